Source: an optimization exercise on an open RTL-to-GDS flow (aim: small area, a short achievable clock period and few clock cycles). Production flows keep margins and buffers that such runs may drop. RTL that was checked went through simulation tests only; none was proved equivalent to the original. Order is by start time. A run may have started before the one above it ended, and the first run may already hold edits. The series may have gaps, and a smaller design here may also do less where the tests do not look. Function not checked in runs 2 to 7, 15, 22 to 25 and 31: the RTL went through the layout flow alone. No activity file was given, so power comes from the tool's default toggle rates.

### flow/config.mk
export PLATFORM = sky130hd
export DESIGN_NAME = aoc_solver_top
export DESIGN_NICKNAME = aoc_solver_top
export VERILOG_FILES = /design/flow/design.v
export SDC_FILE = /design/flow/constraint.sdc
export NUM_CORES = 4
export LEC_CHECK = 0
export CAP_MARGIN = 20
export CORE_MARGIN = 2
export CORE_UTILIZATION = 40
export SLEW_MARGIN = 20
### flow/constraint.sdc
create_clock -name core_clock -period 5.0 [get_ports {clock}]
set_input_delay 1.0000 -clock core_clock [delete_from_list [all_inputs] [get_ports {clock}]]
set_output_delay 1.0000 -clock core_clock [all_outputs]
set_load 0.01 [all_outputs]
### flow/design.v
module aoc_solver_top #(
    parameter WIDTH    = 32,
    parameter HEIGHT   = 32,
    parameter LOG_SIZE = 10
) (
    input         clear,
    input         clock,
    input  [31:0] reg_wdata,
    input         reg_write_strobe,
    input  [3:0]  reg_addr,
    output [31:0] reg_rdata
);
    localparam LATENCY = WIDTH + 5;
    localparam CELLS   = WIDTH * HEIGHT;
    localparam [2:0] S_START    = 3'd0;
    localparam [2:0] S_LOAD     = 3'd1;
    localparam [2:0] S_PROCESS  = 3'd2;
    localparam [2:0] S_CHECK    = 3'd3;
    localparam [2:0] S_FINISHED = 3'd4;
    reg  [LOG_SIZE-1:0] ram_write_addr;
    wire ram_write_en = reg_write_strobe & (reg_addr == 4'd3);
    wire start        = reg_write_strobe & (reg_addr == 4'd0) & reg_wdata[0];
    always @(posedge clock)
        if (clear)
            ram_write_addr <= {LOG_SIZE{1'b0}};
        else if (reg_write_strobe & (reg_addr == 4'd2))
            ram_write_addr <= reg_wdata[LOG_SIZE-1:0];
    reg [2:0]          state;
    reg [LOG_SIZE-1:0] x_count, y_count, read_addr;
    reg [15:0]         total_removed;
    reg                has_changed;
    wire in_load      = (state == S_LOAD);
    wire in_process   = (state == S_PROCESS);
    wire enable_shift = in_load | in_process;
    reg mem [0:(1<<LOG_SIZE)-1];
    reg rd_q0, rd_q1, rd_q2;
    always @(posedge clock)
        if (clear) begin
            rd_q0 <= 1'b0;
            rd_q1 <= 1'b0;
            rd_q2 <= 1'b0;
        end else begin
            rd_q0 <= mem[read_addr];
            rd_q1 <= rd_q0;
            rd_q2 <= rd_q1;
        end
    wire row0 = rd_q2;
    reg [WIDTH-1:0] line1, line2;
    wire row1 = line1[WIDTH-1];
    wire row2 = line2[WIDTH-1];
    reg r0c1, r0c2, r1c1, r1c2, r2c1, r2c2;
    always @(posedge clock)
        if (clear) begin
            line1 <= {WIDTH{1'b0}};
            line2 <= {WIDTH{1'b0}};
            {r0c1, r0c2, r1c1, r1c2, r2c1, r2c2} <= 6'd0;
        end else if (enable_shift) begin
            line1 <= {line1[WIDTH-2:0], row0};
            line2 <= {line2[WIDTH-2:0], row1};
            r0c1 <= row0; r0c2 <= r0c1;
            r1c1 <= row1; r1c2 <= r1c1;
            r2c1 <= row2; r2c2 <= r2c1;
        end
    reg [LOG_SIZE-1:0] cur_x_pipe [0:LATENCY-2];
    reg [LOG_SIZE-1:0] cur_y_pipe [0:LATENCY-2];
    reg [LOG_SIZE-1:0] waddr_pipe [0:LATENCY-1];
    integer i;
    always @(posedge clock)
        if (clear) begin
            for (i = 0; i < LATENCY - 1; i = i + 1) begin
                cur_x_pipe[i] <= {LOG_SIZE{1'b0}};
                cur_y_pipe[i] <= {LOG_SIZE{1'b0}};
            end
            for (i = 0; i < LATENCY; i = i + 1)
                waddr_pipe[i] <= {LOG_SIZE{1'b0}};
        end else begin
            cur_x_pipe[0] <= x_count;
            cur_y_pipe[0] <= y_count;
            for (i = 1; i < LATENCY - 1; i = i + 1) begin
                cur_x_pipe[i] <= cur_x_pipe[i-1];
                cur_y_pipe[i] <= cur_y_pipe[i-1];
            end
            waddr_pipe[0] <= read_addr;
            for (i = 1; i < LATENCY; i = i + 1)
                waddr_pipe[i] <= waddr_pipe[i-1];
        end
    wire [LOG_SIZE-1:0] cur_x      = cur_x_pipe[LATENCY-2];
    wire [LOG_SIZE-1:0] cur_y      = cur_y_pipe[LATENCY-2];
    wire [LOG_SIZE-1:0] write_addr = waddr_pipe[LATENCY-1];
    wire is_left   = (cur_x == 0);
    wire is_right  = (cur_x == WIDTH - 1);
    wire is_top    = (cur_y == 0);
    wire is_bottom = (cur_y == HEIGHT - 1);
    wire n_ul = r2c2 & ~(is_top | is_left);
    wire n_u  = r2c1 & ~is_top;
    wire n_ur = row2 & ~(is_top | is_right);
    wire n_l  = r1c2 & ~is_left;
    wire n_r  = row1 & ~is_right;
    wire n_dl = r0c2 & ~(is_bottom | is_left);
    wire n_d  = r0c1 & ~is_bottom;
    wire n_dr = row0 & ~(is_bottom | is_right);
    wire [3:0] count_now = n_ul + n_u + n_ur + n_l + n_r + n_dl + n_d + n_dr;
    reg [3:0] neighbours_count;
    reg       center_delayed;
    always @(posedge clock)
        if (clear) begin
            neighbours_count <= 4'd0;
            center_delayed   <= 1'b0;
        end else if (enable_shift) begin
            neighbours_count <= count_now;
            center_delayed   <= r1c1;
        end
    wire remove    = in_process & center_delayed & (neighbours_count < 4'd4);
    wire advancing = in_load | (in_process & (read_addr < CELLS));
    wire                mem_we    = ram_write_en | remove;
    wire [LOG_SIZE-1:0] mem_waddr = remove ? write_addr : ram_write_addr;
    wire                mem_wdata = remove ? 1'b0 : reg_wdata[0];
    always @(posedge clock)
        if (mem_we)
            mem[mem_waddr] <= mem_wdata;
    always @(posedge clock)
        if (clear) begin
            state         <= S_START;
            x_count       <= {LOG_SIZE{1'b0}};
            y_count       <= {LOG_SIZE{1'b0}};
            read_addr     <= {LOG_SIZE{1'b0}};
            total_removed <= 16'd0;
            has_changed   <= 1'b0;
        end else begin
            if (advancing) begin
                read_addr <= read_addr + 1'b1;
                if (x_count == WIDTH - 1) begin
                    x_count <= {LOG_SIZE{1'b0}};
                    y_count <= y_count + 1'b1;
                end else
                    x_count <= x_count + 1'b1;
            end
            case (state)
                S_START:
                    if (start) begin
                        total_removed <= 16'd0;
                        read_addr     <= {LOG_SIZE{1'b0}};
                        x_count       <= {LOG_SIZE{1'b0}};
                        y_count       <= {LOG_SIZE{1'b0}};
                        has_changed   <= 1'b0;
                        state         <= S_LOAD;
                    end
                S_LOAD:
                    if (read_addr == LATENCY - 1)
                        state <= S_PROCESS;
                S_PROCESS: begin
                    if (remove) begin
                        has_changed   <= 1'b1;
                        total_removed <= total_removed + 16'd1;
                    end
                    if (write_addr == CELLS - 1)
                        state <= S_CHECK;
                end
                S_CHECK:
                    if (has_changed) begin
                        has_changed <= 1'b0;
                        read_addr   <= {LOG_SIZE{1'b0}};
                        x_count     <= {LOG_SIZE{1'b0}};
                        y_count     <= {LOG_SIZE{1'b0}};
                        state       <= S_LOAD;
                    end else
                        state <= S_FINISHED;
                default: ;
            endcase
        end
    wire done = (state == S_FINISHED);
    assign reg_rdata = (reg_addr == 4'd1) ? {total_removed, 15'd0, done} : 32'd0;
endmodule
### flow/run.sh
#!/bin/bash
# synth_recipe.tcl (not shown) runs the flow's synth.tcl, then flattens the netlist and writes it again
# the make line also repeats each setting of config.mk as NAME=value (left out here)
make -C /OpenROAD-flow-scripts/flow DESIGN_CONFIG=/design/flow/config.mk WORK_HOME=/design/flow/orfs CLKGATE_MAP_FILE= SYNTH_SCRIPT=/design/flow/synth_recipe.tcl finish
==> results of run 1 <==
[sequential cells by signal, indices dropped and copies added, names as in the netlist, 2 cells and up]
name              flops
mem                1024
waddr_pipe          370
cur_x_pipe          360
cur_y_pipe          360
line1                32
line2                32
total_removed        16
ram_write_addr       10
read_addr            10
x_count              10
y_count              10
state                 3
neighbours_count      2
[where the power goes]
| group | internal, mW | switching [mW] | total [mW] | leakage, nW |
|---|---|---|---|---|
| Clock | 9.41 | 6.97 | 16.4 | 3.64 |
| Sequential | 19.2 | 0.0288 | 19.2 | 19.0 |
| Combinational | 0.465 | 0.714 | 1.18 | 7.07 |
| Total | 29.1 | 7.71 | 36.8 | 29.7 |
[cells by family (layout without fill, tap and decap cells)]
family	after synthesis	after routing	synth area share
other	1	16	0.0000471
xor gates and xnor gates	41	41	0.00451
and+or+nand+nor	2661	2661	0.165
buffers and inverters	491	618	0.0304
muxes	389	389	0.0795
DFF	2245	2245	0.693
adders and majority gates	10	10	0.00185
AOI/OAI and AO/OA	308	308	0.0263
[placed cells by master (no fill, tap or decap), types with 40 or more instances in the layout]
cell type and n:
a21oi_1 110, buf_4 132, clkbuf_1 43, clkbuf_16 222, clkbuf_8 45, dfxtp_1 1215, edfxtp_1 1024, mux2i_1 170
mux4_2 186, nand2_1 259, nand3_1 43, nor2_1 1115, nor2b_1 1089, nor3_1 40, o221ai_1 47
[worst max-delay path, delay by kind of cell]
kind | cells | cell delay (ps)
buffers and inverters | 2 | 1000
AND/OR/NAND/NOR | 2 | 1140
[final cells by class]
class,count,area share
Inverter,16,0.000679
Sequential cell,2245,0.612
Clock buffer,313,0.0704
Antenna cell,1,0.0000277
Multi-Input combinational cell,3424,0.246
Tap cell,2640,0.0366
Clock inverter,84,0.0117
Timing Repair Buffer,205,0.0235
[layer usage]
layer	routed length, µm	GRT usage	share of wire	up-vias
met2	77400	0.260	0.46	1411
li1	-	-	-	20700
met3	12900	0.0310	0.077	283
met1	72000	0.221	0.43	22200
met4	4430	0.0497	0.027	2
met5	13	0	0.000078	-
[worst paths after layout]
check	endpoint	slack [ps]
worst min register to register	cur_y_pipe[23][7]	410
worst max-delay path	reg_rdata[0]	850
worst min-delay path	cur_y_pipe[23][7]	410
worst max register to register	neighbours_count[2]	1140
[through the flow]
stage / cells / cell area, µm² / TNS [ps] / hold WS [ps] / util
4_1_cts: 8926 / 90200 / 0 / 413 / 0.457
3_5_place_dp: 8529 / 82800 / 0 / 420 / 0.419
2_1_floorplan: 6160 / 79700 / -836780 / 414 / -
6_report: 8928 / 90300 / 0 / 414 / 0.457
5_1_grt: 8927 / 90300 / 0 / 427 / 0.457
3_3_place_gp: 8529 / 82800 / 0 / 415 / 0.419
==> summary.txt, run 1 <==
Cell type with the highest occurrence count on the critical path = clkdlybuf4s50_1
Post-CTS Hold Fix Bufs = 0
Maximum buffer depth of the clock tree = 3
Initial antenna violation count = 5
Reg-to-Reg Start = cur_y_pipe[35][7]
Crit. End Element = output pin
Clock tree from TritonCTS = yes
CTS root buffer = clkbuf_16
Via count of the first global-routing pass = 42.0k
Worst stage delay on the critical path = 860 ps
Worst Skew = 51.1 ps
Static leakage = 29.7 nW
Cell row count = 163
Vias post-DR = 44.6k
Fill cell instance count of the final layout = 17.6k
Proportion of register bits with asynchronous set or reset after synthesis = 0
Start point of the critical path = reg_addr[1]
Number of vias per cell after detailed routing = 5.00
Worst setup path class = in2out
Result of the run = no timing/DRC/antenna violations
Nets = 6153
Layout cells sized above 1 = 0.121
Hold Path Origin = cur_y_pipe[22][7]
Global-route wire length before repair = 252000 µm
Max-cap viol count = 0
Chain of cells forming the critical path = clkdlybuf4s50_1 -> nor4b_2 -> and3_1 -> clkdlybuf4s50_1
Register cell area after layout = 55200 µm²
Type of origin of the critical path = input port
Library cell with the highest instance count after synthesis = dfxtp_1
Final clock period utilization by the worst path = 0.830
Number of DRC markers in iteration 0 = 4343
GRT Resource Usage Total = 0.162
Area fraction of the dominant cell type after synthesis = 0.386
Largest net degree at the start of global routing = 172
Crit path max fanout = 17
Total overflow reported by the global router = 0
Overall power = 36.8 mW
WL per Instance = 18.7 µm
Half-perimeter wire length of the detailed placement result = 92400 µm
Type of the most critical hold path = reg2reg
TritonCTS Sinks = 2245
Total standard cell area after synthesis = 79700 µm²
Count of unique library cells instantiated by Yosys = 71
Sequential element share of the synthesized area = 0.693
Post-place setup slack = 834 ps
Flip-flop and latch count after synthesis = 2245
Worst-skew pair later-pin latency = 860 ps
Die width = 450 µm
Number of setup buffers added after CTS = 0
Final Routed Wirelength = 167000 µm
Full die area = 203000 µm²
First-pass detailed-route iteration total = 5
Number of top-level pins = 71
Yosys warning count = 4
Worst IR drop on VDD = 0.378 mV
Syn-to-layout area delta = 13.3%
Initial core utilization = 0.403
Dominant register cell in the synthesized netlist = dfxtp_1
Core ar. = 198000 µm²
Count of flip-flops with a built-in enable after synthesis = 1024
Reg2reg path depth = 16
Maximum operating frequency = 0.241 GHz
Number of standard cells after synthesis = 6146
Critical Path AT = 3150 ps
Worst-Margin Slew = 1150 ps
Multi-input gate area = 22200 µm²
Main area contributors after synthesis = edfxtp_1, dfxtp_1, nor2b_1
Clock-pin slew reported for the worst setup and hold paths after clock tree synthesis = 60 ps
Cell type of the slowest stage on the worst timing path = nor4b_2
H-tree Lvls = 4
Smallest setup slack after layout = 850 ps
Average size of a mapped cell = 13.0 µm²
Inserted Clock Buffers = 212
Req. time, crit path = 4000 ps
Remaining antenna violation count after routing = 0
Commonest cells in the synthesized netlist = dfxtp_1, nor2_1, nor2b_1, edfxtp_1, clkbuf_1
RePlAce Congestion = 0.817
Biggest area consumer among synthesized cells = edfxtp_1
Post_cts resized = 0
Count of buffers inserted at the top-level ports = 33
Ratio of total power to cell area = 407 nW/µm²
Tightest slew margin relative to the limit = 0.230
Hold depth = 1
Number of failing hold endpoints at the final stage = 0
Number of setup violations in the final report = 0
Minimum clock period = 4150 ps
Final-report max-slew violation count = 0
Unrepaired setup endpoints after global routing = no
Post-route DRC violation count = 0
Die height = 450 µm
Testbench counts, summed over its fixed seeds: cycles 1,697,650.
==> inputs of run 2 (changes only) <==
==> flow/design.v (replaced) <==
module aoc_solver_top (
    input         clear,
    input         clock,
    input  [31:0] reg_wdata,
    input         reg_write_strobe,
    input  [3:0]  reg_addr,
    output [31:0] reg_rdata
);
    reg       in_aw, in_dw, in_start;
    reg [9:0] in_a;
    always @(posedge clock) begin
        in_aw    <= ~clear & reg_write_strobe & (reg_addr == 4'd2);
        in_dw    <= ~clear & reg_write_strobe & (reg_addr == 4'd3);
        in_start <= ~clear & reg_write_strobe & (reg_addr == 4'd0) & reg_wdata[0];
        in_a     <= reg_wdata[9:0];
    end
    reg [4:0] off, ax, pr;
    reg       a_up, a_dn, b_up, b_dn;
    always @(posedge clock)
        if (clear) begin
            off  <= 5'd0;
            ax   <= 5'd0;
            pr   <= 5'd1;
            a_up <= 1'b1;
            a_dn <= 1'b0;
            b_up <= 1'b1;
            b_dn <= 1'b1;
        end else begin
            off  <= off + 5'd1;
            a_up <= off != 5'd30;
            a_dn <= off != 5'd31;
            b_up <= off != 5'd14;
            b_dn <= off != 5'd15;
            if (in_aw) begin
                ax <= in_a[4:0];
                pr <= in_a[9:5] + off + 5'd2;
            end else
                pr <= pr + 5'd1;
        end
    reg  [1023:0] ring;     
    wire [31:0]   outA, outB, rmA, rmB;
    wire          en;
    aoc_row_proc pa (.en(en),
        .up(ring[32*30 +: 32] & {32{a_up}}), .mid(ring[32*31 +: 32]),
        .dn(ring[0 +: 32] & {32{a_dn}}), .out(outA), .rm(rmA));
    aoc_row_proc pb (.en(en),
        .up(ring[32*14 +: 32] & {32{b_up}}), .mid(ring[32*15 +: 32]),
        .dn(ring[32*16 +: 32] & {32{b_dn}}), .out(outB), .rm(rmB));
    reg       pend_v, pend_d;
    reg [4:0] pend_x;
    reg [3:0] pend_p;
    always @(posedge clock) begin
        pend_v <= ~clear & in_dw & pr[0];
        pend_d <= in_a[0];
        pend_x <= ax;
        pend_p <= pr[4:1] + 4'd1;
    end
    wire        now_v   = in_dw & ~pr[0];
    wire        wr_v    = now_v | pend_v;
    wire        wr_d    = now_v ? in_a[0] : pend_d;
    wire [4:0]  wr_x    = now_v ? ax : pend_x;
    wire [3:0]  wr_p    = now_v ? pr[4:1] : pend_p;
    wire [31:0] col_sel = 32'd1 << wr_x;
    genvar p;
    generate
        for (p = 0; p < 32; p = p + 1) begin : g_row
            wire [31:0] prev;
            if (p == 0)       assign prev = outA;
            else if (p == 16) assign prev = outB;
            else              assign prev = ring[32*(p-1) +: 32];
            if (p % 2 == 0) begin : g_wr
                wire        rsel = wr_v & (wr_p == p / 2);
                wire [31:0] wsel = col_sel & {32{rsel}};
                always @(posedge clock)
                    ring[32*p +: 32] <= (prev & ~wsel) | ({32{wr_d}} & wsel);
            end else begin : g_nowr
                always @(posedge clock)
                    ring[32*p +: 32] <= prev;
            end
        end
    endgenerate
    wire [63:0] cin = {ring[32*31 +: 32], ring[32*15 +: 32]};
    reg  [3:0]  part [0:7];
    reg         v1, rq1;
    integer i;
    always @(posedge clock) begin
        for (i = 0; i < 8; i = i + 1)
            part[i] <= ((cin[8*i] + cin[8*i+1]) + (cin[8*i+2] + cin[8*i+3]))
                     + ((cin[8*i+4] + cin[8*i+5]) + (cin[8*i+6] + cin[8*i+7]));
        rq1 <= |{rmA, rmB};
    end
    reg [6:0] psum;
    reg       v2, rq2;
    always @(posedge clock)
        psum <= ((part[0] + part[1]) + (part[2] + part[3]))
              + ((part[4] + part[5]) + (part[6] + part[7]));
    reg        solving, done, blk0, bq;
    reg [3:0]  bc;
    reg [10:0] b0, removed;    
    wire       bq_now = (bc == 4'd0) ? rq2 : (bq | rq2);
    assign en = solving;
    always @(posedge clock)
        if (clear) begin
            v1      <= 1'b0;
            v2      <= 1'b0;
            rq2     <= 1'b0;
            solving <= 1'b0;
            done    <= 1'b0;
            blk0    <= 1'b1;
            bq      <= 1'b0;
            bc      <= 4'd0;
            b0      <= 11'd0;
            removed <= 11'd0;
        end else begin
            v1  <= en & ~done;
            v2  <= v1 & ~done;
            rq2 <= rq1;
            if (in_start & ~done)
                solving <= 1'b1;
            if (v2 & ~done) begin
                bc <= bc + 4'd1;
                bq <= bq_now;
                if (blk0)
                    b0 <= b0 + psum;
                else
                    removed <= ((bc == 4'd0) ? b0 : removed) - psum;
                if (bc == 4'd15) begin
                    blk0 <= 1'b0;
                    if (~bq_now) begin
                        solving <= 1'b0;
                        done    <= 1'b1;
                    end
                end
            end
        end
    assign reg_rdata = (reg_addr == 4'd1) ? {5'd0, removed, 15'd0, done} : 32'd0;
endmodule
module aoc_row_proc (
    input         en,
    input  [31:0] up,
    input  [31:0] mid,
    input  [31:0] dn,
    output [31:0] out,
    output [31:0] rm
);
    wire [33:0] u  = {1'b0, up, 1'b0};
    wire [33:0] m  = {1'b0, mid, 1'b0};
    wire [33:0] d  = {1'b0, dn, 1'b0};
    wire [33:0] cs = u ^ m ^ d;
    wire [33:0] cc = (u & m) | (u & d) | (m & d);
    genvar x;
    generate
        for (x = 0; x < 32; x = x + 1) begin : g_col
            wire c0 = cc[x], c1 = cc[x+1], c2 = cc[x+2];
            wire s0 = cs[x], s1 = cs[x+1], s2 = cs[x+2];
            wire ge5 = (((c0 & c1) | (c0 & c2) | (c1 & c2)) & (s0 | s1 | s2 | (c0 & c1 & c2)))
                     | ((c0 | c1 | c2) & s0 & s1 & s2);
            assign rm[x] = en & mid[x] & ~ge5;
        end
    endgenerate
    assign out = mid & ~rm;
endmodule
--- a/flow/config.mk
+++ b/flow/config.mk
@@ -5,7 +5,9 @@
 export SDC_FILE = /design/flow/constraint.sdc
 export NUM_CORES = 4
 export LEC_CHECK = 0
+export ABC_CLOCK_PERIOD_IN_PS = 2700
 export CAP_MARGIN = 20
 export CORE_MARGIN = 2
 export CORE_UTILIZATION = 40
+export SETUP_SLACK_MARGIN = 2.3
 export SLEW_MARGIN = 20
==> run 2 against run 1 <==
Still clean on timing, DRC and antenna. Via count decreased by 34%. Sequential power down 52%. Synthesized area fell by 49%. Wire length down 36%. Clock skew shrank 17 ps. Final cell count decreased by 39%. Power shrank 51%. Hold slack got worse by 110 ps. Clock power fell by 49%. Count of clock-buffer cells in the layout down 160. Sequential share of layout area fell by 13 points.
==> summary.txt, run 2 <==
Flip-flop and latch count after synthesis = 1140
WL per Instance = 19.4 µm
Static leakage = 17.6 nW
Library cell with the highest instance count after synthesis = dfxtp_1
Clock tree from TritonCTS = yes
Commonest non-fill, non-tap cell in the layout = dfxtp_1
Post-CTS Hold Fix Bufs = 0
Core ar. = 100000 µm²
Worst-Margin Slew = 1180 ps
Sequential element share of the synthesized area = 0.563
Share of total power in sequential cells = 0.512
Worst stage delay on the critical path = 550 ps
Switching pwr = 3.74 mW
Commonest cells in the synthesized netlist = dfxtp_1, a21oi_1, a31oi_1, nand2_1, clkbuf_1
Net switching share of the total power = 0.209
Die width = 322 µm
Max-cap viol count = 0
Initial core utilization = 0.404
Number of DRC markers in iteration 0 = 2527
Dominant register cell in the synthesized netlist = dfxtp_1
Inserted Clock Buffers = 108
Req. time, crit path = 5580 ps
Biggest register = ring
Vias post-DR = 29.3k
Worst Skew = 33.9 ps
Nets = 4244
Buffers plus inverters on the worst setup path = 6
CTS root buffer = clkbuf_16
Fill cell instance count of the final layout = 9106
Syn-to-layout area delta = 17.3%
Crit. End Element = flop
Largest net degree at the start of global routing = 131
Number of setup violations in the final report = 0
Chain of cells forming the critical path = inv_2 -> fa_1 -> inv_2 -> fa_1 -> fa_1 -> inv_1 -> fa_1 -> inv_2 -> ha_4 -> inv_2 -> fa_2 -> buf_4 -> xnor2_1
Power share of the clock group = 0.472
Result of the run = no timing/DRC/antenna violations
Area fraction of the dominant cell type after synthesis = 0.563
TritonCTS Sinks = 1140
Multi-input gate area = 16300 µm²
Post-route DRC violation count = 0
Average size of a mapped cell = 10.0 µm²
Number of failing hold endpoints at the final stage = 0
Number of vias per cell after detailed routing = 5.36
Number of top-level pins = 71
Cell row count = 116
Half-perimeter wire length of the detailed placement result = 63500 µm
Post-place setup slack = 1080 ps
Maximum buffer depth of the clock tree = 3
Total overflow reported by the global router = 0
Type of the most critical hold path = reg2reg
Crit-path leading delay family = adder cells
Layout cells sized above 1 = 0.153
Worst IR drop on VDD = 0.307 mV
GRT Resource Usage Total = 0.199
Minimum clock period = 3370 ps
Biggest regs = ring (1024), part (32)
Cell type of the slowest stage on the worst timing path = fa_1
Count of unique library cells instantiated by Yosys = 78
RePlAce Congestion = 0.908
Clock-pin slew reported for the worst setup and hold paths after clock tree synthesis = 60 ps
Total standard cell area after synthesis = 40500 µm²
Register cell area after layout = 22900 µm²
Smallest setup slack after layout = 1630 ps
Main area contributors after synthesis = dfxtp_1, a31oi_1, a21oi_1
Count of buffers inserted at the top-level ports = 28
Initial antenna violation count = 4
Highest-count cells in the layout ignoring fill and taps = dfxtp_1, a21oi_1, a31oi_1
Biggest area consumer among synthesized cells = dfxtp_1
Final-report max-slew violation count = 0
Via count of the first global-routing pass = 27.4k
Full die area = 104000 µm²
Count of flip-flops with a built-in enable after synthesis = 0
First-pass detailed-route iteration total = 5
Critical Path AT = 3950 ps
Max reg flops = 1024
Remaining antenna violation count after routing = 0
Yosys warning count = 2
Logic pwr share = 0.016
Final Routed Wirelength = 106000 µm
Type of origin of the critical path = flop
Worst-skew pair later-pin latency = 700 ps
Unrepaired setup endpoints after global routing = yes
Internal power of the cells = 14.1 mW
Sum Neg Setup Slack = 0 ps
Maximum operating frequency = 0.296 GHz
Die height = 322 µm
Worst setup path class = reg2reg
H-tree Lvls = 3
Final clock period utilization by the worst path = 0.675
Global-route wire length before repair = 162000 µm
Crit path max fanout = 2
Ratio of total power to cell area = 375 nW/µm²
Tightest slew margin relative to the limit = 0.208
Proportion of register bits with asynchronous set or reset after synthesis = 0
Number of standard cells after synthesis = 4036
-- run 2: cell types whose count changed after synthesis, sizes merged, moves of 191 or more --
cell	previous run	this run
nor2	1116	121
a21oi	110	558
nor2b	1091	22
a31oi	8	464
mux4	191	0
edfxtp	1024	0
-- run 2: power groups by stage --
stage	logic (mW)	clock network (mW)	registers, mW
final	0.282	8.42	9.13
after global routing	0.308	8.93	9.13
after CTS	0.266	8.58	9.13
after detailed placement	0.235	0	9.34
after global placement	0.233	0	9.34
after floorplan	0.174	0	9.32
-- run 2: worst paths after layout --
path              startpoint         to  slack, ps  cells past startpoint
setup / recovery  part[0][2]    psum[4]       1630                     13
hold / removal     ring[134]  ring[166]        310                      0
setup reg to reg  part[0][2]    psum[4]       1630                     13
hold reg to reg    ring[134]  ring[166]        310                      0
-- run 2: final cells by class --
cell class,count,share of cell area
Clock buffer,153,0.0670
Inverter,193,0.0152
Clock inverter,43,0.0109
Multi-Input combinational cell,2369,0.344
Sequential cell,1140,0.481
Tap cell,1357,0.0357
Antenna cell,1,0.0000526
Timing Repair Buffer,211,0.0459
-- run 2: cell families (layout without fill, tap and decap cells) --
logic type | Yosys count | count (layout) | share of synthesized area
other | 1 | 21 | 0.0000925
DFF | 1140 | 1140 | 0.563
AOI/OAI and AO/OA | 1269 | 1269 | 0.183
buffers and inverters | 553 | 600 | 0.0575
adders and majority gates | 211 | 211 | 0.0861
and+or+nand+nor | 787 | 794 | 0.0916
muxes | 44 | 44 | 0.0115
xor gates and xnor gates | 31 | 31 | 0.00670
-- run 2: routing by layer --
metal | track usage | vias up | routed length (µm)
li1 | - | 14100 | -
met1 | 0.276 | 14200 | 48800
met2 | 0.315 | 829 | 48200
met3 | 0.0328 | 173 | 5950
met4 | 0.0677 | 2 | 3040
met5 | 0 | - | 9
-- run 2: timing repair --
| action | in CTS | in global routing |
|---|---|---|
| pin swaps | 52 | 52 |
| endpoints found under the setup margin | 542 | 223 |
| setup buffers | 53 | 45 |
| resized for setup | 232 | 98 |
| cloned | 6 | 4 |
-- run 2: through the flow --
stage	cell area (µm²)	cells	hold slack [ps]	total power [mW]	utilization
5_1_grt	47500	5466	306	18.4	0.474
3_5_place_dp	42000	5162	312	9.57	0.418
2_1_floorplan	40800	4055	310	9.50	-
3_3_place_gp	41900	5161	310	9.57	0.418
6_report	47500	5467	305	17.8	0.474
4_1_cts	46800	5417	305	18.0	0.466
==> inputs of run 3 (changes only) <==
--- a/flow/config.mk
+++ b/flow/config.mk
@@ -5,9 +5,8 @@
 export SDC_FILE = /design/flow/constraint.sdc
 export NUM_CORES = 4
 export LEC_CHECK = 0
-export ABC_CLOCK_PERIOD_IN_PS = 2700
 export CAP_MARGIN = 20
 export CORE_MARGIN = 2
 export CORE_UTILIZATION = 40
-export SETUP_SLACK_MARGIN = 2.3
+export SETUP_SLACK_MARGIN = 1.8
 export SLEW_MARGIN = 20
==> run 3 against run 2 <==
Cell area is 2.9% lower. Register-to-register slack worse by 40 ps. Die area did not move. Wire length shrank 7.3%. Setup slack got worse by 35 ps. Count of clock-buffer cells in the layout is 4 lower. Maximum frequency fell by 1.0%. Final cell count is 1.5% lower. Hold slack worse by 23 ps. Still clean on timing, DRC and antenna.
==> summary.txt, run 3 <==
Result of the run = no timing/DRC/antenna violations
Clock tree from TritonCTS = yes
Register cell area after layout = 22800 µm²
Worst stage delay on the critical path = 610 ps
Post-placement cell area = 41900 µm²
Half-perimeter wire length of the detailed placement result = 63500 µm
Via count of the first global-routing pass = 26.9k
Biggest regs = ring (1024), part (32)
Final Routed Wirelength = 98200 µm
Cell row count = 116
Number of cells in the design after placement = 5162
Biggest register = ring
Multi-input gate area = 15800 µm²
Inserted Clock Buffers = 110
Crit-path leading delay family = simple AND/OR/NAND/NOR gates
Finished Layout Cells = 5386
Worst setup path class = reg2reg
Main area contributors after synthesis = dfxtp_1, a31oi_1, a21oi_1
Crit path max fanout = 17
Multiplexer share of the synthesized area = 0.0115
Synth Area in Compound Gates = 0.183
Proportion of register bits with asynchronous set or reset after synthesis = 0
Initial core utilization = 0.404
Critical Path AT = 3980 ps
Layout cells sized above 1 = 0.104
RePlAce Congestion = 0.903
Number of vias per cell after detailed routing = 5.30
Tightest slew margin relative to the limit = 0.315
Unrepaired setup endpoints after global routing = yes
Yosys warning count = 2
Library cell with the highest instance count after synthesis = dfxtp_1
Max-cap viol count = 0
First-pass detailed-route iteration total = 5
Highest-count cells in the layout ignoring fill and taps = dfxtp_1, a21oi_1, a31oi_1
Worst-skew pair later-pin latency = 700 ps
Count of unique library cells instantiated by Yosys = 78
Area fraction of the dominant cell type after synthesis = 0.563
Number of top-level pins = 71
Largest net degree at the start of global routing = 116
Total overflow reported by the global router = 0
Number of setup violations in the final report = 0
Nets = 4156
TritonCTS Sinks = 1140
Sequential element share of the synthesized area = 0.563
Average size of a mapped cell = 10.0 µm²
Worst Skew = 52.8 ps
Count of flip-flops with a built-in enable after synthesis = 0
Cell type with the highest occurrence count on the critical path = nand4_1
Full die area = 104000 µm²
Maximum operating frequency = 0.293 GHz
Final-report max-slew violation count = 0
Post-synthesis simple-gate area fraction = 0.0916
Req. time, crit path = 5570 ps
Cell type of the slowest stage on the worst timing path = fa_1
Remaining antenna violation count after routing = 0
Die width = 322 µm
Final clock period utilization by the worst path = 0.682
Minimum clock period = 3410 ps
Sum Neg Setup Slack = 0 ps
Main combinational cell family by area after synthesis = compound AO/OA/AOI/OAI gates
Syn-to-layout area delta = 13.9%
Buffers plus inverters on the worst setup path = 1
Core ar. = 100000 µm²
Chain of cells forming the critical path = buf_4 -> nand2_1 -> fa_1 -> or2_2 -> o311a_1 -> o31a_1 -> o21ai_0 -> nand4_1 -> nor4_1 -> nand4_1
Finished Cell Area = 46200 µm²
Count of buffers inserted at the top-level ports = 28
H-tree Lvls = 3
Clock-pin slew reported for the worst setup and hold paths after clock tree synthesis = 70 ps
Dominant register cell in the synthesized netlist = dfxtp_1
GRT Resource Usage Total = 0.187
Worst IR drop on VDD = 0.323 mV
Fill cell instance count of the final layout = 9332
Worst-Margin Slew = 1020 ps
Commonest non-fill, non-tap cell in the layout = dfxtp_1
Synthesized-area fraction occupied by adder cells = 0.0861
Global-route wire length before repair = 154000 µm
Ratio of total power to cell area = 395 nW/µm²
Biggest area consumer among synthesized cells = dfxtp_1
Crit. End Element = flop
Total standard cell area after synthesis = 40500 µm²
Number of DRC markers in iteration 0 = 2290
Type of the most critical hold path = reg2reg
Xor-xnor portion of the synthesized cell area = 0.00670
WL per Instance = 18.2 µm
Post-route DRC violation count = 0
Maximum buffer depth of the clock tree = 3
CTS root buffer = clkbuf_16
Flip-flop and latch count after synthesis = 1140
Type of origin of the critical path = flop
Commonest cells in the synthesized netlist = dfxtp_1, a21oi_1, a31oi_1, nand2_1, clkbuf_1
Initial antenna violation count = 1
Number of failing hold endpoints at the final stage = 0
Vias post-DR = 28.5k
Number of standard cells after synthesis = 4036
Max reg flops = 1024
Die height = 322 µm
Static leakage = 17.2 nW
## run 3: cell counts after synthesis
No cell type changed its count.
## run 3: layout make-up
type	count	area share
Antenna cell	2	0.000108
Clock buffer	149	0.0682
Clock inverter	55	0.0177
Inverter	193	0.0157
Multi-Input combinational cell	2363	0.343
Sequential cell	1140	0.495
Tap cell	1357	0.0368
Timing Repair Buffer	127	0.0242
## run 3: what timing repair did
| item | CTS | global route |
|---|---|---|
| gates cloned | 2 | 0 |
| hold buffers | 0 | 0 |
| buffers inserted | 10 | 5 |
| pin swaps | 22 | 10 |
| setup endpoints to repair | 59 | 106 |
| gates resized for setup | 70 | 37 |
## run 3: logic make-up (layout without fill, tap and decap cells)
family,Yosys count,after routing
AO/OA/AOI/OAI,1269,1269
XOR/XNOR,31,31
adder cells (fa/ha/maj),211,211
buffers and inverters,553,524
flip-flops,1140,1140
multiplexers,44,44
other,1,22
AND/OR/NAND/NOR,787,788
## run 3: path summary, 6_finish.rpt
kind / start / end / slack, ps / cells after the start
max: a_dn / rq1 / 1590 / 10
min: ring[733] / ring[765] / 280 / 0
max reg2reg: a_dn / rq1 / 1590 / 10
min reg2reg: ring[733] / ring[765] / 280 / 0
## run 3: through the flow
| step | hold WS, ps | power [mW] | util | setup WS [ps] |
|---|---|---|---|---|
| 3_3_place_gp | 310 | 9.57 | 0.418 | 1250 |
| 4_1_cts | 288 | 18.4 | 0.459 | 1550 |
| 3_5_place_dp | 312 | 9.57 | 0.418 | 1180 |
| 2_1_floorplan | 310 | 9.50 | - | 1730 |
| 5_1_grt | 293 | 18.9 | 0.460 | 1480 |
| 6_report | 283 | 18.3 | 0.460 | 1590 |
## run 3: report_power, final
part	switching [mW]	internal (mW)
combinational	0.165	0.0730
clock	3.60	5.28
sequential	0.0337	9.11
## run 3: per-layer routing
layer	wire, µm	track usage
met1	46800	0.262
met2	44600	0.298
met3	4080	0.0249
met4	2760	0.0628
met5	0	0
==> inputs of run 4 (changes only) <==
--- a/flow/design.v
+++ b/flow/design.v
@@ -80,60 +80,70 @@
         end
     endgenerate
     wire [63:0] cin = {ring[32*31 +: 32], ring[32*15 +: 32]};
+    wire [63:0] rmv = {rmA, rmB};
     reg  [3:0]  part [0:7];
-    reg         v1, rq1;
+    reg  [3:0]  ro;
     integer i;
     always @(posedge clock) begin
         for (i = 0; i < 8; i = i + 1)
             part[i] <= ((cin[8*i] + cin[8*i+1]) + (cin[8*i+2] + cin[8*i+3]))
                      + ((cin[8*i+4] + cin[8*i+5]) + (cin[8*i+6] + cin[8*i+7]));
-        rq1 <= |{rmA, rmB};
+        for (i = 0; i < 4; i = i + 1)
+            ro[i] <= |rmv[16*i +: 16];
     end
+    reg [5:0] q0, q1;
     reg [6:0] psum;
-    reg       v2, rq2;
-    always @(posedge clock)
-        psum <= ((part[0] + part[1]) + (part[2] + part[3]))
-              + ((part[4] + part[5]) + (part[6] + part[7]));
-    reg        solving, done, blk0, bq;
+    reg       rq2, rq3;
+    always @(posedge clock) begin
+        q0   <= (part[0] + part[1]) + (part[2] + part[3]);
+        q1   <= (part[4] + part[5]) + (part[6] + part[7]);
+        psum <= q0 + q1;
+        rq2  <= |ro;
+        rq3  <= rq2;
+    end
+    reg        solving, fin, done, blk0, cp, bq;
+    reg [2:0]  vs;            
     reg [3:0]  bc;
-    reg [10:0] b0, removed;    
-    wire       bq_now = (bc == 4'd0) ? rq2 : (bq | rq2);
+    reg [10:0] bs, b0;
+    wire       go     = vs[2] & ~fin;
+    wire       bq_now = (bc == 4'd0) ? rq3 : (bq | rq3);
     assign en = solving;
     always @(posedge clock)
         if (clear) begin
-            v1      <= 1'b0;
-            v2      <= 1'b0;
-            rq2     <= 1'b0;
             solving <= 1'b0;
+            fin     <= 1'b0;
             done    <= 1'b0;
             blk0    <= 1'b1;
+            cp      <= 1'b0;
             bq      <= 1'b0;
+            vs      <= 3'd0;
             bc      <= 4'd0;
+            bs      <= 11'd0;
             b0      <= 11'd0;
-            removed <= 11'd0;
         end else begin
-            v1  <= en & ~done;
-            v2  <= v1 & ~done;
-            rq2 <= rq1;
-            if (in_start & ~done)
+            vs <= {vs[1:0], solving & ~fin};
+            if (in_start & ~solving & ~fin & ~done)
                 solving <= 1'b1;
-            if (v2 & ~done) begin
+            cp <= go & blk0 & (bc == 4'd15);
+            if (go) begin
                 bc <= bc + 4'd1;
                 bq <= bq_now;
-                if (blk0)
-                    b0 <= b0 + psum;
-                else
-                    removed <= ((bc == 4'd0) ? b0 : removed) - psum;
+                bs <= ((bc == 4'd0) ? 11'd0 : bs) + psum;
                 if (bc == 4'd15) begin
                     blk0 <= 1'b0;
                     if (~bq_now) begin
                         solving <= 1'b0;
-                        done    <= 1'b1;
+                        fin     <= 1'b1;
                     end
                 end
             end
+            if (fin & ~done) begin
+                done <= 1'b1;
+                b0   <= cp ? 11'd0 : (b0 - bs);
+            end else if (cp)
+                b0 <= bs;
         end
-    assign reg_rdata = (reg_addr == 4'd1) ? {5'd0, removed, 15'd0, done} : 32'd0;
+    assign reg_rdata = (reg_addr == 4'd1) ? {5'd0, b0, 15'd0, done} : 32'd0;
 endmodule
 module aoc_row_proc (
     input         en,
--- a/flow/config.mk
+++ b/flow/config.mk
@@ -5,8 +5,9 @@
 export SDC_FILE = /design/flow/constraint.sdc
 export NUM_CORES = 4
 export LEC_CHECK = 0
+export ABC_CLOCK_PERIOD_IN_PS = 2500
 export CAP_MARGIN = 20
 export CORE_MARGIN = 2
 export CORE_UTILIZATION = 40
-export SETUP_SLACK_MARGIN = 1.8
+export SETUP_SLACK_MARGIN = 2.5
 export SLEW_MARGIN = 20
==> run 4 against run 3 <==
Critical path type is now in2out. Global-route usage up 2.2 points. Sequential share of layout area is 3.5 points lower. Synthesized cell count rose by 1.4%. First-iteration DRC count grew 21%.
==> summary.txt, run 4 <==
Clock-pin slew reported for the worst setup and hold paths after clock tree synthesis = 60 ps
Number of standard cells after synthesis = 4094
Syn-to-layout area delta = 21.1%
Biggest regs = ring (1024), part (32)
Worst IR drop on VDD = 0.272 mV
Max-cap viol count = 0
Commonest non-fill, non-tap cell in the layout = dfxtp_1
Logic pwr share = 0.026
Cell row count = 118
Cell type with the highest occurrence count on the critical path = buf_6
Final clock period utilization by the worst path = 0.584
Minimum clock period = 2920 ps
Library cell with the highest instance count after synthesis = dfxtp_1
GRT Resource Usage Total = 0.209
Worst-skew pair later-pin latency = 700 ps
Total standard cell area after synthesis = 41800 µm²
Chain of cells forming the critical path = buf_8 -> nor2_4 -> nand2_4 -> nor2_4 -> buf_6 -> buf_6 -> buf_6 -> and2_4 -> buf_6
Worst Skew = 28.7 ps
Hold depth = 0
Global-route wire length before repair = 174000 µm
Initial core utilization = 0.403
Worst setup path class = in2out
TritonCTS Sinks = 1159
Crit-path leading delay family = buffers and inverters
Crit path max fanout = 4
Sequential element share of the synthesized area = 0.556
Switching pwr = 4.01 mW
Number of setup violations in the final report = 0
Worst stage delay on the critical path = 130 ps
Worst-Margin Slew = 1140 ps
Number of top-level pins = 71
Area fraction of the dominant cell type after synthesis = 0.556
Count of flip-flops with a built-in enable after synthesis = 0
Reg2reg path depth = 9
CTS root buffer = clkbuf_16
Average size of a mapped cell = 10.2 µm²
Req. time, crit path = 4000 ps
Final Routed Wirelength = 117000 µm
Critical Path AT = 1920 ps
Yosys warning count = 2
RePlAce Congestion = 0.898
Number of vias per cell after detailed routing = 5.50
Crit. End Element = output pin
Setup slack of the worst register-to-register path = 2130 ps
Count of unique library cells instantiated by Yosys = 82
Number of DRC markers in iteration 0 = 2765
Largest net degree at the start of global routing = 84
End point of the worst hold path = ring[701]
Nets = 4387
Type of origin of the critical path = input port
Half-perimeter wire length of the detailed placement result = 69000 µm
Layout cells sized above 1 = 0.199
Type of the most critical hold path = reg2reg
Flip-flop and latch count after synthesis = 1159
H-tree Lvls = 3
Commonest cells in the synthesized netlist = dfxtp_1, a21oi_1, a31oi_1, nand2_1, clkbuf_1
Share of total power in sequential cells = 0.497
Sum Neg Setup Slack = 0 ps
Biggest register = ring
Highest-count cells in the layout ignoring fill and taps = dfxtp_1, a21oi_1, a31oi_1
Buffers plus inverters on the worst setup path = 5
Unrepaired setup endpoints after global routing = yes
Remaining antenna violation count after routing = 0
Proportion of register bits with asynchronous set or reset after synthesis = 0
Fill cell instance count of the final layout = 9223
Final-report max-slew violation count = 0
Maximum operating frequency = 0.342 GHz
Dominant register cell in the synthesized netlist = dfxtp_1
Internal power of the cells = 14.7 mW
Power share of the clock group = 0.477
WL per Instance = 20.8 µm
Die width = 327 µm
Die height = 327 µm
Static leakage = 19.0 nW
Inserted Clock Buffers = 114
Number of failing hold endpoints at the final stage = 0
Post-route DRC violation count = 0
Result of the run = no timing/DRC/antenna violations
Total overflow reported by the global router = 0
Ratio of total power to cell area = 371 nW/µm²
First-pass detailed-route iteration total = 6
Maximum buffer depth of the clock tree = 3
Overall power = 18.7 mW
Biggest area consumer among synthesized cells = dfxtp_1
Hold Path Origin = ring[669]
Net switching share of the total power = 0.214
Tightest slew margin relative to the limit = 0.238
Clock tree from TritonCTS = yes
Full die area = 107000 µm²
Max reg flops = 1024
Initial antenna violation count = 5
Core ar. = 103000 µm²
Main area contributors after synthesis = dfxtp_1, a21oi_1, a31oi_1
Reg-to-Reg Start = ring[497]
Cell type of the slowest stage on the worst timing path = and2_4
Vias post-DR = 31.0k
Terminus of the critical flop-to-flop path = part[2][1]
Via count of the first global-routing pass = 28.8k
Count of buffers inserted at the top-level ports = 28
run 4: changes by cell type in the layout (fill, tap and decap cells not counted), sizes merged, moves of 28 or more:
| cell | previous run | this run |
|---|---|---|
| a21oi | 558 | 503 |
| a31oi | 464 | 384 |
| buf | 105 | 283 |
| nand2 | 335 | 271 |
| nand3 | 87 | 36 |
| nor3 | 62 | 34 |
| o21ai | 100 | 161 |
| o31ai | 4 | 96 |
run 4: timing repair:
action / 4_1_cts / 5_1_grt
buffers inserted: 111 / 75
gates resized for setup: 308 / 217
hold buffers: 0 / 0
cloned: 15 / 3
pin swaps: 85 / 128
endpoints found under the setup margin: 555 / 332
run 4: logic make-up after synthesis:
| kind of cell | count (synthesis) | synth area share |
|---|---|---|
| AO/OA/AOI/OAI | 1402 | 0.208 |
| XOR/XNOR | 40 | 0.00839 |
| adder cells (fa/ha/maj) | 200 | 0.0801 |
| buffers and inverters | 561 | 0.0577 |
| flip-flops | 1159 | 0.556 |
| multiplexers | 45 | 0.0114 |
| other | 1 | 0.0000898 |
| AND/OR/NAND/NOR | 686 | 0.0788 |
run 4: layer usage:
metal	routed length (µm)	vias up	track usage
li1	-	14600	-
met1	53000	15200	0.292
met2	52500	994	0.325
met3	8430	193	0.0416
met4	3130	0	0.0665
met5	0	-	0
run 4: layout make-up:
cell class,instances,area [µm²],area share
flip-flops and latches,1159,23300,0.460
multi-input cells,2401,17700,0.350
clock buffers,155,3220,0.0637
repair buffers,307,3220,0.0636
well taps,1380,1730,0.0342
clock inverters,55,736,0.0146
inverters,177,667,0.0132
diodes,3,7.51,0.000148
run 4: how the worst max path moves through the flow:
stage                               end         from  slack (ps)  cells past startpoint
after floorplan              part[0][2]    ring[480]        2300                      9
after global placement    reg_rdata[24]  reg_addr[3]        1390                      7
after detailed placement  reg_rdata[24]  reg_addr[3]        1360                      7
after CTS                 reg_rdata[26]  reg_addr[2]        2080                      9
after global routing      reg_rdata[26]  reg_addr[3]        2030                      9
final                     reg_rdata[26]  reg_addr[3]        2080                      9
run 4: power by group through the flow:
stage               sequential, mW  combinational, mW  clock, mW
CTS                           9.31              0.458       9.06
floorplan                     9.50              0.280          0
finish                        9.31              0.497       8.94
global placement              9.52              0.380          0
detailed placement            9.52              0.390          0
global route                  9.31              0.537       9.46
run 4: stage by stage:
step           utilization  setup slack (ps)  hold slack (ps)  instances  area (µm²)
2_1_floorplan            -              2300              310       4113       41900
3_3_place_gp         0.416              1390              310       5219       43000
3_5_place_dp         0.416              1360              312       5220       43000
4_1_cts              0.474              2080              318       5556       49100
5_1_grt              0.488              2030              325       5634       50500
6_report             0.488              2080              320       5637       50600
==> inputs of run 5 (changes only) <==
--- a/flow/config.mk
+++ b/flow/config.mk
@@ -5,9 +5,9 @@
 export SDC_FILE = /design/flow/constraint.sdc
 export NUM_CORES = 4
 export LEC_CHECK = 0
-export ABC_CLOCK_PERIOD_IN_PS = 2500
+export ABC_AREA = 1
 export CAP_MARGIN = 20
 export CORE_MARGIN = 2
 export CORE_UTILIZATION = 40
-export SETUP_SLACK_MARGIN = 2.5
+export SETUP_SLACK_MARGIN = 2.2
 export SLEW_MARGIN = 20
==> run 5 against run 4 <==
Final cell count is 18% higher. Wire length decreased by 0.22%. Power shrank 0.27%. Largest power group unchanged. Highest routed layer unchanged. Critical path type is now reg2reg. Global-route usage grew 0.067 points. Die area up 3.2%.
==> summary.txt, run 5 <==
Sum Neg Setup Slack = 0 ps
Total overflow reported by the global router = 0
Post-route DRC violation count = 0
First-pass detailed-route iteration total = 5
Overall power = 18.7 mW
Commonest non-fill, non-tap cell in the layout = nand2_1
Tightest slew margin relative to the limit = 0.246
Biggest regs = ring (1024), part (32)
Nets = 5371
CTS root buffer = clkbuf_16
GRT Resource Usage Total = 0.210
Fill cell instance count of the final layout = 10.3k
Largest net degree at the start of global routing = 93
Crit. End Element = flop
H-tree Lvls = 3
Via count of the first global-routing pass = 31.5k
Post-CTS Hold Fix Bufs = 0
Count of unique library cells instantiated by Yosys = 36
Ratio of total power to cell area = 382 nW/µm²
Max reg flops = 1024
Inserted Clock Buffers = 113
Max-cap viol count = 0
Net switching share of the total power = 0.220
Number of DRC markers in iteration 0 = 2578
Main area contributors after synthesis = dfxtp_1, nand2_1, nand3_1
Layout cells sized above 1 = 0.0850
Sequential element share of the synthesized area = 0.538
Full die area = 110000 µm²
Crit path max fanout = 2
Core ar. = 107000 µm²
Number of setup violations in the final report = 0
Final-report max-slew violation count = 0
Total standard cell area after synthesis = 43100 µm²
Post-layout util = 0.457
Area fraction of the dominant cell type after synthesis = 0.538
Number of standard cells after synthesis = 5164
Worst setup path class = reg2reg
Worst Skew = 22.9 ps
Global-route wire length before repair = 184000 µm
Number of failing hold endpoints at the final stage = 0
Final clock period utilization by the worst path = 0.566
Syn-to-layout area delta = 13.6%
Power share of the clock group = 0.471
Clock-pin slew reported for the worst setup and hold paths after clock tree synthesis = 60 ps
Worst-skew pair later-pin latency = 700 ps
RePlAce Congestion = 0.860
Type of origin of the critical path = flop
Die height = 332 µm
Number of vias per cell after detailed routing = 4.94
Dominant register cell in the synthesized netlist = dfxtp_1
Half-perimeter wire length of the detailed placement result = 76100 µm
WL per Instance = 17.6 µm
Result of the run = no timing/DRC/antenna violations
TritonCTS Sinks = 1159
Commonest cells in the synthesized netlist = nand2_1, dfxtp_1, nand3_1, o21ai_0, inv_1
Yosys warning count = 2
Critical Path AT = 3430 ps
Vias post-DR = 32.8k
Internal power of the cells = 14.6 mW
Share of total power in sequential cells = 0.498
Average size of a mapped cell = 8.35 µm²
Type of the most critical hold path = reg2reg
Logic pwr share = 0.031
Minimum clock period = 2830 ps
Unrepaired setup endpoints after global routing = yes
Remaining antenna violation count after routing = 0
Highest-count cells in the layout ignoring fill and taps = nand2_1, dfxtp_1, nand3_1
Flip-flop and latch count after synthesis = 1159
Cell row count = 120
Library cell with the highest instance count after synthesis = nand2_1
Clock tree from TritonCTS = yes
Initial antenna violation count = 5
Final Routed Wirelength = 117000 µm
Worst-Margin Slew = 1130 ps
Biggest register = ring
Switching pwr = 4.11 mW
Proportion of register bits with asynchronous set or reset after synthesis = 0
Initial core utilization = 0.403
Count of buffers inserted at the top-level ports = 28
Count of flip-flops with a built-in enable after synthesis = 0
Req. time, crit path = 5600 ps
Die width = 332 µm
Maximum buffer depth of the clock tree = 3
Biggest area consumer among synthesized cells = dfxtp_1
Worst IR drop on VDD = 0.294 mV
Maximum operating frequency = 0.353 GHz
Number of top-level pins = 71
Static leakage = 22.3 nW
[run 5: what timing repair did]
item	in CTS	in global routing
gates resized for setup	140	53
endpoints found under the setup margin	346	481
gates cloned	6	0
setup buffers	24	7
pin swaps	32	17
[run 5: final timing paths]
| path | start | to | slack [ps] | cells past startpoint |
|---|---|---|---|---|
| setup reg to reg | ring[1016] | part[7][1] | 2170 | 9 |
| hold / removal | ring[200] | ring[232] | 310 | 0 |
| hold reg to reg | ring[200] | ring[232] | 310 | 0 |
| setup / recovery | ring[1016] | part[7][1] | 2170 | 9 |
[run 5: cells by family after synthesis]
group                    share of synthesized area
adder cells (fa/ha/maj)                     0.0747
other                                    0.0000870
flip-flops                                   0.538
AO/OA/AOI/OAI                               0.0700
buffers and inverters                       0.0678
XOR/XNOR                                   0.00548
AND/OR/NAND/NOR                              0.244
[run 5: power by group through the flow]
stage | sequential [mW] | combinational, mW | clock (mW)
after detailed placement | 9.53 | 0.536 | 0
after global routing | 9.31 | 0.640 | 9.33
after CTS | 9.32 | 0.561 | 8.96
after global placement | 9.53 | 0.529 | 0
after floorplan | 9.51 | 0.365 | 0
final | 9.32 | 0.573 | 8.81
[run 5: through the flow]
step / hold WS, ps / setup slack [ps] / instance area (µm²) / cells
CTS: 311 / 2030 / 48800 / 6632
finish: 312 / 2170 / 49000 / 6641
global route: 316 / 2080 / 49000 / 6639
floorplan: 310 / 2280 / 43200 / 5183
detailed placement: 312 / 1170 / 44500 / 6395
global placement: 309 / 1190 / 44500 / 6395
[run 5: layout make-up]
cell class	count	area, µm²	share of cell area
inverters	397	1520	0.0311
well taps	1403	1760	0.0358
diodes	2	5.00	0.000102
clock buffers	160	3270	0.0667
repair inverters	3	20.0	0.000409
clock inverters	47	606	0.0124
repair buffers	133	1160	0.0238
multi-input cells	3337	17400	0.355
flip-flops and latches	1159	23200	0.475
[run 5: critical path, stage by stage, from the launching register on]
cell	delay, ps
dfxtp_4	360
fa_1	540
inv_1	50
fa_1	490
fa_1	410
inv_1	80
ha_2	180
inv_2	40
fa_2	540
inv_1	30
[run 5: layer usage]
| metal | vias up | global-route usage | wire length [µm] |
|---|---|---|---|
| met5 | - | 0 | 0 |
| li1 | 16400 | - | - |
| met4 | 0 | 0.0647 | 3080 |
| met1 | 15400 | 0.291 | 54900 |
| met3 | 192 | 0.0309 | 6280 |
| met2 | 861 | 0.337 | 52600 |
==> inputs of run 6 (changes only) <==
--- a/flow/config.mk
+++ b/flow/config.mk
@@ -9,5 +9,6 @@
 export CAP_MARGIN = 20
 export CORE_MARGIN = 2
 export CORE_UTILIZATION = 40
+export CTS_BUF_LIST = sky130_fd_sc_hd__clkbuf_4 sky130_fd_sc_hd__clkbuf_8
 export SETUP_SLACK_MARGIN = 2.2
 export SLEW_MARGIN = 20
==> run 6 against run 5 <==
Die area did not move. Flip-flop and latch count unchanged. Largest cell class unchanged. Critical path depth fell by 2.
==> summary.txt, run 6 <==
Initial antenna violation count = 7
WL per Instance = 17.4 µm
Post-place setup slack = 1170 ps
Die height = 332 µm
Result of the run = no timing/DRC/antenna violations
Layout cells sized above 1 = 0.112
Final Routed Wirelength = 118000 µm
Commonest non-fill, non-tap cell in the layout = nand2_1
TritonCTS Sinks = 1159
Biggest register = ring
Worst-Margin Slew = 1150 ps
Sequential element share of the synthesized area = 0.538
Critical Path AT = 1790 ps
Post-CTS Hold Fix Bufs = 0
Smallest setup slack after layout = 2210 ps
Vias post-DR = 33.5k
Reg2reg path depth = 9
Library cell with the highest instance count after synthesis = nand2_1
Crit path max fanout = 5
Area fraction of the dominant cell type after synthesis = 0.538
Flip-flop and latch count after synthesis = 1159
Worst IR drop on VDD = 0.247 mV
Post-route DRC violation count = 0
Remaining antenna violation count after routing = 0
Worst Skew = 58.6 ps
Number of DRC markers in iteration 0 = 2853
Number of top-level pins = 71
Maximum operating frequency = 0.358 GHz
Reg-to-Reg Start = ring[499]
Number of standard cells after synthesis = 5164
Total standard cell area after synthesis = 43100 µm²
Max reg flops = 1024
Average size of a mapped cell = 8.35 µm²
Clock-pin slew reported for the worst setup and hold paths after clock tree synthesis = 60 ps
Main area contributors after synthesis = dfxtp_1, nand2_1, nand3_1
Hold Path Origin = ring[277]
Static leakage = 22.7 nW
Terminus of the critical flop-to-flop path = part[2][1]
Inserted Clock Buffers = 184
First-pass detailed-route iteration total = 6
Largest net degree at the start of global routing = 93
Biggest regs = ring (1024), part (32)
Full die area = 110000 µm²
Total overflow reported by the global router = 0
Die width = 332 µm
Type of origin of the critical path = input port
Ratio of total power to cell area = 382 nW/µm²
End point of the worst hold path = ring[309]
Count of flip-flops with a built-in enable after synthesis = 0
Half-perimeter wire length of the detailed placement result = 76100 µm
Final-report max-slew violation count = 0
Hold depth = 0
Req. time, crit path = 4000 ps
CTS root buffer = clkbuf_8
Type of the most critical hold path = reg2reg
Maximum buffer depth of the clock tree = 3
Highest-count cells in the layout ignoring fill and taps = nand2_1, dfxtp_1, nand3_1
Global-route wire length before repair = 185000 µm
Proportion of register bits with asynchronous set or reset after synthesis = 0
Minimum clock period = 2790 ps
H-tree Lvls = 4
Unrepaired setup endpoints after global routing = yes
Tightest slew margin relative to the limit = 0.232
Biggest area consumer among synthesized cells = dfxtp_1
Worst setup path class = in2out
Count of unique library cells instantiated by Yosys = 36
Cell row count = 120
Number of setup violations in the final report = 0
Number of vias per cell after detailed routing = 4.94
Setup slack of the worst register-to-register path = 2220 ps
Commonest cells in the synthesized netlist = nand2_1, dfxtp_1, nand3_1, o21ai_0, inv_1
Dominant register cell in the synthesized netlist = dfxtp_1
Max-cap viol count = 0
Initial core utilization = 0.403
Worst-skew pair later-pin latency = 880 ps
Core ar. = 107000 µm²
Syn-to-layout area delta = 14.6%
Nets = 5453
Yosys warning count = 2
Number of failing hold endpoints at the final stage = 0
RePlAce Congestion = 0.860
Sum Neg Setup Slack = 0 ps
Clock tree from TritonCTS = yes
Crit. End Element = output pin
Fill cell instance count of the final layout = 10.3k
Final clock period utilization by the worst path = 0.558
GRT Resource Usage Total = 0.213
Count of buffers inserted at the top-level ports = 28
Via count of the first global-routing pass = 32.3k
run 6: changes by cell type in the layout (fill, tap and decap cells not counted), sizes merged:
cell           before  now
diode               2    4
bufinv             11   12
clkinv             19   20
clkbuf            162  283
inv               397  399
clkinvlp           20   14
buf               118  131
clkdlybuf4s15       1    0
run 6: area by class of cell:
| cell class | count | area [µm²] | area share |
|---|---|---|---|
| timing repair buffer | 144 | 1240 | 0.0252 |
| timing repair inverter | 3 | 20.0 | 0.000405 |
| antenna | 4 | 10.0 | 0.000203 |
| clock buffer | 282 | 3560 | 0.0721 |
| sequential | 1159 | 23200 | 0.471 |
| multi-input combinational | 3337 | 17400 | 0.353 |
| clock inverter | 45 | 626 | 0.0127 |
| tap | 1403 | 1760 | 0.0355 |
| inverter | 397 | 1520 | 0.0308 |
run 6: how the worst max path moves through the flow:
stage / start / depth (start not counted) / to
5_1_grt: reg_addr[3] / 7 / reg_rdata[16]
6_report: reg_addr[3] / 7 / reg_rdata[16]
3_3_place_gp: reg_addr[3] / 5 / reg_rdata[20]
2_1_floorplan: ring[1000] / 8 / part[5][2]
4_1_cts: pr[0] / 9 / ring[530]
3_5_place_dp: reg_addr[3] / 5 / reg_rdata[26]
run 6: cell families after synthesis:
group | synth area share
DFF | 0.538
buffers and inverters | 0.0678
adders and majority gates | 0.0747
other | 0.0000870
xor gates and xnor gates | 0.00548
and+or+nand+nor | 0.244
AOI/OAI and AO/OA | 0.0700
run 6: worst max-delay path, stage by stage:
cell,delay (ps)
buf_6,90
nor2_4,110
buf_6,110
nand3_4,100
buf_4,160
nor2_1,80
buf_2,130
run 6: metrics by stage:
step                instances  area, µm²  hold slack (ps)   util  power, mW
floorplan                5183      43200              310      -       9.87
global placement         6395      44500              309  0.415       10.1
detailed placement       6395      44500              312  0.415       10.1
CTS                      6755      49100              293  0.459       19.1
global route             6772      49400              310  0.461       19.5
finish                   6774      49400              306  0.461       18.9
run 6: layer usage:
layer / part of all wire / wire [µm] / GRT usage / vias to the layer above
met5: 0 / 0 / 0 / -
met4: 0.027 / 3170 / 0.0715 / 0
met3: 0.057 / 6710 / 0.0372 / 212
met2: 0.45 / 53500 / 0.340 / 947
met1: 0.46 / 54700 / 0.291 / 15700
li1: - / - / - / 16600
run 6: repair_timing:
item | 4_1_cts | 5_1_grt
gates cloned | 6 | 0
resized for setup | 139 | 67
pin swaps | 36 | 24
setup buffers | 27 | 15
setup endpoints to repair | 338 | 466
run 6: power breakdown:
| part | switching [mW] | internal, mW | leakage [nW] | total (mW) |
|---|---|---|---|---|
| Sequential | 0.0368 | 9.28 | 9.39 | 9.32 |
| Clock | 3.80 | 5.19 | 2.21 | 8.99 |
| Combinational | 0.393 | 0.187 | 11.1 | 0.580 |
==> inputs of run 7 (changes only) <==
--- a/flow/config.mk
+++ b/flow/config.mk
@@ -9,6 +9,7 @@
 export CAP_MARGIN = 20
 export CORE_MARGIN = 2
 export CORE_UTILIZATION = 40
-export CTS_BUF_LIST = sky130_fd_sc_hd__clkbuf_4 sky130_fd_sc_hd__clkbuf_8
+export CTS_BUF_LIST = sky130_fd_sc_hd__clkbuf_8
+export CTS_CLUSTER_SIZE = 30
 export SETUP_SLACK_MARGIN = 2.2
 export SLEW_MARGIN = 20
==> run 7 against run 6 <==
Still clean. Final cell count is essentially flat. Critical endpoint is now ring[578]. Setup slack lost 21 ps. Die area is the same. Combinational power shrank 0.7%. Synthesized cell count is the same. Clock power shrank 4.2%.
==> summary.txt, run 7 <==
Internal power of the cells = 14.3 mW
Half-perimeter wire length of the detailed placement result = 76100 µm
Count of flip-flops with a built-in enable after synthesis = 0
Nets = 5449
Die height = 332 µm
Post-placement cell area = 44500 µm²
Crit path max fanout = 26
Number of DRC markers in iteration 0 = 2769
Initial core utilization = 0.403
Final clock period utilization by the worst path = 0.562
Share of total power in sequential cells = 0.504
Commonest cells in the synthesized netlist = nand2_1, dfxtp_1, nand3_1, o21ai_0, inv_1
Crit. End Element = flop
Largest net degree at the start of global routing = 93
Maximum operating frequency = 0.356 GHz
Flip-flop and latch count after synthesis = 1159
Post-layout util = 0.459
First-pass detailed-route iteration total = 6
Switching pwr = 4.23 mW
Worst-skew pair later-pin latency = 880 ps
Highest-count cells in the layout ignoring fill and taps = nand2_1, dfxtp_1, nand3_1
Number of failing hold endpoints at the final stage = 0
Hold Path Origin = ring[403]
Net switching share of the total power = 0.229
Vias post-DR = 33.5k
Count of buffers inserted at the top-level ports = 28
Xor-xnor portion of the synthesized cell area = 0.00548
Post-route DRC violation count = 0
Initial antenna violation count = 6
Count of unique library cells instantiated by Yosys = 36
Multiplexer share of the synthesized area = 0
Dominant register cell in the synthesized netlist = dfxtp_1
Number of vias per cell after detailed routing = 4.95
Worst IR drop on VDD = 0.247 mV
Proportion of register bits with asynchronous set or reset after synthesis = 0
End point of the worst hold path = ring[435]
Logic pwr share = 0.031
Req. time, crit path = 5680 ps
Biggest register = ring
Type of the most critical hold path = reg2reg
Power share of the clock group = 0.465
Synth Area in Compound Gates = 0.0700
RePlAce Congestion = 0.860
Sequential element share of the synthesized area = 0.538
Tightest slew margin relative to the limit = 0.238
H-tree Lvls = 4
Result of the run = no timing/DRC/antenna violations
Hold depth = 0
Remaining antenna violation count after routing = 0
Number of setup violations in the final report = 0
Area fraction of the dominant cell type after synthesis = 0.538
Terminus of the critical flop-to-flop path = ring[578]
Unrepaired setup endpoints after global routing = yes
Number of standard cells after synthesis = 5164
Worst Skew = 62.1 ps
Average size of a mapped cell = 8.35 µm²
Final Routed Wirelength = 118000 µm
Cell row count = 120
CTS root buffer = clkbuf_8
Layout cells sized above 1 = 0.102
Post-synthesis simple-gate area fraction = 0.244
TritonCTS Sinks = 1159
Worst setup path class = reg2reg
Worst-Margin Slew = 1140 ps
Synthesized-area fraction occupied by adder cells = 0.0747
Sum Neg Setup Slack = 0 ps
Reg-to-Reg Start = pr[0]
Commonest non-fill, non-tap cell in the layout = nand2_1
Yosys warning count = 2
Library cell with the highest instance count after synthesis = nand2_1
Finished Cell Area = 49200 µm²
Full die area = 110000 µm²
Total standard cell area after synthesis = 43100 µm²
Critical Path AT = 3500 ps
Static leakage = 22.7 nW
Inserted Clock Buffers = 184
Setup slack of the worst register-to-register path = 2190 ps
Maximum buffer depth of the clock tree = 3
Type of origin of the critical path = flop
Final-report max-slew violation count = 0
Reg2reg path depth = 8
Via count of the first global-routing pass = 32.2k
Die width = 332 µm
GRT Resource Usage Total = 0.212
Global-route wire length before repair = 185000 µm
Clock tree from TritonCTS = yes
WL per Instance = 17.4 µm
Max reg flops = 1024
Total overflow reported by the global router = 0
Main area contributors after synthesis = dfxtp_1, nand2_1, nand3_1
Minimum clock period = 2810 ps
Max-cap viol count = 0
Start point of the critical path = pr[0]
Biggest area consumer among synthesized cells = dfxtp_1
Core ar. = 107000 µm²
Number of top-level pins = 71
Biggest regs = ring (1024), part (32)
Syn-to-layout area delta = 14.0%
Main combinational cell family by area after synthesis = simple AND/OR/NAND/NOR gates
Clock-pin slew reported for the worst setup and hold paths after clock tree synthesis = 60 ps
Ratio of total power to cell area = 376 nW/µm²
## run 7: layout make-up
class | count | area (µm²)
sequential | 1159 | 23200
multi-input combinational | 3337 | 17400
fill | 10300 | 57900
tap | 1403 | 1760
antenna | 4 | 10.0
timing repair buffer | 141 | 1220
clock buffer | 231 | 3180
clock inverter | 96 | 817
timing repair inverter | 2 | 12.5
inverter | 397 | 1520
## run 7: per-layer routing
layer  vias up  GRT usage  part of all wire
li1      16600          -                 -
met1     15700      0.291              0.47
met2       972      0.336              0.45
met3       209     0.0365             0.055
met4         0     0.0744             0.028
met5         -          0                 0
## run 7: worst max path at each step
stage,depth (start not counted),end
finish,8,ring[578]
global placement,5,reg_rdata[20]
detailed placement,5,reg_rdata[26]
floorplan,8,part[5][2]
CTS,4,reg_rdata[26]
global route,9,ring[594]
## run 7: power groups by stage
stage          sequential (mW)  combinational, mW  clock, mW
2_1_floorplan             9.51              0.365          0
3_3_place_gp              9.53              0.529          0
3_5_place_dp              9.53              0.536          0
4_1_cts                   9.32              0.562       8.79
5_1_grt                   9.32              0.642       9.20
6_report                  9.32              0.576       8.61
## run 7: cells by family after synthesis
kind of cell / after synthesis
xor gates and xnor gates: 27
adders and majority gates: 188
DFF: 1159
buffers and inverters: 690
other: 1
AOI/OAI and AO/OA: 588
and+or+nand+nor: 2511
## run 7: through the flow
stage | setup WS (ps) | power, mW | hold WS [ps] | std cells
3_5_place_dp | 1170 | 10.1 | 312 | 6395
5_1_grt | 2010 | 19.2 | 309 | 6768
3_3_place_gp | 1190 | 10.1 | 309 | 6395
4_1_cts | 2120 | 18.7 | 294 | 6751
2_1_floorplan | 2280 | 9.87 | 310 | 5183
6_report | 2190 | 18.5 | 308 | 6770
## run 7: worst max-delay path, stage by stage (launching register included)
cell and delay (ps):
dfxtp_1 360, inv_2 120, nand2_4 160, nand2_1 100, nand2_1 80, inv_2 550, nand2_1 670, o21ai_0 350
nand2_1 210
## run 7: what timing repair did
item / CTS / global route
buffers inserted: 24 / 15
resized for setup: 136 / 61
endpoints found under the hold margin: 0 / 0
endpoints found under the setup margin: 339 / 431
hold buffers: 0 / 0
cloned: 5 / 0
pin swaps: 36 / 23
==> inputs of run 8 (changes only) <==
--- a/flow/design.v
+++ b/flow/design.v
@@ -79,34 +79,34 @@
             end
         end
     endgenerate
-    wire [63:0] cin = {ring[32*31 +: 32], ring[32*15 +: 32]};
+    wire [63:0] cin = {ring[32*30 +: 32], ring[32*14 +: 32]};
     wire [63:0] rmv = {rmA, rmB};
-    reg  [3:0]  part [0:7];
+    reg  [2:0]  part [0:8];
+    reg         part9;
     reg  [3:0]  ro;
     integer i;
     always @(posedge clock) begin
-        for (i = 0; i < 8; i = i + 1)
-            part[i] <= ((cin[8*i] + cin[8*i+1]) + (cin[8*i+2] + cin[8*i+3]))
-                     + ((cin[8*i+4] + cin[8*i+5]) + (cin[8*i+6] + cin[8*i+7]));
+        for (i = 0; i < 9; i = i + 1)
+            part[i] <= pop7(cin[7*i +: 7]);
+        part9 <= cin[63];
         for (i = 0; i < 4; i = i + 1)
             ro[i] <= |rmv[16*i +: 16];
     end
     reg [5:0] q0, q1;
     reg [6:0] psum;
-    reg       rq2, rq3;
+    reg       rq2;
     always @(posedge clock) begin
-        q0   <= (part[0] + part[1]) + (part[2] + part[3]);
-        q1   <= (part[4] + part[5]) + (part[6] + part[7]);
+        q0   <= ((part[0] + part[1]) + (part[2] + part[3])) + part[4];
+        q1   <= ((part[5] + part[6]) + (part[7] + part[8])) + part9;
         psum <= q0 + q1;
         rq2  <= |ro;
-        rq3  <= rq2;
     end
     reg        solving, fin, done, blk0, cp, bq;
-    reg [2:0]  vs;            
+    reg [1:0]  vs;            
     reg [3:0]  bc;
     reg [10:0] bs, b0;
-    wire       go     = vs[2] & ~fin;
-    wire       bq_now = (bc == 4'd0) ? rq3 : (bq | rq3);
+    wire       go     = vs[1] & ~fin;
+    wire       bq_now = (bc == 4'd0) ? rq2 : (bq | rq2);
     assign en = solving;
     always @(posedge clock)
         if (clear) begin
@@ -116,12 +116,12 @@
             blk0    <= 1'b1;
             cp      <= 1'b0;
             bq      <= 1'b0;
-            vs      <= 3'd0;
+            vs      <= 2'd0;
             bc      <= 4'd0;
             bs      <= 11'd0;
             b0      <= 11'd0;
         end else begin
-            vs <= {vs[1:0], solving & ~fin};
+            vs <= {vs[0], solving & ~fin};
             if (in_start & ~solving & ~fin & ~done)
                 solving <= 1'b1;
             cp <= go & blk0 & (bc == 4'd15);
@@ -143,6 +143,15 @@
             end else if (cp)
                 b0 <= bs;
         end
+    function [2:0] pop7(input [6:0] b);
+        reg c1, s1, c2, s2, c3, s3;
+        begin
+            {c1, s1} = b[0] + b[1] + b[2];
+            {c2, s2} = b[3] + b[4] + b[5];
+            {c3, s3} = s1 + s2 + b[6];
+            pop7 = {2'b00, s3} + ({1'b0, c1} + c2 + c3) * 2;
+        end
+    endfunction
     assign reg_rdata = (reg_addr == 4'd1) ? {5'd0, b0, 15'd0, done} : 32'd0;
 endmodule
 module aoc_row_proc (
--- a/flow/config.mk
+++ b/flow/config.mk
@@ -9,7 +9,5 @@
 export CAP_MARGIN = 20
 export CORE_MARGIN = 2
 export CORE_UTILIZATION = 40
-export CTS_BUF_LIST = sky130_fd_sc_hd__clkbuf_8
-export CTS_CLUSTER_SIZE = 30
 export SETUP_SLACK_MARGIN = 2.2
 export SLEW_MARGIN = 20
==> run 8 against run 7 <==
Cell area grew 0.12%. Setup slack got worse by 60 ps. Still clean on timing, DRC and antenna. Clock power decreased by 2%. Clock skew fell by 25 ps. Hold slack better by 7.1 ps. Critical path type unchanged. Non-clock buffer count increased by 16.
==> summary.txt, run 8 <==
Static leakage = 22.5 nW
Reg2reg path depth = 9
Post-placement cell area = 44600 µm²
Hold depth = 0
Cell row count = 120
Highest-count cells in the layout ignoring fill and taps = nand2_1, dfxtp_1, nand3_1
Unrepaired setup endpoints after global routing = yes
Die width = 332 µm
Post-route DRC violation count = 0
Sum Neg Setup Slack = 0 ps
Cell type with the highest occurrence count on the critical path = inv_2
Number of DRC markers in iteration 0 = 2536
Cell type of the slowest stage on the worst timing path = nor2_2
Type of origin of the critical path = flop
Finished Cell Area = 49200 µm²
First-pass detailed-route iteration total = 6
Post-CTS Hold Fix Bufs = 0
Logic pwr share = 0.036
Proportion of register bits with asynchronous set or reset after synthesis = 0
Biggest regs = ring (1024), part (27)
Yosys warning count = 2
Reg-to-Reg Start = pr[0]
Commonest non-fill, non-tap cell in the layout = nand2_1
Max-cap viol count = 0
Final clock period utilization by the worst path = 0.574
Worst setup path class = reg2reg
Met1 GRT Util = 0.277
Average size of a mapped cell = 8.14 µm²
Switching pwr = 4.12 mW
RePlAce Congestion = 0.928
Start point of the critical path = pr[0]
Buffers plus inverters on the worst setup path = 3
CTS root buffer = clkbuf_16
Main area contributors after synthesis = dfxtp_1, nand2_1, nand3_1
Most congested layer reported by global routing = met2
Clock tree from TritonCTS = yes
Critical Path AT = 3510 ps
Net switching share of the total power = 0.223
Syn-to-layout area delta = 14.1%
Remaining antenna violation count after routing = 0
Nets = 5509
Power share of the clock group = 0.460
Vias post-DR = 33.5k
Number of standard cells after synthesis = 5299
Full die area = 110000 µm²
Crit. End Element = flop
Area fraction of the dominant cell type after synthesis = 0.534
Count of unique library cells instantiated by Yosys = 40
Dominant register cell in the synthesized netlist = dfxtp_1
Tightest slew margin relative to the limit = 0.321
Ant diodes = 0
Final Routed Wirelength = 118000 µm
Count of buffers inserted at the top-level ports = 28
Type of the most critical hold path = reg2reg
Number of cells on the critical path = 9
TritonCTS Sinks = 1151
Chain of cells forming the critical path = inv_2 -> nand2_4 -> inv_2 -> nor2_1 -> inv_1 -> nand3_2 -> nor2_2 -> nand3_1 -> nand2_1
Minimum clock period = 2870 ps
Worst stage delay on the critical path = 950 ps
Ratio of total power to cell area = 374 nW/µm²
Largest net degree at the start of global routing = 120
Clock-pin slew reported for the worst setup and hold paths after clock tree synthesis = 60 ps
Req. time, crit path = 5640 ps
Hold Path Origin = ring[399]
Number of failing hold endpoints at the final stage = 0
Layout cells sized above 1 = 0.0860
Met3 Use GR = 0.0336
Sequential element share of the synthesized area = 0.534
Count of flip-flops with a built-in enable after synthesis = 0
Core ar. = 107000 µm²
Total standard cell area after synthesis = 43100 µm²
Commonest cells in the synthesized netlist = nand2_1, dfxtp_1, nand3_1, inv_1, nor2_1
Share of total power in sequential cells = 0.504
Half-perimeter wire length of the detailed placement result = 73900 µm
Crit-path leading delay family = simple AND/OR/NAND/NOR gates
Worst IR drop on VDD = 0.281 mV
Global-route wire length before repair = 180000 µm
Inserted Clock Buffers = 111
Max reg flops = 1024
Number of vias per cell after detailed routing = 4.92
Initial antenna violation count = 1
Final-report max-slew violation count = 0
Biggest register = ring
Die height = 332 µm
H-tree Lvls = 3
Initial core utilization = 0.403
Flip-flop and latch count after synthesis = 1151
Internal power of the cells = 14.3 mW
Maximum operating frequency = 0.348 GHz
GRT Resource Usage Total = 0.207
Worst-Margin Slew = 1020 ps
Number of setup violations in the final report = 0
Result of the run = no timing/DRC/antenna violations
Worst Skew = 37.3 ps
Number of top-level pins = 71
Biggest area consumer among synthesized cells = dfxtp_1
Library cell with the highest instance count after synthesis = nand2_1
WL per Instance = 17.4 µm
GR met2 Demand/Resource = 0.326
Worst-skew pair later-pin latency = 700 ps
Maximum buffer depth of the clock tree = 3
Via count of the first global-routing pass = 31.7k
Total overflow reported by the global router = 0
Crit path max fanout = 27
-- run 8: cell types whose count changed after synthesis, moves of 12 or more --
cell      change
inv_1        +37
clkbuf_1     -12
nand2_1     +276
nor2_1       -20
buf_2        +47
inv_2        +22
nor2_2       +12
o21ai_1      +42
buf_4        -38
a21oi_1      +12
o21ai_0     -215
ha_1         -26
-- run 8: per-layer routing --
metal  wire (µm)  share of wire
met1       53000           0.45
met2       52900           0.45
met3        6880          0.058
met4        5230          0.044
met5           0              0
-- run 8: cell type report --
type | instances | area (µm²)
clock inverter | 44 | 473
multi-input combinational | 3428 | 17500
fill | 10200 | 57800
clock buffer | 159 | 3250
inverter | 456 | 1730
timing repair buffer | 157 | 1480
tap | 1403 | 1760
sequential | 1151 | 23100
-- run 8: repair_timing --
item	CTS	global route
cloned	7	6
buffers inserted	39	25
endpoints found under the setup margin	330	225
resized for setup	78	59
pin swaps	23	22
-- run 8: worst paths after layout --
path | to | slack (ps)
max | ring[540] | 2130
min | ring[431] | 320
max reg2reg | ring[540] | 2130
min reg2reg | ring[431] | 320
-- run 8: logic make-up (layout without fill, tap and decap cells) --
group | Yosys count | in the layout | share of synthesized area
and+or+nand+nor | 2772 | 2785 | 0.268
DFF | 1151 | 1151 | 0.534
buffers and inverters | 752 | 816 | 0.0720
AOI/OAI and AO/OA | 438 | 438 | 0.0533
adders and majority gates | 165 | 165 | 0.0686
xor gates and xnor gates | 20 | 20 | 0.00406
other | 1 | 20 | 0.0000870
-- run 8: power by group through the flow --
stage / clock network (mW) / registers, mW / logic [mW]
after floorplan: 0 / 9.48 / 0.461
after global placement: 0 / 9.49 / 0.607
after detailed placement: 0 / 9.49 / 0.615
after CTS: 8.61 / 9.29 / 0.631
after global routing: 8.99 / 9.29 / 0.754
final: 8.48 / 9.29 / 0.671
-- run 8: through the flow --
| step | setup slack, ps | cells | total power [mW] | hold WS, ps | util |
|---|---|---|---|---|---|
| floorplan | 2290 | 5318 | 9.94 | 310 | - |
| global placement | 1340 | 6517 | 10.1 | 310 | 0.416 |
| detailed placement | 1310 | 6517 | 10.1 | 312 | 0.416 |
| CTS | 1890 | 6766 | 18.5 | 318 | 0.455 |
| global route | 2010 | 6798 | 19.0 | 323 | 0.460 |
| finish | 2130 | 6798 | 18.4 | 315 | 0.460 |
Testbench counts for the RTL of run 8, summed over its fixed seeds: cycles 148,160.
==> inputs of run 9 (changes only) <==
--- a/flow/config.mk
+++ b/flow/config.mk
@@ -9,5 +9,7 @@
 export CAP_MARGIN = 20
 export CORE_MARGIN = 2
 export CORE_UTILIZATION = 40
+export CTS_CLUSTER_DIAMETER = 100
+export CTS_CLUSTER_SIZE = 30
 export SETUP_SLACK_MARGIN = 2.2
 export SLEW_MARGIN = 20
==> run 9 against run 8 <==
Synthesized area unchanged. Combinational power decreased by 1%. Setup slack improved by 80 ps. Count of clock-buffer cells in the layout decreased by 110. Wire length decreased by 2.0%. Final cell count decreased by 2.1%. Hold slack got worse by 19 ps. Highest routed layer unchanged.
==> summary.txt, run 9 <==
Result of the run = no timing/DRC/antenna violations
Number of setup violations in the final report = 0
Number of top-level pins = 71
Crit path max fanout = 2
Terminus of the critical flop-to-flop path = q0[3]
Unrepaired setup endpoints after global routing = yes
Total overflow reported by the global router = 0
Via count of the first global-routing pass = 30.7k
TritonCTS Sinks = 1151
Commonest cells in the synthesized netlist = nand2_1, dfxtp_1, nand3_1, inv_1, nor2_1
Layout cells sized above 1 = 0.0648
Initial antenna violation count = 1
Finished Cell Area = 46900 µm²
Nets = 5442
Yosys warning count = 2
WL per Instance = 17.4 µm
Worst setup path class = reg2reg
Setup slack of the worst register-to-register path = 2210 ps
Cell row count = 120
Met3 Use GR = 0.0236
Static leakage = 21.3 nW
Number of failing hold endpoints at the final stage = 0
Dominant register cell in the synthesized netlist = dfxtp_1
Maximum operating frequency = 0.358 GHz
Ratio of total power to cell area = 314 nW/µm²
Type of the most critical hold path = reg2reg
Crit. End Element = flop
Proportion of register bits with asynchronous set or reset after synthesis = 0
Type of origin of the critical path = flop
Post-placement cell area = 44600 µm²
Highest-count cells in the layout ignoring fill and taps = nand2_1, dfxtp_1, nand3_1
Post-layout util = 0.438
Reg2reg path depth = 8
Minimum clock period = 2790 ps
Max reg flops = 1024
Final-report max-slew violation count = 0
Biggest area consumer among synthesized cells = dfxtp_1
RePlAce Congestion = 0.928
Vias post-DR = 32.9k
Max-cap viol count = 0
Final Routed Wirelength = 116000 µm
Die height = 332 µm
Clock-pin slew reported for the worst setup and hold paths after clock tree synthesis = 110 ps
Worst IR drop on VDD = 0.308 mV
Worst Skew = 28.4 ps
Remaining antenna violation count after routing = 0
Fill cell instance count of the final layout = 10.5k
Reg-to-Reg Start = part[2][1]
Average size of a mapped cell = 8.14 µm²
Sequential element share of the synthesized area = 0.534
Commonest non-fill, non-tap cell in the layout = nand2_1
GRT Resource Usage Total = 0.202
Inserted Clock Buffers = 47
Count of buffers inserted at the top-level ports = 28
Largest net degree at the start of global routing = 120
Worst-skew pair later-pin latency = 680 ps
Most congested layer reported by global routing = met2
Total standard cell area after synthesis = 43100 µm²
Hold depth = 0
Tightest slew margin relative to the limit = 0.372
Critical Path AT = 3350 ps
Syn-to-layout area delta = 8.86%
Overall power = 14.7 mW
Biggest regs = ring (1024), part (27)
Number of vias per cell after detailed routing = 4.94
Biggest register = ring
Final clock period utilization by the worst path = 0.559
Start point of the critical path = part[2][1]
Post-CTS Hold Fix Bufs = 0
Number of DRC markers in iteration 0 = 2706
Met1 GRT Util = 0.279
GR met2 Demand/Resource = 0.325
Die width = 332 µm
Flip-flop and latch count after synthesis = 1151
Hold Path Origin = ring[711]
Area fraction of the dominant cell type after synthesis = 0.534
Sum Neg Setup Slack = 0 ps
Library cell with the highest instance count after synthesis = nand2_1
Count of flip-flops with a built-in enable after synthesis = 0
CTS root buffer = clkbuf_16
Count of unique library cells instantiated by Yosys = 40
Half-perimeter wire length of the detailed placement result = 73900 µm
Core ar. = 107000 µm²
First-pass detailed-route iteration total = 6
Post-route DRC violation count = 0
Full die area = 110000 µm²
Clock tree from TritonCTS = yes
Req. time, crit path = 5560 ps
Global-route wire length before repair = 176000 µm
Main area contributors after synthesis = dfxtp_1, nand2_1, nand3_1
Number of standard cells after synthesis = 5299
H-tree Lvls = 2
Initial core utilization = 0.403
End point of the worst hold path = ring[743]
Worst-Margin Slew = 941 ps
Maximum buffer depth of the clock tree = 3
## run 9: cell counts after synthesis
No cell type changed its count.
## run 9: how the worst max path moves through the flow
| stage | depth (start not counted) | endpoint |
|---|---|---|
| 2_1_floorplan | 8 | q0[3] |
| 3_3_place_gp | 5 | reg_rdata[26] |
| 3_5_place_dp | 5 | reg_rdata[19] |
| 4_1_cts | 11 | ring[900] |
| 5_1_grt | 11 | q0[4] |
| 6_report | 8 | q0[3] |
## run 9: worst max-delay path, stage by stage, from the launching register on
cell and delay [ps]:
dfxtp_2 340, inv_2 30, fa_2 620, fa_1 420, inv_1 80, fa_1 420
ha_2 220, fa_2 360, xor2_1 170
## run 9: cells by family after synthesis
group,Yosys count,synth area share
adders and majority gates,165,0.0686
other,1,0.0000870
DFF,1151,0.534
and+or+nand+nor,2772,0.268
buffers and inverters,752,0.0720
AOI/OAI and AO/OA,438,0.0533
xor gates and xnor gates,20,0.00406
## run 9: where the power goes
part           internal, mW  total [mW]  leakage [nW]  switching [mW]
Sequential             9.24        9.28          9.35          0.0415
Combinational         0.224       0.662          11.3           0.438
Clock                  1.86        4.78         0.675            2.92
## run 9: area by class of cell
class	instances	area (µm²)	share of cell area
Sequential cell	1151	23100	0.491
Multi-Input combinational cell	3428	17500	0.373
Tap cell	1403	1760	0.0374
Inverter	456	1730	0.0369
Timing Repair Buffer	154	1510	0.0321
Clock buffer	49	1200	0.0257
Clock inverter	12	184	0.00392
Antenna cell	1	2.50	0.0000533
## run 9: what timing repair did
action	CTS	global route
endpoints found under the hold margin	0	0
pin swaps	23	16
gates resized for setup	79	71
gates cloned	7	6
setup buffers	39	22
endpoints found under the setup margin	353	251
## run 9: per-stage QoR
stage,hold slack [ps],cells,setup slack (ps)
3_3_place_gp,310,6517,1340
4_1_cts,299,6624,1890
2_1_floorplan,310,5318,2290
3_5_place_dp,312,6517,1310
6_report,296,6654,2210
5_1_grt,296,6653,2130
## run 9: routing by layer
metal  vias up  wire (µm)
li1      16400          -
met1     15500      53200
met2       797      52000
met3       178       5930
met4         0       4660
met5         -          0
==> inputs of run 10 (changes only) <==
--- a/flow/config.mk
+++ b/flow/config.mk
@@ -9,7 +9,7 @@
 export CAP_MARGIN = 20
 export CORE_MARGIN = 2
 export CORE_UTILIZATION = 40
-export CTS_CLUSTER_DIAMETER = 100
-export CTS_CLUSTER_SIZE = 30
+export CTS_CLUSTER_DIAMETER = 80
+export CTS_CLUSTER_SIZE = 24
 export SETUP_SLACK_MARGIN = 2.2
 export SLEW_MARGIN = 20
==> run 10 against run 9 <==
Flip-flop and latch count stayed put. Final cell count is 0.20% higher. Hold slack better by 20 ps. Non-clock buffer count is 1 higher. Combinational power hardly changed. Critical path type unchanged. Setup slack worse by 2.4 ps. Core utilization is 0.18 points higher. Largest power group unchanged. Via count is 0.17% higher. Global-route usage is 0.057 points lower. First-iteration DRC count is 4.8% lower.
==> summary.txt, run 10 <==
Result of the run = no timing/DRC/antenna violations
Final-report max-slew violation count = 0
Nets = 5452
Count of flip-flops with a built-in enable after synthesis = 0
Area fraction of the dominant cell type after synthesis = 0.534
Full die area = 110000 µm²
Req. time, crit path = 5550 ps
Sum Neg Setup Slack = 0 ps
Crit path max fanout = 2
Chain of cells forming the critical path = inv_2 -> fa_2 -> fa_1 -> inv_2 -> fa_1 -> ha_2 -> fa_2 -> xor2_1
Post-place setup slack = 1310 ps
Clock-pin slew reported for the worst setup and hold paths after clock tree synthesis = 100 ps
Biggest area consumer among synthesized cells = dfxtp_1
Main area contributors after synthesis = dfxtp_1, nand2_1, nand3_1
Number of standard cells after synthesis = 5299
Worst Skew = 42.2 ps
Buffers plus inverters on the worst setup path = 2
Final Routed Wirelength = 115000 µm
Worst-skew pair later-pin latency = 690 ps
Crit-path leading delay family = adder cells
Smallest setup slack after layout = 2200 ps
WL per Instance = 17.3 µm
Cell type of the slowest stage on the worst timing path = fa_1
Vias post-DR = 33.0k
Yosys warning count = 2
Largest net degree at the start of global routing = 120
Biggest register = ring
Proportion of register bits with asynchronous set or reset after synthesis = 0
H-tree Lvls = 2
TritonCTS Sinks = 1151
GRT Resource Usage Total = 0.201
Logic pwr share = 0.044
Number of cells in the design after placement = 6517
Unrepaired setup endpoints after global routing = yes
Number of failing hold endpoints at the final stage = 0
Final clock period utilization by the worst path = 0.559
Minimum clock period = 2800 ps
Maximum operating frequency = 0.358 GHz
Flip-flop and latch count after synthesis = 1151
Ratio of total power to cell area = 320 nW/µm²
Via count of the first global-routing pass = 30.9k
Syn-to-layout area delta = 9.31%
Overall power = 15.1 mW
Library cell with the highest instance count after synthesis = nand2_1
Inserted Clock Buffers = 56
Type of the most critical hold path = reg2reg
Number of top-level pins = 71
Total standard cell area after synthesis = 43100 µm²
Clock tree from TritonCTS = yes
Biggest regs = ring (1024), part (27)
Share of total power in sequential cells = 0.614
Count of unique library cells instantiated by Yosys = 40
Core ar. = 107000 µm²
Remaining antenna violation count after routing = 0
Commonest non-fill, non-tap cell in the layout = nand2_1
First-pass detailed-route iteration total = 7
Net switching share of the total power = 0.226
Max reg flops = 1024
Die width = 332 µm
Initial core utilization = 0.403
Cell row count = 120
Power share of the clock group = 0.342
Crit. End Element = flop
Worst stage delay on the critical path = 570 ps
Worst-Margin Slew = 976 ps
Critical Path AT = 3350 ps
Switching pwr = 3.41 mW
Commonest cells in the synthesized netlist = nand2_1, dfxtp_1, nand3_1, inv_1, nor2_1
Type of origin of the critical path = flop
Global-route wire length before repair = 177000 µm
Number of DRC markers in iteration 0 = 2577
Number of vias per cell after detailed routing = 4.94
Dominant register cell in the synthesized netlist = dfxtp_1
Tightest slew margin relative to the limit = 0.348
Count of buffers inserted at the top-level ports = 28
Sequential element share of the synthesized area = 0.534
Half-perimeter wire length of the detailed placement result = 73900 µm
Total overflow reported by the global router = 0
RePlAce Congestion = 0.928
Internal power of the cells = 11.7 mW
Finished Layout Cells = 6667
Max-cap viol count = 0
Post-layout util = 0.440
Post-route DRC violation count = 0
Average size of a mapped cell = 8.14 µm²
Worst setup path class = reg2reg
Die height = 332 µm
Layout cells sized above 1 = 0.0656
Static leakage = 21.5 nW
Maximum buffer depth of the clock tree = 3
Highest-count cells in the layout ignoring fill and taps = nand2_1, dfxtp_1, nand3_1
Initial antenna violation count = 0
CTS root buffer = clkbuf_16
Worst IR drop on VDD = 0.267 mV
Number of setup violations in the final report = 0
run 10: changes by cell type in the layout (fill, tap and decap cells not counted), moves of 2 or more:
cell / delta
clkbuf_16: +9
inv_6: +4
clkinv_8: -2
dfxtp_2: -2
clkbuf_8: +3
buf_2: +2
nor2_1: +6
clkinv_2: +2
inv_8: -2
nor2_4: -5
run 10: worst paths after layout:
kind | from | to | slack (ps) | depth (start not counted)
worst min register to register | ring[851] | ring[883] | 320 | 0
worst min-delay path | ring[851] | ring[883] | 320 | 0
worst max register to register | part[0][1] | q0[3] | 2200 | 8
worst max-delay path | part[0][1] | q0[3] | 2200 | 8
run 10: worst register-to-register path: cells and delay by family, from the launching register on:
family	cells	cell delay [ps]
buffers and inverters	2	90
DFF	1	340
xor gates and xnor gates	1	150
adders and majority gates	5	2110
run 10: timing repair:
action,CTS,global route
pin swaps,29,20
endpoints found under the setup margin,358,265
endpoints found under the hold margin,0,0
gates resized for setup,78,56
setup buffers,40,22
cloned,7,6
hold buffers,0,0
run 10: layout make-up:
class / instances / area (µm²)
antenna: 1 / 2.50
clock buffer: 60 / 1470
clock inverter: 13 / 155
fill: 10500 / 59900
inverter: 456 / 1730
multi-input combinational: 3428 / 17400
sequential: 1151 / 23100
tap: 1403 / 1760
timing repair buffer: 155 / 1520
run 10: layer usage:
layer / vias up / track usage / routed length (µm)
li1: 16400 / - / -
met1: 15600 / 0.278 / 53200
met2: 766 / 0.327 / 52100
met3: 188 / 0.0203 / 5480
met4: 0 / 0.0742 / 4670
met5: - / 0 / 0
run 10: cell families (layout without fill, tap and decap cells):
| family | count (synthesis) | after routing | synth area share |
|---|---|---|---|
| compound gates | 438 | 438 | 0.0533 |
| xor+xnor | 20 | 20 | 0.00406 |
| fa+ha+maj | 165 | 165 | 0.0686 |
| buf+inv | 752 | 684 | 0.0720 |
| flops | 1151 | 1151 | 0.534 |
| other cells | 1 | 21 | 0.0000870 |
| simple gates | 2772 | 2785 | 0.268 |
run 10: power groups by stage:
stage	clock network [mW]	logic, mW	registers [mW]
2_1_floorplan	0	0.461	9.48
4_1_cts	5.28	0.632	9.28
3_3_place_gp	0	0.607	9.49
3_5_place_dp	0	0.615	9.49
6_report	5.16	0.660	9.28
5_1_grt	5.60	0.746	9.29
run 10: per-stage QoR:
stage	hold slack, ps	area [µm²]
finish	316	47100
global route	315	47100
CTS	311	46700
detailed placement	312	44600
global placement	310	44600
floorplan	310	43200
==> inputs of run 11 (changes only) <==
==> flow/config.mk (replaced) <==
export PLATFORM = sky130hd
export DESIGN_NAME = aoc_solver_top
export DESIGN_NICKNAME = aoc_solver_top
export VERILOG_FILES = /design/flow/design.v
export SDC_FILE = /design/flow/constraint.sdc
export NUM_CORES = 4
export LEC_CHECK = 0
export CAP_MARGIN = 20
export CORE_MARGIN = 2
export CORE_UTILIZATION = 40
export CTS_CLUSTER_DIAMETER = 100
export CTS_CLUSTER_SIZE = 30
export SETUP_SLACK_MARGIN = 2.2
export SLEW_MARGIN = 20
==> run 11 against run 10 <==
Clock skew grew 5.4 ps. Sequential share of layout area grew 2.1 points. Die area shrank 5.2%. Critical path depth grew 2. Register-to-register slack lost 400 ps. Setup slack lost 400 ps. Highest routed layer unchanged.
==> summary.txt, run 11 <==
Tightest slew margin relative to the limit = 0.254
Via count of the first global-routing pass = 26.4k
Half-perimeter wire length of the detailed placement result = 62300 µm
Chain of cells forming the critical path = buf_6 -> nand2_1 -> fa_2 -> buf_2 -> a311o_1 -> o2111ai_2 -> a21oi_4 -> or4_1 -> or4b_4 -> or3_1
Total overflow reported by the global router = 0
Setup slack of the worst register-to-register path = 1810 ps
Number of failing hold endpoints at the final stage = 0
Number of standard cells after synthesis = 4060
Post-CTS Hold Fix Bufs = 0
Ratio of total power to cell area = 318 nW/µm²
Worst stage delay on the critical path = 510 ps
Number of DRC markers in iteration 0 = 2890
Switching pwr = 3.19 mW
RePlAce Congestion = 0.840
Die width = 324 µm
Worst-Margin Slew = 1120 ps
Count of buffers inserted at the top-level ports = 28
Final-report max-slew violation count = 0
Clock-pin slew reported for the worst setup and hold paths after clock tree synthesis = 110 ps
Max reg flops = 1024
Dominant register cell in the synthesized netlist = dfxtp_1
Count of flip-flops with a built-in enable after synthesis = 0
Critical Path AT = 3740 ps
Number of top-level pins = 71
Req. time, crit path = 5550 ps
Logic pwr share = 0.033
Syn-to-layout area delta = 10.6%
Sequential element share of the synthesized area = 0.564
Post-place setup slack = 1140 ps
Full die area = 105000 µm²
Reg2reg path depth = 10
Layout cells sized above 1 = 0.113
H-tree Lvls = 2
Result of the run = no timing/DRC/antenna violations
Commonest cells in the synthesized netlist = dfxtp_1, a21oi_1, a31oi_1, nand2_1, clkbuf_1
Main area contributors after synthesis = dfxtp_1, a21oi_1, fa_1
Yosys warning count = 2
Flip-flop and latch count after synthesis = 1151
Crit path max fanout = 6
GRT Resource Usage Total = 0.191
Initial core utilization = 0.402
Internal power of the cells = 11.2 mW
Buffers plus inverters on the worst setup path = 2
Biggest area consumer among synthesized cells = dfxtp_1
Die height = 324 µm
Worst Skew = 47.6 ps
Biggest regs = ring (1024), part (27)
WL per Instance = 19.2 µm
Share of total power in sequential cells = 0.645
Core ar. = 102000 µm²
Largest net degree at the start of global routing = 150
Cell type of the slowest stage on the worst timing path = or4b_4
CTS root buffer = clkbuf_16
Remaining antenna violation count after routing = 0
Reg-to-Reg Start = b_dn
Area fraction of the dominant cell type after synthesis = 0.564
Clock tree from TritonCTS = yes
Nets = 4153
Total standard cell area after synthesis = 40900 µm²
Highest-count cells in the layout ignoring fill and taps = dfxtp_1, a21oi_1, a31oi_1
First-pass detailed-route iteration total = 6
Power share of the clock group = 0.322
Type of origin of the critical path = flop
Static leakage = 16.5 nW
Biggest register = ring
Worst setup path class = reg2reg
Post-route DRC violation count = 0
Smallest setup slack after layout = 1810 ps
Maximum operating frequency = 0.313 GHz
Sum Neg Setup Slack = 0 ps
Type of the most critical hold path = reg2reg
Crit-path leading delay family = simple AND/OR/NAND/NOR gates
Critical Path Sink = ro[0]
Net switching share of the total power = 0.222
Crit. End Element = flop
Average size of a mapped cell = 10.1 µm²
Initial antenna violation count = 1
TritonCTS Sinks = 1151
Start point of the critical path = b_dn
Number of vias per cell after detailed routing = 5.43
Unrepaired setup endpoints after global routing = yes
Count of unique library cells instantiated by Yosys = 79
Final Routed Wirelength = 102000 µm
Library cell with the highest instance count after synthesis = dfxtp_1
Cell row count = 117
Final clock period utilization by the worst path = 0.638
Worst-skew pair later-pin latency = 670 ps
Minimum clock period = 3190 ps
Number of cells on the critical path = 10
Commonest non-fill, non-tap cell in the layout = dfxtp_1
Maximum buffer depth of the clock tree = 3
Global-route wire length before repair = 157000 µm
Vias post-DR = 28.9k
Terminus of the critical flop-to-flop path = ro[0]
Proportion of register bits with asynchronous set or reset after synthesis = 0
Number of setup violations in the final report = 0
Max-cap viol count = 0
Worst IR drop on VDD = 0.214 mV
Inserted Clock Buffers = 46
## run 11: cell families (layout without fill, tap and decap cells)
| family | count (synthesis) | count (layout) | share of synthesized area |
|---|---|---|---|
| AO/OA/AOI/OAI | 1386 | 1386 | 0.209 |
| flip-flops | 1151 | 1151 | 0.564 |
| AND/OR/NAND/NOR | 687 | 690 | 0.0785 |
| buffers and inverters | 593 | 471 | 0.0584 |
| adder cells (fa/ha/maj) | 178 | 178 | 0.0756 |
| multiplexers | 34 | 34 | 0.00839 |
| XOR/XNOR | 30 | 30 | 0.00643 |
| other | 1 | 21 | 0.0000918 |
## run 11: routing by layer
layer | wire length (µm) | track usage
met1 | 48400 | 0.275
met2 | 46100 | 0.303
met3 | 5090 | 0.0235
met4 | 2780 | 0.0530
met5 | 0 | 0
## run 11: final cells by class
class,instances,area [µm²]
clock inverters,8,120
repair buffers,202,1960
multi-input cells,2338,16300
clock buffers,51,1210
well taps,1368,1710
flip-flops and latches,1151,23100
inverters,210,788
diodes,1,2.50
fillers,9625,56400
## run 11: power by group through the flow
| stage | Clock [mW] | Combinational (mW) | Sequential [mW] |
|---|---|---|---|
| after CTS | 4.76 | 0.465 | 9.27 |
| after global placement | 0 | 0.429 | 9.48 |
| final | 4.62 | 0.473 | 9.27 |
| after floorplan | 0 | 0.317 | 9.45 |
| after detailed placement | 0 | 0.435 | 9.48 |
| after global routing | 5.07 | 0.527 | 9.28 |
## run 11: worst min path at each step
| stage | startpoint | to | slack, ps | cells past startpoint |
|---|---|---|---|---|
| floorplan | ring[68] | ring[100] | 310 | 0 |
| global placement | ring[322] | ring[354] | 310 | 0 |
| detailed placement | ring[718] | ring[750] | 310 | 0 |
| CTS | ring[275] | ring[307] | 310 | 0 |
| global route | ring[275] | ring[307] | 320 | 0 |
| finish | ring[770] | ring[802] | 310 | 0 |
## run 11: metrics by stage
step | utilization | total power [mW] | instances | area [µm²] | hold WS, ps
global placement | 0.416 | 9.91 | 5174 | 42300 | 310
detailed placement | 0.416 | 9.91 | 5174 | 42300 | 312
global route | 0.445 | 14.9 | 5328 | 45200 | 320
CTS | 0.441 | 14.5 | 5312 | 44800 | 314
finish | 0.445 | 14.4 | 5329 | 45200 | 313
floorplan | - | 9.77 | 4079 | 41000 | 310
## run 11: timing repair
action / in CTS / in global routing
resized for setup: 203 / 75
setup endpoints to repair: 531 / 156
pin swaps: 58 / 28
buffers inserted: 74 / 14
gates cloned: 5 / 2
==> inputs of run 12 (changes only) <==
--- a/flow/config.mk
+++ b/flow/config.mk
@@ -5,9 +5,10 @@
 export SDC_FILE = /design/flow/constraint.sdc
 export NUM_CORES = 4
 export LEC_CHECK = 0
+export ABC_AREA = 1
 export CAP_MARGIN = 20
 export CORE_MARGIN = 2
-export CORE_UTILIZATION = 40
+export CORE_UTILIZATION = 60
 export CTS_CLUSTER_DIAMETER = 100
 export CTS_CLUSTER_SIZE = 30
 export SETUP_SLACK_MARGIN = 2.2
==> run 12 against run 11 <==
Still clean. Hold slack improved by 12 ps. First-iteration DRC count up 16%. Critical endpoint is now q0[3]. Core utilization increased by 21 points. Synthesized area increased by 5.5%. Largest cell class unchanged. Register-to-register slack gained 270 ps.
==> summary.txt, run 12 <==
Biggest regs = ring (1024), part (27)
Biggest area consumer among synthesized cells = dfxtp_1
Biggest register = ring
Cell row count = 98
Final clock period utilization by the worst path = 0.585
Result of the run = no timing/DRC/antenna violations
Remaining antenna violation count after routing = 0
Hold depth = 0
Ratio of total power to cell area = 311 nW/µm²
Max reg flops = 1024
RePlAce Congestion = 0.905
Buffers plus inverters on the worst setup path = 2
Global-route wire length before repair = 172000 µm
Type of the most critical hold path = reg2reg
Overall power = 14.5 mW
Initial antenna violation count = 1
Flip-flop and latch count after synthesis = 1151
Number of vias per cell after detailed routing = 5.40
Logic pwr share = 0.046
Layout cells sized above 1 = 0.0701
Worst IR drop on VDD = 0.365 mV
Switching pwr = 3.32 mW
Sum Neg Setup Slack = 0 ps
Max-cap viol count = 0
Commonest non-fill, non-tap cell in the layout = nand2_1
Tightest slew margin relative to the limit = 0.291
Syn-to-layout area delta = 8.50%
Worst-Margin Slew = 1060 ps
Number of standard cells after synthesis = 5299
Core ar. = 71400 µm²
Initial core utilization = 0.604
Ant diodes = 0
Full die area = 74000 µm²
Req. time, crit path = 5540 ps
Via count of the first global-routing pass = 30.1k
Count of unique library cells instantiated by Yosys = 40
Die height = 272 µm
Number of cells on the critical path = 8
Crit. End Element = flop
Crit path max fanout = 2
GRT Resource Usage Total = 0.298
Number of top-level pins = 71
Number of setup violations in the final report = 0
Worst stage delay on the critical path = 590 ps
Largest net degree at the start of global routing = 130
Proportion of register bits with asynchronous set or reset after synthesis = 0
Chain of cells forming the critical path = inv_2 -> fa_1 -> fa_1 -> inv_2 -> fa_1 -> ha_2 -> fa_2 -> xor2_1
Cell type with the highest occurrence count on the critical path = fa_1
Total standard cell area after synthesis = 43100 µm²
Final-report max-slew violation count = 0
Dominant register cell in the synthesized netlist = dfxtp_1
Maximum buffer depth of the clock tree = 3
Commonest cells in the synthesized netlist = nand2_1, dfxtp_1, nand3_1, inv_1, nor2_1
Number of failing hold endpoints at the final stage = 0
Library cell with the highest instance count after synthesis = nand2_1
Crit-path leading delay family = adder cells
Maximum operating frequency = 0.342 GHz
Share of total power in sequential cells = 0.638
Clock tree from TritonCTS = yes
Die width = 272 µm
TritonCTS Sinks = 1151
Count of flip-flops with a built-in enable after synthesis = 0
Highest-count cells in the layout ignoring fill and taps = nand2_1, dfxtp_1, nand3_1
Clock-pin slew reported for the worst setup and hold paths after clock tree synthesis = 120 ps
Minimum clock period = 2920 ps
Worst setup path class = reg2reg
Half-perimeter wire length of the detailed placement result = 71800 µm
H-tree Lvls = 2
Sequential element share of the synthesized area = 0.534
Type of origin of the critical path = flop
Static leakage = 21.5 nW
Vias post-DR = 33.6k
Net switching share of the total power = 0.228
Multi-input gate area = 17600 µm²
Average size of a mapped cell = 8.14 µm²
Fill cell instance count of the final layout = 6094
Area fraction of the dominant cell type after synthesis = 0.534
Worst-skew pair later-pin latency = 650 ps
Power share of the clock group = 0.315
Internal power of the cells = 11.2 mW
Critical Path AT = 3460 ps
Number of DRC markers in iteration 0 = 3358
Post-route DRC violation count = 0
Final Routed Wirelength = 116000 µm
WL per Instance = 18.7 µm
Cell type of the slowest stage on the worst timing path = fa_1
Register cell area after layout = 23100 µm²
Worst Skew = 25.5 ps
Count of buffers inserted at the top-level ports = 28
Reg2reg path depth = 8
Yosys warning count = 2
Nets = 5470
Post-CTS Hold Fix Bufs = 0
Total overflow reported by the global router = 0
Main area contributors after synthesis = dfxtp_1, nand2_1, nand3_1
CTS root buffer = clkbuf_16
Inserted Clock Buffers = 46
Unrepaired setup endpoints after global routing = yes
First-pass detailed-route iteration total = 7
==> run 12: final timing paths <==
kind               from        end  slack, ps
max          part[1][1]      q0[3]       2080
min           ring[645]  ring[677]        330
max reg2reg  part[1][1]      q0[3]       2080
min reg2reg   ring[645]  ring[677]        330
==> run 12: power groups by stage <==
stage               clock network, mW  logic (mW)  registers, mW
detailed placement                  0       0.616           9.50
floorplan                           0       0.461           9.48
global placement                    0       0.604           9.50
finish                           4.59       0.676           9.29
global route                     4.98       0.750           9.30
CTS                              4.67       0.636           9.29
==> run 12: layer usage <==
| layer | wire (µm) | vias up | track usage |
|---|---|---|---|
| met5 | 0 | - | 0 |
| met1 | 52200 | 15900 | 0.428 |
| met4 | 3850 | 0 | 0.101 |
| li1 | - | 16500 | - |
| met3 | 8420 | 192 | 0.0381 |
| met2 | 52000 | 1083 | 0.467 |
==> run 12: what timing repair did <==
action / 4_1_cts / 5_1_grt
setup endpoints to repair: 359 / 464
pin swaps: 30 / 41
gates resized for setup: 84 / 77
gates cloned: 6 / 13
buffers inserted: 33 / 54
==> run 12: layout make-up <==
cell class / instances / share of cell area
flip-flops and latches: 1151 / 0.493
multi-input cells: 3434 / 0.376
repair buffers: 177 / 0.0405
inverters: 456 / 0.0372
well taps: 950 / 0.0254
clock buffers: 47 / 0.0251
clock inverters: 10 / 0.00262
==> run 12: through the flow <==
step / instance area [µm²] / cells / hold WS [ps] / setup WS [ps] / util
floorplan: 43200 / 5318 / 310 / 2290 / -
detailed placement: 44000 / 6059 / 312 / 1300 / 0.616
global placement: 43900 / 6057 / 310 / 1350 / 0.616
CTS: 45700 / 6155 / 331 / 1940 / 0.641
global route: 46800 / 6225 / 331 / 2010 / 0.656
finish: 46800 / 6225 / 325 / 2080 / 0.656
==> run 12: logic make-up (layout without fill, tap and decap cells) <==
kind of cell,after synthesis,count (layout),share of synthesized area
fa+ha+maj,165,165,0.0686
xor+xnor,20,20,0.00406
flops,1151,1151,0.534
buf+inv,752,690,0.0720
other cells,1,20,0.0000870
compound gates,438,438,0.0533
simple gates,2772,2791,0.268
==> run 12: worst register-to-register path: stages (launching register included) <==
cell     delay [ps]
dfxtp_2         340
inv_2            30
fa_1            520
fa_1            590
inv_2            60
fa_1            490
ha_2            230
fa_2            410
xor2_1          160
==> inputs of run 13 (changes only) <==
--- a/flow/design.v
+++ b/flow/design.v
@@ -46,21 +46,15 @@
     aoc_row_proc pb (.en(en),
         .up(ring[32*14 +: 32] & {32{b_up}}), .mid(ring[32*15 +: 32]),
         .dn(ring[32*16 +: 32] & {32{b_dn}}), .out(outB), .rm(rmB));
-    reg       pend_v, pend_d;
-    reg [4:0] pend_x;
-    reg [3:0] pend_p;
+    reg         pend_v, pend_d;
     always @(posedge clock) begin
         pend_v <= ~clear & in_dw & pr[0];
         pend_d <= in_a[0];
-        pend_x <= ax;
-        pend_p <= pr[4:1] + 4'd1;
     end
-    wire        now_v   = in_dw & ~pr[0];
-    wire        wr_v    = now_v | pend_v;
-    wire        wr_d    = now_v ? in_a[0] : pend_d;
-    wire [4:0]  wr_x    = now_v ? ax : pend_x;
-    wire [3:0]  wr_p    = now_v ? pr[4:1] : pend_p;
-    wire [31:0] col_sel = 32'd1 << wr_x;
+    wire        wr_v    = (in_dw | pend_v) & ~pr[0];
+    wire        wr_d    = in_dw ? in_a[0] : pend_d;
+    wire [3:0]  wr_p    = pr[4:1];
+    wire [31:0] col_sel = 32'd1 << ax;
     genvar p;
     generate
         for (p = 0; p < 32; p = p + 1) begin : g_row
--- a/flow/config.mk
+++ b/flow/config.mk
@@ -8,8 +8,8 @@
 export ABC_AREA = 1
 export CAP_MARGIN = 20
 export CORE_MARGIN = 2
-export CORE_UTILIZATION = 60
-export CTS_CLUSTER_DIAMETER = 100
-export CTS_CLUSTER_SIZE = 30
-export SETUP_SLACK_MARGIN = 2.2
+export CORE_UTILIZATION = 40
+export CTS_CLUSTER_DIAMETER = 80
+export CTS_CLUSTER_SIZE = 24
+export SETUP_SLACK_MARGIN = 2.4
 export SLEW_MARGIN = 20
==> run 13 against run 12 <==
Die area grew 39%. Highest routed layer unchanged. Combinational power shrank 65%. Synthesized cell count shrank 17%. Global-route usage shrank 12 points. Critical path type is now in2out. Still clean.
==> summary.txt, run 13 <==
Result of the run = no timing/DRC/antenna violations
Crit path max fanout = 3
Initial antenna violation count = 1
Main area contributors after synthesis = dfxtp_1, a31oi_1, nand2_1
Worst setup path class = in2out
Hold depth = 0
Max-cap viol count = 0
Die height = 321 µm
Via count of the first global-routing pass = 26.7k
Terminus of the critical flop-to-flop path = q0[3]
Largest net degree at the start of global routing = 127
Worst-Margin Slew = 1020 ps
Tightest slew margin relative to the limit = 0.322
Reg2reg path depth = 8
Remaining antenna violation count after routing = 0
Unrepaired setup endpoints after global routing = yes
Total overflow reported by the global router = 0
GRT Resource Usage Total = 0.180
Crit. End Element = output pin
Worst-skew pair later-pin latency = 660 ps
Critical Path AT = 1840 ps
Number of vias per cell after detailed routing = 5.14
Area fraction of the dominant cell type after synthesis = 0.568
Max reg flops = 1024
CTS root buffer = clkbuf_16
Highest-count cells in the layout ignoring fill and taps = dfxtp_1, nand2_1, a21oi_1
Post-CTS Hold Fix Bufs = 0
Number of setup violations in the final report = 0
Type of the most critical hold path = reg2reg
Register cell area after layout = 22900 µm²
Clock-pin slew reported for the worst setup and hold paths after clock tree synthesis = 90 ps
Global-route wire length before repair = 149000 µm
Dominant register cell in the synthesized netlist = dfxtp_1
Cell type with the highest occurrence count on the critical path = buf_6
Number of standard cells after synthesis = 4391
Number of DRC markers in iteration 0 = 2360
Proportion of register bits with asynchronous set or reset after synthesis = 0
Number of top-level pins = 71
Buffers plus inverters on the worst setup path = 4
Initial core utilization = 0.403
Commonest cells in the synthesized netlist = dfxtp_1, nand2_1, a21oi_1, inv_1, a31oi_1
Reg-to-Reg Start = part[0][1]
Commonest non-fill, non-tap cell in the layout = dfxtp_1
Crit-path leading delay family = buffers and inverters
Library cell with the highest instance count after synthesis = dfxtp_1
Fill cell instance count of the final layout = 9677
Maximum buffer depth of the clock tree = 3
Chain of cells forming the critical path = buf_6 -> nor2_4 -> nand3_4 -> buf_6 -> buf_4 -> nor2_2 -> buf_2
Ratio of total power to cell area = 329 nW/µm²
Sum Neg Setup Slack = 0 ps
Clock tree from TritonCTS = yes
Setup slack of the worst register-to-register path = 2260 ps
Biggest register = ring
Multi-input gate area = 14800 µm²
Syn-to-layout area delta = 8.04%
Req. time, crit path = 4000 ps
Count of buffers inserted at the top-level ports = 28
Hold slack = 320 ps
Hold Path Origin = ring[329]
Sequential element share of the synthesized area = 0.568
Core ar. = 99900 µm²
Worst Skew = 28.9 ps
Average size of a mapped cell = 9.16 µm²
Flip-flop and latch count after synthesis = 1142
Total standard cell area after synthesis = 40200 µm²
Vias post-DR = 28.8k
Maximum operating frequency = 0.352 GHz
Full die area = 103000 µm²
Static leakage = 17.6 nW
RePlAce Congestion = 0.884
Worst stage delay on the critical path = 190 ps
WL per Instance = 16.9 µm
Inserted Clock Buffers = 56
Biggest area consumer among synthesized cells = dfxtp_1
Die width = 321 µm
Half-perimeter wire length of the detailed placement result = 58600 µm
Nets = 4493
Count of flip-flops with a built-in enable after synthesis = 0
H-tree Lvls = 2
Final Routed Wirelength = 94700 µm
Cell type of the slowest stage on the worst timing path = nor2_4
Final-report max-slew violation count = 0
Post-route DRC violation count = 0
End point of the worst hold path = ring[361]
Layout cells sized above 1 = 0.0637
Biggest regs = ring (1024), part (27)
Yosys warning count = 2
Type of origin of the critical path = input port
TritonCTS Sinks = 1142
Number of failing hold endpoints at the final stage = 0
Minimum clock period = 2840 ps
Count of unique library cells instantiated by Yosys = 38
Final clock period utilization by the worst path = 0.568
Worst IR drop on VDD = 0.239 mV
Cell row count = 116
First-pass detailed-route iteration total = 6
==> run 13: cell types whose count changed after synthesis, sizes merged, moves of 13 or more <==
cell    before  now
a31oi       14  416
o21ai      288  207
nand2     1743  690
inv        456  426
o21bai      19    1
nor2       274  214
buf        162  149
a21oi      107  501
nand3      682  224
==> run 13: repair_timing <==
item,CTS,global route
endpoints found under the setup margin,195,281
pin swaps,11,7
buffers inserted,19,9
gates resized for setup,98,27
cloned,3,0
==> run 13: cell families after synthesis <==
group,Yosys count,synth area share
AO/OA/AOI/OAI,1135,0.155
XOR/XNOR,17,0.00370
adder cells (fa/ha/maj),164,0.0732
buffers and inverters,720,0.0735
flip-flops,1142,0.568
other,1,0.0000932
AND/OR/NAND/NOR,1212,0.127
==> run 13: layer usage <==
layer / vias up / routed length, µm / GRT usage
li1: 14300 / - / -
met1: 13600 / 46200 / 0.261
met2: 692 / 41300 / 0.283
met3: 138 / 4630 / 0.0213
met4: 0 / 2470 / 0.0489
met5: - / 0 / 0
==> run 13: per-stage QoR <==
step                      setup slack [ps]  instance area (µm²)  total power [mW]  std cells   util
final                                 2160                43500              14.3       5600  0.435
after global routing                  2130                43500              14.8       5599  0.435
after CTS                             2160                43300              14.4       5590  0.433
after detailed placement              1110                41500              9.55       5499  0.416
after global placement                1110                41500              9.55       5499  0.416
after floorplan                       2390                40300              9.49       4410      -
==> run 13: layout make-up <==
cell class	count	area share
well taps	1298	0.0374
multi-input cells	2551	0.341
clock inverters	11	0.00276
diodes	1	0.0000576
clock buffers	58	0.0329
inverters	426	0.0371
flip-flops and latches	1142	0.526
repair buffers	113	0.0230
==> run 13: worst max-delay path by stage <==
stage / startpoint / end / slack, ps / depth (start not counted)
final: reg_addr[3] / reg_rdata[18] / 2160 / 7
after global routing: reg_addr[3] / reg_rdata[18] / 2130 / 7
after CTS: reg_addr[2] / reg_rdata[18] / 2160 / 7
after detailed placement: reg_addr[3] / reg_rdata[26] / 1110 / 5
after global placement: reg_addr[3] / reg_rdata[0] / 1110 / 5
after floorplan: part[2][1] / q0[3] / 2390 / 8
==> run 13: power by group <==
group	total (mW)	leakage, nW	switching (mW)	internal (mW)
Sequential	9.12	9.21	0.0192	9.10
Clock	4.94	0.759	2.85	2.09
Combinational	0.235	7.62	0.174	0.0609
Total	14.3	17.6	3.05	11.3
Testbench counts for the RTL of run 13, summed over its fixed seeds: cycles 148,160.
==> inputs of run 14 (changes only) <==
--- a/flow/config.mk
+++ b/flow/config.mk
@@ -11,5 +11,5 @@
 export CORE_UTILIZATION = 40
 export CTS_CLUSTER_DIAMETER = 80
 export CTS_CLUSTER_SIZE = 24
-export SETUP_SLACK_MARGIN = 2.4
+export SETUP_SLACK_MARGIN = 2.2
 export SLEW_MARGIN = 20
==> run 14 against run 13 <==
Cell area is 0.64% lower. Still clean on timing, DRC and antenna. Synthesized cell count stayed put. Register-to-register slack worse by 40 ps. Largest power group unchanged. Die area stayed put. Sequential share of layout area is 0.35 points higher. Highest routed layer unchanged. Via count is 0.37% lower. Final cell count is 0.43% lower. Critical path type is now reg2reg.
==> summary.txt, run 14 <==
Layout cells sized above 1 = 0.0547
Hold depth = 0
Average size of a mapped cell = 9.16 µm²
Proportion of register bits with asynchronous set or reset after synthesis = 0
Commonest cells in the synthesized netlist = dfxtp_1, nand2_1, a21oi_1, inv_1, a31oi_1
Number of standard cells after synthesis = 4391
Half-perimeter wire length of the detailed placement result = 59500 µm
Biggest regs = ring (1024), part (27)
Library cell with the highest instance count after synthesis = dfxtp_1
Cell row count = 116
Unrepaired setup endpoints after global routing = yes
Remaining antenna violation count after routing = 0
Vias post-DR = 28.7k
Count of flip-flops with a built-in enable after synthesis = 0
Result of the run = no timing/DRC/antenna violations
Clock-pin slew reported for the worst setup and hold paths after clock tree synthesis = 100 ps
Number of failing hold endpoints at the final stage = 0
Final clock period utilization by the worst path = 0.555
Final-report max-slew violation count = 0
Full die area = 103000 µm²
Crit. End Element = flop
Count of buffers inserted at the top-level ports = 28
Total standard cell area after synthesis = 40200 µm²
Static leakage = 17.5 nW
GRT Resource Usage Total = 0.180
Area fraction of the dominant cell type after synthesis = 0.568
Finished Cell Area = 43200 µm²
Post-CTS Hold Fix Bufs = 0
Max-cap viol count = 0
Clock tree from TritonCTS = yes
Yosys warning count = 2
Worst IR drop on VDD = 0.393 mV
Max reg flops = 1024
Core ar. = 99900 µm²
Inserted Clock Buffers = 56
WL per Instance = 16.9 µm
Post-place setup slack = 1260 ps
Via count of the first global-routing pass = 26.7k
Initial antenna violation count = 0
Largest net degree at the start of global routing = 149
Nets = 4471
Maximum buffer depth of the clock tree = 3
Worst-skew pair later-pin latency = 670 ps
Flip-flop and latch count after synthesis = 1142
Critical Path AT = 3330 ps
Maximum operating frequency = 0.360 GHz
Minimum clock period = 2780 ps
Number of vias per cell after detailed routing = 5.15
Ratio of total power to cell area = 330 nW/µm²
First-pass detailed-route iteration total = 8
Post-route DRC violation count = 0
Worst setup path class = reg2reg
Biggest register = ring
Main area contributors after synthesis = dfxtp_1, a31oi_1, nand2_1
Worst-Margin Slew = 1060 ps
Post-layout util = 0.433
Commonest non-fill, non-tap cell in the layout = dfxtp_1
Req. time, crit path = 5560 ps
Type of origin of the critical path = flop
Initial core utilization = 0.403
Biggest area consumer among synthesized cells = dfxtp_1
Final Routed Wirelength = 94100 µm
CTS root buffer = clkbuf_16
Die width = 321 µm
Syn-to-layout area delta = 7.35%
Sequential element share of the synthesized area = 0.568
Worst Skew = 28.6 ps
Fill cell instance count of the final layout = 9716
RePlAce Congestion = 0.892
H-tree Lvls = 2
TritonCTS Sinks = 1142
Highest-count cells in the layout ignoring fill and taps = dfxtp_1, nand2_1, a21oi_1
Total overflow reported by the global router = 0
Type of the most critical hold path = reg2reg
Die height = 321 µm
Global-route wire length before repair = 149000 µm
Number of setup violations in the final report = 0
Tightest slew margin relative to the limit = 0.293
Number of DRC markers in iteration 0 = 2335
Sum Neg Setup Slack = 0 ps
Smallest setup slack after layout = 2220 ps
Dominant register cell in the synthesized netlist = dfxtp_1
Multi-input gate area = 14700 µm²
Register cell area after layout = 22900 µm²
Count of unique library cells instantiated by Yosys = 38
Crit path max fanout = 2
Reg2reg path depth = 8
Number of top-level pins = 71
Post-placement cell area = 41500 µm²
==> run 14: cell counts after synthesis <==
No cell type changed its count.
==> run 14: metrics by stage <==
stage | hold WS [ps] | power (mW) | instances
2_1_floorplan | 310 | 9.49 | 4410
3_3_place_gp | 310 | 9.55 | 5498
3_5_place_dp | 312 | 9.55 | 5498
4_1_cts | 309 | 14.4 | 5572
5_1_grt | 322 | 14.8 | 5575
6_report | 317 | 14.3 | 5576
==> run 14: cell families after synthesis <==
group                      synth area share
other                             0.0000932
AOI/OAI and AO/OA                     0.155
and+or+nand+nor                       0.127
xor gates and xnor gates            0.00370
DFF                                   0.568
adders and majority gates            0.0732
buffers and inverters                0.0735
==> run 14: metal layers <==
metal  up-vias  GRT usage  routed length (µm)
li1      14300          -                   -
met1     13600      0.260               46200
met2       694      0.283               40900
met3       129     0.0202                4500
met4         0     0.0504                2420
met5         -          0                   0
==> run 14: where the power goes <==
part / switching, mW / internal, mW / leakage [nW] / total (mW)
logic: 0.169 / 0.0578 / 7.51 / 0.227
clock network: 2.87 / 2.05 / 0.750 / 4.92
registers: 0.0214 / 9.10 / 9.21 / 9.12
==> run 14: timing repair <==
item / CTS / global route
endpoints found under the setup margin: 138 / 135
pin swaps: 16 / 6
cloned: 1 / 1
buffers inserted: 6 / 1
resized for setup: 79 / 21
==> run 14: critical path: stages, from the launching register on <==
cell and delay, ps:
dfxtp_4 390, inv_2 40, fa_1 560, fa_1 450, fa_1 510, inv_2 50
ha_4 160, fa_2 350, xor2_1 160
==> run 14: worst paths after layout <==
path	endpoint	start	slack (ps)
setup / recovery	q0[3]	part[1][1]	2220
hold / removal	ring[298]	ring[266]	320
setup reg to reg	q0[3]	part[1][1]	2220
hold reg to reg	ring[298]	ring[266]	320
==> run 14: layout make-up <==
type / count / area share
multi-input combinational: 2550 / 0.341
inverter: 426 / 0.0373
sequential: 1142 / 0.530
clock buffer: 56 / 0.0324
timing repair buffer: 92 / 0.0186
tap: 1298 / 0.0376
clock inverter: 11 / 0.00301
antenna: 1 / 0.0000579
==> inputs of run 15 (changes only) <==
--- a/flow/design.v
+++ b/flow/design.v
@@ -161,13 +161,19 @@
     wire [33:0] d  = {1'b0, dn, 1'b0};
     wire [33:0] cs = u ^ m ^ d;
     wire [33:0] cc = (u & m) | (u & d) | (m & d);
+    wire [32:0] cca = cc[32:0] & cc[33:1];
+    wire [32:0] cco = cc[32:0] | cc[33:1];
+    wire [32:0] csa = cs[32:0] & cs[33:1];
+    wire [32:0] cso = cs[32:0] | cs[33:1];
     genvar x;
     generate
         for (x = 0; x < 32; x = x + 1) begin : g_col
-            wire c0 = cc[x], c1 = cc[x+1], c2 = cc[x+2];
-            wire s0 = cs[x], s1 = cs[x+1], s2 = cs[x+2];
-            wire ge5 = (((c0 & c1) | (c0 & c2) | (c1 & c2)) & (s0 | s1 | s2 | (c0 & c1 & c2)))
-                     | ((c0 | c1 | c2) & s0 & s1 & s2);
+            wire c_maj = cca[x] | cca[x+1] | (cc[x] & cc[x+2]);
+            wire c_all = cca[x] & cca[x+1];
+            wire c_any = cco[x] | cco[x+1];
+            wire s_all = csa[x] & csa[x+1];
+            wire s_any = cso[x] | cso[x+1];
+            wire ge5   = (c_maj & s_any) | c_all | (c_any & s_all);
             assign rm[x] = en & mid[x] & ~ge5;
         end
     endgenerate
==> run 15 against run 14 <==
Still clean on timing, DRC and antenna. Sequential share of layout area decreased by 0.088 points. Sequential power hardly changed. First-iteration DRC count down 14%. Wire length shrank 2.7%. Maximum frequency is 3.1% lower. Via count is 1.7% lower. Power is 0.19% higher. Count of clock-buffer cells in the layout increased by 1. Hold slack got worse by 4.2 ps. Non-clock buffer count grew 9. Die area grew 0.17%. Cell area rose by 0.13%.
==> summary.txt, run 15 <==
Ratio of total power to cell area = 331 nW/µm²
Total overflow reported by the global router = 0
Overall power = 14.3 mW
Unrepaired setup endpoints after global routing = yes
Worst-skew pair later-pin latency = 670 ps
Initial antenna violation count = 1
Cell type with the highest occurrence count on the critical path = inv_2
Cell row count = 116
Biggest register = ring
Remaining antenna violation count after routing = 0
Crit-path leading delay family = adder cells
Worst setup path class = reg2reg
Worst-Margin Slew = 1060 ps
WL per Instance = 16.5 µm
Highest-count cells in the layout ignoring fill and taps = dfxtp_1, nand2_1, a21oi_1
H-tree Lvls = 2
Area fraction of the dominant cell type after synthesis = 0.567
Initial core utilization = 0.403
First-pass detailed-route iteration total = 6
Proportion of register bits with asynchronous set or reset after synthesis = 0
Main area contributors after synthesis = dfxtp_1, a31oi_1, a21oi_1
Syn-to-layout area delta = 7.30%
Post-CTS Hold Fix Bufs = 0
Number of standard cells after synthesis = 4368
Crit path max fanout = 2
Type of the most critical hold path = reg2reg
Terminus of the critical flop-to-flop path = q0[2]
Final Routed Wirelength = 91600 µm
Max reg flops = 1024
Average size of a mapped cell = 9.23 µm²
Cell type of the slowest stage on the worst timing path = fa_1
Half-perimeter wire length of the detailed placement result = 58700 µm
Hold depth = 0
Critical Path AT = 3420 ps
Clock tree from TritonCTS = yes
Maximum buffer depth of the clock tree = 3
Worst IR drop on VDD = 0.271 mV
Req. time, crit path = 5550 ps
Sequential element share of the synthesized area = 0.567
Via count of the first global-routing pass = 26.5k
Count of buffers inserted at the top-level ports = 28
Commonest cells in the synthesized netlist = dfxtp_1, nand2_1, a21oi_1, a31oi_1, inv_1
Number of vias per cell after detailed routing = 5.08
Hold Path Origin = ring[385]
End point of the worst hold path = ring[417]
Reg-to-Reg Start = part[0][1]
Buffers plus inverters on the worst setup path = 4
GRT Resource Usage Total = 0.174
Count of unique library cells instantiated by Yosys = 39
Number of top-level pins = 71
Die width = 321 µm
Sum Neg Setup Slack = 0 ps
Count of flip-flops with a built-in enable after synthesis = 0
Static leakage = 17.9 nW
Max-cap viol count = 0
Crit. End Element = flop
Ant diodes = 0
Number of setup violations in the final report = 0
Clock-pin slew reported for the worst setup and hold paths after clock tree synthesis = 100 ps
Setup slack of the worst register-to-register path = 2140 ps
Chain of cells forming the critical path = inv_2 -> fa_2 -> fa_1 -> inv_2 -> fa_1 -> ha_2 -> inv_2 -> fa_2 -> inv_1
Library cell with the highest instance count after synthesis = dfxtp_1
Nets = 4450
Yosys warning count = 2
Reg2reg path depth = 9
Worst stage delay on the critical path = 540 ps
Full die area = 103000 µm²
Final-report max-slew violation count = 0
Maximum operating frequency = 0.349 GHz
Total standard cell area after synthesis = 40300 µm²
Die height = 321 µm
CTS root buffer = clkbuf_16
Tightest slew margin relative to the limit = 0.293
Worst Skew = 26.7 ps
Dominant register cell in the synthesized netlist = dfxtp_1
Final clock period utilization by the worst path = 0.573
Commonest non-fill, non-tap cell in the layout = dfxtp_1
Inserted Clock Buffers = 55
Layout cells sized above 1 = 0.0567
Vias post-DR = 28.2k
Result of the run = no timing/DRC/antenna violations
Biggest area consumer among synthesized cells = dfxtp_1
Largest net degree at the start of global routing = 143
Minimum clock period = 2860 ps
Flip-flop and latch count after synthesis = 1142
Global-route wire length before repair = 145000 µm
TritonCTS Sinks = 1142
Number of failing hold endpoints at the final stage = 0
Core ar. = 100000 µm²
Number of DRC markers in iteration 0 = 2017
Post-route DRC violation count = 0
RePlAce Congestion = 0.903
Biggest regs = ring (1024), part (27)
Type of origin of the critical path = flop
[run 15: per-stage QoR]
stage                      util  setup slack, ps  cell area (µm²)  cells  hold slack [ps]
final                     0.432             2140            43200   5552              313
after global routing      0.432             2030            43200   5552              310
after CTS                 0.432             2110            43200   5549              313
after detailed placement  0.415             1110            41500   5477              312
after global placement    0.415             1150            41500   5476              310
after floorplan               -             2310            40400   4387              310
[run 15: worst max path at each step]
| stage | start | endpoint | slack (ps) | cells past startpoint |
|---|---|---|---|---|
| after global placement | reg_addr[3] | reg_rdata[19] | 1150 | 5 |
| after floorplan | part[0][1] | q0[3] | 2310 | 9 |
| final | part[0][1] | q0[2] | 2140 | 9 |
| after global routing | part[1][2] | q0[4] | 2030 | 11 |
| after detailed placement | reg_addr[3] | reg_rdata[26] | 1110 | 5 |
| after CTS | ax[4] | ring[528] | 2110 | 6 |
[run 15: final cells by class]
type | instances | area [µm²]
Clock inverter | 7 | 121
Multi-Input combinational cell | 2518 | 14700
Timing Repair Buffer | 101 | 886
Sequential cell | 1142 | 22900
Tap cell | 1298 | 1620
Fill cell | 9648 | 56800
Clock buffer | 57 | 1430
Inverter | 429 | 1620
[run 15: routing by layer]
| layer | global-route usage | part of all wire |
|---|---|---|
| met4 | 0.0525 | 0.027 |
| met2 | 0.279 | 0.44 |
| met5 | 0 | 0 |
| met3 | 0.0193 | 0.039 |
| met1 | 0.246 | 0.49 |
[run 15: cell families after synthesis]
family / synth area share
AOI/OAI and AO/OA: 0.160
xor gates and xnor gates: 0.00348
adders and majority gates: 0.0731
buffers and inverters: 0.0745
DFF: 0.567
other: 0.0000930
and+or+nand+nor: 0.122
[run 15: power by group]
| group | leakage [nW] | internal [mW] | switching (mW) | total (mW) |
|---|---|---|---|---|
| clock | 0.759 | 2.12 | 2.83 | 4.95 |
| sequential | 9.20 | 9.10 | 0.0218 | 9.12 |
| combinational | 7.90 | 0.0555 | 0.165 | 0.220 |
| total | 17.9 | 11.3 | 3.02 | 14.3 |
[run 15: repair_timing]
action	4_1_cts	5_1_grt
setup endpoints to repair	34	67
cloned	1	1
pin swaps	11	9
buffers inserted	7	0
resized for setup	87	10
==> inputs of run 16 (changes only) <==
--- a/flow/design.v
+++ b/flow/design.v
@@ -161,19 +161,13 @@
     wire [33:0] d  = {1'b0, dn, 1'b0};
     wire [33:0] cs = u ^ m ^ d;
     wire [33:0] cc = (u & m) | (u & d) | (m & d);
-    wire [32:0] cca = cc[32:0] & cc[33:1];
-    wire [32:0] cco = cc[32:0] | cc[33:1];
-    wire [32:0] csa = cs[32:0] & cs[33:1];
-    wire [32:0] cso = cs[32:0] | cs[33:1];
     genvar x;
     generate
         for (x = 0; x < 32; x = x + 1) begin : g_col
-            wire c_maj = cca[x] | cca[x+1] | (cc[x] & cc[x+2]);
-            wire c_all = cca[x] & cca[x+1];
-            wire c_any = cco[x] | cco[x+1];
-            wire s_all = csa[x] & csa[x+1];
-            wire s_any = cso[x] | cso[x+1];
-            wire ge5   = (c_maj & s_any) | c_all | (c_any & s_all);
+            wire c0 = cc[x], c1 = cc[x+1], c2 = cc[x+2];
+            wire s0 = cs[x], s1 = cs[x+1], s2 = cs[x+2];
+            wire ge5 = (((c0 & c1) | (c0 & c2) | (c1 & c2)) & (s0 | s1 | s2 | (c0 & c1 & c2)))
+                     | ((c0 | c1 | c2) & s0 & s1 & s2);
             assign rm[x] = en & mid[x] & ~ge5;
         end
     endgenerate
--- a/flow/config.mk
+++ b/flow/config.mk
@@ -6,10 +6,10 @@
 export NUM_CORES = 4
 export LEC_CHECK = 0
 export ABC_AREA = 1
-export CAP_MARGIN = 20
+export CAP_MARGIN = 5
 export CORE_MARGIN = 2
 export CORE_UTILIZATION = 40
 export CTS_CLUSTER_DIAMETER = 80
 export CTS_CLUSTER_SIZE = 24
 export SETUP_SLACK_MARGIN = 2.2
-export SLEW_MARGIN = 20
+export SLEW_MARGIN = 5
==> run 16 against run 15 <==
Sequential share of layout area rose by 0.080 points. Highest routed layer unchanged. Still clean. Maximum frequency up 4.0%. Flip-flop and latch count unchanged. Wire length rose by 1.9%. Synthesized cell count grew 0.53%. Combinational power increased by 2%. Global-route usage rose by 0.50 points. Final cell count rose by 0.45%.
==> summary.txt, run 16 <==
Inserted Clock Buffers = 56
Commonest non-fill, non-tap cell in the layout = dfxtp_1
Die height = 321 µm
Half-perimeter wire length of the detailed placement result = 59500 µm
Crit path max fanout = 2
Via count of the first global-routing pass = 26.5k
Ant diodes = 0
Maximum operating frequency = 0.363 GHz
Number of vias per cell after detailed routing = 5.15
Worst-Margin Slew = 1170 ps
Max reg flops = 1024
Post-CTS Hold Fix Bufs = 0
Final clock period utilization by the worst path = 0.551
Highest-count cells in the layout ignoring fill and taps = dfxtp_1, nand2_1, a21oi_1
Fill cell instance count of the final layout = 9651
Vias post-DR = 28.7k
Count of unique library cells instantiated by Yosys = 38
Critical Path AT = 3320 ps
CTS root buffer = clkbuf_16
First-pass detailed-route iteration total = 5
Initial antenna violation count = 0
Commonest cells in the synthesized netlist = dfxtp_1, nand2_1, a21oi_1, inv_1, a31oi_1
Proportion of register bits with asynchronous set or reset after synthesis = 0
Result of the run = no timing/DRC/antenna violations
Syn-to-layout area delta = 7.35%
Die width = 321 µm
Worst Skew = 23.2 ps
Number of failing hold endpoints at the final stage = 0
Type of origin of the critical path = flop
Chain of cells forming the critical path = inv_2 -> fa_1 -> fa_1 -> fa_1 -> inv_2 -> ha_4 -> fa_2 -> xor2_1
Number of DRC markers in iteration 0 = 2348
WL per Instance = 16.7 µm
Cell type of the slowest stage on the worst timing path = fa_1
Buffers plus inverters on the worst setup path = 2
H-tree Lvls = 2
RePlAce Congestion = 0.892
Biggest regs = ring (1024), part (27)
Cell row count = 116
Number of setup violations in the final report = 0
Dominant register cell in the synthesized netlist = dfxtp_1
Global-route wire length before repair = 148000 µm
Core ar. = 99900 µm²
Sequential element share of the synthesized area = 0.568
Number of standard cells after synthesis = 4391
Max-cap viol count = 0
Total overflow reported by the global router = 0
GRT Resource Usage Total = 0.179
Flip-flop and latch count after synthesis = 1142
Worst stage delay on the critical path = 530 ps
Crit. End Element = flop
Worst-skew pair later-pin latency = 660 ps
Biggest area consumer among synthesized cells = dfxtp_1
Type of the most critical hold path = reg2reg
Number of top-level pins = 71
Nets = 4472
Post-route DRC violation count = 0
Full die area = 103000 µm²
Tightest slew margin relative to the limit = 0.217
Cell type with the highest occurrence count on the critical path = fa_1
Clock-pin slew reported for the worst setup and hold paths after clock tree synthesis = 90 ps
TritonCTS Sinks = 1142
Static leakage = 17.5 nW
Main area contributors after synthesis = dfxtp_1, a31oi_1, nand2_1
Maximum buffer depth of the clock tree = 3
Req. time, crit path = 5570 ps
Biggest register = ring
Count of buffers inserted at the top-level ports = 28
Area fraction of the dominant cell type after synthesis = 0.568
Largest net degree at the start of global routing = 149
Final Routed Wirelength = 93300 µm
Layout cells sized above 1 = 0.0549
Library cell with the highest instance count after synthesis = dfxtp_1
Average size of a mapped cell = 9.16 µm²
Total standard cell area after synthesis = 40200 µm²
Worst IR drop on VDD = 0.265 mV
Crit-path leading delay family = adder cells
Clock tree from TritonCTS = yes
Final-report max-slew violation count = 0
Minimum clock period = 2750 ps
Overall power = 14.3 mW
Sum Neg Setup Slack = 0 ps
Initial core utilization = 0.403
Unrepaired setup endpoints after global routing = yes
Remaining antenna violation count after routing = 0
Ratio of total power to cell area = 332 nW/µm²
Count of flip-flops with a built-in enable after synthesis = 0
Yosys warning count = 2
Worst setup path class = reg2reg
[run 16: cell types whose count changed in the layout (fill, tap and decap cells not counted), moves of 6 or more]
cell     previous run  this run
nor2_2             29        22
nor2_1            204       169
a21oi_1           545       501
nor2_4             17        23
nand4_1             6        12
o21ai_1            24        30
a31oi_1           450       416
o21ai_0           104       177
nor3_1             13        49
o22ai_1            20         1
nand2_1           642       686
[run 16: power by group]
part	switching (mW)	internal, mW	total [mW]
registers	0.0215	9.10	9.12
logic	0.165	0.0585	0.224
clock network	2.86	2.14	5.00
[run 16: cell type report]
cell class / instances / area [µm²] / area share
Clock buffer: 57 / 1430 / 0.0330
Clock inverter: 11 / 139 / 0.00322
Inverter: 426 / 1610 / 0.0373
Multi-Input combinational cell: 2549 / 14700 / 0.341
Sequential cell: 1142 / 22900 / 0.530
Tap cell: 1298 / 1620 / 0.0376
Timing Repair Buffer: 94 / 796 / 0.0184
[run 16: logic make-up after synthesis]
kind of cell / count (synthesis) / share of synthesized area
AO/OA/AOI/OAI: 1135 / 0.155
XOR/XNOR: 17 / 0.00370
adder cells (fa/ha/maj): 164 / 0.0732
buffers and inverters: 720 / 0.0735
flip-flops: 1142 / 0.568
other: 1 / 0.0000932
AND/OR/NAND/NOR: 1212 / 0.127
[run 16: worst paths after layout]
path / slack (ps) / startpoint / cells after the start / to
min: 310 / ring[266] / 0 / ring[298]
max reg2reg: 2250 / part[1][1] / 8 / q0[3]
max: 2250 / part[1][1] / 8 / q0[3]
min reg2reg: 310 / ring[266] / 0 / ring[298]
[run 16: routing by layer]
layer	up-vias	global-route usage	wire (µm)
met3	138	0.0217	4090
met1	13700	0.259	46000
met5	-	0	0
met2	639	0.278	40500
li1	14300	-	-
met4	0	0.0549	2790
[run 16: through the flow]
stage / cells / utilization / hold slack (ps) / setup slack, ps / instance area (µm²)
after floorplan: 4410 / - / 310 / 2270 / 40300
after global placement: 5498 / 0.415 / 310 / 1300 / 41500
after detailed placement: 5498 / 0.415 / 312 / 1240 / 41500
after CTS: 5576 / 0.432 / 317 / 2200 / 43200
after global routing: 5577 / 0.433 / 325 / 2050 / 43200
final: 5577 / 0.433 / 314 / 2250 / 43200
[run 16: repair_timing]
item	CTS	global route
gates resized for setup	78	19
endpoints found under the hold margin	0	0
setup buffers	9	1
pin swaps	18	10
gates cloned	1	0
setup endpoints to repair	153	115
Testbench counts for the RTL of run 16, summed over its fixed seeds: cycles 148,160.
==> inputs of run 17 (changes only) <==
==> flow/flow/run.sh (new file) <==
#!/bin/bash
# The standard layout, with the port buffers made of sky130_fd_sc_hd__buf_4
# instead of the buffer cell buffer_ports picks by itself (a slow
# clkdlybuf4s50_1 here, which sizing then keeps within its footprint).
set -euo pipefail
bash standard.sh 'BUFFER_PORTS_ARGS=-buffer_cell sky130_fd_sc_hd__buf_4' finish > standard_make.log 2>&1
==> flow/standard.sh (new file) <==
#!/bin/bash
# synth_recipe.tcl (not shown) runs the flow's synth.tcl, then flattens the netlist and writes it again
# the make line also repeats each setting of config.mk as NAME=value (left out here)
make -C /OpenROAD-flow-scripts/flow DESIGN_CONFIG=/design/flow/config.mk WORK_HOME=/design/flow/orfs CLKGATE_MAP_FILE= SYNTH_SCRIPT=/design/flow/synth_recipe.tcl "${@:-finish}"
--- a/flow/config.mk
+++ b/flow/config.mk
@@ -6,10 +6,10 @@
 export NUM_CORES = 4
 export LEC_CHECK = 0
 export ABC_AREA = 1
-export CAP_MARGIN = 5
+export CAP_MARGIN = 20
 export CORE_MARGIN = 2
 export CORE_UTILIZATION = 40
 export CTS_CLUSTER_DIAMETER = 80
 export CTS_CLUSTER_SIZE = 24
 export SETUP_SLACK_MARGIN = 2.2
-export SLEW_MARGIN = 5
+export SLEW_MARGIN = 20
removed: flow/run.sh
==> run 17 against run 16 <==
Critical path depth fell by 3. Cell area barely moved. Register-to-register slack barely moved. Die area did not move. Clock skew rose by 11 ps. Sequential share of layout area barely moved. Setup slack improved by 1.5 ps. Wire length fell by 0.55%. Largest power group unchanged. Highest routed layer unchanged.
==> summary.txt, run 17 <==
Result of the run = no timing/DRC/antenna violations
Average size of a mapped cell = 9.16 µm²
H-tree Lvls = 2
Final-report max-slew violation count = 0
Static leakage = 17.5 nW
Clock tree from TritonCTS = yes
Worst Skew = 34.6 ps
Remaining antenna violation count after routing = 0
Post-place setup slack = 1650 ps
Main area contributors after synthesis = dfxtp_1, a31oi_1, nand2_1
Largest net degree at the start of global routing = 144
Count of flip-flops with a built-in enable after synthesis = 0
Highest-count cells in the layout ignoring fill and taps = dfxtp_1, nand2_1, a21oi_1
Tightest slew margin relative to the limit = 0.227
Worst-Margin Slew = 1160 ps
TritonCTS Sinks = 1142
Area fraction of the dominant cell type after synthesis = 0.568
Type of origin of the critical path = input port
Worst stage delay on the critical path = 190 ps
Worst IR drop on VDD = 0.293 mV
Die height = 321 µm
Max-cap viol count = 0
Fill cell instance count of the final layout = 9730
Proportion of register bits with asynchronous set or reset after synthesis = 0
Number of standard cells after synthesis = 4391
Post-CTS Hold Fix Bufs = 0
Die width = 321 µm
Ant diodes = 0
Inserted Clock Buffers = 56
Half-perimeter wire length of the detailed placement result = 59300 µm
Maximum buffer depth of the clock tree = 3
Vias post-DR = 28.5k
Count of buffers inserted at the top-level ports = 28
Cell type of the slowest stage on the worst timing path = nand3_2
Commonest non-fill, non-tap cell in the layout = dfxtp_1
Core ar. = 99900 µm²
Syn-to-layout area delta = 7.40%
Smallest setup slack after layout = 2250 ps
Cell type with the highest occurrence count on the critical path = buf_4
Minimum clock period = 2750 ps
Worst-skew pair later-pin latency = 670 ps
Critical Path AT = 1750 ps
Max reg flops = 1024
Overall power = 14.3 mW
Biggest register = ring
Commonest cells in the synthesized netlist = dfxtp_1, nand2_1, a21oi_1, inv_1, a31oi_1
Initial core utilization = 0.403
Unrepaired setup endpoints after global routing = yes
Nets = 4476
Via count of the first global-routing pass = 26.6k
Hold slack = 312 ps
Number of failing hold endpoints at the final stage = 0
Initial antenna violation count = 1
RePlAce Congestion = 0.858
Ratio of total power to cell area = 331 nW/µm²
Maximum operating frequency = 0.363 GHz
Post-placement cell area = 41500 µm²
Worst setup path class = in2out
Final clock period utilization by the worst path = 0.550
Full die area = 103000 µm²
GRT Resource Usage Total = 0.179
Clock-pin slew reported for the worst setup and hold paths after clock tree synthesis = 100 ps
Cell row count = 116
Total standard cell area after synthesis = 40200 µm²
Flip-flop and latch count after synthesis = 1142
Number of setup violations in the final report = 0
Biggest regs = ring (1024), part (27)
Biggest area consumer among synthesized cells = dfxtp_1
Number of vias per cell after detailed routing = 5.10
Global-route wire length before repair = 149000 µm
First-pass detailed-route iteration total = 5
Req. time, crit path = 4000 ps
Sequential element share of the synthesized area = 0.568
Count of unique library cells instantiated by Yosys = 38
Crit path max fanout = 6
Yosys warning count = 2
Total overflow reported by the global router = 0
Library cell with the highest instance count after synthesis = dfxtp_1
Final Routed Wirelength = 92800 µm
Sum Neg Setup Slack = 0 ps
Layout cells sized above 1 = 0.0574
Type of the most critical hold path = reg2reg
WL per Instance = 16.6 µm
Chain of cells forming the critical path = buf_4 -> nor2_4 -> nand3_2 -> nor2_1 -> buf_4
Number of DRC markers in iteration 0 = 2055
CTS root buffer = clkbuf_16
Crit. End Element = output pin
Post-route DRC violation count = 0
Number of top-level pins = 71
Dominant register cell in the synthesized netlist = dfxtp_1
Finished Cell Area = 43200 µm²
[run 17: cell counts after synthesis]
Identical to the previous run, type by type.
[run 17: final cells by class]
class | count | area [µm²] | area share
Clock buffer | 60 | 1450 | 0.0335
Tap cell | 1298 | 1620 | 0.0376
Clock inverter | 10 | 114 | 0.00263
Sequential cell | 1142 | 22900 | 0.529
Timing Repair Buffer | 98 | 826 | 0.0191
Inverter | 426 | 1610 | 0.0373
Multi-Input combinational cell | 2549 | 14700 | 0.340
[run 17: report_power, final]
| part | switching [mW] | total (mW) | internal, mW |
|---|---|---|---|
| Sequential | 0.0218 | 9.12 | 9.10 |
| Clock | 2.87 | 4.98 | 2.11 |
| Combinational | 0.164 | 0.216 | 0.0520 |
| Total | 3.06 | 14.3 | 11.3 |
[run 17: worst paths after layout]
path | startpoint | end | slack (ps) | depth (start not counted)
max reg2reg | part[1][1] | q0[3] | 2250 | 8
min | ring[913] | ring[945] | 310 | 0
max | reg_addr[3] | reg_rdata[0] | 2250 | 5
min reg2reg | ring[913] | ring[945] | 310 | 0
[run 17: critical path: cells and delay by family]
kind	cells	cell delay [ps]
buffers and inverters	2	250
AND/OR/NAND/NOR	3	510
[run 17: logic make-up after synthesis]
logic type / synth area share
AO/OA/AOI/OAI: 0.155
XOR/XNOR: 0.00370
adder cells (fa/ha/maj): 0.0732
buffers and inverters: 0.0735
flip-flops: 0.568
other: 0.0000932
AND/OR/NAND/NOR: 0.127
[run 17: metrics by stage]
step,instances,utilization
CTS,5579,0.432
global route,5583,0.433
global placement,5503,0.415
finish,5583,0.433
detailed placement,5505,0.415
floorplan,4410,-
[run 17: per-layer routing]
layer / up-vias / share of wire / GRT usage
li1: 14300 / - / -
met1: 13500 / 0.50 / 0.263
met2: 576 / 0.44 / 0.280
met3: 113 / 0.042 / 0.0203
met4: 0 / 0.025 / 0.0480
met5: - / 0 / 0
[run 17: timing repair]
action | in CTS | in global routing
pin swaps | 0 | 7
gates cloned | 0 | 1
gates resized for setup | 19 | 12
buffers inserted | 4 | 3
endpoints found under the setup margin | 171 | 58
==> inputs of run 18 (changes only) <==
==> flow/run.sh (new file) <==
#!/bin/bash
# synth_recipe.tcl (not shown) runs the flow's synth.tcl, then flattens the netlist and writes it again
# the make line also repeats each setting of config.mk as NAME=value (left out here)
make -C /OpenROAD-flow-scripts/flow DESIGN_CONFIG=/design/flow/config.mk WORK_HOME=/design/flow/orfs CLKGATE_MAP_FILE= SYNTH_SCRIPT=/design/flow/synth_recipe.tcl finish
--- a/flow/config.mk
+++ b/flow/config.mk
@@ -11,5 +11,7 @@
 export CORE_UTILIZATION = 40
 export CTS_CLUSTER_DIAMETER = 80
 export CTS_CLUSTER_SIZE = 24
+export GPL_ROUTABILITY_DRIVEN = 0
+export GPL_TIMING_DRIVEN = 0
 export SETUP_SLACK_MARGIN = 2.2
 export SLEW_MARGIN = 20
removed: flow/flow/run.sh
removed: flow/standard.sh
==> run 18 against run 17 <==
Core utilization rose by 0.71 points. Hold slack gained 14 ps. Power increased by 1.3%. Largest cell class unchanged. Critical path depth increased by 3. Flip-flop and latch count unchanged.
==> summary.txt, run 18 <==
Max reg flops = 1024
Worst Skew = 31.9 ps
Minimum clock period = 2880 ps
Sum Neg Setup Slack = 0 ps
Core ar. = 99900 µm²
Flip-flop and latch count after synthesis = 1142
Post-route DRC violation count = 0
WL per Instance = 20.0 µm
Cell row count = 116
Worst setup path class = reg2reg
Critical Path AT = 3440 ps
Post-layout util = 0.440
Unrepaired setup endpoints after global routing = yes
Static leakage = 18.1 nW
Half-perimeter wire length of the detailed placement result = 90500 µm
Buffers plus inverters on the worst setup path = 2
Type of origin of the critical path = flop
Clock-pin slew reported for the worst setup and hold paths after clock tree synthesis = 100 ps
Initial antenna violation count = 7
Cell type of the slowest stage on the worst timing path = fa_2
Biggest area consumer among synthesized cells = dfxtp_1
Post-placement cell area = 42200 µm²
Dominant register cell in the synthesized netlist = dfxtp_1
Setup slack of the worst register-to-register path = 2120 ps
Final-report max-slew violation count = 0
Largest net degree at the start of global routing = 25
Library cell with the highest instance count after synthesis = dfxtp_1
Total standard cell area after synthesis = 40200 µm²
Yosys warning count = 2
Total overflow reported by the global router = 0
Type of the most critical hold path = reg2reg
Worst-Margin Slew = 1250 ps
Finished Layout Cells = 5817
Worst IR drop on VDD = 0.295 mV
Area fraction of the dominant cell type after synthesis = 0.568
CTS root buffer = clkbuf_16
Full die area = 103000 µm²
Final clock period utilization by the worst path = 0.576
Post-place setup slack = 1270 ps
Crit-path leading delay family = adder cells
Proportion of register bits with asynchronous set or reset after synthesis = 0
GRT Resource Usage Total = 0.221
Clock tree from TritonCTS = yes
Biggest regs = ring (1024), part (27)
Worst stage delay on the critical path = 690 ps
Syn-to-layout area delta = 9.17%
Tightest slew margin relative to the limit = 0.164
Smallest setup slack after layout = 2120 ps
Vias post-DR = 30.4k
Commonest cells in the synthesized netlist = dfxtp_1, nand2_1, a21oi_1, inv_1, a31oi_1
Number of cells in the design after placement = 5736
Finished Cell Area = 43900 µm²
Initial core utilization = 0.403
Post-CTS Hold Fix Bufs = 0
Commonest non-fill, non-tap cell in the layout = dfxtp_1
Number of failing hold endpoints at the final stage = 0
Crit path max fanout = 2
H-tree Lvls = 2
Number of setup violations in the final report = 0
Highest-count cells in the layout ignoring fill and taps = dfxtp_1, nand2_1, a21oi_1
Biggest register = ring
Maximum buffer depth of the clock tree = 3
Average size of a mapped cell = 9.16 µm²
Global-route wire length before repair = 173000 µm
Overall power = 14.5 mW
Die height = 321 µm
Count of flip-flops with a built-in enable after synthesis = 0
Remaining antenna violation count after routing = 0
Worst-skew pair later-pin latency = 680 ps
Number of vias per cell after detailed routing = 5.23
Chain of cells forming the critical path = inv_2 -> fa_2 -> fa_1 -> fa_1 -> inv_1 -> ha_2 -> fa_2 -> xor2_1
Number of DRC markers in iteration 0 = 3005
Req. time, crit path = 5560 ps
Maximum operating frequency = 0.347 GHz
Count of buffers inserted at the top-level ports = 28
Inserted Clock Buffers = 56
Sequential element share of the synthesized area = 0.568
Via count of the first global-routing pass = 28.5k
First-pass detailed-route iteration total = 9
TritonCTS Sinks = 1142
Count of unique library cells instantiated by Yosys = 38
Result of the run = no timing/DRC/antenna violations
Final Routed Wirelength = 116000 µm
Nets = 4703
Fill cell instance count of the final layout = 9688
Hold slack = 326 ps
Number of top-level pins = 71
Layout cells sized above 1 = 0.0663
Crit. End Element = flop
Number of standard cells after synthesis = 4391
Ratio of total power to cell area = 330 nW/µm²
Die width = 321 µm
Max-cap viol count = 0
Main area contributors after synthesis = dfxtp_1, a31oi_1, nand2_1
[run 18: cell counts after synthesis]
No cell type changed its count.
[run 18: cell families after synthesis]
group,count (synthesis),share of synthesized area
AND/OR/NAND/NOR,1212,0.127
flip-flops,1142,0.568
AO/OA/AOI/OAI,1135,0.155
buffers and inverters,720,0.0735
adder cells (fa/ha/maj),164,0.0732
XOR/XNOR,17,0.00370
other,1,0.0000932
[run 18: final timing paths]
kind                            startpoint   endpoint  depth (start not counted)
worst max-delay path            part[1][1]      q0[3]                          8
worst min-delay path             ring[650]  ring[682]                          0
worst max register to register  part[1][1]      q0[3]                          8
worst min register to register   ring[650]  ring[682]                          0
[run 18: layout make-up]
class                           count  area (µm²)  share of cell area
Antenna cell                        6        15.0            0.000342
Sequential cell                  1142       22900               0.521
Timing Repair Buffer               32         259             0.00590
Clock inverter                     12         188             0.00427
Clock buffer                       59        1440              0.0329
Buffer                            294        1390              0.0317
Inverter                          426        1600              0.0364
Tap cell                         1298        1620              0.0370
Multi-Input combinational cell   2548       14500               0.331
[run 18: what timing repair did]
item,CTS,global route
gates resized for setup,89,18
endpoints found under the hold margin,0,0
cloned,1,0
buffers inserted,2,1
pin swaps,6,0
endpoints found under the setup margin,30,17
[run 18: layer usage]
metal,share of wire,wire [µm],track usage,vias to the layer above
met2,0.44,51500,0.353,1054
li1,-,-,-,14700
met4,0.039,4500,0.0795,4
met5,0.00021,24,0,-
met1,0.44,51500,0.300,14500
met3,0.074,8610,0.0377,185
[run 18: where the power goes]
part | total [mW] | internal (mW) | switching [mW]
clock network | 5.10 | 2.17 | 2.94
registers | 9.12 | 9.10 | 0.0168
logic | 0.278 | 0.0730 | 0.205
total | 14.5 | 11.3 | 3.16
==> inputs of run 19 (changes only) <==
--- a/flow/config.mk
+++ b/flow/config.mk
@@ -8,10 +8,9 @@
 export ABC_AREA = 1
 export CAP_MARGIN = 20
 export CORE_MARGIN = 2
-export CORE_UTILIZATION = 40
+export CORE_UTILIZATION = 50
 export CTS_CLUSTER_DIAMETER = 80
 export CTS_CLUSTER_SIZE = 24
-export GPL_ROUTABILITY_DRIVEN = 0
-export GPL_TIMING_DRIVEN = 0
+export PLACE_DENSITY = 0.65
 export SETUP_SLACK_MARGIN = 2.2
 export SLEW_MARGIN = 20
==> run 19 against run 18 <==
Largest cell class unchanged. Critical endpoint is now q0[4]. Critical path depth is 3 higher. Still clean. Sequential power about the same. Wire length fell by 23%. Synthesized area stayed put. Register-to-register slack improved by 20 ps. Hold slack worse by 14 ps.
==> summary.txt, run 19 <==
Syn-to-layout area delta = 6.95%
Clock tree from TritonCTS = yes
Via count of the first global-routing pass = 26.7k
Crit path max fanout = 2
Remaining antenna violation count after routing = 0
Finished Cell Area = 43000 µm²
Proportion of register bits with asynchronous set or reset after synthesis = 0
First-pass detailed-route iteration total = 6
Commonest non-fill, non-tap cell in the layout = dfxtp_1
Met2 Routed Length = 40200 µm
End point of the worst hold path = ring[628]
Post-placement cell area = 41200 µm²
Ant diodes = 0
Vias post-DR = 28.6k
Fill cell instance count of the final layout = 7256
Worst-skew pair later-pin latency = 650 ps
TritonCTS Sinks = 1142
Highest-count cells in the layout ignoring fill and taps = dfxtp_1, nand2_1, a21oi_1
Max reg flops = 1024
Number of setup violations in the final report = 0
Minimum clock period = 2860 ps
Nets = 4473
Post-CTS Hold Fix Bufs = 0
Reg-to-Reg Start = part[0][2]
Type of the most critical hold path = reg2reg
CTS root buffer = clkbuf_16
Unrepaired setup endpoints after global routing = yes
Hold Path Origin = ring[596]
Result of the run = no timing/DRC/antenna violations
Total standard cell area after synthesis = 40200 µm²
Number of top-level pins = 71
Maximum operating frequency = 0.350 GHz
Worst-Margin Slew = 1100 ps
Die height = 288 µm
Sum Neg Setup Slack = 0 ps
Setup slack of the worst register-to-register path = 2140 ps
Hold depth = 0
Number of vias per cell after detailed routing = 5.36
Layout cells sized above 1 = 0.0565
Reg2reg path depth = 11
Uppermost layer routed = met4
H-tree Lvls = 2
RePlAce Congestion = 0.927
Hold slack = 312 ps
Die width = 288 µm
Register cell area after layout = 22900 µm²
Final clock period utilization by the worst path = 0.571
WL per Instance = 16.8 µm
Count of flip-flops with a built-in enable after synthesis = 0
Maximum buffer depth of the clock tree = 3
Average size of a mapped cell = 9.16 µm²
Biggest area consumer among synthesized cells = dfxtp_1
Worst Skew = 21.8 ps
Initial antenna violation count = 2
Req. time, crit path = 5530 ps
Max-cap viol count = 0
Count of buffers inserted at the top-level ports = 28
Sequential element share of the synthesized area = 0.568
Biggest regs = ring (1024), part (27)
Count of unique library cells instantiated by Yosys = 38
Critical Path AT = 3390 ps
Terminus of the critical flop-to-flop path = q0[4]
Tightest slew margin relative to the limit = 0.266
Library cell with the highest instance count after synthesis = dfxtp_1
GRT Resource Usage Total = 0.216
Area fraction of the dominant cell type after synthesis = 0.568
Final-report max-slew violation count = 0
Flip-flop and latch count after synthesis = 1142
Type of origin of the critical path = flop
Largest net degree at the start of global routing = 128
Number of DRC markers in iteration 0 = 2199
Half-perimeter wire length of the detailed placement result = 57700 µm
Global-route wire length before repair = 144000 µm
Number of failing hold endpoints at the final stage = 0
Yosys warning count = 2
Biggest register = ring
Multi-input gate area = 14700 µm²
Clock-pin slew reported for the worst setup and hold paths after clock tree synthesis = 90 ps
Main area contributors after synthesis = dfxtp_1, a31oi_1, nand2_1
Worst setup path class = reg2reg
Number of standard cells after synthesis = 4391
Cell row count = 104
Commonest cells in the synthesized netlist = dfxtp_1, nand2_1, a21oi_1, inv_1, a31oi_1
Ratio of total power to cell area = 333 nW/µm²
Dominant register cell in the synthesized netlist = dfxtp_1
Met3 wire length = 4170 µm
Worst IR drop on VDD = 0.265 mV
Crit. End Element = flop
Core ar. = 80200 µm²
Total overflow reported by the global router = 0
Static leakage = 17.5 nW
Total routed wire length on the met1 layer = 43000 µm
Inserted Clock Buffers = 56
Full die area = 82800 µm²
Final Routed Wirelength = 89600 µm
Initial core utilization = 0.502
Post-route DRC violation count = 0
## run 19: worst max-delay path, cell delays in order (launching register included)
cell	delay (ps)
dfxtp_1	330
inv_2	40
fa_2	640
inv_2	50
fa_1	480
inv_1	50
fa_1	510
inv_2	50
ha_1	260
nand3_1	90
nand3_1	100
xor2_1	150
## run 19: area by class of cell
type | count | area share
Sequential cell | 1142 | 0.532
Clock inverter | 10 | 0.00326
Timing Repair Buffer | 95 | 0.0205
Clock buffer | 59 | 0.0338
Inverter | 426 | 0.0375
Multi-Input combinational cell | 2549 | 0.342
Tap cell | 1060 | 0.0308
## run 19: worst max-delay path by stage
stage / from / endpoint
2_1_floorplan: part[0][1] / q0[3]
3_3_place_gp: reg_addr[3] / reg_rdata[19]
3_5_place_dp: reg_addr[3] / reg_rdata[24]
4_1_cts: part[2][1] / q0[3]
5_1_grt: part[0][1] / q0[3]
6_report: part[0][2] / q0[4]
## run 19: kinds of logic (layout without fill, tap and decap cells)
kind of cell               Yosys count  in the layout  share of synthesized area
and+or+nand+nor                   1212           1213                      0.127
DFF                               1142           1142                      0.568
AOI/OAI and AO/OA                 1135           1135                      0.155
buffers and inverters              720            590                     0.0735
adders and majority gates          164            164                     0.0732
xor gates and xnor gates            17             17                    0.00370
other                                1             20                  0.0000932
## run 19: report_power, final
part | internal, mW | switching (mW)
logic | 0.0586 | 0.166
clock network | 2.16 | 2.82
registers | 9.10 | 0.0198
total | 11.3 | 3.01
## run 19: stage by stage
step	std cells	total power [mW]	setup WS, ps	utilization
after floorplan	4410	9.49	2270	-
after global placement	5255	9.55	1230	0.513
after detailed placement	5258	9.55	1220	0.514
after CTS	5338	14.5	2160	0.535
after global routing	5341	14.8	2070	0.537
final	5341	14.3	2140	0.537
## run 19: timing repair
action | CTS | global route
resized for setup | 96 | 22
endpoints found under the setup margin | 176 | 90
pin swaps | 12 | 9
cloned | 1 | 0
buffers inserted | 10 | 0
endpoints found under the hold margin | 0 | 0
## run 19: layer usage
| layer | GRT usage | vias up |
|---|---|---|
| met5 | 0 | - |
| met2 | 0.344 | 642 |
| met1 | 0.313 | 13600 |
| li1 | - | 14300 |
| met3 | 0.0216 | 129 |
| met4 | 0.0588 | 0 |
==> inputs of run 20 (changes only) <==
--- a/flow/design.v
+++ b/flow/design.v
@@ -39,11 +39,11 @@
         end
     reg  [1023:0] ring;     
     wire [31:0]   outA, outB, rmA, rmB;
-    wire          en;
+    wire          en, enB;
     aoc_row_proc pa (.en(en),
         .up(ring[32*30 +: 32] & {32{a_up}}), .mid(ring[32*31 +: 32]),
         .dn(ring[0 +: 32] & {32{a_dn}}), .out(outA), .rm(rmA));
-    aoc_row_proc pb (.en(en),
+    aoc_row_proc pb (.en(enB),
         .up(ring[32*14 +: 32] & {32{b_up}}), .mid(ring[32*15 +: 32]),
         .dn(ring[32*16 +: 32] & {32{b_dn}}), .out(outB), .rm(rmB));
     reg         pend_v, pend_d;
@@ -73,35 +73,29 @@
             end
         end
     endgenerate
-    wire [63:0] cin = {ring[32*30 +: 32], ring[32*14 +: 32]};
+    wire [31:0] cin = ring[32*30 +: 32];
     wire [63:0] rmv = {rmA, rmB};
-    reg  [2:0]  part [0:8];
-    reg         part9;
+    reg  [2:0]  part [0:4];
     reg  [3:0]  ro;
     integer i;
     always @(posedge clock) begin
-        for (i = 0; i < 9; i = i + 1)
+        for (i = 0; i < 4; i = i + 1)
             part[i] <= pop7(cin[7*i +: 7]);
-        part9 <= cin[63];
+        part[4] <= pop7({3'b000, cin[31:28]});
         for (i = 0; i < 4; i = i + 1)
             ro[i] <= |rmv[16*i +: 16];
     end
-    reg [5:0] q0, q1;
-    reg [6:0] psum;
-    reg       rq2;
-    always @(posedge clock) begin
-        q0   <= ((part[0] + part[1]) + (part[2] + part[3])) + part[4];
-        q1   <= ((part[5] + part[6]) + (part[7] + part[8])) + part9;
-        psum <= q0 + q1;
-        rq2  <= |ro;
-    end
-    reg        solving, fin, done, blk0, cp, bq;
-    reg [1:0]  vs;            
-    reg [3:0]  bc;
+    reg [5:0] psum;
+    always @(posedge clock)
+        psum <= ((part[0] + part[1]) + (part[2] + part[3])) + part[4];
+    reg        solving, fin, done, blk0, cp, bq, vs;
+    reg [4:0]  bc;
     reg [10:0] bs, b0;
-    wire       go     = vs[1] & ~fin;
-    wire       bq_now = (bc == 4'd0) ? rq2 : (bq | rq2);
-    assign en = solving;
+    wire       go     = vs & ~fin;
+    wire       rq     = |ro;
+    wire       bq_now = (bc == 5'd0) ? rq : (bq | rq);
+    assign en  = solving;
+    assign enB = solving & ~(blk0 & (bc < 5'd15));
     always @(posedge clock)
         if (clear) begin
             solving <= 1'b0;
@@ -110,20 +104,20 @@
             blk0    <= 1'b1;
             cp      <= 1'b0;
             bq      <= 1'b0;
-            vs      <= 2'd0;
-            bc      <= 4'd0;
+            vs      <= 1'b0;
+            bc      <= 5'd0;
             bs      <= 11'd0;
             b0      <= 11'd0;
         end else begin
-            vs <= {vs[0], solving & ~fin};
+            vs <= solving & ~fin;
             if (in_start & ~solving & ~fin & ~done)
                 solving <= 1'b1;
-            cp <= go & blk0 & (bc == 4'd15);
+            cp <= go & blk0 & (bc == 5'd31);
             if (go) begin
-                bc <= bc + 4'd1;
+                bc <= bc + 5'd1;
                 bq <= bq_now;
-                bs <= ((bc == 4'd0) ? 11'd0 : bs) + psum;
-                if (bc == 4'd15) begin
+                bs <= ((bc == 5'd0) ? 11'd0 : bs) + psum;
+                if (bc == 5'd31) begin
                     blk0 <= 1'b0;
                     if (~bq_now) begin
                         solving <= 1'b0;
--- a/flow/config.mk
+++ b/flow/config.mk
@@ -8,9 +8,8 @@
 export ABC_AREA = 1
 export CAP_MARGIN = 20
 export CORE_MARGIN = 2
-export CORE_UTILIZATION = 50
+export CORE_UTILIZATION = 40
 export CTS_CLUSTER_DIAMETER = 80
 export CTS_CLUSTER_SIZE = 24
-export PLACE_DENSITY = 0.65
-export SETUP_SLACK_MARGIN = 2.2
+export SETUP_SLACK_MARGIN = 2.3
 export SLEW_MARGIN = 20
==> run 20 against run 19 <==
Flip-flop and latch count is 25 lower. Hold slack gained 9.9 ps. Sequential share of layout area is 0.26 points lower. Highest routed layer unchanged. Still clean on timing, DRC and antenna. Power is 0.17% lower. Cell area down 1.7%. Count of clock-buffer cells in the layout is 2 lower. Non-clock buffer count rose by 5.
==> summary.txt, run 20 <==
Maximum operating frequency = 0.355 GHz
Half-perimeter wire length of the detailed placement result = 57100 µm
Net switching share of the total power = 0.220
Terminus of the critical flop-to-flop path = ring[643]
Crit. End Element = output pin
Finished Cell Area = 42300 µm²
Crit-path leading delay family = buffers and inverters
Inserted Clock Buffers = 56
CTS root buffer = clkbuf_16
Worst-Margin Slew = 1310 ps
H-tree Lvls = 2
Crit path max fanout = 6
Worst-skew pair later-pin latency = 660 ps
Cell type of the slowest stage on the worst timing path = nor2_4
Syn-to-layout area delta = 7.39%
Tightest slew margin relative to the limit = 0.123
Die width = 318 µm
Commonest cells in the synthesized netlist = dfxtp_1, nand2_1, a21oi_1, a31oi_1, inv_1
Highest-count cells in the layout ignoring fill and taps = dfxtp_1, nand2_1, a21oi_1
Start point of the critical path = reg_addr[3]
Count of flip-flops with a built-in enable after synthesis = 0
Flip-flop and latch count after synthesis = 1117
Dominant register cell in the synthesized netlist = dfxtp_1
Total overflow reported by the global router = 0
Clock tree from TritonCTS = yes
Type of origin of the critical path = input port
Number of failing hold endpoints at the final stage = 0
TritonCTS Sinks = 1117
Proportion of register bits with asynchronous set or reset after synthesis = 0
Final Routed Wirelength = 93000 µm
Number of DRC markers in iteration 0 = 2223
Internal power of the cells = 11.2 mW
WL per Instance = 17.0 µm
Unrepaired setup endpoints after global routing = yes
Max reg flops = 1024
Library cell with the highest instance count after synthesis = dfxtp_1
Number of cells in the design after placement = 5389
Result of the run = no timing/DRC/antenna violations
Nets = 4351
Biggest regs = ring (1024), part (15)
Setup slack of the worst register-to-register path = 2330 ps
Layout cells sized above 1 = 0.0651
Reg-to-Reg Start = pr[2]
Commonest non-fill, non-tap cell in the layout = dfxtp_1
Minimum clock period = 2820 ps
Cell type with the highest occurrence count on the critical path = buf_6
Number of standard cells after synthesis = 4303
Register cell area after layout = 22400 µm²
Multi-input gate area = 14500 µm²
Ant diodes = 0
Die height = 318 µm
Remaining antenna violation count after routing = 0
Core ar. = 98000 µm²
Number of top-level pins = 71
Critical Path Sink = reg_rdata[24]
Biggest register = ring
RePlAce Congestion = 0.866
Fill cell instance count of the final layout = 9545
Switching pwr = 3.15 mW
Number of cells on the critical path = 7
GRT Resource Usage Total = 0.176
Chain of cells forming the critical path = buf_6 -> nor2_4 -> buf_6 -> buf_12 -> nand3_4 -> nor2_2 -> buf_2
Sequential element share of the synthesized area = 0.568
Full die area = 101000 µm²
Largest net degree at the start of global routing = 116
Maximum buffer depth of the clock tree = 3
Via count of the first global-routing pass = 25.9k
Max-cap viol count = 0
Number of vias per cell after detailed routing = 5.15
Average size of a mapped cell = 9.16 µm²
Worst stage delay on the critical path = 140 ps
Post-route DRC violation count = 0
Count of unique library cells instantiated by Yosys = 43
Type of the most critical hold path = reg2reg
Clock-pin slew reported for the worst setup and hold paths after clock tree synthesis = 90 ps
Req. time, crit path = 4000 ps
Main area contributors after synthesis = dfxtp_1, a31oi_1, a21oi_1
First-pass detailed-route iteration total = 5
Cell row count = 115
Post-CTS Hold Fix Bufs = 0
Finished Layout Cells = 5483
Worst Skew = 34.7 ps
Final clock period utilization by the worst path = 0.564
Total standard cell area after synthesis = 39400 µm²
Area fraction of the dominant cell type after synthesis = 0.568
Count of buffers inserted at the top-level ports = 28
Buffers plus inverters on the worst setup path = 4
Hold depth = 0
Global-route wire length before repair = 144000 µm
Static leakage = 17.6 nW
Power share of the clock group = 0.346
Vias post-DR = 28.2k
Logic pwr share = 0.029
Initial core utilization = 0.402
Biggest area consumer among synthesized cells = dfxtp_1
Share of total power in sequential cells = 0.625
Final-report max-slew violation count = 0
Number of setup violations in the final report = 0
Post-placement cell area = 40300 µm²
Yosys warning count = 2
Initial antenna violation count = 0
Sum Neg Setup Slack = 0 ps
Reg2reg path depth = 5
Critical Path AT = 1820 ps
Ratio of total power to cell area = 338 nW/µm²
Worst setup path class = in2out
Overall power = 14.3 mW
Worst IR drop on VDD = 0.251 mV
Hold Path Origin = ring[913]
[run 20: changes by cell type in the layout (fill, tap and decap cells not counted), moves of 18 or more]
cell	change
a21oi_1	+18
inv_1	-79
nor2_1	+67
dfxtp_1	-27
o21ai_0	-64
nand3_1	-18
a31oi_1	+35
fa_1	-25
[run 20: stage by stage]
stage	utilization	setup WS, ps	hold WS [ps]
floorplan	-	2360	310
global route	0.432	2110	324
detailed placement	0.412	1070	312
finish	0.432	2180	322
global placement	0.412	1120	310
CTS	0.429	2190	326
[run 20: repair_timing]
action	4_1_cts	5_1_grt
pin swaps	11	20
resized for setup	95	41
setup endpoints to repair	51	102
setup buffers	7	9
gates cloned	1	3
[run 20: area by class of cell]
cell class	count	share of cell area
clock buffer	57	0.0332
inverter	352	0.0321
timing repair buffer	100	0.0214
multi-input combinational	2554	0.342
clock inverter	16	0.00435
sequential	1117	0.529
tap	1287	0.0381
[run 20: power by group through the flow]
stage / clock network (mW) / logic (mW) / registers, mW
detailed placement: 0 / 0.387 / 9.16
CTS: 5.10 / 0.401 / 8.95
global placement: 0 / 0.382 / 9.16
finish: 4.95 / 0.414 / 8.95
global route: 5.41 / 0.461 / 8.95
floorplan: 0 / 0.303 / 9.14
[run 20: worst min-delay path by stage]
stage	end	slack, ps
final	ring[945]	320
after global routing	ring[162]	320
after CTS	ring[169]	330
after detailed placement	ring[630]	310
after global placement	ring[819]	310
after floorplan	ring[100]	310
[run 20: logic make-up after synthesis]
family	count (synthesis)	share of synthesized area
compound gates	1139	0.161
xor+xnor	11	0.00245
fa+ha+maj	131	0.0591
buf+inv	655	0.0739
flops	1117	0.568
mux	1	0.000254
other cells	1	0.0000952
simple gates	1248	0.136
[run 20: routing by layer]
| metal | GRT usage | wire length (µm) | up-vias |
|---|---|---|---|
| met1 | 0.251 | 45300 | 13400 |
| met4 | 0.0489 | 2420 | 0 |
| met5 | 0 | 0 | - |
| li1 | - | - | 14100 |
| met3 | 0.0221 | 4270 | 111 |
| met2 | 0.279 | 41100 | 615 |
[run 20: worst register-to-register path, stage by stage (launching register included)]
cell,delay (ps)
dfxtp_1,490
inv_2,70
or2_1,620
nor2_8,1000
a21oi_1,220
a31oi_1,180
Testbench counts for the RTL of run 20, summed over its fixed seeds: cycles 150,336.
==> inputs of run 21 (changes only) <==
--- a/flow/config.mk
+++ b/flow/config.mk
@@ -11,5 +11,5 @@
 export CORE_UTILIZATION = 40
 export CTS_CLUSTER_DIAMETER = 80
 export CTS_CLUSTER_SIZE = 24
-export SETUP_SLACK_MARGIN = 2.3
+export SETUP_SLACK_MARGIN = 2.2
 export SLEW_MARGIN = 20
==> run 21 against run 20 <==
Count of clock-buffer cells in the layout stayed put. First-iteration DRC count is 5.2% lower. Critical path depth stayed put. Wire length is 2.5% lower. Sequential power hardly changed. Final cell count is 0.22% lower. Clock power hardly changed. Cell area is 0.37% lower. Flip-flop and latch count stayed put. Synthesized area stayed put.
==> summary.txt, run 21 <==
Hold slack = 321 ps
Type of origin of the critical path = input port
Post-place setup slack = 1070 ps
Ant diodes = 0
Result of the run = no timing/DRC/antenna violations
Crit. End Element = output pin
Nets = 4339
Flip-flop and latch count after synthesis = 1117
Count of unique library cells instantiated by Yosys = 43
Ratio of total power to cell area = 339 nW/µm²
Highest-count cells in the layout ignoring fill and taps = dfxtp_1, nand2_1, a21oi_1
Via count of the first global-routing pass = 26.0k
GRT Resource Usage Total = 0.176
H-tree Lvls = 2
Sequential element share of the synthesized area = 0.568
Yosys warning count = 2
Worst-skew pair later-pin latency = 660 ps
Biggest register = ring
Unrepaired setup endpoints after global routing = yes
Final Routed Wirelength = 90700 µm
Initial core utilization = 0.402
Total overflow reported by the global router = 0
Sum Neg Setup Slack = 0 ps
Worst IR drop on VDD = 0.250 mV
Setup slack of the worst register-to-register path = 2280 ps
Die height = 318 µm
Count of buffers inserted at the top-level ports = 28
Biggest area consumer among synthesized cells = dfxtp_1
Area fraction of the dominant cell type after synthesis = 0.568
Worst setup path class = in2out
Full die area = 101000 µm²
Number of DRC markers in iteration 0 = 2107
Post-placement cell area = 40300 µm²
Worst-Margin Slew = 1090 ps
Total standard cell area after synthesis = 39400 µm²
Type of the most critical hold path = reg2reg
Smallest setup slack after layout = 2180 ps
Vias post-DR = 28.1k
WL per Instance = 16.6 µm
Layout cells sized above 1 = 0.0600
Minimum clock period = 2820 ps
Commonest non-fill, non-tap cell in the layout = dfxtp_1
Tightest slew margin relative to the limit = 0.275
Final-report max-slew violation count = 0
Main area contributors after synthesis = dfxtp_1, a31oi_1, a21oi_1
Biggest regs = ring (1024), part (15)
Number of setup violations in the final report = 0
Number of standard cells after synthesis = 4303
Post-CTS Hold Fix Bufs = 0
Global-route wire length before repair = 144000 µm
Maximum buffer depth of the clock tree = 3
Syn-to-layout area delta = 6.99%
Proportion of register bits with asynchronous set or reset after synthesis = 0
Clock tree from TritonCTS = yes
Number of failing hold endpoints at the final stage = 0
Inserted Clock Buffers = 56
Final clock period utilization by the worst path = 0.563
Initial antenna violation count = 0
Core ar. = 98000 µm²
Die width = 318 µm
Finished Layout Cells = 5471
Library cell with the highest instance count after synthesis = dfxtp_1
Max-cap viol count = 0
RePlAce Congestion = 0.866
Count of flip-flops with a built-in enable after synthesis = 0
Number of top-level pins = 71
TritonCTS Sinks = 1117
Largest net degree at the start of global routing = 116
Static leakage = 17.5 nW
Clock-pin slew reported for the worst setup and hold paths after clock tree synthesis = 90 ps
Finished Cell Area = 42200 µm²
Max reg flops = 1024
Remaining antenna violation count after routing = 0
Req. time, crit path = 4000 ps
Number of vias per cell after detailed routing = 5.13
Maximum operating frequency = 0.355 GHz
Critical Path AT = 1820 ps
Dominant register cell in the synthesized netlist = dfxtp_1
Commonest cells in the synthesized netlist = dfxtp_1, nand2_1, a21oi_1, a31oi_1, inv_1
Average size of a mapped cell = 9.16 µm²
First-pass detailed-route iteration total = 5
Post-route DRC violation count = 0
Cell row count = 115
CTS root buffer = clkbuf_16
Worst Skew = 33.5 ps
Crit path max fanout = 6
Number of cells in the design after placement = 5389
Half-perimeter wire length of the detailed placement result = 57100 µm
run 21: layer usage:
metal / GRT usage / vias up / share of wire
met1: 0.250 / 13300 / 0.49
li1: - / 14100 / -
met3: 0.0221 / 106 / 0.044
met2: 0.280 / 584 / 0.44
met4: 0.0489 / 0 / 0.025
met5: 0 / - / 0
run 21: area by class of cell:
class | instances | area [µm²]
fill | 9557 | 55800
sequential | 1117 | 22400
multi-input combinational | 2551 | 14400
tap | 1287 | 1610
clock buffer | 57 | 1410
inverter | 352 | 1340
timing repair buffer | 91 | 835
clock inverter | 16 | 184
run 21: through the flow:
stage	power, mW	utilization
floorplan	9.45	-
detailed placement	9.54	0.412
global placement	9.54	0.412
global route	14.8	0.430
finish	14.3	0.430
CTS	14.4	0.429
run 21: where the power goes:
group	total, mW	internal, mW	switching (mW)
Sequential	8.95	8.92	0.0273
Clock	4.94	2.12	2.82
Combinational	0.401	0.121	0.280
run 21: repair_timing:
action | CTS | global route
resized for setup | 85 | 29
endpoints found under the setup margin | 15 | 63
pin swaps | 8 | 8
setup buffers | 7 | 0
cloned | 1 | 0
endpoints found under the hold margin | 0 | 0
run 21: kinds of logic (layout without fill, tap and decap cells):
family / after synthesis / in the layout / synth area share
compound gates: 1139 / 1139 / 0.161
xor+xnor: 11 / 11 / 0.00245
fa+ha+maj: 131 / 131 / 0.0591
buf+inv: 655 / 516 / 0.0739
flops: 1117 / 1117 / 0.568
mux: 1 / 1 / 0.000254
other cells: 1 / 20 / 0.0000952
simple gates: 1248 / 1249 / 0.136
run 21: worst max-delay path, cell delays in order:
cell     delay (ps)
buf_6           100
nor2_4          140
buf_6           130
buf_12          100
nand3_4         110
nor2_2          100
buf_2           130
run 21: path summary, 6_finish.rpt:
path | start | endpoint | depth (start not counted)
hold reg to reg | ring[913] | ring[945] | 0
hold / removal | ring[913] | ring[945] | 0
setup reg to reg | in_a[0] | ring[463] | 5
setup / recovery | reg_addr[3] | reg_rdata[24] | 7
==> inputs of run 22 (changes only) <==
--- a/flow/design.v
+++ b/flow/design.v
@@ -6,14 +6,10 @@
     input  [3:0]  reg_addr,
     output [31:0] reg_rdata
 );
-    reg       in_aw, in_dw, in_start;
-    reg [9:0] in_a;
-    always @(posedge clock) begin
-        in_aw    <= ~clear & reg_write_strobe & (reg_addr == 4'd2);
-        in_dw    <= ~clear & reg_write_strobe & (reg_addr == 4'd3);
-        in_start <= ~clear & reg_write_strobe & (reg_addr == 4'd0) & reg_wdata[0];
-        in_a     <= reg_wdata[9:0];
-    end
+    wire in_aw    = ~clear & reg_write_strobe & (reg_addr == 4'd2);
+    wire in_dw    = ~clear & reg_write_strobe & (reg_addr == 4'd3);
+    wire in_start = ~clear & reg_write_strobe & (reg_addr == 4'd0) & reg_wdata[0];
+    wire [9:0] in_a = reg_wdata[9:0];
     reg [4:0] off, ax, pr;
     reg       a_up, a_dn, b_up, b_dn;
     always @(posedge clock)
@@ -39,11 +35,11 @@
         end
     reg  [1023:0] ring;     
     wire [31:0]   outA, outB, rmA, rmB;
-    wire          en, enB;
+    wire          en;
     aoc_row_proc pa (.en(en),
         .up(ring[32*30 +: 32] & {32{a_up}}), .mid(ring[32*31 +: 32]),
         .dn(ring[0 +: 32] & {32{a_dn}}), .out(outA), .rm(rmA));
-    aoc_row_proc pb (.en(enB),
+    aoc_row_proc pb (.en(en),
         .up(ring[32*14 +: 32] & {32{b_up}}), .mid(ring[32*15 +: 32]),
         .dn(ring[32*16 +: 32] & {32{b_dn}}), .out(outB), .rm(rmB));
     reg         pend_v, pend_d;
@@ -73,29 +69,35 @@
             end
         end
     endgenerate
-    wire [31:0] cin = ring[32*30 +: 32];
+    wire [63:0] cin = {ring[32*30 +: 32], ring[32*14 +: 32]};
     wire [63:0] rmv = {rmA, rmB};
-    reg  [2:0]  part [0:4];
+    reg  [2:0]  part [0:8];
+    reg         part9;
     reg  [3:0]  ro;
     integer i;
     always @(posedge clock) begin
-        for (i = 0; i < 4; i = i + 1)
+        for (i = 0; i < 9; i = i + 1)
             part[i] <= pop7(cin[7*i +: 7]);
-        part[4] <= pop7({3'b000, cin[31:28]});
+        part9 <= cin[63];
         for (i = 0; i < 4; i = i + 1)
             ro[i] <= |rmv[16*i +: 16];
     end
-    reg [5:0] psum;
-    always @(posedge clock)
-        psum <= ((part[0] + part[1]) + (part[2] + part[3])) + part[4];
-    reg        solving, fin, done, blk0, cp, bq, vs;
-    reg [4:0]  bc;
+    reg [5:0] q0, q1;
+    reg [6:0] psum;
+    reg       rq2;
+    always @(posedge clock) begin
+        q0   <= ((part[0] + part[1]) + (part[2] + part[3])) + part[4];
+        q1   <= ((part[5] + part[6]) + (part[7] + part[8])) + part9;
+        psum <= q0 + q1;
+        rq2  <= |ro;
+    end
+    reg        solving, fin, done, blk0, cp, bq;
+    reg [1:0]  vs;            
+    reg [3:0]  bc;
     reg [10:0] bs, b0;
-    wire       go     = vs & ~fin;
-    wire       rq     = |ro;
-    wire       bq_now = (bc == 5'd0) ? rq : (bq | rq);
-    assign en  = solving;
-    assign enB = solving & ~(blk0 & (bc < 5'd15));
+    wire       go     = vs[1] & ~fin;
+    wire       bq_now = (bc == 4'd0) ? rq2 : (bq | rq2);
+    assign en = solving;
     always @(posedge clock)
         if (clear) begin
             solving <= 1'b0;
@@ -104,20 +106,20 @@
             blk0    <= 1'b1;
             cp      <= 1'b0;
             bq      <= 1'b0;
-            vs      <= 1'b0;
-            bc      <= 5'd0;
+            vs      <= 2'd0;
+            bc      <= 4'd0;
             bs      <= 11'd0;
             b0      <= 11'd0;
         end else begin
-            vs <= solving & ~fin;
+            vs <= {vs[0], solving & ~fin};
             if (in_start & ~solving & ~fin & ~done)
                 solving <= 1'b1;
-            cp <= go & blk0 & (bc == 5'd31);
+            cp <= go & blk0 & (bc == 4'd15);
             if (go) begin
-                bc <= bc + 5'd1;
+                bc <= bc + 4'd1;
                 bq <= bq_now;
-                bs <= ((bc == 5'd0) ? 11'd0 : bs) + psum;
-                if (bc == 5'd31) begin
+                bs <= ((bc == 4'd0) ? 11'd0 : bs) + psum;
+                if (bc == 4'd15) begin
                     blk0 <= 1'b0;
                     if (~bq_now) begin
                         solving <= 1'b0;
==> run 22 against run 21 <==
Maximum frequency grew 0.75%. Synthesized cell count rose by 14%. Core utilization rose by 0.58 points. Clock skew is 2.5 ps higher.
==> summary.txt, run 22 <==
Number of top-level pins = 71
Final clock period utilization by the worst path = 0.559
Met1 GRT Util = 0.315
GRT Resource Usage Total = 0.219
Number of setup violations in the final report = 0
Library cell with the highest instance count after synthesis = dfxtp_1
Die height = 329 µm
Half-perimeter wire length of the detailed placement result = 75600 µm
Max reg flops = 1024
Via count of the first global-routing pass = 31.2k
Xor-xnor portion of the synthesized cell area = 0.00353
Number of failing hold endpoints at the final stage = 0
Setup slack of the worst register-to-register path = 2210 ps
TritonCTS Sinks = 1129
Unrepaired setup endpoints after global routing = yes
Maximum operating frequency = 0.358 GHz
Post-synthesis simple-gate area fraction = 0.225
GR met2 Demand/Resource = 0.343
Reg-to-Reg Start = part[1][1]
Count of flip-flops with a built-in enable after synthesis = 0
Result of the run = no timing/DRC/antenna violations
Cell row count = 119
Main combinational cell family by area after synthesis = simple AND/OR/NAND/NOR gates
Crit path max fanout = 2
Crit. End Element = flop
Terminus of the critical flop-to-flop path = q0[3]
Fill cell instance count of the final layout = 10.3k
Chain of cells forming the critical path = inv_2 -> fa_1 -> fa_1 -> fa_1 -> inv_2 -> ha_4 -> fa_2 -> xor2_1
Flip-flop and latch count after synthesis = 1129
Number of standard cells after synthesis = 4926
Final Routed Wirelength = 121000 µm
Cell type of the slowest stage on the worst timing path = fa_1
Die width = 329 µm
Ant diodes = 0
Average size of a mapped cell = 8.56 µm²
Worst setup path class = reg2reg
Type of origin of the critical path = flop
Synthesized-area fraction occupied by adder cells = 0.0699
Clock-pin slew reported for the worst setup and hold paths after clock tree synthesis = 100 ps
Static leakage = 20.1 nW
Count of buffers inserted at the top-level ports = 28
Req. time, crit path = 5550 ps
Post-CTS Hold Fix Bufs = 0
CTS root buffer = clkbuf_16
Ratio of total power to cell area = 319 nW/µm²
Critical Path AT = 3340 ps
Crit-path leading delay family = adder cells
Met3 Use GR = 0.0285
Nets = 5018
Reg2reg path depth = 8
Highest-count cells in the layout ignoring fill and taps = dfxtp_1, nand2_1, o21ai_0
Sequential element share of the synthesized area = 0.536
Most congested layer reported by global routing = met2
Buffers plus inverters on the worst setup path = 2
Overall power = 14.6 mW
H-tree Lvls = 2
Core ar. = 105000 µm²
Final-report max-slew violation count = 0
First-pass detailed-route iteration total = 6
Biggest area consumer among synthesized cells = dfxtp_1
End point of the worst hold path = ring[187]
Full die area = 108000 µm²
Main area contributors after synthesis = dfxtp_1, nand2_1, o21ai_0
Cell type with the highest occurrence count on the critical path = fa_1
Hold Path Origin = ring[155]
Layout cells sized above 1 = 0.0621
Worst Skew = 36.0 ps
Vias post-DR = 33.0k
Yosys warning count = 2
Biggest register = ring
WL per Instance = 19.4 µm
Inserted Clock Buffers = 55
Tightest slew margin relative to the limit = 0.373
RePlAce Congestion = 0.888
Type of the most critical hold path = reg2reg
Worst-skew pair later-pin latency = 670 ps
Initial antenna violation count = 3
Proportion of register bits with asynchronous set or reset after synthesis = 0
Sum Neg Setup Slack = 0 ps
Post-route DRC violation count = 0
Maximum buffer depth of the clock tree = 3
Hold depth = 0
Worst stage delay on the critical path = 580 ps
Dominant register cell in the synthesized netlist = dfxtp_1
Number of DRC markers in iteration 0 = 3045
Multiplexer share of the synthesized area = 0
Syn-to-layout area delta = 8.58%
Clock tree from TritonCTS = yes
Initial core utilization = 0.402
Worst-Margin Slew = 941 ps
Multi-input gate area = 16800 µm²
Total standard cell area after synthesis = 42100 µm²
Global-route wire length before repair = 186000 µm
Max-cap viol count = 0
Number of vias per cell after detailed routing = 5.30
Biggest regs = ring (1024), part (27)
Minimum clock period = 2790 ps
Worst IR drop on VDD = 0.322 mV
Largest net degree at the start of global routing = 99
Area fraction of the dominant cell type after synthesis = 0.536
Commonest cells in the synthesized netlist = dfxtp_1, nand2_1, o21ai_0, inv_1, nand4_1
Commonest non-fill, non-tap cell in the layout = dfxtp_1
Synth Area in Compound Gates = 0.0884
Hold slack = 309 ps
Total overflow reported by the global router = 0
Register cell area after layout = 22600 µm²
Remaining antenna violation count after routing = 0
Count of unique library cells instantiated by Yosys = 43
## run 22: what timing repair did
item,in CTS,in global routing
setup endpoints to repair,531,433
resized for setup,130,66
cloned,3,3
setup buffers,8,5
pin swaps,4,12
hold endpoints to repair,0,0
## run 22: cells by family (layout without fill, tap and decap cells)
family	Yosys count	count (layout)
compound gates	733	733
xor+xnor	17	17
fa+ha+maj	164	164
buf+inv	773	656
flops	1129	1129
other cells	1	20
simple gates	2109	2109
## run 22: cell type report
class,instances,share of cell area
clock inverter,10,0.00227
multi-input combinational,3043,0.367
inverter,452,0.0373
timing repair buffer,134,0.0293
sequential,1129,0.494
clock buffer,60,0.0316
tap,1391,0.0380
## run 22: metal layers
metal  vias up  wire (µm)
met1     16000      57100
li1      15800          -
met3       152       6940
met4         0       3360
met2       951      53400
met5         -          0
## run 22: worst max-delay path by stage
stage          startpoint   endpoint  slack (ps)  cells past startpoint
3_3_place_gp        clear  ring[799]         840                     10
5_1_grt        part[1][1]      q0[5]        2150                      9
2_1_floorplan  part[0][1]      q0[3]        2270                      8
4_1_cts             clear  ring[335]        2120                     11
3_5_place_dp        clear  ring[335]         760                     10
6_report       part[1][1]      q0[3]        2210                      8
## run 22: metrics by stage
stage / std cells / setup WS, ps / util / instance area [µm²]
3_3_place_gp: 6130 / 838 / 0.415 / 43600
2_1_floorplan: 4945 / 2270 / - / 42200
3_5_place_dp: 6130 / 759 / 0.415 / 43600
5_1_grt: 6219 / 2150 / 0.436 / 45800
6_report: 6219 / 2210 / 0.436 / 45800
4_1_cts: 6211 / 2120 / 0.433 / 45400
## run 22: power breakdown
group	total, mW	leakage (nW)	switching (mW)	internal [mW]
logic	0.503	10.1	0.355	0.148
clock network	4.98	0.766	2.88	2.10
registers	9.10	9.19	0.0399	9.06
total	14.6	20.1	3.28	11.3
==> inputs of run 23 (changes only) <==
--- a/flow/design.v
+++ b/flow/design.v
@@ -6,10 +6,14 @@
     input  [3:0]  reg_addr,
     output [31:0] reg_rdata
 );
-    wire in_aw    = ~clear & reg_write_strobe & (reg_addr == 4'd2);
-    wire in_dw    = ~clear & reg_write_strobe & (reg_addr == 4'd3);
-    wire in_start = ~clear & reg_write_strobe & (reg_addr == 4'd0) & reg_wdata[0];
-    wire [9:0] in_a = reg_wdata[9:0];
+    reg       in_aw, in_dw, in_start;
+    reg [9:0] in_a;
+    always @(posedge clock) begin
+        in_aw    <= ~clear & reg_write_strobe & (reg_addr == 4'd2);
+        in_dw    <= ~clear & reg_write_strobe & (reg_addr == 4'd3);
+        in_start <= ~clear & reg_write_strobe & (reg_addr == 4'd0) & reg_wdata[0];
+        in_a     <= reg_wdata[9:0];
+    end
     reg [4:0] off, ax, pr;
     reg       a_up, a_dn, b_up, b_dn;
     always @(posedge clock)
@@ -82,13 +86,14 @@
         for (i = 0; i < 4; i = i + 1)
             ro[i] <= |rmv[16*i +: 16];
     end
-    reg [5:0] q0, q1;
+    reg [4:0] q0, q1, q2;
     reg [6:0] psum;
     reg       rq2;
     always @(posedge clock) begin
-        q0   <= ((part[0] + part[1]) + (part[2] + part[3])) + part[4];
-        q1   <= ((part[5] + part[6]) + (part[7] + part[8])) + part9;
-        psum <= q0 + q1;
+        q0   <= (part[0] + part[1]) + part[2];
+        q1   <= (part[3] + part[4]) + part[5];
+        q2   <= (part[6] + part[7]) + (part[8] + part9);
+        psum <= (q0 + q1) + q2;
         rq2  <= |ro;
     end
     reg        solving, fin, done, blk0, cp, bq;
==> flow/flow/run.sh (new file) <==
#!/bin/bash
# The standard layout with two changes, both to the design's combinational
# logic in front of the ports, none to its registers:
#  - reg_rdata: flow/rdata_patch.py replaces the shared reg_addr decode that
#    synthesis puts in front of the status bits by a 2-gate cone per bit
#    (see the script);
#  - the port buffers are sky130_fd_sc_hd__buf_4, not the slow
#    clkdlybuf4s50_1 that buffer_ports picks by itself.
# Each step's output goes to a log file of its own in this folder.
set -euo pipefail
bash standard.sh synth > standard_synth.log 2>&1
python3 flow/rdata_patch.py orfs/results/sky130hd/aoc_solver_top/base/1_2_yosys.v > rdata_patch.log 2>&1
bash standard.sh 'BUFFER_PORTS_ARGS=-buffer_cell sky130_fd_sc_hd__buf_4' finish > standard_finish.log 2>&1
==> flow/flow/rdata_patch.py (new file) <==
#!/usr/bin/env python3
"""Rewrites the logic in front of reg_rdata in a Yosys netlist of aoc_solver_top.

Every reg_rdata bit that holds state is (reg_addr == 1) & state_bit. Synthesis shares one
decode of reg_addr among them, three gates deep behind the port. This puts a 2-gate cone
in front of each such bit instead:
  n   = nand2(reg_addr[0], state_bit)
  out = nor4(reg_addr[3], reg_addr[2], reg_addr[1], n)
and drops the gates left driving nothing. The registers are not touched.
usage: rdata_patch.py NETLIST  (rewritten in place)
"""
import re, sys

path = sys.argv[1]
text = open(path).read()
STATE = {0: 'done'}
STATE.update({16 + i: '\\b0[%d]' % i for i in range(11)})
OUTPINS = {'X', 'Y', 'Q', 'Q_N', 'SUM', 'COUT', 'HI', 'LO'}

head_end = text.index('  sky130_fd_sc_hd__')
head, body = text[:head_end], text[head_end:]
tail_start = body.rindex('endmodule')
body, tail = body[:tail_start], body[tail_start:]
inst_re = re.compile(r'  (sky130_fd_sc_hd__\w+) (\\?\S+)\s+\((.*?)\n  \);\n', re.S)
insts = []
pos = 0
for m in inst_re.finditer(body):
    assert body[pos:m.start()].strip() == '', body[pos:m.start()][:200]
    pins = [(p, n.strip()) for p, n in re.findall(r'\.(\w+)\(([^()]*)\)', m.group(3))]
    insts.append([m.group(1), m.group(2), pins])
    pos = m.end()
rest = body[pos:]
assert rest.strip().startswith('assign') or rest.strip() == '' or True

def esc(n):
    return n + ' ' if n.startswith('\\') else n

def outs(i):
    return [n for p, n in i[2] if p in OUTPINS]

drivers = {}
for i in insts:
    for n in outs(i):
        drivers[n] = i
# the state nets must be flip-flop outputs
for bit, net in STATE.items():
    d = drivers.get(net)
    if d is None or 'df' not in d[0]:
        print('state net %r not a flip-flop output; netlist left as is' % net)
        sys.exit(0)
removed = set()
for bit in STATE:
    d = drivers.get('reg_rdata[%d]' % bit)
    if d is None:
        print('reg_rdata[%d] has no driver; netlist left as is' % bit)
        sys.exit(0)
    removed.add(id(d))
# drop gates that drive nothing (not flip-flops)
ports = set(re.findall(r'(?:output|input)\s+(?:\[\d+:\d+\]\s+)?(\w+)', head))
changed = True
while changed:
    changed = False
    used = set()
    for i in insts:
        if id(i) in removed:
            continue
        for p, n in i[2]:
            if p not in OUTPINS:
                used.add(n)
    used |= set(re.findall(r'assign\s+\S+\s*=\s*(\\?\S+?)\s*;', rest))
    for i in insts:
        if id(i) in removed or 'df' in i[0]:
            continue
        o = outs(i)
        if o and all((n not in used) and not n.startswith('reg_rdata') for n in o):
            removed.add(id(i))
            changed = True
kept = [i for i in insts if id(i) not in removed]
new = []
wires = []
for bit, net in sorted(STATE.items()):
    w = 'rdpatch_n%d' % bit
    wires.append('  wire %s;\n' % w)
    new.append('  sky130_fd_sc_hd__nand2_1 rdpatch_nand%d (\n    .A(reg_addr[0]),\n    .B(%s),\n    .Y(%s)\n  );\n' % (bit, esc(net), w))
    new.append('  sky130_fd_sc_hd__nor4_1 rdpatch_nor%d (\n    .A(reg_addr[3]),\n    .B(reg_addr[2]),\n    .C(reg_addr[1]),\n    .D(%s),\n    .Y(reg_rdata[%d])\n  );\n' % (bit, w, bit))
def fmt(i):
    return '  %s %s (\n%s\n  );\n' % (i[0], esc(i[1]), ',\n'.join('    .%s(%s)' % (p, esc(n)) for p, n in i[2]))
out = head + ''.join(wires) + ''.join(fmt(i) for i in kept) + ''.join(new) + rest + tail
open(path, 'w').write(out)
print('removed %d cells, added %d' % (len(insts) - len(kept), len(new)))
==> flow/standard.sh (new file) <==
#!/bin/bash
# synth_recipe.tcl (not shown) runs the flow's synth.tcl, then flattens the netlist and writes it again
# the make line also repeats each setting of config.mk as NAME=value (left out here)
make -C /OpenROAD-flow-scripts/flow DESIGN_CONFIG=/design/flow/config.mk WORK_HOME=/design/flow/orfs CLKGATE_MAP_FILE= SYNTH_SCRIPT=/design/flow/synth_recipe.tcl "${@:-finish}"
--- a/flow/config.mk
+++ b/flow/config.mk
@@ -11,5 +11,5 @@
 export CORE_UTILIZATION = 40
 export CTS_CLUSTER_DIAMETER = 80
 export CTS_CLUSTER_SIZE = 24
-export SETUP_SLACK_MARGIN = 2.2
+export SETUP_SLACK_MARGIN = 2.5
 export SLEW_MARGIN = 20
removed: flow/run.sh
==> run 23 against run 22 <==
Die area down 5.0%. Flip-flop and latch count up 17. Clock skew down 4.2 ps. Global-route usage down 3.1 points. Clock power down 2%. Critical path type is now in2out. Final cell count down 12%. First-iteration DRC count down 17%. Count of clock-buffer cells in the layout down 3. Power down 1.8%. Critical endpoint is now reg_rdata[22]. Core utilization up 0.22 points.
==> summary.txt, run 23 <==
Final clock period utilization by the worst path = 0.543
Static leakage = 17.5 nW
Library cell with the highest instance count after synthesis = dfxtp_1
Multi-input gate area = 14900 µm²
Register cell area after layout = 23000 µm²
Chain of cells forming the critical path = buf_12 -> buf_4 -> nand2_1 -> nor4_1 -> buf_4
Syn-to-layout area delta = 9.15%
Worst setup path class = in2out
Max reg flops = 1024
Critical Path AT = 1710 ps
Crit-path leading delay family = buffers and inverters
Crit. End Element = output pin
Die width = 320 µm
Ant diodes = 0
Tightest slew margin relative to the limit = 0.295
Ratio of total power to cell area = 328 nW/µm²
GRT Resource Usage Total = 0.188
First-pass detailed-route iteration total = 6
Cell row count = 116
Worst-skew pair later-pin latency = 670 ps
Layout cells sized above 1 = 0.0720
TritonCTS Sinks = 1146
Vias post-DR = 29.1k
Commonest non-fill, non-tap cell in the layout = dfxtp_1
Type of the most critical hold path = reg2reg
Count of flip-flops with a built-in enable after synthesis = 0
Number of setup violations in the final report = 0
Initial core utilization = 0.401
Count of buffers inserted at the top-level ports = 28
RePlAce Congestion = 0.894
Worst-Margin Slew = 1060 ps
Fill cell instance count of the final layout = 9531
Initial antenna violation count = 0
Sum Neg Setup Slack = 0 ps
Half-perimeter wire length of the detailed placement result = 59900 µm
Max-cap viol count = 0
Core ar. = 99700 µm²
Post-place setup slack = 1860 ps
Highest-count cells in the layout ignoring fill and taps = dfxtp_1, a21oi_1, nand2_1
Inserted Clock Buffers = 55
Maximum operating frequency = 0.368 GHz
Nets = 4391
Number of vias per cell after detailed routing = 5.29
Die height = 320 µm
Clock tree from TritonCTS = yes
Yosys warning count = 2
Req. time, crit path = 4000 ps
Global-route wire length before repair = 153000 µm
H-tree Lvls = 2
Biggest area consumer among synthesized cells = dfxtp_1
Commonest cells in the synthesized netlist = dfxtp_1, a21oi_1, nand2_1, a31oi_1, inv_1
Worst IR drop on VDD = 0.247 mV
Count of unique library cells instantiated by Yosys = 38
Unrepaired setup endpoints after global routing = yes
Full die area = 103000 µm²
CTS root buffer = clkbuf_16
Biggest register = ring
Number of DRC markers in iteration 0 = 2534
Number of standard cells after synthesis = 4275
Remaining antenna violation count after routing = 0
Number of failing hold endpoints at the final stage = 0
Main area contributors after synthesis = dfxtp_1, a31oi_1, a21oi_1
Clock-pin slew reported for the worst setup and hold paths after clock tree synthesis = 90 ps
Worst stage delay on the critical path = 270 ps
Sequential element share of the synthesized area = 0.574
Result of the run = no timing/DRC/antenna violations
Hold slack = 323 ps
Average size of a mapped cell = 9.36 µm²
Dominant register cell in the synthesized netlist = dfxtp_1
Maximum buffer depth of the clock tree = 3
Total standard cell area after synthesis = 40000 µm²
Biggest regs = ring (1024), part (27)
Buffers plus inverters on the worst setup path = 3
WL per Instance = 18.4 µm
Crit path max fanout = 6
Smallest setup slack after layout = 2290 ps
Total overflow reported by the global router = 0
Type of origin of the critical path = input port
Via count of the first global-routing pass = 26.6k
Flip-flop and latch count after synthesis = 1146
Number of top-level pins = 71
Largest net degree at the start of global routing = 138
Area fraction of the dominant cell type after synthesis = 0.574
Cell type of the slowest stage on the worst timing path = nor4_1
Cell type with the highest occurrence count on the critical path = buf_4
Minimum clock period = 2710 ps
Post-route DRC violation count = 0
Final-report max-slew violation count = 0
Worst Skew = 31.8 ps
Final Routed Wirelength = 101000 µm
Proportion of register bits with asynchronous set or reset after synthesis = 0
## run 23: cell count changes after synthesis, sizes merged, moves of 13 or more
cell and change:
nand3 -59, a31oi +457, nand4 -399, a21oi +444
o21ai -441, o211ai +13, dfxtp +17, nor2 -75
buf -32, inv -56, nand2 -540
## run 23: metal layers
| metal | global-route usage | routed length, µm |
|---|---|---|
| met3 | 0.0191 | 4600 |
| met1 | 0.277 | 49500 |
| met2 | 0.294 | 44300 |
| met4 | 0.0477 | 2500 |
| met5 | 0 | 0 |
## run 23: layout make-up
class / instances / area share
Timing Repair Buffer: 125 / 0.0286
Clock buffer: 57 / 0.0322
Sequential cell: 1146 / 0.526
Clock inverter: 8 / 0.00218
Timing Repair inverter: 2 / 0.000344
Tap cell: 1298 / 0.0372
Inverter: 385 / 0.0336
Multi-Input combinational cell: 2474 / 0.340
## run 23: repair_timing
| action | in CTS | in global routing |
|---|---|---|
| cloned | 7 | 8 |
| endpoints found under the setup margin | 281 | 185 |
| hold endpoints to repair | 0 | 0 |
| setup buffers | 12 | 24 |
| hold buffers | 0 | 0 |
| resized for setup | 65 | 31 |
| pin swaps | 14 | 11 |
## run 23: logic make-up (layout without fill, tap and decap cells)
family          after synthesis  in the layout  synth area share
compound gates             1212           1212             0.168
flops                      1146           1146             0.574
simple gates               1039           1060             0.110
buf+inv                     695            577            0.0699
fa+ha+maj                   163            163            0.0737
xor+xnor                     19             19           0.00416
other cells                   1             20         0.0000938
## run 23: report_power, final
part	leakage, nW	switching (mW)	internal (mW)
clock network	0.732	2.85	2.03
registers	9.25	0.0194	9.14
logic	7.48	0.208	0.0762
total	17.5	3.08	11.2
## run 23: final timing paths
path / slack, ps / start / endpoint / cells after the start
min: 320 / ring[654] / ring[686] / 0
max: 2290 / reg_addr[0] / reg_rdata[22] / 5
max reg2reg: 2580 / in_dw / ring[971] / 7
min reg2reg: 320 / ring[654] / ring[686] / 0
## run 23: through the flow
stage / utilization / cells / total power [mW] / cell area (µm²)
final: 0.438 / 5495 / 14.3 / 43700
after global placement: 0.414 / 5378 / 9.60 / 41200
after floorplan: - / 4294 / 9.53 / 40100
after global routing: 0.438 / 5495 / 14.8 / 43700
after detailed placement: 0.414 / 5378 / 9.61 / 41200
after CTS: 0.433 / 5462 / 14.4 / 43200
==> inputs of run 24 (changes only) <==
==> flow/run.sh (new file) <==
#!/bin/bash
# synth_recipe.tcl (not shown) runs the flow's synth.tcl, then flattens the netlist and writes it again
# the make line also repeats each setting of config.mk as NAME=value (left out here)
make -C /OpenROAD-flow-scripts/flow DESIGN_CONFIG=/design/flow/config.mk WORK_HOME=/design/flow/orfs CLKGATE_MAP_FILE= SYNTH_SCRIPT=/design/flow/synth_recipe.tcl finish
--- a/flow/config.mk
+++ b/flow/config.mk
@@ -11,5 +11,5 @@
 export CORE_UTILIZATION = 40
 export CTS_CLUSTER_DIAMETER = 80
 export CTS_CLUSTER_SIZE = 24
-export SETUP_SLACK_MARGIN = 2.5
+export SETUP_SLACK_MARGIN = 2.2
 export SLEW_MARGIN = 20
removed: flow/flow/run.sh
removed: flow/flow/rdata_patch.py
removed: flow/standard.sh
==> run 24 against run 23 <==
Still clean. Wire length down 7.6%. Via count decreased by 2.1%. Synthesized cell count unchanged. Cell area down 1.1%. Synthesized area hardly changed. Final cell count down 0.53%. Setup slack got worse by 46 ps. Non-clock buffer count decreased by 21. Clock skew hardly changed. Register-to-register slack got worse by 300 ps. Clock power up 5.5%. Count of clock-buffer cells in the layout up 7. Critical path type unchanged. Highest routed layer unchanged.
==> summary.txt, run 24 <==
Commonest non-fill, non-tap cell in the layout = dfxtp_1
Proportion of register bits with asynchronous set or reset after synthesis = 0
Worst setup path class = in2out
Unrepaired setup endpoints after global routing = yes
Final clock period utilization by the worst path = 0.552
Overall power = 14.5 mW
Die width = 320 µm
Dominant register cell in the synthesized netlist = dfxtp_1
Nets = 4361
Max-cap viol count = 0
Count of buffers inserted at the top-level ports = 28
Remaining antenna violation count after routing = 0
Max reg flops = 1024
Total overflow reported by the global router = 0
Clock tree from TritonCTS = yes
Main area contributors after synthesis = dfxtp_1, a31oi_1, a21oi_1
RePlAce Congestion = 0.913
Crit. End Element = output pin
Average size of a mapped cell = 9.36 µm²
Ratio of total power to cell area = 337 nW/µm²
Flip-flop and latch count after synthesis = 1146
Commonest cells in the synthesized netlist = dfxtp_1, a21oi_1, nand2_1, a31oi_1, inv_1
Logic pwr share = 0.016
Post-layout util = 0.438
Tightest slew margin relative to the limit = 0.241
Library cell with the highest instance count after synthesis = dfxtp_1
Net switching share of the total power = 0.214
GRT Resource Usage Total = 0.178
Yosys warning count = 2
Static leakage = 17.3 nW
Type of origin of the critical path = input port
Biggest register = ring
Multi-input gate area = 14500 µm²
Internal power of the cells = 11.4 mW
Sequential element share of the synthesized area = 0.574
Number of failing hold endpoints at the final stage = 0
Half-perimeter wire length of the detailed placement result = 59300 µm
Vias post-DR = 28.5k
WL per Instance = 17.1 µm
Area fraction of the dominant cell type after synthesis = 0.574
Worst Skew = 31.6 ps
Die height = 320 µm
CTS root buffer = clkbuf_16
Post-CTS Hold Fix Bufs = 0
Critical Path AT = 1760 ps
Worst-Margin Slew = 1140 ps
Final Routed Wirelength = 93300 µm
Hold slack = 312 ps
Count of unique library cells instantiated by Yosys = 38
Number of DRC markers in iteration 0 = 2330
Switching pwr = 3.12 mW
Global-route wire length before repair = 148000 µm
Share of total power in sequential cells = 0.629
Maximum buffer depth of the clock tree = 3
Minimum clock period = 2760 ps
Cell row count = 115
Sum Neg Setup Slack = 0 ps
First-pass detailed-route iteration total = 7
Type of the most critical hold path = reg2reg
Largest net degree at the start of global routing = 141
Number of standard cells after synthesis = 4275
Fill cell instance count of the final layout = 9507
Result of the run = no timing/DRC/antenna violations
Biggest regs = ring (1024), part (27)
Register cell area after layout = 23000 µm²
Number of setup violations in the final report = 0
Via count of the first global-routing pass = 26.5k
Initial core utilization = 0.405
Req. time, crit path = 4000 ps
Maximum operating frequency = 0.362 GHz
Clock-pin slew reported for the worst setup and hold paths after clock tree synthesis = 90 ps
Crit path max fanout = 3
Number of vias per cell after detailed routing = 5.21
Highest-count cells in the layout ignoring fill and taps = dfxtp_1, a21oi_1, nand2_1
Worst IR drop on VDD = 0.287 mV
Post-route DRC violation count = 0
Total standard cell area after synthesis = 40000 µm²
Initial antenna violation count = 1
Count of flip-flops with a built-in enable after synthesis = 0
Power share of the clock group = 0.354
Number of top-level pins = 71
Syn-to-layout area delta = 8.04%
Final-report max-slew violation count = 0
Worst-skew pair later-pin latency = 670 ps
Biggest area consumer among synthesized cells = dfxtp_1
H-tree Lvls = 2
Layout cells sized above 1 = 0.0582
Full die area = 103000 µm²
Inserted Clock Buffers = 57
Core ar. = 98700 µm²
TritonCTS Sinks = 1146
-- run 24: cell count changes in the layout (fill, tap and decap cells not counted), moves of 8 or more --
cell	before	now
dfxtp_1	1134	1142
nand2_4	8	0
inv_1	378	389
nor4_4	10	0
buf_2	0	11
buf_4	102	64
clkdlybuf4s50_1	0	12
-- run 24: logic make-up after synthesis --
logic type / share of synthesized area
other: 0.0000938
adder cells (fa/ha/maj): 0.0737
buffers and inverters: 0.0699
flip-flops: 0.574
AO/OA/AOI/OAI: 0.168
AND/OR/NAND/NOR: 0.110
XOR/XNOR: 0.00416
-- run 24: power groups by stage --
stage,combinational (mW),sequential [mW],clock [mW]
3_3_place_gp,0.227,9.37,0
2_1_floorplan,0.171,9.36,0
5_1_grt,0.267,9.16,5.64
3_5_place_dp,0.229,9.37,0
4_1_cts,0.237,9.16,5.30
6_report,0.240,9.16,5.15
-- run 24: critical path, cell delays in order --
cell and delay (ps):
buf_6 90, nor2_4 180, nand3_4 130, buf_6 160
nor2_2 60, buf_2 130
-- run 24: metal layers --
metal  global-route usage  vias to the layer above  share of wire
met5                    0                        -              0
met4               0.0483                        0          0.024
met3               0.0225                      142          0.055
met2                0.278                      696           0.44
met1                0.260                    13500           0.48
li1                     -                    14100              -
-- run 24: per-stage QoR --
stage               setup slack, ps  area (µm²)  instances
floorplan                      2360       40100       4294
global placement               1180       41300       5372
detailed placement             1120       41300       5372
CTS                            2190       43100       5457
global route                   2100       43200       5464
finish                         2240       43200       5466
-- run 24: what timing repair did --
item,CTS,global route
buffers inserted,8,3
resized for setup,80,16
cloned,1,1
endpoints found under the setup margin,32,41
pin swaps,4,5
-- run 24: worst paths after layout --
kind	slack (ps)	start	end	depth (start not counted)
min	310	ring[196]	ring[228]	0
min reg2reg	310	ring[196]	ring[228]	0
max reg2reg	2280	in_dw	ring[204]	7
max	2240	reg_addr[3]	reg_rdata[23]	6
-- run 24: layout make-up --
cell class | instances | share of cell area
well taps | 1287 | 0.0373
repair buffers | 104 | 0.0216
multi-input cells | 2455 | 0.336
inverters | 395 | 0.0346
diodes | 3 | 0.000174
clock buffers | 64 | 0.0358
flip-flops and latches | 1146 | 0.531
clock inverters | 12 | 0.00307
==> inputs of run 25 (changes only) <==
==> flow/flow/run.sh (new file) <==
#!/bin/bash
# The standard layout with two changes, both to the design's combinational
# logic in front of the ports, none to its registers:
#  - reg_rdata: flow/rdata_patch.py replaces the shared reg_addr decode that
#    synthesis puts in front of the status bits by a 2-gate cone per bit
#    (see the script);
#  - the port buffers are sky130_fd_sc_hd__buf_4, not the slow
#    clkdlybuf4s50_1 that buffer_ports picks by itself.
# Each step's output goes to a log file of its own in this folder.
set -euo pipefail
bash standard.sh synth > standard_synth.log 2>&1
python3 flow/rdata_patch.py orfs/results/sky130hd/aoc_solver_top/base/1_2_yosys.v > rdata_patch.log 2>&1
bash standard.sh 'BUFFER_PORTS_ARGS=-buffer_cell sky130_fd_sc_hd__buf_4' finish > standard_finish.log 2>&1
==> flow/flow/rdata_patch.py (new file) <==
#!/usr/bin/env python3
"""Rewrites the logic in front of reg_rdata in a Yosys netlist of aoc_solver_top.

Every reg_rdata bit that holds state is (reg_addr == 1) & state_bit. Synthesis shares one
decode of reg_addr among them, three gates deep behind the port. This puts a 2-gate cone
in front of each such bit instead:
  n   = nand2(reg_addr[0], state_bit)
  out = nor4(reg_addr[3], reg_addr[2], reg_addr[1], n)   (a nor4_2: the port buffer after it
  is the only load, and a nor4_1 drives it with a slow edge)
and drops the gates left driving nothing. The registers are not touched.
usage: rdata_patch.py NETLIST  (rewritten in place)
"""
import re, sys

path = sys.argv[1]
text = open(path).read()
STATE = {0: 'done'}
STATE.update({16 + i: '\\b0[%d]' % i for i in range(11)})
OUTPINS = {'X', 'Y', 'Q', 'Q_N', 'SUM', 'COUT', 'HI', 'LO'}

head_end = text.index('  sky130_fd_sc_hd__')
head, body = text[:head_end], text[head_end:]
tail_start = body.rindex('endmodule')
body, tail = body[:tail_start], body[tail_start:]
inst_re = re.compile(r'  (sky130_fd_sc_hd__\w+) (\\?\S+)\s+\((.*?)\n  \);\n', re.S)
insts = []
pos = 0
for m in inst_re.finditer(body):
    assert body[pos:m.start()].strip() == '', body[pos:m.start()][:200]
    pins = [(p, n.strip()) for p, n in re.findall(r'\.(\w+)\(([^()]*)\)', m.group(3))]
    insts.append([m.group(1), m.group(2), pins])
    pos = m.end()
rest = body[pos:]
assert rest.strip().startswith('assign') or rest.strip() == '' or True

def esc(n):
    return n + ' ' if n.startswith('\\') else n

def outs(i):
    return [n for p, n in i[2] if p in OUTPINS]

drivers = {}
for i in insts:
    for n in outs(i):
        drivers[n] = i
# the state nets must be flip-flop outputs
for bit, net in STATE.items():
    d = drivers.get(net)
    if d is None or 'df' not in d[0]:
        print('state net %r not a flip-flop output; netlist left as is' % net)
        sys.exit(0)
removed = set()
for bit in STATE:
    d = drivers.get('reg_rdata[%d]' % bit)
    if d is None:
        print('reg_rdata[%d] has no driver; netlist left as is' % bit)
        sys.exit(0)
    removed.add(id(d))
# drop gates that drive nothing (not flip-flops)
ports = set(re.findall(r'(?:output|input)\s+(?:\[\d+:\d+\]\s+)?(\w+)', head))
changed = True
while changed:
    changed = False
    used = set()
    for i in insts:
        if id(i) in removed:
            continue
        for p, n in i[2]:
            if p not in OUTPINS:
                used.add(n)
    used |= set(re.findall(r'assign\s+\S+\s*=\s*(\\?\S+?)\s*;', rest))
    for i in insts:
        if id(i) in removed or 'df' in i[0]:
            continue
        o = outs(i)
        if o and all((n not in used) and not n.startswith('reg_rdata') for n in o):
            removed.add(id(i))
            changed = True
kept = [i for i in insts if id(i) not in removed]
new = []
wires = []
for bit, net in sorted(STATE.items()):
    w = 'rdpatch_n%d' % bit
    wires.append('  wire %s;\n' % w)
    new.append('  sky130_fd_sc_hd__nand2_1 rdpatch_nand%d (\n    .A(reg_addr[0]),\n    .B(%s),\n    .Y(%s)\n  );\n' % (bit, esc(net), w))
    new.append('  sky130_fd_sc_hd__nor4_2 rdpatch_nor%d (\n    .A(reg_addr[3]),\n    .B(reg_addr[2]),\n    .C(reg_addr[1]),\n    .D(%s),\n    .Y(reg_rdata[%d])\n  );\n' % (bit, w, bit))
def fmt(i):
    return '  %s %s (\n%s\n  );\n' % (i[0], esc(i[1]), ',\n'.join('    .%s(%s)' % (p, esc(n)) for p, n in i[2]))
out = head + ''.join(wires) + ''.join(fmt(i) for i in kept) + ''.join(new) + rest + tail
open(path, 'w').write(out)
print('removed %d cells, added %d' % (len(insts) - len(kept), len(new)))
==> flow/standard.sh (new file) <==
#!/bin/bash
# synth_recipe.tcl (not shown) runs the flow's synth.tcl, then flattens the netlist and writes it again
# the make line also repeats each setting of config.mk as NAME=value (left out here)
make -C /OpenROAD-flow-scripts/flow DESIGN_CONFIG=/design/flow/config.mk WORK_HOME=/design/flow/orfs CLKGATE_MAP_FILE= SYNTH_SCRIPT=/design/flow/synth_recipe.tcl "${@:-finish}"
--- a/flow/config.mk
+++ b/flow/config.mk
@@ -11,5 +11,5 @@
 export CORE_UTILIZATION = 40
 export CTS_CLUSTER_DIAMETER = 80
 export CTS_CLUSTER_SIZE = 24
-export SETUP_SLACK_MARGIN = 2.2
+export SETUP_SLACK_MARGIN = 2.5
 export SLEW_MARGIN = 20
removed: flow/run.sh
==> run 25 against run 24 <==
Still clean on timing, DRC and antenna. Global-route usage up 0.49 points. Critical path type is now reg2reg. Cell area rose by 0.95%. Hold slack better by 10 ps. Sequential share of layout area down 0.47 points. Synthesized area up 0.26%.
==> summary.txt, run 25 <==
GRT Resource Usage Total = 0.183
Number of top-level pins = 71
Cell row count = 116
Die width = 321 µm
Max-cap viol count = 0
Largest net degree at the start of global routing = 139
Library cell with the highest instance count after synthesis = dfxtp_1
Logic pwr share = 0.019
Number of standard cells after synthesis = 4275
Biggest regs = ring (1024), part (27)
Area fraction of the dominant cell type after synthesis = 0.574
Core ar. = 99700 µm²
Global-route wire length before repair = 152000 µm
Hold slack = 322 ps
Worst-Margin Slew = 1070 ps
Ant diodes = 0
Type of the most critical hold path = reg2reg
Yosys warning count = 2
Internal power of the cells = 11.4 mW
Clock-pin slew reported for the worst setup and hold paths after clock tree synthesis = 110 ps
Reg-to-Reg Start = pr[2]
Chain of cells forming the critical path = inv_2 -> or2_1 -> nor2_4 -> buf_4 -> a21oi_1 -> a31oi_1
Result of the run = no timing/DRC/antenna violations
Layout cells sized above 1 = 0.0681
Share of total power in sequential cells = 0.634
Inserted Clock Buffers = 55
Req. time, crit path = 5590 ps
Type of origin of the critical path = flop
Syn-to-layout area delta = 8.78%
Vias post-DR = 28.8k
Crit-path leading delay family = simple AND/OR/NAND/NOR gates
Nets = 4378
Full die area = 103000 µm²
Crit path max fanout = 35
Worst stage delay on the critical path = 770 ps
Count of flip-flops with a built-in enable after synthesis = 0
Count of buffers inserted at the top-level ports = 28
Dominant register cell in the synthesized netlist = dfxtp_1
H-tree Lvls = 2
Tightest slew margin relative to the limit = 0.287
Crit. End Element = flop
Proportion of register bits with asynchronous set or reset after synthesis = 0
Sequential element share of the synthesized area = 0.574
Die height = 321 µm
Number of vias per cell after detailed routing = 5.25
Max reg flops = 1024
Final Routed Wirelength = 97200 µm
Main area contributors after synthesis = dfxtp_1, a31oi_1, a21oi_1
Maximum operating frequency = 0.376 GHz
Clock tree from TritonCTS = yes
Post-CTS Hold Fix Bufs = 0
Hold Path Origin = ring[735]
Reg2reg path depth = 6
Yosys stat chip area = 40000 µm²
Ratio of total power to cell area = 331 nW/µm²
Worst setup path class = reg2reg
Hold depth = 0
Cell type of the slowest stage on the worst timing path = nor2_4
Average size of a mapped cell = 9.38 µm²
Total overflow reported by the global router = 0
Maximum buffer depth of the clock tree = 3
Final-report max-slew violation count = 0
Net switching share of the total power = 0.213
Critical Path AT = 3250 ps
Commonest cells in the synthesized netlist = dfxtp_1, a21oi_1, nand2_1, a31oi_1, inv_1
RePlAce Congestion = 0.886
Biggest area consumer among synthesized cells = dfxtp_1
Count of unique library cells instantiated by Yosys = 38
Terminus of the critical flop-to-flop path = ring[395]
CTS root buffer = clkbuf_16
Via count of the first global-routing pass = 27.0k
Static leakage = 17.4 nW
Remaining antenna violation count after routing = 0
Switching pwr = 3.08 mW
Flip-flop and latch count after synthesis = 1146
Unrepaired setup endpoints after global routing = yes
Worst-skew pair later-pin latency = 680 ps
Worst IR drop on VDD = 0.265 mV
Number of setup violations in the final report = 0
Worst Skew = 33.7 ps
Number of DRC markers in iteration 0 = 2378
Initial core utilization = 0.402
First-pass detailed-route iteration total = 6
Power share of the clock group = 0.347
Biggest register = ring
Initial antenna violation count = 2
Post-route DRC violation count = 0
Number of failing hold endpoints at the final stage = 0
Minimum clock period = 2660 ps
Total standard cell area after synthesis = 40100 µm²
Setup slack of the worst register-to-register path = 2340 ps
Highest-count cells in the layout ignoring fill and taps = dfxtp_1, a21oi_1, nand2_1
Commonest non-fill, non-tap cell in the layout = dfxtp_1
End point of the worst hold path = ring[767]
TritonCTS Sinks = 1146
Buffers plus inverters on the worst setup path = 2
WL per Instance = 17.7 µm
Final clock period utilization by the worst path = 0.532
Sum Neg Setup Slack = 0 ps
Half-perimeter wire length of the detailed placement result = 61700 µm
==> run 25: cell counts after synthesis <==
Identical to the previous run, type by type.
==> run 25: cell type report <==
class,count,area [µm²]
clock buffers,58,1410
fillers,9613,56100
repair inverters,2,15.0
well taps,1298,1620
inverters,385,1460
multi-input cells,2465,14800
flip-flops and latches,1146,23000
repair buffers,121,1230
clock inverters,9,145
==> run 25: kinds of logic (layout without fill, tap and decap cells) <==
logic type,after synthesis,count (layout),synth area share
AOI/OAI and AO/OA,1212,1212,0.168
xor gates and xnor gates,19,19,0.00416
adders and majority gates,163,163,0.0737
buffers and inverters,695,575,0.0699
DFF,1146,1146,0.574
other,1,20,0.0000938
and+or+nand+nor,1039,1051,0.110
==> run 25: worst max path at each step <==
stage              endpoint   startpoint  depth (start not counted)
3_3_place_gp          ro[2]         a_up                         11
2_1_floorplan  reg_rdata[0]  reg_addr[3]                          1
4_1_cts           ring[908]        pr[2]                          6
3_5_place_dp          ro[2]         a_up                         11
6_report          ring[395]        pr[2]                          6
5_1_grt           ring[845]        in_dw                          7
==> run 25: routing by layer <==
layer	GRT usage	vias to the layer above	wire length [µm]
met5	0	-	0
met4	0.0444	0	2010
met3	0.0188	113	4780
met2	0.287	650	42500
met1	0.270	13800	48000
li1	-	14200	-
==> run 25: repair_timing <==
action	4_1_cts	5_1_grt
pin swaps	9	5
gates resized for setup	43	30
cloned	1	6
endpoints found under the hold margin	0	0
setup buffers	4	19
setup endpoints to repair	226	202
==> run 25: metrics by stage <==
| stage | cell area, µm² | power [mW] | std cells | util | worst slack, ps |
|---|---|---|---|---|---|
| 3_5_place_dp | 41400 | 9.61 | 5384 | 0.415 | 1910 |
| 4_1_cts | 43100 | 14.6 | 5456 | 0.433 | 2310 |
| 5_1_grt | 43600 | 14.9 | 5484 | 0.437 | 2160 |
| 2_1_floorplan | 40200 | 9.53 | 4294 | - | 2650 |
| 6_report | 43600 | 14.4 | 5484 | 0.437 | 2340 |
| 3_3_place_gp | 41400 | 9.61 | 5384 | 0.415 | 1930 |
==> run 25: power groups by stage <==
stage               registers, mW  logic, mW  clock network, mW
floorplan                    9.36      0.170                  0
global placement             9.37      0.239                  0
detailed placement           9.37      0.241                  0
CTS                          9.16      0.256               5.15
global route                 9.16      0.301               5.45
finish                       9.16      0.274               5.00
==> inputs of run 26 (changes only) <==
--- a/flow/design.v
+++ b/flow/design.v
@@ -51,10 +51,14 @@
         pend_v <= ~clear & in_dw & pr[0];
         pend_d <= in_a[0];
     end
-    wire        wr_v    = (in_dw | pend_v) & ~pr[0];
     wire        wr_d    = in_dw ? in_a[0] : pend_d;
-    wire [3:0]  wr_p    = pr[4:1];
     wire [31:0] col_sel = 32'd1 << ax;
+    wire        dw_next = ~clear & reg_write_strobe & (reg_addr == 4'd3);
+    wire        pv_next = ~clear & in_dw & pr[0];
+    wire [4:0]  pr_next = clear ? 5'd1 : in_aw ? (in_a[9:5] + off + 5'd2) : (pr + 5'd1);
+    reg  [15:0] rs;
+    always @(posedge clock)
+        rs <= ((dw_next | pv_next) & ~pr_next[0]) ? (16'd1 << pr_next[4:1]) : 16'd0;
     genvar p;
     generate
         for (p = 0; p < 32; p = p + 1) begin : g_row
@@ -63,7 +67,7 @@
             else if (p == 16) assign prev = outB;
             else              assign prev = ring[32*(p-1) +: 32];
             if (p % 2 == 0) begin : g_wr
-                wire        rsel = wr_v & (wr_p == p / 2);
+                wire        rsel = rs[p / 2];
                 wire [31:0] wsel = col_sel & {32{rsel}};
                 always @(posedge clock)
                     ring[32*p +: 32] <= (prev & ~wsel) | ({32{wr_d}} & wsel);
==> flow/run.sh (new file) <==
#!/bin/bash
# synth_recipe.tcl (not shown) runs the flow's synth.tcl, then flattens the netlist and writes it again
# the make line also repeats each setting of config.mk as NAME=value (left out here)
make -C /OpenROAD-flow-scripts/flow DESIGN_CONFIG=/design/flow/config.mk WORK_HOME=/design/flow/orfs CLKGATE_MAP_FILE= SYNTH_SCRIPT=/design/flow/synth_recipe.tcl finish
--- a/flow/config.mk
+++ b/flow/config.mk
@@ -11,5 +11,5 @@
 export CORE_UTILIZATION = 40
 export CTS_CLUSTER_DIAMETER = 80
 export CTS_CLUSTER_SIZE = 24
-export SETUP_SLACK_MARGIN = 2.5
+export SETUP_SLACK_MARGIN = 2.2
 export SLEW_MARGIN = 20
removed: flow/flow/run.sh
removed: flow/flow/rdata_patch.py
removed: flow/standard.sh
==> run 26 against run 25 <==
Wire length fell by 2.5%. Clock skew rose by 8.4 ps. Maximum frequency fell by 6.3%. Die area rose by 1.4%. Largest power group unchanged. Sequential power rose by 1%. Largest cell class unchanged. Still clean on timing, DRC and antenna. Global-route usage fell by 0.25 points.
==> summary.txt, run 26 <==
Worst setup path class = in2out
Post-place setup slack = 1210 ps
Yosys warning count = 2
Result of the run = no timing/DRC/antenna violations
Cell row count = 116
Biggest register = ring
Multiplexer share of the synthesized area = 0.000277
Post-route DRC violation count = 0
Post-CTS Hold Fix Bufs = 0
TritonCTS Sinks = 1161
RePlAce Congestion = 0.898
Vias post-DR = 29.0k
Crit. End Element = output pin
Commonest non-fill, non-tap cell in the layout = dfxtp_1
Finished Cell Area = 43800 µm²
Chain of cells forming the critical path = buf_6 -> nor2_4 -> buf_12 -> nand3_4 -> buf_6 -> nor2_4 -> buf_6
Half-perimeter wire length of the detailed placement result = 61600 µm
Total overflow reported by the global router = 0
Ratio of total power to cell area = 335 nW/µm²
Final-report max-slew violation count = 0
Area fraction of the dominant cell type after synthesis = 0.571
Number of DRC markers in iteration 0 = 2363
Static leakage = 17.6 nW
Main combinational cell family by area after synthesis = compound AO/OA/AOI/OAI gates
Full die area = 104000 µm²
WL per Instance = 16.5 µm
Nets = 4588
Minimum clock period = 2840 ps
Synth Area in Compound Gates = 0.144
Core ar. = 100000 µm²
Req. time, crit path = 4000 ps
Overall power = 14.7 mW
Worst IR drop on VDD = 0.290 mV
Number of failing hold endpoints at the final stage = 0
Synthesized-area fraction occupied by adder cells = 0.0725
Syn-to-layout area delta = 7.59%
Clock tree from TritonCTS = yes
Commonest cells in the synthesized netlist = dfxtp_1, nand2_1, inv_1, a21oi_1, o21ai_0
Via count of the first global-routing pass = 26.5k
Sequential element share of the synthesized area = 0.571
Maximum operating frequency = 0.353 GHz
Smallest setup slack after layout = 2160 ps
GRT Resource Usage Total = 0.181
Cell type of the slowest stage on the worst timing path = nor2_4
Maximum buffer depth of the clock tree = 3
Final Routed Wirelength = 94800 µm
Type of the most critical hold path = reg2reg
Dominant register cell in the synthesized netlist = dfxtp_1
Hold slack = 306 ps
Number of setup violations in the final report = 0
Initial core utilization = 0.405
Post-placement cell area = 42100 µm²
Count of flip-flops with a built-in enable after synthesis = 0
Average size of a mapped cell = 9.06 µm²
Post-synthesis simple-gate area fraction = 0.139
Die height = 323 µm
Remaining antenna violation count after routing = 0
Number of vias per cell after detailed routing = 5.03
Proportion of register bits with asynchronous set or reset after synthesis = 0
Number of top-level pins = 71
Number of standard cells after synthesis = 4489
Sum Neg Setup Slack = 0 ps
Layout cells sized above 1 = 0.0471
Highest-count cells in the layout ignoring fill and taps = dfxtp_1, nand2_1, inv_1
Cell type with the highest occurrence count on the critical path = buf_6
Unrepaired setup endpoints after global routing = yes
Worst-skew pair later-pin latency = 670 ps
Max-cap viol count = 0
Critical Path AT = 1840 ps
Total standard cell area after synthesis = 40700 µm²
Type of origin of the critical path = input port
Main area contributors after synthesis = dfxtp_1, nand2_1, fa_1
Flip-flop and latch count after synthesis = 1161
Clock-pin slew reported for the worst setup and hold paths after clock tree synthesis = 90 ps
Crit path max fanout = 4
Inserted Clock Buffers = 57
Global-route wire length before repair = 149000 µm
Count of unique library cells instantiated by Yosys = 38
Die width = 323 µm
CTS root buffer = clkbuf_16
Biggest area consumer among synthesized cells = dfxtp_1
Tightest slew margin relative to the limit = 0.271
Largest net degree at the start of global routing = 139
Worst Skew = 42.1 ps
Library cell with the highest instance count after synthesis = dfxtp_1
First-pass detailed-route iteration total = 6
Initial antenna violation count = 2
Biggest regs = ring (1024), part (27), rs (16)
Xor-xnor portion of the synthesized cell area = 0.00323
Worst-Margin Slew = 1090 ps
Worst stage delay on the critical path = 170 ps
Count of buffers inserted at the top-level ports = 28
Max reg flops = 1024
H-tree Lvls = 2
Final clock period utilization by the worst path = 0.567
==> run 26: cell types whose count changed in the layout (fill, tap and decap cells not counted), sizes merged, moves of 13 or more <==
cell | before | now
a21oi | 537 | 374
o211ai | 15 | 2
a31oi | 461 | 283
inv | 386 | 438
o31ai | 0 | 56
nor2 | 209 | 238
nand4 | 25 | 12
o21ai | 180 | 337
dfxtp | 1146 | 1161
buf | 117 | 74
nand2 | 541 | 854
==> run 26: routing by layer <==
metal  wire (µm)  GRT usage  up-vias  part of all wire
met1       46100      0.260    13700              0.49
met2       41400      0.281      629              0.44
li1            -          -    14500                 -
met3        4680     0.0227      125             0.049
met5           0          0        -                 0
met4        2690     0.0566        0             0.028
==> run 26: stage by stage <==
| stage | instances | util |
|---|---|---|
| CTS | 5753 | 0.436 |
| finish | 5754 | 0.436 |
| global route | 5753 | 0.436 |
| global placement | 5679 | 0.419 |
| detailed placement | 5679 | 0.419 |
| floorplan | 4508 | - |
==> run 26: path summary, 6_finish.rpt <==
check / from / to / slack (ps) / depth (start not counted)
hold / removal: ring[659] / ring[691] / 310 / 0
setup / recovery: reg_addr[3] / reg_rdata[23] / 2160 / 7
hold reg to reg: ring[659] / ring[691] / 310 / 0
setup reg to reg: ax[4] / ring[967] / 2380 / 3
==> run 26: kinds of logic (layout without fill, tap and decap cells) <==
| family | count (synthesis) | in the layout |
|---|---|---|
| compound gates | 1064 | 1064 |
| flops | 1161 | 1161 |
| other cells | 1 | 21 |
| mux | 1 | 1 |
| fa+ha+maj | 163 | 163 |
| buf+inv | 704 | 591 |
| xor+xnor | 15 | 15 |
| simple gates | 1380 | 1381 |
==> run 26: critical path, delay by kind of cell <==
kind	cells	cell delay, ps
buffers and inverters	4	480
AND/OR/NAND/NOR	3	350
==> run 26: area by class of cell <==
class	instances	area [µm²]
Multi-Input combinational cell	2644	14800
Antenna cell	1	2.50
Sequential cell	1161	23300
Inverter	435	1640
Clock inverter	10	170
Clock buffer	59	1480
Timing Repair Buffer	87	727
Fill cell	9769	56700
Tap cell	1357	1700
==> run 26: where the power goes <==
part / switching (mW) / internal (mW)
clock network: 2.89 / 2.25
registers: 0.0226 / 9.26
logic: 0.177 / 0.0718
==> run 26: repair_timing <==
item | CTS | global route
pin swaps | 5 | 1
gates resized for setup | 74 | 14
buffers inserted | 4 | 0
endpoints found under the setup margin | 32 | 13
gates cloned | 1 | 0
Testbench counts for the RTL of run 26, summed over its fixed seeds: cycles 148,160.
==> inputs of run 27 (changes only) <==
==> flow/flow/run.sh (new file) <==
#!/bin/bash
# The standard layout with two changes, both to the design's combinational
# logic in front of the ports, none to its registers:
#  - reg_rdata: flow/rdata_patch.py replaces the shared reg_addr decode that
#    synthesis puts in front of the status bits by a 2-gate cone per bit
#    (see the script);
#  - the port buffers are sky130_fd_sc_hd__buf_4, not the slow
#    clkdlybuf4s50_1 that buffer_ports picks by itself.
# Each step's output goes to a log file of its own in this folder.
set -euo pipefail
bash standard.sh synth > standard_synth.log 2>&1
python3 flow/rdata_patch.py orfs/results/sky130hd/aoc_solver_top/base/1_2_yosys.v > rdata_patch.log 2>&1
bash standard.sh 'BUFFER_PORTS_ARGS=-buffer_cell sky130_fd_sc_hd__buf_4' finish > standard_finish.log 2>&1
==> flow/flow/rdata_patch.py: back to that of run 25 <==
==> flow/standard.sh (new file) <==
#!/bin/bash
# synth_recipe.tcl (not shown) runs the flow's synth.tcl, then flattens the netlist and writes it again
# the make line also repeats each setting of config.mk as NAME=value (left out here)
make -C /OpenROAD-flow-scripts/flow DESIGN_CONFIG=/design/flow/config.mk WORK_HOME=/design/flow/orfs CLKGATE_MAP_FILE= SYNTH_SCRIPT=/design/flow/synth_recipe.tcl "${@:-finish}"
--- a/flow/config.mk
+++ b/flow/config.mk
@@ -11,5 +11,5 @@
 export CORE_UTILIZATION = 40
 export CTS_CLUSTER_DIAMETER = 80
 export CTS_CLUSTER_SIZE = 24
-export SETUP_SLACK_MARGIN = 2.2
+export SETUP_SLACK_MARGIN = 2.5
 export SLEW_MARGIN = 20
removed: flow/run.sh
==> run 27 against run 26 <==
Hold slack better by 3.0 ps. Die area up 0.25%. Synthesized cell count unchanged. Clock power about the same. Count of clock-buffer cells in the layout up 4. Final cell count up 0.35%. Largest power group unchanged. Register-to-register slack better by 210 ps. Flip-flop and latch count unchanged. Via count down 0.37%. Synthesized area up 0.26%. Setup slack better by 230 ps. First-iteration DRC count up 6.8%.
==> summary.txt, run 27 <==
Flip-flop and latch count after synthesis = 1161
Count of buffers inserted at the top-level ports = 28
Terminus of the critical flop-to-flop path = ring[136]
Ratio of total power to cell area = 333 nW/µm²
Post-placement cell area = 42100 µm²
Crit-path leading delay family = buffers and inverters
Number of failing hold endpoints at the final stage = 0
Global-route wire length before repair = 150000 µm
TritonCTS Sinks = 1161
Commonest cells in the synthesized netlist = dfxtp_1, nand2_1, inv_1, a21oi_1, o21ai_0
Yosys stat chip area = 40700 µm²
Chain of cells forming the critical path = buf_12 -> buf_6 -> nand2_1 -> nor4_2 -> buf_4
Static leakage = 17.7 nW
Initial antenna violation count = 2
Unrepaired setup endpoints after global routing = yes
WL per Instance = 16.9 µm
Number of standard cells after synthesis = 4489
Max reg flops = 1024
Biggest area consumer among synthesized cells = dfxtp_1
Hold depth = 0
Number of DRC markers in iteration 0 = 2523
Die width = 323 µm
Full die area = 105000 µm²
Maximum buffer depth of the clock tree = 3
H-tree Lvls = 2
Cell row count = 117
Die height = 323 µm
Vias post-DR = 28.9k
Post-route DRC violation count = 0
Worst stage delay on the critical path = 170 ps
Biggest regs = ring (1024), part (27), rs (16)
Type of origin of the critical path = input port
Sequential element share of the synthesized area = 0.571
CTS root buffer = clkbuf_16
Proportion of register bits with asynchronous set or reset after synthesis = 0
Sum Neg Setup Slack = 0 ps
Main area contributors after synthesis = dfxtp_1, nand2_1, fa_1
RePlAce Congestion = 0.877
Cell type of the slowest stage on the worst timing path = nor4_2
Half-perimeter wire length of the detailed placement result = 60900 µm
Worst setup path class = in2out
Average size of a mapped cell = 9.09 µm²
Minimum clock period = 2600 ps
Inserted Clock Buffers = 57
Area fraction of the dominant cell type after synthesis = 0.571
Req. time, crit path = 4000 ps
Biggest register = ring
Worst IR drop on VDD = 0.278 mV
Layout cells sized above 1 = 0.0565
Remaining antenna violation count after routing = 0
Initial core utilization = 0.402
Total standard cell area after synthesis = 40800 µm²
Buffers plus inverters on the worst setup path = 3
Post-layout util = 0.435
Hold Path Origin = ring[338]
Number of setup violations in the final report = 0
Nets = 4592
Count of flip-flops with a built-in enable after synthesis = 0
Post-place setup slack = 1850 ps
Reg2reg path depth = 4
Worst-skew pair later-pin latency = 660 ps
Yosys warning count = 2
Type of the most critical hold path = reg2reg
Clock-pin slew reported for the worst setup and hold paths after clock tree synthesis = 90 ps
GRT Resource Usage Total = 0.184
Tightest slew margin relative to the limit = 0.345
Core ar. = 101000 µm²
Smallest setup slack after layout = 2400 ps
Reg-to-Reg Start = in_dw
First-pass detailed-route iteration total = 6
Worst-Margin Slew = 983 ps
Max-cap viol count = 0
Setup slack of the worst register-to-register path = 2590 ps
Final-report max-slew violation count = 0
Finished Cell Area = 44100 µm²
Crit path max fanout = 6
Count of unique library cells instantiated by Yosys = 38
Result of the run = no timing/DRC/antenna violations
Maximum operating frequency = 0.384 GHz
Dominant register cell in the synthesized netlist = dfxtp_1
Largest net degree at the start of global routing = 123
Total overflow reported by the global router = 0
Highest-count cells in the layout ignoring fill and taps = dfxtp_1, nand2_1, inv_1
Worst Skew = 34.0 ps
Final clock period utilization by the worst path = 0.521
Clock tree from TritonCTS = yes
Crit. End Element = output pin
Library cell with the highest instance count after synthesis = dfxtp_1
Number of top-level pins = 71
Syn-to-layout area delta = 8.11%
Number of vias per cell after detailed routing = 5.00
Critical Path AT = 1600 ps
Via count of the first global-routing pass = 26.3k
Fill cell instance count of the final layout = 9783
End point of the worst hold path = ring[370]
Commonest non-fill, non-tap cell in the layout = dfxtp_1
Final Routed Wirelength = 97800 µm
run 27: cell counts after synthesis:
No cell type changed its count.
run 27: final cells by class:
type                    instances  area (µm²)  area share
flip-flops and latches       1161       23300       0.528
multi-input cells            2654       15000       0.340
well taps                    1368        1710      0.0388
inverters                     425        1600      0.0363
clock buffers                  63        1490      0.0338
repair buffers                 91         873      0.0198
clock inverters                11         140     0.00318
diodes                          1        2.50   0.0000568
run 27: kinds of logic after synthesis:
logic type                 after synthesis  synth area share
other                                    1         0.0000922
buffers and inverters                  704            0.0702
muxes                                    1          0.000277
AOI/OAI and AO/OA                     1064             0.144
and+or+nand+nor                       1380             0.139
adders and majority gates              163            0.0725
DFF                                   1161             0.571
xor gates and xnor gates                15           0.00323
run 27: worst max-delay path by stage:
stage,from,end,slack [ps],depth (start not counted)
after floorplan,reg_addr[3],reg_rdata[0],2650,1
after global placement,b_dn,ro[1],1860,11
after detailed placement,b_up,ro[0],1850,11
after CTS,reg_addr[0],reg_rdata[22],2430,5
after global routing,reg_addr[0],reg_rdata[17],2350,5
final,reg_addr[0],reg_rdata[17],2400,5
run 27: report_power, final:
part	total [mW]	internal, mW	switching (mW)
logic	0.269	0.0784	0.191
registers	9.28	9.26	0.0198
clock network	5.12	2.21	2.91
total	14.7	11.5	3.12
run 27: per-layer routing:
| layer | global-route usage | up-vias | routed length [µm] |
|---|---|---|---|
| met5 | 0 | - | 0 |
| met4 | 0.0518 | 0 | 2630 |
| met2 | 0.287 | 642 | 42400 |
| met3 | 0.0245 | 137 | 5140 |
| li1 | - | 14500 | - |
| met1 | 0.265 | 13600 | 47600 |
run 27: what timing repair did:
item,CTS,global route
resized for setup,35,19
cloned,0,1
setup endpoints to repair,155,65
hold buffers,0,0
setup buffers,6,9
pin swaps,3,3
run 27: through the flow:
stage | std cells | total power [mW] | hold WS, ps
final | 5774 | 14.7 | 309
after global routing | 5773 | 15.2 | 317
after CTS | 5763 | 14.8 | 308
after detailed placement | 5683 | 9.74 | 312
after global placement | 5683 | 9.74 | 309
after floorplan | 4508 | 9.67 | 310
==> inputs of run 28 (changes only) <==
--- a/flow/design.v
+++ b/flow/design.v
@@ -81,14 +81,14 @@
     wire [63:0] rmv = {rmA, rmB};
     reg  [2:0]  part [0:8];
     reg         part9;
-    reg  [3:0]  ro;
+    reg  [7:0]  ro;
     integer i;
     always @(posedge clock) begin
         for (i = 0; i < 9; i = i + 1)
             part[i] <= pop7(cin[7*i +: 7]);
         part9 <= cin[63];
-        for (i = 0; i < 4; i = i + 1)
-            ro[i] <= |rmv[16*i +: 16];
+        for (i = 0; i < 8; i = i + 1)
+            ro[i] <= |rmv[8*i +: 8];
     end
     reg [4:0] q0, q1, q2;
     reg [6:0] psum;
--- a/flow/flow/rdata_patch.py
+++ b/flow/flow/rdata_patch.py
@@ -4,9 +4,8 @@
 Every reg_rdata bit that holds state is (reg_addr == 1) & state_bit. Synthesis shares one
 decode of reg_addr among them, three gates deep behind the port. This puts a 2-gate cone
 in front of each such bit instead:
-  n   = nand2(reg_addr[0], state_bit)
-  out = nor4(reg_addr[3], reg_addr[2], reg_addr[1], n)   (a nor4_2: the port buffer after it
-  is the only load, and a nor4_1 drives it with a slow edge)
+  z   = nor3(reg_addr[3], reg_addr[2], reg_addr[1])
+  out = and3(z, reg_addr[0], state_bit)
 and drops the gates left driving nothing. The registers are not touched.
 usage: rdata_patch.py NETLIST  (rewritten in place)
 """
@@ -82,8 +81,8 @@
 for bit, net in sorted(STATE.items()):
     w = 'rdpatch_n%d' % bit
     wires.append('  wire %s;\n' % w)
-    new.append('  sky130_fd_sc_hd__nand2_1 rdpatch_nand%d (\n    .A(reg_addr[0]),\n    .B(%s),\n    .Y(%s)\n  );\n' % (bit, esc(net), w))
-    new.append('  sky130_fd_sc_hd__nor4_2 rdpatch_nor%d (\n    .A(reg_addr[3]),\n    .B(reg_addr[2]),\n    .C(reg_addr[1]),\n    .D(%s),\n    .Y(reg_rdata[%d])\n  );\n' % (bit, w, bit))
+    new.append('  sky130_fd_sc_hd__nor3_1 rdpatch_nor%d (\n    .A(reg_addr[3]),\n    .B(reg_addr[2]),\n    .C(reg_addr[1]),\n    .Y(%s)\n  );\n' % (bit, w))
+    new.append('  sky130_fd_sc_hd__and3_1 rdpatch_and%d (\n    .A(%s),\n    .B(reg_addr[0]),\n    .C(%s),\n    .X(reg_rdata[%d])\n  );\n' % (bit, w, esc(net), bit))
 def fmt(i):
     return '  %s %s (\n%s\n  );\n' % (i[0], esc(i[1]), ',\n'.join('    .%s(%s)' % (p, esc(n)) for p, n in i[2]))
 out = head + ''.join(wires) + ''.join(fmt(i) for i in kept) + ''.join(new) + rest + tail
--- a/flow/config.mk
+++ b/flow/config.mk
@@ -11,5 +11,5 @@
 export CORE_UTILIZATION = 40
 export CTS_CLUSTER_DIAMETER = 80
 export CTS_CLUSTER_SIZE = 24
-export SETUP_SLACK_MARGIN = 2.5
+export SETUP_SLACK_MARGIN = 2.55
 export SLEW_MARGIN = 20
==> run 28 against run 27 <==
Still clean. Clock skew decreased by 7.2 ps. Setup slack lost 4.4 ps. Die area decreased by 1.2%. Sequential power about the same. Synthesized cell count down 3.9%. Via count fell by 1.4%. Critical path depth is 1 lower. First-iteration DRC count down 14%. Clock power up 2%. Power rose by 0.62%. Final cell count is 4.1% lower. Maximum frequency down 0.17%. Critical endpoint is now reg_rdata[24]. Largest power group unchanged.
==> summary.txt, run 28 <==
Reg2reg path depth = 10
Hold slack = 326 ps
Yosys stat chip area = 40300 µm²
Unrepaired setup endpoints after global routing = yes
Yosys warning count = 2
Critical Path AT = 1610 ps
Biggest register = ring
Minimum clock period = 2610 ps
Via count of the first global-routing pass = 26.5k
Count of flip-flops with a built-in enable after synthesis = 0
Vias post-DR = 28.5k
Smallest setup slack after layout = 2390 ps
Total overflow reported by the global router = 0
Result of the run = no timing/DRC/antenna violations
Half-perimeter wire length of the detailed placement result = 63600 µm
Largest net degree at the start of global routing = 115
Number of top-level pins = 71
Clock-pin slew reported for the worst setup and hold paths after clock tree synthesis = 90 ps
Post-route DRC violation count = 0
Maximum buffer depth of the clock tree = 3
Req. time, crit path = 4000 ps
Initial core utilization = 0.403
Worst Skew = 26.8 ps
Main area contributors after synthesis = dfxtp_1, nand2_1, fa_1
Dominant register cell in the synthesized netlist = dfxtp_1
GRT Resource Usage Total = 0.187
Tightest slew margin relative to the limit = 0.360
Area fraction of the dominant cell type after synthesis = 0.579
Switching pwr = 3.10 mW
Number of DRC markers in iteration 0 = 2173
Final clock period utilization by the worst path = 0.522
Post-CTS Hold Fix Bufs = 0
Logic pwr share = 0.015
Layout cells sized above 1 = 0.0632
Number of standard cells after synthesis = 4313
Type of the most critical hold path = reg2reg
Number of failing hold endpoints at the final stage = 0
Worst-skew pair later-pin latency = 660 ps
Count of unique library cells instantiated by Yosys = 37
Nets = 4428
Core ar. = 100000 µm²
Global-route wire length before repair = 152000 µm
Hold depth = 0
Share of total power in sequential cells = 0.630
Sum Neg Setup Slack = 0 ps
Maximum operating frequency = 0.383 GHz
Max reg flops = 1024
Library cell with the highest instance count after synthesis = dfxtp_1
Proportion of register bits with asynchronous set or reset after synthesis = 0
Number of setup violations in the final report = 0
Die height = 321 µm
H-tree Lvls = 2
First-pass detailed-route iteration total = 6
Ratio of total power to cell area = 338 nW/µm²
Remaining antenna violation count after routing = 0
Worst setup path class = in2out
Average size of a mapped cell = 9.35 µm²
TritonCTS Sinks = 1165
WL per Instance = 17.6 µm
Static leakage = 16.9 nW
Sequential element share of the synthesized area = 0.579
Worst-Margin Slew = 959 ps
Die width = 321 µm
Full die area = 103000 µm²
Syn-to-layout area delta = 8.46%
Crit. End Element = output pin
Net switching share of the total power = 0.210
Highest-count cells in the layout ignoring fill and taps = dfxtp_1, nand2_1, inv_1
Final-report max-slew violation count = 0
Clock tree from TritonCTS = yes
Total standard cell area after synthesis = 40300 µm²
Worst IR drop on VDD = 0.240 mV
Initial antenna violation count = 5
Inserted Clock Buffers = 57
Count of buffers inserted at the top-level ports = 28
Flip-flop and latch count after synthesis = 1165
Type of origin of the critical path = input port
Internal power of the cells = 11.7 mW
Crit path max fanout = 7
RePlAce Congestion = 0.919
Cell row count = 116
Commonest cells in the synthesized netlist = dfxtp_1, nand2_1, inv_1, a21oi_1, o21ai_0
Power share of the clock group = 0.355
Final Routed Wirelength = 97800 µm
Commonest non-fill, non-tap cell in the layout = dfxtp_1
Biggest regs = ring (1024), part (27), rs (16)
CTS root buffer = clkbuf_16
Biggest area consumer among synthesized cells = dfxtp_1
Max-cap viol count = 0
Post-place setup slack = 2110 ps
Number of vias per cell after detailed routing = 5.14
## run 28: cell types whose count changed in the layout (fill, tap and decap cells not counted), moves of 8 or more
cell | before | now
a21oi_1 | 374 | 366
and3_1 | 1 | 9
buf_4 | 73 | 83
inv_1 | 421 | 371
nand2_1 | 860 | 714
nand3_1 | 204 | 157
nand4_1 | 12 | 54
nor2_1 | 198 | 150
nor3_1 | 47 | 55
nor3_2 | 3 | 12
nor4_2 | 9 | 0
o211ai_1 | 2 | 22
o21ai_0 | 329 | 339
o21ai_1 | 8 | 41
## run 28: metrics by stage
stage                     instances  total power, mW  utilization  instance area [µm²]
after global placement         5450             9.72        0.416                41600
after floorplan                4332             9.66            -                40400
after global routing           5539             15.3        0.437                43700
after CTS                      5526             14.9        0.434                43400
final                          5540             14.8        0.437                43700
after detailed placement       5451             9.72        0.416                41600
## run 28: what timing repair did
action / CTS / global route
resized for setup: 31 / 42
pin swaps: 6 / 11
cloned: 0 / 3
setup buffers: 1 / 10
hold endpoints to repair: 0 / 0
endpoints found under the setup margin: 99 / 82
## run 28: cell families (layout without fill, tap and decap cells)
kind of cell	after synthesis	count (layout)	synth area share
other cells	1	21	0.0000931
flops	1165	1165	0.579
simple gates	1204	1215	0.126
buf+inv	655	553	0.0662
fa+ha+maj	163	163	0.0732
xor+xnor	13	13	0.00283
compound gates	1111	1111	0.152
mux	1	1	0.000342
## run 28: path summary, 6_finish.rpt
| path | slack [ps] | from | to |
|---|---|---|---|
| worst max-delay path | 2390 | reg_addr[3] | reg_rdata[24] |
| worst min-delay path | 330 | ring[74] | ring[106] |
| worst max register to register | 2690 | a_dn | ro[5] |
| worst min register to register | 330 | ring[74] | ring[106] |
## run 28: metal layers
layer	vias to the layer above	routed length, µm	global-route usage	share of wire
met2	735	43300	0.297	0.44
met1	13400	46400	0.265	0.47
met5	-	13	0	0.00013
met3	142	5250	0.0246	0.054
met4	2	2810	0.0548	0.029
li1	14200	-	-	-
## run 28: area by class of cell
class                           count  area, µm²
Fill cell                        9479      56300
Sequential cell                  1165      23300
Multi-Input combinational cell   2523      14700
Tap cell                         1298       1620
Clock buffer                       61       1490
Inverter                          377       1420
Timing Repair Buffer              102        976
Clock inverter                     13        183
Antenna cell                        1       2.50
## run 28: worst max-delay path: stages
cell and delay [ps]:
buf_16 130, nor3_4 180, and3_4 210, buf_6 100
## run 28: power groups by stage
stage | Combinational (mW) | Clock [mW] | Sequential, mW
2_1_floorplan | 0.147 | 0 | 9.51
3_3_place_gp | 0.200 | 0 | 9.52
3_5_place_dp | 0.202 | 0 | 9.52
4_1_cts | 0.209 | 5.37 | 9.30
5_1_grt | 0.248 | 5.71 | 9.30
6_report | 0.227 | 5.24 | 9.30
Testbench counts for the RTL of run 28, summed over its fixed seeds: cycles 148,160.
==> inputs of run 29 (changes only) <==
--- a/flow/config.mk
+++ b/flow/config.mk
@@ -11,5 +11,5 @@
 export CORE_UTILIZATION = 40
 export CTS_CLUSTER_DIAMETER = 80
 export CTS_CLUSTER_SIZE = 24
-export SETUP_SLACK_MARGIN = 2.55
+export SETUP_SLACK_MARGIN = 2.45
 export SLEW_MARGIN = 20
==> run 29 against run 28 <==
Still clean. Die area stayed put. Maximum frequency grew 0.33%. Clock skew grew 3.0 ps. Sequential power barely moved. Power hardly changed. Hold slack worse by 1.9 ps. Cell area decreased by 0.31%. Critical path type unchanged. Critical endpoint unchanged. Largest cell class unchanged.
==> summary.txt, run 29 <==
Number of top-level pins = 71
Full die area = 103000 µm²
Worst-skew pair later-pin latency = 660 ps
Commonest non-fill, non-tap cell in the layout = dfxtp_1
Total routed wire length on the met1 layer = 46600 µm
Worst Skew = 29.8 ps
Vias post-DR = 28.5k
Commonest cells in the synthesized netlist = dfxtp_1, nand2_1, inv_1, a21oi_1, o21ai_0
Final-report max-slew violation count = 0
Max reg flops = 1024
Crit path max fanout = 7
Remaining antenna violation count after routing = 0
Number of failing hold endpoints at the final stage = 0
Core ar. = 100000 µm²
Number of DRC markers in iteration 0 = 2227
Max-cap viol count = 0
Number of standard cells after synthesis = 4313
Dominant register cell in the synthesized netlist = dfxtp_1
Main area contributors after synthesis = dfxtp_1, nand2_1, fa_1
Area fraction of the dominant cell type after synthesis = 0.579
Number of setup violations in the final report = 0
Tightest slew margin relative to the limit = 0.353
Critical Path AT = 1600 ps
Crit-path leading delay family = simple AND/OR/NAND/NOR gates
Clock tree from TritonCTS = yes
Post-layout util = 0.436
Worst IR drop on VDD = 0.240 mV
Met2 Routed Length = 43200 µm
Inserted Clock Buffers = 57
Crit. End Element = output pin
Global-route wire length before repair = 152000 µm
Result of the run = no timing/DRC/antenna violations
Minimum clock period = 2600 ps
Count of buffers inserted at the top-level ports = 28
Unrepaired setup endpoints after global routing = yes
Reg2reg path depth = 5
Post-place setup slack = 2110 ps
Largest net degree at the start of global routing = 115
Smallest setup slack after layout = 2400 ps
Sequential element share of the synthesized area = 0.579
CTS root buffer = clkbuf_16
Type of origin of the critical path = input port
Final clock period utilization by the worst path = 0.520
Via count of the first global-routing pass = 26.5k
Maximum buffer depth of the clock tree = 3
First-pass detailed-route iteration total = 5
Total overflow reported by the global router = 0
WL per Instance = 17.6 µm
Buffers plus inverters on the worst setup path = 2
Type of the most critical hold path = reg2reg
Ratio of total power to cell area = 338 nW/µm²
GRT Resource Usage Total = 0.187
Yosys stat chip area = 40300 µm²
Syn-to-layout area delta = 8.12%
Initial antenna violation count = 5
Count of unique library cells instantiated by Yosys = 37
Library cell with the highest instance count after synthesis = dfxtp_1
Biggest regs = ring (1024), part (27), rs (16)
Die height = 321 µm
RePlAce Congestion = 0.919
Maximum operating frequency = 0.385 GHz
Number of cells on the critical path = 4
Proportion of register bits with asynchronous set or reset after synthesis = 0
Nets = 4421
Total standard cell area after synthesis = 40300 µm²
Flip-flop and latch count after synthesis = 1165
Half-perimeter wire length of the detailed placement result = 63600 µm
Worst setup path class = in2out
Chain of cells forming the critical path = buf_16 -> nor3_2 -> and3_1 -> buf_4
Initial core utilization = 0.403
Die width = 321 µm
Met3 wire length = 4970 µm
Yosys warning count = 2
Static leakage = 16.8 nW
Cell row count = 116
Uppermost layer routed = met5
TritonCTS Sinks = 1165
H-tree Lvls = 2
Highest-count cells in the layout ignoring fill and taps = dfxtp_1, nand2_1, inv_1
Sum Neg Setup Slack = 0 ps
Clock-pin slew reported for the worst setup and hold paths after clock tree synthesis = 90 ps
Req. time, crit path = 4000 ps
Biggest area consumer among synthesized cells = dfxtp_1
Cell type of the slowest stage on the worst timing path = and3_1
Final Routed Wirelength = 97300 µm
Average size of a mapped cell = 9.35 µm²
Layout cells sized above 1 = 0.0593
Worst stage delay on the critical path = 190 ps
Hold depth = 0
Number of vias per cell after detailed routing = 5.15
Worst-Margin Slew = 971 ps
Count of flip-flops with a built-in enable after synthesis = 0
Biggest register = ring
Post-route DRC violation count = 0
[run 29: cell counts after synthesis]
Identical to the previous run, type by type.
[run 29: timing repair]
item	in CTS	in global routing
hold buffers	0	0
gates cloned	0	2
gates resized for setup	26	30
setup endpoints to repair	74	46
setup buffers	1	4
pin swaps	6	8
[run 29: logic make-up after synthesis]
family          after synthesis  synth area share
simple gates               1204             0.126
flops                      1165             0.579
compound gates             1111             0.152
buf+inv                     655            0.0662
fa+ha+maj                   163            0.0732
xor+xnor                     13           0.00283
other cells                   1         0.0000931
mux                           1          0.000342
[run 29: final timing paths]
| kind | from | end | slack [ps] |
|---|---|---|---|
| min reg2reg | ring[74] | ring[106] | 320 |
| min | ring[74] | ring[106] | 320 |
| max | reg_addr[3] | reg_rdata[24] | 2400 |
| max reg2reg | ax[2] | ring[967] | 2570 |
[run 29: through the flow]
| stage | hold WS (ps) | cells | total power [mW] | cell area, µm² |
|---|---|---|---|---|
| after floorplan | 310 | 4332 | 9.66 | 40400 |
| after global placement | 309 | 5450 | 9.72 | 41600 |
| after detailed placement | 312 | 5451 | 9.72 | 41600 |
| after CTS | 328 | 5526 | 14.9 | 43400 |
| after global routing | 331 | 5532 | 15.3 | 43600 |
| final | 325 | 5533 | 14.7 | 43600 |
[run 29: final cells by class]
| class | count | area [µm²] |
|---|---|---|
| Clock inverter | 13 | 183 |
| Fill cell | 9494 | 56400 |
| Inverter | 377 | 1420 |
| Antenna cell | 1 | 2.50 |
| Tap cell | 1298 | 1620 |
| Clock buffer | 61 | 1490 |
| Timing Repair Buffer | 95 | 886 |
| Sequential cell | 1165 | 23300 |
| Multi-Input combinational cell | 2523 | 14600 |
[run 29: per-layer routing]
layer / global-route usage / vias to the layer above
li1: - / 14100
met2: 0.298 / 700
met5: 0 / -
met1: 0.265 / 13500
met4: 0.0548 / 2
met3: 0.0246 / 135
[run 29: where the power goes]
part / internal [mW] / total [mW] / switching, mW
Clock: 2.32 / 5.23 / 2.91
Sequential: 9.28 / 9.30 / 0.0133
Combinational: 0.0584 / 0.220 / 0.162
[run 29: worst register-to-register path, delay by kind of cell (launching register included)]
kind,cells,cell delay [ps]
AOI/OAI and AO/OA,1,690
and+or+nand+nor,3,640
DFF,1,570
buffers and inverters,1,330
==> inputs of run 30 (changes only) <==
--- a/flow/design.v
+++ b/flow/design.v
@@ -39,11 +39,11 @@
         end
     reg  [1023:0] ring;     
     wire [31:0]   outA, outB, rmA, rmB;
-    wire          en;
+    wire          en, enB;
     aoc_row_proc pa (.en(en),
         .up(ring[32*30 +: 32] & {32{a_up}}), .mid(ring[32*31 +: 32]),
         .dn(ring[0 +: 32] & {32{a_dn}}), .out(outA), .rm(rmA));
-    aoc_row_proc pb (.en(en),
+    aoc_row_proc pb (.en(enB),
         .up(ring[32*14 +: 32] & {32{b_up}}), .mid(ring[32*15 +: 32]),
         .dn(ring[32*16 +: 32] & {32{b_dn}}), .out(outB), .rm(rmB));
     reg         pend_v, pend_d;
@@ -77,36 +77,35 @@
             end
         end
     endgenerate
-    wire [63:0] cin = {ring[32*30 +: 32], ring[32*14 +: 32]};
+    wire [31:0] cin = ring[32*30 +: 32];
     wire [63:0] rmv = {rmA, rmB};
-    reg  [2:0]  part [0:8];
-    reg         part9;
+    reg  [2:0]  part [0:4];
     reg  [7:0]  ro;
     integer i;
     always @(posedge clock) begin
-        for (i = 0; i < 9; i = i + 1)
+        for (i = 0; i < 4; i = i + 1)
             part[i] <= pop7(cin[7*i +: 7]);
-        part9 <= cin[63];
+        part[4] <= pop7({3'b000, cin[31:28]});
         for (i = 0; i < 8; i = i + 1)
             ro[i] <= |rmv[8*i +: 8];
     end
-    reg [4:0] q0, q1, q2;
-    reg [6:0] psum;
+    reg [4:0] q0, q1;
+    reg [5:0] psum;
     reg       rq2;
     always @(posedge clock) begin
         q0   <= (part[0] + part[1]) + part[2];
-        q1   <= (part[3] + part[4]) + part[5];
-        q2   <= (part[6] + part[7]) + (part[8] + part9);
-        psum <= (q0 + q1) + q2;
+        q1   <= part[3] + part[4];
+        psum <= q0 + q1;
         rq2  <= |ro;
     end
     reg        solving, fin, done, blk0, cp, bq;
     reg [1:0]  vs;            
-    reg [3:0]  bc;
+    reg [4:0]  bc;
     reg [10:0] bs, b0;
     wire       go     = vs[1] & ~fin;
-    wire       bq_now = (bc == 4'd0) ? rq2 : (bq | rq2);
-    assign en = solving;
+    wire       bq_now = (bc == 5'd0) ? rq2 : (bq | rq2);
+    assign en  = solving;
+    assign enB = solving & ~(blk0 & (bc < 5'd14));
     always @(posedge clock)
         if (clear) begin
             solving <= 1'b0;
@@ -116,19 +115,19 @@
             cp      <= 1'b0;
             bq      <= 1'b0;
             vs      <= 2'd0;
-            bc      <= 4'd0;
+            bc      <= 5'd0;
             bs      <= 11'd0;
             b0      <= 11'd0;
         end else begin
             vs <= {vs[0], solving & ~fin};
             if (in_start & ~solving & ~fin & ~done)
                 solving <= 1'b1;
-            cp <= go & blk0 & (bc == 4'd15);
+            cp <= go & blk0 & (bc == 5'd31);
             if (go) begin
-                bc <= bc + 4'd1;
+                bc <= bc + 5'd1;
                 bq <= bq_now;
-                bs <= ((bc == 4'd0) ? 11'd0 : bs) + psum;
-                if (bc == 4'd15) begin
+                bs <= ((bc == 5'd0) ? 11'd0 : bs) + psum;
+                if (bc == 5'd31) begin
                     blk0 <= 1'b0;
                     if (~bq_now) begin
                         solving <= 1'b0;
==> run 30 against run 29 <==
Critical path type unchanged. Largest cell class unchanged. Synthesized area shrank 2.4%. Register-to-register slack lost 70 ps. Highest routed layer is now met4. Still clean on timing, DRC and antenna. Core utilization shrank 0.26 points. First-iteration DRC count is essentially flat.
==> summary.txt, run 30 <==
CTS root buffer = clkbuf_16
Multiplexer share of the synthesized area = 0
Synthesized-area fraction occupied by adder cells = 0.0592
WL per Instance = 16.6 µm
Post-CTS Hold Fix Bufs = 0
Cell row count = 115
Number of standard cells after synthesis = 4283
Fill cell instance count of the final layout = 9548
Syn-to-layout area delta = 7.92%
Biggest regs = ring (1024), rs (16), part (15)
Post-route DRC violation count = 0
Worst setup path class = in2out
Minimum clock period = 2600 ps
Vias post-DR = 27.9k
Total overflow reported by the global router = 0
Req. time, crit path = 4000 ps
Remaining antenna violation count after routing = 0
GRT Resource Usage Total = 0.176
Number of setup violations in the final report = 0
Number of cells in the design after placement = 5389
Ant diodes = 0
Worst IR drop on VDD = 0.314 mV
Die width = 318 µm
Clock tree from TritonCTS = yes
Number of vias per cell after detailed routing = 5.09
Overall power = 14.5 mW
Yosys stat chip area = 39300 µm²
Highest-count cells in the layout ignoring fill and taps = dfxtp_1, nand2_1, a21oi_1
Chain of cells forming the critical path = buf_16 -> nor3_2 -> and3_1 -> buf_4
Cell type of the slowest stage on the worst timing path = and3_1
Die height = 318 µm
Smallest setup slack after layout = 2400 ps
H-tree Lvls = 2
Unrepaired setup endpoints after global routing = yes
Count of buffers inserted at the top-level ports = 28
Number of failing hold endpoints at the final stage = 0
Post-layout util = 0.433
Hold slack = 319 ps
Commonest non-fill, non-tap cell in the layout = dfxtp_1
Count of unique library cells instantiated by Yosys = 35
Max reg flops = 1024
Finished Cell Area = 42400 µm²
Largest net degree at the start of global routing = 149
Biggest area consumer among synthesized cells = dfxtp_1
Crit. End Element = output pin
Xor-xnor portion of the synthesized cell area = 0.00223
Yosys warning count = 2
Ratio of total power to cell area = 341 nW/µm²
Crit path max fanout = 7
Inserted Clock Buffers = 56
Post-placement cell area = 40300 µm²
Initial core utilization = 0.401
Final Routed Wirelength = 91000 µm
Post-synthesis simple-gate area fraction = 0.142
Post-place setup slack = 2130 ps
Area fraction of the dominant cell type after synthesis = 0.584
Via count of the first global-routing pass = 26.4k
Initial antenna violation count = 0
Maximum operating frequency = 0.385 GHz
Multi-input gate area = 14200 µm²
Type of the most critical hold path = reg2reg
Worst stage delay on the critical path = 180 ps
Number of top-level pins = 71
Main combinational cell family by area after synthesis = compound AO/OA/AOI/OAI gates
Static leakage = 16.2 nW
Flip-flop and latch count after synthesis = 1147
Count of flip-flops with a built-in enable after synthesis = 0
Final clock period utilization by the worst path = 0.520
Worst Skew = 30.3 ps
Synth Area in Compound Gates = 0.147
Core ar. = 98000 µm²
Critical Path AT = 1600 ps
Number of DRC markers in iteration 0 = 2225
Nets = 4348
Type of origin of the critical path = input port
Library cell with the highest instance count after synthesis = dfxtp_1
Result of the run = no timing/DRC/antenna violations
Tightest slew margin relative to the limit = 0.258
Max-cap viol count = 0
Full die area = 101000 µm²
Finished Layout Cells = 5476
Final-report max-slew violation count = 0
Proportion of register bits with asynchronous set or reset after synthesis = 0
Sequential element share of the synthesized area = 0.584
Layout cells sized above 1 = 0.0640
Clock-pin slew reported for the worst setup and hold paths after clock tree synthesis = 90 ps
Dominant register cell in the synthesized netlist = dfxtp_1
First-pass detailed-route iteration total = 7
Main area contributors after synthesis = dfxtp_1, nand2_1, a21oi_1
Maximum buffer depth of the clock tree = 3
Sum Neg Setup Slack = 0 ps
Global-route wire length before repair = 144000 µm
Biggest register = ring
Half-perimeter wire length of the detailed placement result = 57000 µm
Total standard cell area after synthesis = 39300 µm²
Average size of a mapped cell = 9.18 µm²
Register cell area after layout = 23000 µm²
Worst-skew pair later-pin latency = 670 ps
RePlAce Congestion = 0.839
Commonest cells in the synthesized netlist = dfxtp_1, nand2_1, a21oi_1, inv_1, a31oi_1
Worst-Margin Slew = 1110 ps
TritonCTS Sinks = 1147
-- run 30: cell types whose count changed after synthesis, sizes merged, moves of 15 or more --
cell	previous run	this run
nand2	715	817
inv	385	322
o31ai	56	0
fa	121	90
a21oi	366	391
buf	114	139
clkbuf	154	136
dfxtp	1165	1147
nand4	54	39
nor2	190	205
-- run 30: layout make-up --
class,count,area share
multi-input cells,2569,0.334
well taps,1287,0.0379
flip-flops and latches,1147,0.542
repair buffers,91,0.0208
clock buffers,61,0.0345
inverters,312,0.0279
clock inverters,9,0.00318
-- run 30: what timing repair did --
action | CTS | global route
gates resized for setup | 38 | 37
setup endpoints to repair | 57 | 104
endpoints found under the hold margin | 0 | 0
cloned | 0 | 2
pin swaps | 6 | 12
setup buffers | 5 | 10
-- run 30: worst paths after layout --
kind	startpoint	endpoint	slack, ps	depth (start not counted)
worst max-delay path	reg_addr[3]	reg_rdata[18]	2400	4
worst min-delay path	ring[276]	ring[308]	320	0
worst max register to register	ax[4]	ring[926]	2500	6
worst min register to register	ring[276]	ring[308]	320	0
-- run 30: logic make-up after synthesis --
logic type | after synthesis
simple gates | 1326
flops | 1147
xor+xnor | 10
other cells | 1
buf+inv | 597
fa+ha+maj | 132
compound gates | 1070
-- run 30: metal layers --
metal,wire length (µm),GRT usage
met4,1800,0.0416
met3,3240,0.0204
met2,40700,0.287
met1,45300,0.250
met5,0,0
-- run 30: worst max-delay path: cells and delay by family --
kind          cells  cell delay, ps
simple gates      2             330
buf+inv           2             260
-- run 30: where the power goes --
group	internal, mW	leakage [nW]	total, mW	switching (mW)
Sequential	9.14	9.25	9.15	0.0135
Clock	2.17	0.778	5.08	2.91
Combinational	0.0576	6.21	0.224	0.166
Total	11.4	16.2	14.5	3.09
Testbench counts for the RTL of run 30, summed over its fixed seeds: cycles 150,400.
==> inputs of run 31 (changes only) <==
--- a/flow/design.v
+++ b/flow/design.v
@@ -98,12 +98,11 @@
         psum <= q0 + q1;
         rq2  <= |ro;
     end
-    reg        solving, fin, done, blk0, cp, bq;
+    reg        solving, fin, done, blk0;
     reg [1:0]  vs;            
-    reg [4:0]  bc;
+    reg [4:0]  bc, qc;
     reg [10:0] bs, b0;
-    wire       go     = vs[1] & ~fin;
-    wire       bq_now = (bc == 5'd0) ? rq2 : (bq | rq2);
+    wire       go = vs[1] & ~fin;
     assign en  = solving;
     assign enB = solving & ~(blk0 & (bc < 5'd14));
     always @(posedge clock)
@@ -112,24 +111,29 @@
             fin     <= 1'b0;
             done    <= 1'b0;
             blk0    <= 1'b1;
-            cp      <= 1'b0;
-            bq      <= 1'b0;
             vs      <= 2'd0;
             bc      <= 5'd0;
+            qc      <= 5'd0;
             bs      <= 11'd0;
             b0      <= 11'd0;
         end else begin
             vs <= {vs[0], solving & ~fin};
             if (in_start & ~solving & ~fin & ~done)
                 solving <= 1'b1;
-            cp <= go & blk0 & (bc == 5'd31);
             if (go) begin
-                bc <= bc + 5'd1;
-                bq <= bq_now;
-                bs <= ((bc == 5'd0) ? 11'd0 : bs) + psum;
-                if (bc == 5'd31) begin
-                    blk0 <= 1'b0;
-                    if (~bq_now) begin
+                if (blk0) begin
+                    bc <= bc + 5'd1;
+                    b0 <= b0 + psum;
+                    if (bc == 5'd31)
+                        blk0 <= 1'b0;
+                end
+                if (rq2) begin
+                    qc <= 5'd0;
+                    bs <= 11'd0;
+                end else begin
+                    qc <= qc + 5'd1;
+                    bs <= bs + psum;
+                    if (qc == 5'd31) begin
                         solving <= 1'b0;
                         fin     <= 1'b1;
                     end
@@ -137,9 +141,8 @@
             end
             if (fin & ~done) begin
                 done <= 1'b1;
-                b0   <= cp ? 11'd0 : (b0 - bs);
-            end else if (cp)
-                b0 <= bs;
+                b0   <= b0 - bs;
+            end
         end
     function [2:0] pop7(input [6:0] b);
         reg c1, s1, c2, s2, c3, s3;
==> run 31 against run 30 <==
Critical endpoint is now reg_rdata[22]. Register-to-register slack improved by 80 ps. Still clean. Clock power fell by 3%. Wire length fell by 4.1%. Non-clock buffer count rose by 2. Synthesized area rose by 0.44%. Flip-flop and latch count rose by 3. Cell area rose by 0.47%.
==> summary.txt, run 31 <==
Result of the run = no timing/DRC/antenna violations
Type of the most critical hold path = reg2reg
Maximum buffer depth of the clock tree = 3
Inserted Clock Buffers = 55
Global-route wire length before repair = 141000 µm
Number of setup violations in the final report = 0
Post-CTS Hold Fix Bufs = 0
Number of failing hold endpoints at the final stage = 0
First-pass detailed-route iteration total = 5
RePlAce Congestion = 0.852
Clock-pin slew reported for the worst setup and hold paths after clock tree synthesis = 90 ps
Half-perimeter wire length of the detailed placement result = 56200 µm
Max reg flops = 1024
H-tree Lvls = 2
Post-layout util = 0.435
CTS root buffer = clkbuf_16
Worst Skew = 29.3 ps
Average size of a mapped cell = 9.28 µm²
Minimum clock period = 2620 ps
Chain of cells forming the critical path = buf_16 -> nor3_2 -> and3_1 -> buf_6
Highest-count cells in the layout ignoring fill and taps = dfxtp_1, nand2_1, a21oi_1
Fill cell instance count of the final layout = 9509
Number of top-level pins = 71
Remaining antenna violation count after routing = 0
Req. time, crit path = 4000 ps
Worst stage delay on the critical path = 200 ps
Clock tree from TritonCTS = yes
Worst IR drop on VDD = 0.277 mV
Number of cells in the design after placement = 5355
Cell type of the slowest stage on the worst timing path = and3_1
Ratio of total power to cell area = 336 nW/µm²
Cell row count = 115
Finished Cell Area = 42600 µm²
Full die area = 101000 µm²
Layout cells sized above 1 = 0.0668
Initial core utilization = 0.403
Initial antenna violation count = 0
GRT Resource Usage Total = 0.168
Biggest regs = ring (1024), rs (16), part (15)
Logic pwr share = 0.017
Maximum operating frequency = 0.382 GHz
Final clock period utilization by the worst path = 0.523
Post-placement cell area = 40400 µm²
WL per Instance = 16.0 µm
Finished Layout Cells = 5450
Internal power of the cells = 11.3 mW
Tightest slew margin relative to the limit = 0.275
Number of vias per cell after detailed routing = 5.10
Worst-Margin Slew = 1090 ps
Syn-to-layout area delta = 7.95%
Commonest non-fill, non-tap cell in the layout = dfxtp_1
Largest net degree at the start of global routing = 127
Critical Path AT = 1620 ps
Switching pwr = 3.03 mW
Crit. End Element = output pin
Number of standard cells after synthesis = 4258
TritonCTS Sinks = 1150
Die height = 318 µm
Unrepaired setup endpoints after global routing = yes
Share of total power in sequential cells = 0.640
Number of DRC markers in iteration 0 = 1946
Nets = 4327
Die width = 318 µm
Max-cap viol count = 0
Power share of the clock group = 0.343
Total overflow reported by the global router = 0
Final-report max-slew violation count = 0
Final Routed Wirelength = 87300 µm
Static leakage = 16.2 nW
Core ar. = 98100 µm²
Net switching share of the total power = 0.211
Vias post-DR = 27.8k
Count of buffers inserted at the top-level ports = 28
Biggest register = ring
Type of origin of the critical path = input port
Worst-skew pair later-pin latency = 660 ps
Via count of the first global-routing pass = 26.3k
Crit path max fanout = 6
Total standard cell area after synthesis = 39500 µm²
Yosys warning count = 2
Sum Neg Setup Slack = 0 ps
Worst setup path class = in2out
Overall power = 14.3 mW
Post-route DRC violation count = 0
[run 31: path summary, 6_finish.rpt]
check                        to  cells past startpoint  slack [ps]        start
setup / recovery  reg_rdata[22]                      4        2380  reg_addr[1]
hold / removal        ring[873]                      0         320    ring[841]
setup reg to reg      ring[983]                      6        2580        in_dw
hold reg to reg       ring[873]                      0         320    ring[841]
[run 31: area by class of cell]
| type | instances | area [µm²] | area share |
|---|---|---|---|
| multi-input combinational | 2550 | 14300 | 0.335 |
| tap | 1287 | 1610 | 0.0378 |
| clock inverter | 7 | 105 | 0.00246 |
| antenna | 1 | 2.50 | 0.0000587 |
| sequential | 1150 | 23100 | 0.541 |
| inverter | 304 | 1170 | 0.0274 |
| clock buffer | 58 | 1410 | 0.0330 |
| timing repair buffer | 93 | 982 | 0.0230 |
[run 31: worst max-delay path: cells and delay by family]
family | cells | cell delay, ps
buf+inv | 2 | 230
simple gates | 2 | 380
[run 31: layer usage]
layer  vias up  track usage  share of wire
li1      14000            -              -
met2       430        0.272           0.45
met4         0       0.0397          0.020
met1     13300        0.240           0.49
met3        91       0.0188          0.037
met5         -            0              0
[run 31: through the flow]
step / worst slack, ps / hold slack, ps
2_1_floorplan: 2660 / 310
3_3_place_gp: 1980 / 310
3_5_place_dp: 2020 / 312
4_1_cts: 2170 / 321
5_1_grt: 2360 / 332
6_report: 2380 / 315
[run 31: repair_timing]
item                                    4_1_cts  5_1_grt
cloned                                        2        2
pin swaps                                    11       19
gates resized for setup                      40       45
setup buffers                                 7       16
endpoints found under the setup margin      149      277
[run 31: power groups by stage]
stage	clock [mW]	sequential (mW)	combinational [mW]
2_1_floorplan	0	9.39	0.164
3_3_place_gp	0	9.40	0.208
3_5_place_dp	0	9.40	0.210
4_1_cts	5.06	9.18	0.221
5_1_grt	5.38	9.19	0.265
6_report	4.93	9.18	0.240
==> inputs of run 32 (changes only) <==
--- a/flow/design.v
+++ b/flow/design.v
@@ -98,11 +98,12 @@
         psum <= q0 + q1;
         rq2  <= |ro;
     end
-    reg        solving, fin, done, blk0;
+    reg        solving, fin, done, blk0, cp, bq;
     reg [1:0]  vs;            
-    reg [4:0]  bc, qc;
+    reg [4:0]  bc;
     reg [10:0] bs, b0;
-    wire       go = vs[1] & ~fin;
+    wire       go     = vs[1] & ~fin;
+    wire       bq_now = (bc == 5'd0) ? rq2 : (bq | rq2);
     assign en  = solving;
     assign enB = solving & ~(blk0 & (bc < 5'd14));
     always @(posedge clock)
@@ -111,29 +112,24 @@
             fin     <= 1'b0;
             done    <= 1'b0;
             blk0    <= 1'b1;
+            cp      <= 1'b0;
+            bq      <= 1'b0;
             vs      <= 2'd0;
             bc      <= 5'd0;
-            qc      <= 5'd0;
             bs      <= 11'd0;
             b0      <= 11'd0;
         end else begin
             vs <= {vs[0], solving & ~fin};
             if (in_start & ~solving & ~fin & ~done)
                 solving <= 1'b1;
+            cp <= go & blk0 & (bc == 5'd31);
             if (go) begin
-                if (blk0) begin
-                    bc <= bc + 5'd1;
-                    b0 <= b0 + psum;
-                    if (bc == 5'd31)
-                        blk0 <= 1'b0;
-                end
-                if (rq2) begin
-                    qc <= 5'd0;
-                    bs <= 11'd0;
-                end else begin
-                    qc <= qc + 5'd1;
-                    bs <= bs + psum;
-                    if (qc == 5'd31) begin
+                bc <= bc + 5'd1;
+                bq <= bq_now;
+                bs <= ((bc == 5'd0) ? 11'd0 : bs) + psum;
+                if (bc == 5'd31) begin
+                    blk0 <= 1'b0;
+                    if (~bq_now) begin
                         solving <= 1'b0;
                         fin     <= 1'b1;
                     end
@@ -141,8 +137,9 @@
             end
             if (fin & ~done) begin
                 done <= 1'b1;
-                b0   <= b0 - bs;
-            end
+                b0   <= cp ? 11'd0 : (b0 - bs);
+            end else if (cp)
+                b0 <= bs;
         end
     function [2:0] pop7(input [6:0] b);
         reg c1, s1, c2, s2, c3, s3;
--- a/flow/config.mk
+++ b/flow/config.mk
@@ -11,5 +11,5 @@
 export CORE_UTILIZATION = 40
 export CTS_CLUSTER_DIAMETER = 80
 export CTS_CLUSTER_SIZE = 24
-export SETUP_SLACK_MARGIN = 2.45
+export SETUP_SLACK_MARGIN = 2.35
 export SLEW_MARGIN = 20
==> run 32 against run 31 <==
Wire length rose by 3.4%. Still clean. Setup slack improved by 28 ps. Synthesized area fell by 0.44%. Count of clock-buffer cells in the layout rose by 3. Largest power group unchanged. Synthesized cell count rose by 0.59%. Core utilization fell by 0.48 points. Final cell count rose by 0.29%. Clock power rose by 3%.
==> summary.txt, run 32 <==
Count of unique library cells instantiated by Yosys = 35
Worst-skew pair later-pin latency = 670 ps
Tightest slew margin relative to the limit = 0.267
Crit path max fanout = 13
Library cell with the highest instance count after synthesis = dfxtp_1
Maximum buffer depth of the clock tree = 3
Synth Area in Compound Gates = 0.147
Number of top-level pins = 71
Minimum clock period = 2590 ps
Ant diodes = 0
Number of standard cells after synthesis = 4283
Static leakage = 16.1 nW
Finished Layout Cells = 5466
Commonest non-fill, non-tap cell in the layout = dfxtp_1
Final-report max-slew violation count = 0
Synthesized-area fraction occupied by adder cells = 0.0592
Biggest area consumer among synthesized cells = dfxtp_1
Worst setup path class = in2out
Ratio of total power to cell area = 343 nW/µm²
Layout cells sized above 1 = 0.0577
Crit. End Element = output pin
Smallest setup slack after layout = 2410 ps
Syn-to-layout area delta = 7.08%
Highest-count cells in the layout ignoring fill and taps = dfxtp_1, nand2_1, a21oi_1
Final clock period utilization by the worst path = 0.518
Number of cells in the design after placement = 5389
Unrepaired setup endpoints after global routing = yes
Remaining antenna violation count after routing = 0
Main area contributors after synthesis = dfxtp_1, nand2_1, a21oi_1
CTS root buffer = clkbuf_16
Biggest register = ring
Count of buffers inserted at the top-level ports = 28
Via count of the first global-routing pass = 26.3k
Type of the most critical hold path = reg2reg
Proportion of register bits with asynchronous set or reset after synthesis = 0
Multiplexer share of the synthesized area = 0
Worst IR drop on VDD = 0.315 mV
Initial antenna violation count = 0
Clock tree from TritonCTS = yes
Number of DRC markers in iteration 0 = 2171
Clock-pin slew reported for the worst setup and hold paths after clock tree synthesis = 90 ps
Cell row count = 115
Nets = 4338
GRT Resource Usage Total = 0.176
Inserted Clock Buffers = 56
Post-placement cell area = 40300 µm²
Post-place setup slack = 2130 ps
Number of vias per cell after detailed routing = 5.08
Total overflow reported by the global router = 0
Xor-xnor portion of the synthesized cell area = 0.00223
Sum Neg Setup Slack = 0 ps
Type of origin of the critical path = input port
Biggest regs = ring (1024), rs (16), part (15)
First-pass detailed-route iteration total = 5
Average size of a mapped cell = 9.18 µm²
Maximum operating frequency = 0.386 GHz
Worst-Margin Slew = 1100 ps
Main combinational cell family by area after synthesis = compound AO/OA/AOI/OAI gates
Fill cell instance count of the final layout = 9577
Initial core utilization = 0.401
Number of failing hold endpoints at the final stage = 0
Full die area = 101000 µm²
Post-layout util = 0.430
Yosys warning count = 2
Worst Skew = 31.1 ps
Sequential element share of the synthesized area = 0.584
WL per Instance = 16.5 µm
Total standard cell area after synthesis = 39300 µm²
Vias post-DR = 27.8k
RePlAce Congestion = 0.839
Req. time, crit path = 4000 ps
Count of flip-flops with a built-in enable after synthesis = 0
Post-route DRC violation count = 0
Max reg flops = 1024
Flip-flop and latch count after synthesis = 1147
Yosys stat chip area = 39300 µm²
Dominant register cell in the synthesized netlist = dfxtp_1
Half-perimeter wire length of the detailed placement result = 57000 µm
Commonest cells in the synthesized netlist = dfxtp_1, nand2_1, a21oi_1, inv_1, a31oi_1
Post-synthesis simple-gate area fraction = 0.142
TritonCTS Sinks = 1147
Max-cap viol count = 0
Overall power = 14.4 mW
Result of the run = no timing/DRC/antenna violations
Hold slack = 317 ps
Finished Cell Area = 42100 µm²
Die width = 318 µm
Critical Path AT = 1590 ps
Area fraction of the dominant cell type after synthesis = 0.584
Global-route wire length before repair = 144000 µm
Final Routed Wirelength = 90200 µm
Number of setup violations in the final report = 0
H-tree Lvls = 2
Die height = 318 µm
Largest net degree at the start of global routing = 149
Core ar. = 98000 µm²
[run 32: cell types whose count changed in the layout (fill, tap and decap cells not counted), sizes merged, moves of 7 or more]
cell / previous run / this run
o211ai: 22 / 15
nand3: 156 / 169
buf: 91 / 81
nor2: 162 / 193
nand4: 47 / 39
inv: 307 / 315
nor3: 85 / 76
o21ai: 359 / 375
[run 32: worst paths after layout]
path / start / end / slack [ps] / cells after the start
setup / recovery: reg_addr[3] / reg_rdata[16] / 2410 / 4
setup reg to reg: in_dw / ring[789] / 2500 / 7
hold / removal: ring[276] / ring[308] / 320 / 0
hold reg to reg: ring[276] / ring[308] / 320 / 0
[run 32: where the power goes]
part	switching [mW]	internal, mW
sequential	0.0136	9.14
combinational	0.159	0.0466
clock	2.90	2.17
[run 32: logic make-up (layout without fill, tap and decap cells)]
| family | Yosys count | in the layout |
|---|---|---|
| compound gates | 1070 | 1070 |
| xor+xnor | 10 | 10 |
| fa+ha+maj | 132 | 132 |
| buf+inv | 597 | 463 |
| flops | 1147 | 1147 |
| other cells | 1 | 20 |
| simple gates | 1326 | 1337 |
[run 32: critical path, stage by stage]
cell,delay (ps)
buf_6,130
nor3_1,170
and3_1,180
buf_4,120
[run 32: final cells by class]
cell class | count | area (µm²) | area share
multi-input cells | 2569 | 14100 | 0.334
flip-flops and latches | 1147 | 23000 | 0.546
repair buffers | 81 | 677 | 0.0161
inverters | 312 | 1180 | 0.0280
clock buffers | 61 | 1460 | 0.0347
clock inverters | 9 | 135 | 0.00321
well taps | 1287 | 1610 | 0.0382
[run 32: timing repair]
item | CTS | global route
resized for setup | 8 | 18
endpoints found under the setup margin | 14 | 29
setup buffers | 4 | 3
pin swaps | 1 | 5
hold buffers | 0 | 0
endpoints found under the hold margin | 0 | 0
[run 32: per-layer routing]
layer  vias up  routed length [µm]  track usage  part of all wire
li1      14000                   -            -                 -
met4         0                1900       0.0413             0.021
met2       445               40100        0.286              0.44
met3       111                3240       0.0203             0.036
met5         -                   0            0                 0
met1     13200               45000        0.250              0.50
Testbench counts for the RTL of run 32, summed over its fixed seeds: cycles 150,400.
==> inputs of run 33 (changes only) <==
--- a/flow/config.mk
+++ b/flow/config.mk
@@ -9,7 +9,7 @@
 export CAP_MARGIN = 20
 export CORE_MARGIN = 2
 export CORE_UTILIZATION = 40
-export CTS_CLUSTER_DIAMETER = 80
-export CTS_CLUSTER_SIZE = 24
-export SETUP_SLACK_MARGIN = 2.35
+export CTS_CLUSTER_DIAMETER = 90
+export CTS_CLUSTER_SIZE = 30
+export SETUP_SLACK_MARGIN = 2.45
 export SLEW_MARGIN = 20
==> run 33 against run 32 <==
Critical path type unchanged. Die area is the same. Count of clock-buffer cells in the layout decreased by 11. Largest power group unchanged. Via count is 0.46% higher. Power decreased by 3.6%. Critical endpoint is now reg_rdata[18]. Sequential share of layout area shrank 0.13 points.
==> summary.txt, run 33 <==
Result of the run = no timing/DRC/antenna violations
Worst stage delay on the critical path = 230 ps
Clock-pin slew reported for the worst setup and hold paths after clock tree synthesis = 110 ps
Maximum operating frequency = 0.374 GHz
Vias post-DR = 27.9k
Main area contributors after synthesis = dfxtp_1, nand2_1, a21oi_1
Multi-input gate area = 14200 µm²
Worst-skew pair later-pin latency = 650 ps
WL per Instance = 16.6 µm
Number of standard cells after synthesis = 4283
Worst setup path class = in2out
Die height = 318 µm
Crit-path leading delay family = simple AND/OR/NAND/NOR gates
Full die area = 101000 µm²
Biggest regs = ring (1024), rs (16), part (15)
Number of top-level pins = 71
Max reg flops = 1024
Post-placement cell area = 40300 µm²
Worst-Margin Slew = 1070 ps
Commonest non-fill, non-tap cell in the layout = dfxtp_1
Highest-count cells in the layout ignoring fill and taps = dfxtp_1, nand2_1, a21oi_1
Global-route wire length before repair = 144000 µm
Clock tree from TritonCTS = yes
Remaining antenna violation count after routing = 0
Unrepaired setup endpoints after global routing = yes
Number of failing hold endpoints at the final stage = 0
Minimum clock period = 2670 ps
Fill cell instance count of the final layout = 9557
Crit. End Element = output pin
Number of setup violations in the final report = 0
Type of the most critical hold path = reg2reg
GRT Resource Usage Total = 0.176
Number of vias per cell after detailed routing = 5.10
Biggest register = ring
Max-cap viol count = 0
Final clock period utilization by the worst path = 0.535
Type of origin of the critical path = input port
Number of DRC markers in iteration 0 = 2074
Count of unique library cells instantiated by Yosys = 35
Hold slack = 328 ps
CTS root buffer = clkbuf_16
Initial antenna violation count = 0
Total standard cell area after synthesis = 39300 µm²
Dominant register cell in the synthesized netlist = dfxtp_1
Tightest slew margin relative to the limit = 0.283
Nets = 4341
Inserted Clock Buffers = 45
Cell row count = 115
Req. time, crit path = 4000 ps
Core ar. = 98000 µm²
Total overflow reported by the global router = 0
Sequential element share of the synthesized area = 0.584
First-pass detailed-route iteration total = 5
Finished Cell Area = 42200 µm²
Maximum buffer depth of the clock tree = 3
Ant diodes = 0
Syn-to-layout area delta = 7.34%
Layout cells sized above 1 = 0.0613
Area fraction of the dominant cell type after synthesis = 0.584
Proportion of register bits with asynchronous set or reset after synthesis = 0
Initial core utilization = 0.401
Final Routed Wirelength = 90800 µm
Static leakage = 16.1 nW
Library cell with the highest instance count after synthesis = dfxtp_1
Yosys stat chip area = 39300 µm²
Largest net degree at the start of global routing = 149
Chain of cells forming the critical path = buf_16 -> nor3_2 -> and3_1 -> buf_6
Count of flip-flops with a built-in enable after synthesis = 0
Worst Skew = 23.7 ps
TritonCTS Sinks = 1147
Sum Neg Setup Slack = 0 ps
Half-perimeter wire length of the detailed placement result = 57000 µm
Biggest area consumer among synthesized cells = dfxtp_1
Critical Path AT = 1670 ps
Die width = 318 µm
Buffers plus inverters on the worst setup path = 2
Count of buffers inserted at the top-level ports = 28
RePlAce Congestion = 0.839
Yosys warning count = 2
Smallest setup slack after layout = 2330 ps
Final-report max-slew violation count = 0
Average size of a mapped cell = 9.18 µm²
Commonest cells in the synthesized netlist = dfxtp_1, nand2_1, a21oi_1, inv_1, a31oi_1
H-tree Lvls = 2
Cell type of the slowest stage on the worst timing path = and3_1
Worst IR drop on VDD = 0.308 mV
Post-route DRC violation count = 0
Flip-flop and latch count after synthesis = 1147
Register cell area after layout = 23000 µm²
Post-CTS Hold Fix Bufs = 0
Ratio of total power to cell area = 329 nW/µm²
Crit path max fanout = 7
Post-place setup slack = 2130 ps
Via count of the first global-routing pass = 26.3k
==> run 33: cell counts after synthesis <==
No cell type changed its count.
==> run 33: kinds of logic after synthesis <==
logic type      synth area share
simple gates               0.142
flops                      0.584
compound gates             0.147
buf+inv                   0.0649
fa+ha+maj                 0.0592
xor+xnor                 0.00223
other cells            0.0000954
==> run 33: per-layer routing <==
metal	routed length [µm]	part of all wire	global-route usage
met1	45100	0.50	0.251
met2	40800	0.45	0.286
met3	3310	0.036	0.0198
met4	1580	0.017	0.0385
met5	0	0	0
==> run 33: final timing paths <==
| check | startpoint | end | slack (ps) | depth (start not counted) |
|---|---|---|---|---|
| hold reg to reg | ring[336] | ring[368] | 330 | 0 |
| hold / removal | ring[336] | ring[368] | 330 | 0 |
| setup reg to reg | ax[4] | ring[926] | 2520 | 6 |
| setup / recovery | reg_addr[1] | reg_rdata[18] | 2330 | 4 |
==> run 33: worst reg2reg max path, cell delays in order (launching register included) <==
cell and delay, ps:
dfxtp_1 330, buf_4 380, inv_2 440, nor2_4 480, buf_4 320, a21oi_1 90, a31oi_1 310
==> run 33: power by group <==
part           leakage (nW)  internal [mW]  switching (mW)  total [mW]
combinational          6.25         0.0589           0.166       0.225
sequential             9.25           9.14          0.0134        9.16
clock                 0.626           1.76            2.76        4.53
==> run 33: layout make-up <==
| cell class | count | area share |
|---|---|---|
| repair buffers | 95 | 0.0235 |
| well taps | 1287 | 0.0381 |
| inverters | 312 | 0.0281 |
| flip-flops and latches | 1147 | 0.545 |
| clock buffers | 50 | 0.0286 |
| clock inverters | 5 | 0.00172 |
| multi-input cells | 2569 | 0.335 |
==> run 33: timing repair <==
action                                  CTS  global route
setup buffers                             5            13
gates cloned                              2             1
pin swaps                                 8            17
endpoints found under the setup margin   59            99
resized for setup                        40            31
==> run 33: per-stage QoR <==
step | utilization | std cells | total power [mW]
4_1_cts | 0.428 | 5451 | 14.0
6_report | 0.431 | 5465 | 13.9
3_3_place_gp | 0.412 | 5389 | 9.57
2_1_floorplan | - | 4302 | 9.51
3_5_place_dp | 0.412 | 5389 | 9.57
5_1_grt | 0.431 | 5465 | 14.4
==> inputs of run 34 (changes only) <==
--- a/flow/config.mk
+++ b/flow/config.mk
@@ -9,7 +9,7 @@
 export CAP_MARGIN = 20
 export CORE_MARGIN = 2
 export CORE_UTILIZATION = 40
-export CTS_CLUSTER_DIAMETER = 90
-export CTS_CLUSTER_SIZE = 30
-export SETUP_SLACK_MARGIN = 2.45
+export CTS_CLUSTER_DIAMETER = 80
+export CTS_CLUSTER_SIZE = 24
+export SETUP_SLACK_MARGIN = 2.25
 export SLEW_MARGIN = 20
==> run 34 against run 33 <==
Core utilization down 0.17 points. First-iteration DRC count increased by 5.6%. Power is 3.7% higher. Combinational power down 9.8%. Global-route usage barely moved. Maximum frequency up 1.9%. Non-clock buffer count decreased by 17. Largest cell class unchanged.
==> summary.txt, run 34 <==
Number of setup violations in the final report = 0
Biggest register = ring
Post-route DRC violation count = 0
Flip-flop and latch count after synthesis = 1147
Multiplexer share of the synthesized area = 0
Crit path max fanout = 13
Half-perimeter wire length of the detailed placement result = 57000 µm
Library cell with the highest instance count after synthesis = dfxtp_1
Type of origin of the critical path = input port
Maximum buffer depth of the clock tree = 3
Synth Area in Compound Gates = 0.147
Crit-path leading delay family = simple AND/OR/NAND/NOR gates
Biggest regs = ring (1024), rs (16), part (15)
Number of vias per cell after detailed routing = 5.08
Cell row count = 115
Biggest area consumer among synthesized cells = dfxtp_1
Req. time, crit path = 4000 ps
Cell type with the highest occurrence count on the critical path = buf_4
Number of top-level pins = 71
Ratio of total power to cell area = 343 nW/µm²
Start point of the critical path = reg_addr[3]
Yosys stat chip area = 39300 µm²
Static leakage = 16.1 nW
Terminus of the critical flop-to-flop path = ring[926]
Maximum operating frequency = 0.381 GHz
Yosys warning count = 2
Post-synthesis simple-gate area fraction = 0.142
Met3 Use GR = 0.0206
Worst stage delay on the critical path = 170 ps
Number of cells on the critical path = 4
Ant diodes = 0
Reg-to-Reg Start = ax[3]
GRT Resource Usage Total = 0.176
Max reg flops = 1024
Final-report max-slew violation count = 0
Count of unique library cells instantiated by Yosys = 35
Count of flip-flops with a built-in enable after synthesis = 0
WL per Instance = 16.5 µm
Initial core utilization = 0.401
Critical Path AT = 1620 ps
Vias post-DR = 27.8k
Worst IR drop on VDD = 0.314 mV
TritonCTS Sinks = 1147
Reg2reg path depth = 5
Proportion of register bits with asynchronous set or reset after synthesis = 0
Minimum clock period = 2620 ps
Worst Skew = 31.8 ps
Result of the run = no timing/DRC/antenna violations
Buffers plus inverters on the worst setup path = 2
Inserted Clock Buffers = 56
Post-place setup slack = 2130 ps
Dominant register cell in the synthesized netlist = dfxtp_1
Via count of the first global-routing pass = 26.3k
Largest net degree at the start of global routing = 149
Worst-skew pair later-pin latency = 670 ps
Total standard cell area after synthesis = 39300 µm²
Count of buffers inserted at the top-level ports = 28
Tightest slew margin relative to the limit = 0.273
Commonest non-fill, non-tap cell in the layout = dfxtp_1
Total overflow reported by the global router = 0
Number of failing hold endpoints at the final stage = 0
Cell type of the slowest stage on the worst timing path = nor3_1
Syn-to-layout area delta = 6.91%
Crit. End Element = output pin
CTS root buffer = clkbuf_16
Worst-Margin Slew = 1090 ps
Average size of a mapped cell = 9.18 µm²
Final clock period utilization by the worst path = 0.525
Die height = 318 µm
Number of standard cells after synthesis = 4283
H-tree Lvls = 2
Layout cells sized above 1 = 0.0553
Worst setup path class = in2out
GR met2 Demand/Resource = 0.286
Number of DRC markers in iteration 0 = 2190
Die width = 318 µm
Xor-xnor portion of the synthesized cell area = 0.00223
Global-route wire length before repair = 144000 µm
Most congested layer reported by global routing = met2
Clock tree from TritonCTS = yes
Chain of cells forming the critical path = buf_4 -> nor3_1 -> and3_1 -> buf_4
Final Routed Wirelength = 90200 µm
Full die area = 101000 µm²
Unrepaired setup endpoints after global routing = yes
Sequential element share of the synthesized area = 0.584
Met1 GRT Util = 0.250
Sum Neg Setup Slack = 0 ps
Core ar. = 98000 µm²
Remaining antenna violation count after routing = 0
Critical Path Sink = reg_rdata[22]
Commonest cells in the synthesized netlist = dfxtp_1, nand2_1, a21oi_1, inv_1, a31oi_1
Type of the most critical hold path = reg2reg
Max-cap viol count = 0
Area fraction of the dominant cell type after synthesis = 0.584
Synthesized-area fraction occupied by adder cells = 0.0592
Clock-pin slew reported for the worst setup and hold paths after clock tree synthesis = 90 ps
Main combinational cell family by area after synthesis = compound AO/OA/AOI/OAI gates
Smallest setup slack after layout = 2380 ps
First-pass detailed-route iteration total = 5
Highest-count cells in the layout ignoring fill and taps = dfxtp_1, nand2_1, a21oi_1
Setup slack of the worst register-to-register path = 2430 ps
Nets = 4335
Main area contributors after synthesis = dfxtp_1, nand2_1, a21oi_1
RePlAce Congestion = 0.839
Initial antenna violation count = 0
Post-CTS Hold Fix Bufs = 0
-- run 34: changes by cell type in the layout (fill, tap and decap cells not counted), moves of 3 or more --
| cell | change |
|---|---|
| buf_6 | -9 |
| buf_12 | -9 |
| clkbuf_16 | +10 |
| buf_4 | +5 |
| nor3_2 | -7 |
| nor3_1 | +13 |
| nor3_4 | -6 |
| buf_16 | -3 |
-- run 34: report_power, final --
group / switching [mW] / leakage (nW) / internal (mW)
Combinational: 0.158 / 6.06 / 0.0449
Clock: 2.90 / 0.778 / 2.17
Sequential: 0.0135 / 9.25 / 9.14
Total: 3.07 / 16.1 / 11.4
-- run 34: repair_timing --
item | 4_1_cts | 5_1_grt
endpoints found under the setup margin | 4 | 18
gates cloned | 0 | 0
gates resized for setup | 3 | 10
pin swaps | 0 | 2
setup buffers | 0 | 4
-- run 34: routing by layer --
metal | wire, µm | part of all wire
met1 | 44500 | 0.49
met2 | 40400 | 0.45
met3 | 3590 | 0.040
met4 | 1770 | 0.020
met5 | 0 | 0
-- run 34: cell families after synthesis --
kind of cell,Yosys count
adders and majority gates,132
buffers and inverters,597
AOI/OAI and AO/OA,1070
other,1
xor gates and xnor gates,10
DFF,1147
and+or+nand+nor,1326
-- run 34: per-stage QoR --
stage                     cell area, µm²  hold WS (ps)  utilization  power (mW)  instances
final                              42000           318        0.429        14.4       5463
after global routing               42000           319        0.429        14.9       5463
after CTS                          41900           324        0.428        14.6       5459
after detailed placement           40300           312        0.412        9.57       5389
after global placement             40300           310        0.412        9.57       5389
after floorplan                    39400           310            -        9.51       4302
-- run 34: cell type report --
| class | count | area [µm²] |
|---|---|---|
| multi-input cells | 2569 | 14000 |
| repair buffers | 78 | 639 |
| well taps | 1287 | 1610 |
| clock inverters | 9 | 135 |
| fillers | 9588 | 55900 |
| inverters | 312 | 1180 |
| flip-flops and latches | 1147 | 23000 |
| clock buffers | 61 | 1460 |
-- run 34: worst min-delay path by stage --
stage               slack [ps]  cells past startpoint        end  startpoint
finish                     320                      0  ring[308]   ring[276]
floorplan                  310                      0  ring[100]    ring[68]
global placement           310                      0  ring[940]   ring[908]
global route               320                      0  ring[624]   ring[592]
CTS                        320                      0  ring[121]    ring[89]
detailed placement         310                      0  ring[166]   ring[134]
==> inputs of run 35 (changes only) <==
--- a/flow/config.mk
+++ b/flow/config.mk
@@ -11,5 +11,5 @@
 export CORE_UTILIZATION = 40
 export CTS_CLUSTER_DIAMETER = 80
 export CTS_CLUSTER_SIZE = 24
-export SETUP_SLACK_MARGIN = 2.25
+export SETUP_SLACK_MARGIN = 2.3
 export SLEW_MARGIN = 20
==> run 35 against run 34 <==
Critical endpoint is now reg_rdata[16]. Die area is the same. Power is essentially flat. Critical path depth is the same. Largest power group unchanged. Largest cell class unchanged. Hold slack is essentially flat. Core utilization is essentially flat. Critical path type unchanged. Register-to-register slack gained 60 ps. Wire length is essentially flat.
==> summary.txt, run 35 <==
Biggest regs = ring (1024), rs (16), part (15)
Commonest non-fill, non-tap cell in the layout = dfxtp_1
Worst setup path class = in2out
Final-report max-slew violation count = 0
Crit. End Element = output pin
GRT Resource Usage Total = 0.176
Post-layout util = 0.429
Number of top-level pins = 71
Count of flip-flops with a built-in enable after synthesis = 0
Nets = 4336
Count of buffers inserted at the top-level ports = 28
Ratio of total power to cell area = 343 nW/µm²
Half-perimeter wire length of the detailed placement result = 57000 µm
Maximum buffer depth of the clock tree = 3
Type of origin of the critical path = input port
Biggest register = ring
Cell row count = 115
Syn-to-layout area delta = 6.98%
Die width = 318 µm
Chain of cells forming the critical path = buf_4 -> nor3_1 -> and3_1 -> buf_4
Cell type of the slowest stage on the worst timing path = and3_1
Largest net degree at the start of global routing = 149
Terminus of the critical flop-to-flop path = ring[22]
First-pass detailed-route iteration total = 6
Clock tree from TritonCTS = yes
Finished Layout Cells = 5464
Maximum operating frequency = 0.380 GHz
Flip-flop and latch count after synthesis = 1147
Hold Path Origin = ring[276]
Layout cells sized above 1 = 0.0567
End point of the worst hold path = ring[308]
Final clock period utilization by the worst path = 0.526
Global-route wire length before repair = 144000 µm
Crit path max fanout = 13
Static leakage = 16.1 nW
CTS root buffer = clkbuf_16
Internal power of the cells = 11.4 mW
Inserted Clock Buffers = 56
Yosys stat chip area = 39300 µm²
Final Routed Wirelength = 90200 µm
Result of the run = no timing/DRC/antenna violations
Number of standard cells after synthesis = 4283
TritonCTS Sinks = 1147
Sequential element share of the synthesized area = 0.584
Total standard cell area after synthesis = 39300 µm²
Yosys warning count = 2
H-tree Lvls = 2
Logic pwr share = 0.014
Critical Path AT = 1630 ps
Req. time, crit path = 4000 ps
Total overflow reported by the global router = 0
Max reg flops = 1024
Die height = 318 µm
Reg2reg path depth = 6
Unrepaired setup endpoints after global routing = no
WL per Instance = 16.5 µm
Worst-skew pair later-pin latency = 670 ps
Reg-to-Reg Start = ax[4]
Type of the most critical hold path = reg2reg
Setup slack of the worst register-to-register path = 2490 ps
Main area contributors after synthesis = dfxtp_1, nand2_1, a21oi_1
Biggest area consumer among synthesized cells = dfxtp_1
Number of vias per cell after detailed routing = 5.09
Post-place setup slack = 2130 ps
Ant diodes = 0
Library cell with the highest instance count after synthesis = dfxtp_1
Minimum clock period = 2630 ps
Buffers plus inverters on the worst setup path = 2
Post-CTS Hold Fix Bufs = 0
Cell type with the highest occurrence count on the critical path = buf_4
Crit-path leading delay family = simple AND/OR/NAND/NOR gates
Initial core utilization = 0.401
Vias post-DR = 27.8k
Power share of the clock group = 0.352
Remaining antenna violation count after routing = 0
Highest-count cells in the layout ignoring fill and taps = dfxtp_1, nand2_1, a21oi_1
Sum Neg Setup Slack = 0 ps
Dominant register cell in the synthesized netlist = dfxtp_1
Number of setup violations in the final report = 0
Worst-Margin Slew = 1110 ps
Worst IR drop on VDD = 0.314 mV
Tightest slew margin relative to the limit = 0.261
Worst Skew = 30.1 ps
Number of cells in the design after placement = 5389
Full die area = 101000 µm²
Share of total power in sequential cells = 0.634
Proportion of register bits with asynchronous set or reset after synthesis = 0
Max-cap viol count = 0
Number of failing hold endpoints at the final stage = 0
Clock-pin slew reported for the worst setup and hold paths after clock tree synthesis = 90 ps
Commonest cells in the synthesized netlist = dfxtp_1, nand2_1, a21oi_1, inv_1, a31oi_1
Via count of the first global-routing pass = 26.3k
RePlAce Congestion = 0.839
Count of unique library cells instantiated by Yosys = 35
Switching pwr = 3.08 mW
Average size of a mapped cell = 9.18 µm²
Net switching share of the total power = 0.213
Number of DRC markers in iteration 0 = 2226
Area fraction of the dominant cell type after synthesis = 0.584
Smallest setup slack after layout = 2370 ps
Worst stage delay on the critical path = 180 ps
Core ar. = 98000 µm²
Post-route DRC violation count = 0
Hold depth = 0
Initial antenna violation count = 0
run 35: kinds of logic after synthesis:
group                    count (synthesis)  share of synthesized area
AO/OA/AOI/OAI                         1070                      0.147
buffers and inverters                  597                     0.0649
other                                    1                  0.0000954
adder cells (fa/ha/maj)                132                     0.0592
flip-flops                            1147                      0.584
XOR/XNOR                                10                    0.00223
AND/OR/NAND/NOR                       1326                      0.142
run 35: what timing repair did:
| item | CTS | global route |
|---|---|---|
| endpoints found under the setup margin | 5 | 42 |
| buffers inserted | 0 | 5 |
| pin swaps | 0 | 2 |
| gates resized for setup | 4 | 15 |
| cloned | 0 | 0 |
run 35: worst max path at each step:
stage | start | end | slack (ps) | cells after the start
final | reg_addr[3] | reg_rdata[16] | 2370 | 4
after global routing | ax[4] | ring[22] | 2300 | 6
after CTS | ax[4] | ring[725] | 2290 | 5
after detailed placement | clear | rs[15] | 2130 | 8
after global placement | clear | rs[10] | 2110 | 8
after floorplan | reg_addr[3] | reg_rdata[0] | 2660 | 2
run 35: metal layers:
metal | part of all wire | GRT usage | vias up
met5 | 0 | 0 | -
met4 | 0.020 | 0.0414 | 0
met3 | 0.039 | 0.0206 | 106
met2 | 0.45 | 0.286 | 464
met1 | 0.49 | 0.250 | 13300
li1 | - | - | 14000
run 35: area by class of cell:
cell class | count | area (µm²)
Tap cell | 1287 | 1610
Timing Repair Buffer | 79 | 647
Sequential cell | 1147 | 23000
Inverter | 312 | 1180
Multi-Input combinational cell | 2569 | 14000
Clock buffer | 61 | 1460
Clock inverter | 9 | 135
Fill cell | 9586 | 55900
run 35: worst reg2reg max path, stage by stage (launching register included):
cell     delay, ps
dfxtp_1        320
buf_4          380
inv_2          450
nor3_4         790
nand2_1        170
nand3_1        130
o21ai_0         90
run 35: stage by stage:
step	hold WS (ps)	cell area, µm²	power (mW)
after CTS	324	42000	14.6
after global routing	319	42100	14.9
after floorplan	310	39400	9.51
after global placement	310	40300	9.57
final	318	42100	14.4
after detailed placement	312	40300	9.57
run 35: power by group through the flow:
stage / combinational (mW) / clock (mW) / sequential (mW)
2_1_floorplan: 0.150 / 0 / 9.36
5_1_grt: 0.226 / 5.51 / 9.16
4_1_cts: 0.203 / 5.21 / 9.15
6_report: 0.204 / 5.08 / 9.15
3_3_place_gp: 0.202 / 0 / 9.37
3_5_place_dp: 0.202 / 0 / 9.37
==> inputs of run 36 (changes only) <==
--- a/flow/flow/rdata_patch.py
+++ b/flow/flow/rdata_patch.py
@@ -30,7 +30,6 @@
     insts.append([m.group(1), m.group(2), pins])
     pos = m.end()
 rest = body[pos:]
-assert rest.strip().startswith('assign') or rest.strip() == '' or True
 
 def esc(n):
     return n + ' ' if n.startswith('\\') else n
--- a/flow/config.mk
+++ b/flow/config.mk
@@ -11,5 +11,5 @@
 export CORE_UTILIZATION = 40
 export CTS_CLUSTER_DIAMETER = 80
 export CTS_CLUSTER_SIZE = 24
-export SETUP_SLACK_MARGIN = 2.3
+export SETUP_SLACK_MARGIN = 2.35
 export SLEW_MARGIN = 20
==> run 36 against run 35 <==
Hold slack lost 1.4 ps. Clock power is essentially flat. Setup slack gained 43 ps. Via count shrank 0.16%. Core utilization is essentially flat. Flip-flop and latch count is the same. First-iteration DRC count shrank 2.5%. Sequential share of layout area shrank 0.052 points. Cell area is essentially flat. Sequential power is essentially flat. Combinational power is essentially flat. Final cell count is essentially flat.
==> summary.txt, run 36 <==
First-pass detailed-route iteration total = 5
Number of standard cells after synthesis = 4283
Area fraction of the dominant cell type after synthesis = 0.584
Maximum operating frequency = 0.386 GHz
Half-perimeter wire length of the detailed placement result = 57000 µm
Full die area = 101000 µm²
Cell row count = 115
Final clock period utilization by the worst path = 0.518
End point of the worst hold path = ring[308]
Clock-pin slew reported for the worst setup and hold paths after clock tree synthesis = 90 ps
Post-place setup slack = 2130 ps
H-tree Lvls = 2
Worst setup path class = in2out
Switching pwr = 3.07 mW
Tightest slew margin relative to the limit = 0.267
Global-route wire length before repair = 144000 µm
Final Routed Wirelength = 90200 µm
Ratio of total power to cell area = 343 nW/µm²
Commonest non-fill, non-tap cell in the layout = dfxtp_1
Flip-flop and latch count after synthesis = 1147
Total overflow reported by the global router = 0
Number of vias per cell after detailed routing = 5.08
Share of total power in sequential cells = 0.634
Req. time, crit path = 4000 ps
Worst IR drop on VDD = 0.315 mV
Proportion of register bits with asynchronous set or reset after synthesis = 0
Setup slack of the worst register-to-register path = 2500 ps
CTS root buffer = clkbuf_16
Ant diodes = 0
Number of top-level pins = 71
Inserted Clock Buffers = 56
Type of the most critical hold path = reg2reg
WL per Instance = 16.5 µm
Reg2reg path depth = 7
Static leakage = 16.1 nW
Fill cell instance count of the final layout = 9577
Crit path max fanout = 13
Finished Layout Cells = 5466
Count of unique library cells instantiated by Yosys = 35
Count of buffers inserted at the top-level ports = 28
Sum Neg Setup Slack = 0 ps
Biggest register = ring
Dominant register cell in the synthesized netlist = dfxtp_1
RePlAce Congestion = 0.839
Crit. End Element = output pin
Clock tree from TritonCTS = yes
Power share of the clock group = 0.351
Yosys stat chip area = 39300 µm²
Type of origin of the critical path = input port
Unrepaired setup endpoints after global routing = yes
Internal power of the cells = 11.4 mW
Layout cells sized above 1 = 0.0577
Biggest area consumer among synthesized cells = dfxtp_1
Syn-to-layout area delta = 7.08%
Reg-to-Reg Start = in_dw
Minimum clock period = 2590 ps
Final-report max-slew violation count = 0
Result of the run = no timing/DRC/antenna violations
Worst-Margin Slew = 1100 ps
Max reg flops = 1024
Die width = 318 µm
Via count of the first global-routing pass = 26.3k
Largest net degree at the start of global routing = 149
Worst Skew = 31.1 ps
Die height = 318 µm
Number of cells in the design after placement = 5389
Average size of a mapped cell = 9.18 µm²
Maximum buffer depth of the clock tree = 3
Logic pwr share = 0.014
Smallest setup slack after layout = 2410 ps
Terminus of the critical flop-to-flop path = ring[789]
Net switching share of the total power = 0.213
Core ar. = 98000 µm²
Nets = 4338
Yosys warning count = 2
Number of setup violations in the final report = 0
Total standard cell area after synthesis = 39300 µm²
Commonest cells in the synthesized netlist = dfxtp_1, nand2_1, a21oi_1, inv_1, a31oi_1
Highest-count cells in the layout ignoring fill and taps = dfxtp_1, nand2_1, a21oi_1
Finished Cell Area = 42100 µm²
Library cell with the highest instance count after synthesis = dfxtp_1
Hold depth = 0
Number of DRC markers in iteration 0 = 2171
Hold Path Origin = ring[276]
TritonCTS Sinks = 1147
Worst-skew pair later-pin latency = 670 ps
Post-placement cell area = 40300 µm²
Count of flip-flops with a built-in enable after synthesis = 0
Max-cap viol count = 0
Sequential element share of the synthesized area = 0.584
Initial core utilization = 0.401
GRT Resource Usage Total = 0.176
Initial antenna violation count = 0
Number of failing hold endpoints at the final stage = 0
Post-route DRC violation count = 0
Post-CTS Hold Fix Bufs = 0
Remaining antenna violation count after routing = 0
Biggest regs = ring (1024), rs (16), part (15)
Critical Path AT = 1590 ps
Vias post-DR = 27.8k
Main area contributors after synthesis = dfxtp_1, nand2_1, a21oi_1
-- run 36: cell counts after synthesis --
No cell type changed its count.
-- run 36: kinds of logic (layout without fill, tap and decap cells) --
logic type / Yosys count / after routing / share of synthesized area
xor+xnor: 10 / 10 / 0.00223
flops: 1147 / 1147 / 0.584
fa+ha+maj: 132 / 132 / 0.0592
buf+inv: 597 / 463 / 0.0649
compound gates: 1070 / 1070 / 0.147
simple gates: 1326 / 1337 / 0.142
other cells: 1 / 20 / 0.0000954
-- run 36: worst max path at each step --
stage / start / endpoint / cells past startpoint
4_1_cts: ax[3] / ring[20] / 6
3_3_place_gp: clear / rs[10] / 8
3_5_place_dp: clear / rs[15] / 8
6_report: reg_addr[3] / reg_rdata[16] / 4
2_1_floorplan: reg_addr[3] / reg_rdata[0] / 2
5_1_grt: bc[0] / bs[10] / 18
-- run 36: layout make-up --
type | instances | area (µm²) | area share
Sequential cell | 1147 | 23000 | 0.546
Multi-Input combinational cell | 2569 | 14100 | 0.334
Tap cell | 1287 | 1610 | 0.0382
Clock buffer | 61 | 1460 | 0.0347
Inverter | 312 | 1180 | 0.0280
Timing Repair Buffer | 81 | 677 | 0.0161
Clock inverter | 9 | 135 | 0.00321
-- run 36: power groups by stage --
stage                     Sequential, mW  Clock [mW]  Combinational, mW
after floorplan                     9.36           0              0.150
after global placement              9.37           0              0.202
after detailed placement            9.37           0              0.202
after CTS                           9.15        5.21              0.203
after global routing                9.16        5.51              0.228
final                               9.15        5.07              0.206
-- run 36: per-layer routing --
layer / wire length (µm) / GRT usage / up-vias
met2: 40100 / 0.286 / 445
met4: 1900 / 0.0413 / 0
li1: - / - / 14000
met5: 0 / 0 / -
met3: 3240 / 0.0203 / 111
met1: 45000 / 0.250 / 13200
-- run 36: what timing repair did --
item                                    CTS  global route
buffers inserted                          4             3
pin swaps                                 1             5
endpoints found under the setup margin   14            29
gates resized for setup                   8            18
-- run 36: worst max-delay path: stages --
cell,delay [ps]
buf_6,130
nor3_1,170
and3_1,180
buf_4,120
-- run 36: metrics by stage --
stage / total power, mW / hold WS, ps / util
after global placement: 9.57 / 310 / 0.412
final: 14.4 / 317 / 0.430
after CTS: 14.6 / 324 / 0.429
after detailed placement: 9.57 / 312 / 0.412
after global routing: 14.9 / 319 / 0.430
after floorplan: 9.51 / 310 / -

==> port drivers added, routing unchanged <==
The flow's constraints put no driver on any port. The routed layouts listed below were extracted and timed again, unchanged, in two steps.
Step 1 (the two cells are an assumption about what drives the block):
set clk [get_ports {clock}]
set_driving_cell -lib_cell sky130_fd_sc_hd__clkbuf_16 $clk
set_driving_cell -lib_cell sky130_fd_sc_hd__buf_2 [delete_from_list [all_inputs] $clk]
Step 2, shift: input delay + t, output delay - t, t = (earliest + latest rising clock arrival at the registers) / 2. This alone moves slack from input paths to output paths.
Slacks: ideal / step 1 / step 2; pairs: ideal / step 1.
run	shift t [ns]	setup WS [ns]	hold slack, ns	worst setup path at the end
run 1	0.925	0.850 / 0.822 / 0.822	0.414 / 0.414 / 0.414	input to output
run 2	0.752	1.626 / 1.626 / 1.626	0.305 / 0.305 / 0.305	register to register
run 3	0.746	1.590 / 1.590 / 1.590	0.283 / 0.283 / 0.283	register to register
run 4	0.758	2.078 / 2.038 / 2.038	0.320 / 0.320 / 0.320	input to output
run 5	0.758	2.169 / 2.169 / 2.169	0.312 / 0.312 / 0.312	register to register
run 6	0.915	2.208 / 2.177 / 2.177	0.306 / 0.306 / 0.306	input to output
run 7	0.915	2.188 / 2.188 / 2.188	0.308 / 0.308 / 0.308	register to register
run 8	0.756	2.128 / 2.128 / 2.128	0.315 / 0.315 / 0.315	register to register
run 9	0.748	2.207 / 2.207 / 2.207	0.296 / 0.296 / 0.296	register to register
run 10	0.741	2.205 / 2.205 / 2.205	0.316 / 0.316 / 0.316	register to register
run 11	0.705	1.808 / 1.808 / 1.808	0.313 / 0.313 / 0.313	register to register
run 12	0.701	2.075 / 2.075 / 2.075	0.325 / 0.325 / 0.325	register to register
run 13	0.716	2.162 / 2.128 / 1.969	0.320 / 0.320 / 0.320	input to register
run 14	0.726	2.224 / 2.224 / 2.181	0.317 / 0.317 / 0.317	input to register
run 15	0.718	2.135 / 2.135 / 2.135	0.313 / 0.313 / 0.313	register to register
run 16	0.720	2.247 / 2.234 / 2.220	0.314 / 0.314 / 0.314	input to register
run 17	0.722	2.248 / 2.221 / 2.089	0.312 / 0.312 / 0.312	input to register
run 18	0.731	2.121 / 2.121 / 2.121	0.326 / 0.326 / 0.326	register to register
run 19	0.706	2.143 / 2.143 / 1.751	0.312 / 0.312 / 0.312	input to register
run 20	0.708	2.181 / 2.148 / 2.125	0.322 / 0.322 / 0.322	input to register
run 21	0.709	2.185 / 2.152 / 2.114	0.321 / 0.321 / 0.321	input to register
run 22	0.720	2.206 / 2.206 / 1.573	0.309 / 0.309 / 0.309	input to register
run 23	0.716	2.285 / 2.142 / 2.142	0.323 / 0.323 / 0.323	input to output
run 24	0.723	2.239 / 2.207 / 2.093	0.312 / 0.312 / 0.312	input to register
run 25	0.726	2.342 / 2.244 / 2.244	0.322 / 0.322 / 0.322	input to output
run 26	0.714	2.164 / 2.127 / 1.969	0.306 / 0.306 / 0.306	input to register
run 27	0.707	2.395 / 2.329 / 2.233	0.309 / 0.309 / 0.309	input to register
run 28	0.720	2.391 / 2.306 / 2.306	0.326 / 0.326 / 0.326	input to output
run 29	0.720	2.399 / 2.308 / 2.308	0.325 / 0.325 / 0.325	input to output
run 30	0.719	2.402 / 2.306 / 2.156	0.319 / 0.319 / 0.319	input to register
run 31	0.710	2.383 / 2.287 / 2.287	0.315 / 0.315 / 0.315	input to output
run 32	0.717	2.410 / 2.377 / 2.166	0.317 / 0.317 / 0.317	input to register
run 33	0.701	2.326 / 2.227 / 2.152	0.328 / 0.328 / 0.328	input to register
run 34	0.717	2.375 / 2.350 / 2.170	0.318 / 0.318 / 0.318	input to register
run 35	0.720	2.368 / 2.342 / 2.140	0.318 / 0.318 / 0.318	input to register
run 36	0.717	2.410 / 2.377 / 2.166	0.317 / 0.317 / 0.317	input to register
After both steps every run listed still meets setup and hold. For run 22, which loses most, drivers alone change the setup slack by 0.000 ns; drivers and shift together by -0.633 ns.
